Background: an optimization exercise with open tools, aiming at small area and a short achievable clock period. Do not read the settings as production practice. RTL that was checked went through simulation tests only; none was proved equivalent to the original. Runs are listed by start time; runs that overlapped did not see each other's results, and the first one shown may already differ from the original design. Some runs may be left out. An edit can pass the tests and still lose a function that they never use. For runs 4 to 10, 22, 23 and 36, only the layout was checked, not whether the RTL still works. Power figures rest on the tool's default switching activity, not on a simulated workload.

File: config.mk
export PLATFORM = sky130hd
export DESIGN_NAME = KF6845
export DESIGN_NICKNAME = KF6845
export VERILOG_FILES = /design/flow/design.v
export SDC_FILE = /design/flow/constraint.sdc
export NUM_CORES = 4
export LEC_CHECK = 0
export CAP_MARGIN = 20
export CORE_MARGIN = 2
export CORE_UTILIZATION = 40
export SLEW_MARGIN = 20
File: constraint.sdc
create_clock -name core_clock -period 4.0 [get_ports {clock}]
set_input_delay 0.8000 -clock core_clock [delete_from_list [all_inputs] [get_ports {clock}]]
set_output_delay 0.8000 -clock core_clock [all_outputs]
set_load 0.01 [all_outputs]
File: design.v
module KF6845_Bus_Control_Logic (
    input   logic           clock,
    input   logic           reset,
    input   logic           CS_N,
    input   logic           RS,
    input   logic           ENABLE,
    input   logic           R_OR_W,
    input   logic   [7:0]   D_IN,
    output  logic   [7:0]   internal_data_bus,
    output  logic           write_horizontal_total_register,
    output  logic           write_horizontal_displayed_register,
    output  logic           write_horizontal_sync_position_register,
    output  logic           write_horizontal_sync_width_register,
    output  logic           write_vertical_total_register,
    output  logic           write_vertical_total_adjust_register,
    output  logic           write_vertical_displayed_register,
    output  logic           write_vertical_sync_position_register,
    output  logic           write_interlace_mode_register,
    output  logic           write_maximum_scan_line_register,
    output  logic           write_cursor_start_register,
    output  logic           write_cursor_end_register,
    output  logic           write_start_address_h_register,
    output  logic           write_start_address_l_register,
    output  logic           write_cursor_h_register,
    output  logic           write_cursor_l_register,
    output  logic           write_light_pen_h_register,
    output  logic           write_light_pen_l_register,
    output  logic           read_cursor_h_register,
    output  logic           read_cursor_l_register,
    output  logic           read_light_pen_h_register,
    output  logic           read_light_pen_l_register
);
    logic           latch_chip_select_n;
    logic           latch_r_or_s;
    logic           latch_read_or_write;
    logic   [7:0]   latch_data;
    always_ff @(posedge clock, posedge reset) begin
        if (reset) begin
            latch_chip_select_n <= 1'b1;
            latch_r_or_s        <= 1'b1;
            latch_read_or_write <= 1'b1;
            latch_data          <= 8'hFF;
        end
        else begin
            latch_chip_select_n <= CS_N;
            latch_r_or_s        <= RS;
            latch_read_or_write <= R_OR_W;
            latch_data          <= D_IN;
        end
    end
    logic           prev_enable;
    logic           strobe;
    always_ff @(posedge clock, posedge reset) begin
        if (reset)
            prev_enable         <= 1'b0;
        else
            prev_enable         <= ENABLE;
    end
    assign  strobe  = prev_enable & ~ENABLE;
    wire    write   = strobe      & ~latch_chip_select_n & ~latch_read_or_write;
    wire    read    = prev_enable & ~latch_chip_select_n &  latch_read_or_write;
    logic   [4:0]   address;
    always_ff @(posedge clock, posedge reset) begin
        if (reset)
            address             <= 5'h00;
        else if (write & ~latch_r_or_s)
            address             <= latch_data;
        else
            address             <= address;
    end
    assign  internal_data_bus   =  latch_data;
    wire    write_register  = write & latch_r_or_s;
    assign  write_horizontal_total_register         = (write_register & (address == 5'h00));
    assign  write_horizontal_displayed_register     = (write_register & (address == 5'h01));
    assign  write_horizontal_sync_position_register = (write_register & (address == 5'h02));
    assign  write_horizontal_sync_width_register    = (write_register & (address == 5'h03));
    assign  write_vertical_total_register           = (write_register & (address == 5'h04));
    assign  write_vertical_total_adjust_register    = (write_register & (address == 5'h05));
    assign  write_vertical_displayed_register       = (write_register & (address == 5'h06));
    assign  write_vertical_sync_position_register   = (write_register & (address == 5'h07));
    assign  write_interlace_mode_register           = (write_register & (address == 5'h08));
    assign  write_maximum_scan_line_register        = (write_register & (address == 5'h09));
    assign  write_cursor_start_register             = (write_register & (address == 5'h0A));
    assign  write_cursor_end_register               = (write_register & (address == 5'h0B));
    assign  write_start_address_h_register          = (write_register & (address == 5'h0C));
    assign  write_start_address_l_register          = (write_register & (address == 5'h0D));
    assign  write_cursor_h_register                 = (write_register & (address == 5'h0E));
    assign  write_cursor_l_register                 = (write_register & (address == 5'h0F));
    assign  write_light_pen_h_register              = (write_register & (address == 5'h10));
    assign  write_light_pen_l_register              = (write_register & (address == 5'h11));
    wire    read_register   = read & latch_r_or_s;
    assign  read_cursor_h_register                  = (read_register  & (address == 5'h0E));
    assign  read_cursor_l_register                  = (read_register  & (address == 5'h0F));
    assign  read_light_pen_h_register               = (read_register  & (address == 5'h10));
    assign  read_light_pen_l_register               = (read_register  & (address == 5'h11));
endmodule
module KF6845_Horizontal_Control (
    input   logic           clock,
    input   logic           video_clock_enable,
    input   logic           reset,
    input   logic   [7:0]   internal_data_bus,
    input   logic           write_horizontal_total_register,
    input   logic           write_horizontal_displayed_register,
    input   logic           write_horizontal_sync_position_register,
    input   logic           write_horizontal_sync_width_register,
    output  logic           Horizontal,
    output  logic           Horizontal_Half,
    output  logic           Horizontal_End,
    output  logic           H_Display,
    output  logic           HSYNC
);
    logic   [7:0]   horizontal_total;
    always_ff @(posedge clock, posedge reset) begin
        if (reset)
            horizontal_total                    <= 8'h00;
        else if (write_horizontal_total_register)
            horizontal_total                    <= internal_data_bus;
        else
            horizontal_total                    <= horizontal_total;
    end
    logic   [7:0]   horizontal_displayed;
    always_ff @(posedge clock, posedge reset) begin
        if (reset)
            horizontal_displayed                <= 8'h00;
        else if (write_horizontal_displayed_register)
            horizontal_displayed                <= internal_data_bus;
        else
            horizontal_displayed                <= horizontal_displayed;
    end
    logic   [7:0]   horizontal_sync_position;
    always_ff @(posedge clock, posedge reset) begin
        if (reset)
            horizontal_sync_position            <= 8'h00;
        else if (write_horizontal_sync_position_register)
            horizontal_sync_position            <= internal_data_bus;
        else
            horizontal_sync_position            <= horizontal_sync_position;
    end
    logic   [3:0]   horizontal_sync_width;
    always_ff @(posedge clock, posedge reset) begin
        if (reset)
            horizontal_sync_width               <= 4'h0;
        else if (write_horizontal_sync_width_register)
            horizontal_sync_width               <= internal_data_bus;
        else
            horizontal_sync_width               <= horizontal_sync_width;
    end
    logic   [7:0]   horizontal_counter;
    logic   [7:0]   next_horizontal_counter;
    always_comb begin
        if (Horizontal)
            next_horizontal_counter             = 8'h00;
        else
            next_horizontal_counter             = horizontal_counter + 8'h01;
    end
    always_ff @(posedge clock, posedge reset) begin
        if (reset)
            horizontal_counter                  <= 8'hFF;
        else if (video_clock_enable)
            horizontal_counter                  <= next_horizontal_counter;
        else
            horizontal_counter                  <= horizontal_counter;
    end
    logic   [3:0]   horizontal_sync_width_counter;
    logic   [3:0]   next_horizontal_sync_width_counter;
    logic           wire_reset_horizontal_sync_width;
    logic           reset_horizontal_sync_width;
    always_comb begin
        if (reset_horizontal_sync_width)
            next_horizontal_sync_width_counter  = 4'h0;
        else if (HSYNC)
            next_horizontal_sync_width_counter  = horizontal_sync_width_counter + 4'h1;
        else
            next_horizontal_sync_width_counter  = horizontal_sync_width_counter;
    end
    always_ff @(posedge clock, posedge reset) begin
        if (reset)
            horizontal_sync_width_counter       <= 4'h0;
        else if (video_clock_enable)
            horizontal_sync_width_counter       <= next_horizontal_sync_width_counter;
        else
            horizontal_sync_width_counter       <= horizontal_sync_width_counter;
    end
    assign  wire_reset_horizontal_sync_width = (next_horizontal_sync_width_counter == horizontal_sync_width);
    always_ff @(posedge clock, posedge reset) begin
        if (reset)
            reset_horizontal_sync_width         <= 1'b0;
        else if (video_clock_enable)
            reset_horizontal_sync_width         <= wire_reset_horizontal_sync_width;
        else
            reset_horizontal_sync_width         <= reset_horizontal_sync_width;
    end
    wire    wire_Horizontal         = (next_horizontal_counter == horizontal_total);
    wire    wire_Horizontal_Half    = (next_horizontal_counter == {1'b0, horizontal_total[7:1]});
    wire    wire_Horizontal_End     = (next_horizontal_counter == horizontal_displayed);
    always_ff @(posedge clock, posedge reset) begin
        if (reset)
            Horizontal      <= 1'b0;
        else if (video_clock_enable)
            Horizontal      <= wire_Horizontal;
        else
            Horizontal      <= Horizontal;
    end
    always_ff @(posedge clock, posedge reset) begin
        if (reset)
            Horizontal_Half <= 1'b0;
        else if (video_clock_enable)
            Horizontal_Half <= wire_Horizontal_Half;
        else
            Horizontal_Half <= Horizontal_Half;
    end
    always_ff @(posedge clock, posedge reset) begin
        if (reset)
            Horizontal_End  <= 1'b0;
        else if (video_clock_enable)
            Horizontal_End  <= wire_Horizontal_End;
        else
            Horizontal_End  <= Horizontal_End;
    end
    always_ff @(posedge clock, posedge reset) begin
        if (reset)
            H_Display       <= 1'b0;
        else if ((video_clock_enable) && (wire_Horizontal_End))
            H_Display       <= 1'b0;
        else if ((video_clock_enable) && (wire_Horizontal))
            H_Display       <= 1'b1;
        else
            H_Display       <= H_Display;
    end
    always_ff @(posedge clock, posedge reset) begin
        if (reset)
            HSYNC           <= 1'b0;
        else if ((video_clock_enable) && (wire_reset_horizontal_sync_width))
            HSYNC           <= 1'b0;
        else if ((video_clock_enable) && (next_horizontal_counter == horizontal_sync_position))
            HSYNC           <= 1'b1;
        else
            HSYNC           <= HSYNC;
    end
endmodule
module KF6845_Vertical_Control (
    input   logic           clock,
    input   logic           video_clock_enable,
    input   logic           reset,
    input   logic   [7:0]   internal_data_bus,
    input   logic           write_vertical_total_register,
    input   logic           write_vertical_total_adjust_register,
    input   logic           write_vertical_displayed_register,
    input   logic           write_vertical_sync_position_register,
    input   logic           write_interlace_mode_register,
    input   logic           write_maximum_scan_line_register,
    input   logic           Horizontal,
    input   logic           Horizontal_Half,
    output  logic   [1:0]   interlace,
    output  logic           V_total,
    output  logic           V_Display,
    output  logic           Scanline_End,
    output  logic   [4:0]   RA,
    output  logic           VSYNC
);
    logic   [6:0]   vertical_total;
    always_ff @(posedge clock, posedge reset) begin
        if (reset)
            vertical_total              <= 7'h00;
        else if (write_vertical_total_register)
            vertical_total              <= internal_data_bus[6:0];
        else
            vertical_total              <= vertical_total;
    end
    logic   [4:0]   vertical_total_adjust;
    always_ff @(posedge clock, posedge reset) begin
        if (reset)
            vertical_total_adjust       <= 5'h00;
        else if (write_vertical_total_adjust_register)
            vertical_total_adjust       <= internal_data_bus[4:0];
        else
            vertical_total_adjust       <= vertical_total_adjust;
    end
    logic   [6:0]   vertical_displayed;
    always_ff @(posedge clock, posedge reset) begin
        if (reset)
            vertical_displayed          <= 7'h00;
        else if (write_vertical_displayed_register)
            vertical_displayed          <= internal_data_bus[6:0];
        else
            vertical_displayed          <= vertical_displayed;
    end
    logic   [6:0]   vertical_sync_position;
    always_ff @(posedge clock, posedge reset) begin
        if (reset)
            vertical_sync_position      <= 7'h3F;
        else if (write_vertical_sync_position_register)
            vertical_sync_position      <= internal_data_bus[6:0];
        else
            vertical_sync_position      <= vertical_sync_position;
    end
    logic   [1:0]   interlace_mode;
    always_ff @(posedge clock, posedge reset) begin
        if (reset)
            interlace_mode              <= 2'b00;
        else if (write_interlace_mode_register)
            interlace_mode              <= internal_data_bus[1:0];
        else
            interlace_mode              <= interlace_mode;
    end
    logic   [4:0]   maximum_scan_line;
    always_ff @(posedge clock, posedge reset) begin
        if (reset)
            maximum_scan_line           <= 5'h00;
        else if (write_maximum_scan_line_register)
            maximum_scan_line           <= internal_data_bus[4:0];
        else
            maximum_scan_line           <= maximum_scan_line;
    end
    logic   [4:0]   scan_line_counter;
    always_ff @(posedge clock, posedge reset) begin
        if (reset)
            scan_line_counter           <= 5'h00;
        else if ((video_clock_enable) && (Horizontal))
            if (V_total || Scanline_End)
                scan_line_counter       <= 5'h00;
            else
                scan_line_counter       <= scan_line_counter + 5'h01;
        else
            scan_line_counter           <= scan_line_counter;
    end
    assign  Scanline_End    = video_clock_enable & Horizontal & (scan_line_counter == maximum_scan_line);
    logic   [6:0]   next_character_row_counter;
    logic   [6:0]   character_row_counter;
    always_comb begin
        if (V_total)
            next_character_row_counter  = 8'h00;
        else if (Scanline_End)
            next_character_row_counter  = character_row_counter + 8'h01;
        else
            next_character_row_counter  = character_row_counter;
    end
    always_ff @(posedge clock, posedge reset) begin
        if (reset)
            character_row_counter       <= 8'h00;
        else
            character_row_counter       <= next_character_row_counter;
    end
    logic           odd_or_even;
    always_ff @(posedge clock, posedge reset) begin
        if (reset) begin
            interlace                   <= 2'b00;
            odd_or_even                 <= 1'b1;
        end
        else if (V_total) begin
            interlace                   <= interlace_mode[1:0];
            if (~interlace_mode[0])
                odd_or_even             <= 1'b1;
            else
                odd_or_even             <= ~odd_or_even;
        end
        else begin
            interlace                   <= interlace;
            odd_or_even                 <= odd_or_even;
        end
    end
    logic   Vadjust;
    always_ff @(posedge clock, posedge reset) begin
        if (reset)
            Vadjust                     <= 1'b0;
        else if (V_total)
            Vadjust                     <= 1'b0;
        else if (Scanline_End && (character_row_counter == vertical_total))
            Vadjust                     <= 1'b1;
        else
            Vadjust                     <= Vadjust;
    end
    always_comb begin
        if (odd_or_even)     
            if (~|vertical_total_adjust)     
                V_total = (character_row_counter == vertical_total);
            else                             
                V_total = (Vadjust & scan_line_counter == (vertical_total_adjust-5'h01));
        else                 
            V_total = (Vadjust & (scan_line_counter == vertical_total_adjust));
        V_total = video_clock_enable & Horizontal & V_total;
    end
    wire wire_Vertical_End  = (next_character_row_counter == vertical_displayed);
    always_ff @(posedge clock, posedge reset) begin
        if (reset)
            V_Display                   <= 1'b0;
        else if (wire_Vertical_End)
            V_Display                   <= 1'b0;
        else if (V_total)
            V_Display                   <= 1'b1;
        else
            V_Display                   <= V_Display;
    end
    wire    update_ra_timing = video_clock_enable & Horizontal;
    always_ff @(posedge clock, posedge reset) begin
        if (reset)
            RA                          <= 5'h00;
        else if (V_total || Scanline_End)
            if (~interlace[0] || ~interlace[1] || ~odd_or_even)  
                RA                      <= 5'h00;
            else                                                 
                RA                      <= 5'h01;
        else if (update_ra_timing)
            if (~interlace[0] || ~interlace[1])                  
                RA                      <= RA + 5'h01;
            else                                                 
                RA                      <= RA + 5'h02;
        else
            RA                          <= RA;
    end
    logic   [4:0]   Vsync_counter;
    logic   [4:0]   increment_Vsync_counter;
    logic           Vsync_odd;
    logic           Vsync_even;
    assign  increment_Vsync_counter = Vsync_counter + 5'h1;
    always_ff @(posedge clock, posedge reset) begin
        if (reset) begin
            Vsync_odd                   <= 1'b0;
            Vsync_counter               <= 5'h0;
        end
        else if (update_ra_timing)
            if ((Scanline_End) && (next_character_row_counter == vertical_sync_position)) begin
                Vsync_odd               <= 1'b1;
                Vsync_counter           <= 5'h0;
            end
            else if (increment_Vsync_counter == 5'h10) begin
                Vsync_odd               <= 1'b0;
                Vsync_counter           <= 5'h0;
            end
            else begin
                Vsync_odd               <= Vsync_odd;
                Vsync_counter           <= increment_Vsync_counter;
            end
        else begin
            Vsync_odd                   <= Vsync_odd;
            Vsync_counter               <= Vsync_counter;
        end
    end
    always_ff @(posedge clock, posedge reset) begin
        if (reset)
            Vsync_even                  <= 1'b0;
        else if (video_clock_enable & Horizontal_Half)
            Vsync_even                  <= Vsync_odd;
        else
            Vsync_even                  <= Vsync_even;
    end
    assign  VSYNC   = (odd_or_even) ? Vsync_odd : Vsync_even;
endmodule
module KF6845_Linear_Address_Generator (
    input   logic           clock,
    input   logic           video_clock_enable,
    input   logic           reset,
    input   logic   [7:0]   internal_data_bus,
    input   logic           write_start_address_h_register,
    input   logic           write_start_address_l_register,
    input   logic           Horizontal,
    input   logic           Horizontal_End,
    input   logic           V_total,
    input   logic           Scanline_End,
    output  logic   [13:0]  MA
);
    logic   [13:0]  start_address;
    always_ff @(posedge clock, posedge reset) begin
        if (reset)
            start_address   <= 14'h0;
        else if (write_start_address_h_register)
            start_address   <= {internal_data_bus[5:0], start_address[7:0]};
        else if (write_start_address_l_register)
            start_address   <= {start_address[13:8],    internal_data_bus };
        else
            start_address   <= start_address;
    end
    wire    [13:0]  increment_ma = MA + 14'h1;
    logic   [13:0]  retrace_ma;
    logic   [13:0]  next_line_ma;
    always_ff @(posedge clock, posedge reset) begin
        if (reset)
            retrace_ma      <= 14'h0;
        else if (video_clock_enable)
            if (V_total)
                retrace_ma  <= start_address;
            else if (Scanline_End)
                retrace_ma  <= next_line_ma;
            else
                retrace_ma  <= retrace_ma;
        else
            retrace_ma      <= retrace_ma;
    end
    always_ff @(posedge clock, posedge reset) begin
        if (reset)
            next_line_ma    <= 14'h0;
        else if (video_clock_enable && Horizontal_End)
            next_line_ma    <= increment_ma;
        else
            next_line_ma    <= next_line_ma;
    end
    always_ff @(posedge clock, posedge reset) begin
        if (reset)
            MA              <= 14'h0;
        else if (video_clock_enable)
            if (V_total)
                MA          <= start_address;
            else if (Scanline_End)
                MA          <= next_line_ma;
            else if (Horizontal)
                MA          <= retrace_ma;
            else
                MA          <= increment_ma;
        else
            MA              <= MA;
    end
endmodule
module KF6845_Cursor (
    input   logic           clock,
    input   logic           video_clock_enable,
    input   logic           reset,
    input   logic   [7:0]   internal_data_bus_in,
    output  logic   [7:0]   internal_data_bus_out,
    input   logic           write_cursor_start_register,
    input   logic           write_cursor_end_register,
    input   logic           write_cursor_h_register,
    input   logic           write_cursor_l_register,
    input   logic           read_cursor_h_register,
    input   logic           read_cursor_l_register,
    input   logic           V_total,
    input   logic   [4:0]   RA,
    input   logic   [13:0]  MA,
    output  logic           CURSOR
);
    logic   [1:0]   blink_config;
    logic   [4:0]   cursor_start;
    always_ff @(posedge clock, posedge reset) begin
        if (reset) begin
            blink_config            <= 2'h1;
            cursor_start            <= 5'h0;
        end
        else if (write_cursor_start_register) begin
            blink_config            <= internal_data_bus_in[6:5];
            cursor_start            <= internal_data_bus_in[4:0];
        end
        else begin
            blink_config            <= blink_config;
            cursor_start            <= cursor_start;
        end
    end
    logic   [4:0]   cursor_end;
    always_ff @(posedge clock, posedge reset) begin
        if (reset)
            cursor_end              <= 5'h0;
        else if (write_cursor_end_register)
            cursor_end              <= internal_data_bus_in[4:0];
        else
            cursor_end              <= cursor_end;
    end
    logic   [13:0]  cursor_address;
    always_ff @(posedge clock, posedge reset) begin
        if (reset)
            cursor_address          <= 14'h0;
        else if (write_cursor_h_register)
            cursor_address          <= {internal_data_bus_in[5:0], cursor_address[7:0]};
        else if (write_cursor_l_register)
            cursor_address          <= {cursor_address[13:8], internal_data_bus_in};
        else
            cursor_address          <= cursor_address;
    end
    always_comb begin
        if (read_cursor_h_register)
            internal_data_bus_out   = {2'b00, cursor_address[13:8]};
        else if (read_cursor_l_register)
            internal_data_bus_out   = cursor_address[7:0];
        else
            internal_data_bus_out   = 8'hFF;
    end
    logic   [4:0]   field_rate_counter;
    logic           cursor_on;
    always_ff @(posedge clock, posedge reset) begin
        if (reset)
            field_rate_counter      <= 5'h0;
        else if (V_total)
            field_rate_counter      <= field_rate_counter + 5'h1;
        else
            field_rate_counter      <= field_rate_counter;
    end
    always_ff @(posedge clock, posedge reset) begin
        if (reset)
            cursor_on               <= 1'b0;
        else
            casez (blink_config)
                2'b00:  cursor_on   <= 1'b1;
                2'b01:  cursor_on   <= 1'b0;
                2'b10:  if (V_total)
                            cursor_on   <= (~|field_rate_counter[3:0]) ? ~cursor_on : cursor_on;
                        else
                            cursor_on   <= cursor_on;
                2'b11:  if (V_total)
                            cursor_on   <= (~|field_rate_counter[4:0]) ? ~cursor_on : cursor_on;
                        else
                            cursor_on   <= cursor_on;
            endcase
    end
    wire    cursor_character = (cursor_address == MA);
    wire    cursor_scanline  = (cursor_start <= RA) && (RA <= cursor_end);
    assign  CURSOR  = cursor_character & cursor_scanline & cursor_on;
endmodule
module KF6845_Light_Pen (
    input   logic           clock,
    input   logic           video_clock_enable,
    input   logic           reset,
    output  logic   [7:0]   internal_data_bus_out,
    input   logic           read_light_pen_h_register,
    input   logic           read_light_pen_l_register,
    input   logic   [13:0]  MA,
    input   logic           LPSTB
);
    logic   prev_lpstb;
    always_ff @(posedge clock, posedge reset) begin
        if (reset)
            prev_lpstb              <= 1'b1;
        else if (video_clock_enable)
            prev_lpstb              <= LPSTB;
        else
            prev_lpstb              <= prev_lpstb;
    end
    wire    lpstb_edge  = ~prev_lpstb & LPSTB;
    logic   [13:0]  light_pen;
    always_ff @(posedge clock, posedge reset) begin
        if (reset)
            light_pen               <= 14'h0;
        else if (video_clock_enable & lpstb_edge)
            light_pen               <= MA;
        else
            light_pen               <= light_pen;
    end
    always_comb begin
        if (read_light_pen_h_register)
            internal_data_bus_out   = {2'b00, light_pen[13:8]};
        else if (read_light_pen_l_register)
            internal_data_bus_out   = light_pen[7:0];
        else
            internal_data_bus_out   = 8'hFF;
    end
endmodule
module KF6845 (
    input   logic           clock,
    input   logic           video_clock_enable,
    input   logic           reset,
    input   logic           CS_N,
    input   logic           RS,
    input   logic           ENABLE,
    input   logic           R_OR_W,
    input   logic   [7:0]   D_IN,
    output  logic   [7:0]   D_OUT,
    input   logic           LPSTB,
    output  logic           CURSOR,
    output  logic           HSYNC,
    output  logic           VSYNC,
    output  logic   [4:0]   RA,
    output  logic   [13:0]  MA,
    output  logic           DE
);
    logic   [7:0]   internal_data_bus;
    logic   [7:0]   internal_data_bus_out_cursor;
    logic   [7:0]   internal_data_bus_out_light_pen;
    logic           write_horizontal_total_register;
    logic           write_horizontal_displayed_register;
    logic           write_horizontal_sync_position_register;
    logic           write_horizontal_sync_width_register;
    logic           write_vertical_total_register;
    logic           write_vertical_total_adjust_register;
    logic           write_vertical_displayed_register;
    logic           write_vertical_sync_position_register;
    logic           write_interlace_mode_register;
    logic           write_maximum_scan_line_register;
    logic           write_cursor_start_register;
    logic           write_cursor_end_register;
    logic           write_start_address_h_register;
    logic           write_start_address_l_register;
    logic           write_cursor_h_register;
    logic           write_cursor_l_register;
    logic           write_light_pen_h_register;
    logic           write_light_pen_l_register;
    logic           read_cursor_h_register;
    logic           read_cursor_l_register;
    logic           read_light_pen_h_register;
    logic           read_light_pen_l_register;
    logic           Horizontal;
    logic           Horizontal_Half;
    logic           Horizontal_End;
    logic           H_Display;
    logic           V_Display;
    logic   [1:0]   interlace;
    logic           V_total;
    logic           Scanline_End;
    logic           CURSOR_Buffer;
    logic           HSYNC_Buffer;
    logic           VSYNC_Buffer;
    logic   [4:0]   RA_Buffer;
    logic   [13:0]  MA_Buffer;
    logic           DE_Buffer;
    KF6845_Bus_Control_Logic u_Bus_Control_Logic (
        .clock                                      (clock),
        .reset                                      (reset),
        .CS_N                                       (CS_N),
        .RS                                         (RS),
        .ENABLE                                     (ENABLE),
        .R_OR_W                                     (R_OR_W),
        .D_IN                                       (D_IN),
        .internal_data_bus                          (internal_data_bus),
        .write_horizontal_total_register            (write_horizontal_total_register),
        .write_horizontal_displayed_register        (write_horizontal_displayed_register),
        .write_horizontal_sync_position_register    (write_horizontal_sync_position_register),
        .write_horizontal_sync_width_register       (write_horizontal_sync_width_register),
        .write_vertical_total_register              (write_vertical_total_register),
        .write_vertical_total_adjust_register       (write_vertical_total_adjust_register),
        .write_vertical_displayed_register          (write_vertical_displayed_register),
        .write_vertical_sync_position_register      (write_vertical_sync_position_register),
        .write_interlace_mode_register              (write_interlace_mode_register),
        .write_maximum_scan_line_register           (write_maximum_scan_line_register),
        .write_cursor_start_register                (write_cursor_start_register),
        .write_cursor_end_register                  (write_cursor_end_register),
        .write_start_address_h_register             (write_start_address_h_register),
        .write_start_address_l_register             (write_start_address_l_register),
        .write_cursor_h_register                    (write_cursor_h_register),
        .write_cursor_l_register                    (write_cursor_l_register),
        .write_light_pen_h_register                 (write_light_pen_h_register),
        .write_light_pen_l_register                 (write_light_pen_l_register),
        .read_cursor_h_register                     (read_cursor_h_register),
        .read_cursor_l_register                     (read_cursor_l_register),
        .read_light_pen_h_register                  (read_light_pen_h_register),
        .read_light_pen_l_register                  (read_light_pen_l_register)
    );
    KF6845_Horizontal_Control u_Horizontal_Control (
        .clock                                      (clock),
        .video_clock_enable                         (video_clock_enable),
        .reset                                      (reset),
        .internal_data_bus                          (internal_data_bus),
        .write_horizontal_total_register            (write_horizontal_total_register),
        .write_horizontal_displayed_register        (write_horizontal_displayed_register),
        .write_horizontal_sync_position_register    (write_horizontal_sync_position_register),
        .write_horizontal_sync_width_register       (write_horizontal_sync_width_register),
        .Horizontal                                 (Horizontal),
        .Horizontal_Half                            (Horizontal_Half),
        .Horizontal_End                             (Horizontal_End),
        .H_Display                                  (H_Display),
        .HSYNC                                      (HSYNC_Buffer)
    );
    KF6845_Vertical_Control u_Vertical_Control (
        .clock                                      (clock),
        .video_clock_enable                         (video_clock_enable),
        .reset                                      (reset),
        .internal_data_bus                          (internal_data_bus),
        .write_vertical_total_register              (write_vertical_total_register),
        .write_vertical_total_adjust_register       (write_vertical_total_adjust_register),
        .write_vertical_displayed_register          (write_vertical_displayed_register),
        .write_vertical_sync_position_register      (write_vertical_sync_position_register),
        .write_interlace_mode_register              (write_interlace_mode_register),
        .write_maximum_scan_line_register           (write_maximum_scan_line_register),
        .Horizontal                                 (Horizontal),
        .Horizontal_Half                            (Horizontal_Half),
        .interlace                                  (interlace),
        .V_total                                    (V_total),
        .V_Display                                  (V_Display),
        .Scanline_End                               (Scanline_End),
        .RA                                         (RA_Buffer),
        .VSYNC                                      (VSYNC_Buffer)
    );
    assign  DE_Buffer   = H_Display & V_Display;
    KF6845_Linear_Address_Generator u_Linear_Address_Generator (
        .clock                                      (clock),
        .video_clock_enable                         (video_clock_enable),
        .reset                                      (reset),
        .internal_data_bus                          (internal_data_bus),
        .write_start_address_h_register             (write_start_address_h_register),
        .write_start_address_l_register             (write_start_address_l_register),
        .Horizontal                                 (Horizontal),
        .Horizontal_End                             (Horizontal_End),
        .V_total                                    (V_total),
        .Scanline_End                               (Scanline_End),
        .MA                                         (MA_Buffer)
    );
    KF6845_Cursor u_Cursor (
        .clock                                      (clock),
        .video_clock_enable                         (video_clock_enable),
        .reset                                      (reset),
        .internal_data_bus_in                       (internal_data_bus),
        .internal_data_bus_out                      (internal_data_bus_out_cursor),
        .write_cursor_start_register                (write_cursor_start_register),
        .write_cursor_end_register                  (write_cursor_end_register),
        .write_cursor_h_register                    (write_cursor_h_register),
        .write_cursor_l_register                    (write_cursor_l_register),
        .read_cursor_h_register                     (read_cursor_h_register),
        .read_cursor_l_register                     (read_cursor_l_register),
        .V_total                                    (V_total),
        .RA                                         (RA_Buffer),
        .MA                                         (MA_Buffer),
        .CURSOR                                     (CURSOR_Buffer)
    );
    KF6845_Light_Pen u_Light_Pen (
        .clock                                      (clock),
        .video_clock_enable                         (video_clock_enable),
        .reset                                      (reset),
        .internal_data_bus_out                      (internal_data_bus_out_light_pen),
        .read_light_pen_h_register                  (read_light_pen_h_register),
        .read_light_pen_l_register                  (read_light_pen_l_register),
        .MA                                         (MA),
        .LPSTB                                      (LPSTB)
    );
    always_comb begin
        if (read_cursor_h_register)
            D_OUT   = internal_data_bus_out_cursor;
        else if (read_cursor_l_register)
            D_OUT   = internal_data_bus_out_cursor;
        else if (read_light_pen_h_register)
            D_OUT   = internal_data_bus_out_light_pen;
        else if (read_light_pen_l_register)
            D_OUT   = internal_data_bus_out_light_pen;
        else
            D_OUT   = 8'hFF;
    end
    always_ff @(posedge clock, posedge reset) begin
        if (reset) begin
            CURSOR  <= 1'b0;
            HSYNC   <= 1'b0;
            VSYNC   <= 1'b0;
            RA      <= 5'h0;
            MA      <= 14'h0;
            DE      <= 1'b0;
        end
        else begin
            CURSOR  <= CURSOR_Buffer;
            HSYNC   <= HSYNC_Buffer;
            VSYNC   <= VSYNC_Buffer;
            RA      <= RA_Buffer;
            MA      <= MA_Buffer;
            DE      <= DE_Buffer;
        end
    end
endmodule
File: run.sh
#!/bin/bash
# synth_recipe.tcl (not shown) runs the flow's synth.tcl, then flattens the netlist and writes it again
# the make line also repeats each setting of config.mk as NAME=value (left out here)
make -C /OpenROAD-flow-scripts/flow DESIGN_CONFIG=/design/flow/config.mk WORK_HOME=/design/flow/orfs CLKGATE_MAP_FILE= SYNTH_SCRIPT=/design/flow/synth_recipe.tcl finish
==> flow_summary.toml, run 1 <==
[synthesis]
synthMuxAreaShare_pct = 12.50
yosysSeqAreaShare_pct = 52.63
avgSynthCellArea_um2 = 11.11
synth_edf_count = 0
synth.top_cells.by_area = "dfrtp_1 (46%), mux2_2 (12%), dfstp_2 (6.1%)"
synth_top_family_by_area = "multiplexers"
synth_fa_ha_area_share_pct = 2.189
ys.warnings.count = 7
syn_area_um2 = 12000
synth-seq-cells = 251
syn-num-nets = 1117
syn_inst = 1080
synthSimpleGateAreaFrac_pct = 12.04
synth_common_cells = "dfrtp_1 (223), mux2_2 (132), nand2_1 (127), o21ai_0 (59), xnor2_1 (55)"
yosysMostFrequentCell = "dfrtp_1"
synthXorXnorAreaFrac_pct = 7.955
ys_types = 64
yosysTopAreaCellShare_pct = 46.50
ys.flop_type = "dfrtp_1"
synth_compound_area_share_pct = 9.852
async_flop_share_pct = 100.0
synth_top_area_cell = "dfrtp_1"

[cells_and_area]
area_delta_synth_final_pct = 15.66
diodes = 0
fillers = 2715
drive_gt1_share_pct = 21.08
fin_util_pct = 46.96
layout.nets = 1163

[run]
max-cap-violations = 0

[clock_network]
post_cts_buffers = 0
cts_tree = "built"
h-tree-depth = 1
cts_root_buffer = "clkbuf_16"
clock_latency_ns = 0.55
postCtsHoldBufs = 0
numCtsBuffers = 29
cts_buffer_depth = 3
path_clk_slew_ns = 0.06
clock_sinks = 251
ctsResizeCount = 0

[power]
report.power.total_mw = 8.774
switchingPower_mw = 2.843
p_leak_nw = 6.437
seq_power_share_pct = 42.9
swShare_pct = 32.40
peakVddDrop_mv = 0.3460
intPower_mw = 5.931
pwr-share-clk_pct = 30.6
power_density_nw_per_um2 = 632.1
power_frac_comb_pct = 26.5

[floorplanning]
io_pins = 47
die_y_um = 177.2
dieArea_um2 = 31410
start_util_pct = 40.60
core_area_um2 = 29560
dieWidth_um = 177.2
rows = 63

[sta]
maxSlewHeadroom_pct = 25.73
setup_tns_ns = 0
rsz0062_at_grt = "false"
fin_skew_ns = 0.009586
post-route-period-util_pct = 91.55
max_freq_mhz = 273.1
timing_hold_violations_final = 0
slew_violations = 0
worst_pin_slew_ns = 1.114
setup_viol_count_final = 0
timing.final.crit_period_ns = 3.662

[worst_hold_path]
min_to = "RA[3]$_DFF_PP0_"
worstHoldPathType = "register to register"
hold_depth = 0
worstHoldStart = "u_Vertical_Control.RA[3]$_DFFE_PP0P_"

[drt]
routed_via_density = 5.353
routed-via-count = 8233
first_pass_iters = 5
ant_nets = 0
drc = 0
post_drt_wl_per_cell_um = 18.43
drt_iter0_drc = 536
routed_wl_um = 28340

[setup_path]
r2r-start = "u_Vertical_Control.scan_line_counter[1]$_DFFE_PP0P_"
cp_max_fo = 12
crit_type = "register to output pin"
required_ns = 3.20
r2r_cells = 9
end_kind = "output pin"
crit_path_start_kind = "register"
critPathArrivalTime_ns = 2.86
ff2ff_setup_slack_ns = 1.11
reg2reg_to = "u_Vertical_Control.Vsync_counter[1]$_DFFE_PP0P_"

[grt]
grt_overflow_total = 0
antenna_found_initial = 0
grt_use_met2_pct = 29.30
grt_pass1_wl_um = 45260
first_global_vias = 8086
track_usage_pct = 18.32
met3_usage_pct = 2.899
use_met1_pct = 26.26
grt_max_degree = 173
grt-busiest-layer = "met2"

[run_status]
status = "no timing/DRC/antenna violations"

[placement]
io_buffers = 46
gp_congestion = 0.8060
dp_hpwl_um = 18260
## layout by cell type (no fill, tap or decap), types with 7 or more instances in the layout
cell | netlist | final
nor4_1 | 9 | 9
buf_4 | 0 | 12
xnor2_1 | 55 | 55
xor2_1 | 54 | 54
nor2b_1 | 7 | 7
clkbuf_16 | 0 | 29
o21ai_0 | 59 | 59
dfrtp_1 | 223 | 223
a211o_1 | 7 | 7
o22ai_1 | 7 | 7
nand3_1 | 30 | 30
nor3_1 | 9 | 9
ha_1 | 21 | 21
clkinv_2 | 0 | 8
a21oi_1 | 45 | 45
and3_1 | 14 | 14
inv_1 | 37 | 36
a21o_1 | 9 | 9
a31oi_1 | 10 | 10
nor2_1 | 50 | 50
o21a_1 | 7 | 7
nand2_1 | 127 | 127
mux2_2 | 132 | 132
nand4_1 | 15 | 15
nand2b_1 | 7 | 7
dfstp_2 | 28 | 28
clkdlybuf4s50_1 | 0 | 46
## sequential cells by signal, summed over array words and instances, names as in the netlist, 7 cells and up
register	flops
MA	14
u_Cursor.cursor_address	14
u_Light_Pen.light_pen	14
u_Linear_Address_Generator.MA	14
u_Linear_Address_Generator.next_line_ma	14
u_Linear_Address_Generator.retrace_ma	14
u_Linear_Address_Generator.start_address	14
u_Bus_Control_Logic.latch_data	8
u_Horizontal_Control.horizontal_counter	8
u_Horizontal_Control.horizontal_displayed	8
u_Horizontal_Control.horizontal_sync_position	8
u_Horizontal_Control.horizontal_total	8
u_Vertical_Control.character_row_counter	7
u_Vertical_Control.vertical_displayed	7
u_Vertical_Control.vertical_sync_position	7
u_Vertical_Control.vertical_total	7
## stage by stage
stage / setup WS [ns] / std cells / hold slack, ns / instance area (um2)
after floorplan: -0.07883 / 1080 / 0.3798 / 12010
after global placement: 0.5313 / 1485 / 0.4192 / 12910
after detailed placement: 0.4849 / 1485 / 0.4201 / 12910
after CTS: 0.2792 / 1538 / 0.4363 / 13880
after global routing: 0.03686 / 1538 / 0.4435 / 13880
final: 0.3382 / 1538 / 0.4342 / 13880
## worst max-delay path by stage
stage               slack [ns]                                       start  cells past startpoint                                      end
finish                    0.34  u_Bus_Control_Logic.address[3]$_DFFE_PP0P_                      5                                 D_OUT[5]
global route              0.04  u_Bus_Control_Logic.address[3]$_DFFE_PP0P_                      5                                 D_OUT[4]
CTS                       0.28  u_Bus_Control_Logic.address[3]$_DFFE_PP0P_                      5                                 D_OUT[4]
detailed placement        0.48                                      ENABLE                      7  u_Cursor.cursor_address[11]$_DFFE_PP0P_
global placement          0.53                                      ENABLE                      7  u_Cursor.cursor_address[12]$_DFFE_PP0P_
floorplan                -0.08                                       reset                      1                         CURSOR$_DFF_PP0_
## logic make-up (layout without fill, tap and decap cells)
| group | count (synthesis) | in the layout |
|---|---|---|
| multiplexers | 133 | 133 |
| adder cells (fa/ha/maj) | 21 | 21 |
| flip-flops | 251 | 251 |
| XOR/XNOR | 109 | 109 |
| AO/OA/AOI/OAI | 187 | 187 |
| buffers and inverters | 83 | 151 |
| AND/OR/NAND/NOR | 296 | 296 |
## layer usage
layer | wire (um) | vias to the layer above
met2 | 13070 | 188
met4 | 532 | 0
met1 | 13440 | 4123
met3 | 1304 | 41
met5 | 0 | -
li1 | - | 3881
## layout make-up
type	instances	area (um2)	share of cell area, %
flip-flops and latches	251	6316	45.50
multi-input cells	746	5349	38.53
clock buffers	40	827.0	5.958
repair buffers	61	610.6	4.399
well taps	390	488.0	3.515
clock inverters	13	147.6	1.064
inverters	37	142.6	1.028
## worst max-delay path, stage by stage (launching register included)
cell and delay, ns:
dfrtp_1 0.47, nor4b_1 0.52, nand2_1 0.40, o221ai_1 0.27, o21ai_0 0.13, clkdlybuf4s50_1 0.52
## power groups by stage
stage	logic [mW]	registers [mW]	clock network, mW
4_1_cts	2.35	3.76	2.74
2_1_floorplan	1.75	3.60	0
6_report	2.33	3.76	2.68
3_3_place_gp	2.29	3.78	0
5_1_grt	2.62	3.85	2.85
3_5_place_dp	2.34	3.80	0
==> run 2: changes to the inputs <==
--- a/config.mk
+++ b/config.mk
@@ -7,5 +7,6 @@
 export LEC_CHECK = 0
 export CAP_MARGIN = 20
 export CORE_MARGIN = 2
-export CORE_UTILIZATION = 40
+export CORE_UTILIZATION = 60
+export SETUP_SLACK_MARGIN = 1.5
 export SLEW_MARGIN = 20
==> flow_summary.toml, run 2 <==
[synthesis]
ys.flop_type = "dfrtp_1"
synth_top_area_cell = "dfrtp_1"
synth.top_cells.by_area = "dfrtp_1 (46%), mux2_2 (12%), dfstp_2 (6.1%)"
yosysMostFrequentCell = "dfrtp_1"
syn_inst = 1080
avgSynthCellArea_um2 = 11.11
async_flop_share_pct = 100.0
synth_edf_count = 0
synth_common_cells = "dfrtp_1 (223), mux2_2 (132), nand2_1 (127), o21ai_0 (59), xnor2_1 (55)"
syn_area_um2 = 12000
yosysSeqAreaShare_pct = 52.63
syn-num-nets = 1117
ys_types = 64
yosysTopAreaCellShare_pct = 46.50
synth-seq-cells = 251
ys.warnings.count = 7

[clock_network]
numCtsBuffers = 27
path_clk_slew_ns = 0.07
cts_tree = "built"
clock_sinks = 251
clock_latency_ns = 0.53
cts_buffer_depth = 3
h-tree-depth = 1
cts_root_buffer = "clkbuf_16"

[grt]
grt_max_degree = 94
track_usage_pct = 26.56
first_global_vias = 8459
antenna_found_initial = 0
grt_pass1_wl_um = 45350
grt_overflow_total = 0

[sta]
setup_viol_count_final = 0
timing_hold_violations_final = 0
post-route-period-util_pct = 69.48
fin_skew_ns = 0.01395
rsz0062_at_grt = "true"
fin_ws_ns = 1.221
timing.final.crit_period_ns = 2.779
slew_violations = 0
max_freq_mhz = 359.8
maxSlewHeadroom_pct = 44.18
worst_pin_slew_ns = 0.8353

[power]
power_density_nw_per_um2 = 627.1
peakVddDrop_mv = 0.6954
report.power.total_mw = 9.302
p_leak_nw = 6.794

[setup_path]
critPathArrivalTime_ns = 1.98
cp_max_fo = 6
reg2reg_to = "u_Linear_Address_Generator.MA[4]$_DFFE_PP0P_"
crit_end = "D_OUT[0]"
required_ns = 3.20
end_kind = "output pin"
crit_path_start_kind = "register"
r2r-start = "u_Vertical_Control.vertical_total_adjust[0]$_DFFE_PP0P_"
worstSetupStartpoint = "u_Bus_Control_Logic.latch_r_or_s$_DFF_PP1_"
r2r_cells = 12
ff2ff_setup_slack_ns = 1.43
crit_type = "register to output pin"

[cells_and_area]
final_cell_mix = "dfrtp_1 (216), nand2_1 (115), mux2_2 (110), xnor2_1 (52), xor2_1 (52)"
layout.nets = 1205
area_delta_synth_final_pct = 23.59
finalNonFillerCells = 1453
fillers = 1328
drive_gt1_share_pct = 32.32
final_area_um2 = 14830
fin_util_pct = 75.96
final_common_cell = "dfrtp_1"
diodes = 0

[placement]
dp_hpwl_um = 17620
dpl_cell_area_um2 = 12920
dp_slack_ns = 0.6072
io_buffers = 46
gp_congestion = 0.8524
dp_cells = 1359

[drt]
post_drt_wl_per_cell_um = 19.71
routed-via-count = 8576
routed_via_density = 5.902
first_pass_iters = 5
drc = 0
ant_nets = 0
drt_iter0_drc = 442
routed_wl_um = 28640

[floorplanning]
core_area_um2 = 19530
rows = 51
start_util_pct = 61.46
io_pins = 47
dieArea_um2 = 21150
dieWidth_um = 145.4
die_y_um = 145.4

[worst_hold_path]
worstHoldPathType = "register to register"
worstHoldStart = "u_Vertical_Control.RA[3]$_DFFE_PP0P_"
hold_depth = 0

[run_status]
status = "no timing/DRC/antenna violations"

[run]
max-cap-violations = 0
-- run 2: changes by cell type in the layout (fill, tap and decap cells not counted), sizes merged --
cell,previous run,this run
clkdlybuf4s50,46,36
bufinv,3,8
clkdlybuf4s15,0,2
clkinv,8,4
nand2,127,128
inv,38,36
clkbuf,40,34
clkinvlp,1,5
buf,15,65
-- run 2: cell families after synthesis --
group	after synthesis	share of synthesized area, %
and+or+nand+nor	296	12.04
DFF	251	52.63
AOI/OAI and AO/OA	187	9.852
muxes	133	12.50
xor gates and xnor gates	109	7.954
buffers and inverters	83	2.836
adders and majority gates	21	2.189
-- run 2: how the worst min path moves through the flow --
stage	end	slack, ns
floorplan	RA[3]$_DFF_PP0_	0.38
global placement	RA[3]$_DFF_PP0_	0.42
finish	RA[3]$_DFF_PP0_	0.44
CTS	RA[3]$_DFF_PP0_	0.44
global route	RA[3]$_DFF_PP0_	0.46
detailed placement	RA[3]$_DFF_PP0_	0.43
-- run 2: where the power goes --
part | switching (mW) | internal (mW)
registers | 0.648 | 3.16
clock network | 1.02 | 1.81
logic | 1.34 | 1.33
-- run 2: cell type report --
cell class / count / area, um2 / area share, %
clock inverters: 16 / 290.3 / 1.957
flip-flops and latches: 251 / 6325 / 42.64
multi-input cells: 747 / 6022 / 40.60
repair buffers: 104 / 991.0 / 6.681
clock buffers: 33 / 728.2 / 4.909
well taps: 265 / 331.6 / 2.235
inverters: 37 / 145.1 / 0.9785
-- run 2: what timing repair did --
| action | 4_1_cts | 5_1_grt |
|---|---|---|
| setup endpoints to repair | 157 | 122 |
| pin swaps | 19 | 36 |
| cloned | 1 | 1 |
| resized for setup | 81 | 82 |
| hold buffers | 0 | 0 |
| setup buffers | 20 | 23 |
-- run 2: worst max-delay path, cell delays in order, from the launching register on --
cell,delay [ns]
dfstp_2,0.53
and4b_4,0.32
buf_6,0.14
nand2_8,0.07
o221ai_2,0.13
o21ai_1,0.09
buf_2,0.16
-- run 2: stage by stage --
step	hold WS (ns)	setup TNS (ns)
6_report	0.4370	0
5_1_grt	0.4569	0
4_1_cts	0.4416	0
3_5_place_dp	0.4274	0
3_3_place_gp	0.4175	0
2_1_floorplan	0.3798	-17.58
-- run 2: metal layers --
layer / vias up / GRT usage, % / share of wire, %
met5: - / 0 / 0
met4: 0 / 6.863 / 2.3
met3: 55 / 3.354 / 4.6
met2: 201 / 42.70 / 48
met1: 4365 / 38.73 / 45
li1: 3955 / - / -
==> run 3: changes to the inputs <==
--- a/config.mk
+++ b/config.mk
@@ -7,6 +7,6 @@
 export LEC_CHECK = 0
 export CAP_MARGIN = 20
 export CORE_MARGIN = 2
-export CORE_UTILIZATION = 60
-export SETUP_SLACK_MARGIN = 1.5
+export CORE_UTILIZATION = 70
+export CTS_BUF_LIST = sky130_fd_sc_hd__clkbuf_8
 export SLEW_MARGIN = 20
==> flow_summary.toml, run 3 <==
[sta]
worst_pin_slew_ns = 0.9013
rsz0062_at_grt = "false"
slew_violations = 0
timing_hold_violations_final = 0
hold_ws_ns = 0.4299
maxSlewHeadroom_pct = 39.84
setup_viol_count_final = 0
setup_tns_ns = 0
max_freq_mhz = 275.8
post-route-period-util_pct = 90.66
timing.final.crit_period_ns = 3.626
fin_skew_ns = 0.02199

[synthesis]
ys.flop_type = "dfrtp_1"
ys_types = 64
syn_inst = 1080
syn_area_um2 = 12000
ys.warnings.count = 7
syn-num-nets = 1117
avgSynthCellArea_um2 = 11.11
yosysSeqAreaShare_pct = 52.63
synthSimpleGateAreaFrac_pct = 12.04
synth_edf_count = 0
yosysMostFrequentCell = "dfrtp_1"
synth_fa_ha_area_share_pct = 2.189
synth_top_family_by_area = "multiplexers"
yosysTopAreaCellShare_pct = 46.50
synth_common_cells = "dfrtp_1 (223), mux2_2 (132), nand2_1 (127), o21ai_0 (59), xnor2_1 (55)"
synth_top_area_cell = "dfrtp_1"
synth_compound_area_share_pct = 9.852
synthXorXnorAreaFrac_pct = 7.955
async_flop_share_pct = 100.0
synthMuxAreaShare_pct = 12.50
synth.top_cells.by_area = "dfrtp_1 (46%), mux2_2 (12%), dfstp_2 (6.1%)"
synth-seq-cells = 251

[power]
report.power.total_mw = 8.315
peakVddDrop_mv = 0.5191
p_leak_nw = 6.436
power_density_nw_per_um2 = 614.9

[setup_path]
cp_cell_sequence = "nor4b_2, nand2_1, o221ai_1, o21ai_0, clkdlybuf4s50_1"
end_kind = "output pin"
max_stage_delay_ns = 0.53
worst_path_max_delay_cell = "dfrtp_1"
cp_num_buf_inv = 1
required_ns = 3.20
crit_type = "register to output pin"
critPathArrivalTime_ns = 2.83
cp_max_fo = 12
critPathTopFamily = "simple AND/OR/NAND/NOR gates"
crit_path_start_kind = "register"

[drt]
routed_wl_um = 27540
post_drt_wl_per_cell_um = 19.80
routed-via-count = 8571
ant_nets = 0
first_pass_iters = 5
drt_iter0_drc = 567
routed_via_density = 6.162
drc = 0

[clock_network]
postCtsHoldBufs = 0
cts_root_buffer = "clkbuf_8"
ctsResizeCount = 0
clock_sinks = 251
numCtsBuffers = 41
clock_latency_ns = 0.55
post_cts_buffers = 0
path_clk_slew_ns = 0.06
cts_buffer_depth = 3
cts_tree = "built"
h-tree-depth = 2

[cells_and_area]
final_area_um2 = 13520
final_cell_mix = "dfrtp_1 (223), mux2_2 (132), nand2_1 (127), o21ai_0 (59), xnor2_1 (55)"
fillers = 1060
finalNonFillerCells = 1391
layout.nets = 1176
area_delta_synth_final_pct = 12.68
diodes = 0
drive_gt1_share_pct = 21.95
final_common_cell = "dfrtp_1"

[floorplanning]
start_util_pct = 71.86
dieWidth_um = 134.9
die_y_um = 134.9
rows = 47
io_pins = 47
core_area_um2 = 16700
dieArea_um2 = 18210

[placement]
io_buffers = 46
gp_congestion = 0.8893
dp_cells = 1316
dp_hpwl_um = 17970
dpl_cell_area_um2 = 12700

[grt]
grt_max_degree = 61
grt_pass1_wl_um = 45200
grt-busiest-layer = "met2"
track_usage_pct = 31.89
use_met1_pct = 45.68
grt_overflow_total = 0
first_global_vias = 8611
antenna_found_initial = 0
grt_use_met2_pct = 50.11
met3_usage_pct = 4.992

[worst_hold_path]
worstHoldPathType = "register to register"

[run_status]
status = "no timing/DRC/antenna violations"

[run]
max-cap-violations = 0
[run 3: path summary, 6_finish.rpt]
kind / start / end / slack [ns] / cells past startpoint
worst max register to register: u_Vertical_Control.scan_line_counter[2]$_DFFE_PP0P_ / u_Vertical_Control.Vsync_counter[3]$_DFFE_PP0P_ / 1.14 / 9
max in group asynchronous: reset / u_Light_Pen.light_pen[12]$_DFFE_PP0P_ / 2.44 / 3
worst min-delay path: u_Vertical_Control.RA[3]$_DFFE_PP0P_ / RA[3]$_DFF_PP0_ / 0.43 / 0
worst max-delay path: u_Bus_Control_Logic.address[1]$_DFFE_PP0P_ / D_OUT[0] / 0.37 / 5
worst min register to register: u_Vertical_Control.RA[3]$_DFFE_PP0P_ / RA[3]$_DFF_PP0_ / 0.43 / 0
min in group asynchronous: reset / u_Horizontal_Control.horizontal_displayed[5]$_DFFE_PP0P_ / 0.72 / 2
[run 3: layer usage]
metal	up-vias	wire [um]
li1	3928	-
met3	58	1603
met4	0	725
met2	294	13060
met5	-	0
met1	4291	12160
[run 3: power breakdown]
group          leakage [nW]  switching [mW]  total [mW]  internal (mW)
combinational          2.69            1.20        2.34           1.15
sequential             3.27           0.634        3.79           3.15
clock                 0.480            1.01        2.18           1.17
[run 3: cell type report]
type | instances | area [um2] | area share, %
clock buffers | 52 | 715.7 | 5.292
clock inverters | 23 | 100.1 | 0.7402
inverters | 37 | 142.6 | 1.055
multi-input cells | 746 | 5355 | 39.60
flip-flops and latches | 251 | 6316 | 46.71
well taps | 220 | 275.3 | 2.036
repair buffers | 62 | 618.1 | 4.571
[run 3: stage by stage]
stage               worst slack, ns  utilization [%]
floorplan                  -0.07883                -
global placement             0.5243            76.05
detailed placement           0.4721            76.05
CTS                          0.2351            80.93
global route                 0.1888            80.97
finish                       0.3737            80.97
[run 3: cells by family (layout without fill, tap and decap cells)]
kind of cell	count (synthesis)	count (layout)
compound gates	187	187
simple gates	296	296
buf+inv	83	174
xor+xnor	109	109
fa+ha+maj	21	21
flops	251	251
mux	133	133
==> run 4: changes to the inputs <==
==> design.v (replaced) <==
module KF6845_Bus_Control_Logic (
    input   logic           clock,
    input   logic           reset,
    input   logic           CS_N,
    input   logic           RS,
    input   logic           ENABLE,
    input   logic           R_OR_W,
    input   logic   [7:0]   D_IN,
    output  logic   [7:0]   internal_data_bus,
    output  logic   [15:0]  write_register,
    output  logic           read_cursor_h_register,
    output  logic           read_cursor_l_register,
    output  logic           read_light_pen_h_register,
    output  logic           read_light_pen_l_register,
    output  logic           read_none
);
    logic   [7:0]   latch_data;
    always_ff @(posedge clock) begin
        latch_data  <= D_IN;
    end
    assign  internal_data_bus   = latch_data;
    logic   [4:0]   address;
    logic           wr_addr_arm;
    logic           wr_reg_arm;
    wire    sel_wr  = ENABLE & ~CS_N & ~R_OR_W;
    wire    sel_rd  = ENABLE & ~CS_N &  R_OR_W & RS;
    always_ff @(posedge clock, posedge reset) begin
        if (reset) begin
            wr_addr_arm                 <= 1'b0;
            wr_reg_arm                  <= 1'b0;
            read_cursor_h_register      <= 1'b0;
            read_cursor_l_register      <= 1'b0;
            read_light_pen_h_register   <= 1'b0;
            read_light_pen_l_register   <= 1'b0;
            read_none                   <= 1'b1;
        end
        else begin
            wr_addr_arm                 <= sel_wr & ~RS;
            wr_reg_arm                  <= sel_wr &  RS;
            read_cursor_h_register      <= sel_rd & (address == 5'h0E);
            read_cursor_l_register      <= sel_rd & (address == 5'h0F);
            read_light_pen_h_register   <= sel_rd & (address == 5'h10);
            read_light_pen_l_register   <= sel_rd & (address == 5'h11);
            read_none                   <= ~(sel_rd & (address[4:2] == 3'b011) & address[1])
                                         & ~(sel_rd & (address[4:1] == 4'b1000));
        end
    end
    always_ff @(posedge clock, posedge reset) begin
        if (reset)
            address             <= 5'h00;
        else if (wr_addr_arm & ~ENABLE)
            address             <= latch_data[4:0];
    end
    wire    write_reg   = wr_reg_arm & ~ENABLE;
    genvar i;
    generate
        for (i = 0; i < 16; i = i + 1) begin : g_we
            assign  write_register[i]   = write_reg & (address == i);
        end
    endgenerate
endmodule
module KF6845_Horizontal_Control (
    input   logic           clock,
    input   logic           video_clock_enable,
    input   logic           reset,
    input   logic   [7:0]   internal_data_bus,
    input   logic           write_horizontal_total_register,
    input   logic           write_horizontal_displayed_register,
    input   logic           write_horizontal_sync_position_register,
    input   logic           write_horizontal_sync_width_register,
    output  logic           Horizontal,
    output  logic           Horizontal_Half,
    output  logic           Horizontal_End,
    output  logic           H_Display,
    output  logic           HSYNC
);
    logic   [7:0]   horizontal_total;
    logic   [7:0]   horizontal_displayed;
    logic   [7:0]   horizontal_sync_position;
    logic   [3:0]   horizontal_sync_width;
    always_ff @(posedge clock, posedge reset) begin
        if (reset) begin
            horizontal_total            <= 8'h00;
            horizontal_displayed        <= 8'h00;
            horizontal_sync_position    <= 8'h00;
            horizontal_sync_width       <= 4'h0;
        end
        else begin
            if (write_horizontal_total_register)
                horizontal_total            <= internal_data_bus;
            if (write_horizontal_displayed_register)
                horizontal_displayed        <= internal_data_bus;
            if (write_horizontal_sync_position_register)
                horizontal_sync_position    <= internal_data_bus;
            if (write_horizontal_sync_width_register)
                horizontal_sync_width       <= internal_data_bus[3:0];
        end
    end
    logic   [7:0]   horizontal_counter;
    wire    [7:0]   increment_counter   = horizontal_counter + 8'h01;
    wire    [7:0]   next_horizontal_counter = Horizontal ? 8'h00 : increment_counter;
    always_ff @(posedge clock, posedge reset) begin
        if (reset)
            horizontal_counter  <= 8'hFF;
        else if (video_clock_enable)
            horizontal_counter  <= next_horizontal_counter;
    end
    wire    wire_Horizontal         = (next_horizontal_counter == horizontal_total);
    wire    wire_Horizontal_Half    = (next_horizontal_counter == {1'b0, horizontal_total[7:1]});
    wire    wire_Horizontal_End     = (next_horizontal_counter == horizontal_displayed);
    wire    wire_Sync_Start         = (next_horizontal_counter == horizontal_sync_position);
    logic   [3:0]   horizontal_sync_width_counter;
    logic           reset_horizontal_sync_width;
    wire    [3:0]   next_horizontal_sync_width_counter =
                        reset_horizontal_sync_width ? 4'h0 :
                        HSYNC ? horizontal_sync_width_counter + 4'h1 : horizontal_sync_width_counter;
    wire    wire_reset_horizontal_sync_width = (next_horizontal_sync_width_counter == horizontal_sync_width);
    always_ff @(posedge clock, posedge reset) begin
        if (reset) begin
            horizontal_sync_width_counter   <= 4'h0;
            reset_horizontal_sync_width     <= 1'b0;
            Horizontal                      <= 1'b0;
            Horizontal_Half                 <= 1'b0;
            Horizontal_End                  <= 1'b0;
            H_Display                       <= 1'b0;
            HSYNC                           <= 1'b0;
        end
        else if (video_clock_enable) begin
            horizontal_sync_width_counter   <= next_horizontal_sync_width_counter;
            reset_horizontal_sync_width     <= wire_reset_horizontal_sync_width;
            Horizontal                      <= wire_Horizontal;
            Horizontal_Half                 <= wire_Horizontal_Half;
            Horizontal_End                  <= wire_Horizontal_End;
            if (wire_Horizontal_End)
                H_Display                   <= 1'b0;
            else if (wire_Horizontal)
                H_Display                   <= 1'b1;
            if (wire_reset_horizontal_sync_width)
                HSYNC                       <= 1'b0;
            else if (wire_Sync_Start)
                HSYNC                       <= 1'b1;
        end
    end
endmodule
module KF6845_Vertical_Control (
    input   logic           clock,
    input   logic           video_clock_enable,
    input   logic           reset,
    input   logic   [7:0]   internal_data_bus,
    input   logic           write_vertical_total_register,
    input   logic           write_vertical_total_adjust_register,
    input   logic           write_vertical_displayed_register,
    input   logic           write_vertical_sync_position_register,
    input   logic           write_interlace_mode_register,
    input   logic           write_maximum_scan_line_register,
    input   logic           Horizontal,
    input   logic           Horizontal_Half,
    output  logic           V_total,
    output  logic           V_Display,
    output  logic           Scanline_End,
    output  logic   [4:0]   RA,
    output  logic           VSYNC
);
    logic   [6:0]   vertical_total;
    logic   [4:0]   vertical_total_adjust;
    logic   [6:0]   vertical_displayed;
    logic   [6:0]   vertical_sync_position;
    logic   [1:0]   interlace_mode;
    logic   [4:0]   maximum_scan_line;
    always_ff @(posedge clock, posedge reset) begin
        if (reset) begin
            vertical_total              <= 7'h00;
            vertical_total_adjust       <= 5'h00;
            vertical_displayed          <= 7'h00;
            vertical_sync_position      <= 7'h3F;
            interlace_mode              <= 2'b00;
            maximum_scan_line           <= 5'h00;
        end
        else begin
            if (write_vertical_total_register)
                vertical_total          <= internal_data_bus[6:0];
            if (write_vertical_total_adjust_register)
                vertical_total_adjust   <= internal_data_bus[4:0];
            if (write_vertical_displayed_register)
                vertical_displayed      <= internal_data_bus[6:0];
            if (write_vertical_sync_position_register)
                vertical_sync_position  <= internal_data_bus[6:0];
            if (write_interlace_mode_register)
                interlace_mode          <= internal_data_bus[1:0];
            if (write_maximum_scan_line_register)
                maximum_scan_line       <= internal_data_bus[4:0];
        end
    end
    logic   [4:0]   scan_line_counter;
    logic   [6:0]   character_row_counter;
    logic   [1:0]   interlace;
    logic           odd_or_even;
    logic           Vadjust;
    logic   [3:0]   Vsync_counter;
    logic           Vsync_odd;
    logic           Vsync_even;
    wire    update_ra_timing    = video_clock_enable & Horizontal;
    wire    scan_line_match     = (scan_line_counter == maximum_scan_line);
    wire    row_match           = (character_row_counter == vertical_total);
    logic   v_total_match;
    always_comb begin
        if (odd_or_even)
            if (~|vertical_total_adjust)
                v_total_match   = row_match;
            else
                v_total_match   = Vadjust & (scan_line_counter == (vertical_total_adjust - 5'h01));
        else
            v_total_match       = Vadjust & (scan_line_counter == vertical_total_adjust);
    end
    assign  Scanline_End    = update_ra_timing & scan_line_match;
    assign  V_total         = update_ra_timing & v_total_match;
    wire    [6:0]   row_increment   = character_row_counter + 7'h01;
    wire    vdisp_zero  = (vertical_displayed == 7'h00);
    wire    vdisp_inc   = (row_increment == vertical_displayed);
    wire    vdisp_hold  = (character_row_counter == vertical_displayed);
    wire    vsp_zero    = (vertical_sync_position == 7'h00);
    wire    vsp_inc     = (row_increment == vertical_sync_position);
    wire    vertical_end    = V_total ? vdisp_zero : (Scanline_End ? vdisp_inc : vdisp_hold);
    wire    vsync_start     = Scanline_End & (V_total ? vsp_zero : vsp_inc);
    always_ff @(posedge clock, posedge reset) begin
        if (reset) begin
            scan_line_counter       <= 5'h00;
            character_row_counter   <= 7'h00;
            interlace               <= 2'b00;
            odd_or_even             <= 1'b1;
            Vadjust                 <= 1'b0;
            V_Display               <= 1'b0;
            RA                      <= 5'h00;
            Vsync_counter           <= 4'h0;
            Vsync_odd               <= 1'b0;
            Vsync_even              <= 1'b0;
        end
        else begin
            if (V_total)
                character_row_counter   <= 7'h00;
            else if (Scanline_End)
                character_row_counter   <= row_increment;
            if (V_total) begin
                interlace           <= interlace_mode;
                odd_or_even         <= ~interlace_mode[0] | ~odd_or_even;
            end
            if (V_total)
                Vadjust             <= 1'b0;
            else if (Scanline_End & row_match)
                Vadjust             <= 1'b1;
            if (vertical_end)
                V_Display           <= 1'b0;
            else if (V_total)
                V_Display           <= 1'b1;
            if (update_ra_timing) begin
                if (V_total | scan_line_match) begin
                    scan_line_counter   <= 5'h00;
                    RA                  <= {4'h0, (&interlace) & odd_or_even};
                end
                else begin
                    scan_line_counter   <= scan_line_counter + 5'h01;
                    RA                  <= RA + {3'h0, &interlace, ~&interlace};
                end
                if (vsync_start) begin
                    Vsync_odd           <= 1'b1;
                    Vsync_counter       <= 4'h0;
                end
                else begin
                    if (&Vsync_counter)
                        Vsync_odd       <= 1'b0;
                    Vsync_counter       <= Vsync_counter + 4'h1;
                end
            end
            if (video_clock_enable & Horizontal_Half)
                Vsync_even          <= Vsync_odd;
        end
    end
    assign  VSYNC   = odd_or_even ? Vsync_odd : Vsync_even;
endmodule
module KF6845_Linear_Address_Generator (
    input   logic           clock,
    input   logic           video_clock_enable,
    input   logic           reset,
    input   logic   [7:0]   internal_data_bus,
    input   logic           write_start_address_h_register,
    input   logic           write_start_address_l_register,
    input   logic           Horizontal,
    input   logic           Horizontal_End,
    input   logic           V_total,
    input   logic           Scanline_End,
    output  logic   [13:0]  MA
);
    logic   [13:0]  start_address;
    always_ff @(posedge clock, posedge reset) begin
        if (reset)
            start_address   <= 14'h0;
        else begin
            if (write_start_address_h_register)
                start_address[13:8] <= internal_data_bus[5:0];
            if (write_start_address_l_register)
                start_address[7:0]  <= internal_data_bus;
        end
    end
    wire    [13:0]  increment_ma = MA + 14'h1;
    logic   [13:0]  retrace_ma;
    logic   [13:0]  next_line_ma;
    wire    [13:0]  load_ma = V_total ? start_address : next_line_ma;
    always_ff @(posedge clock, posedge reset) begin
        if (reset) begin
            retrace_ma      <= 14'h0;
            next_line_ma    <= 14'h0;
            MA              <= 14'h0;
        end
        else begin
            if (V_total | Scanline_End)
                retrace_ma  <= load_ma;
            if (video_clock_enable & Horizontal_End)
                next_line_ma    <= increment_ma;
            if (V_total | Scanline_End)
                MA          <= load_ma;
            else if (video_clock_enable)
                MA          <= Horizontal ? retrace_ma : increment_ma;
        end
    end
endmodule
module KF6845_Cursor (
    input   logic           clock,
    input   logic           reset,
    input   logic   [7:0]   internal_data_bus_in,
    input   logic           write_cursor_start_register,
    input   logic           write_cursor_end_register,
    input   logic           write_cursor_h_register,
    input   logic           write_cursor_l_register,
    output  logic   [13:0]  cursor_address,
    input   logic           V_total,
    input   logic   [4:0]   RA,
    input   logic   [13:0]  MA,
    output  logic           CURSOR
);
    logic   [1:0]   blink_config;
    logic   [4:0]   cursor_start;
    logic   [4:0]   cursor_end;
    always_ff @(posedge clock, posedge reset) begin
        if (reset) begin
            blink_config            <= 2'h1;
            cursor_start            <= 5'h0;
            cursor_end              <= 5'h0;
            cursor_address          <= 14'h0;
        end
        else begin
            if (write_cursor_start_register) begin
                blink_config        <= internal_data_bus_in[6:5];
                cursor_start        <= internal_data_bus_in[4:0];
            end
            if (write_cursor_end_register)
                cursor_end          <= internal_data_bus_in[4:0];
            if (write_cursor_h_register)
                cursor_address[13:8] <= internal_data_bus_in[5:0];
            if (write_cursor_l_register)
                cursor_address[7:0] <= internal_data_bus_in;
        end
    end
    logic   [4:0]   field_rate_counter;
    logic           cursor_on;
    always_ff @(posedge clock, posedge reset) begin
        if (reset) begin
            field_rate_counter      <= 5'h0;
            cursor_on               <= 1'b0;
        end
        else begin
            if (V_total)
                field_rate_counter  <= field_rate_counter + 5'h1;
            if (~blink_config[1])
                cursor_on           <= ~blink_config[0];
            else if (V_total & ~|field_rate_counter[3:0] & (~blink_config[0] | ~field_rate_counter[4]))
                cursor_on           <= ~cursor_on;
        end
    end
    wire    cursor_character = (cursor_address == MA);
    wire    cursor_scanline  = (cursor_start <= RA) && (RA <= cursor_end);
    assign  CURSOR  = cursor_character & cursor_scanline & cursor_on;
endmodule
module KF6845_Light_Pen (
    input   logic           clock,
    input   logic           video_clock_enable,
    input   logic           reset,
    output  logic   [13:0]  light_pen,
    input   logic   [13:0]  MA,
    input   logic           LPSTB
);
    logic   prev_lpstb;
    always_ff @(posedge clock, posedge reset) begin
        if (reset) begin
            prev_lpstb      <= 1'b1;
            light_pen       <= 14'h0;
        end
        else if (video_clock_enable) begin
            prev_lpstb      <= LPSTB;
            if (~prev_lpstb & LPSTB)
                light_pen   <= MA;
        end
    end
endmodule
module KF6845 (
    input   logic           clock,
    input   logic           video_clock_enable,
    input   logic           reset,
    input   logic           CS_N,
    input   logic           RS,
    input   logic           ENABLE,
    input   logic           R_OR_W,
    input   logic   [7:0]   D_IN,
    output  logic   [7:0]   D_OUT,
    input   logic           LPSTB,
    output  logic           CURSOR,
    output  logic           HSYNC,
    output  logic           VSYNC,
    output  logic   [4:0]   RA,
    output  logic   [13:0]  MA,
    output  logic           DE
);
    logic   [7:0]   internal_data_bus;
    logic   [15:0]  write_register;
    logic           read_cursor_h_register;
    logic           read_cursor_l_register;
    logic           read_light_pen_h_register;
    logic           read_light_pen_l_register;
    logic           read_none;
    logic           Horizontal;
    logic           Horizontal_Half;
    logic           Horizontal_End;
    logic           H_Display;
    logic           V_Display;
    logic           V_total;
    logic           Scanline_End;
    logic           CURSOR_Buffer;
    logic           HSYNC_Buffer;
    logic           VSYNC_Buffer;
    logic   [4:0]   RA_Buffer;
    logic   [13:0]  MA_Buffer;
    logic   [13:0]  cursor_address;
    logic   [13:0]  light_pen;
    KF6845_Bus_Control_Logic u_Bus_Control_Logic (
        .clock                                      (clock),
        .reset                                      (reset),
        .CS_N                                       (CS_N),
        .RS                                         (RS),
        .ENABLE                                     (ENABLE),
        .R_OR_W                                     (R_OR_W),
        .D_IN                                       (D_IN),
        .internal_data_bus                          (internal_data_bus),
        .write_register                             (write_register),
        .read_cursor_h_register                     (read_cursor_h_register),
        .read_cursor_l_register                     (read_cursor_l_register),
        .read_light_pen_h_register                  (read_light_pen_h_register),
        .read_light_pen_l_register                  (read_light_pen_l_register),
        .read_none                                  (read_none)
    );
    KF6845_Horizontal_Control u_Horizontal_Control (
        .clock                                      (clock),
        .video_clock_enable                         (video_clock_enable),
        .reset                                      (reset),
        .internal_data_bus                          (internal_data_bus),
        .write_horizontal_total_register            (write_register[0]),
        .write_horizontal_displayed_register        (write_register[1]),
        .write_horizontal_sync_position_register    (write_register[2]),
        .write_horizontal_sync_width_register       (write_register[3]),
        .Horizontal                                 (Horizontal),
        .Horizontal_Half                            (Horizontal_Half),
        .Horizontal_End                             (Horizontal_End),
        .H_Display                                  (H_Display),
        .HSYNC                                      (HSYNC_Buffer)
    );
    KF6845_Vertical_Control u_Vertical_Control (
        .clock                                      (clock),
        .video_clock_enable                         (video_clock_enable),
        .reset                                      (reset),
        .internal_data_bus                          (internal_data_bus),
        .write_vertical_total_register              (write_register[4]),
        .write_vertical_total_adjust_register       (write_register[5]),
        .write_vertical_displayed_register          (write_register[6]),
        .write_vertical_sync_position_register      (write_register[7]),
        .write_interlace_mode_register              (write_register[8]),
        .write_maximum_scan_line_register           (write_register[9]),
        .Horizontal                                 (Horizontal),
        .Horizontal_Half                            (Horizontal_Half),
        .V_total                                    (V_total),
        .V_Display                                  (V_Display),
        .Scanline_End                               (Scanline_End),
        .RA                                         (RA_Buffer),
        .VSYNC                                      (VSYNC_Buffer)
    );
    KF6845_Linear_Address_Generator u_Linear_Address_Generator (
        .clock                                      (clock),
        .video_clock_enable                         (video_clock_enable),
        .reset                                      (reset),
        .internal_data_bus                          (internal_data_bus),
        .write_start_address_h_register             (write_register[12]),
        .write_start_address_l_register             (write_register[13]),
        .Horizontal                                 (Horizontal),
        .Horizontal_End                             (Horizontal_End),
        .V_total                                    (V_total),
        .Scanline_End                               (Scanline_End),
        .MA                                         (MA_Buffer)
    );
    KF6845_Cursor u_Cursor (
        .clock                                      (clock),
        .reset                                      (reset),
        .internal_data_bus_in                       (internal_data_bus),
        .write_cursor_start_register                (write_register[10]),
        .write_cursor_end_register                  (write_register[11]),
        .write_cursor_h_register                    (write_register[14]),
        .write_cursor_l_register                    (write_register[15]),
        .cursor_address                             (cursor_address),
        .V_total                                    (V_total),
        .RA                                         (RA_Buffer),
        .MA                                         (MA_Buffer),
        .CURSOR                                     (CURSOR_Buffer)
    );
    KF6845_Light_Pen u_Light_Pen (
        .clock                                      (clock),
        .video_clock_enable                         (video_clock_enable),
        .reset                                      (reset),
        .light_pen                                  (light_pen),
        .MA                                         (MA),
        .LPSTB                                      (LPSTB)
    );
    assign  D_OUT   = {8{read_none}}
                    | ({8{read_cursor_h_register}}    & {2'b00, cursor_address[13:8]})
                    | ({8{read_cursor_l_register}}    & cursor_address[7:0])
                    | ({8{read_light_pen_h_register}} & {2'b00, light_pen[13:8]})
                    | ({8{read_light_pen_l_register}} & light_pen[7:0]);
    always_ff @(posedge clock, posedge reset) begin
        if (reset) begin
            CURSOR  <= 1'b0;
            HSYNC   <= 1'b0;
            VSYNC   <= 1'b0;
            RA      <= 5'h0;
            MA      <= 14'h0;
            DE      <= 1'b0;
        end
        else begin
            CURSOR  <= CURSOR_Buffer;
            HSYNC   <= HSYNC_Buffer;
            VSYNC   <= VSYNC_Buffer;
            RA      <= RA_Buffer;
            MA      <= MA_Buffer;
            DE      <= H_Display & V_Display;
        end
    end
endmodule
--- a/config.mk
+++ b/config.mk
@@ -7,6 +7,6 @@
 export LEC_CHECK = 0
 export CAP_MARGIN = 20
 export CORE_MARGIN = 2
-export CORE_UTILIZATION = 70
-export CTS_BUF_LIST = sky130_fd_sc_hd__clkbuf_8
+export CORE_UTILIZATION = 60
+export SETUP_SLACK_MARGIN = 2.2
 export SLEW_MARGIN = 20
==> flow_summary.toml, run 4 <==
[setup_path]
max_stage_delay_ns = 0.46
r2r_cells = 11
end_kind = "output pin"
crit_type = "register to output pin"
required_ns = 3.20
cp_max_fo = 6
worst_path_max_delay_cell = "dfrtp_2"
crit_path_start_kind = "register"
critPathArrivalTime_ns = 1.66
cp_cell_sequence = "buf_6, a222oi_1, nand2_1, buf_2"

[drt]
met3_wirelength_um = 1847
drc = 0
first_pass_iters = 5
top_layer = "met4"
post_drt_wl_per_cell_um = 21.77
routed-via-count = 8967
routed_wl_um = 32070
m1WireLength_um = 13640
route.met2.wl_um = 15640
ant_nets = 0
drt_iter0_drc = 802
routed_via_density = 6.088

[power]
swShare_pct = 35.54
power_density_nw_per_um2 = 650.6
p_leak_nw = 6.724
pwr-share-clk_pct = 23.1
switchingPower_mw = 3.501
intPower_mw = 6.351
peakVddDrop_mv = 0.4728
seq_power_share_pct = 39.8
power_frac_comb_pct = 37.0

[run]
max-cap-violations = 0

[synthesis]
yosysSeqAreaShare_pct = 52.44
syn-num-nets = 1115
ys_types = 68
synth-seq-cells = 253
ys.flop_type = "dfrtp_1"
syn_area_um2 = 12040
async_flop_share_pct = 96.84
synth_edf_count = 0
syn_inst = 1077
avgSynthCellArea_um2 = 11.18
yosysMostFrequentCell = "dfrtp_1"
synth_common_cells = "dfrtp_1 (227), mux2_2 (134), nand2_1 (105), nor2_1 (66), xnor2_1 (56)"
synth.top_cells.by_area = "dfrtp_1 (47%), mux2_2 (13%), xnor2_1 (4.1%)"
yosysTopAreaCellShare_pct = 47.18
ys.warnings.count = 7
synth_top_area_cell = "dfrtp_1"

[placement]
io_buffers = 46
gp_congestion = 0.8608
dp_slack_ns = 0.7914
dp_hpwl_um = 18170
dpl_cell_area_um2 = 12960

[run_status]
status = "no timing/DRC/antenna violations"

[cells_and_area]
drive_gt1_share_pct = 38.00
diodes = 0
final_common_cell = "dfrtp_1"
layout.nets = 1227
area_delta_synth_final_pct = 25.76
final_area_um2 = 15140
final_cell_mix = "dfrtp_1 (212), mux2_2 (132), nand2_1 (87), xor2_1 (54), xnor2_1 (53)"

[grt]
grt-busiest-layer = "met2"
track_usage_pct = 29.82
grt_max_degree = 107
grt_pass1_wl_um = 50320
first_global_vias = 9037
met3_usage_pct = 4.545
use_met1_pct = 40.85
grt_use_met2_pct = 50.28
antenna_found_initial = 2
grt_overflow_total = 0

[clock_network]
clock_sinks = 253
cts_tree = "built"
cts_buffer_depth = 3
path_clk_slew_ns = 0.06
numCtsBuffers = 26
cts_root_buffer = "clkbuf_16"
clock_latency_ns = 0.54
h-tree-depth = 1
postCtsHoldBufs = 0

[floorplanning]
die_y_um = 145.7
dieWidth_um = 145.7
start_util_pct = 61.46
core_area_um2 = 19590
rows = 51
io_pins = 47
dieArea_um2 = 21220

[sta]
rsz0062_at_grt = "true"
slew_violations = 0
setup_tns_ns = 0
post-route-period-util_pct = 61.54
fin_ws_ns = 1.538
timing_hold_violations_final = 0
hold_ws_ns = 0.4328
max_freq_mhz = 406.2
maxSlewHeadroom_pct = 28.38
worst_pin_slew_ns = 1.073
timing.final.crit_period_ns = 2.462
fin_skew_ns = 0.02217
setup_viol_count_final = 0

[worst_hold_path]
hold_depth = 0
worstHoldPathType = "register to register"
==> run 4: changes by cell type in the layout (fill, tap and decap cells not counted), moves of 20 or more <==
cell / delta
clkbuf_8: -49
o21ai_0: -35
buf_2: +29
inv_1: -24
a21oi_1: -20
buf_4: +38
nand2_1: -40
clkbuf_16: +28
clkdlybuf4s50_1: -33
==> run 4: cells by family after synthesis <==
group | after synthesis | share of synthesized area (%)
and+or+nand+nor | 297 | 11.94
AOI/OAI and AO/OA | 171 | 9.270
buffers and inverters | 83 | 2.795
adders and majority gates | 22 | 2.349
xor gates and xnor gates | 113 | 8.345
muxes | 138 | 12.87
DFF | 253 | 52.44
==> run 4: repair_timing <==
action,4_1_cts,5_1_grt
cloned,10,1
endpoints found under the setup margin,229,166
gates resized for setup,232,84
setup buffers,49,19
pin swaps,43,37
==> run 4: path summary, 6_finish.rpt <==
check / start / to / slack [ns]
worst min-delay path: u_Vertical_Control.RA[4]$_DFFE_PP0P_ / RA[4]$_DFF_PP0_ / 0.43
min in group asynchronous: reset / u_Bus_Control_Logic.wr_addr_arm$_DFF_PP0_ / 0.80
worst max-delay path: u_Bus_Control_Logic.read_cursor_l_register$_DFF_PP0_ / D_OUT[1] / 1.54
worst max register to register: u_Vertical_Control.vertical_total_adjust[0]$_DFFE_PP0P_ / u_Vertical_Control.Vsync_counter[1]$_DFFE_PP0P_ / 1.63
worst min register to register: u_Vertical_Control.RA[4]$_DFFE_PP0P_ / RA[4]$_DFF_PP0_ / 0.43
max in group asynchronous: reset / u_Vertical_Control.character_row_counter[0]$_DFFE_PP0P_ / 2.68
==> run 4: cell type report <==
cell class,instances,area [um2]
multi-input combinational,751,6447
tap,265,331.6
inverter,31,131.4
timing repair buffer,126,1117
fill,1267,4448
clock buffer,46,777.0
sequential,253,6332
clock inverter,1,5.005
==> run 4: power by group through the flow <==
| stage | Sequential (mW) | Clock (mW) | Combinational, mW |
|---|---|---|---|
| floorplan | 3.68 | 0 | 2.00 |
| global placement | 3.90 | 0 | 2.47 |
| detailed placement | 3.91 | 0 | 2.53 |
| CTS | 3.87 | 2.30 | 3.20 |
| global route | 4.00 | 2.41 | 3.93 |
| finish | 3.92 | 2.28 | 3.65 |
==> run 4: per-stage QoR <==
step	power, mW	utilization, %	std cells
after floorplan	5.673	-	1077
after global placement	6.366	66.18	1347
after detailed placement	6.434	66.18	1347
after CTS	9.378	74.33	1453
after global routing	10.35	77.29	1473
final	9.852	77.29	1473
==> run 4: critical path: cells and delay by family (launching register included) <==
family	cells	cell delay, ns
AOI/OAI and AO/OA	1	0.30
buffers and inverters	2	0.29
DFF	1	0.46
and+or+nand+nor	1	0.09
==> run 5: changes to the inputs <==
--- a/config.mk
+++ b/config.mk
@@ -8,5 +8,4 @@
 export CAP_MARGIN = 20
 export CORE_MARGIN = 2
 export CORE_UTILIZATION = 60
-export SETUP_SLACK_MARGIN = 2.2
 export SLEW_MARGIN = 20
==> flow_summary.toml, run 5 <==
[clock_network]
cts_tree = "built"
cts_buffer_depth = 3
clock_latency_ns = 0.54
numCtsBuffers = 27
path_clk_slew_ns = 0.06
cts_root_buffer = "clkbuf_16"
clock_sinks = 253
h-tree-depth = 1
ctsResizeCount = 0
postCtsHoldBufs = 0
post_cts_buffers = 0

[floorplanning]
io_pins = 47
rows = 51
dieWidth_um = 145.7
die_y_um = 145.7
dieArea_um2 = 21220
core_area_um2 = 19590
start_util_pct = 61.46

[synthesis]
syn-num-nets = 1115
syn_inst = 1077
syn_area_um2 = 12040
synth-seq-cells = 253
yosysSeqAreaShare_pct = 52.44
ys_types = 68
ys.warnings.count = 7
yosysMostFrequentCell = "dfrtp_1"
async_flop_share_pct = 96.84
synth_common_cells = "dfrtp_1 (227), mux2_2 (134), nand2_1 (105), nor2_1 (66), xnor2_1 (56)"
ys.flop_type = "dfrtp_1"
avgSynthCellArea_um2 = 11.18
synth_edf_count = 0
yosysTopAreaCellShare_pct = 47.18
synth_top_area_cell = "dfrtp_1"
synth.top_cells.by_area = "dfrtp_1 (47%), mux2_2 (13%), xnor2_1 (4.1%)"

[setup_path]
max_stage_delay_ns = 0.58
cp_max_fo = 9
required_ns = 4.41
critPathArrivalTime_ns = 3.31
cp_cell_sequence = "ha_1, nand3_1, nor2_1, xnor2_1, o211ai_1, a211o_1, a221oi_2, o21ai_1"
crit_path_start_kind = "register"
worst_path_max_delay_cell = "dfrtp_1"
crit_type = "register to register"
end_kind = "register"

[grt]
grt_overflow_total = 0
grt_pass1_wl_um = 45060
antenna_found_initial = 0
grt_max_degree = 131
track_usage_pct = 26.40
first_global_vias = 8304

[power]
p_leak_nw = 6.199
peakVddDrop_mv = 0.4458
report.power.total_mw = 8.824
power_density_nw_per_um2 = 644.7

[worst_hold_path]
worstHoldPathType = "register to register"

[sta]
worst_pin_slew_ns = 1.082
post-route-period-util_pct = 72.62
timing_hold_violations_final = 0
fin_skew_ns = 0.01820
setup_viol_count_final = 0
max_freq_mhz = 344.3
fin_ws_ns = 1.095
setup_tns_ns = 0
maxSlewHeadroom_pct = 27.74
slew_violations = 0
rsz0062_at_grt = "false"
timing.final.crit_period_ns = 2.905

[placement]
dpl_cell_area_um2 = 12770
gp_congestion = 0.8629
io_buffers = 46
dp_slack_ns = 0.7987
dp_hpwl_um = 18210

[cells_and_area]
fin_util_pct = 69.86
layout.nets = 1155
diodes = 0
final_area_um2 = 13690
area_delta_synth_final_pct = 13.66
drive_gt1_share_pct = 19.60
final_cell_mix = "dfrtp_1 (227), mux2_2 (134), nand2_1 (105), nor2_1 (66), xnor2_1 (56)"
final_common_cell = "dfrtp_1"

[drt]
first_pass_iters = 7
routed-via-count = 8272
drt_iter0_drc = 558
drc = 0
post_drt_wl_per_cell_um = 19.45
ant_nets = 0
routed_wl_um = 27290
routed_via_density = 5.896

[run]
max-cap-violations = 0

[run_status]
status = "no timing/DRC/antenna violations"
run 5: cell counts after synthesis:
Identical to the previous run, type by type.
run 5: critical path: cells and delay by family, from the launching register on:
family | cells | cell delay, ns
flops | 1 | 0.58
xor+xnor | 1 | 0.22
simple gates | 2 | 0.54
fa+ha+maj | 1 | 0.43
compound gates | 4 | 0.99
run 5: path summary, 6_finish.rpt:
path | from | end | slack, ns | depth (start not counted)
worst min register to register | u_Vertical_Control.RA[4]$_DFFE_PP0P_ | RA[4]$_DFF_PP0_ | 0.42 | 0
max in group asynchronous | reset | u_Linear_Address_Generator.next_line_ma[6]$_DFFE_PP0P_ | 2.60 | 3
worst max-delay path | u_Vertical_Control.character_row_counter[0]$_DFFE_PP0P_ | u_Vertical_Control.Vsync_counter[1]$_DFFE_PP0P_ | 1.10 | 8
worst max register to register | u_Vertical_Control.character_row_counter[0]$_DFFE_PP0P_ | u_Vertical_Control.Vsync_counter[1]$_DFFE_PP0P_ | 1.10 | 8
worst min-delay path | u_Vertical_Control.RA[4]$_DFFE_PP0P_ | RA[4]$_DFF_PP0_ | 0.42 | 0
min in group asynchronous | reset | RA[2]$_DFF_PP0_ | 0.73 | 3
run 5: power by group:
| part | total [mW] | switching, mW | leakage [nW] | internal [mW] |
|---|---|---|---|---|
| registers | 3.88 | 0.684 | 3.18 | 3.20 |
| clock network | 2.56 | 1.01 | 0.444 | 1.55 |
| logic | 2.38 | 1.20 | 2.57 | 1.18 |
| total | 8.82 | 2.89 | 6.20 | 5.93 |
run 5: area by class of cell:
type	count	area, um2
fillers	1485	5904
well taps	265	331.6
multi-input cells	741	5390
clock inverters	9	128.9
clock buffers	41	788.3
inverters	31	120.1
repair buffers	63	613.1
flip-flops and latches	253	6314
run 5: cells by family (layout without fill, tap and decap cells):
logic type | after synthesis | after routing | synth area share [%]
buffers and inverters | 83 | 144 | 2.795
AO/OA/AOI/OAI | 171 | 171 | 9.270
XOR/XNOR | 113 | 113 | 8.345
multiplexers | 138 | 138 | 12.87
AND/OR/NAND/NOR | 297 | 297 | 11.94
flip-flops | 253 | 253 | 52.44
adder cells (fa/ha/maj) | 22 | 22 | 2.349
run 5: stage by stage:
step	cells	hold WS [ns]
2_1_floorplan	1077	0.3519
3_5_place_dp	1353	0.4133
4_1_cts	1403	0.4293
6_report	1403	0.4244
3_3_place_gp	1353	0.4185
5_1_grt	1403	0.4520
run 5: metal layers:
layer  wire (um)  part of all wire (%)  vias up  global-route usage (%)
met5           0                     0        -                       0
met4         618                   2.3        0                   6.569
met3        1242                   4.6       52                   3.386
met2       12550                    46      212                   41.60
met1       12880                    47     4102                   39.27
li1            -                     -     3906                       -
==> run 6: changes to the inputs <==
--- a/design.v
+++ b/design.v
@@ -8,41 +8,26 @@
     input   logic   [7:0]   D_IN,
     output  logic   [7:0]   internal_data_bus,
     output  logic   [15:0]  write_register,
-    output  logic           read_cursor_h_register,
-    output  logic           read_cursor_l_register,
-    output  logic           read_light_pen_h_register,
-    output  logic           read_light_pen_l_register,
-    output  logic           read_none
+    output  logic           read_next,
+    output  logic   [4:0]   address
 );
     logic   [7:0]   latch_data;
     always_ff @(posedge clock) begin
         latch_data  <= D_IN;
     end
     assign  internal_data_bus   = latch_data;
-    logic   [4:0]   address;
     logic           wr_addr_arm;
     logic           wr_reg_arm;
     wire    sel_wr  = ENABLE & ~CS_N & ~R_OR_W;
-    wire    sel_rd  = ENABLE & ~CS_N &  R_OR_W & RS;
+    assign  read_next   = ENABLE & ~CS_N &  R_OR_W & RS;
     always_ff @(posedge clock, posedge reset) begin
         if (reset) begin
-            wr_addr_arm                 <= 1'b0;
-            wr_reg_arm                  <= 1'b0;
-            read_cursor_h_register      <= 1'b0;
-            read_cursor_l_register      <= 1'b0;
-            read_light_pen_h_register   <= 1'b0;
-            read_light_pen_l_register   <= 1'b0;
-            read_none                   <= 1'b1;
+            wr_addr_arm     <= 1'b0;
+            wr_reg_arm      <= 1'b0;
         end
         else begin
-            wr_addr_arm                 <= sel_wr & ~RS;
-            wr_reg_arm                  <= sel_wr &  RS;
-            read_cursor_h_register      <= sel_rd & (address == 5'h0E);
-            read_cursor_l_register      <= sel_rd & (address == 5'h0F);
-            read_light_pen_h_register   <= sel_rd & (address == 5'h10);
-            read_light_pen_l_register   <= sel_rd & (address == 5'h11);
-            read_none                   <= ~(sel_rd & (address[4:2] == 3'b011) & address[1])
-                                         & ~(sel_rd & (address[4:1] == 4'b1000));
+            wr_addr_arm     <= sel_wr & ~RS;
+            wr_reg_arm      <= sel_wr &  RS;
         end
     end
     always_ff @(posedge clock, posedge reset) begin
@@ -96,14 +81,13 @@
                 horizontal_sync_width       <= internal_data_bus[3:0];
         end
     end
-    logic   [7:0]   horizontal_counter;
-    wire    [7:0]   increment_counter   = horizontal_counter + 8'h01;
-    wire    [7:0]   next_horizontal_counter = Horizontal ? 8'h00 : increment_counter;
+    logic   [7:0]   counter_plus_one;
+    wire    [7:0]   next_horizontal_counter = Horizontal ? 8'h00 : counter_plus_one;
     always_ff @(posedge clock, posedge reset) begin
         if (reset)
-            horizontal_counter  <= 8'hFF;
+            counter_plus_one    <= 8'h00;
         else if (video_clock_enable)
-            horizontal_counter  <= next_horizontal_counter;
+            counter_plus_one    <= next_horizontal_counter + 8'h01;
     end
     wire    wire_Horizontal         = (next_horizontal_counter == horizontal_total);
     wire    wire_Horizontal_Half    = (next_horizontal_counter == {1'b0, horizontal_total[7:1]});
@@ -131,14 +115,8 @@
             Horizontal                      <= wire_Horizontal;
             Horizontal_Half                 <= wire_Horizontal_Half;
             Horizontal_End                  <= wire_Horizontal_End;
-            if (wire_Horizontal_End)
-                H_Display                   <= 1'b0;
-            else if (wire_Horizontal)
-                H_Display                   <= 1'b1;
-            if (wire_reset_horizontal_sync_width)
-                HSYNC                       <= 1'b0;
-            else if (wire_Sync_Start)
-                HSYNC                       <= 1'b1;
+            H_Display                       <= ~wire_Horizontal_End & (wire_Horizontal | H_Display);
+            HSYNC                           <= ~wire_reset_horizontal_sync_width & (wire_Sync_Start | HSYNC);
         end
     end
 endmodule
@@ -155,12 +133,32 @@
     input   logic           write_maximum_scan_line_register,
     input   logic           Horizontal,
     input   logic           Horizontal_Half,
-    output  logic           V_total,
+    output  logic           V_total_at,
+    output  logic           Scanline_End_at,
     output  logic           V_Display,
-    output  logic           Scanline_End,
     output  logic   [4:0]   RA,
     output  logic           VSYNC
 );
+    function automatic logic inc_eq7(input logic [6:0] a, input logic [6:0] b);
+        logic [6:0] carry;
+        integer i;
+        begin
+            carry[0] = 1'b1;
+            for (i = 1; i < 7; i = i + 1)
+                carry[i] = carry[i-1] & a[i-1];
+            inc_eq7 = ((a ^ carry) == b);
+        end
+    endfunction
+    function automatic logic inc_eq5(input logic [4:0] a, input logic [4:0] b);
+        logic [4:0] carry;
+        integer i;
+        begin
+            carry[0] = 1'b1;
+            for (i = 1; i < 5; i = i + 1)
+                carry[i] = carry[i-1] & a[i-1];
+            inc_eq5 = ((a ^ carry) == b);
+        end
+    endfunction
     logic   [6:0]   vertical_total;
     logic   [4:0]   vertical_total_adjust;
     logic   [6:0]   vertical_displayed;
@@ -199,29 +197,24 @@
     logic   [3:0]   Vsync_counter;
     logic           Vsync_odd;
     logic           Vsync_even;
-    wire    update_ra_timing    = video_clock_enable & Horizontal;
-    wire    scan_line_match     = (scan_line_counter == maximum_scan_line);
-    wire    row_match           = (character_row_counter == vertical_total);
-    logic   v_total_match;
-    always_comb begin
-        if (odd_or_even)
-            if (~|vertical_total_adjust)
-                v_total_match   = row_match;
-            else
-                v_total_match   = Vadjust & (scan_line_counter == (vertical_total_adjust - 5'h01));
-        else
-            v_total_match       = Vadjust & (scan_line_counter == vertical_total_adjust);
-    end
-    assign  Scanline_End    = update_ra_timing & scan_line_match;
-    assign  V_total         = update_ra_timing & v_total_match;
-    wire    [6:0]   row_increment   = character_row_counter + 7'h01;
-    wire    vdisp_zero  = (vertical_displayed == 7'h00);
-    wire    vdisp_inc   = (row_increment == vertical_displayed);
+    wire    scan_line_match = (scan_line_counter == maximum_scan_line);
+    wire    row_match       = (character_row_counter == vertical_total);
+    wire    adjust_zero     = ~|vertical_total_adjust;
+    wire    adjust_match    = (scan_line_counter == vertical_total_adjust);
+    wire    adjust_match_m1 = inc_eq5(scan_line_counter, vertical_total_adjust);
+    wire    v_total_match   = odd_or_even ? (adjust_zero ? row_match : (Vadjust & adjust_match_m1))
+                                          : (Vadjust & adjust_match);
+    assign  Scanline_End_at = Horizontal & scan_line_match;
+    assign  V_total_at      = Horizontal & v_total_match;
+    wire    vdisp_zero  = ~|vertical_displayed;
+    wire    vdisp_inc   = inc_eq7(character_row_counter, vertical_displayed);
     wire    vdisp_hold  = (character_row_counter == vertical_displayed);
-    wire    vsp_zero    = (vertical_sync_position == 7'h00);
-    wire    vsp_inc     = (row_increment == vertical_sync_position);
-    wire    vertical_end    = V_total ? vdisp_zero : (Scanline_End ? vdisp_inc : vdisp_hold);
-    wire    vsync_start     = Scanline_End & (V_total ? vsp_zero : vsp_inc);
+    wire    vsp_zero    = ~|vertical_sync_position;
+    wire    vsp_inc     = inc_eq7(character_row_counter, vertical_sync_position);
+    wire    v_display_hold  = ~vdisp_hold & V_Display;
+    wire    v_display_event = V_total_at      ? ~vdisp_zero :
+                              Scanline_End_at ? (~vdisp_inc & V_Display) : v_display_hold;
+    wire    vsync_start     = Scanline_End_at & (V_total_at ? vsp_zero : vsp_inc);
     always_ff @(posedge clock, posedge reset) begin
         if (reset) begin
             scan_line_counter       <= 5'h00;
@@ -236,43 +229,42 @@
             Vsync_even              <= 1'b0;
         end
         else begin
-            if (V_total)
-                character_row_counter   <= 7'h00;
-            else if (Scanline_End)
-                character_row_counter   <= row_increment;
-            if (V_total) begin
-                interlace           <= interlace_mode;
-                odd_or_even         <= ~interlace_mode[0] | ~odd_or_even;
-            end
-            if (V_total)
-                Vadjust             <= 1'b0;
-            else if (Scanline_End & row_match)
-                Vadjust             <= 1'b1;
-            if (vertical_end)
-                V_Display           <= 1'b0;
-            else if (V_total)
-                V_Display           <= 1'b1;
-            if (update_ra_timing) begin
-                if (V_total | scan_line_match) begin
-                    scan_line_counter   <= 5'h00;
-                    RA                  <= {4'h0, (&interlace) & odd_or_even};
-                end
-                else begin
-                    scan_line_counter   <= scan_line_counter + 5'h01;
-                    RA                  <= RA + {3'h0, &interlace, ~&interlace};
+            V_Display               <= video_clock_enable ? v_display_event : v_display_hold;
+            if (video_clock_enable) begin
+                if (V_total_at)
+                    character_row_counter   <= 7'h00;
+                else if (Scanline_End_at)
+                    character_row_counter   <= character_row_counter + 7'h01;
+                if (V_total_at) begin
+                    interlace           <= interlace_mode;
+                    odd_or_even         <= ~interlace_mode[0] | ~odd_or_even;
                 end
-                if (vsync_start) begin
-                    Vsync_odd           <= 1'b1;
-                    Vsync_counter       <= 4'h0;
-                end
-                else begin
-                    if (&Vsync_counter)
-                        Vsync_odd       <= 1'b0;
-                    Vsync_counter       <= Vsync_counter + 4'h1;
+                if (V_total_at)
+                    Vadjust             <= 1'b0;
+                else if (Scanline_End_at & row_match)
+                    Vadjust             <= 1'b1;
+                if (Horizontal) begin
+                    if (v_total_match | scan_line_match) begin
+                        scan_line_counter   <= 5'h00;
+                        RA                  <= {4'h0, (&interlace) & odd_or_even};
+                    end
+                    else begin
+                        scan_line_counter   <= scan_line_counter + 5'h01;
+                        RA                  <= RA + {3'h0, &interlace, ~&interlace};
+                    end
+                    if (vsync_start) begin
+                        Vsync_odd           <= 1'b1;
+                        Vsync_counter       <= 4'h0;
+                    end
+                    else begin
+                        if (&Vsync_counter)
+                            Vsync_odd       <= 1'b0;
+                        Vsync_counter       <= Vsync_counter + 4'h1;
+                    end
                 end
+                if (Horizontal_Half)
+                    Vsync_even          <= Vsync_odd;
             end
-            if (video_clock_enable & Horizontal_Half)
-                Vsync_even          <= Vsync_odd;
         end
     end
     assign  VSYNC   = odd_or_even ? Vsync_odd : Vsync_even;
@@ -286,8 +278,8 @@
     input   logic           write_start_address_l_register,
     input   logic           Horizontal,
     input   logic           Horizontal_End,
-    input   logic           V_total,
-    input   logic           Scanline_End,
+    input   logic           V_total_at,
+    input   logic           Scanline_End_at,
     output  logic   [13:0]  MA
 );
     logic   [13:0]  start_address;
@@ -304,27 +296,26 @@
     wire    [13:0]  increment_ma = MA + 14'h1;
     logic   [13:0]  retrace_ma;
     logic   [13:0]  next_line_ma;
-    wire    [13:0]  load_ma = V_total ? start_address : next_line_ma;
+    wire    [13:0]  line_ma = V_total_at ? start_address :
+                              Scanline_End_at ? next_line_ma : retrace_ma;
     always_ff @(posedge clock, posedge reset) begin
         if (reset) begin
             retrace_ma      <= 14'h0;
             next_line_ma    <= 14'h0;
             MA              <= 14'h0;
         end
-        else begin
-            if (V_total | Scanline_End)
-                retrace_ma  <= load_ma;
-            if (video_clock_enable & Horizontal_End)
+        else if (video_clock_enable) begin
+            if (Horizontal)
+                retrace_ma  <= line_ma;
+            if (Horizontal_End)
                 next_line_ma    <= increment_ma;
-            if (V_total | Scanline_End)
-                MA          <= load_ma;
-            else if (video_clock_enable)
-                MA          <= Horizontal ? retrace_ma : increment_ma;
+            MA              <= Horizontal ? line_ma : increment_ma;
         end
     end
 endmodule
 module KF6845_Cursor (
     input   logic           clock,
+    input   logic           video_clock_enable,
     input   logic           reset,
     input   logic   [7:0]   internal_data_bus_in,
     input   logic           write_cursor_start_register,
@@ -332,7 +323,7 @@
     input   logic           write_cursor_h_register,
     input   logic           write_cursor_l_register,
     output  logic   [13:0]  cursor_address,
-    input   logic           V_total,
+    input   logic           V_total_at,
     input   logic   [4:0]   RA,
     input   logic   [13:0]  MA,
     output  logic           CURSOR
@@ -362,6 +353,7 @@
     end
     logic   [4:0]   field_rate_counter;
     logic           cursor_on;
+    wire    V_total = video_clock_enable & V_total_at;
     always_ff @(posedge clock, posedge reset) begin
         if (reset) begin
             field_rate_counter      <= 5'h0;
@@ -385,20 +377,23 @@
     input   logic           video_clock_enable,
     input   logic           reset,
     output  logic   [13:0]  light_pen,
+    output  logic   [13:0]  next_light_pen,
     input   logic   [13:0]  MA,
     input   logic           LPSTB
 );
     logic   prev_lpstb;
     always_ff @(posedge clock, posedge reset) begin
-        if (reset) begin
+        if (reset)
             prev_lpstb      <= 1'b1;
-            light_pen       <= 14'h0;
-        end
-        else if (video_clock_enable) begin
+        else if (video_clock_enable)
             prev_lpstb      <= LPSTB;
-            if (~prev_lpstb & LPSTB)
-                light_pen   <= MA;
-        end
+    end
+    assign  next_light_pen  = (video_clock_enable & ~prev_lpstb & LPSTB) ? MA : light_pen;
+    always_ff @(posedge clock, posedge reset) begin
+        if (reset)
+            light_pen       <= 14'h0;
+        else
+            light_pen       <= next_light_pen;
     end
 endmodule
 module KF6845 (
@@ -421,18 +416,16 @@
 );
     logic   [7:0]   internal_data_bus;
     logic   [15:0]  write_register;
-    logic           read_cursor_h_register;
-    logic           read_cursor_l_register;
-    logic           read_light_pen_h_register;
-    logic           read_light_pen_l_register;
-    logic           read_none;
+    logic           read_next;
+    logic   [4:0]   address;
+    logic   [13:0]  next_light_pen;
     logic           Horizontal;
     logic           Horizontal_Half;
     logic           Horizontal_End;
     logic           H_Display;
     logic           V_Display;
-    logic           V_total;
-    logic           Scanline_End;
+    logic           V_total_at;
+    logic           Scanline_End_at;
     logic           CURSOR_Buffer;
     logic           HSYNC_Buffer;
     logic           VSYNC_Buffer;
@@ -450,11 +443,8 @@
         .D_IN                                       (D_IN),
         .internal_data_bus                          (internal_data_bus),
         .write_register                             (write_register),
-        .read_cursor_h_register                     (read_cursor_h_register),
-        .read_cursor_l_register                     (read_cursor_l_register),
-        .read_light_pen_h_register                  (read_light_pen_h_register),
-        .read_light_pen_l_register                  (read_light_pen_l_register),
-        .read_none                                  (read_none)
+        .read_next                                  (read_next),
+        .address                                    (address)
     );
     KF6845_Horizontal_Control u_Horizontal_Control (
         .clock                                      (clock),
@@ -484,9 +474,9 @@
         .write_maximum_scan_line_register           (write_register[9]),
         .Horizontal                                 (Horizontal),
         .Horizontal_Half                            (Horizontal_Half),
-        .V_total                                    (V_total),
+        .V_total_at                                 (V_total_at),
         .V_Display                                  (V_Display),
-        .Scanline_End                               (Scanline_End),
+        .Scanline_End_at                            (Scanline_End_at),
         .RA                                         (RA_Buffer),
         .VSYNC                                      (VSYNC_Buffer)
     );
@@ -499,12 +489,13 @@
         .write_start_address_l_register             (write_register[13]),
         .Horizontal                                 (Horizontal),
         .Horizontal_End                             (Horizontal_End),
-        .V_total                                    (V_total),
-        .Scanline_End                               (Scanline_End),
+        .V_total_at                                 (V_total_at),
+        .Scanline_End_at                            (Scanline_End_at),
         .MA                                         (MA_Buffer)
     );
     KF6845_Cursor u_Cursor (
         .clock                                      (clock),
+        .video_clock_enable                         (video_clock_enable),
         .reset                                      (reset),
         .internal_data_bus_in                       (internal_data_bus),
         .write_cursor_start_register                (write_register[10]),
@@ -512,7 +503,7 @@
         .write_cursor_h_register                    (write_register[14]),
         .write_cursor_l_register                    (write_register[15]),
         .cursor_address                             (cursor_address),
-        .V_total                                    (V_total),
+        .V_total_at                                 (V_total_at),
         .RA                                         (RA_Buffer),
         .MA                                         (MA_Buffer),
         .CURSOR                                     (CURSOR_Buffer)
@@ -522,14 +513,26 @@
         .video_clock_enable                         (video_clock_enable),
         .reset                                      (reset),
         .light_pen                                  (light_pen),
+        .next_light_pen                             (next_light_pen),
         .MA                                         (MA),
         .LPSTB                                      (LPSTB)
     );
-    assign  D_OUT   = {8{read_none}}
-                    | ({8{read_cursor_h_register}}    & {2'b00, cursor_address[13:8]})
-                    | ({8{read_cursor_l_register}}    & cursor_address[7:0])
-                    | ({8{read_light_pen_h_register}} & {2'b00, light_pen[13:8]})
-                    | ({8{read_light_pen_l_register}} & light_pen[7:0]);
+    logic   [7:0]   read_data;
+    always_comb begin
+        case (address)
+            5'h0E:   read_data  = {2'b00, cursor_address[13:8]};
+            5'h0F:   read_data  = cursor_address[7:0];
+            5'h10:   read_data  = {2'b00, next_light_pen[13:8]};
+            5'h11:   read_data  = next_light_pen[7:0];
+            default: read_data  = 8'hFF;
+        endcase
+    end
+    always_ff @(posedge clock, posedge reset) begin
+        if (reset)
+            D_OUT   <= 8'hFF;
+        else
+            D_OUT   <= read_next ? read_data : 8'hFF;
+    end
     always_ff @(posedge clock, posedge reset) begin
         if (reset) begin
             CURSOR  <= 1'b0;
--- a/config.mk
+++ b/config.mk
@@ -8,4 +8,5 @@
 export CAP_MARGIN = 20
 export CORE_MARGIN = 2
 export CORE_UTILIZATION = 60
+export SETUP_SLACK_MARGIN = 2.2
 export SLEW_MARGIN = 20
==> flow_summary.toml, run 6 <==
[grt]
use_met1_pct = 43.84
grt_max_degree = 66
grt_pass1_wl_um = 53680
track_usage_pct = 31.63
grt-busiest-layer = "met2"
grt_overflow_total = 0
antenna_found_initial = 0
met3_usage_pct = 4.410
first_global_vias = 9578
grt_use_met2_pct = 51.31

[setup_path]
max_stage_delay_ns = 0.58
required_ns = 4.40
end_kind = "register"
cp_num_buf_inv = 2
critPathTopFamily = "simple AND/OR/NAND/NOR gates"
worst_path_max_delay_cell = "or4_4"
crit_type = "register to register"
cp_max_fo = 5
crit_top_cell = "nor3_4"
critPathArrivalTime_ns = 3.09
cp_cell_sequence = "or4_4, o2111ai_4, nor3_4, nor3_4, clkbuf_16, buf_8, nand3_4, o211ai_1, o311ai_1"
crit_path_start_kind = "register"

[clock_network]
path_clk_slew_ns = 0.06
cts_root_buffer = "clkbuf_16"
cts_tree = "built"
numCtsBuffers = 28
clock_latency_ns = 0.55
clock_sinks = 256
cts_buffer_depth = 3
h-tree-depth = 1

[sta]
post-route-period-util_pct = 67.09
fin_skew_ns = 0.008526
hold_ws_ns = 0.4757
maxSlewHeadroom_pct = 26.13
rsz0062_at_grt = "true"
worst_pin_slew_ns = 1.107
timing_hold_violations_final = 0
setup_viol_count_final = 0
slew_violations = 0
timing.final.crit_period_ns = 2.684
max_freq_mhz = 372.6

[cells_and_area]
layout.nets = 1298
final_common_cell = "dfrtp_1"
final_area_um2 = 16220
final_cell_mix = "dfrtp_1 (204), buf_4 (86), nand2_1 (84), mux2_2 (71)"
drive_gt1_share_pct = 40.64
area_delta_synth_final_pct = 31.65
diodes = 0
fillers = 1181
fin_util_pct = 80.41

[run]
max-cap-violations = 0

[power]
power_density_nw_per_um2 = 558.6
peakVddDrop_mv = 0.3893
p_leak_nw = 7.229
report.power.total_mw = 9.060

[drt]
first_pass_iters = 5
met3_wirelength_um = 2018
routed_via_density = 6.158
route.met2.wl_um = 16290
post_drt_wl_per_cell_um = 21.89
ant_nets = 0
m1WireLength_um = 14270
routed_wl_um = 33870
drc = 0
routed-via-count = 9526
top_layer = "met4"
drt_iter0_drc = 637

[synthesis]
yosysSeqAreaShare_pct = 51.85
syn_inst = 1120
syn_area_um2 = 12320
ys.warnings.count = 7
synth_top_area_cell = "dfrtp_1"
synth_common_cells = "dfrtp_1 (231), mux2_2 (127), nand2_1 (96), nor2_1 (65), xnor2_1 (62)"
yosysTopAreaCellShare_pct = 46.92
yosysMostFrequentCell = "dfrtp_1"
synth.top_cells.by_area = "dfrtp_1 (47%), mux2_2 (12%), xnor2_1 (4.4%)"
async_flop_share_pct = 96.88
ys_types = 68
ys.flop_type = "dfrtp_1"
synth-seq-cells = 256
synth_edf_count = 0
avgSynthCellArea_um2 = 11.00
syn-num-nets = 1163

[floorplanning]
io_pins = 47
dieWidth_um = 147.3
start_util_pct = 61.08
dieArea_um2 = 21690
core_area_um2 = 20170
rows = 52
die_y_um = 147.3

[placement]
dp_hpwl_um = 19930
gp_congestion = 0.8185
io_buffers = 46
dpl_cell_area_um2 = 13690

[worst_hold_path]
worstHoldPathType = "register to register"

[run_status]
status = "no timing/DRC/antenna violations"
run 6: cell types whose count changed after synthesis, moves of 13 or more:
cell      change
xor2_1       -23
nand2b_1     +13
a31oi_1      -22
nand3_1      +28
clkbuf_1     +19
run 6: where the power goes:
| part | total (mW) | internal, mW | switching (mW) |
|---|---|---|---|
| clock | 2.75 | 1.71 | 1.05 |
| combinational | 2.68 | 1.35 | 1.32 |
| sequential | 3.63 | 3.06 | 0.575 |
| total | 9.06 | 6.11 | 2.95 |
run 6: final cells by class:
class                      instances  area (um2)  share of cell area, %
clock buffer                      41       840.8                  5.184
clock inverter                    11       155.1                 0.9566
inverter                          35       142.6                 0.8795
multi-input combinational        766        6726                  41.47
sequential                       256        6421                  39.59
tap                              270       337.8                  2.083
timing repair buffer             168        1594                  9.829
run 6: cells by family after synthesis:
family                     synth area share (%)
and+or+nand+nor                           13.95
DFF                                       51.85
AOI/OAI and AO/OA                         9.212
muxes                                     12.34
buffers and inverters                     3.159
xor gates and xnor gates                  6.683
adders and majority gates                 2.803
run 6: worst min-delay path, cell delays in order (launching register included):
cell	delay, ns
dfrtp_1	0.34
nand2_1	0.05
nand2_1	0.05
run 6: metrics by stage:
step,instances,setup WS (ns),setup TNS (ns)
2_1_floorplan,1120,-0.04584,-10.59
3_3_place_gp,1394,0.9383,0
3_5_place_dp,1394,0.9056,0
4_1_cts,1514,1.360,0
5_1_grt,1547,1.261,0
6_report,1547,1.316,0
run 6: timing repair:
item                       in CTS  in global routing
cloned                          5                  0
setup endpoints to repair     245                171
setup buffers                  63                 33
pin swaps                      35                 39
gates resized for setup       236                 80
hold buffers                    0                  0
run 6: final timing paths:
check | startpoint | to | slack [ns] | cells past startpoint
hold / removal | u_Linear_Address_Generator.retrace_ma[13]$_DFFE_PP0P_ | u_Linear_Address_Generator.retrace_ma[13]$_DFFE_PP0P_ | 0.48 | 2
setup reg to reg | u_Vertical_Control.vertical_total_adjust[0]$_DFFE_PP0P_ | u_Linear_Address_Generator.MA[13]$_DFFE_PP0P_ | 1.32 | 9
setup / recovery | u_Vertical_Control.vertical_total_adjust[0]$_DFFE_PP0P_ | u_Linear_Address_Generator.MA[13]$_DFFE_PP0P_ | 1.32 | 9
min in group asynchronous | reset | u_Horizontal_Control.HSYNC$_DFFE_PP0P_ | 0.78 | 2
max in group asynchronous | reset | u_Cursor.blink_config[0]$_DFFE_PP1P_ | 2.36 | 3
hold reg to reg | u_Linear_Address_Generator.retrace_ma[13]$_DFFE_PP0P_ | u_Linear_Address_Generator.retrace_ma[13]$_DFFE_PP0P_ | 0.48 | 2
==> run 7: changes to the inputs <==
--- a/design.v
+++ b/design.v
@@ -159,6 +159,19 @@
             inc_eq5 = ((a ^ carry) == b);
         end
     endfunction
+    function automatic logic inc_eq4(input logic [3:0] a, input logic [3:0] b);
+        logic [3:0] carry;
+        integer i;
+        begin
+            carry[0] = 1'b1;
+            for (i = 1; i < 4; i = i + 1)
+                carry[i] = carry[i-1] & a[i-1];
+            inc_eq4 = ((a ^ carry) == b);
+        end
+    endfunction
+    function automatic logic inc2_eq5(input logic [4:0] a, input logic [4:0] b);
+        inc2_eq5 = (a[0] == b[0]) & inc_eq4(a[4:1], b[4:1]);
+    endfunction
     logic   [6:0]   vertical_total;
     logic   [4:0]   vertical_total_adjust;
     logic   [6:0]   vertical_displayed;
@@ -197,13 +210,61 @@
     logic   [3:0]   Vsync_counter;
     logic           Vsync_odd;
     logic           Vsync_even;
-    wire    scan_line_match = (scan_line_counter == maximum_scan_line);
-    wire    row_match       = (character_row_counter == vertical_total);
+    logic           scan_line_match;
+    logic           adjust_match;
+    logic           adjust_match_m1;
+    logic           row_match;
     wire    adjust_zero     = ~|vertical_total_adjust;
-    wire    adjust_match    = (scan_line_counter == vertical_total_adjust);
-    wire    adjust_match_m1 = inc_eq5(scan_line_counter, vertical_total_adjust);
     wire    v_total_match   = odd_or_even ? (adjust_zero ? row_match : (Vadjust & adjust_match_m1))
                                           : (Vadjust & adjust_match);
+    wire    [4:0]   bus5    = internal_data_bus[4:0];
+    wire    [6:0]   bus7    = internal_data_bus[6:0];
+    wire    sl_eq_bus       = (scan_line_counter == bus5);
+    wire    sl1_eq_bus      = inc_eq5(scan_line_counter, bus5);
+    wire    sl2_eq_bus      = inc2_eq5(scan_line_counter, bus5);
+    wire    sl1_eq_msl      = inc_eq5(scan_line_counter, maximum_scan_line);
+    wire    sl2_eq_adj      = inc2_eq5(scan_line_counter, vertical_total_adjust);
+    wire    bus5_zero       = (bus5 == 5'd0);
+    wire    bus5_one        = (bus5 == 5'd1);
+    wire    msl_zero        = ~|maximum_scan_line;
+    wire    adj_one         = (vertical_total_adjust == 5'd1);
+    wire    row_eq_bus      = (character_row_counter == bus7);
+    wire    row1_eq_bus     = inc_eq7(character_row_counter, bus7);
+    wire    row1_eq_vt      = inc_eq7(character_row_counter, vertical_total);
+    wire    bus7_zero       = (bus7 == 7'd0);
+    wire    vt_zero         = ~|vertical_total;
+    wire    we_msl          = write_maximum_scan_line_register;
+    wire    we_adj          = write_vertical_total_adjust_register;
+    wire    we_vt           = write_vertical_total_register;
+    always_ff @(posedge clock, posedge reset) begin
+        if (reset) begin
+            scan_line_match     <= 1'b1;
+            adjust_match        <= 1'b1;
+            adjust_match_m1     <= 1'b0;
+            row_match           <= 1'b1;
+        end
+        else if (video_clock_enable & Horizontal & (v_total_match | scan_line_match)) begin
+            scan_line_match     <= we_msl ? bus5_zero : msl_zero;
+            adjust_match        <= we_adj ? bus5_zero : adjust_zero;
+            adjust_match_m1     <= we_adj ? bus5_one  : adj_one;
+            if (v_total_match)
+                row_match       <= we_vt ? bus7_zero : vt_zero;
+            else
+                row_match       <= we_vt ? row1_eq_bus : row1_eq_vt;
+        end
+        else if (video_clock_enable & Horizontal) begin
+            scan_line_match     <= we_msl ? sl1_eq_bus : sl1_eq_msl;
+            adjust_match        <= we_adj ? sl1_eq_bus : adjust_match_m1;
+            adjust_match_m1     <= we_adj ? sl2_eq_bus : sl2_eq_adj;
+            row_match           <= we_vt  ? row_eq_bus : row_match;
+        end
+        else begin
+            scan_line_match     <= we_msl ? sl_eq_bus  : scan_line_match;
+            adjust_match        <= we_adj ? sl_eq_bus  : adjust_match;
+            adjust_match_m1     <= we_adj ? sl1_eq_bus : adjust_match_m1;
+            row_match           <= we_vt  ? row_eq_bus : row_match;
+        end
+    end
     assign  Scanline_End_at = Horizontal & scan_line_match;
     assign  V_total_at      = Horizontal & v_total_match;
     wire    vdisp_zero  = ~|vertical_displayed;
==> flow_summary.toml, run 7 <==
[drt]
top_layer = "met5"
m1WireLength_um = 16420
met3_wirelength_um = 3489
routed_via_density = 6.541
drt_iter0_drc = 1195
drc = 0
post_drt_wl_per_cell_um = 23.96
routed_wl_um = 40900
routed-via-count = 11170
ant_nets = 0
route.met2.wl_um = 18670
first_pass_iters = 5

[power]
swShare_pct = 30.95
peakVddDrop_mv = 0.4952
power_leader = "sequential cells"
pg_clk_mw = 2.60
report.power.total_mw = 7.623
power_density_nw_per_um2 = 440.1
p_comb_mw = 1.60
intPower_mw = 5.263
power_frac_comb_pct = 21.0
switchingPower_mw = 2.360
seq_power_mw = 3.43
seq_power_share_pct = 44.9
p_leak_nw = 7.677
pwr-share-clk_pct = 34.1

[grt]
antenna_found_initial = 1
grt_pass1_wl_um = 59880
grt-busiest-layer = "met2"
use_met1_pct = 44.13
grt_max_degree = 80
grt_use_met2_pct = 49.40
track_usage_pct = 32.14
first_global_vias = 10650
grt_overflow_total = 0
met3_usage_pct = 6.805

[sta]
hold_ws_ns = 0.4156
max_freq_mhz = 400.5
fin_ws_ns = 1.503
setup_viol_count_final = 0
timing.final.crit_period_ns = 2.497
worst_pin_slew_ns = 0.8485
maxSlewHeadroom_pct = 43.36
timing_hold_violations_final = 0
slew_violations = 0
rsz0062_at_grt = "true"
fin_skew_ns = 0.01412
post-route-period-util_pct = 62.43

[setup_path]
required_ns = 4.50
cp_max_fo = 3
r2r_cells = 9
ff2ff_setup_slack_ns = 1.50
crit_type = "register to register"
crit_path_start_kind = "register"
r2r-start = "u_Vertical_Control.character_row_counter[1]$_DFFE_PP0P_"
critPathArrivalTime_ns = 2.99
end_kind = "register"
reg2reg_to = "u_Vertical_Control.row_match$_DFFE_PP1P_"

[synthesis]
synth-seq-cells = 260
ys_types = 78
synth_top_area_cell = "dfrtp_1"
async_flop_share_pct = 96.92
synth.top_cells.by_area = "dfrtp_1 (43%), mux2_2 (9.4%), xnor2_1 (5.0%)"
syn_area_um2 = 13370
synth_edf_count = 0
ys.flop_type = "dfrtp_1"
yosysSeqAreaShare_pct = 48.56
avgSynthCellArea_um2 = 10.58
ys.warnings.count = 7
yosysMostFrequentCell = "dfrtp_1"
synth_common_cells = "dfrtp_1 (232), mux2_2 (111), nand2_1 (97), xnor2_1 (76), nor2_1 (71)"
syn-num-nets = 1308
syn_inst = 1263
yosysTopAreaCellShare_pct = 43.43

[floorplanning]
start_util_pct = 61.25
core_area_um2 = 21820
rows = 54
io_pins = 47
die_y_um = 153.3
dieArea_um2 = 23490
dieWidth_um = 153.3

[cells_and_area]
final_area_um2 = 17320
final_cell_mix = "dfrtp_1 (207), nand2_1 (82), buf_4 (80), xnor2_1 (71), mux2_2 (64)"
diodes = 0
fillers = 1295
final_common_cell = "dfrtp_1"
area_delta_synth_final_pct = 29.59
drive_gt1_share_pct = 36.37
layout.nets = 1451

[clock_network]
numCtsBuffers = 28
cts_buffer_depth = 3
h-tree-depth = 1
clock_latency_ns = 0.56
cts_root_buffer = "clkbuf_16"
postCtsHoldBufs = 0
cts_tree = "built"
path_clk_slew_ns = 0.07
clock_sinks = 260

[worst_hold_path]
hold_depth = 0
min_to = "RA[4]$_DFF_PP0_"
worstHoldStart = "u_Vertical_Control.RA[4]$_DFFE_PP0P_"
worstHoldPathType = "register to register"

[placement]
dpl_cell_area_um2 = 14520
gp_congestion = 0.8608
dp_slack_ns = 0.9057
io_buffers = 46
dp_hpwl_um = 22310

[run_status]
status = "no timing/DRC/antenna violations"

[run]
max-cap-violations = 0
## run 7: cell types whose count changed after synthesis, sizes merged, moves of 7 or more
cell | previous run | this run
o21ai | 35 | 66
mux2i | 9 | 35
a21oi | 38 | 58
nand3 | 55 | 35
mux2 | 127 | 111
xnor2 | 62 | 76
and3 | 7 | 17
buf | 11 | 21
clkbuf | 52 | 62
nand4 | 16 | 25
nor4bb | 2 | 10
nand2b | 19 | 12
## run 7: how the worst max path moves through the flow
| stage | from | endpoint | slack [ns] | cells past startpoint |
|---|---|---|---|---|
| detailed placement | ENABLE | u_Horizontal_Control.horizontal_total[0]$_DFFE_PP0P_ | 0.91 | 6 |
| floorplan | reset | CURSOR$_DFF_PP0_ | -0.1 | 1 |
| global route | u_Vertical_Control.character_row_counter[1]$_DFFE_PP0P_ | u_Vertical_Control.row_match$_DFFE_PP1P_ | 1.45 | 9 |
| finish | u_Vertical_Control.character_row_counter[1]$_DFFE_PP0P_ | u_Vertical_Control.row_match$_DFFE_PP1P_ | 1.50 | 9 |
| global placement | ENABLE | u_Horizontal_Control.horizontal_total[0]$_DFFE_PP0P_ | 0.96 | 6 |
| CTS | u_Vertical_Control.character_row_counter[1]$_DFFE_PP0P_ | u_Vertical_Control.row_match$_DFFE_PP1P_ | 1.52 | 9 |
## run 7: logic make-up after synthesis
kind of cell | share of synthesized area, %
xor gates and xnor gates | 7.469
buffers and inverters | 3.510
and+or+nand+nor | 14.14
adders and majority gates | 2.771
AOI/OAI and AO/OA | 11.55
DFF | 48.56
muxes | 12.00
## run 7: metrics by stage
| step | util [%] | setup TNS [ns] | cells |
|---|---|---|---|
| floorplan | - | -23.05 | 1263 |
| global placement | 66.52 | 0 | 1532 |
| detailed placement | 66.52 | 0 | 1532 |
| CTS | 75.95 | 0 | 1668 |
| global route | 79.38 | 0 | 1707 |
| finish | 79.38 | 0 | 1707 |
## run 7: what timing repair did
action | CTS | global route
gates resized for setup | 265 | 127
endpoints found under the setup margin | 237 | 186
gates cloned | 7 | 2
setup buffers | 78 | 37
pin swaps | 40 | 45
## run 7: layout make-up
type	instances	area, um2	share of cell area (%)
multi-input cells	886	7495	43.26
flip-flops and latches	260	6533	37.71
repair buffers	193	1894	10.94
clock buffers	45	815.8	4.709
well taps	280	350.3	2.022
inverters	37	151.4	0.8740
clock inverters	6	83.83	0.4839
## run 7: worst max-delay path, cell delays in order (launching register included)
cell and delay [ns]:
dfrtp_2 0.44, ha_4 0.18, ha_4 0.16, ha_4 0.16, ha_4 0.16, ha_4 0.23, xor2_1 0.15, or4_4 0.50
a2111oi_4 0.31, a21o_1 0.15
==> run 8: changes to the inputs <==
--- a/config.mk
+++ b/config.mk
@@ -7,6 +7,6 @@
 export LEC_CHECK = 0
 export CAP_MARGIN = 20
 export CORE_MARGIN = 2
-export CORE_UTILIZATION = 60
-export SETUP_SLACK_MARGIN = 2.2
+export CORE_UTILIZATION = 65
+export SETUP_SLACK_MARGIN = 2.5
 export SLEW_MARGIN = 20
==> flow_summary.toml, run 8 <==
[floorplanning]
core_area_um2 = 20230
dieWidth_um = 147.4
die_y_um = 147.4
start_util_pct = 66.06
io_pins = 47
rows = 52
dieArea_um2 = 21730

[drt]
post_drt_wl_per_cell_um = 34.04
first_pass_iters = 10
drc = 0
routed_via_density = 7.758
routed-via-count = 13780
ant_nets = 0
drt_iter0_drc = 2361
routed_wl_um = 60450

[grt]
grt_max_degree = 83
first_global_vias = 12360
track_usage_pct = 42.02
antenna_found_initial = 2
grt_pass1_wl_um = 70120
grt_overflow_total = 0

[sta]
timing.final.crit_period_ns = 2.580
setup_tns_ns = 0
fin_ws_ns = 1.420
hold_ws_ns = 0.4555
rsz0062_at_grt = "true"
timing_hold_violations_final = 0
setup_viol_count_final = 0
max_freq_mhz = 387.7
post-route-period-util_pct = 64.49
fin_skew_ns = 0.04257
slew_violations = 0
worst_pin_slew_ns = 1.065
maxSlewHeadroom_pct = 28.89

[synthesis]
syn_area_um2 = 13370
yosysTopAreaCellShare_pct = 43.43
synth_compound_area_share_pct = 11.55
synthXorXnorAreaFrac_pct = 7.469
yosysSeqAreaShare_pct = 48.56
syn_inst = 1263
async_flop_share_pct = 96.92
synthSimpleGateAreaFrac_pct = 14.14
synth_top_area_cell = "dfrtp_1"
synth_fa_ha_area_share_pct = 2.770
yosysMostFrequentCell = "dfrtp_1"
synthMuxAreaShare_pct = 12.00
ys.warnings.count = 7
synth_top_family_by_area = "simple AND/OR/NAND/NOR gates"
ys_types = 78
synth.top_cells.by_area = "dfrtp_1 (43%), mux2_2 (9.4%), xnor2_1 (5.0%)"
avgSynthCellArea_um2 = 10.58
synth-seq-cells = 260
ys.flop_type = "dfrtp_1"
syn-num-nets = 1308
synth_common_cells = "dfrtp_1 (232), mux2_2 (111), nand2_1 (97), xnor2_1 (76), nor2_1 (71)"
synth_edf_count = 0

[clock_network]
h-tree-depth = 1
cts_buffer_depth = 3
clock_latency_ns = 0.58
clock_sinks = 260
cts_root_buffer = "clkbuf_16"
numCtsBuffers = 27
cts_tree = "built"
path_clk_slew_ns = 0.07

[cells_and_area]
final_cell_mix = "dfrtp_1 (197), buf_4 (128), buf_6 (75), xnor2_1 (68), nand2_1 (64)"
fillers = 574
area_delta_synth_final_pct = 41.48
drive_gt1_share_pct = 47.71
final_area_um2 = 18910
fin_util_pct = 93.47
final_common_cell = "dfrtp_1"
layout.nets = 1529
finalNonFillerCells = 1776

[placement]
gp_congestion = 0.8758
dp_slack_ns = 0.9164
dp_hpwl_um = 21980
dpl_cell_area_um2 = 14700
dp_cells = 1513
io_buffers = 46

[setup_path]
required_ns = 4.49
crit_type = "register to register"
critPathArrivalTime_ns = 3.06
crit_path_start_kind = "register"
end_kind = "register"
cp_max_fo = 3

[run]
max-cap-violations = 0

[power]
seq_power_share_pct = 40.5
report.power.total_mw = 8.547
swShare_pct = 34.79
switchingPower_mw = 2.973
p_leak_nw = 8.258
peakVddDrop_mv = 0.4832
pwr-share-clk_pct = 30.5
intPower_mw = 5.573
power_density_nw_per_um2 = 451.9
power_frac_comb_pct = 29.0

[run_status]
status = "no timing/DRC/antenna violations"

[worst_hold_path]
worstHoldPathType = "register to register"
-- run 8: kinds of logic after synthesis --
kind of cell,Yosys count
compound gates,238
xor+xnor,114
fa+ha+maj,29
buf+inv,120
flops,260
mux,146
simple gates,356
-- run 8: cell type report --
type	instances	area (um2)	area share [%]
Antenna cell	1	2.502	0.01323
Clock buffer	40	804.5	4.254
Clock inverter	10	83.83	0.4432
Inverter	37	165.2	0.8732
Multi-Input combinational cell	888	8314	43.96
Sequential cell	260	6550	34.63
Tap cell	270	337.8	1.786
Timing Repair Buffer	269	2650	14.01
Timing Repair inverter	1	5.005	0.02646
-- run 8: final timing paths --
check                                                                        startpoint                                  endpoint  slack, ns  depth (start not counted)
worst max-delay path            u_Vertical_Control.character_row_counter[1]$_DFFE_PP0P_  u_Vertical_Control.row_match$_DFFE_PP1P_       1.42                          9
worst min-delay path                               u_Vertical_Control.RA[4]$_DFFE_PP0P_                           RA[4]$_DFF_PP0_       0.46                          0
worst max register to register  u_Vertical_Control.character_row_counter[1]$_DFFE_PP0P_  u_Vertical_Control.row_match$_DFFE_PP1P_       1.42                          9
worst min register to register                     u_Vertical_Control.RA[4]$_DFFE_PP0P_                           RA[4]$_DFF_PP0_       0.46                          0
max in group asynchronous                                                         reset    u_Horizontal_Control.HSYNC$_DFFE_PP0P_       2.60                          3
min in group asynchronous                                                         reset        u_Cursor.cursor_end[0]$_DFFE_PP0P_       0.77                          2
-- run 8: what timing repair did --
item | CTS | global route
resized for setup | 383 | 135
buffers inserted | 158 | 43
hold buffers | 0 | 0
setup endpoints to repair | 478 | 229
pin swaps | 87 | 65
cloned | 10 | 1
-- run 8: power groups by stage --
stage	clock, mW	combinational (mW)	sequential (mW)
after floorplan	0	1.23	3.18
after global placement	0	1.32	3.45
after detailed placement	0	1.35	3.47
after CTS	2.53	1.91	3.34
after global routing	2.70	2.53	3.46
final	2.61	2.48	3.46
-- run 8: critical path, cell delays in order (launching register included) --
cell       delay [ns]
dfrtp_2          0.45
ha_4             0.18
ha_4             0.17
ha_4             0.16
ha_4             0.15
ha_4             0.23
xor2_1           0.15
or4_4            0.51
a2111oi_4        0.34
a21o_1           0.17
-- run 8: metal layers --
metal / track usage, % / routed length, um / part of all wire [%] / up-vias
met5: 0 / 36 / 0.060 / -
met4: 24.09 / 6960 / 12 / 6
met3: 9.043 / 9105 / 15 / 726
met2: 66.82 / 25490 / 42 / 1647
met1: 53.89 / 18860 / 31 / 6408
li1: - / - / - / 4991
==> run 9: changes to the inputs <==
--- a/design.v
+++ b/design.v
@@ -140,33 +140,36 @@
     output  logic           VSYNC
 );
     function automatic logic inc_eq7(input logic [6:0] a, input logic [6:0] b);
-        logic [6:0] carry;
+        logic [6:0] diff;
+        logic [6:0] ones_below;
         integer i;
         begin
-            carry[0] = 1'b1;
-            for (i = 1; i < 7; i = i + 1)
-                carry[i] = carry[i-1] & a[i-1];
-            inc_eq7 = ((a ^ carry) == b);
+            diff = a ^ b;
+            for (i = 0; i < 7; i = i + 1)
+                ones_below[i] = ~|(~a & ((7'd1 << i) - 7'd1));
+            inc_eq7 = (diff == ones_below);
         end
     endfunction
     function automatic logic inc_eq5(input logic [4:0] a, input logic [4:0] b);
-        logic [4:0] carry;
+        logic [4:0] diff;
+        logic [4:0] ones_below;
         integer i;
         begin
-            carry[0] = 1'b1;
-            for (i = 1; i < 5; i = i + 1)
-                carry[i] = carry[i-1] & a[i-1];
-            inc_eq5 = ((a ^ carry) == b);
+            diff = a ^ b;
+            for (i = 0; i < 5; i = i + 1)
+                ones_below[i] = ~|(~a & ((5'd1 << i) - 5'd1));
+            inc_eq5 = (diff == ones_below);
         end
     endfunction
     function automatic logic inc_eq4(input logic [3:0] a, input logic [3:0] b);
-        logic [3:0] carry;
+        logic [3:0] diff;
+        logic [3:0] ones_below;
         integer i;
         begin
-            carry[0] = 1'b1;
-            for (i = 1; i < 4; i = i + 1)
-                carry[i] = carry[i-1] & a[i-1];
-            inc_eq4 = ((a ^ carry) == b);
+            diff = a ^ b;
+            for (i = 0; i < 4; i = i + 1)
+                ones_below[i] = ~|(~a & ((4'd1 << i) - 4'd1));
+            inc_eq4 = (diff == ones_below);
         end
     endfunction
     function automatic logic inc2_eq5(input logic [4:0] a, input logic [4:0] b);
--- a/config.mk
+++ b/config.mk
@@ -7,6 +7,6 @@
 export LEC_CHECK = 0
 export CAP_MARGIN = 20
 export CORE_MARGIN = 2
-export CORE_UTILIZATION = 65
-export SETUP_SLACK_MARGIN = 2.5
+export CORE_UTILIZATION = 60
+export SETUP_SLACK_MARGIN = 1.8
 export SLEW_MARGIN = 20
==> flow_summary.toml, run 9 <==
[setup_path]
critical_path_cell_count = 6
cp_num_buf_inv = 0
worstSetupStartpoint = "u_Bus_Control_Logic.address[1]$_DFFE_PP0P_"
cp_max_fo = 6
crit_path_start_kind = "register"
r2r_cells = 6
required_ns = 4.45
max_stage_delay_ns = 0.59
cp_cell_sequence = "or4b_4, or3_4, mux2_2, xor2_1, nand4_1, o31ai_2"
r2r-start = "u_Bus_Control_Logic.address[1]$_DFFE_PP0P_"
end_kind = "register"
critPathArrivalTime_ns = 2.85
reg2reg_to = "u_Vertical_Control.row_match$_DFFE_PP1P_"
crit_end = "u_Vertical_Control.row_match$_DFFE_PP1P_"
ff2ff_setup_slack_ns = 1.60
critPathTopFamily = "simple AND/OR/NAND/NOR gates"
worst_path_max_delay_cell = "or4b_4"
crit_type = "register to register"

[floorplanning]
rows = 54
start_util_pct = 60.67
dieArea_um2 = 23060
dieWidth_um = 151.9
io_pins = 47
core_area_um2 = 21620
die_y_um = 151.9

[sta]
worst_pin_slew_ns = 0.8540
hold_ws_ns = 0.4604
fin_skew_ns = 0.01126
setup_viol_count_final = 0
timing.final.crit_period_ns = 2.398
maxSlewHeadroom_pct = 42.99
setup_tns_ns = 0
post-route-period-util_pct = 59.95
max_freq_mhz = 417.0
timing_hold_violations_final = 0
slew_violations = 0
rsz0062_at_grt = "true"

[clock_network]
ctsResizeCount = 56
clock_latency_ns = 0.54
cts_buffer_depth = 3
cts_root_buffer = "clkbuf_16"
path_clk_slew_ns = 0.06
postCtsHoldBufs = 0
numCtsBuffers = 28
h-tree-depth = 1
post_cts_buffers = 8
clock_sinks = 260
cts_tree = "built"

[synthesis]
ys_types = 67
synth.top_cells.by_area = "dfrtp_1 (44%), mux2_2 (11%), xnor2_1 (4.5%)"
syn_inst = 1279
synth_common_cells = "dfrtp_1 (232), nand2_1 (144), mux2_2 (123), o21ai_0 (99), clkbuf_1 (72)"
syn_area_um2 = 13120
synth_edf_count = 0
avgSynthCellArea_um2 = 10.26
synth_top_area_cell = "dfrtp_1"
ys.flop_type = "dfrtp_1"
ys.warnings.count = 7
syn-num-nets = 1319
async_flop_share_pct = 96.92
yosysSeqAreaShare_pct = 49.48
synth-seq-cells = 260
yosysMostFrequentCell = "dfrtp_1"
yosysTopAreaCellShare_pct = 44.26

[power]
switchingPower_mw = 2.600
peakVddDrop_mv = 0.5366
intPower_mw = 5.810
pwr-share-clk_pct = 34.6
power_density_nw_per_um2 = 549.5
power_frac_comb_pct = 21.3
swShare_pct = 30.91
p_leak_nw = 6.843
seq_power_share_pct = 44.1

[drt]
drc = 0
routed_via_density = 6.063
first_pass_iters = 6
routed-via-count = 9853
routed_wl_um = 31630
ant_nets = 0
post_drt_wl_per_cell_um = 19.47
drt_iter0_drc = 659

[placement]
dp_hpwl_um = 20630
gp_congestion = 0.8452
io_buffers = 46
dp_cells = 1556
dpl_cell_area_um2 = 13920

[cells_and_area]
diodes = 0
final_cell_mix = "dfrtp_1 (225), nand2_1 (143), mux2_2 (122), o21ai_0 (97)"
area_delta_synth_final_pct = 16.66
finalNonFillerCells = 1625
drive_gt1_share_pct = 22.16
layout.nets = 1363
final_area_um2 = 15300
final_common_cell = "dfrtp_1"

[worst_hold_path]
worstHoldStart = "u_Vertical_Control.interlace_mode[1]$_DFFE_PP0P_"
hold_depth = 2
worstHoldPathType = "register to register"

[grt]
grt_overflow_total = 0
track_usage_pct = 27.21
grt_pass1_wl_um = 51030
grt_max_degree = 82
antenna_found_initial = 0
first_global_vias = 9533

[run_status]
status = "no timing/DRC/antenna violations"

[run]
max-cap-violations = 0
run 9: cell count changes after synthesis, sizes merged, moves of 6 or more:
cell	previous run	this run
nand4	25	19
and3	17	11
nand2	98	144
a21oi	58	45
o21ai	66	101
clkbuf	62	72
nand3	35	61
buf	21	6
mux2	111	124
mux2i	35	10
xnor2	76	68
run 9: how the worst min path moves through the flow:
| stage | slack [ns] | end |
|---|---|---|
| 2_1_floorplan | 0.35 | HSYNC$_DFF_PP0_ |
| 3_3_place_gp | 0.45 | RA[4]$_DFF_PP0_ |
| 3_5_place_dp | 0.46 | RA[4]$_DFF_PP0_ |
| 4_1_cts | 0.47 | u_Vertical_Control.interlace[1]$_DFFE_PP0P_ |
| 5_1_grt | 0.48 | RA[4]$_DFF_PP0_ |
| 6_report | 0.46 | u_Vertical_Control.interlace[1]$_DFFE_PP0P_ |
run 9: kinds of logic (layout without fill, tap and decap cells):
| kind of cell | after synthesis | count (layout) | share of synthesized area, % |
|---|---|---|---|
| muxes | 134 | 134 | 11.44 |
| adders and majority gates | 24 | 24 | 2.346 |
| AOI/OAI and AO/OA | 243 | 243 | 11.35 |
| buffers and inverters | 111 | 176 | 3.234 |
| and+or+nand+nor | 405 | 406 | 15.18 |
| DFF | 260 | 260 | 49.48 |
| xor gates and xnor gates | 102 | 102 | 6.973 |
run 9: cell type report:
cell class | count | area, um2
inverters | 33 | 131.4
fillers | 1660 | 6317
multi-input cells | 909 | 6441
repair buffers | 91 | 810.8
clock inverters | 15 | 239.0
clock buffers | 37 | 825.8
well taps | 280 | 350.3
flip-flops and latches | 260 | 6505
run 9: tightest hold or removal path: cells and delay by family, from the launching register on:
kind | cells | cell delay [ns]
AND/OR/NAND/NOR | 2 | 0.10
flip-flops | 1 | 0.34
run 9: stage by stage:
stage | utilization (%) | setup slack [ns] | power, mW
2_1_floorplan | - | -0.09935 | 4.863
3_3_place_gp | 64.37 | 0.5049 | 5.407
3_5_place_dp | 64.37 | 0.4622 | 5.457
4_1_cts | 69.80 | 1.621 | 8.385
5_1_grt | 70.78 | 1.509 | 8.845
6_report | 70.78 | 1.602 | 8.410
run 9: layer usage:
metal | track usage (%) | vias to the layer above | share of wire, %
met5 | 0 | - | 0
met4 | 7.477 | 0 | 1.9
met3 | 4.022 | 50 | 6.4
met2 | 43.14 | 288 | 47
met1 | 39.64 | 4892 | 45
li1 | - | 4623 | -
run 9: power by group through the flow:
stage / sequential, mW / combinational (mW) / clock [mW]
after floorplan: 3.42 / 1.44 / 0
after global placement: 3.74 / 1.67 / 0
after detailed placement: 3.75 / 1.71 / 0
after CTS: 3.68 / 1.75 / 2.95
after global routing: 3.78 / 2.00 / 3.06
final: 3.71 / 1.79 / 2.91
==> run 10: changes to the inputs <==
--- a/config.mk
+++ b/config.mk
@@ -8,5 +8,5 @@
 export CAP_MARGIN = 20
 export CORE_MARGIN = 2
 export CORE_UTILIZATION = 60
-export SETUP_SLACK_MARGIN = 1.8
+export SETUP_SLACK_MARGIN = 2.2
 export SLEW_MARGIN = 20
==> flow_summary.toml, run 10 <==
[cells_and_area]
area_delta_synth_final_pct = 33.57
multiInputGateArea_um2 = 7523
final_common_cell = "dfrtp_1"
finalNonFillerCells = 1747
regArea_um2 = 6543
fillers = 1284
diodes = 0
drive_gt1_share_pct = 40.76
final_cell_mix = "dfrtp_1 (197), nand2_1 (125), buf_4 (91), mux2_2 (85), xnor2_1 (60)"
layout.nets = 1485

[grt]
antenna_found_initial = 0
use_met1_pct = 44.91
grt-busiest-layer = "met2"
grt_max_degree = 111
track_usage_pct = 32.13
grt_overflow_total = 0
first_global_vias = 10630
grt_use_met2_pct = 51.31
grt_pass1_wl_um = 59240
met3_usage_pct = 5.533

[sta]
worst_pin_slew_ns = 0.8721
timing.final.crit_period_ns = 2.323
post-route-period-util_pct = 58.07
timing_hold_violations_final = 0
maxSlewHeadroom_pct = 41.78
fin_ws_ns = 1.677
setup_viol_count_final = 0
fin_skew_ns = 0.01548
max_freq_mhz = 430.5
rsz0062_at_grt = "true"
slew_violations = 0

[floorplanning]
start_util_pct = 60.67
dieArea_um2 = 23060
dieWidth_um = 151.9
die_y_um = 151.9
core_area_um2 = 21620
io_pins = 47
rows = 54

[power]
peakVddDrop_mv = 0.4468
p_leak_nw = 7.818
power_density_nw_per_um2 = 503.6
report.power.total_mw = 8.823

[clock_network]
clock_sinks = 260
cts_buffer_depth = 3
cts_root_buffer = "clkbuf_16"
cts_tree = "built"
clock_latency_ns = 0.55
h-tree-depth = 1
numCtsBuffers = 28
path_clk_slew_ns = 0.06
postCtsHoldBufs = 0

[placement]
gp_congestion = 0.8777
dp_slack_ns = 0.5550
dp_hpwl_um = 21650
dp_cells = 1549
io_buffers = 46

[synthesis]
ys.warnings.count = 7
synth.top_cells.by_area = "dfrtp_1 (44%), mux2_2 (11%), xnor2_1 (4.5%)"
synth_common_cells = "dfrtp_1 (232), nand2_1 (144), mux2_2 (123), o21ai_0 (99), clkbuf_1 (72)"
yosysMostFrequentCell = "dfrtp_1"
synth-seq-cells = 260
syn_inst = 1279
synth_edf_count = 0
syn-num-nets = 1319
ys.flop_type = "dfrtp_1"
syn_area_um2 = 13120
ys_types = 67
synth_top_area_cell = "dfrtp_1"
yosysTopAreaCellShare_pct = 44.26
yosysSeqAreaShare_pct = 49.48
async_flop_share_pct = 96.92
avgSynthCellArea_um2 = 10.26

[setup_path]
r2r-start = "u_Bus_Control_Logic.address[1]$_DFFE_PP0P_"
required_ns = 4.46
r2r_cells = 6
critPathArrivalTime_ns = 2.78
crit_type = "primary input to register"
reg2reg_to = "u_Vertical_Control.row_match$_DFFE_PP1P_"
crit_path_start_kind = "primary input"
ff2ff_setup_slack_ns = 1.69
cp_max_fo = 8
end_kind = "register"

[drt]
drt_iter0_drc = 1016
post_drt_wl_per_cell_um = 22.88
routed_via_density = 6.358
routed_wl_um = 39970
routed-via-count = 11110
first_pass_iters = 8
drc = 0
ant_nets = 0

[worst_hold_path]
hold_depth = 0
min_to = "RA[1]$_DFF_PP0_"
worstHoldPathType = "register to register"
worstHoldStart = "u_Vertical_Control.RA[1]$_DFFE_PP0P_"

[run_status]
status = "no timing/DRC/antenna violations"

[run]
max-cap-violations = 0
run 10: cell families after synthesis:
logic type	count (synthesis)	synth area share (%)
flops	260	49.48
simple gates	405	15.18
buf+inv	111	3.234
xor+xnor	102	6.973
mux	134	11.44
fa+ha+maj	24	2.346
compound gates	243	11.35
run 10: area by class of cell:
cell class | instances | share of cell area, %
clock buffers | 41 | 4.684
clock inverters | 11 | 0.4927
inverters | 33 | 0.7855
multi-input cells | 914 | 42.94
flip-flops and latches | 260 | 37.34
well taps | 280 | 1.999
repair buffers | 208 | 11.76
run 10: report_power, final:
group	internal [mW]	switching, mW
Clock	1.48	1.08
Combinational	1.24	1.31
Sequential	3.11	0.598
Total	5.83	2.99
run 10: how the worst max path moves through the flow:
| stage | start | endpoint | slack (ns) |
|---|---|---|---|
| finish | ENABLE | u_Vertical_Control.row_match$_DFFE_PP1P_ | 1.68 |
| global route | u_Bus_Control_Logic.address[4]$_DFFE_PP0P_ | u_Vertical_Control.adjust_match_m1$_DFF_PP0_ | 1.64 |
| CTS | u_Bus_Control_Logic.address[1]$_DFFE_PP0P_ | u_Vertical_Control.row_match$_DFFE_PP1P_ | 1.69 |
| detailed placement | ENABLE | u_Vertical_Control.row_match$_DFFE_PP1P_ | 0.56 |
| global placement | ENABLE | u_Vertical_Control.row_match$_DFFE_PP1P_ | 0.56 |
| floorplan | reset | CURSOR$_DFF_PP0_ | -0.1 |
run 10: per-stage QoR:
stage	TNS, ns	area, um2	hold WS (ns)	util, %
floorplan	-23.05	13600	0.3519	-
global placement	0	14210	0.4533	65.74
detailed placement	0	14210	0.4582	65.74
CTS	0	16730	0.4263	77.39
global route	0	17520	0.4466	81.04
finish	0	17520	0.4292	81.04
run 10: repair_timing:
| action | CTS | global route |
|---|---|---|
| endpoints found under the setup margin | 245 | 207 |
| resized for setup | 352 | 114 |
| pin swaps | 60 | 51 |
| buffers inserted | 95 | 42 |
| cloned | 7 | 2 |
run 10: routing by layer:
layer / part of all wire, % / routed length, um
met1: 41 / 16450
met2: 47 / 18810
met3: 7.1 / 2843
met4: 4.7 / 1863
met5: 0 / 0
run 10: critical path, stage by stage:
cell	delay (ns)
clkdlybuf4s15_2	0.21
or4b_4	0.53
or3_4	0.42
mux2_2	0.32
xor2_1	0.14
nand3_1	0.12
o31ai_2	0.24
==> run 11: changes to the inputs <==
--- a/design.v
+++ b/design.v
@@ -18,16 +18,25 @@
     assign  internal_data_bus   = latch_data;
     logic           wr_addr_arm;
     logic           wr_reg_arm;
+    logic           wr_vt_arm;
+    logic           wr_adj_arm;
+    logic           wr_msl_arm;
     wire    sel_wr  = ENABLE & ~CS_N & ~R_OR_W;
     assign  read_next   = ENABLE & ~CS_N &  R_OR_W & RS;
     always_ff @(posedge clock, posedge reset) begin
         if (reset) begin
             wr_addr_arm     <= 1'b0;
             wr_reg_arm      <= 1'b0;
+            wr_vt_arm       <= 1'b0;
+            wr_adj_arm      <= 1'b0;
+            wr_msl_arm      <= 1'b0;
         end
         else begin
             wr_addr_arm     <= sel_wr & ~RS;
             wr_reg_arm      <= sel_wr &  RS;
+            wr_vt_arm       <= sel_wr &  RS & (address == 5'h04);
+            wr_adj_arm      <= sel_wr &  RS & (address == 5'h05);
+            wr_msl_arm      <= sel_wr &  RS & (address == 5'h09);
         end
     end
     always_ff @(posedge clock, posedge reset) begin
@@ -40,7 +49,14 @@
     genvar i;
     generate
         for (i = 0; i < 16; i = i + 1) begin : g_we
-            assign  write_register[i]   = write_reg & (address == i);
+            if (i == 4)
+                assign  write_register[i]   = wr_vt_arm & ~ENABLE;
+            else if (i == 5)
+                assign  write_register[i]   = wr_adj_arm & ~ENABLE;
+            else if (i == 9)
+                assign  write_register[i]   = wr_msl_arm & ~ENABLE;
+            else
+                assign  write_register[i]   = write_reg & (address == i);
         end
     endgenerate
 endmodule
@@ -175,30 +191,31 @@
     function automatic logic inc2_eq5(input logic [4:0] a, input logic [4:0] b);
         inc2_eq5 = (a[0] == b[0]) & inc_eq4(a[4:1], b[4:1]);
     endfunction
-    logic   [6:0]   vertical_total;
+    logic   [6:0]   vertical_total_m1;             
+    wire    [6:0]   bus7_m1 = internal_data_bus[6:0] - 7'h01;
     logic   [4:0]   vertical_total_adjust;
     logic   [6:0]   vertical_displayed;
-    logic   [6:0]   vertical_sync_position;
+    logic   [6:0]   vertical_sync_position_m1;     
     logic   [1:0]   interlace_mode;
     logic   [4:0]   maximum_scan_line;
     always_ff @(posedge clock, posedge reset) begin
         if (reset) begin
-            vertical_total              <= 7'h00;
+            vertical_total_m1           <= 7'h7F;
             vertical_total_adjust       <= 5'h00;
             vertical_displayed          <= 7'h00;
-            vertical_sync_position      <= 7'h3F;
+            vertical_sync_position_m1   <= 7'h3E;
             interlace_mode              <= 2'b00;
             maximum_scan_line           <= 5'h00;
         end
         else begin
             if (write_vertical_total_register)
-                vertical_total          <= internal_data_bus[6:0];
+                vertical_total_m1       <= bus7_m1;
             if (write_vertical_total_adjust_register)
                 vertical_total_adjust   <= internal_data_bus[4:0];
             if (write_vertical_displayed_register)
                 vertical_displayed      <= internal_data_bus[6:0];
             if (write_vertical_sync_position_register)
-                vertical_sync_position  <= internal_data_bus[6:0];
+                vertical_sync_position_m1   <= internal_data_bus[6:0] - 7'h01;
             if (write_interlace_mode_register)
                 interlace_mode          <= internal_data_bus[1:0];
             if (write_maximum_scan_line_register)
@@ -232,10 +249,10 @@
     wire    msl_zero        = ~|maximum_scan_line;
     wire    adj_one         = (vertical_total_adjust == 5'd1);
     wire    row_eq_bus      = (character_row_counter == bus7);
-    wire    row1_eq_bus     = inc_eq7(character_row_counter, bus7);
-    wire    row1_eq_vt      = inc_eq7(character_row_counter, vertical_total);
+    wire    row1_eq_bus     = (character_row_counter == bus7_m1);
+    wire    row1_eq_vt      = (character_row_counter == vertical_total_m1);
     wire    bus7_zero       = (bus7 == 7'd0);
-    wire    vt_zero         = ~|vertical_total;
+    wire    vt_zero         = &vertical_total_m1;
     wire    we_msl          = write_maximum_scan_line_register;
     wire    we_adj          = write_vertical_total_adjust_register;
     wire    we_vt           = write_vertical_total_register;
@@ -273,8 +290,8 @@
     wire    vdisp_zero  = ~|vertical_displayed;
     wire    vdisp_inc   = inc_eq7(character_row_counter, vertical_displayed);
     wire    vdisp_hold  = (character_row_counter == vertical_displayed);
-    wire    vsp_zero    = ~|vertical_sync_position;
-    wire    vsp_inc     = inc_eq7(character_row_counter, vertical_sync_position);
+    wire    vsp_zero    = &vertical_sync_position_m1;
+    wire    vsp_inc     = (character_row_counter == vertical_sync_position_m1);
     wire    v_display_hold  = ~vdisp_hold & V_Display;
     wire    v_display_event = V_total_at      ? ~vdisp_zero :
                               Scanline_End_at ? (~vdisp_inc & V_Display) : v_display_hold;
--- a/config.mk
+++ b/config.mk
@@ -8,5 +8,5 @@
 export CAP_MARGIN = 20
 export CORE_MARGIN = 2
 export CORE_UTILIZATION = 60
-export SETUP_SLACK_MARGIN = 2.2
+export SETUP_SLACK_MARGIN = 1.7
 export SLEW_MARGIN = 20
==> flow_summary.toml, run 11 <==
[clock_network]
ctsResizeCount = 19
clock_latency_ns = 0.55
path_clk_slew_ns = 0.06
postCtsHoldBufs = 0
cts_buffer_depth = 3
cts_tree = "built"
h-tree-depth = 1
numCtsBuffers = 29
cts_root_buffer = "clkbuf_16"
post_cts_buffers = 5
clock_sinks = 263

[drt]
first_pass_iters = 5
drt_iter0_drc = 747
post_drt_wl_per_cell_um = 20.57
drc = 0
routed-via-count = 10240
ant_nets = 0
routed_via_density = 6.152
routed_wl_um = 34240

[grt]
grt_max_degree = 58
grt_pass1_wl_um = 54970
grt_overflow_total = 0
track_usage_pct = 29.49
antenna_found_initial = 0
first_global_vias = 9796

[power]
swShare_pct = 32.08
report.power.total_mw = 8.288
p_leak_nw = 6.623
seq_power_share_pct = 45.9
switchingPower_mw = 2.659
pwr-share-clk_pct = 31.8
intPower_mw = 5.630
power_frac_comb_pct = 22.3
peakVddDrop_mv = 0.5160
power_density_nw_per_um2 = 544.3

[sta]
post-route-period-util_pct = 58.57
setup_viol_count_final = 0
timing.final.crit_period_ns = 2.343
worst_pin_slew_ns = 0.9495
rsz0062_at_grt = "true"
setup_tns_ns = 0
timing_hold_violations_final = 0
max_freq_mhz = 426.9
fin_ws_ns = 1.657
maxSlewHeadroom_pct = 36.57
slew_violations = 0
fin_skew_ns = 0.01638

[setup_path]
crit_path_start_kind = "register"
critPathArrivalTime_ns = 2.82
worstSetupStartpoint = "u_Bus_Control_Logic.latch_data[0]$_DFF_P_"
cp_max_fo = 6
r2r-start = "u_Bus_Control_Logic.latch_data[0]$_DFF_P_"
ff2ff_setup_slack_ns = 1.66
reg2reg_to = "u_Vertical_Control.row_match$_DFFE_PP1P_"
crit_end = "u_Vertical_Control.row_match$_DFFE_PP1P_"
crit_type = "register to register"
end_kind = "register"
required_ns = 4.47
r2r_cells = 8

[cells_and_area]
layout.nets = 1404
drive_gt1_share_pct = 16.97
fillers = 1708
final_cell_mix = "dfrtp_1 (227), nand2_1 (146), o21ai_0 (119), mux2_2 (79), nor2_1 (78)"
diodes = 0
multiInputGateArea_um2 = 6377
fin_util_pct = 69.77
final_common_cell = "dfrtp_1"
regArea_um2 = 6579
finalNonFillerCells = 1665
area_delta_synth_final_pct = 13.94

[synthesis]
synth_edf_count = 0
synth.top_cells.by_area = "dfrtp_1 (43%), mux2_2 (6.7%), dfstp_2 (5.1%)"
yosysMostFrequentCell = "dfrtp_1"
ys.flop_type = "dfrtp_1"
ys_types = 84
synth-seq-cells = 263
avgSynthCellArea_um2 = 10.06
syn-num-nets = 1371
async_flop_share_pct = 96.96
synth_top_area_cell = "dfrtp_1"
yosysSeqAreaShare_pct = 49.19
syn_area_um2 = 13360
synth_common_cells = "dfrtp_1 (229), nand2_1 (147), o21ai_0 (119), mux2_2 (79), nor2_1 (78)"
syn_inst = 1329
ys.warnings.count = 7
yosysTopAreaCellShare_pct = 42.88

[floorplanning]
die_y_um = 153.2
start_util_pct = 61.24
dieWidth_um = 153.2
rows = 54
io_pins = 47
core_area_um2 = 21820
dieArea_um2 = 23480

[placement]
dp_slack_ns = 0.8601
io_buffers = 46
gp_congestion = 0.8635
dp_hpwl_um = 22480
dp_cells = 1597

[run]
max-cap-violations = 0

[worst_hold_path]
worstHoldPathType = "register to register"

[run_status]
status = "no timing/DRC/antenna violations"
-- run 11: cell types whose count changed after synthesis, moves of 7 or more --
cell	previous run	this run
mux2_2	123	79
buf_2	0	29
clkbuf_1	72	44
o21ai_0	99	119
nor2_1	69	78
o21a_1	9	18
xnor2_1	67	75
o31ai_1	2	9
-- run 11: worst min path at each step --
stage / start / end / cells after the start
after floorplan: u_Linear_Address_Generator.MA[2]$_DFFE_PP0P_ / MA[2]$_DFF_PP0_ / 0
after global placement: u_Vertical_Control.RA[4]$_DFFE_PP0P_ / RA[4]$_DFF_PP0_ / 0
after detailed placement: u_Vertical_Control.RA[4]$_DFFE_PP0P_ / RA[4]$_DFF_PP0_ / 0
after CTS: u_Vertical_Control.RA[4]$_DFFE_PP0P_ / RA[4]$_DFF_PP0_ / 0
after global routing: u_Vertical_Control.RA[4]$_DFFE_PP0P_ / RA[4]$_DFF_PP0_ / 0
final: u_Vertical_Control.RA[4]$_DFFE_PP0P_ / RA[4]$_DFF_PP0_ / 0
-- run 11: power by group through the flow --
stage	clock (mW)	combinational (mW)	sequential, mW
finish	2.63	1.85	3.81
floorplan	0	1.51	3.51
global placement	0	1.78	3.82
CTS	2.68	1.83	3.79
global route	2.76	2.08	3.89
detailed placement	0	1.82	3.83
-- run 11: through the flow --
step / hold WS [ns] / instance area [um2]
3_5_place_dp: 0.4356 / 14070
2_1_floorplan: 0.3487 / 13370
5_1_grt: 0.4602 / 15230
3_3_place_gp: 0.4299 / 14070
4_1_cts: 0.4445 / 15080
6_report: 0.4439 / 15230
-- run 11: final cells by class --
| type | count | area share (%) |
|---|---|---|
| clock buffers | 41 | 5.325 |
| clock inverters | 13 | 0.8546 |
| inverters | 36 | 0.9860 |
| multi-input cells | 944 | 41.88 |
| flip-flops and latches | 263 | 43.20 |
| well taps | 280 | 2.301 |
| repair buffers | 88 | 5.448 |
-- run 11: cells by family after synthesis --
logic type	count (synthesis)	synth area share [%]
simple gates	442	16.79
compound gates	273	12.83
flops	263	49.19
buf+inv	123	3.820
xor+xnor	106	6.947
mux	96	7.939
fa+ha+maj	26	2.490
-- run 11: worst max-delay path, stage by stage, from the launching register on --
cell	delay, ns
dfxtp_1	0.40
clkinvlp_4	0.24
ha_1	0.30
xnor2_1	0.42
and3_1	0.24
o32ai_1	0.10
nor4b_2	0.27
nand4_1	0.13
a31oi_1	0.18
-- run 11: routing by layer --
metal | global-route usage (%) | part of all wire (%)
met5 | 0 | 0
met1 | 42.59 | 45
met3 | 4.565 | 6.3
met2 | 46.49 | 46
met4 | 8.862 | 2.8
==> run 12: changes to the inputs <==
--- a/config.mk
+++ b/config.mk
@@ -8,5 +8,6 @@
 export CAP_MARGIN = 20
 export CORE_MARGIN = 2
 export CORE_UTILIZATION = 60
-export SETUP_SLACK_MARGIN = 1.7
+export SETUP_SLACK_MARGIN = 2.2
 export SLEW_MARGIN = 20
+export TNS_END_PERCENT = 5
==> flow_summary.toml, run 12 <==
[placement]
dp_hpwl_um = 22480
dpl_cell_area_um2 = 14070
io_buffers = 46
gp_congestion = 0.8635

[cells_and_area]
fillers = 1674
fin_util_pct = 71.37
diodes = 0
layout.nets = 1428
final_cell_mix = "dfrtp_1 (211), nand2_1 (145), o21ai_0 (117), mux2_2 (78), nor2_1 (76)"
final_area_um2 = 15570
final_common_cell = "dfrtp_1"
area_delta_synth_final_pct = 16.54
drive_gt1_share_pct = 21.08
multiInputGateArea_um2 = 6514
regArea_um2 = 6601

[floorplanning]
start_util_pct = 61.24
rows = 54
io_pins = 47
dieWidth_um = 153.2
core_area_um2 = 21820
die_y_um = 153.2
dieArea_um2 = 23480

[setup_path]
reg2reg_to = "u_Linear_Address_Generator.retrace_ma[1]$_DFFE_PP0P_"
max_stage_delay_ns = 0.55
crit_path_start_kind = "register"
worst_path_max_delay_cell = "dfstp_2"
crit_end = "u_Linear_Address_Generator.retrace_ma[1]$_DFFE_PP0P_"
critPathArrivalTime_ns = 2.59
cp_num_buf_inv = 1
r2r-start = "u_Vertical_Control.odd_or_even$_DFFE_PP1P_"
end_kind = "register"
ff2ff_setup_slack_ns = 1.86
r2r_cells = 6
worstSetupStartpoint = "u_Vertical_Control.odd_or_even$_DFFE_PP1P_"
crit_type = "register to register"
cp_cell_sequence = "and3b_1, a41o_4, o21ai_4, buf_12, mux2_4, mux2_4"
critical_path_cell_count = 6
crit_top_cell = "mux2_4"
critPathTopFamily = "compound AO/OA/AOI/OAI gates"
cp_max_fo = 6
required_ns = 4.44

[grt]
grt_pass1_wl_um = 55780
track_usage_pct = 29.92
grt_overflow_total = 0
first_global_vias = 9975
grt_max_degree = 58
antenna_found_initial = 0

[drt]
routed_wl_um = 35130
top_layer = "met4"
first_pass_iters = 5
drt_iter0_drc = 723
route.met2.wl_um = 16170
routed-via-count = 10440
routed_via_density = 6.182
drc = 0
ant_nets = 0
post_drt_wl_per_cell_um = 20.80
m1WireLength_um = 15630
met3_wirelength_um = 2311

[sta]
timing_hold_violations_final = 0
worst_pin_slew_ns = 0.9319
post-route-period-util_pct = 53.61
slew_violations = 0
maxSlewHeadroom_pct = 37.75
max_freq_mhz = 466.3
timing.final.crit_period_ns = 2.144
fin_skew_ns = 0.01796
rsz0062_at_grt = "true"
setup_viol_count_final = 0

[synthesis]
avgSynthCellArea_um2 = 10.06
async_flop_share_pct = 96.96
yosysMostFrequentCell = "dfrtp_1"
syn_area_um2 = 13360
yosysTopAreaCellShare_pct = 42.88
ys_types = 84
synth_common_cells = "dfrtp_1 (229), nand2_1 (147), o21ai_0 (119), mux2_2 (79), nor2_1 (78)"
synth.top_cells.by_area = "dfrtp_1 (43%), mux2_2 (6.7%), dfstp_2 (5.1%)"
ys.warnings.count = 7
synth-seq-cells = 263
ys.flop_type = "dfrtp_1"
syn-num-nets = 1371
yosysSeqAreaShare_pct = 49.19
syn_inst = 1329
synth_edf_count = 0
synth_top_area_cell = "dfrtp_1"

[run]
max-cap-violations = 0

[clock_network]
cts_buffer_depth = 3
clock_sinks = 263
cts_tree = "built"
cts_root_buffer = "clkbuf_16"
clock_latency_ns = 0.56
h-tree-depth = 1
numCtsBuffers = 29
postCtsHoldBufs = 0
path_clk_slew_ns = 0.06

[power]
p_leak_nw = 6.830
peakVddDrop_mv = 0.5147
power_density_nw_per_um2 = 537.4

[worst_hold_path]
worstHoldPathType = "register to register"

[run_status]
status = "no timing/DRC/antenna violations"
[run 12: cell counts after synthesis]
No cell type changed its count.
[run 12: worst min-delay path by stage]
stage / start / endpoint / slack, ns / cells past startpoint
after floorplan: u_Linear_Address_Generator.MA[2]$_DFFE_PP0P_ / MA[2]$_DFF_PP0_ / 0.35 / 0
after global placement: u_Vertical_Control.RA[4]$_DFFE_PP0P_ / RA[4]$_DFF_PP0_ / 0.43 / 0
after detailed placement: u_Vertical_Control.RA[4]$_DFFE_PP0P_ / RA[4]$_DFF_PP0_ / 0.44 / 0
after CTS: u_Vertical_Control.RA[4]$_DFFE_PP0P_ / RA[4]$_DFF_PP0_ / 0.44 / 0
after global routing: u_Vertical_Control.RA[4]$_DFFE_PP0P_ / RA[4]$_DFF_PP0_ / 0.46 / 0
final: u_Vertical_Control.RA[4]$_DFFE_PP0P_ / RA[4]$_DFF_PP0_ / 0.44 / 0
[run 12: power breakdown]
part | switching, mW | leakage (nW) | internal [mW]
sequential | 0.649 | 3.27 | 3.16
clock | 1.10 | 0.464 | 1.54
combinational | 0.963 | 3.09 | 0.954
[run 12: cell families after synthesis]
group | count (synthesis) | synth area share (%)
DFF | 263 | 49.19
xor gates and xnor gates | 106 | 6.947
buffers and inverters | 123 | 3.820
and+or+nand+nor | 442 | 16.79
muxes | 96 | 7.939
adders and majority gates | 26 | 2.490
AOI/OAI and AO/OA | 273 | 12.83
[run 12: stage by stage]
stage               TNS [ns]  cells  hold WS [ns]  power [mW]  worst slack (ns)
floorplan             -31.24   1329        0.3487       5.014           -0.1364
global placement           0   1597        0.4299       5.605            0.8926
detailed placement         0   1597        0.4356       5.652            0.8601
CTS                        0   1666        0.4445       8.277             1.890
global route               0   1689        0.4602       8.803             1.763
finish                     0   1689        0.4441       8.369             1.856
[run 12: routing by layer]
metal	vias up	track usage [%]
met4	0	9.303
met3	70	4.225
met1	5201	43.23
met5	-	0
met2	364	47.30
li1	4807	-
[run 12: repair_timing]
action	4_1_cts	5_1_grt
setup endpoints to repair	242	191
pin swaps	7	19
setup buffers	13	23
gates cloned	2	0
gates resized for setup	84	42
[run 12: layout make-up]
| type | count | area share (%) |
|---|---|---|
| clock inverters | 13 | 0.8355 |
| multi-input cells | 945 | 41.82 |
| repair buffers | 111 | 6.563 |
| well taps | 280 | 2.249 |
| flip-flops and latches | 263 | 42.38 |
| inverters | 36 | 0.9399 |
| clock buffers | 41 | 5.206 |
==> run 13: changes to the inputs <==
--- a/config.mk
+++ b/config.mk
@@ -8,6 +8,5 @@
 export CAP_MARGIN = 20
 export CORE_MARGIN = 2
 export CORE_UTILIZATION = 60
-export SETUP_SLACK_MARGIN = 2.2
+export SETUP_SLACK_MARGIN = 2.0
 export SLEW_MARGIN = 20
-export TNS_END_PERCENT = 5
==> flow_summary.toml, run 13 <==
[synthesis]
synth_top_area_cell = "dfrtp_1"
synth_edf_count = 0
yosysTopAreaCellShare_pct = 42.88
avgSynthCellArea_um2 = 10.06
synth.top_cells.by_area = "dfrtp_1 (43%), mux2_2 (6.7%), dfstp_2 (5.1%)"
ys.warnings.count = 7
syn_area_um2 = 13360
yosysMostFrequentCell = "dfrtp_1"
yosysSeqAreaShare_pct = 49.19
syn-num-nets = 1371
synth-seq-cells = 263
async_flop_share_pct = 96.96
synth_common_cells = "dfrtp_1 (229), nand2_1 (147), o21ai_0 (119), mux2_2 (79), nor2_1 (78)"
syn_inst = 1329
ys.flop_type = "dfrtp_1"
ys_types = 84

[sta]
setup_tns_ns = 0
fin_ws_ns = 1.907
setup_viol_count_final = 0
worst_pin_slew_ns = 0.9479
slew_violations = 0
rsz0062_at_grt = "true"
timing_hold_violations_final = 0
timing.final.crit_period_ns = 2.093
fin_skew_ns = 0.01952
post-route-period-util_pct = 52.33
max_freq_mhz = 477.8
maxSlewHeadroom_pct = 36.81

[cells_and_area]
layout.nets = 1438
area_delta_synth_final_pct = 18.56
fillers = 1578
final_common_cell = "dfrtp_1"
final_cell_mix = "dfrtp_1 (211), nand2_1 (145), o21ai_0 (114), mux2_2 (78), nor2_1 (74)"
finalNonFillerCells = 1699
drive_gt1_share_pct = 23.06
final_area_um2 = 15840

[setup_path]
end_kind = "register"
worstSetupStartpoint = "u_Bus_Control_Logic.latch_data[2]$_DFF_P_"
r2r_cells = 6
required_ns = 4.47
critical_path_cell_count = 6
crit_path_start_kind = "register"
r2r-start = "u_Bus_Control_Logic.latch_data[2]$_DFF_P_"
cp_max_fo = 16
critPathTopFamily = "simple AND/OR/NAND/NOR gates"
ff2ff_setup_slack_ns = 1.91
cp_num_buf_inv = 0
crit_end = "u_Vertical_Control.row_match$_DFFE_PP1P_"
cp_cell_sequence = "or4b_4, mux2i_2, o211ai_1, xnor2_1, nand4_1, a31oi_1"
critPathArrivalTime_ns = 2.56
max_stage_delay_ns = 0.66
reg2reg_to = "u_Vertical_Control.row_match$_DFFE_PP1P_"
worst_path_max_delay_cell = "or4b_4"
crit_type = "register to register"

[drt]
post_drt_wl_per_cell_um = 20.45
routed_wl_um = 34740
drt_iter0_drc = 701
ant_nets = 0
drc = 0
routed_via_density = 6.094
routed-via-count = 10350
first_pass_iters = 5

[power]
seq_power_share_pct = 44.2
peakVddDrop_mv = 0.4503
power_density_nw_per_um2 = 545.8
pwr-share-clk_pct = 33.3
pg_clk_mw = 2.88
p_leak_nw = 6.890
report.power.total_mw = 8.647
power_leader = "sequential cells"
seq_power_mw = 3.83
power_frac_comb_pct = 22.4
p_comb_mw = 1.94
intPower_mw = 5.953
switchingPower_mw = 2.694
swShare_pct = 31.16

[placement]
dp_slack_ns = 0.8075
gp_congestion = 0.8558
dpl_cell_area_um2 = 14060
dp_cells = 1591
dp_hpwl_um = 21430
io_buffers = 46

[clock_network]
path_clk_slew_ns = 0.06
cts_tree = "built"
h-tree-depth = 1
clock_sinks = 263
cts_buffer_depth = 3
cts_root_buffer = "clkbuf_16"
clock_latency_ns = 0.54
numCtsBuffers = 28

[run_status]
status = "no timing/DRC/antenna violations"

[floorplanning]
dieArea_um2 = 23480
start_util_pct = 61.24
dieWidth_um = 153.2
die_y_um = 153.2
io_pins = 47
rows = 54
core_area_um2 = 21820

[run]
max-cap-violations = 0

[grt]
track_usage_pct = 29.50
first_global_vias = 9986
grt_overflow_total = 0
grt_max_degree = 177
antenna_found_initial = 1
grt_pass1_wl_um = 55070

[worst_hold_path]
worstHoldPathType = "register to register"
run 13: cell count changes in the layout (fill, tap and decap cells not counted), sizes merged:
| cell | delta |
|---|---|
| buf | +19 |
| bufinv | +3 |
| clkbuf | +2 |
| clkdlybuf4s15 | +8 |
| clkinv | -6 |
| clkinvlp | +2 |
| diode | +1 |
| dlygate4sd2 | -18 |
| inv | -2 |
| o21ai | +1 |
run 13: logic make-up (layout without fill, tap and decap cells):
group	after synthesis	count (layout)	share of synthesized area (%)
xor+xnor	106	106	6.947
fa+ha+maj	26	26	2.490
flops	263	263	49.19
simple gates	442	443	16.79
mux	96	96	7.939
other cells	0	1	0
buf+inv	123	209	3.820
compound gates	273	275	12.83
run 13: cell type report:
cell class | instances | area [um2] | share of cell area (%)
flip-flops and latches | 263 | 6605 | 41.69
multi-input cells | 946 | 6578 | 41.51
repair buffers | 121 | 1102 | 6.957
clock buffers | 42 | 864.6 | 5.457
well taps | 280 | 350.3 | 2.211
clock inverters | 10 | 182.7 | 1.153
inverters | 36 | 158.9 | 1.003
diodes | 1 | 2.502 | 0.01579
run 13: worst min-delay path by stage:
| stage | startpoint | endpoint | slack [ns] | cells past startpoint |
|---|---|---|---|---|
| after floorplan | u_Linear_Address_Generator.MA[2]$_DFFE_PP0P_ | MA[2]$_DFF_PP0_ | 0.35 | 0 |
| after global placement | u_Vertical_Control.RA[4]$_DFFE_PP0P_ | RA[4]$_DFF_PP0_ | 0.43 | 0 |
| after detailed placement | u_Vertical_Control.RA[4]$_DFFE_PP0P_ | RA[4]$_DFF_PP0_ | 0.44 | 0 |
| after CTS | u_Vertical_Control.RA[4]$_DFFE_PP0P_ | RA[4]$_DFF_PP0_ | 0.46 | 0 |
| after global routing | u_Vertical_Control.RA[4]$_DFFE_PP0P_ | RA[4]$_DFF_PP0_ | 0.47 | 0 |
| final | u_Vertical_Control.RA[4]$_DFFE_PP0P_ | RA[4]$_DFF_PP0_ | 0.46 | 0 |
run 13: stage by stage:
stage / utilization (%) / hold slack [ns]
after floorplan: - / 0.3487
after global placement: 64.44 / 0.4314
after detailed placement: 64.44 / 0.4424
after CTS: 71.02 / 0.4586
after global routing: 72.59 / 0.4722
final: 72.60 / 0.4650
run 13: repair_timing:
item / CTS / global route
gates cloned: 1 / 2
setup endpoints to repair: 229 / 89
buffers inserted: 27 / 25
gates resized for setup: 122 / 47
pin swaps: 10 / 18
hold buffers: 0 / 0
run 13: per-layer routing:
metal / wire (um) / track usage, %
met1: 15350 / 42.36
met5: 0 / 0
met3: 2246 / 4.281
met4: 1085 / 9.656
met2: 16060 / 46.49
==> run 14: changes to the inputs <==
--- a/config.mk
+++ b/config.mk
@@ -5,6 +5,7 @@
 export SDC_FILE = /design/flow/constraint.sdc
 export NUM_CORES = 4
 export LEC_CHECK = 0
+export ABC_AREA = 1
 export CAP_MARGIN = 20
 export CORE_MARGIN = 2
 export CORE_UTILIZATION = 60
==> flow_summary.toml, run 14 <==
[run_status]
status = "no timing/DRC/antenna violations"

[drt]
post_drt_wl_per_cell_um = 18.14
routed-via-count = 10930
drc = 0
routed_wl_um = 34740
first_pass_iters = 5
routed_via_density = 5.707
ant_nets = 0
drt_iter0_drc = 802

[floorplanning]
dieArea_um2 = 22960
core_area_um2 = 21220
io_pins = 47
rows = 53
dieWidth_um = 151.5
die_y_um = 151.5
start_util_pct = 61.53

[sta]
rsz0062_at_grt = "true"
worst_pin_slew_ns = 0.7250
fin_skew_ns = 0.01201
post-route-period-util_pct = 49.58
timing_hold_violations_final = 0
slew_violations = 0
timing.final.crit_period_ns = 1.983
max_freq_mhz = 504.2
maxSlewHeadroom_pct = 51.40
setup_viol_count_final = 0

[placement]
io_buffers = 46
dp_hpwl_um = 22350
dpl_cell_area_um2 = 13700
dp_cells = 1832
gp_congestion = 0.9048

[cells_and_area]
final_cell_mix = "nand2_1 (461), dfrtp_1 (222), o21ai_0 (153), inv_1 (140), nand3_1 (83)"
drive_gt1_share_pct = 13.17
fillers = 1715
multiInputGateArea_um2 = 5751
final_area_um2 = 15010
area_delta_synth_final_pct = 14.93
final_common_cell = "nand2_1"
finalNonFillerCells = 1915
regArea_um2 = 6589
layout.nets = 1662
diodes = 0

[grt]
track_usage_pct = 30.49
grt_max_degree = 90
grt_pass1_wl_um = 54410
antenna_found_initial = 0
first_global_vias = 10200
grt_overflow_total = 0

[setup_path]
required_ns = 4.47
critPathArrivalTime_ns = 2.45
worst_path_max_delay_cell = "dfxtp_2"
crit_top_cell = "nand2_1"
crit_path_start_kind = "register"
cp_max_fo = 10
end_kind = "register"
crit_type = "register to register"
ff2ff_setup_slack_ns = 2.02
max_stage_delay_ns = 0.40
cp_cell_sequence = "clkinvlp_4, buf_4, ha_1, inv_1, nand3_1, nand2_1, nand2_1, nand2_1, nand2_1, nor2_1, nand2_1, nor2_1, nand3_1, a21oi_1"
r2r_cells = 14

[synthesis]
synth_edf_count = 0
avgSynthCellArea_um2 = 8.397
synth_common_cells = "nand2_1 (464), dfrtp_1 (229), o21ai_0 (153), inv_1 (145), nand3_1 (87)"
syn_area_um2 = 13060
yosysSeqAreaShare_pct = 50.34
synth.top_cells.by_area = "dfrtp_1 (44%), nand2_1 (13%), o21ai_0 (5.9%)"
async_flop_share_pct = 96.96
syn-num-nets = 1597
synth_top_area_cell = "dfrtp_1"
ys.flop_type = "dfrtp_1"
yosysMostFrequentCell = "nand2_1"
ys_types = 55
yosysTopAreaCellShare_pct = 43.89
synth-seq-cells = 263
syn_inst = 1555
ys.warnings.count = 7

[clock_network]
numCtsBuffers = 28
path_clk_slew_ns = 0.06
postCtsHoldBufs = 0
cts_buffer_depth = 3
cts_root_buffer = "clkbuf_16"
h-tree-depth = 1
clock_latency_ns = 0.54
clock_sinks = 263
cts_tree = "built"

[worst_hold_path]
hold_depth = 0
worstHoldPathType = "register to register"

[power]
p_leak_nw = 7.082
peakVddDrop_mv = 0.4336
power_density_nw_per_um2 = 580.3
report.power.total_mw = 8.709

[run]
max-cap-violations = 0
run 14: cell families after synthesis:
kind of cell | Yosys count | share of synthesized area [%]
multiplexers | 1 | 0.07666
adder cells (fa/ha/maj) | 26 | 2.549
AO/OA/AOI/OAI | 245 | 10.44
flip-flops | 263 | 50.34
XOR/XNOR | 72 | 4.829
AND/OR/NAND/NOR | 738 | 25.12
buffers and inverters | 210 | 6.650
run 14: layout make-up:
type | instances | share of cell area [%]
Timing Repair Buffer | 83 | 5.153
Timing Repair inverter | 2 | 0.06670
Clock inverter | 10 | 0.5169
Multi-Input combinational cell | 1085 | 38.32
Inverter | 157 | 4.235
Sequential cell | 263 | 43.91
Clock buffer | 40 | 5.511
Tap cell | 275 | 2.293
run 14: timing repair:
| action | 4_1_cts | 5_1_grt |
|---|---|---|
| pin swaps | 2 | 3 |
| resized for setup | 91 | 55 |
| endpoints found under the setup margin | 197 | 107 |
| cloned | 2 | 3 |
| hold endpoints to repair | 0 | 0 |
| setup buffers | 15 | 13 |
run 14: worst paths after layout:
path	end	start
worst min-delay path	RA[2]$_DFF_PP0_	u_Vertical_Control.RA[2]$_DFFE_PP0P_
worst max register to register	u_Vertical_Control.row_match$_DFFE_PP1P_	u_Bus_Control_Logic.latch_data[1]$_DFF_P_
min in group asynchronous	u_Vertical_Control.maximum_scan_line[0]$_DFFE_PP0P_	reset
worst max-delay path	u_Vertical_Control.row_match$_DFFE_PP1P_	u_Bus_Control_Logic.latch_data[1]$_DFF_P_
max in group asynchronous	u_Light_Pen.prev_lpstb$_DFFE_PP1P_	reset
worst min register to register	RA[2]$_DFF_PP0_	u_Vertical_Control.RA[2]$_DFFE_PP0P_
run 14: routing by layer:
metal | track usage, % | part of all wire (%)
met2 | 47.13 | 45
met5 | 0 | 0
met3 | 5.240 | 6.8
met4 | 11.06 | 3.7
met1 | 43.71 | 44
run 14: critical path: cells and delay by family (launching register included):
family                     cells  cell delay [ns]
AOI/OAI and AO/OA              1             0.15
adders and majority gates      1             0.30
buffers and inverters          3             0.35
DFF                            1             0.40
and+or+nand+nor                9             0.72
run 14: metrics by stage:
stage,setup TNS (ns),util [%],setup slack (ns),hold slack [ns]
final,0,70.72,2.017,0.4370
after global routing,0,70.72,1.906,0.4538
after floorplan,-31.24,-,-0.1364,0.3519
after detailed placement,0,64.55,0.8954,0.4300
after CTS,0,69.55,1.864,0.4432
after global placement,0,64.55,0.9569,0.4295
run 14: power breakdown:
part           switching, mW  internal (mW)  total, mW
clock                   1.06           1.49       2.55
combinational           1.43          0.949       2.38
sequential             0.539           3.24       3.78
==> run 15: changes to the inputs <==
--- a/config.mk
+++ b/config.mk
@@ -5,9 +5,9 @@
 export SDC_FILE = /design/flow/constraint.sdc
 export NUM_CORES = 4
 export LEC_CHECK = 0
-export ABC_AREA = 1
 export CAP_MARGIN = 20
 export CORE_MARGIN = 2
 export CORE_UTILIZATION = 60
+export CTS_BUF_LIST = sky130_fd_sc_hd__clkbuf_8
 export SETUP_SLACK_MARGIN = 2.0
 export SLEW_MARGIN = 20
==> flow_summary.toml, run 15 <==
[clock_network]
numCtsBuffers = 44
cts_tree = "built"
h-tree-depth = 2
postCtsHoldBufs = 0
ctsResizeCount = 129
clock_sinks = 263
post_cts_buffers = 27
cts_buffer_depth = 3
clock_latency_ns = 0.55
path_clk_slew_ns = 0.06
cts_root_buffer = "clkbuf_8"

[synthesis]
synth_top_family_by_area = "simple AND/OR/NAND/NOR gates"
ys.warnings.count = 7
synth-seq-cells = 263
synthMuxAreaShare_pct = 7.939
yosysMostFrequentCell = "dfrtp_1"
synthXorXnorAreaFrac_pct = 6.947
avgSynthCellArea_um2 = 10.06
synthSimpleGateAreaFrac_pct = 16.79
ys_types = 84
synth_top_area_cell = "dfrtp_1"
syn_area_um2 = 13360
synth_edf_count = 0
async_flop_share_pct = 96.96
yosysSeqAreaShare_pct = 49.19
synth_fa_ha_area_share_pct = 2.490
syn_inst = 1329
syn-num-nets = 1371
synth_compound_area_share_pct = 12.83
ys.flop_type = "dfrtp_1"
synth_common_cells = "dfrtp_1 (229), nand2_1 (147), o21ai_0 (119), mux2_2 (79), nor2_1 (78)"
yosysTopAreaCellShare_pct = 42.88
synth.top_cells.by_area = "dfrtp_1 (43%), mux2_2 (6.7%), dfstp_2 (5.1%)"

[sta]
rsz0062_at_grt = "true"
setup_tns_ns = 0
timing_hold_violations_final = 0
timing.final.crit_period_ns = 2.050
maxSlewHeadroom_pct = 27.86
hold_ws_ns = 0.4627
post-route-period-util_pct = 51.26
slew_violations = 0
max_freq_mhz = 487.7
setup_viol_count_final = 0
fin_skew_ns = 0.01538
worst_pin_slew_ns = 1.082

[drt]
ant_nets = 0
first_pass_iters = 5
routed_wl_um = 34580
drc = 0
post_drt_wl_per_cell_um = 20.02
routed-via-count = 10400
routed_via_density = 6.020
drt_iter0_drc = 758

[floorplanning]
rows = 54
dieArea_um2 = 23480
die_y_um = 153.2
dieWidth_um = 153.2
io_pins = 47
start_util_pct = 61.24
core_area_um2 = 21820

[cells_and_area]
area_delta_synth_final_pct = 17.70
final_common_cell = "dfrtp_1"
final_cell_mix = "dfrtp_1 (210), nand2_1 (144), o21ai_0 (112), mux2_2 (78), nor2_1 (74)"
fillers = 1636
drive_gt1_share_pct = 24.43
finalNonFillerCells = 1727
layout.nets = 1455

[power]
p_leak_nw = 6.947
seq_power_share_pct = 47.2
intPower_mw = 5.384
peakVddDrop_mv = 0.4044
power_frac_comb_pct = 24.5
swShare_pct = 33.38
pwr-share-clk_pct = 28.3
report.power.total_mw = 8.081
power_density_nw_per_um2 = 513.8
switchingPower_mw = 2.698

[grt]
first_global_vias = 10060
use_met1_pct = 41.97
grt_pass1_wl_um = 55190
grt-busiest-layer = "met2"
antenna_found_initial = 2
grt_overflow_total = 0
track_usage_pct = 29.53
grt_max_degree = 177
met3_usage_pct = 5.387
grt_use_met2_pct = 45.90

[setup_path]
r2r_cells = 9
crit_type = "register to register"
crit_path_start_kind = "register"
worstSetupStartpoint = "u_Bus_Control_Logic.latch_data[0]$_DFF_P_"
end_kind = "register"
crit_end = "u_Vertical_Control.row_match$_DFFE_PP1P_"
ff2ff_setup_slack_ns = 1.95
critPathArrivalTime_ns = 2.53
r2r-start = "u_Bus_Control_Logic.latch_data[0]$_DFF_P_"
cp_max_fo = 4
reg2reg_to = "u_Vertical_Control.row_match$_DFFE_PP1P_"
required_ns = 4.48

[placement]
dp_hpwl_um = 21430
gp_congestion = 0.8558
dp_cells = 1591
io_buffers = 46

[run]
max-cap-violations = 0

[worst_hold_path]
worstHoldPathType = "register to register"
hold_depth = 0

[run_status]
status = "no timing/DRC/antenna violations"
==> run 15: how the worst min path moves through the flow <==
stage,end,start
2_1_floorplan,MA[2]$_DFF_PP0_,u_Linear_Address_Generator.MA[2]$_DFFE_PP0P_
3_3_place_gp,RA[4]$_DFF_PP0_,u_Vertical_Control.RA[4]$_DFFE_PP0P_
3_5_place_dp,RA[4]$_DFF_PP0_,u_Vertical_Control.RA[4]$_DFFE_PP0P_
4_1_cts,RA[4]$_DFF_PP0_,u_Vertical_Control.RA[4]$_DFFE_PP0P_
5_1_grt,RA[4]$_DFF_PP0_,u_Vertical_Control.RA[4]$_DFFE_PP0P_
6_report,RA[4]$_DFF_PP0_,u_Vertical_Control.RA[4]$_DFFE_PP0P_
==> run 15: critical path, stage by stage (launching register included) <==
cell	delay (ns)
dfxtp_2	0.33
buf_12	0.14
inv_12	0.07
ha_4	0.15
or4b_4	0.51
mux2i_1	0.19
o211ai_1	0.18
xnor2_1	0.17
nand4_1	0.09
a31oi_1	0.15
==> run 15: final cells by class <==
cell class | instances | area [um2] | area share (%)
flip-flops and latches | 263 | 6606 | 42.00
multi-input cells | 944 | 6578 | 41.82
repair buffers | 124 | 1187 | 7.549
clock buffers | 54 | 743.2 | 4.725
well taps | 280 | 350.3 | 2.227
inverters | 36 | 158.9 | 1.010
clock inverters | 24 | 101.3 | 0.6443
diodes | 2 | 5.005 | 0.03182
==> run 15: metrics by stage <==
| step | instance area, um2 | setup WS (ns) | utilization [%] |
|---|---|---|---|
| global placement | 14060 | 0.8716 | 64.44 |
| global route | 15730 | 1.838 | 72.06 |
| finish | 15730 | 1.950 | 72.08 |
| CTS | 15320 | 1.962 | 70.20 |
| floorplan | 13450 | -0.1364 | - |
| detailed placement | 14060 | 0.8075 | 64.44 |
==> run 15: kinds of logic (layout without fill, tap and decap cells) <==
family                   count (synthesis)  in the layout
flip-flops                             263            263
other                                    0              2
multiplexers                            96             96
XOR/XNOR                               106            106
AND/OR/NAND/NOR                        442            442
buffers and inverters                  123            238
adder cells (fa/ha/maj)                 26             26
AO/OA/AOI/OAI                          273            274
==> run 15: layer usage <==
| layer | wire length, um | up-vias |
|---|---|---|
| met4 | 890 | 0 |
| met2 | 16020 | 351 |
| met3 | 2288 | 71 |
| met1 | 15380 | 5113 |
| li1 | - | 4861 |
| met5 | 0 | - |
==> run 15: power groups by stage <==
stage          sequential, mW  combinational, mW  clock [mW]
3_3_place_gp             3.84               1.77           0
6_report                 3.81               1.98        2.29
5_1_grt                  3.88               2.22        2.45
4_1_cts                  3.80               1.84        2.32
2_1_floorplan            3.51               1.51           0
3_5_place_dp             3.85               1.80           0
==> run 16: changes to the inputs <==
--- a/config.mk
+++ b/config.mk
@@ -5,6 +5,7 @@
 export SDC_FILE = /design/flow/constraint.sdc
 export NUM_CORES = 4
 export LEC_CHECK = 0
+export ABC_AREA = 1
 export CAP_MARGIN = 20
 export CORE_MARGIN = 2
 export CORE_UTILIZATION = 60
==> flow_summary.toml, run 16 <==
[cells_and_area]
multiInputGateArea_um2 = 5808
regArea_um2 = 6586
fillers = 1705
fin_util_pct = 70.41
finalNonFillerCells = 1930
layout.nets = 1666
final_area_um2 = 14940
final_cell_mix = "nand2_1 (460), dfrtp_1 (223), o21ai_0 (152), inv_1 (148), nand3_1 (81)"
final_common_cell = "nand2_1"
drive_gt1_share_pct = 14.14
diodes = 0
area_delta_synth_final_pct = 14.42

[floorplanning]
start_util_pct = 61.53
io_pins = 47
rows = 53
core_area_um2 = 21220
dieArea_um2 = 22960
die_y_um = 151.5
dieWidth_um = 151.5

[clock_network]
path_clk_slew_ns = 0.06
postCtsHoldBufs = 0
clock_sinks = 263
h-tree-depth = 2
numCtsBuffers = 44
cts_buffer_depth = 3
cts_root_buffer = "clkbuf_8"
cts_tree = "built"
clock_latency_ns = 0.55

[sta]
maxSlewHeadroom_pct = 48.63
worst_pin_slew_ns = 0.7663
setup_viol_count_final = 0
slew_violations = 0
timing.final.crit_period_ns = 2.027
fin_skew_ns = 0.01986
hold_ws_ns = 0.4559
max_freq_mhz = 493.3
rsz0062_at_grt = "true"
timing_hold_violations_final = 0
fin_ws_ns = 1.973
post-route-period-util_pct = 50.68
setup_tns_ns = 0

[power]
pwr-share-clk_pct = 28.3
power_frac_comb_pct = 27.3
p_leak_nw = 7.081
power_density_nw_per_um2 = 570.8
intPower_mw = 5.473
swShare_pct = 35.83
seq_power_share_pct = 44.4
peakVddDrop_mv = 0.3075
report.power.total_mw = 8.528
switchingPower_mw = 3.056

[placement]
dp_cells = 1832
gp_congestion = 0.9048
dp_hpwl_um = 22350
io_buffers = 46
dp_slack_ns = 0.8954
dpl_cell_area_um2 = 13700

[grt]
grt_pass1_wl_um = 54150
grt_max_degree = 90
grt_overflow_total = 0
track_usage_pct = 30.53
antenna_found_initial = 0
first_global_vias = 10270

[synthesis]
synth_edf_count = 0
syn_inst = 1555
syn-num-nets = 1597
syn_area_um2 = 13060
synth_common_cells = "nand2_1 (464), dfrtp_1 (229), o21ai_0 (153), inv_1 (145), nand3_1 (87)"
ys.flop_type = "dfrtp_1"
ys_types = 55
yosysMostFrequentCell = "nand2_1"
synth_top_area_cell = "dfrtp_1"
ys.warnings.count = 7
yosysTopAreaCellShare_pct = 43.89
synth-seq-cells = 263
synth.top_cells.by_area = "dfrtp_1 (44%), nand2_1 (13%), o21ai_0 (5.9%)"
avgSynthCellArea_um2 = 8.397
yosysSeqAreaShare_pct = 50.34
async_flop_share_pct = 96.96

[setup_path]
cp_max_fo = 10
end_kind = "register"
crit_path_start_kind = "primary input"
required_ns = 4.47
r2r_cells = 14
critPathArrivalTime_ns = 2.50
crit_type = "primary input to register"

[drt]
post_drt_wl_per_cell_um = 17.93
first_pass_iters = 6
drc = 0
ant_nets = 0
routed_wl_um = 34610
routed_via_density = 5.679
drt_iter0_drc = 843
routed-via-count = 10960

[worst_hold_path]
hold_depth = 0
worstHoldPathType = "register to register"

[run_status]
status = "no timing/DRC/antenna violations"

[run]
max-cap-violations = 0
-- run 16: cells by family after synthesis --
kind of cell	Yosys count	synth area share, %
xor gates and xnor gates	72	4.829
DFF	263	50.34
adders and majority gates	26	2.549
buffers and inverters	210	6.650
muxes	1	0.07666
and+or+nand+nor	738	25.12
AOI/OAI and AO/OA	245	10.44
-- run 16: path summary, 6_finish.rpt --
kind,startpoint,endpoint,slack [ns]
worst max-delay path,ENABLE,u_Vertical_Control.row_match$_DFFE_PP1P_,1.97
worst min-delay path,u_Vertical_Control.RA[2]$_DFFE_PP0P_,RA[2]$_DFF_PP0_,0.46
worst max register to register,u_Bus_Control_Logic.latch_data[1]$_DFF_P_,u_Vertical_Control.row_match$_DFFE_PP1P_,2.00
worst min register to register,u_Vertical_Control.RA[2]$_DFFE_PP0P_,RA[2]$_DFF_PP0_,0.46
max in group asynchronous,reset,u_Light_Pen.prev_lpstb$_DFFE_PP1P_,2.66
min in group asynchronous,reset,u_Vertical_Control.maximum_scan_line[0]$_DFFE_PP0P_,0.56
-- run 16: metal layers --
metal  global-route usage (%)  wire, um
met5                        0         0
met4                    12.36      1168
met3                    5.329      2384
met2                    46.63     15580
met1                    43.67     15480
-- run 16: cell type report --
type / instances / area share [%]
multi-input combinational: 1085 / 38.87
tap: 275 / 2.303
clock inverter: 21 / 0.8040
inverter: 157 / 4.212
sequential: 263 / 44.08
timing repair inverter: 2 / 0.08374
clock buffer: 56 / 5.159
timing repair buffer: 71 / 4.480
-- run 16: critical path, stage by stage --
cell	delay [ns]
clkdlybuf4s50_1	0.57
inv_4	0.13
nand2_4	0.14
nand2_2	0.08
or3_1	0.38
a21oi_1	0.20
nor2_1	0.06
a21oi_1	0.14
-- run 16: timing repair --
action,in CTS,in global routing
pin swaps,2,2
gates resized for setup,101,51
gates cloned,2,3
buffers inserted,10,6
endpoints found under the setup margin,190,92
-- run 16: power by group through the flow --
stage,Clock (mW),Sequential [mW],Combinational (mW)
finish,2.41,3.79,2.33
global route,2.56,3.85,2.66
CTS,2.45,3.78,2.24
detailed placement,0,3.82,2.25
global placement,0,3.81,2.18
floorplan,0,3.64,1.65
==> run 17: changes to the inputs <==
--- a/design.v
+++ b/design.v
@@ -227,6 +227,7 @@
     logic   [1:0]   interlace;
     logic           odd_or_even;
     logic           Vadjust;
+    logic           ra_base;
     logic   [3:0]   Vsync_counter;
     logic           Vsync_odd;
     logic           Vsync_even;
@@ -234,7 +235,13 @@
     logic           adjust_match;
     logic           adjust_match_m1;
     logic           row_match;
-    wire    adjust_zero     = ~|vertical_total_adjust;
+    logic           adjust_zero;     
+    always_ff @(posedge clock, posedge reset) begin
+        if (reset)
+            adjust_zero     <= 1'b1;
+        else if (write_vertical_total_adjust_register)
+            adjust_zero     <= ~|internal_data_bus[4:0];
+    end
     wire    v_total_match   = odd_or_even ? (adjust_zero ? row_match : (Vadjust & adjust_match_m1))
                                           : (Vadjust & adjust_match);
     wire    [4:0]   bus5    = internal_data_bus[4:0];
@@ -304,7 +311,7 @@
             odd_or_even             <= 1'b1;
             Vadjust                 <= 1'b0;
             V_Display               <= 1'b0;
-            RA                      <= 5'h00;
+            ra_base                 <= 1'b0;
             Vsync_counter           <= 4'h0;
             Vsync_odd               <= 1'b0;
             Vsync_even              <= 1'b0;
@@ -327,11 +334,10 @@
                 if (Horizontal) begin
                     if (v_total_match | scan_line_match) begin
                         scan_line_counter   <= 5'h00;
-                        RA                  <= {4'h0, (&interlace) & odd_or_even};
+                        ra_base             <= (&interlace) & odd_or_even;
                     end
                     else begin
                         scan_line_counter   <= scan_line_counter + 5'h01;
-                        RA                  <= RA + {3'h0, &interlace, ~&interlace};
                     end
                     if (vsync_start) begin
                         Vsync_odd           <= 1'b1;
@@ -349,6 +355,8 @@
         end
     end
     assign  VSYNC   = odd_or_even ? Vsync_odd : Vsync_even;
+    assign  RA      = (&interlace) ? {scan_line_counter[3:0], ra_base}
+                                   : scan_line_counter + {4'h0, ra_base};
 endmodule
 module KF6845_Linear_Address_Generator (
     input   logic           clock,
--- a/config.mk
+++ b/config.mk
@@ -10,5 +10,6 @@
 export CORE_MARGIN = 2
 export CORE_UTILIZATION = 60
 export CTS_BUF_LIST = sky130_fd_sc_hd__clkbuf_8
-export SETUP_SLACK_MARGIN = 2.0
+export SETUP_SLACK_MARGIN = 2.3
 export SLEW_MARGIN = 20
+export TNS_END_PERCENT = 20
==> flow_summary.toml, run 17 <==
[clock_network]
cts_buffer_depth = 3
numCtsBuffers = 44
postCtsHoldBufs = 0
cts_root_buffer = "clkbuf_8"
clock_sinks = 260
clock_latency_ns = 0.56
path_clk_slew_ns = 0.06
h-tree-depth = 2
cts_tree = "built"

[synthesis]
syn_area_um2 = 12670
ys.warnings.count = 7
synth.top_cells.by_area = "dfrtp_1 (44%), nand2_1 (13%), o21ai_0 (6.1%)"
synth_compound_area_share_pct = 11.51
syn_inst = 1523
yosysSeqAreaShare_pct = 51.29
synthXorXnorAreaFrac_pct = 5.460
async_flop_share_pct = 96.92
synth_common_cells = "nand2_1 (452), dfrtp_1 (225), o21ai_0 (155), inv_1 (150), nand3_1 (87)"
avgSynthCellArea_um2 = 8.321
synth_edf_count = 0
synth-seq-cells = 260
synth_top_family_by_area = "simple AND/OR/NAND/NOR gates"
yosysMostFrequentCell = "nand2_1"
synth_fa_ha_area_share_pct = 1.777
synth_top_area_cell = "dfrtp_1"
synthMuxAreaShare_pct = 0
ys.flop_type = "dfrtp_1"
syn-num-nets = 1557
ys_types = 50
yosysTopAreaCellShare_pct = 44.43
synthSimpleGateAreaFrac_pct = 23.20

[grt]
grt_pass1_wl_um = 55320
first_global_vias = 10240
track_usage_pct = 31.96
grt_max_degree = 172
antenna_found_initial = 0
grt_overflow_total = 0

[power]
power_density_nw_per_um2 = 542.5
swShare_pct = 35.97
intPower_mw = 5.280
peakVddDrop_mv = 0.3487
p_leak_nw = 7.404
report.power.total_mw = 8.247
pwr-share-clk_pct = 26.4
switchingPower_mw = 2.967
seq_power_share_pct = 42.6
power_frac_comb_pct = 31.0

[drt]
drt_iter0_drc = 864
routed_wl_um = 34880
routed-via-count = 10880
m1WireLength_um = 15280
route.met2.wl_um = 15910
first_pass_iters = 6
ant_nets = 0
drc = 0
routed_via_density = 5.578
post_drt_wl_per_cell_um = 17.89
top_layer = "met4"
met3_wirelength_um = 2592

[setup_path]
r2r-start = "u_Vertical_Control.character_row_counter[1]$_DFFE_PP0P_"
cp_num_buf_inv = 1
cp_max_fo = 1
cp_cell_sequence = "buf_6"
r2r_cells = 13
reg2reg_to = "u_Vertical_Control.V_Display$_DFF_PP0_"
crit_path_start_kind = "register"
worst_path_max_delay_cell = "dfstp_2"
max_stage_delay_ns = 0.53
crit_type = "register to output pin"
required_ns = 3.20
end_kind = "output pin"
critPathTopFamily = "flip-flops"
critPathArrivalTime_ns = 1.18
ff2ff_setup_slack_ns = 2.12

[sta]
max_freq_mhz = 504.0
rsz0062_at_grt = "true"
maxSlewHeadroom_pct = 58.07
timing.final.crit_period_ns = 1.984
post-route-period-util_pct = 49.61
timing_hold_violations_final = 0
slew_violations = 0
setup_viol_count_final = 0
fin_skew_ns = 0.02991
fin_ws_ns = 2.016
worst_pin_slew_ns = 0.6282

[placement]
io_buffers = 46
gp_congestion = 0.9228
dp_slack_ns = 1.047
dp_hpwl_um = 21830
dp_cells = 1800

[cells_and_area]
final_common_cell = "nand2_1"
finalNonFillerCells = 1950
fillers = 1665
area_delta_synth_final_pct = 19.95
final_cell_mix = "nand2_1 (433), dfrtp_1 (211), inv_1 (161), o21ai_0 (151), nand3_1 (82)"
layout.nets = 1676
diodes = 0
fin_util_pct = 72.77
drive_gt1_share_pct = 19.16

[floorplanning]
dieWidth_um = 149.3
start_util_pct = 60.66
io_pins = 47
rows = 53
die_y_um = 149.3
core_area_um2 = 20890
dieArea_um2 = 22300

[worst_hold_path]
worstHoldStart = "u_Linear_Address_Generator.MA[13]$_DFFE_PP0P_"
min_to = "MA[13]$_DFF_PP0_"
hold_depth = 0
worstHoldPathType = "register to register"

[run_status]
status = "no timing/DRC/antenna violations"

[run]
max-cap-violations = 0
==> run 17: worst max path at each step <==
stage / cells past startpoint / to / startpoint / slack (ns)
floorplan: 1 / CURSOR$_DFF_PP0_ / reset / -0.09
global placement: 10 / D_OUT[7]$_DFF_PP1_ / video_clock_enable / 1.12
detailed placement: 10 / D_OUT[7]$_DFF_PP1_ / video_clock_enable / 1.05
CTS: 1 / D_OUT[6] / D_OUT[6]$_DFF_PP1_ / 2.00
global route: 1 / D_OUT[7] / D_OUT[7]$_DFF_PP1_ / 1.99
finish: 1 / D_OUT[6] / D_OUT[6]$_DFF_PP1_ / 2.02
==> run 17: final cells by class <==
class,instances,area (um2),share of cell area (%)
clock buffer,49,674.4,4.437
clock inverter,30,123.9,0.8149
inverter,158,660.6,4.346
multi-input combinational,1051,5746,37.80
sequential,260,6528,42.94
tap,275,344.1,2.264
timing repair buffer,125,1110,7.301
timing repair inverter,2,15.01,0.09877
==> run 17: per-stage QoR <==
stage               hold WS [ns]  TNS (ns)  area [um2]
floorplan                 0.3529    -21.07       12680
global placement          0.3887         0       13320
detailed placement        0.3922         0       13320
CTS                       0.4068         0       14780
global route              0.4267         0       15200
finish                    0.4069         0       15200
==> run 17: power by group through the flow <==
stage	clock, mW	sequential (mW)	combinational, mW
final	2.18	3.51	2.56
after global routing	2.34	3.56	2.86
after CTS	2.21	3.49	2.31
after detailed placement	0	3.57	2.06
after global placement	0	3.57	2.02
after floorplan	0	3.42	1.57
==> run 17: cells by family (layout without fill, tap and decap cells) <==
group,count (synthesis),in the layout
compound gates,256,256
xor+xnor,79,79
fa+ha+maj,18,18
buf+inv,212,364
flops,260,260
simple gates,698,698
==> run 17: timing repair <==
action,CTS,global route
gates cloned,3,1
resized for setup,229,68
buffers inserted,42,25
pin swaps,14,17
endpoints found under the setup margin,373,354
==> run 17: metal layers <==
| layer | vias to the layer above | global-route usage (%) |
|---|---|---|
| li1 | 5210 | - |
| met1 | 5152 | 45.94 |
| met2 | 434 | 49.12 |
| met3 | 81 | 6.239 |
| met4 | 0 | 10.62 |
| met5 | - | 0 |
==> run 18: changes to the inputs <==
--- a/config.mk
+++ b/config.mk
@@ -12,4 +12,3 @@
 export CTS_BUF_LIST = sky130_fd_sc_hd__clkbuf_8
 export SETUP_SLACK_MARGIN = 2.3
 export SLEW_MARGIN = 20
-export TNS_END_PERCENT = 20
==> flow_summary.toml, run 18 <==
[run_status]
status = "no timing/DRC/antenna violations"

[synthesis]
yosysSeqAreaShare_pct = 51.29
ys.warnings.count = 7
synthXorXnorAreaFrac_pct = 5.460
synth_common_cells = "nand2_1 (452), dfrtp_1 (225), o21ai_0 (155), inv_1 (150), nand3_1 (87)"
synth_top_family_by_area = "simple AND/OR/NAND/NOR gates"
ys_types = 50
avgSynthCellArea_um2 = 8.321
syn_area_um2 = 12670
ys.flop_type = "dfrtp_1"
synth_compound_area_share_pct = 11.51
syn-num-nets = 1557
synth_top_area_cell = "dfrtp_1"
yosysTopAreaCellShare_pct = 44.43
yosysMostFrequentCell = "nand2_1"
synthMuxAreaShare_pct = 0
async_flop_share_pct = 96.92
synth_edf_count = 0
syn_inst = 1523
synthSimpleGateAreaFrac_pct = 23.20
synth-seq-cells = 260
synth.top_cells.by_area = "dfrtp_1 (44%), nand2_1 (13%), o21ai_0 (6.1%)"
synth_fa_ha_area_share_pct = 1.777

[clock_network]
cts_buffer_depth = 3
numCtsBuffers = 44
path_clk_slew_ns = 0.06
h-tree-depth = 2
clock_latency_ns = 0.55
postCtsHoldBufs = 0
cts_tree = "built"
cts_root_buffer = "clkbuf_8"
clock_sinks = 260

[sta]
setup_viol_count_final = 0
max_freq_mhz = 510.9
fin_ws_ns = 2.043
rsz0062_at_grt = "true"
hold_ws_ns = 0.4270
worst_pin_slew_ns = 0.6443
maxSlewHeadroom_pct = 57.00
post-route-period-util_pct = 48.93
timing.final.crit_period_ns = 1.957
slew_violations = 0
timing_hold_violations_final = 0
fin_skew_ns = 0.02391

[floorplanning]
start_util_pct = 60.66
die_y_um = 149.3
rows = 53
core_area_um2 = 20890
dieWidth_um = 149.3
dieArea_um2 = 22300
io_pins = 47

[cells_and_area]
final_cell_mix = "nand2_1 (411), dfrtp_1 (207), inv_1 (140), o21ai_0 (135), buf_4 (77)"
multiInputGateArea_um2 = 6057
layout.nets = 1706
regArea_um2 = 6541
drive_gt1_share_pct = 24.49
final_common_cell = "nand2_1"
fillers = 1540
diodes = 0
area_delta_synth_final_pct = 26.53

[power]
power_density_nw_per_um2 = 554.8
p_leak_nw = 7.792
peakVddDrop_mv = 0.3826

[drt]
drc = 0
post_drt_wl_per_cell_um = 18.17
met3_wirelength_um = 2766
ant_nets = 0
top_layer = "met4"
route.met2.wl_um = 16620
routed_via_density = 5.698
routed-via-count = 11270
first_pass_iters = 5
m1WireLength_um = 15210
drt_iter0_drc = 970
routed_wl_um = 35950

[setup_path]
cp_num_buf_inv = 1
end_kind = "output pin"
cp_cell_sequence = "buf_6"
max_stage_delay_ns = 0.53
crit_path_start_kind = "register"
critPathTopFamily = "flip-flops"
cp_max_fo = 1
required_ns = 3.20
critPathArrivalTime_ns = 1.16
crit_type = "register to output pin"
worst_path_max_delay_cell = "dfstp_2"

[grt]
track_usage_pct = 31.37
first_global_vias = 10510
met3_usage_pct = 5.443
antenna_found_initial = 1
grt_pass1_wl_um = 54620
use_met1_pct = 43.45
grt_use_met2_pct = 50.05
grt-busiest-layer = "met2"
grt_overflow_total = 0
grt_max_degree = 82

[placement]
gp_congestion = 0.8924
dp_hpwl_um = 21930
dp_slack_ns = 1.176
io_buffers = 46

[worst_hold_path]
worstHoldPathType = "register to register"

[run]
max-cap-violations = 0
==> run 18: cells by family (layout without fill, tap and decap cells) <==
family,Yosys count,in the layout
xor+xnor,79,79
fa+ha+maj,18,18
buf+inv,212,391
compound gates,256,256
simple gates,698,699
flops,260,260
==> run 18: worst register-to-register path: cells and delay by family, from the launching register on <==
family | cells | cell delay [ns]
simple gates | 2 | 0.14
buf+inv | 4 | 0.62
compound gates | 3 | 0.46
flops | 1 | 0.50
==> run 18: where the power goes <==
part | internal [mW] | switching [mW] | leakage [nW] | total, mW
clock network | 1.48 | 1.08 | 0.536 | 2.55
logic | 1.19 | 1.60 | 3.97 | 2.79
registers | 3.12 | 0.429 | 3.29 | 3.55
total | 5.79 | 3.11 | 7.79 | 8.90
==> run 18: path summary, 6_finish.rpt <==
path	start	end	slack (ns)	depth (start not counted)
setup / recovery	D_OUT[4]$_DFF_PP1_	D_OUT[4]	2.04	1
hold / removal	u_Linear_Address_Generator.MA[13]$_DFFE_PP0P_	MA[13]$_DFF_PP0_	0.43	0
setup reg to reg	u_Horizontal_Control.Horizontal$_DFFE_PP0P_	u_Linear_Address_Generator.MA[7]$_DFFE_PP0P_	2.14	9
hold reg to reg	u_Linear_Address_Generator.MA[13]$_DFFE_PP0P_	MA[13]$_DFF_PP0_	0.43	0
max in group asynchronous	reset	u_Vertical_Control.vertical_total_m1[1]$_DFFE_PP1P_	2.47	3
min in group asynchronous	reset	u_Light_Pen.light_pen[1]$_DFF_PP0_	0.67	2
==> run 18: what timing repair did <==
action | in CTS | in global routing
pin swaps | 19 | 53
endpoints found under the setup margin | 232 | 175
gates cloned | 3 | 3
buffers inserted | 45 | 51
gates resized for setup | 245 | 143
==> run 18: through the flow <==
step / instances / setup TNS (ns) / area, um2 / total power [mW] / util, %
6_report: 1978 / 0 / 16030 / 8.896 / 76.76
5_1_grt: 1978 / 0 / 16030 / 9.404 / 76.76
4_1_cts: 1924 / 0 / 15100 / 8.466 / 72.28
3_5_place_dp: 1799 / 0 / 13400 / 5.648 / 64.14
3_3_place_gp: 1799 / 0 / 13400 / 5.597 / 64.14
2_1_floorplan: 1523 / -21.07 / 12800 / 5.001 / -
==> run 18: cell type report <==
| cell class | count | area share, % |
|---|---|---|
| clock buffer | 61 | 5.236 |
| clock inverter | 16 | 0.7335 |
| inverter | 158 | 4.222 |
| multi-input combinational | 1052 | 37.78 |
| sequential | 260 | 40.80 |
| tap | 275 | 2.146 |
| timing repair buffer | 154 | 8.989 |
| timing repair inverter | 2 | 0.1014 |
==> run 19: changes to the inputs <==
--- a/config.mk
+++ b/config.mk
@@ -10,5 +10,5 @@
 export CORE_MARGIN = 2
 export CORE_UTILIZATION = 60
 export CTS_BUF_LIST = sky130_fd_sc_hd__clkbuf_8
-export SETUP_SLACK_MARGIN = 2.3
+export SETUP_SLACK_MARGIN = 2.0
 export SLEW_MARGIN = 20
==> flow_summary.toml, run 19 <==
[grt]
grt_max_degree = 172
grt_overflow_total = 0
first_global_vias = 9989
grt_pass1_wl_um = 53450
antenna_found_initial = 0
track_usage_pct = 30.84

[sta]
timing_hold_violations_final = 0
rsz0062_at_grt = "true"
maxSlewHeadroom_pct = 41.85
max_freq_mhz = 506.4
fin_ws_ns = 2.025
setup_tns_ns = 0
post-route-period-util_pct = 49.37
hold_ws_ns = 0.4057
setup_viol_count_final = 0
fin_skew_ns = 0.02682
worst_pin_slew_ns = 0.8722
slew_violations = 0
timing.final.crit_period_ns = 1.975

[drt]
routed_wl_um = 33100
first_pass_iters = 5
m1WireLength_um = 14760
routed-via-count = 10660
post_drt_wl_per_cell_um = 17.29
drc = 0
met3_wirelength_um = 2356
drt_iter0_drc = 941
routed_via_density = 5.571
route.met2.wl_um = 15120
top_layer = "met4"
ant_nets = 0

[floorplanning]
dieWidth_um = 149.3
rows = 53
dieArea_um2 = 22300
die_y_um = 149.3
start_util_pct = 60.66
io_pins = 47
core_area_um2 = 20890

[clock_network]
h-tree-depth = 2
clock_latency_ns = 0.55
numCtsBuffers = 44
cts_buffer_depth = 3
path_clk_slew_ns = 0.06
cts_root_buffer = "clkbuf_8"
postCtsHoldBufs = 0
cts_tree = "built"
clock_sinks = 260

[synthesis]
synthMuxAreaShare_pct = 0
async_flop_share_pct = 96.92
ys.flop_type = "dfrtp_1"
synth_top_area_cell = "dfrtp_1"
ys.warnings.count = 7
synth_common_cells = "nand2_1 (452), dfrtp_1 (225), o21ai_0 (155), inv_1 (150), nand3_1 (87)"
ys_types = 50
yosysSeqAreaShare_pct = 51.29
avgSynthCellArea_um2 = 8.321
syn-num-nets = 1557
syn_inst = 1523
synth_edf_count = 0
synth-seq-cells = 260
synth.top_cells.by_area = "dfrtp_1 (44%), nand2_1 (13%), o21ai_0 (6.1%)"
synthXorXnorAreaFrac_pct = 5.460
synth_top_family_by_area = "simple AND/OR/NAND/NOR gates"
syn_area_um2 = 12670
synth_fa_ha_area_share_pct = 1.777
yosysTopAreaCellShare_pct = 44.43
yosysMostFrequentCell = "nand2_1"
synth_compound_area_share_pct = 11.51
synthSimpleGateAreaFrac_pct = 23.20

[run_status]
status = "no timing/DRC/antenna violations"

[setup_path]
crit_type = "register to output pin"
end_kind = "output pin"
worst_path_max_delay_cell = "dfstp_2"
cp_num_buf_inv = 1
critPathArrivalTime_ns = 1.17
max_stage_delay_ns = 0.53
cp_cell_sequence = "buf_6"
required_ns = 3.20
critPathTopFamily = "flip-flops"
crit_path_start_kind = "register"
cp_max_fo = 1

[cells_and_area]
layout.nets = 1640
final_cell_mix = "nand2_1 (439), dfrtp_1 (218), inv_1 (167), o21ai_0 (153), nand3_1 (84)"
final_common_cell = "nand2_1"
drive_gt1_share_pct = 14.03
diodes = 0
area_delta_synth_final_pct = 15.50

[power]
power_density_nw_per_um2 = 542.8
report.power.total_mw = 7.945
peakVddDrop_mv = 0.3482
p_leak_nw = 7.128

[placement]
dp_slack_ns = 1.047
dp_hpwl_um = 21830
io_buffers = 46
gp_congestion = 0.9228

[run]
max-cap-violations = 0

[worst_hold_path]
worstHoldPathType = "register to register"
-- run 19: cell counts after synthesis --
Identical to the previous run, type by type.
-- run 19: final timing paths --
kind	slack (ns)	start	endpoint	cells after the start
setup / recovery	2.03	D_OUT[6]$_DFF_PP1_	D_OUT[6]	1
min in group asynchronous	0.56	reset	u_Linear_Address_Generator.MA[7]$_DFFE_PP0P_	2
hold / removal	0.41	u_Linear_Address_Generator.MA[13]$_DFFE_PP0P_	MA[13]$_DFF_PP0_	0
setup reg to reg	2.09	u_Bus_Control_Logic.latch_data[6]$_DFF_P_	u_Vertical_Control.row_match$_DFFE_PP1P_	8
max in group asynchronous	2.25	reset	u_Vertical_Control.character_row_counter[1]$_DFFE_PP0P_	3
hold reg to reg	0.41	u_Linear_Address_Generator.MA[13]$_DFFE_PP0P_	MA[13]$_DFF_PP0_	0
-- run 19: power by group --
| group | switching, mW | leakage (nW) | internal, mW |
|---|---|---|---|
| registers | 0.395 | 3.30 | 3.11 |
| clock network | 1.05 | 0.503 | 1.12 |
| logic | 1.36 | 3.33 | 0.904 |
| total | 2.81 | 7.13 | 5.14 |
-- run 19: per-layer routing --
| metal | vias up | track usage (%) |
|---|---|---|
| met4 | 0 | 9.524 |
| met5 | - | 0 |
| met2 | 384 | 47.37 |
| li1 | 5129 | - |
| met1 | 5081 | 44.81 |
| met3 | 69 | 5.810 |
-- run 19: layout make-up --
| type | instances | area [um2] |
|---|---|---|
| sequential | 260 | 6516 |
| fill | 1758 | 6252 |
| multi-input combinational | 1051 | 5498 |
| timing repair buffer | 89 | 837.1 |
| clock buffer | 49 | 674.4 |
| inverter | 158 | 628.1 |
| tap | 275 | 344.1 |
| clock inverter | 30 | 123.9 |
| timing repair inverter | 2 | 15.01 |
-- run 19: repair_timing --
item	in CTS	in global routing
setup buffers	13	20
resized for setup	102	74
pin swaps	2	9
endpoints found under the setup margin	138	154
cloned	1	1
-- run 19: metrics by stage --
stage,std cells,cell area (um2),util [%]
finish,1914,14640,70.07
global route,1914,14640,70.07
CTS,1893,14280,68.38
detailed placement,1800,13320,63.76
global placement,1800,13320,63.76
floorplan,1523,12680,-
-- run 19: kinds of logic after synthesis --
kind of cell	after synthesis
AO/OA/AOI/OAI	256
XOR/XNOR	79
adder cells (fa/ha/maj)	18
flip-flops	260
AND/OR/NAND/NOR	698
buffers and inverters	212
-- run 19: worst reg2reg max path, delay by kind of cell, from the launching register on --
| kind | cells | cell delay (ns) |
|---|---|---|
| simple gates | 6 | 0.74 |
| flops | 1 | 0.37 |
| compound gates | 1 | 0.15 |
| buf+inv | 1 | 0.59 |
==> run 20: changes to the inputs <==
--- a/design.v
+++ b/design.v
@@ -224,7 +224,7 @@
     end
     logic   [4:0]   scan_line_counter;
     logic   [6:0]   character_row_counter;
-    logic   [1:0]   interlace;
+    logic           interlace_video;     
     logic           odd_or_even;
     logic           Vadjust;
     logic           ra_base;
@@ -307,7 +307,7 @@
         if (reset) begin
             scan_line_counter       <= 5'h00;
             character_row_counter   <= 7'h00;
-            interlace               <= 2'b00;
+            interlace_video         <= 1'b0;
             odd_or_even             <= 1'b1;
             Vadjust                 <= 1'b0;
             V_Display               <= 1'b0;
@@ -324,7 +324,7 @@
                 else if (Scanline_End_at)
                     character_row_counter   <= character_row_counter + 7'h01;
                 if (V_total_at) begin
-                    interlace           <= interlace_mode;
+                    interlace_video     <= &interlace_mode;
                     odd_or_even         <= ~interlace_mode[0] | ~odd_or_even;
                 end
                 if (V_total_at)
@@ -334,7 +334,7 @@
                 if (Horizontal) begin
                     if (v_total_match | scan_line_match) begin
                         scan_line_counter   <= 5'h00;
-                        ra_base             <= (&interlace) & odd_or_even;
+                        ra_base             <= interlace_video & odd_or_even;
                     end
                     else begin
                         scan_line_counter   <= scan_line_counter + 5'h01;
@@ -355,7 +355,7 @@
         end
     end
     assign  VSYNC   = odd_or_even ? Vsync_odd : Vsync_even;
-    assign  RA      = (&interlace) ? {scan_line_counter[3:0], ra_base}
+    assign  RA      = interlace_video ? {scan_line_counter[3:0], ra_base}
                                    : scan_line_counter + {4'h0, ra_base};
 endmodule
 module KF6845_Linear_Address_Generator (
--- a/config.mk
+++ b/config.mk
@@ -10,5 +10,7 @@
 export CORE_MARGIN = 2
 export CORE_UTILIZATION = 60
 export CTS_BUF_LIST = sky130_fd_sc_hd__clkbuf_8
+export CTS_CLUSTER_DIAMETER = 60
+export CTS_CLUSTER_SIZE = 16
 export SETUP_SLACK_MARGIN = 2.0
 export SLEW_MARGIN = 20
==> flow_summary.toml, run 20 <==
[setup_path]
critPathTopFamily = "simple AND/OR/NAND/NOR gates"
cp_cell_sequence = "clkdlybuf4s50_1, inv_2, nand2_1, nor2_4, nand3_1, nand2_1, o21ai_1"
crit_top_cell = "nand2_1"
crit_type = "primary input to register"
crit_path_start_kind = "primary input"
worst_path_max_delay_cell = "nand3_1"
required_ns = 4.41
ff2ff_setup_slack_ns = 2.03
max_stage_delay_ns = 0.45
cp_max_fo = 16
end_kind = "register"
critPathArrivalTime_ns = 2.43
cp_num_buf_inv = 2

[clock_network]
cts_tree = "built"
cts_root_buffer = "clkbuf_8"
clock_sinks = 259
clock_latency_ns = 0.57
cts_buffer_depth = 3
numCtsBuffers = 24
path_clk_slew_ns = 0.10
h-tree-depth = 1

[cells_and_area]
layout.nets = 1605
drive_gt1_share_pct = 13.80
diodes = 0
final_common_cell = "nand2_1"
final_area_um2 = 14210
final_cell_mix = "nand2_1 (419), dfrtp_1 (218), inv_1 (141), o21ai_0 (103), nor2_1 (83)"
area_delta_synth_final_pct = 11.36

[run_status]
status = "no timing/DRC/antenna violations"

[synthesis]
synth_common_cells = "nand2_1 (428), dfrtp_1 (224), inv_1 (142), o21ai_0 (105), nor2_1 (84)"
syn_area_um2 = 12760
synth_top_family_by_area = "simple AND/OR/NAND/NOR gates"
synth-seq-cells = 259
synthMuxAreaShare_pct = 0
ys_types = 52
synth_compound_area_share_pct = 11.98
avgSynthCellArea_um2 = 8.399
yosysSeqAreaShare_pct = 50.75
synthXorXnorAreaFrac_pct = 5.070
yosysTopAreaCellShare_pct = 43.93
synth.top_cells.by_area = "dfrtp_1 (44%), nand2_1 (13%), dfstp_2 (5.6%)"
syn_inst = 1519
synth_top_area_cell = "dfrtp_1"
syn-num-nets = 1554
ys.flop_type = "dfrtp_1"
ys.warnings.count = 7
async_flop_share_pct = 96.91
synthSimpleGateAreaFrac_pct = 23.73
synth_fa_ha_area_share_pct = 1.863
yosysMostFrequentCell = "nand2_1"
synth_edf_count = 0

[floorplanning]
core_area_um2 = 20960
dieWidth_um = 149.8
rows = 53
io_pins = 47
die_y_um = 149.8
dieArea_um2 = 22450
start_util_pct = 60.88

[power]
p_leak_nw = 6.752
power_frac_comb_pct = 32.6
seq_power_share_pct = 46.7
swShare_pct = 39.09
pwr-share-clk_pct = 20.7
intPower_mw = 5.059
power_density_nw_per_um2 = 584.6
report.power.total_mw = 8.305
peakVddDrop_mv = 0.4933
switchingPower_mw = 3.247

[grt]
grt-busiest-layer = "met2"
antenna_found_initial = 0
grt_use_met2_pct = 47.88
met3_usage_pct = 3.720
track_usage_pct = 29.22
use_met1_pct = 41.10
first_global_vias = 9952
grt_max_degree = 173
grt_overflow_total = 0
grt_pass1_wl_um = 51780

[drt]
routed-via-count = 10370
met3_wirelength_um = 2019
routed_via_density = 5.568
m1WireLength_um = 14120
post_drt_wl_per_cell_um = 17.27
ant_nets = 0
first_pass_iters = 5
drc = 0
routed_wl_um = 32150
top_layer = "met4"
route.met2.wl_um = 15140
drt_iter0_drc = 746

[sta]
worst_pin_slew_ns = 0.9988
timing_hold_violations_final = 0
maxSlewHeadroom_pct = 33.41
post-route-period-util_pct = 50.47
setup_viol_count_final = 0
max_freq_mhz = 495.3
slew_violations = 0
fin_skew_ns = 0.03162
timing.final.crit_period_ns = 2.019
rsz0062_at_grt = "true"
hold_ws_ns = 0.4784

[placement]
dpl_cell_area_um2 = 13430
dp_hpwl_um = 21710
io_buffers = 46
gp_congestion = 0.9045

[run]
max-cap-violations = 0

[worst_hold_path]
worstHoldPathType = "register to register"
[run 20: cell count changes after synthesis, sizes merged, moves of 6 or more]
cell	change
a21oi	-8
nand2	-20
nand3	-6
nand4	+13
nor2	+8
nor3	-7
o211ai	+8
o22ai	+7
or2	+6
[run 20: power by group through the flow]
| stage | sequential (mW) | clock, mW | combinational, mW |
|---|---|---|---|
| 2_1_floorplan | 3.66 | 0 | 1.99 |
| 3_3_place_gp | 3.92 | 0 | 2.51 |
| 3_5_place_dp | 3.92 | 0 | 2.57 |
| 4_1_cts | 3.87 | 1.76 | 2.60 |
| 5_1_grt | 3.95 | 1.86 | 3.06 |
| 6_report | 3.88 | 1.72 | 2.71 |
[run 20: repair_timing]
action                                  in CTS  in global routing
gates resized for setup                    129                 51
endpoints found under the setup margin     136                127
pin swaps                                    3                 11
hold buffers                                 0                  0
cloned                                       0                  1
buffers inserted                             8                 12
[run 20: worst min-delay path, delay by kind of cell, from the launching register on]
family / cells / cell delay, ns
AND/OR/NAND/NOR: 2 / 0.10
flip-flops: 1 / 0.38
[run 20: final timing paths]
check                                                                          end  depth (start not counted)                                   start
setup / recovery           u_Linear_Address_Generator.start_address[5]$_DFFE_PP0P_                          7                                  ENABLE
hold / removal                                  u_Light_Pen.prev_lpstb$_DFFE_PP1P_                          2      u_Light_Pen.prev_lpstb$_DFFE_PP1P_
setup reg to reg                                                  CURSOR$_DFF_PP0_                         13  u_Vertical_Control.ra_base$_DFFE_PP0P_
hold reg to reg                                 u_Light_Pen.prev_lpstb$_DFFE_PP1P_                          2      u_Light_Pen.prev_lpstb$_DFFE_PP1P_
max in group asynchronous             u_Linear_Address_Generator.MA[0]$_DFFE_PP0P_                          3                                   reset
min in group asynchronous                       u_Cursor.cursor_end[1]$_DFFE_PP0P_                          3                                   reset
[run 20: area by class of cell]
cell class,instances,area [um2]
Clock buffer,25,344.1
Clock inverter,18,165.2
Fill cell,1795,6748
Inverter,162,641.9
Multi-Input combinational cell,1047,5600
Sequential cell,259,6487
Tap cell,275,344.1
Timing Repair Buffer,76,624.3
[run 20: metrics by stage]
step	setup TNS [ns]	setup WS (ns)	cells	utilization, %
3_3_place_gp	0	1.033	1798	64.11
4_1_cts	0	1.847	1849	66.96
3_5_place_dp	0	1.036	1798	64.11
2_1_floorplan	-17.84	-0.07964	1519	-
5_1_grt	0	1.793	1862	67.80
6_report	0	1.981	1862	67.80
[run 20: kinds of logic after synthesis]
logic type               after synthesis
adder cells (fa/ha/maj)               19
AO/OA/AOI/OAI                        263
flip-flops                           259
XOR/XNOR                              73
buffers and inverters                214
AND/OR/NAND/NOR                      691
==> run 21: changes to the inputs <==
--- a/config.mk
+++ b/config.mk
@@ -10,7 +10,5 @@
 export CORE_MARGIN = 2
 export CORE_UTILIZATION = 60
 export CTS_BUF_LIST = sky130_fd_sc_hd__clkbuf_8
-export CTS_CLUSTER_DIAMETER = 60
-export CTS_CLUSTER_SIZE = 16
 export SETUP_SLACK_MARGIN = 2.0
 export SLEW_MARGIN = 20
==> flow_summary.toml, run 21 <==
[run_status]
status = "no timing/DRC/antenna violations"

[synthesis]
synth-seq-cells = 259
syn_area_um2 = 12760
synth_common_cells = "nand2_1 (428), dfrtp_1 (224), inv_1 (142), o21ai_0 (105), nor2_1 (84)"
ys.flop_type = "dfrtp_1"
synth_edf_count = 0
avgSynthCellArea_um2 = 8.399
ys_types = 52
synth_top_area_cell = "dfrtp_1"
syn-num-nets = 1554
async_flop_share_pct = 96.91
syn_inst = 1519
yosysMostFrequentCell = "nand2_1"
yosysTopAreaCellShare_pct = 43.93
synth.top_cells.by_area = "dfrtp_1 (44%), nand2_1 (13%), dfstp_2 (5.6%)"
yosysSeqAreaShare_pct = 50.75
ys.warnings.count = 7

[grt]
grt_max_degree = 173
track_usage_pct = 29.70
grt_overflow_total = 0
antenna_found_initial = 0
first_global_vias = 10100
grt_pass1_wl_um = 52520

[setup_path]
end_kind = "register"
critPathArrivalTime_ns = 2.38
crit_type = "primary input to register"
crit_path_start_kind = "primary input"
cp_max_fo = 16
required_ns = 4.39

[placement]
io_buffers = 46
dp_hpwl_um = 21710
dp_cells = 1798
dp_slack_ns = 1.036
dpl_cell_area_um2 = 13430
gp_congestion = 0.9045

[clock_network]
cts_buffer_depth = 3
path_clk_slew_ns = 0.06
clock_latency_ns = 0.54
h-tree-depth = 2
cts_tree = "built"
numCtsBuffers = 44
clock_sinks = 259
postCtsHoldBufs = 0
cts_root_buffer = "clkbuf_8"

[sta]
timing_hold_violations_final = 0
max_freq_mhz = 503.8
fin_ws_ns = 2.015
setup_viol_count_final = 0
worst_pin_slew_ns = 0.9951
post-route-period-util_pct = 49.62
fin_skew_ns = 0.02292
maxSlewHeadroom_pct = 33.66
rsz0062_at_grt = "true"
slew_violations = 0
timing.final.crit_period_ns = 1.985

[floorplanning]
die_y_um = 149.8
start_util_pct = 60.88
rows = 53
dieWidth_um = 149.8
core_area_um2 = 20960
io_pins = 47
dieArea_um2 = 22450

[cells_and_area]
layout.nets = 1620
drive_gt1_share_pct = 13.75
multiInputGateArea_um2 = 5650
diodes = 0
finalNonFillerCells = 1890
fillers = 1756
final_cell_mix = "nand2_1 (418), dfrtp_1 (218), inv_1 (153), o21ai_0 (103), nor2_1 (81)"
regArea_um2 = 6487
final_common_cell = "nand2_1"
area_delta_synth_final_pct = 14.56
fin_util_pct = 69.75
final_area_um2 = 14620

[drt]
drc = 0
ant_nets = 0
routed-via-count = 10570
routed_wl_um = 32690
first_pass_iters = 5
post_drt_wl_per_cell_um = 17.29
drt_iter0_drc = 856
routed_via_density = 5.595

[power]
p_leak_nw = 6.944
power_density_nw_per_um2 = 611.8
peakVddDrop_mv = 0.4891

[worst_hold_path]
worstHoldPathType = "register to register"

[run]
max-cap-violations = 0
==> run 21: cell counts after synthesis <==
Identical to the previous run, type by type.
==> run 21: kinds of logic after synthesis <==
family / synth area share (%)
compound gates: 11.98
xor+xnor: 5.070
fa+ha+maj: 1.863
flops: 50.75
simple gates: 23.73
buf+inv: 6.600
==> run 21: power by group <==
group          switching, mW  internal, mW
logic                   1.65          1.08
registers              0.639          3.25
clock network           1.04          1.28
total                   3.33          5.61
==> run 21: final timing paths <==
path / start / to / slack, ns / depth (start not counted)
worst max-delay path: ENABLE / u_Horizontal_Control.horizontal_displayed[6]$_DFFE_PP0P_ / 2.02 / 7
worst max register to register: u_Vertical_Control.scan_line_counter[0]$_DFFE_PP0P_ / CURSOR$_DFF_PP0_ / 2.04 / 12
max in group asynchronous: reset / u_Horizontal_Control.Horizontal$_DFFE_PP0P_ / 2.32 / 3
worst min register to register: u_Light_Pen.light_pen[7]$_DFF_PP0_ / u_Light_Pen.light_pen[7]$_DFF_PP0_ / 0.47 / 2
min in group asynchronous: reset / u_Cursor.cursor_end[1]$_DFFE_PP0P_ / 0.85 / 3
worst min-delay path: u_Light_Pen.light_pen[7]$_DFF_PP0_ / u_Light_Pen.light_pen[7]$_DFF_PP0_ / 0.47 / 2
==> run 21: worst max-delay path: stages <==
cell and delay (ns):
clkdlybuf4s50_1 0.44, inv_4 0.14, nand2_1 0.16, nor2_4 0.28, nand3_2 0.33, nand2_1 0.13
o21ai_0 0.10
==> run 21: timing repair <==
action,4_1_cts,5_1_grt
setup endpoints to repair,143,109
setup buffers,4,10
cloned,0,2
resized for setup,96,53
pin swaps,4,12
==> run 21: routing by layer <==
metal | GRT usage [%] | routed length [um] | up-vias
li1 | - | - | 5117
met1 | 41.04 | 14360 | 5089
met5 | 0 | 0 | -
met2 | 48.74 | 15730 | 306
met4 | 9.481 | 749 | 0
met3 | 4.329 | 1841 | 62
==> run 21: metrics by stage <==
| stage | TNS [ns] | total power [mW] | hold slack (ns) |
|---|---|---|---|
| after global placement | 0 | 6.423 | 0.4530 |
| final | 0 | 8.942 | 0.4722 |
| after CTS | 0 | 8.848 | 0.4690 |
| after global routing | 0 | 9.523 | 0.4879 |
| after floorplan | -17.84 | 5.658 | 0.3487 |
| after detailed placement | 0 | 6.496 | 0.4568 |
==> run 21: cell type report <==
class,instances,share of cell area (%)
Sequential cell,259,44.38
Multi-Input combinational cell,1047,38.66
Clock buffer,54,5.085
Inverter,162,4.408
Timing Repair Buffer,70,4.272
Tap cell,275,2.354
Clock inverter,22,0.7875
Timing Repair inverter,1,0.05136
==> run 22: changes to the inputs <==
--- a/design.v
+++ b/design.v
@@ -18,25 +18,16 @@
     assign  internal_data_bus   = latch_data;
     logic           wr_addr_arm;
     logic           wr_reg_arm;
-    logic           wr_vt_arm;
-    logic           wr_adj_arm;
-    logic           wr_msl_arm;
     wire    sel_wr  = ENABLE & ~CS_N & ~R_OR_W;
     assign  read_next   = ENABLE & ~CS_N &  R_OR_W & RS;
     always_ff @(posedge clock, posedge reset) begin
         if (reset) begin
             wr_addr_arm     <= 1'b0;
             wr_reg_arm      <= 1'b0;
-            wr_vt_arm       <= 1'b0;
-            wr_adj_arm      <= 1'b0;
-            wr_msl_arm      <= 1'b0;
         end
         else begin
             wr_addr_arm     <= sel_wr & ~RS;
             wr_reg_arm      <= sel_wr &  RS;
-            wr_vt_arm       <= sel_wr &  RS & (address == 5'h04);
-            wr_adj_arm      <= sel_wr &  RS & (address == 5'h05);
-            wr_msl_arm      <= sel_wr &  RS & (address == 5'h09);
         end
     end
     always_ff @(posedge clock, posedge reset) begin
@@ -49,14 +40,7 @@
     genvar i;
     generate
         for (i = 0; i < 16; i = i + 1) begin : g_we
-            if (i == 4)
-                assign  write_register[i]   = wr_vt_arm & ~ENABLE;
-            else if (i == 5)
-                assign  write_register[i]   = wr_adj_arm & ~ENABLE;
-            else if (i == 9)
-                assign  write_register[i]   = wr_msl_arm & ~ENABLE;
-            else
-                assign  write_register[i]   = write_reg & (address == i);
+            assign  write_register[i]   = write_reg & (address == i);
         end
     endgenerate
 endmodule
@@ -191,8 +175,7 @@
     function automatic logic inc2_eq5(input logic [4:0] a, input logic [4:0] b);
         inc2_eq5 = (a[0] == b[0]) & inc_eq4(a[4:1], b[4:1]);
     endfunction
-    logic   [6:0]   vertical_total_m1;             
-    wire    [6:0]   bus7_m1 = internal_data_bus[6:0] - 7'h01;
+    logic   [6:0]   vertical_total;
     logic   [4:0]   vertical_total_adjust;
     logic   [6:0]   vertical_displayed;
     logic   [6:0]   vertical_sync_position_m1;     
@@ -200,7 +183,7 @@
     logic   [4:0]   maximum_scan_line;
     always_ff @(posedge clock, posedge reset) begin
         if (reset) begin
-            vertical_total_m1           <= 7'h7F;
+            vertical_total              <= 7'h00;
             vertical_total_adjust       <= 5'h00;
             vertical_displayed          <= 7'h00;
             vertical_sync_position_m1   <= 7'h3E;
@@ -209,7 +192,7 @@
         end
         else begin
             if (write_vertical_total_register)
-                vertical_total_m1       <= bus7_m1;
+                vertical_total          <= internal_data_bus[6:0];
             if (write_vertical_total_adjust_register)
                 vertical_total_adjust   <= internal_data_bus[4:0];
             if (write_vertical_displayed_register)
@@ -227,71 +210,16 @@
     logic           interlace_video;     
     logic           odd_or_even;
     logic           Vadjust;
-    logic           ra_base;
     logic   [3:0]   Vsync_counter;
     logic           Vsync_odd;
     logic           Vsync_even;
-    logic           scan_line_match;
-    logic           adjust_match;
-    logic           adjust_match_m1;
-    logic           row_match;
-    logic           adjust_zero;     
-    always_ff @(posedge clock, posedge reset) begin
-        if (reset)
-            adjust_zero     <= 1'b1;
-        else if (write_vertical_total_adjust_register)
-            adjust_zero     <= ~|internal_data_bus[4:0];
-    end
+    wire    scan_line_match = (scan_line_counter == maximum_scan_line);
+    wire    row_match       = (character_row_counter == vertical_total);
+    wire    adjust_zero     = ~|vertical_total_adjust;
+    wire    adjust_match    = (scan_line_counter == vertical_total_adjust);
+    wire    adjust_match_m1 = inc_eq5(scan_line_counter, vertical_total_adjust);
     wire    v_total_match   = odd_or_even ? (adjust_zero ? row_match : (Vadjust & adjust_match_m1))
                                           : (Vadjust & adjust_match);
-    wire    [4:0]   bus5    = internal_data_bus[4:0];
-    wire    [6:0]   bus7    = internal_data_bus[6:0];
-    wire    sl_eq_bus       = (scan_line_counter == bus5);
-    wire    sl1_eq_bus      = inc_eq5(scan_line_counter, bus5);
-    wire    sl2_eq_bus      = inc2_eq5(scan_line_counter, bus5);
-    wire    sl1_eq_msl      = inc_eq5(scan_line_counter, maximum_scan_line);
-    wire    sl2_eq_adj      = inc2_eq5(scan_line_counter, vertical_total_adjust);
-    wire    bus5_zero       = (bus5 == 5'd0);
-    wire    bus5_one        = (bus5 == 5'd1);
-    wire    msl_zero        = ~|maximum_scan_line;
-    wire    adj_one         = (vertical_total_adjust == 5'd1);
-    wire    row_eq_bus      = (character_row_counter == bus7);
-    wire    row1_eq_bus     = (character_row_counter == bus7_m1);
-    wire    row1_eq_vt      = (character_row_counter == vertical_total_m1);
-    wire    bus7_zero       = (bus7 == 7'd0);
-    wire    vt_zero         = &vertical_total_m1;
-    wire    we_msl          = write_maximum_scan_line_register;
-    wire    we_adj          = write_vertical_total_adjust_register;
-    wire    we_vt           = write_vertical_total_register;
-    always_ff @(posedge clock, posedge reset) begin
-        if (reset) begin
-            scan_line_match     <= 1'b1;
-            adjust_match        <= 1'b1;
-            adjust_match_m1     <= 1'b0;
-            row_match           <= 1'b1;
-        end
-        else if (video_clock_enable & Horizontal & (v_total_match | scan_line_match)) begin
-            scan_line_match     <= we_msl ? bus5_zero : msl_zero;
-            adjust_match        <= we_adj ? bus5_zero : adjust_zero;
-            adjust_match_m1     <= we_adj ? bus5_one  : adj_one;
-            if (v_total_match)
-                row_match       <= we_vt ? bus7_zero : vt_zero;
-            else
-                row_match       <= we_vt ? row1_eq_bus : row1_eq_vt;
-        end
-        else if (video_clock_enable & Horizontal) begin
-            scan_line_match     <= we_msl ? sl1_eq_bus : sl1_eq_msl;
-            adjust_match        <= we_adj ? sl1_eq_bus : adjust_match_m1;
-            adjust_match_m1     <= we_adj ? sl2_eq_bus : sl2_eq_adj;
-            row_match           <= we_vt  ? row_eq_bus : row_match;
-        end
-        else begin
-            scan_line_match     <= we_msl ? sl_eq_bus  : scan_line_match;
-            adjust_match        <= we_adj ? sl_eq_bus  : adjust_match;
-            adjust_match_m1     <= we_adj ? sl1_eq_bus : adjust_match_m1;
-            row_match           <= we_vt  ? row_eq_bus : row_match;
-        end
-    end
     assign  Scanline_End_at = Horizontal & scan_line_match;
     assign  V_total_at      = Horizontal & v_total_match;
     wire    vdisp_zero  = ~|vertical_displayed;
@@ -311,7 +239,7 @@
             odd_or_even             <= 1'b1;
             Vadjust                 <= 1'b0;
             V_Display               <= 1'b0;
-            ra_base                 <= 1'b0;
+            RA                      <= 5'h00;
             Vsync_counter           <= 4'h0;
             Vsync_odd               <= 1'b0;
             Vsync_even              <= 1'b0;
@@ -334,10 +262,11 @@
                 if (Horizontal) begin
                     if (v_total_match | scan_line_match) begin
                         scan_line_counter   <= 5'h00;
-                        ra_base             <= interlace_video & odd_or_even;
+                        RA                  <= {4'h0, interlace_video & odd_or_even};
                     end
                     else begin
                         scan_line_counter   <= scan_line_counter + 5'h01;
+                        RA                  <= RA + {3'h0, interlace_video, ~interlace_video};
                     end
                     if (vsync_start) begin
                         Vsync_odd           <= 1'b1;
@@ -355,8 +284,6 @@
         end
     end
     assign  VSYNC   = odd_or_even ? Vsync_odd : Vsync_even;
-    assign  RA      = interlace_video ? {scan_line_counter[3:0], ra_base}
-                                   : scan_line_counter + {4'h0, ra_base};
 endmodule
 module KF6845_Linear_Address_Generator (
     input   logic           clock,
==> flow_summary.toml, run 22 <==
[floorplanning]
core_area_um2 = 19650
dieWidth_um = 146.1
dieArea_um2 = 21330
rows = 51
io_pins = 47
die_y_um = 146.1
start_util_pct = 61.61

[cells_and_area]
layout.nets = 1521
finalNonFillerCells = 1782
final_common_cell = "nand2_1"
drive_gt1_share_pct = 21.70
area_delta_synth_final_pct = 21.16
final_cell_mix = "nand2_1 (344), dfrtp_1 (217), inv_1 (151), o21ai_0 (147), clkbuf_8 (56)"
final_area_um2 = 14670

[placement]
dp_cells = 1662
io_buffers = 46
dp_slack_ns = 0.7461
dpl_cell_area_um2 = 12760
dp_hpwl_um = 19000
gp_congestion = 0.9222

[power]
p_leak_nw = 6.965
switchingPower_mw = 3.510
power_frac_comb_pct = 35.0
power_density_nw_per_um2 = 636.2
intPower_mw = 5.824
report.power.total_mw = 9.334
peakVddDrop_mv = 0.4131
seq_power_share_pct = 40.2
swShare_pct = 37.61
pwr-share-clk_pct = 24.8

[run_status]
status = "no timing/DRC/antenna violations"

[setup_path]
crit_type = "register to register"
cp_max_fo = 7
ff2ff_setup_slack_ns = 1.92
crit_path_start_kind = "register"
r2r-start = "u_Vertical_Control.scan_line_counter[0]$_DFFE_PP0P_"
r2r_cells = 13
critPathArrivalTime_ns = 2.56
end_kind = "register"
required_ns = 4.48
reg2reg_to = "u_Cursor.field_rate_counter[4]$_DFFE_PP0P_"

[sta]
timing_hold_violations_final = 0
worst_pin_slew_ns = 0.8667
slew_violations = 0
maxSlewHeadroom_pct = 42.16
max_freq_mhz = 480.5
rsz0062_at_grt = "true"
fin_skew_ns = 0.01694
setup_tns_ns = 0
post-route-period-util_pct = 52.03
fin_ws_ns = 1.919
timing.final.crit_period_ns = 2.081
setup_viol_count_final = 0

[synthesis]
yosysTopAreaCellShare_pct = 47.74
synth_top_area_cell = "dfrtp_1"
syn_inst = 1392
synth_common_cells = "nand2_1 (392), dfrtp_1 (231), o21ai_0 (161), inv_1 (144), nand3_1 (85)"
async_flop_share_pct = 96.86
ys_types = 49
synth.top_cells.by_area = "dfrtp_1 (48%), nand2_1 (12%), o21ai_0 (6.7%)"
avgSynthCellArea_um2 = 8.699
syn_area_um2 = 12110
synth-seq-cells = 255
yosysSeqAreaShare_pct = 52.53
ys.flop_type = "dfrtp_1"
syn-num-nets = 1432
synth_edf_count = 0
yosysMostFrequentCell = "nand2_1"
ys.warnings.count = 7

[clock_network]
h-tree-depth = 2
numCtsBuffers = 44
cts_root_buffer = "clkbuf_8"
clock_sinks = 255
path_clk_slew_ns = 0.06
clock_latency_ns = 0.56
cts_buffer_depth = 3
cts_tree = "built"

[drt]
ant_nets = 0
routed_wl_um = 30640
drt_iter0_drc = 644
routed_via_density = 5.533
first_pass_iters = 5
routed-via-count = 9860
post_drt_wl_per_cell_um = 17.19
drc = 0

[run]
max-cap-violations = 0

[worst_hold_path]
min_to = "RA[2]$_DFF_PP0_"
worstHoldPathType = "register to register"
hold_depth = 0
worstHoldStart = "u_Vertical_Control.RA[2]$_DFFE_PP0P_"

[grt]
track_usage_pct = 29.02
grt_max_degree = 97
grt_pass1_wl_um = 49600
grt_overflow_total = 0
antenna_found_initial = 0
first_global_vias = 9618
## run 22: cells by family after synthesis
family          share of synthesized area, %
compound gates                         9.950
xor+xnor                               5.931
fa+ha+maj                              2.542
buf+inv                                6.726
flops                                  52.53
mux                                    1.385
simple gates                           20.93
## run 22: critical path: stages (launching register included)
cell and delay (ns):
dfrtp_2 0.45, ha_4 0.20, ha_4 0.17, nand3_2 0.06, nand2_2 0.05, nor2_2 0.10, nand3_2 0.11, nand3_4 0.14
buf_12 0.13, nand2_8 0.07, nor2_4 0.25, buf_6 0.18, nand2_2 0.05, nand2_1 0.06
## run 22: final cells by class
class                   count  area (um2)
well taps                 265       331.6
repair buffers             86       867.1
multi-input cells         942        5595
diodes                      1       2.502
fillers                  1511        4982
inverters                 151       608.1
repair inverters            1       8.758
flip-flops and latches    255        6379
clock buffers              56       770.7
clock inverters            25       108.9
## run 22: power by group through the flow
stage / logic (mW) / registers, mW / clock network [mW]
4_1_cts: 2.72 / 3.72 / 2.36
2_1_floorplan: 1.79 / 3.60 / 0
5_1_grt: 3.62 / 3.83 / 2.48
3_3_place_gp: 2.37 / 3.73 / 0
6_report: 3.27 / 3.75 / 2.32
3_5_place_dp: 2.43 / 3.75 / 0
## run 22: worst max path at each step
stage	from	endpoint	depth (start not counted)
2_1_floorplan	reset	CURSOR$_DFF_PP0_	1
3_3_place_gp	video_clock_enable	D_OUT[6]$_DFF_PP1_	5
3_5_place_dp	video_clock_enable	D_OUT[6]$_DFF_PP1_	5
4_1_cts	u_Horizontal_Control.Horizontal$_DFFE_PP0P_	u_Horizontal_Control.counter_plus_one[6]$_DFFE_PP0P_	9
5_1_grt	u_Vertical_Control.scan_line_counter[1]$_DFFE_PP0P_	u_Cursor.field_rate_counter[0]$_DFFE_PP0P_	12
6_report	u_Vertical_Control.scan_line_counter[0]$_DFFE_PP0P_	u_Cursor.field_rate_counter[4]$_DFFE_PP0P_	13
## run 22: repair_timing
item	in CTS	in global routing
buffers inserted	20	13
pin swaps	12	35
gates cloned	4	1
gates resized for setup	134	178
endpoints found under the setup margin	177	161
hold buffers	0	0
## run 22: routing by layer
metal | GRT usage (%) | part of all wire, %
met3 | 5.438 | 5.9
met4 | 10.49 | 2.7
met1 | 40.49 | 44
met2 | 45.99 | 47
met5 | 0 | 0
## run 22: through the flow
stage / utilization [%] / hold WS [ns]
after floorplan: - / 0.3519
after global placement: 64.93 / 0.4163
after detailed placement: 64.93 / 0.4208
after CTS: 71.30 / 0.4329
after global routing: 74.64 / 0.4557
final: 74.65 / 0.4412
==> run 23: changes to the inputs <==
==> flow/run.sh (new file) <==
#!/bin/bash
set -euo pipefail
export BUFFER_PORTS_ARGS="-buffer_cell sky130_fd_sc_hd__buf_4"
export CTS_ARGS="-sink_clustering_enable -repair_clock_nets -sink_clustering_size 16 -sink_clustering_max_diameter 60 -buf_list sky130_fd_sc_hd__clkbuf_8 -dont_use_dummy_load"
bash standard.sh finish > flow_make.log 2>&1
==> standard.sh (new file) <==
#!/bin/bash
# synth_recipe.tcl (not shown) runs the flow's synth.tcl, then flattens the netlist and writes it again
# the make line also repeats each setting of config.mk as NAME=value (left out here)
make -C /OpenROAD-flow-scripts/flow DESIGN_CONFIG=/design/flow/config.mk WORK_HOME=/design/flow/orfs CLKGATE_MAP_FILE= SYNTH_SCRIPT=/design/flow/synth_recipe.tcl "${@:-finish}"
--- a/config.mk
+++ b/config.mk
@@ -9,6 +9,5 @@
 export CAP_MARGIN = 20
 export CORE_MARGIN = 2
 export CORE_UTILIZATION = 60
-export CTS_BUF_LIST = sky130_fd_sc_hd__clkbuf_8
 export SETUP_SLACK_MARGIN = 2.0
 export SLEW_MARGIN = 20
removed: run.sh
==> flow_summary.toml, run 23 <==
[run_status]
status = "no timing/DRC/antenna violations"

[power]
seq_power_mw = 3.72
power_frac_comb_pct = 35.2
p_leak_nw = 6.459
peakVddDrop_mv = 0.3531
power_leader = "sequential cells"
p_comb_mw = 2.74
swShare_pct = 38.17
report.power.total_mw = 7.788
pwr-share-clk_pct = 17.0
intPower_mw = 4.815
power_density_nw_per_um2 = 576.9
pg_clk_mw = 1.33
seq_power_share_pct = 47.7
switchingPower_mw = 2.973

[cells_and_area]
final_common_cell = "nand2_1"
drive_gt1_share_pct = 15.69
diodes = 0
final_cell_mix = "nand2_1 (372), dfrtp_1 (220), o21ai_0 (153), inv_1 (136), nand3_1 (63)"
area_delta_synth_final_pct = 11.48
layout.nets = 1482
final_area_um2 = 13500

[clock_network]
numCtsBuffers = 23
postCtsHoldBufs = 0
cts_buffer_depth = 3
h-tree-depth = 1
path_clk_slew_ns = 0.09
clock_latency_ns = 0.56
cts_tree = "built"
cts_root_buffer = "clkbuf_8"
clock_sinks = 255

[sta]
post-route-period-util_pct = 51.60
max_freq_mhz = 484.5
maxSlewHeadroom_pct = 35.97
slew_violations = 0
timing.final.crit_period_ns = 2.064
setup_viol_count_final = 0
setup_tns_ns = 0
fin_skew_ns = 0.04396
rsz0062_at_grt = "true"
timing_hold_violations_final = 0
worst_pin_slew_ns = 0.9594

[drt]
routed_wl_um = 28800
drt_iter0_drc = 627
routed-via-count = 9462
drc = 0
post_drt_wl_per_cell_um = 16.89
first_pass_iters = 5
ant_nets = 0
routed_via_density = 5.550

[setup_path]
end_kind = "register"
ff2ff_setup_slack_ns = 1.94
crit_end = "u_Linear_Address_Generator.retrace_ma[3]$_DFFE_PP0P_"
r2r-start = "u_Vertical_Control.scan_line_counter[0]$_DFFE_PP0P_"
reg2reg_to = "u_Linear_Address_Generator.retrace_ma[3]$_DFFE_PP0P_"
r2r_cells = 12
cp_max_fo = 6
crit_type = "register to register"
worstSetupStartpoint = "u_Vertical_Control.scan_line_counter[0]$_DFFE_PP0P_"
crit_path_start_kind = "register"
critPathArrivalTime_ns = 2.51
cp_cell_sequence = "ha_4, ha_4, nand3_2, nand2_1, nor2_1, nand3_1, nand3_4, nand3_4, buf_12, nand2_2, nand3_2, o21ai_0"
worst_path_max_delay_cell = "dfrtp_2"
max_stage_delay_ns = 0.43
required_ns = 4.45

[floorplanning]
dieWidth_um = 146.1
start_util_pct = 61.61
io_pins = 47
rows = 51
core_area_um2 = 19650
dieArea_um2 = 21330
die_y_um = 146.1

[grt]
first_global_vias = 8891
track_usage_pct = 26.91
grt_max_degree = 161
antenna_found_initial = 1
grt_overflow_total = 0
grt_pass1_wl_um = 46110

[synthesis]
yosysTopAreaCellShare_pct = 47.74
synth.top_cells.by_area = "dfrtp_1 (48%), nand2_1 (12%), o21ai_0 (6.7%)"
avgSynthCellArea_um2 = 8.699
syn-num-nets = 1432
async_flop_share_pct = 96.86
synth_top_area_cell = "dfrtp_1"
syn_inst = 1392
yosysSeqAreaShare_pct = 52.53
ys.warnings.count = 7
ys.flop_type = "dfrtp_1"
yosysMostFrequentCell = "nand2_1"
synth_common_cells = "nand2_1 (392), dfrtp_1 (231), o21ai_0 (161), inv_1 (144), nand3_1 (85)"
syn_area_um2 = 12110
synth_edf_count = 0
synth-seq-cells = 255
ys_types = 49

[run]
max-cap-violations = 0

[worst_hold_path]
worstHoldPathType = "primary input to register"

[placement]
dp_hpwl_um = 19040
io_buffers = 46
gp_congestion = 0.8799
dpl_cell_area_um2 = 12620
==> run 23: cell families after synthesis <==
| family | after synthesis | synth area share (%) |
|---|---|---|
| XOR/XNOR | 82 | 5.931 |
| flip-flops | 255 | 52.53 |
| buffers and inverters | 199 | 6.726 |
| adder cells (fa/ha/maj) | 24 | 2.542 |
| AND/OR/NAND/NOR | 596 | 20.93 |
| AO/OA/AOI/OAI | 221 | 9.950 |
| multiplexers | 15 | 1.385 |
==> run 23: routing by layer <==
| layer | global-route usage, % | vias up | wire length, um |
|---|---|---|---|
| li1 | - | 4588 | - |
| met1 | 38.05 | 4556 | 13020 |
| met2 | 44.06 | 260 | 13580 |
| met3 | 3.438 | 58 | 1398 |
| met4 | 8.204 | 0 | 795 |
| met5 | 0 | - | 0 |
==> run 23: worst min-delay path by stage <==
stage / startpoint / endpoint / depth (start not counted) / slack [ns]
2_1_floorplan: u_Linear_Address_Generator.MA[10]$_DFFE_PP0P_ / MA[10]$_DFF_PP0_ / 0 / 0.35
6_report: D_IN[5] / u_Bus_Control_Logic.latch_data[5]$_DFF_P_ / 1 / 0.34
3_3_place_gp: u_Vertical_Control.RA[2]$_DFFE_PP0P_ / RA[2]$_DFF_PP0_ / 0 / 0.43
5_1_grt: D_IN[6] / u_Bus_Control_Logic.latch_data[6]$_DFF_P_ / 1 / 0.31
3_5_place_dp: u_Vertical_Control.RA[2]$_DFFE_PP0P_ / RA[2]$_DFF_PP0_ / 0 / 0.43
4_1_cts: D_IN[6] / u_Bus_Control_Logic.latch_data[6]$_DFF_P_ / 1 / 0.31
==> run 23: metrics by stage <==
step	cells	hold slack (ns)	setup slack [ns]	util, %
2_1_floorplan	1392	0.3519	-0.03267	-
3_3_place_gp	1662	0.4261	1.300	64.22
3_5_place_dp	1662	0.4275	1.251	64.22
4_1_cts	1692	0.3113	1.976	66.50
5_1_grt	1705	0.3092	1.816	68.68
6_report	1705	0.3391	1.936	68.68
==> run 23: worst max-delay path, delay by kind of cell, from the launching register on <==
kind | cells | cell delay (ns)
buffers and inverters | 1 | 0.22
adder cells (fa/ha/maj) | 2 | 0.36
flip-flops | 1 | 0.43
AO/OA/AOI/OAI | 1 | 0.11
AND/OR/NAND/NOR | 8 | 0.85
==> run 23: area by class of cell <==
class / count / area [um2]
flip-flops and latches: 255 / 6375
multi-input cells: 939 / 5230
repair inverters: 1 / 6.256
fillers: 1686 / 6155
inverters: 151 / 590.6
well taps: 265 / 331.6
clock buffers: 23 / 316.6
repair buffers: 71 / 649.4
==> run 23: repair_timing <==
item                       CTS  global route
resized for setup           22            92
setup buffers                6            10
gates cloned                 1             2
setup endpoints to repair   70           131
pin swaps                    1            12
==> run 24: changes to the inputs <==
==> design.v: back to that of run 20 <==
==> flow_summary.toml, run 24 <==
[power]
swShare_pct = 38.96
peakVddDrop_mv = 0.3392
report.power.total_mw = 8.017
intPower_mw = 4.894
power_density_nw_per_um2 = 573.8
switchingPower_mw = 3.124
seq_power_share_pct = 48.3
power_frac_comb_pct = 34.8
p_leak_nw = 6.632
pwr-share-clk_pct = 16.9

[sta]
fin_ws_ns = 2.023
hold_ws_ns = 0.3413
timing.final.crit_period_ns = 1.977
setup_viol_count_final = 0
maxSlewHeadroom_pct = 35.46
worst_pin_slew_ns = 0.9681
fin_skew_ns = 0.03799
slew_violations = 0
max_freq_mhz = 505.7
rsz0062_at_grt = "true"
post-route-period-util_pct = 49.43
timing_hold_violations_final = 0
setup_tns_ns = 0

[placement]
dp_slack_ns = 1.195
io_buffers = 46
gp_congestion = 0.8941
dp_cells = 1797
dp_hpwl_um = 21330
dpl_cell_area_um2 = 13310

[synthesis]
syn_area_um2 = 12760
ys_types = 52
yosysSeqAreaShare_pct = 50.75
ys.warnings.count = 7
synth.top_cells.by_area = "dfrtp_1 (44%), nand2_1 (13%), dfstp_2 (5.6%)"
synth_top_area_cell = "dfrtp_1"
synth_common_cells = "nand2_1 (428), dfrtp_1 (224), inv_1 (142), o21ai_0 (105), nor2_1 (84)"
syn-num-nets = 1554
ys.flop_type = "dfrtp_1"
synth-seq-cells = 259
yosysMostFrequentCell = "nand2_1"
synth_edf_count = 0
yosysTopAreaCellShare_pct = 43.93
syn_inst = 1519
avgSynthCellArea_um2 = 8.399
async_flop_share_pct = 96.91

[floorplanning]
core_area_um2 = 20960
start_util_pct = 60.88
rows = 53
die_y_um = 149.8
dieArea_um2 = 22450
dieWidth_um = 149.8
io_pins = 47

[drt]
ant_nets = 0
routed_wl_um = 31890
post_drt_wl_per_cell_um = 17.38
drt_iter0_drc = 663
routed-via-count = 10360
first_pass_iters = 5
routed_via_density = 5.645
drc = 0

[setup_path]
required_ns = 3.20
cp_max_fo = 1
max_stage_delay_ns = 0.54
crit_type = "register to output pin"
critPathTopFamily = "flip-flops"
critPathArrivalTime_ns = 1.18
cp_num_buf_inv = 1
cp_cell_sequence = "buf_6"
crit_path_start_kind = "register"
end_kind = "output pin"
worst_path_max_delay_cell = "dfstp_2"

[cells_and_area]
layout.nets = 1597
fin_util_pct = 66.68
final_cell_mix = "nand2_1 (424), dfrtp_1 (217), inv_1 (138), o21ai_0 (101), nor2_1 (81)"
final_area_um2 = 13970
fillers = 1810
area_delta_synth_final_pct = 9.522
diodes = 0
finalNonFillerCells = 1835
drive_gt1_share_pct = 13.59
final_common_cell = "nand2_1"

[clock_network]
postCtsHoldBufs = 0
h-tree-depth = 1
cts_tree = "built"
cts_buffer_depth = 3
clock_sinks = 259
clock_latency_ns = 0.56
numCtsBuffers = 23
cts_root_buffer = "clkbuf_8"
path_clk_slew_ns = 0.10

[run]
max-cap-violations = 0

[grt]
track_usage_pct = 29.38
grt_overflow_total = 0
grt_max_degree = 173
first_global_vias = 9867
antenna_found_initial = 1
grt_pass1_wl_um = 51830

[worst_hold_path]
worstHoldPathType = "primary input to register"

[run_status]
status = "no timing/DRC/antenna violations"
[run 24: cell count changes after synthesis, moves of 13 or more]
cell,before,now
nor2_1,55,84
o211ai_1,2,37
o21ai_1,13,59
o22ai_1,6,22
mux2_2,14,0
nand2_1,392,428
inv_2,5,18
o21ai_0,161,105
[run 24: final timing paths]
| check | start | end | slack (ns) | depth (start not counted) |
|---|---|---|---|---|
| worst max-delay path | D_OUT[2]$_DFF_PP1_ | D_OUT[2] | 2.02 | 1 |
| min in group asynchronous | reset | u_Light_Pen.light_pen[0]$_DFF_PP0_ | 0.49 | 3 |
| worst min register to register | u_Linear_Address_Generator.MA[4]$_DFFE_PP0P_ | MA[4]$_DFF_PP0_ | 0.47 | 0 |
| worst min-delay path | D_IN[7] | u_Bus_Control_Logic.latch_data[7]$_DFF_P_ | 0.34 | 1 |
| max in group asynchronous | reset | u_Horizontal_Control.Horizontal$_DFFE_PP0P_ | 2.61 | 3 |
| worst max register to register | u_Vertical_Control.ra_base$_DFFE_PP0P_ | CURSOR$_DFF_PP0_ | 2.04 | 15 |
[run 24: logic make-up after synthesis]
family | after synthesis | synth area share [%]
DFF | 259 | 50.75
adders and majority gates | 19 | 1.863
AOI/OAI and AO/OA | 263 | 11.98
and+or+nand+nor | 691 | 23.73
buffers and inverters | 214 | 6.600
xor gates and xnor gates | 73 | 5.070
[run 24: layout make-up]
type                            count  area [um2]  area share, %
Clock buffer                       23       316.6          2.265
Inverter                          162       628.1          4.495
Multi-Input combinational cell   1047        5617          40.20
Sequential cell                   259        6489          46.44
Tap cell                          275       344.1          2.462
Timing Repair Buffer               69       579.3          4.146
[run 24: power by group through the flow]
stage / clock [mW] / sequential [mW] / combinational, mW
after global placement: 0 / 3.90 / 2.50
after detailed placement: 0 / 3.91 / 2.55
after floorplan: 0 / 3.66 / 1.99
after CTS: 1.38 / 3.87 / 2.68
after global routing: 1.48 / 3.95 / 3.17
final: 1.35 / 3.87 / 2.79
[run 24: routing by layer]
layer / track usage [%] / share of wire (%) / wire length [um] / up-vias
li1: - / - / - / 5037
met1: 41.28 / 45 / 14320 / 5001
met2: 48.52 / 48 / 15270 / 274
met3: 3.689 / 5.2 / 1653 / 46
met4: 7.972 / 2.0 / 638 / 0
met5: 0 / 0 / 0 / -
[run 24: repair_timing]
item | 4_1_cts | 5_1_grt
setup endpoints to repair | 64 | 59
gates resized for setup | 27 | 37
buffers inserted | 8 | 6
cloned | 1 | 0
pin swaps | 7 | 12
==> run 25: changes to the inputs <==
--- a/config.mk
+++ b/config.mk
@@ -8,6 +8,6 @@
 export ABC_AREA = 1
 export CAP_MARGIN = 20
 export CORE_MARGIN = 2
-export CORE_UTILIZATION = 60
+export CORE_UTILIZATION = 70
 export SETUP_SLACK_MARGIN = 2.0
 export SLEW_MARGIN = 20
==> flow_summary.toml, run 25 <==
[run_status]
status = "no timing/DRC/antenna violations"

[synthesis]
syn_inst = 1519
ys.flop_type = "dfrtp_1"
async_flop_share_pct = 96.91
synth_top_area_cell = "dfrtp_1"
avgSynthCellArea_um2 = 8.399
ys_types = 52
synth_common_cells = "nand2_1 (428), dfrtp_1 (224), inv_1 (142), o21ai_0 (105), nor2_1 (84)"
synth-seq-cells = 259
syn_area_um2 = 12760
synth_edf_count = 0
yosysMostFrequentCell = "nand2_1"
ys.warnings.count = 7
yosysSeqAreaShare_pct = 50.75
synth.top_cells.by_area = "dfrtp_1 (44%), nand2_1 (13%), dfstp_2 (5.6%)"
yosysTopAreaCellShare_pct = 43.93
syn-num-nets = 1554

[setup_path]
ff2ff_setup_slack_ns = 2.00
worst_path_max_delay_cell = "dfrtp_2"
crit_top_cell = "nand2_2"
crit_path_start_kind = "register"
cp_cell_sequence = "ha_4, ha_4, nand2_2, nand2_2, o22ai_2, inv_2, ha_4, or2_4, nand2_2, nand2_2, nand2_1, nand2_1, nor2_1"
reg2reg_to = "CURSOR$_DFF_PP0_"
end_kind = "register"
critPathArrivalTime_ns = 2.47
cp_max_fo = 3
critPathTopFamily = "simple AND/OR/NAND/NOR gates"
cp_num_buf_inv = 1
r2r_cells = 13
max_stage_delay_ns = 0.44
crit_type = "register to register"
required_ns = 4.46
r2r-start = "u_Vertical_Control.scan_line_counter[0]$_DFFE_PP0P_"

[sta]
max_freq_mhz = 499.0
setup_tns_ns = 0
fin_skew_ns = 0.03411
post-route-period-util_pct = 50.10
timing_hold_violations_final = 0
timing.final.crit_period_ns = 2.004
worst_pin_slew_ns = 0.9170
fin_ws_ns = 1.996
setup_viol_count_final = 0
slew_violations = 0
rsz0062_at_grt = "true"
maxSlewHeadroom_pct = 38.87

[drt]
drc = 0
met3_wirelength_um = 2013
m1WireLength_um = 13610
route.met2.wl_um = 15020
top_layer = "met4"
drt_iter0_drc = 899
routed_via_density = 5.890
post_drt_wl_per_cell_um = 17.68
ant_nets = 0
first_pass_iters = 5
routed_wl_um = 31630
routed-via-count = 10540

[grt]
antenna_found_initial = 0
grt_overflow_total = 0
grt-busiest-layer = "met2"
grt_use_met2_pct = 54.16
track_usage_pct = 32.92
grt_max_degree = 163
first_global_vias = 10310
grt_pass1_wl_um = 51680
met3_usage_pct = 4.523
use_met1_pct = 45.80

[run]
max-cap-violations = 0

[cells_and_area]
drive_gt1_share_pct = 13.27
layout.nets = 1597
diodes = 0
regArea_um2 = 6489
area_delta_synth_final_pct = 8.336
final_common_cell = "nand2_1"
multiInputGateArea_um2 = 5577
final_cell_mix = "nand2_1 (423), dfrtp_1 (218), inv_1 (138), o21ai_0 (102), nor2_1 (81)"
fillers = 1297

[floorplanning]
rows = 49
dieArea_um2 = 19320
core_area_um2 = 17900
dieWidth_um = 139.0
die_y_um = 139.0
io_pins = 47
start_util_pct = 71.27

[worst_hold_path]
worstHoldPathType = "primary input to async pin"

[clock_network]
clock_sinks = 259
numCtsBuffers = 20
cts_tree = "built"
path_clk_slew_ns = 0.10
clock_latency_ns = 0.56
cts_buffer_depth = 3
cts_root_buffer = "clkbuf_8"
h-tree-depth = 1

[power]
power_density_nw_per_um2 = 572.4
peakVddDrop_mv = 0.4504
p_leak_nw = 6.616
report.power.total_mw = 7.911

[placement]
gp_congestion = 0.9869
dp_hpwl_um = 21160
dp_slack_ns = 1.287
io_buffers = 46
## run 25: changes by cell type in the layout (fill, tap and decap cells not counted), moves of 2 or more
cell      delta
buf_4       +12
buf_6       -10
clkbuf_8     -3
dfxtp_2      -2
ha_1         +2
ha_4         -2
## run 25: kinds of logic after synthesis
family	count (synthesis)	synth area share, %
and+or+nand+nor	691	23.73
buffers and inverters	214	6.600
adders and majority gates	19	1.863
xor gates and xnor gates	73	5.070
DFF	259	50.75
AOI/OAI and AO/OA	263	11.98
## run 25: worst register-to-register path, stage by stage, from the launching register on
cell,delay [ns]
dfrtp_2,0.44
ha_4,0.18
ha_4,0.16
nand2_2,0.07
nand2_2,0.07
o22ai_2,0.16
inv_2,0.07
ha_4,0.24
or2_4,0.22
nand2_2,0.08
nand2_2,0.04
nand2_1,0.05
nand2_1,0.05
nor2_1,0.09
## run 25: worst max-delay path by stage
stage / from / endpoint / slack (ns) / cells past startpoint
final: u_Vertical_Control.scan_line_counter[0]$_DFFE_PP0P_ / CURSOR$_DFF_PP0_ / 2.00 / 13
after global routing: u_Vertical_Control.scan_line_counter[0]$_DFFE_PP0P_ / CURSOR$_DFF_PP0_ / 1.87 / 15
after CTS: u_Vertical_Control.row_match$_DFFE_PP1P_ / u_Cursor.field_rate_counter[4]$_DFFE_PP0P_ / 1.90 / 11
after detailed placement: video_clock_enable / u_Vertical_Control.Vsync_counter[2]$_DFFE_PP0P_ / 1.29 / 8
after global placement: video_clock_enable / u_Vertical_Control.Vsync_counter[2]$_DFFE_PP0P_ / 1.33 / 8
after floorplan: reset / CURSOR$_DFF_PP0_ / -0.08 / 1
## run 25: final cells by class
cell class / instances / area share, %
tap: 229 / 2.073
inverter: 162 / 4.580
timing repair buffer: 71 / 4.028
timing repair inverter: 1 / 0.03621
clock buffer: 20 / 1.991
sequential: 259 / 46.94
multi-input combinational: 1047 / 40.35
## run 25: repair_timing
action,in CTS,in global routing
endpoints found under the setup margin,55,53
pin swaps,3,9
gates cloned,0,2
setup buffers,4,11
gates resized for setup,16,36
hold buffers,0,0
## run 25: through the flow
step	hold WS [ns]	area (um2)	std cells	utilization (%)
after CTS	0.1687	13630	1776	76.13
after floorplan	0.3487	12780	1519	-
after global routing	0.1883	13820	1789	77.21
after global placement	0.4509	13260	1752	74.08
final	0.1843	13820	1789	77.21
after detailed placement	0.4557	13260	1752	74.08
## run 25: power breakdown
| group | total, mW | internal, mW | switching [mW] |
|---|---|---|---|
| clock | 1.26 | 0.451 | 0.807 |
| sequential | 3.87 | 3.25 | 0.624 |
| combinational | 2.78 | 1.11 | 1.68 |
| total | 7.91 | 4.80 | 3.11 |
==> run 26: changes to the inputs <==
--- a/design.v
+++ b/design.v
@@ -227,7 +227,6 @@
     logic           interlace_video;     
     logic           odd_or_even;
     logic           Vadjust;
-    logic           ra_base;
     logic   [3:0]   Vsync_counter;
     logic           Vsync_odd;
     logic           Vsync_even;
@@ -311,7 +310,7 @@
             odd_or_even             <= 1'b1;
             Vadjust                 <= 1'b0;
             V_Display               <= 1'b0;
-            ra_base                 <= 1'b0;
+            RA                      <= 5'h00;
             Vsync_counter           <= 4'h0;
             Vsync_odd               <= 1'b0;
             Vsync_even              <= 1'b0;
@@ -334,10 +333,11 @@
                 if (Horizontal) begin
                     if (v_total_match | scan_line_match) begin
                         scan_line_counter   <= 5'h00;
-                        ra_base             <= interlace_video & odd_or_even;
+                        RA                  <= {4'h0, interlace_video & odd_or_even};
                     end
                     else begin
                         scan_line_counter   <= scan_line_counter + 5'h01;
+                        RA                  <= RA + {3'h0, interlace_video, ~interlace_video};
                     end
                     if (vsync_start) begin
                         Vsync_odd           <= 1'b1;
@@ -355,8 +355,6 @@
         end
     end
     assign  VSYNC   = odd_or_even ? Vsync_odd : Vsync_even;
-    assign  RA      = interlace_video ? {scan_line_counter[3:0], ra_base}
-                                   : scan_line_counter + {4'h0, ra_base};
 endmodule
 module KF6845_Linear_Address_Generator (
     input   logic           clock,
@@ -616,12 +614,14 @@
             default: read_data  = 8'hFF;
         endcase
     end
+    logic   [7:0]   D_OUT_n;
     always_ff @(posedge clock, posedge reset) begin
         if (reset)
-            D_OUT   <= 8'hFF;
+            D_OUT_n <= 8'h00;
         else
-            D_OUT   <= read_next ? read_data : 8'hFF;
+            D_OUT_n <= read_next ? ~read_data : 8'h00;
     end
+    assign  D_OUT   = ~D_OUT_n;
     always_ff @(posedge clock, posedge reset) begin
         if (reset) begin
             CURSOR  <= 1'b0;
--- a/config.mk
+++ b/config.mk
@@ -8,6 +8,6 @@
 export ABC_AREA = 1
 export CAP_MARGIN = 20
 export CORE_MARGIN = 2
-export CORE_UTILIZATION = 70
+export CORE_UTILIZATION = 60
 export SETUP_SLACK_MARGIN = 2.0
 export SLEW_MARGIN = 20
==> flow_summary.toml, run 26 <==
[run]
max-cap-violations = 0

[synthesis]
syn_inst = 1485
avgSynthCellArea_um2 = 8.639
yosysSeqAreaShare_pct = 51.18
synth_common_cells = "nand2_1 (390), dfrtp_1 (236), inv_1 (162), o21ai_0 (155), nand3_1 (73)"
ys.warnings.count = 7
synth-seq-cells = 263
synth_top_area_cell = "dfrtp_1"
syn-num-nets = 1527
yosysTopAreaCellShare_pct = 46.04
synth_edf_count = 0
ys.flop_type = "dfrtp_1"
synth.top_cells.by_area = "dfrtp_1 (46%), nand2_1 (11%), o21ai_0 (6.0%)"
syn_area_um2 = 12830
async_flop_share_pct = 96.96
ys_types = 52
yosysMostFrequentCell = "nand2_1"

[setup_path]
end_kind = "register"
critPathTopFamily = "buffers and inverters"
crit_type = "primary input to register"
max_stage_delay_ns = 0.58
crit_path_start_kind = "primary input"
cp_max_fo = 24
r2r_cells = 7
reg2reg_to = "u_Linear_Address_Generator.MA[10]$_DFFE_PP0P_"
r2r-start = "u_Horizontal_Control.Horizontal$_DFFE_PP0P_"
worst_path_max_delay_cell = "nand2_1"
critPathArrivalTime_ns = 2.48
ff2ff_setup_slack_ns = 2.02
cp_cell_sequence = "buf_4, nand2_1, clkinv_1, a31oi_1"
cp_num_buf_inv = 2
required_ns = 4.48

[power]
peakVddDrop_mv = 0.3442
p_leak_nw = 6.754
power_density_nw_per_um2 = 567.0
report.power.total_mw = 8.053

[grt]
track_usage_pct = 29.83
antenna_found_initial = 0
first_global_vias = 9750
grt_max_degree = 86
grt_overflow_total = 0
grt_pass1_wl_um = 52560

[floorplanning]
rows = 53
dieWidth_um = 150.2
io_pins = 47
die_y_um = 150.2
start_util_pct = 61.03
core_area_um2 = 21020
dieArea_um2 = 22570

[sta]
rsz0062_at_grt = "true"
worst_pin_slew_ns = 0.8852
maxSlewHeadroom_pct = 40.86
slew_violations = 0
timing_hold_violations_final = 0
max_freq_mhz = 499.3
fin_skew_ns = 0.05092
post-route-period-util_pct = 50.07
setup_viol_count_final = 0
fin_ws_ns = 1.997
hold_ws_ns = 0.3342
timing.final.crit_period_ns = 2.003

[drt]
routed_wl_um = 32700
post_drt_wl_per_cell_um = 17.90
first_pass_iters = 5
ant_nets = 0
met3_wirelength_um = 1620
route.met2.wl_um = 15230
m1WireLength_um = 14930
drc = 0
top_layer = "met4"
routed-via-count = 10370
drt_iter0_drc = 736
routed_via_density = 5.675

[clock_network]
h-tree-depth = 1
numCtsBuffers = 23
clock_sinks = 263
cts_tree = "built"
cts_root_buffer = "clkbuf_8"
cts_buffer_depth = 3
postCtsHoldBufs = 0
path_clk_slew_ns = 0.10
clock_latency_ns = 0.57

[placement]
dp_hpwl_um = 22090
gp_congestion = 0.9064
io_buffers = 46
dp_slack_ns = 1.095

[cells_and_area]
regArea_um2 = 6583
diodes = 0
drive_gt1_share_pct = 14.18
fillers = 1786
fin_util_pct = 67.56
layout.nets = 1596
final_common_cell = "nand2_1"
multiInputGateArea_um2 = 5507
area_delta_synth_final_pct = 10.71
final_cell_mix = "nand2_1 (385), dfrtp_1 (228), o21ai_0 (154), inv_1 (152), buf_4 (84)"

[run_status]
status = "no timing/DRC/antenna violations"

[worst_hold_path]
min_to = "u_Bus_Control_Logic.latch_data[1]$_DFF_P_"
worstHoldStart = "D_IN[1]"
worstHoldPathType = "primary input to register"
hold_depth = 1
run 26: worst register-to-register path, delay by kind of cell (launching register included):
family / cells / cell delay (ns)
buffers and inverters: 1 / 0.50
AO/OA/AOI/OAI: 4 / 0.59
flip-flops: 1 / 0.46
AND/OR/NAND/NOR: 2 / 0.35
run 26: cell type report:
type | count | area share [%]
Timing Repair Buffer | 93 | 5.427
Multi-Input combinational cell | 1003 | 38.77
Sequential cell | 263 | 46.35
Inverter | 169 | 4.748
Timing Repair inverter | 1 | 0.05286
Clock buffer | 23 | 2.229
Tap cell | 275 | 2.423
run 26: what timing repair did:
item,CTS,global route
buffers inserted,19,17
pin swaps,1,13
gates resized for setup,19,42
endpoints found under the setup margin,58,79
cloned,1,0
hold endpoints to repair,0,0
run 26: power breakdown:
group          internal [mW]  switching [mW]  leakage [nW]
logic                   1.16            1.58          3.22
clock network          0.514           0.853         0.165
registers               3.30           0.640          3.37
total                   4.98            3.08          6.75
run 26: worst max-delay path by stage:
stage	startpoint	end	slack, ns	cells past startpoint
after floorplan	reset	CURSOR$_DFF_PP0_	-0.14	1
after global placement	video_clock_enable	u_Vertical_Control.Vsync_counter[0]$_DFFE_PP0P_	1.17	7
after detailed placement	video_clock_enable	u_Vertical_Control.Vsync_counter[0]$_DFFE_PP0P_	1.09	7
after CTS	u_Bus_Control_Logic.address[0]$_DFFE_PP0P_	u_Horizontal_Control.horizontal_displayed[0]$_DFFE_PP0P_	1.98	4
after global routing	u_Horizontal_Control.Horizontal$_DFFE_PP0P_	u_Linear_Address_Generator.MA[10]$_DFFE_PP0P_	1.89	7
final	video_clock_enable	u_Linear_Address_Generator.next_line_ma[12]$_DFFE_PP0P_	2.00	4
run 26: kinds of logic (layout without fill, tap and decap cells):
group | count (synthesis) | in the layout | synth area share, %
mux | 6 | 6 | 0.6437
flops | 263 | 263 | 51.18
fa+ha+maj | 26 | 26 | 2.594
buf+inv | 219 | 286 | 6.749
xor+xnor | 81 | 81 | 5.530
compound gates | 266 | 266 | 12.31
simple gates | 624 | 624 | 21.00
run 26: metal layers:
layer | track usage, % | vias up
met5 | 0 | -
met4 | 9.387 | 0
met3 | 3.152 | 54
met2 | 47.49 | 291
met1 | 43.38 | 5020
li1 | - | 5003
run 26: stage by stage:
stage / std cells / TNS [ns] / cell area, um2
after floorplan: 1485 / -33.54 / 12830
after global placement: 1767 / 0 / 13410
after detailed placement: 1767 / 0 / 13410
after CTS: 1810 / 0 / 13930
after global routing: 1827 / 0 / 14200
final: 1827 / 0 / 14200
==> run 27: changes to the inputs <==
--- a/design.v
+++ b/design.v
@@ -227,6 +227,7 @@
     logic           interlace_video;     
     logic           odd_or_even;
     logic           Vadjust;
+    logic           ra_base;
     logic   [3:0]   Vsync_counter;
     logic           Vsync_odd;
     logic           Vsync_even;
@@ -310,7 +311,7 @@
             odd_or_even             <= 1'b1;
             Vadjust                 <= 1'b0;
             V_Display               <= 1'b0;
-            RA                      <= 5'h00;
+            ra_base                 <= 1'b0;
             Vsync_counter           <= 4'h0;
             Vsync_odd               <= 1'b0;
             Vsync_even              <= 1'b0;
@@ -333,11 +334,10 @@
                 if (Horizontal) begin
                     if (v_total_match | scan_line_match) begin
                         scan_line_counter   <= 5'h00;
-                        RA                  <= {4'h0, interlace_video & odd_or_even};
+                        ra_base             <= interlace_video & odd_or_even;
                     end
                     else begin
                         scan_line_counter   <= scan_line_counter + 5'h01;
-                        RA                  <= RA + {3'h0, interlace_video, ~interlace_video};
                     end
                     if (vsync_start) begin
                         Vsync_odd           <= 1'b1;
@@ -355,6 +355,8 @@
         end
     end
     assign  VSYNC   = odd_or_even ? Vsync_odd : Vsync_even;
+    assign  RA      = interlace_video ? {scan_line_counter[3:0], ra_base}
+                                   : scan_line_counter + {4'h0, ra_base};
 endmodule
 module KF6845_Linear_Address_Generator (
     input   logic           clock,
@@ -614,14 +616,12 @@
             default: read_data  = 8'hFF;
         endcase
     end
-    logic   [7:0]   D_OUT_n;
     always_ff @(posedge clock, posedge reset) begin
         if (reset)
-            D_OUT_n <= 8'h00;
+            D_OUT   <= 8'hFF;
         else
-            D_OUT_n <= read_next ? ~read_data : 8'h00;
+            D_OUT   <= read_next ? read_data : 8'hFF;
     end
-    assign  D_OUT   = ~D_OUT_n;
     always_ff @(posedge clock, posedge reset) begin
         if (reset) begin
             CURSOR  <= 1'b0;
--- a/config.mk
+++ b/config.mk
@@ -9,5 +9,5 @@
 export CAP_MARGIN = 20
 export CORE_MARGIN = 2
 export CORE_UTILIZATION = 60
-export SETUP_SLACK_MARGIN = 2.0
+export SETUP_SLACK_MARGIN = 2.1
 export SLEW_MARGIN = 20
==> flow_summary.toml, run 27 <==
[floorplanning]
dieWidth_um = 149.8
core_area_um2 = 20960
die_y_um = 149.8
rows = 53
start_util_pct = 60.88
io_pins = 47
dieArea_um2 = 22450

[synthesis]
ys.flop_type = "dfrtp_1"
syn_area_um2 = 12760
ys_types = 52
synth_top_area_cell = "dfrtp_1"
synth.top_cells.by_area = "dfrtp_1 (44%), nand2_1 (13%), dfstp_2 (5.6%)"
yosysMostFrequentCell = "nand2_1"
synth_common_cells = "nand2_1 (428), dfrtp_1 (224), inv_1 (142), o21ai_0 (105), nor2_1 (84)"
yosysTopAreaCellShare_pct = 43.93
yosysSeqAreaShare_pct = 50.75
syn-num-nets = 1554
async_flop_share_pct = 96.91
synth-seq-cells = 259
syn_inst = 1519
synth_edf_count = 0
ys.warnings.count = 7
avgSynthCellArea_um2 = 8.399

[sta]
fin_skew_ns = 0.05827
max_freq_mhz = 500.9
timing_hold_violations_final = 0
worst_pin_slew_ns = 0.9517
post-route-period-util_pct = 49.91
timing.final.crit_period_ns = 1.996
maxSlewHeadroom_pct = 36.42
setup_tns_ns = 0
hold_ws_ns = 0.3382
rsz0062_at_grt = "true"
setup_viol_count_final = 0
slew_violations = 0
fin_ws_ns = 2.004

[setup_path]
end_kind = "register"
worst_path_max_delay_cell = "dfrtp_1"
max_stage_delay_ns = 0.44
r2r-start = "u_Vertical_Control.ra_base$_DFFE_PP0P_"
cp_cell_sequence = "ha_4, ha_4, nand2_4, nand2_4, o22ai_4, inv_2, ha_4, or2_4, nand2_2, nand2_1, nand2_1, nand2_1, nor2_1"
crit_type = "register to register"
cp_max_fo = 3
critPathArrivalTime_ns = 2.48
crit_path_start_kind = "register"
required_ns = 4.49
worstSetupStartpoint = "u_Vertical_Control.ra_base$_DFFE_PP0P_"
ff2ff_setup_slack_ns = 2.00
reg2reg_to = "CURSOR$_DFF_PP0_"
crit_end = "CURSOR$_DFF_PP0_"
r2r_cells = 13

[placement]
dp_slack_ns = 1.530
dp_cells = 1800
dpl_cell_area_um2 = 13360
gp_congestion = 0.9164
io_buffers = 46
dp_hpwl_um = 22020

[drt]
post_drt_wl_per_cell_um = 17.75
first_pass_iters = 5
routed_wl_um = 33330
routed-via-count = 10640
drt_iter0_drc = 756
routed_via_density = 5.663
drc = 0
ant_nets = 0

[worst_hold_path]
worstHoldPathType = "primary input to register"

[cells_and_area]
layout.nets = 1640
drive_gt1_share_pct = 16.91
regArea_um2 = 6494
multiInputGateArea_um2 = 5705
final_common_cell = "nand2_1"
final_area_um2 = 14530
fillers = 1739
finalNonFillerCells = 1878
final_cell_mix = "nand2_1 (420), dfrtp_1 (215), inv_1 (135), o21ai_0 (101), nor2_1 (79)"
diodes = 0
area_delta_synth_final_pct = 13.87

[grt]
track_usage_pct = 30.41
grt_pass1_wl_um = 53810
antenna_found_initial = 0
grt_max_degree = 69
grt_overflow_total = 0
first_global_vias = 10230

[power]
seq_power_share_pct = 46.7
pwr-share-clk_pct = 16.7
power_density_nw_per_um2 = 571.7
intPower_mw = 5.066
switchingPower_mw = 3.240
peakVddDrop_mv = 0.3704
swShare_pct = 39.01
p_leak_nw = 6.890
power_frac_comb_pct = 36.6

[clock_network]
clock_sinks = 259
clock_latency_ns = 0.57
cts_root_buffer = "clkbuf_8"
h-tree-depth = 1
cts_buffer_depth = 3
path_clk_slew_ns = 0.10
postCtsHoldBufs = 0
numCtsBuffers = 24
cts_tree = "built"

[run]
max-cap-violations = 0

[run_status]
status = "no timing/DRC/antenna violations"
==> run 27: cell families (layout without fill, tap and decap cells) <==
group | Yosys count | in the layout | share of synthesized area, %
simple gates | 691 | 692 | 23.73
buf+inv | 214 | 297 | 6.600
xor+xnor | 73 | 73 | 5.070
compound gates | 263 | 263 | 11.98
fa+ha+maj | 19 | 19 | 1.863
flops | 259 | 259 | 50.75
==> run 27: stage by stage <==
step	utilization (%)	power, mW
after floorplan	-	5.663
after global placement	63.76	6.391
after detailed placement	63.76	6.469
after global routing	69.33	8.898
after CTS	67.06	8.045
final	69.33	8.306
==> run 27: worst min path at each step <==
stage	cells past startpoint	slack, ns	startpoint	endpoint
2_1_floorplan	0	0.35	u_Linear_Address_Generator.MA[10]$_DFFE_PP0P_	MA[10]$_DFF_PP0_
3_3_place_gp	2	0.45	u_Light_Pen.light_pen[3]$_DFF_PP0_	u_Light_Pen.light_pen[3]$_DFF_PP0_
3_5_place_dp	2	0.46	u_Light_Pen.light_pen[2]$_DFF_PP0_	u_Light_Pen.light_pen[2]$_DFF_PP0_
4_1_cts	1	0.30	D_IN[0]	u_Bus_Control_Logic.latch_data[0]$_DFF_P_
5_1_grt	1	0.31	D_IN[6]	u_Bus_Control_Logic.latch_data[6]$_DFF_P_
6_report	1	0.34	D_IN[0]	u_Bus_Control_Logic.latch_data[0]$_DFF_P_
==> run 27: area by class of cell <==
type,instances,area share (%)
clock buffers,24,2.274
flip-flops and latches,259,44.70
repair buffers,108,6.692
well taps,275,2.368
inverters,162,4.530
multi-input cells,1047,39.27
repair inverters,3,0.1636
==> run 27: power groups by stage <==
| stage | sequential (mW) | combinational (mW) | clock (mW) |
|---|---|---|---|
| after floorplan | 3.66 | 2.00 | 0 |
| after global placement | 3.89 | 2.50 | 0 |
| after detailed placement | 3.91 | 2.56 | 0 |
| after CTS | 3.86 | 2.76 | 1.42 |
| after global routing | 3.96 | 3.43 | 1.51 |
| final | 3.88 | 3.04 | 1.39 |
==> run 27: critical path: cells and delay by family (launching register included) <==
kind                       cells  cell delay (ns)
AOI/OAI and AO/OA              1             0.12
adders and majority gates      3             0.60
buffers and inverters          1             0.07
DFF                            1             0.44
and+or+nand+nor                8             0.69
==> run 27: repair_timing <==
item / 4_1_cts / 5_1_grt
pin swaps: 8 / 13
cloned: 2 / 2
gates resized for setup: 51 / 60
endpoints found under the setup margin: 83 / 93
buffers inserted: 20 / 30
==> run 27: metal layers <==
layer	vias to the layer above	GRT usage (%)	wire (um)
li1	5143	-	-
met1	5098	41.86	14360
met2	330	50.84	16050
met3	65	3.323	1934
met4	0	9.717	985
met5	-	0	0
==> run 28: changes to the inputs <==
--- a/design.v
+++ b/design.v
@@ -227,7 +227,6 @@
     logic           interlace_video;     
     logic           odd_or_even;
     logic           Vadjust;
-    logic           ra_base;
     logic   [3:0]   Vsync_counter;
     logic           Vsync_odd;
     logic           Vsync_even;
@@ -311,7 +310,7 @@
             odd_or_even             <= 1'b1;
             Vadjust                 <= 1'b0;
             V_Display               <= 1'b0;
-            ra_base                 <= 1'b0;
+            RA                      <= 5'h00;
             Vsync_counter           <= 4'h0;
             Vsync_odd               <= 1'b0;
             Vsync_even              <= 1'b0;
@@ -334,10 +333,11 @@
                 if (Horizontal) begin
                     if (v_total_match | scan_line_match) begin
                         scan_line_counter   <= 5'h00;
-                        ra_base             <= interlace_video & odd_or_even;
+                        RA                  <= {4'h0, interlace_video & odd_or_even};
                     end
                     else begin
                         scan_line_counter   <= scan_line_counter + 5'h01;
+                        RA                  <= RA + {3'h0, interlace_video, ~interlace_video};
                     end
                     if (vsync_start) begin
                         Vsync_odd           <= 1'b1;
@@ -355,8 +355,6 @@
         end
     end
     assign  VSYNC   = odd_or_even ? Vsync_odd : Vsync_even;
-    assign  RA      = interlace_video ? {scan_line_counter[3:0], ra_base}
-                                   : scan_line_counter + {4'h0, ra_base};
 endmodule
 module KF6845_Linear_Address_Generator (
     input   logic           clock,
@@ -616,12 +614,14 @@
             default: read_data  = 8'hFF;
         endcase
     end
+    logic   [7:0]   D_OUT_n;
     always_ff @(posedge clock, posedge reset) begin
         if (reset)
-            D_OUT   <= 8'hFF;
+            D_OUT_n <= 8'h00;
         else
-            D_OUT   <= read_next ? read_data : 8'hFF;
+            D_OUT_n <= read_next ? ~read_data : 8'h00;
     end
+    assign  D_OUT   = ~D_OUT_n;
     always_ff @(posedge clock, posedge reset) begin
         if (reset) begin
             CURSOR  <= 1'b0;
==> flow_summary.toml, run 28 <==
[synthesis]
ys.flop_type = "dfrtp_1"
synthMuxAreaShare_pct = 0.6437
synthXorXnorAreaFrac_pct = 5.530
avgSynthCellArea_um2 = 8.639
synth.top_cells.by_area = "dfrtp_1 (46%), nand2_1 (11%), o21ai_0 (6.0%)"
synth_compound_area_share_pct = 12.31
syn-num-nets = 1527
synth-seq-cells = 263
synth_fa_ha_area_share_pct = 2.594
synth_edf_count = 0
synthSimpleGateAreaFrac_pct = 21.00
synth_top_family_by_area = "simple AND/OR/NAND/NOR gates"
synth_common_cells = "nand2_1 (390), dfrtp_1 (236), inv_1 (162), o21ai_0 (155), nand3_1 (73)"
yosysSeqAreaShare_pct = 51.18
yosysMostFrequentCell = "nand2_1"
ys_types = 52
yosysTopAreaCellShare_pct = 46.04
async_flop_share_pct = 96.96
synth_top_area_cell = "dfrtp_1"
syn_area_um2 = 12830
syn_inst = 1485
ys.warnings.count = 7

[grt]
use_met1_pct = 43.63
grt_use_met2_pct = 47.92
grt-busiest-layer = "met2"
grt_overflow_total = 0
antenna_found_initial = 0
grt_pass1_wl_um = 52990
first_global_vias = 9847
met3_usage_pct = 3.000
grt_max_degree = 86
track_usage_pct = 30.08

[drt]
routed_via_density = 5.673
drt_iter0_drc = 649
drc = 0
routed_wl_um = 33220
ant_nets = 0
routed-via-count = 10450
post_drt_wl_per_cell_um = 18.03
first_pass_iters = 5

[sta]
worst_pin_slew_ns = 0.8826
setup_viol_count_final = 0
max_freq_mhz = 518.2
slew_violations = 0
timing_hold_violations_final = 0
post-route-period-util_pct = 48.24
hold_ws_ns = 0.3341
maxSlewHeadroom_pct = 41.04
rsz0062_at_grt = "true"
fin_skew_ns = 0.05007
fin_ws_ns = 2.070
timing.final.crit_period_ns = 1.930

[floorplanning]
rows = 53
dieWidth_um = 150.2
dieArea_um2 = 22570
die_y_um = 150.2
start_util_pct = 61.03
core_area_um2 = 21020
io_pins = 47

[clock_network]
cts_root_buffer = "clkbuf_8"
clock_sinks = 263
cts_tree = "built"
numCtsBuffers = 23
h-tree-depth = 1
cts_buffer_depth = 3
path_clk_slew_ns = 0.10
clock_latency_ns = 0.56

[cells_and_area]
fillers = 1745
multiInputGateArea_um2 = 5598
drive_gt1_share_pct = 16.66
layout.nets = 1611
diodes = 0
final_cell_mix = "nand2_1 (380), dfrtp_1 (225), inv_1 (148), o21ai_0 (147), buf_4 (70)"
final_common_cell = "nand2_1"
area_delta_synth_final_pct = 13.30
final_area_um2 = 14540
regArea_um2 = 6589

[setup_path]
critPathArrivalTime_ns = 2.33
end_kind = "register"
max_stage_delay_ns = 0.57
worst_path_max_delay_cell = "dfstp_2"
required_ns = 4.40
cp_max_fo = 6
crit_top_cell = "o211ai_1"
ff2ff_setup_slack_ns = 2.07
cp_cell_sequence = "nand2_2, nand3_2, nand2_4, nor2_4, clkinvlp_4, buf_6, o211ai_1, o211ai_1"
crit_type = "register to register"
crit_path_start_kind = "register"

[run_status]
status = "no timing/DRC/antenna violations"

[placement]
io_buffers = 46
dpl_cell_area_um2 = 13410
dp_slack_ns = 1.095
gp_congestion = 0.9064
dp_hpwl_um = 22090

[power]
p_leak_nw = 6.883
power_density_nw_per_um2 = 567.0
peakVddDrop_mv = 0.3123

[worst_hold_path]
worstHoldPathType = "primary input to register"

[run]
max-cap-violations = 0
-- run 28: cell types whose count changed in the layout (fill, tap and decap cells not counted), sizes merged, moves of 9 or more --
cell	previous run	this run
nand2	437	398
nor3	18	29
o22ai	22	13
nor2	98	76
xnor2	26	36
dfrtp	224	236
-- run 28: layer usage --
metal / wire length, um / part of all wire [%]
met4: 1291 / 3.9
met3: 1648 / 5.0
met2: 15170 / 46
met5: 0 / 0
met1: 15110 / 45
-- run 28: through the flow --
| stage | setup TNS [ns] | power [mW] | cells | utilization (%) |
|---|---|---|---|---|
| 6_report | 0 | 8.242 | 1842 | 69.14 |
| 5_1_grt | 0 | 8.818 | 1842 | 69.14 |
| 4_1_cts | 0 | 8.064 | 1823 | 67.29 |
| 3_5_place_dp | 0 | 6.506 | 1767 | 63.79 |
| 3_3_place_gp | 0 | 6.443 | 1767 | 63.79 |
| 2_1_floorplan | -33.54 | 5.721 | 1485 | - |
-- run 28: area by class of cell --
cell class / count / area share [%]
Clock buffer: 23 / 2.178
Inverter: 169 / 4.674
Timing Repair Buffer: 107 / 6.835
Sequential cell: 263 / 45.33
Tap cell: 275 / 2.367
Multi-Input combinational cell: 1003 / 38.51
Timing Repair inverter: 2 / 0.1033
-- run 28: repair_timing --
| action | CTS | global route |
|---|---|---|
| resized for setup | 54 | 76 |
| setup buffers | 32 | 18 |
| setup endpoints to repair | 113 | 110 |
| hold buffers | 0 | 0 |
| pin swaps | 2 | 20 |
| gates cloned | 1 | 1 |
-- run 28: worst max-delay path: cells and delay by family (launching register included) --
family / cells / cell delay, ns
flip-flops: 1 / 0.57
buffers and inverters: 2 / 0.43
AND/OR/NAND/NOR: 4 / 0.38
AO/OA/AOI/OAI: 2 / 0.38
-- run 28: where the power goes --
group	internal [mW]	switching (mW)	total, mW
logic	1.29	1.66	2.94
clock network	0.514	0.845	1.36
registers	3.31	0.633	3.94
-- run 28: worst paths after layout --
check | start | end | depth (start not counted)
max reg2reg | u_Vertical_Control.row_match$_DFFE_PP1P_ | u_Linear_Address_Generator.MA[5]$_DFFE_PP0P_ | 8
max in group asynchronous | reset | u_Horizontal_Control.horizontal_displayed[0]$_DFFE_PP0P_ | 3
min in group asynchronous | reset | u_Light_Pen.light_pen[3]$_DFF_PP0_ | 2
max | u_Vertical_Control.row_match$_DFFE_PP1P_ | u_Linear_Address_Generator.MA[5]$_DFFE_PP0P_ | 8
min | D_IN[1] | u_Bus_Control_Logic.latch_data[1]$_DFF_P_ | 1
min reg2reg | u_Linear_Address_Generator.MA[13]$_DFFE_PP0P_ | MA[13]$_DFF_PP0_ | 0
==> run 29: changes to the inputs <==
==> flow/run.sh (replaced) <==
#!/bin/bash
set -euo pipefail
export BUFFER_PORTS_ARGS="-buffer_cell sky130_fd_sc_hd__buf_4"
export CTS_ARGS="-sink_clustering_enable -repair_clock_nets -sink_clustering_size 16 -sink_clustering_max_diameter 60 -buf_list sky130_fd_sc_hd__clkbuf_16 -dont_use_dummy_load"
bash standard.sh finish > flow_make.log 2>&1
==> flow_summary.toml, run 29 <==
[run_status]
status = "no timing/DRC/antenna violations"

[grt]
track_usage_pct = 30.12
grt-busiest-layer = "met2"
grt_use_met2_pct = 48.40
met3_usage_pct = 3.091
grt_overflow_total = 0
antenna_found_initial = 0
first_global_vias = 9810
use_met1_pct = 44.02
grt_pass1_wl_um = 53200
grt_max_degree = 86

[cells_and_area]
fillers = 1732
final_common_cell = "nand2_1"
layout.nets = 1603
diodes = 0
fin_util_pct = 69.44
drive_gt1_share_pct = 15.39
final_cell_mix = "nand2_1 (381), dfrtp_1 (228), o21ai_0 (155), inv_1 (149), buf_4 (82)"
area_delta_synth_final_pct = 13.79

[clock_network]
clock_latency_ns = 0.52
cts_buffer_depth = 3
h-tree-depth = 1
cts_tree = "built"
clock_sinks = 263
path_clk_slew_ns = 0.07
numCtsBuffers = 23
cts_root_buffer = "clkbuf_16"
postCtsHoldBufs = 0

[synthesis]
avgSynthCellArea_um2 = 8.639
ys.warnings.count = 7
synth-seq-cells = 263
synth_edf_count = 0
ys.flop_type = "dfrtp_1"
synth.top_cells.by_area = "dfrtp_1 (46%), nand2_1 (11%), o21ai_0 (6.0%)"
yosysTopAreaCellShare_pct = 46.04
syn_area_um2 = 12830
synth_top_area_cell = "dfrtp_1"
async_flop_share_pct = 96.96
yosysSeqAreaShare_pct = 51.18
syn_inst = 1485
synth_common_cells = "nand2_1 (390), dfrtp_1 (236), inv_1 (162), o21ai_0 (155), nand3_1 (73)"
ys_types = 52
yosysMostFrequentCell = "nand2_1"
syn-num-nets = 1527

[worst_hold_path]
min_to = "u_Bus_Control_Logic.latch_data[1]$_DFF_P_"
worstHoldPathType = "primary input to register"
worstHoldStart = "D_IN[1]"
hold_depth = 1

[floorplanning]
io_pins = 47
die_y_um = 150.2
dieArea_um2 = 22570
core_area_um2 = 21020
start_util_pct = 61.03
rows = 53
dieWidth_um = 150.2

[sta]
rsz0062_at_grt = "true"
max_freq_mhz = 529.0
timing_hold_violations_final = 0
setup_viol_count_final = 0
fin_skew_ns = 0.03814
fin_ws_ns = 2.110
post-route-period-util_pct = 47.26
hold_ws_ns = 0.3831
timing.final.crit_period_ns = 1.890
maxSlewHeadroom_pct = 40.95
slew_violations = 0
worst_pin_slew_ns = 0.8838

[setup_path]
end_kind = "register"
crit_path_start_kind = "register"
crit_type = "register to register"
ff2ff_setup_slack_ns = 2.11
r2r_cells = 6
reg2reg_to = "D_OUT_n[4]$_DFF_PP0_"
r2r-start = "u_Bus_Control_Logic.address[3]$_DFFE_PP0P_"
critPathArrivalTime_ns = 2.30
required_ns = 4.41
cp_max_fo = 8

[drt]
post_drt_wl_per_cell_um = 18.14
first_pass_iters = 6
routed-via-count = 10400
drc = 0
routed_via_density = 5.670
drt_iter0_drc = 781
routed_wl_um = 33270
ant_nets = 0

[run]
max-cap-violations = 0

[placement]
dp_hpwl_um = 22090
io_buffers = 46
dp_slack_ns = 1.095
gp_congestion = 0.9064

[power]
report.power.total_mw = 8.657
p_leak_nw = 6.917
peakVddDrop_mv = 0.3804
power_density_nw_per_um2 = 593.1
run 29: worst max-delay path by stage:
stage,end,depth (start not counted),from
2_1_floorplan,CURSOR$_DFF_PP0_,1,reset
3_3_place_gp,u_Vertical_Control.Vsync_counter[0]$_DFFE_PP0P_,7,video_clock_enable
4_1_cts,u_Linear_Address_Generator.MA[10]$_DFFE_PP0P_,7,u_Horizontal_Control.Horizontal$_DFFE_PP0P_
3_5_place_dp,u_Vertical_Control.Vsync_counter[0]$_DFFE_PP0P_,7,video_clock_enable
6_report,D_OUT_n[4]$_DFF_PP0_,6,u_Bus_Control_Logic.address[3]$_DFFE_PP0P_
5_1_grt,u_Horizontal_Control.counter_plus_one[6]$_DFFE_PP0P_,9,u_Horizontal_Control.Horizontal$_DFFE_PP0P_
run 29: cell type report:
cell class                      count  area (um2)  share of cell area [%]
Inverter                          169       679.4                   4.654
Tap cell                          275       344.1                   2.357
Timing Repair inverter              2       15.01                  0.1029
Sequential cell                   263        6584                   45.10
Multi-Input combinational cell   1003        5545                   37.99
Timing Repair Buffer               99       854.6                   5.854
Clock buffer                       23       575.6                   3.943
run 29: layer usage:
metal	wire [um]	part of all wire, %	vias to the layer above
li1	-	-	5036
met3	1771	5.3	59
met5	0	0	-
met4	1081	3.2	0
met2	15390	46	340
met1	15020	45	4964
run 29: metrics by stage:
| stage | cells | TNS (ns) | cell area [um2] |
|---|---|---|---|
| after floorplan | 1485 | -33.54 | 12830 |
| after global placement | 1767 | 0 | 13410 |
| after detailed placement | 1767 | 0 | 13410 |
| after CTS | 1816 | 0 | 14270 |
| after global routing | 1834 | 0 | 14600 |
| final | 1834 | 0 | 14600 |
run 29: power by group:
group	switching, mW	internal, mW	leakage [nW]	total, mW
logic	1.63	1.18	3.26	2.81
clock network	0.910	1.01	0.283	1.92
registers	0.617	3.31	3.37	3.92
run 29: repair_timing:
| action | 4_1_cts | 5_1_grt |
|---|---|---|
| gates cloned | 1 | 1 |
| resized for setup | 31 | 53 |
| pin swaps | 2 | 8 |
| endpoints found under the setup margin | 107 | 89 |
| buffers inserted | 25 | 17 |
run 29: cell families (layout without fill, tap and decap cells):
kind of cell	after synthesis	count (layout)	synth area share (%)
flip-flops	263	263	51.18
AO/OA/AOI/OAI	266	266	12.31
adder cells (fa/ha/maj)	26	26	2.594
AND/OR/NAND/NOR	624	624	21.00
XOR/XNOR	81	81	5.530
buffers and inverters	219	293	6.749
multiplexers	6	6	0.6437
run 29: critical path, cell delays in order, from the launching register on:
cell and delay (ns):
dfrtp_1 0.52, nand2_2 0.11, nor2_4 0.21, inv_1 0.08, nor2_1 0.49, a32o_1 0.27
nor3_1 0.07
==> run 30: changes to the inputs <==
==> flow/run.sh (replaced) <==
#!/bin/bash
set -euo pipefail
export BUFFER_PORTS_ARGS="-buffer_cell sky130_fd_sc_hd__buf_4"
export CTS_ARGS="-repair_clock_nets -buf_list sky130_fd_sc_hd__clkbuf_8 -dont_use_dummy_load"
bash standard.sh finish > flow_make.log 2>&1
==> flow_summary.toml, run 30 <==
[floorplanning]
core_area_um2 = 21020
dieArea_um2 = 22570
start_util_pct = 61.03
rows = 53
die_y_um = 150.2
dieWidth_um = 150.2
io_pins = 47

[synthesis]
synth-seq-cells = 263
yosysSeqAreaShare_pct = 51.18
ys.warnings.count = 7
synth_compound_area_share_pct = 12.31
ys.flop_type = "dfrtp_1"
synthSimpleGateAreaFrac_pct = 21.00
synth_edf_count = 0
async_flop_share_pct = 96.96
synthXorXnorAreaFrac_pct = 5.530
synth_fa_ha_area_share_pct = 2.594
yosysMostFrequentCell = "nand2_1"
yosysTopAreaCellShare_pct = 46.04
synthMuxAreaShare_pct = 0.6437
ys_types = 52
synth_top_area_cell = "dfrtp_1"
syn-num-nets = 1527
syn_area_um2 = 12830
synth_top_family_by_area = "simple AND/OR/NAND/NOR gates"
synth_common_cells = "nand2_1 (390), dfrtp_1 (236), inv_1 (162), o21ai_0 (155), nand3_1 (73)"
syn_inst = 1485
synth.top_cells.by_area = "dfrtp_1 (46%), nand2_1 (11%), o21ai_0 (6.0%)"
avgSynthCellArea_um2 = 8.639

[setup_path]
end_kind = "output pin"
critPathArrivalTime_ns = 1.14
cp_max_fo = 1
crit_path_start_kind = "register"
crit_type = "register to output pin"
required_ns = 3.20

[cells_and_area]
final_area_um2 = 14820
final_common_cell = "nand2_1"
final_cell_mix = "nand2_1 (383), dfrtp_1 (226), o21ai_0 (153), inv_1 (149)"
area_delta_synth_final_pct = 15.49
layout.nets = 1636
diodes = 0
fin_util_pct = 70.48
drive_gt1_share_pct = 16.90

[power]
p_leak_nw = 7.042
power_density_nw_per_um2 = 599.1
peakVddDrop_mv = 0.3699

[sta]
setup_viol_count_final = 0
fin_ws_ns = 2.062
setup_tns_ns = 0
max_freq_mhz = 516.1
worst_pin_slew_ns = 0.9025
hold_ws_ns = 0.3353
slew_violations = 0
fin_skew_ns = 0.04230
timing_hold_violations_final = 0
maxSlewHeadroom_pct = 39.71
timing.final.crit_period_ns = 1.938
post-route-period-util_pct = 48.44
rsz0062_at_grt = "true"

[grt]
antenna_found_initial = 0
grt_pass1_wl_um = 54340
grt_overflow_total = 0
first_global_vias = 10210
track_usage_pct = 31.28
grt_max_degree = 86

[drt]
drc = 0
routed_wl_um = 33550
post_drt_wl_per_cell_um = 17.97
ant_nets = 0
first_pass_iters = 5
drt_iter0_drc = 758
routed-via-count = 10610
routed_via_density = 5.681

[run_status]
status = "no timing/DRC/antenna violations"

[worst_hold_path]
worstHoldPathType = "primary input to register"

[placement]
dp_hpwl_um = 22090
io_buffers = 46
dp_slack_ns = 1.095
dpl_cell_area_um2 = 13410
gp_congestion = 0.9064

[clock_network]
numCtsBuffers = 49
cts_root_buffer = "clkbuf_8"
h-tree-depth = 5
clock_sinks = 263
path_clk_slew_ns = 0.09
postCtsHoldBufs = 0
cts_buffer_depth = 3
cts_tree = "built"
clock_latency_ns = 0.59

[run]
max-cap-violations = 0
[run 30: logic make-up after synthesis]
logic type               Yosys count
adder cells (fa/ha/maj)           26
AO/OA/AOI/OAI                    266
XOR/XNOR                          81
flip-flops                       263
AND/OR/NAND/NOR                  624
multiplexers                       6
buffers and inverters            219
[run 30: repair_timing]
item / CTS / global route
pin swaps: 3 / 13
resized for setup: 62 / 42
buffers inserted: 34 / 15
setup endpoints to repair: 110 / 107
cloned: 2 / 0
[run 30: layout make-up]
| type | instances | area (um2) |
|---|---|---|
| clock buffers | 49 | 674.4 |
| fillers | 1690 | 6206 |
| inverters | 169 | 676.9 |
| multi-input cells | 1003 | 5513 |
| flip-flops and latches | 263 | 6586 |
| well taps | 275 | 344.1 |
| repair buffers | 106 | 1006 |
| repair inverters | 2 | 15.01 |
[run 30: worst max-delay path, cell delays in order, from the launching register on]
cell	delay, ns
dfrtp_1	0.38
inv_1	0.07
buf_6	0.10
[run 30: path summary, 6_finish.rpt]
path / start / to / slack (ns) / cells after the start
setup / recovery: D_OUT_n[4]$_DFF_PP0_ / D_OUT[4] / 2.06 / 2
hold / removal: D_IN[7] / u_Bus_Control_Logic.latch_data[7]$_DFF_P_ / 0.34 / 1
setup reg to reg: u_Bus_Control_Logic.latch_data[1]$_DFF_P_ / u_Vertical_Control.row_match$_DFFE_PP1P_ / 2.15 / 13
hold reg to reg: u_Linear_Address_Generator.MA[13]$_DFFE_PP0P_ / MA[13]$_DFF_PP0_ / 0.43 / 0
max in group asynchronous: reset / u_Vertical_Control.row_match$_DFFE_PP1P_ / 2.63 / 3
min in group asynchronous: reset / u_Light_Pen.light_pen[3]$_DFF_PP0_ / 0.38 / 2
[run 30: layer usage]
layer	wire [um]	track usage, %
met2	15830	49.66
met5	0	0
met3	1897	5.455
met4	931	10.85
met1	14890	43.76
[run 30: stage by stage]
step                      std cells  power [mW]
after floorplan                1485       5.721
after global placement         1767       6.443
after detailed placement       1767       6.506
after CTS                      1852       8.758
after global routing           1867       9.494
final                          1867       8.877
[run 30: where the power goes]
part	switching [mW]	leakage (nW)	internal [mW]	total, mW
sequential	0.632	3.37	3.31	3.94
clock	0.972	0.352	1.08	2.05
combinational	1.63	3.32	1.25	2.88
==> run 31: changes to the inputs <==
--- a/design.v
+++ b/design.v
@@ -227,6 +227,7 @@
     logic           interlace_video;     
     logic           odd_or_even;
     logic           Vadjust;
+    logic           ra_base;
     logic   [3:0]   Vsync_counter;
     logic           Vsync_odd;
     logic           Vsync_even;
@@ -310,7 +311,7 @@
             odd_or_even             <= 1'b1;
             Vadjust                 <= 1'b0;
             V_Display               <= 1'b0;
-            RA                      <= 5'h00;
+            ra_base                 <= 1'b0;
             Vsync_counter           <= 4'h0;
             Vsync_odd               <= 1'b0;
             Vsync_even              <= 1'b0;
@@ -333,11 +334,10 @@
                 if (Horizontal) begin
                     if (v_total_match | scan_line_match) begin
                         scan_line_counter   <= 5'h00;
-                        RA                  <= {4'h0, interlace_video & odd_or_even};
+                        ra_base             <= interlace_video & odd_or_even;
                     end
                     else begin
                         scan_line_counter   <= scan_line_counter + 5'h01;
-                        RA                  <= RA + {3'h0, interlace_video, ~interlace_video};
                     end
                     if (vsync_start) begin
                         Vsync_odd           <= 1'b1;
@@ -355,6 +355,8 @@
         end
     end
     assign  VSYNC   = odd_or_even ? Vsync_odd : Vsync_even;
+    assign  RA      = interlace_video ? {scan_line_counter[3:0], ra_base}
+                                   : scan_line_counter + {4'h0, ra_base};
 endmodule
 module KF6845_Linear_Address_Generator (
     input   logic           clock,
@@ -614,14 +616,12 @@
             default: read_data  = 8'hFF;
         endcase
     end
-    logic   [7:0]   D_OUT_n;
     always_ff @(posedge clock, posedge reset) begin
         if (reset)
-            D_OUT_n <= 8'h00;
+            D_OUT   <= 8'hFF;
         else
-            D_OUT_n <= read_next ? ~read_data : 8'h00;
+            D_OUT   <= read_next ? read_data : 8'hFF;
     end
-    assign  D_OUT   = ~D_OUT_n;
     always_ff @(posedge clock, posedge reset) begin
         if (reset) begin
             CURSOR  <= 1'b0;
==> flow/run.sh (replaced) <==
#!/bin/bash
set -euo pipefail
export BUFFER_PORTS_ARGS="-buffer_cell sky130_fd_sc_hd__buf_4"
export CTS_ARGS="-sink_clustering_enable -repair_clock_nets -sink_clustering_size 16 -sink_clustering_max_diameter 60 -buf_list sky130_fd_sc_hd__clkbuf_8 -dont_use_dummy_load"
bash standard.sh finish > flow_make.log 2>&1
--- a/config.mk
+++ b/config.mk
@@ -9,5 +9,6 @@
 export CAP_MARGIN = 20
 export CORE_MARGIN = 2
 export CORE_UTILIZATION = 60
-export SETUP_SLACK_MARGIN = 2.1
+export PLACE_DENSITY = 0.75
+export SETUP_SLACK_MARGIN = 2.05
 export SLEW_MARGIN = 20
==> flow_summary.toml, run 31 <==
[synthesis]
synth-seq-cells = 259
synth_edf_count = 0
ys_types = 52
syn_inst = 1519
yosysSeqAreaShare_pct = 50.75
async_flop_share_pct = 96.91
avgSynthCellArea_um2 = 8.399
ys.warnings.count = 7
syn-num-nets = 1554
yosysMostFrequentCell = "nand2_1"
syn_area_um2 = 12760
synth_top_area_cell = "dfrtp_1"
yosysTopAreaCellShare_pct = 43.93
synth.top_cells.by_area = "dfrtp_1 (44%), nand2_1 (13%), dfstp_2 (5.6%)"
synth_common_cells = "nand2_1 (428), dfrtp_1 (224), inv_1 (142), o21ai_0 (105), nor2_1 (84)"
ys.flop_type = "dfrtp_1"

[sta]
worst_pin_slew_ns = 0.9498
setup_viol_count_final = 0
max_freq_mhz = 495.9
fin_skew_ns = 0.07568
timing.final.crit_period_ns = 2.016
setup_tns_ns = 0
slew_violations = 0
maxSlewHeadroom_pct = 36.55
post-route-period-util_pct = 50.41
timing_hold_violations_final = 0
rsz0062_at_grt = "true"

[setup_path]
max_stage_delay_ns = 0.54
worstSetupStartpoint = "D_OUT[1]$_DFF_PP1_"
critical_path_cell_count = 1
crit_end = "D_OUT[1]"
crit_type = "register to output pin"
worst_path_max_delay_cell = "dfstp_2"
ff2ff_setup_slack_ns = 2.02
critPathArrivalTime_ns = 1.22
required_ns = 3.20
cp_num_buf_inv = 1
cp_max_fo = 1
critPathTopFamily = "flip-flops"
crit_path_start_kind = "register"
reg2reg_to = "CURSOR$_DFF_PP0_"
end_kind = "output pin"
cp_cell_sequence = "buf_6"
r2r-start = "u_Vertical_Control.scan_line_counter[0]$_DFFE_PP0P_"
r2r_cells = 13

[placement]
io_buffers = 46
dp_cells = 1798
dpl_cell_area_um2 = 13350
dp_hpwl_um = 21400
gp_congestion = 0.9533

[drt]
drc = 0
routed-via-count = 10560
first_pass_iters = 5
post_drt_wl_per_cell_um = 17.33
routed_via_density = 5.724
routed_wl_um = 31970
ant_nets = 0
drt_iter0_drc = 801

[floorplanning]
die_y_um = 149.8
core_area_um2 = 20960
start_util_pct = 60.88
io_pins = 47
dieArea_um2 = 22450
rows = 53
dieWidth_um = 149.8

[power]
peakVddDrop_mv = 0.3477
power_density_nw_per_um2 = 571.9
p_leak_nw = 6.706

[grt]
grt_overflow_total = 0
grt_pass1_wl_um = 51000
track_usage_pct = 28.63
first_global_vias = 9920
antenna_found_initial = 0
grt_max_degree = 80

[cells_and_area]
final_common_cell = "nand2_1"
multiInputGateArea_um2 = 5655
final_area_um2 = 14190
drive_gt1_share_pct = 14.65
area_delta_synth_final_pct = 11.19
layout.nets = 1607
finalNonFillerCells = 1845
fillers = 1765
final_cell_mix = "nand2_1 (424), dfrtp_1 (217), inv_1 (136), o21ai_0 (100), nor2_1 (79)"
diodes = 0
regArea_um2 = 6496

[clock_network]
clock_sinks = 259
clock_latency_ns = 0.58
cts_buffer_depth = 3
h-tree-depth = 1
cts_tree = "built"
numCtsBuffers = 22
cts_root_buffer = "clkbuf_8"
path_clk_slew_ns = 0.11
postCtsHoldBufs = 0

[worst_hold_path]
worstHoldPathType = "primary input to register"

[run]
max-cap-violations = 0

[run_status]
status = "no timing/DRC/antenna violations"
run 31: where the power goes:
| group | switching (mW) | leakage [nW] | internal [mW] |
|---|---|---|---|
| clock | 0.842 | 0.158 | 0.493 |
| combinational | 1.71 | 3.24 | 1.20 |
| sequential | 0.624 | 3.30 | 3.24 |
| total | 3.18 | 6.71 | 4.94 |
run 31: kinds of logic (layout without fill, tap and decap cells):
family / after synthesis / in the layout / share of synthesized area [%]
compound gates: 263 / 263 / 11.98
fa+ha+maj: 19 / 19 / 1.863
buf+inv: 214 / 264 / 6.600
xor+xnor: 73 / 73 / 5.070
flops: 259 / 259 / 50.75
simple gates: 691 / 692 / 23.73
run 31: metrics by stage:
step           hold slack [ns]  utilization, %  total power [mW]  worst slack (ns)
2_1_floorplan           0.3487               -             5.663          -0.07964
3_3_place_gp            0.4427           63.69             6.372             1.638
3_5_place_dp            0.4432           63.69             6.447             1.625
4_1_cts                 0.3348           65.94             7.844             1.972
5_1_grt                 0.3360           67.70             8.663             1.953
6_report                0.3505           67.70             8.113             1.984
run 31: per-layer routing:
layer | up-vias | part of all wire, % | global-route usage (%)
met1 | 5076 | 44 | 39.41
met5 | - | 0 | 0
met3 | 65 | 6.3 | 3.750
met2 | 346 | 47 | 47.72
met4 | 0 | 2.7 | 8.585
li1 | 5074 | - | -
run 31: layout make-up:
class                           instances  share of cell area, %
Multi-Input combinational cell       1047                  39.87
Tap cell                              275                  2.425
Timing Repair inverter                  1                0.05292
Clock buffer                           22                  2.134
Inverter                              162                  4.516
Sequential cell                       259                  45.79
Timing Repair Buffer                   79                  5.213
run 31: repair_timing:
action / 4_1_cts / 5_1_grt
endpoints found under the setup margin: 61 / 67
pin swaps: 3 / 22
setup buffers: 5 / 18
gates cloned: 0 / 2
resized for setup: 35 / 56
run 31: worst min-delay path by stage:
stage	start	end	depth (start not counted)	slack [ns]
after global placement	u_Linear_Address_Generator.MA[4]$_DFFE_PP0P_	MA[4]$_DFF_PP0_	0	0.44
after detailed placement	u_Linear_Address_Generator.MA[4]$_DFFE_PP0P_	MA[4]$_DFF_PP0_	0	0.44
after global routing	D_IN[6]	u_Bus_Control_Logic.latch_data[6]$_DFF_P_	1	0.34
final	D_IN[0]	u_Bus_Control_Logic.latch_data[0]$_DFF_P_	1	0.35
after CTS	D_IN[0]	u_Bus_Control_Logic.latch_data[0]$_DFF_P_	1	0.33
after floorplan	u_Linear_Address_Generator.MA[10]$_DFFE_PP0P_	MA[10]$_DFF_PP0_	0	0.35
==> run 32: changes to the inputs <==
--- a/design.v
+++ b/design.v
@@ -18,25 +18,16 @@
     assign  internal_data_bus   = latch_data;
     logic           wr_addr_arm;
     logic           wr_reg_arm;
-    logic           wr_vt_arm;
-    logic           wr_adj_arm;
-    logic           wr_msl_arm;
     wire    sel_wr  = ENABLE & ~CS_N & ~R_OR_W;
     assign  read_next   = ENABLE & ~CS_N &  R_OR_W & RS;
     always_ff @(posedge clock, posedge reset) begin
         if (reset) begin
             wr_addr_arm     <= 1'b0;
             wr_reg_arm      <= 1'b0;
-            wr_vt_arm       <= 1'b0;
-            wr_adj_arm      <= 1'b0;
-            wr_msl_arm      <= 1'b0;
         end
         else begin
             wr_addr_arm     <= sel_wr & ~RS;
             wr_reg_arm      <= sel_wr &  RS;
-            wr_vt_arm       <= sel_wr &  RS & (address == 5'h04);
-            wr_adj_arm      <= sel_wr &  RS & (address == 5'h05);
-            wr_msl_arm      <= sel_wr &  RS & (address == 5'h09);
         end
     end
     always_ff @(posedge clock, posedge reset) begin
@@ -49,14 +40,7 @@
     genvar i;
     generate
         for (i = 0; i < 16; i = i + 1) begin : g_we
-            if (i == 4)
-                assign  write_register[i]   = wr_vt_arm & ~ENABLE;
-            else if (i == 5)
-                assign  write_register[i]   = wr_adj_arm & ~ENABLE;
-            else if (i == 9)
-                assign  write_register[i]   = wr_msl_arm & ~ENABLE;
-            else
-                assign  write_register[i]   = write_reg & (address == i);
+            assign  write_register[i]   = write_reg & (address == i);
         end
     endgenerate
 endmodule
@@ -227,7 +211,6 @@
     logic           interlace_video;     
     logic           odd_or_even;
     logic           Vadjust;
-    logic           ra_base;
     logic   [3:0]   Vsync_counter;
     logic           Vsync_odd;
     logic           Vsync_even;
@@ -311,7 +294,7 @@
             odd_or_even             <= 1'b1;
             Vadjust                 <= 1'b0;
             V_Display               <= 1'b0;
-            ra_base                 <= 1'b0;
+            RA                      <= 5'h00;
             Vsync_counter           <= 4'h0;
             Vsync_odd               <= 1'b0;
             Vsync_even              <= 1'b0;
@@ -334,10 +317,11 @@
                 if (Horizontal) begin
                     if (v_total_match | scan_line_match) begin
                         scan_line_counter   <= 5'h00;
-                        ra_base             <= interlace_video & odd_or_even;
+                        RA                  <= {4'h0, interlace_video & odd_or_even};
                     end
                     else begin
                         scan_line_counter   <= scan_line_counter + 5'h01;
+                        RA                  <= RA + {3'h0, interlace_video, ~interlace_video};
                     end
                     if (vsync_start) begin
                         Vsync_odd           <= 1'b1;
@@ -355,8 +339,6 @@
         end
     end
     assign  VSYNC   = odd_or_even ? Vsync_odd : Vsync_even;
-    assign  RA      = interlace_video ? {scan_line_counter[3:0], ra_base}
-                                   : scan_line_counter + {4'h0, ra_base};
 endmodule
 module KF6845_Linear_Address_Generator (
     input   logic           clock,
@@ -616,12 +598,14 @@
             default: read_data  = 8'hFF;
         endcase
     end
+    logic   [7:0]   D_OUT_n;
     always_ff @(posedge clock, posedge reset) begin
         if (reset)
-            D_OUT   <= 8'hFF;
+            D_OUT_n <= 8'h00;
         else
-            D_OUT   <= read_next ? read_data : 8'hFF;
+            D_OUT_n <= read_next ? ~read_data : 8'h00;
     end
+    assign  D_OUT   = ~D_OUT_n;
     always_ff @(posedge clock, posedge reset) begin
         if (reset) begin
             CURSOR  <= 1'b0;
--- a/config.mk
+++ b/config.mk
@@ -9,6 +9,5 @@
 export CAP_MARGIN = 20
 export CORE_MARGIN = 2
 export CORE_UTILIZATION = 60
-export PLACE_DENSITY = 0.75
-export SETUP_SLACK_MARGIN = 2.05
+export SETUP_SLACK_MARGIN = 2.0
 export SLEW_MARGIN = 20
==> flow_summary.toml, run 32 <==
[sta]
worst_pin_slew_ns = 0.9017
rsz0062_at_grt = "true"
maxSlewHeadroom_pct = 39.76
post-route-period-util_pct = 48.53
slew_violations = 0
timing.final.crit_period_ns = 1.941
setup_viol_count_final = 0
fin_ws_ns = 2.059
max_freq_mhz = 515.2
setup_tns_ns = 0
timing_hold_violations_final = 0
fin_skew_ns = 0.03486

[synthesis]
ys.warnings.count = 7
synth-seq-cells = 260
synthXorXnorAreaFrac_pct = 5.576
synth_common_cells = "nand2_1 (380), dfrtp_1 (233), o21ai_0 (141), inv_1 (137), nand3_1 (76)"
synth_edf_count = 0
synthMuxAreaShare_pct = 1.062
synth_compound_area_share_pct = 12.23
syn_area_um2 = 12720
ys.flop_type = "dfrtp_1"
ys_types = 58
yosysMostFrequentCell = "nand2_1"
yosysSeqAreaShare_pct = 51.01
synth_top_area_cell = "dfrtp_1"
synthSimpleGateAreaFrac_pct = 21.28
synth.top_cells.by_area = "dfrtp_1 (46%), nand2_1 (11%), o21ai_0 (5.5%)"
synth_fa_ha_area_share_pct = 2.616
syn-num-nets = 1497
avgSynthCellArea_um2 = 8.744
synth_top_family_by_area = "simple AND/OR/NAND/NOR gates"
yosysTopAreaCellShare_pct = 45.83
async_flop_share_pct = 96.92
syn_inst = 1455

[setup_path]
end_kind = "output pin"
crit_path_start_kind = "register"
cp_max_fo = 1
critPathArrivalTime_ns = 1.14
ff2ff_setup_slack_ns = 2.08
critPathTopFamily = "flip-flops"
cp_cell_sequence = "buf_4"
cp_num_buf_inv = 1
required_ns = 3.20
crit_type = "register to output pin"
max_stage_delay_ns = 0.43
worst_path_max_delay_cell = "dfrtp_1"

[drt]
drc = 0
first_pass_iters = 5
routed-via-count = 10100
post_drt_wl_per_cell_um = 17.83
met3_wirelength_um = 1868
route.met2.wl_um = 14790
routed_wl_um = 31820
top_layer = "met4"
drt_iter0_drc = 782
routed_via_density = 5.660
m1WireLength_um = 14460
ant_nets = 0

[clock_network]
cts_root_buffer = "clkbuf_8"
clock_latency_ns = 0.56
postCtsHoldBufs = 0
path_clk_slew_ns = 0.11
numCtsBuffers = 23
h-tree-depth = 1
cts_buffer_depth = 3
clock_sinks = 260
cts_tree = "built"

[cells_and_area]
drive_gt1_share_pct = 14.24
final_common_cell = "nand2_1"
layout.nets = 1554
final_cell_mix = "nand2_1 (377), dfrtp_1 (226), o21ai_0 (140), inv_1 (130), nand3_1 (72)"
area_delta_synth_final_pct = 10.08
diodes = 0

[grt]
grt_overflow_total = 0
antenna_found_initial = 0
grt_pass1_wl_um = 51060
track_usage_pct = 29.08
grt_max_degree = 60
first_global_vias = 9543

[placement]
dp_hpwl_um = 21790
gp_congestion = 0.9147
io_buffers = 46
dp_slack_ns = 1.493

[floorplanning]
dieArea_um2 = 22380
start_util_pct = 60.90
core_area_um2 = 20890
dieWidth_um = 149.6
die_y_um = 149.6
io_pins = 47
rows = 53

[power]
peakVddDrop_mv = 0.4143
p_leak_nw = 6.678
power_density_nw_per_um2 = 556.8

[run]
max-cap-violations = 0

[worst_hold_path]
worstHoldPathType = "primary input to register"

[run_status]
status = "no timing/DRC/antenna violations"
## run 32: cell count changes in the layout (fill, tap and decap cells not counted), moves of 9 or more
cell,before,now
o22ai_1,20,7
o21ai_0,100,140
nor3_1,14,23
nand2_1,424,377
nand4_1,31,17
o21ai_1,62,32
dfrtp_1,217,226
buf_6,19,0
buf_4,54,69
nor2_1,79,57
ha_1,12,22
mux2_2,0,12
## run 32: metrics by stage
step,hold slack [ns],cell area [um2],power [mW],util [%],cells
2_1_floorplan,0.3741,12730,5.585,-,1455
3_3_place_gp,0.4375,13340,6.327,63.84,1740
3_5_place_dp,0.4304,13340,6.394,63.84,1740
4_1_cts,0.3101,13720,7.739,65.70,1766
5_1_grt,0.3085,14000,8.368,67.04,1785
6_report,0.3354,14000,7.798,67.04,1785
## run 32: repair_timing
item,4_1_cts,5_1_grt
cloned,0,3
resized for setup,15,33
setup endpoints to repair,40,45
buffers inserted,3,16
pin swaps,1,8
## run 32: cell type report
class	count	area (um2)
clock buffers	23	316.6
fillers	1742	6884
inverters	154	618.1
multi-input cells	995	5533
flip-flops and latches	260	6502
well taps	275	344.1
repair buffers	77	683.2
repair inverters	1	7.507
## run 32: power breakdown
group,leakage [nW],internal (mW),switching [mW],total [mW]
registers,3.33,3.26,0.617,3.88
logic,3.19,1.07,1.51,2.58
clock network,0.165,0.514,0.827,1.34
## run 32: cells by family after synthesis
family | Yosys count
simple gates | 606
compound gates | 269
flops | 260
buf+inv | 201
xor+xnor | 81
fa+ha+maj | 26
mux | 12
## run 32: final timing paths
path                                                                   start                                                  end  depth (start not counted)
worst min register to register  u_Linear_Address_Generator.MA[6]$_DFFE_PP0P_                                      MA[6]$_DFF_PP0_                          0
worst max register to register      u_Vertical_Control.row_match$_DFFE_PP1P_         u_Linear_Address_Generator.MA[7]$_DFFE_PP0P_                          9
worst min-delay path                                                 D_IN[3]            u_Bus_Control_Logic.latch_data[3]$_DFF_P_                          1
worst max-delay path                                         VSYNC$_DFF_PP0_                                                VSYNC                          1
min in group asynchronous                                              reset                                      HSYNC$_DFF_PP0_                          2
max in group asynchronous                                              reset  u_Vertical_Control.vertical_total_m1[4]$_DFFE_PP1P_                          3
## run 32: routing by layer
layer	track usage, %	vias up
met4	6.524	0
met5	0	-
li1	-	4890
met2	47.04	294
met1	42.25	4877
met3	3.811	42
==> run 33: changes to the inputs <==
--- a/design.v
+++ b/design.v
@@ -18,16 +18,25 @@
     assign  internal_data_bus   = latch_data;
     logic           wr_addr_arm;
     logic           wr_reg_arm;
+    logic           wr_vt_arm;
+    logic           wr_adj_arm;
+    logic           wr_msl_arm;
     wire    sel_wr  = ENABLE & ~CS_N & ~R_OR_W;
     assign  read_next   = ENABLE & ~CS_N &  R_OR_W & RS;
     always_ff @(posedge clock, posedge reset) begin
         if (reset) begin
             wr_addr_arm     <= 1'b0;
             wr_reg_arm      <= 1'b0;
+            wr_vt_arm       <= 1'b0;
+            wr_adj_arm      <= 1'b0;
+            wr_msl_arm      <= 1'b0;
         end
         else begin
             wr_addr_arm     <= sel_wr & ~RS;
             wr_reg_arm      <= sel_wr &  RS;
+            wr_vt_arm       <= sel_wr &  RS & (address == 5'h04);
+            wr_adj_arm      <= sel_wr &  RS & (address == 5'h05);
+            wr_msl_arm      <= sel_wr &  RS & (address == 5'h09);
         end
     end
     always_ff @(posedge clock, posedge reset) begin
@@ -40,7 +49,14 @@
     genvar i;
     generate
         for (i = 0; i < 16; i = i + 1) begin : g_we
-            assign  write_register[i]   = write_reg & (address == i);
+            if (i == 4)
+                assign  write_register[i]   = wr_vt_arm & ~ENABLE;
+            else if (i == 5)
+                assign  write_register[i]   = wr_adj_arm & ~ENABLE;
+            else if (i == 9)
+                assign  write_register[i]   = wr_msl_arm & ~ENABLE;
+            else
+                assign  write_register[i]   = write_reg & (address == i);
         end
     endgenerate
 endmodule
--- a/config.mk
+++ b/config.mk
@@ -9,5 +9,6 @@
 export CAP_MARGIN = 20
 export CORE_MARGIN = 2
 export CORE_UTILIZATION = 60
-export SETUP_SLACK_MARGIN = 2.0
+export PLACE_DENSITY = 0.75
+export SETUP_SLACK_MARGIN = 2.05
 export SLEW_MARGIN = 20
==> flow_summary.toml, run 33 <==
[setup_path]
end_kind = "output pin"
reg2reg_to = "u_Vertical_Control.row_match$_DFFE_PP1P_"
crit_type = "register to output pin"
cp_cell_sequence = "buf_4"
max_stage_delay_ns = 0.42
ff2ff_setup_slack_ns = 2.09
crit_path_start_kind = "register"
critical_path_cell_count = 1
required_ns = 3.20
worst_path_max_delay_cell = "dfrtp_1"
r2r-start = "u_Bus_Control_Logic.latch_data[1]$_DFF_P_"
critPathTopFamily = "flip-flops"
cp_num_buf_inv = 1
critPathArrivalTime_ns = 1.11
cp_max_fo = 2
r2r_cells = 12

[synthesis]
syn_inst = 1485
ys.warnings.count = 7
yosysMostFrequentCell = "nand2_1"
synth_top_area_cell = "dfrtp_1"
syn-num-nets = 1527
yosysSeqAreaShare_pct = 51.18
ys.flop_type = "dfrtp_1"
synth.top_cells.by_area = "dfrtp_1 (46%), nand2_1 (11%), o21ai_0 (6.0%)"
synth_edf_count = 0
synth_common_cells = "nand2_1 (390), dfrtp_1 (236), inv_1 (162), o21ai_0 (155), nand3_1 (73)"
synth-seq-cells = 263
avgSynthCellArea_um2 = 8.639
syn_area_um2 = 12830
async_flop_share_pct = 96.96
yosysTopAreaCellShare_pct = 46.04
ys_types = 52

[grt]
antenna_found_initial = 0
track_usage_pct = 29.08
grt_max_degree = 177
first_global_vias = 9978
grt_overflow_total = 0
grt_pass1_wl_um = 51810

[clock_network]
path_clk_slew_ns = 0.10
cts_root_buffer = "clkbuf_8"
cts_buffer_depth = 3
postCtsHoldBufs = 0
numCtsBuffers = 22
clock_latency_ns = 0.56
clock_sinks = 263
cts_tree = "built"
h-tree-depth = 1

[run]
max-cap-violations = 0

[drt]
ant_nets = 0
routed_via_density = 5.713
first_pass_iters = 5
routed_wl_um = 31850
drc = 0
routed-via-count = 10390
drt_iter0_drc = 861
post_drt_wl_per_cell_um = 17.52

[sta]
worst_pin_slew_ns = 1.004
post-route-period-util_pct = 47.72
rsz0062_at_grt = "true"
maxSlewHeadroom_pct = 33.09
fin_skew_ns = 0.04597
setup_viol_count_final = 0
timing_hold_violations_final = 0
hold_ws_ns = 0.3473
slew_violations = 0
max_freq_mhz = 523.9
timing.final.crit_period_ns = 1.909

[power]
power_density_nw_per_um2 = 565.9
p_leak_nw = 6.710
peakVddDrop_mv = 0.3238
report.power.total_mw = 7.965

[cells_and_area]
fillers = 1675
fin_util_pct = 66.96
final_common_cell = "nand2_1"
area_delta_synth_final_pct = 9.724
drive_gt1_share_pct = 13.09
final_cell_mix = "nand2_1 (388), dfrtp_1 (229), o21ai_0 (155), inv_1 (154), buf_4 (77)"
layout.nets = 1587
diodes = 0

[floorplanning]
dieWidth_um = 150.2
start_util_pct = 61.03
dieArea_um2 = 22570
rows = 53
die_y_um = 150.2
core_area_um2 = 21020
io_pins = 47

[worst_hold_path]
hold_depth = 1
worstHoldStart = "D_IN[7]"
worstHoldPathType = "primary input to register"
min_to = "u_Bus_Control_Logic.latch_data[7]$_DFF_P_"

[run_status]
status = "no timing/DRC/antenna violations"

[placement]
dp_hpwl_um = 21020
io_buffers = 46
gp_congestion = 0.8870
run 33: how the worst max path moves through the flow:
stage	end	from
floorplan	CURSOR$_DFF_PP0_	reset
global placement	u_Cursor.cursor_on$_DFFE_PP0P_	video_clock_enable
detailed placement	u_Cursor.cursor_on$_DFFE_PP0P_	video_clock_enable
CTS	u_Linear_Address_Generator.retrace_ma[1]$_DFFE_PP0P_	u_Horizontal_Control.Horizontal$_DFFE_PP0P_
global route	u_Vertical_Control.row_match$_DFFE_PP1P_	u_Bus_Control_Logic.latch_data[5]$_DFF_P_
finish	MA[12]	MA[12]$_DFF_PP0_
run 33: logic make-up (layout without fill, tap and decap cells):
logic type	after synthesis	in the layout	synth area share (%)
adder cells (fa/ha/maj)	26	26	2.594
multiplexers	6	6	0.6437
buffers and inverters	219	277	6.749
flip-flops	263	263	51.18
XOR/XNOR	81	81	5.530
AND/OR/NAND/NOR	624	624	21.00
AO/OA/AOI/OAI	266	266	12.31
run 33: stage by stage:
step	worst slack (ns)	cells	setup TNS, ns	area [um2]
after global routing	1.902	1818	0	14080
after floorplan	-0.1421	1485	-33.54	12830
after detailed placement	1.427	1765	0	13380
after global placement	1.471	1765	0	13380
after CTS	1.993	1807	0	13890
final	2.091	1818	0	14080
run 33: report_power, final:
group	total (mW)	leakage, nW	switching (mW)	internal, mW
registers	3.91	3.37	0.605	3.30
logic	2.73	3.18	1.58	1.15
clock network	1.33	0.158	0.839	0.494
total	7.96	6.71	3.02	4.94
run 33: what timing repair did:
item,4_1_cts,5_1_grt
resized for setup,18,31
cloned,2,0
buffers inserted,18,11
pin swaps,2,2
setup endpoints to repair,51,64
hold endpoints to repair,0,0
run 33: area by class of cell:
cell class              instances  area (um2)  area share [%]
repair inverters                2       15.01          0.1067
inverters                     169       668.1           4.747
flip-flops and latches        263        6584           46.77
repair buffers                 84       699.4           4.969
well taps                     275       344.1           2.444
clock buffers                  22       302.8           2.151
multi-input cells            1003        5463           38.81
run 33: metal layers:
metal | vias up | wire length, um | GRT usage, %
met2 | 371 | 14970 | 47.03
li1 | 4978 | - | -
met5 | - | 0 | 0
met4 | 0 | 1048 | 10.52
met1 | 4968 | 13870 | 40.80
met3 | 70 | 1969 | 3.455
==> run 34: changes to the inputs <==
--- a/design.v
+++ b/design.v
@@ -18,25 +18,16 @@
     assign  internal_data_bus   = latch_data;
     logic           wr_addr_arm;
     logic           wr_reg_arm;
-    logic           wr_vt_arm;
-    logic           wr_adj_arm;
-    logic           wr_msl_arm;
     wire    sel_wr  = ENABLE & ~CS_N & ~R_OR_W;
     assign  read_next   = ENABLE & ~CS_N &  R_OR_W & RS;
     always_ff @(posedge clock, posedge reset) begin
         if (reset) begin
             wr_addr_arm     <= 1'b0;
             wr_reg_arm      <= 1'b0;
-            wr_vt_arm       <= 1'b0;
-            wr_adj_arm      <= 1'b0;
-            wr_msl_arm      <= 1'b0;
         end
         else begin
             wr_addr_arm     <= sel_wr & ~RS;
             wr_reg_arm      <= sel_wr &  RS;
-            wr_vt_arm       <= sel_wr &  RS & (address == 5'h04);
-            wr_adj_arm      <= sel_wr &  RS & (address == 5'h05);
-            wr_msl_arm      <= sel_wr &  RS & (address == 5'h09);
         end
     end
     always_ff @(posedge clock, posedge reset) begin
@@ -49,14 +40,7 @@
     genvar i;
     generate
         for (i = 0; i < 16; i = i + 1) begin : g_we
-            if (i == 4)
-                assign  write_register[i]   = wr_vt_arm & ~ENABLE;
-            else if (i == 5)
-                assign  write_register[i]   = wr_adj_arm & ~ENABLE;
-            else if (i == 9)
-                assign  write_register[i]   = wr_msl_arm & ~ENABLE;
-            else
-                assign  write_register[i]   = write_reg & (address == i);
+            assign  write_register[i]   = write_reg & (address == i);
         end
     endgenerate
 endmodule
==> flow_summary.toml, run 34 <==
[run_status]
status = "no timing/DRC/antenna violations"

[grt]
grt_pass1_wl_um = 49710
antenna_found_initial = 0
grt_overflow_total = 0
first_global_vias = 9681
track_usage_pct = 28.07
grt_max_degree = 132

[sta]
timing.final.crit_period_ns = 1.931
timing_hold_violations_final = 0
setup_viol_count_final = 0
rsz0062_at_grt = "true"
maxSlewHeadroom_pct = 40.70
worst_pin_slew_ns = 0.8821
max_freq_mhz = 517.9
fin_skew_ns = 0.03080
post-route-period-util_pct = 48.27
slew_violations = 0

[drt]
routed-via-count = 10180
met3_wirelength_um = 2282
first_pass_iters = 5
m1WireLength_um = 12950
routed_via_density = 5.736
drc = 0
post_drt_wl_per_cell_um = 17.47
routed_wl_um = 31020
top_layer = "met4"
ant_nets = 0
route.met2.wl_um = 14930
drt_iter0_drc = 986

[power]
power_leader = "sequential cells"
switchingPower_mw = 2.922
p_comb_mw = 2.60
pwr-share-clk_pct = 16.4
seq_power_mw = 3.87
intPower_mw = 4.814
seq_power_share_pct = 50.0
power_frac_comb_pct = 33.6
peakVddDrop_mv = 0.3259
pg_clk_mw = 1.27
p_leak_nw = 6.585
power_density_nw_per_um2 = 558.4
swShare_pct = 37.77

[cells_and_area]
final_common_cell = "nand2_1"
inv_count = 155
diodes = 0
dominant_cells = "sequential cells"
regArea_um2 = 6510
fillers = 1769
clock_area_share_pct = 2.086
drive_gt1_share_pct = 13.67
fin_util_pct = 66.33
layout.nets = 1544
multi_input_gates = 994
final_cell_mix = "nand2_1 (375), dfrtp_1 (224), o21ai_0 (140), inv_1 (131), nand3_1 (74)"
seq_cell_count = 260
multi_input_area_share_pct = 39.73
signal_buffers = 70
final_area_um2 = 13850
area_delta_synth_final_pct = 8.900
nClkBuffers = 21
sh_seq_area_pct = 46.99
area_share_nonclk_buffers_pct = 4.181
multiInputGateArea_um2 = 5504

[floorplanning]
io_pins = 47
core_area_um2 = 20890
die_y_um = 149.6
dieArea_um2 = 22380
rows = 53
start_util_pct = 60.90
dieWidth_um = 149.6
nWellTaps = 275

[synthesis]
ys_types = 58
synth-seq-cells = 260
synth.top_cells.by_area = "dfrtp_1 (46%), nand2_1 (11%), o21ai_0 (5.5%)"
syn_area_um2 = 12720
ys.warnings.count = 7
synth_common_cells = "nand2_1 (380), dfrtp_1 (233), o21ai_0 (141), inv_1 (137), nand3_1 (76)"
yosysMostFrequentCell = "nand2_1"
ys.flop_type = "dfrtp_1"
synth_top_area_cell = "dfrtp_1"
yosysSeqAreaShare_pct = 51.01
synth_edf_count = 0
syn_inst = 1455
syn-num-nets = 1497
avgSynthCellArea_um2 = 8.744
yosysTopAreaCellShare_pct = 45.83
async_flop_share_pct = 96.92

[setup_path]
r2r-start = "u_Horizontal_Control.Horizontal$_DFFE_PP0P_"
required_ns = 4.42
crit_path_start_kind = "register"
cp_max_fo = 15
r2r_cells = 6
end_kind = "register"
crit_type = "register to register"
ff2ff_setup_slack_ns = 2.07
reg2reg_to = "u_Linear_Address_Generator.retrace_ma[9]$_DFFE_PP0P_"
critPathArrivalTime_ns = 2.35

[placement]
io_buffers = 46
dpl_cell_area_um2 = 13280
gp_congestion = 0.8954
dp_hpwl_um = 21490

[run]
max-cap-violations = 0

[clock_network]
clock_latency_ns = 0.54
cts_root_buffer = "clkbuf_8"
cts_buffer_depth = 3
numCtsBuffers = 21
cts_tree = "built"
postCtsHoldBufs = 0
h-tree-depth = 1
path_clk_slew_ns = 0.10
clock_sinks = 260

[worst_hold_path]
worstHoldPathType = "primary input to async pin"
## run 34: cell types whose count changed after synthesis, moves of 6 or more
cell | previous run | this run
nand4_1 | 28 | 17
o21ai_0 | 155 | 141
nand2_1 | 390 | 380
inv_2 | 6 | 15
inv_1 | 162 | 137
o21ai_1 | 7 | 31
nor2_1 | 71 | 58
mux2_2 | 2 | 12
buf_2 | 17 | 11
## run 34: cell families after synthesis
group / synth area share (%)
compound gates: 12.23
xor+xnor: 5.576
fa+ha+maj: 2.616
buf+inv: 6.215
flops: 51.01
mux: 1.062
simple gates: 21.28
## run 34: worst max path at each step
stage	start	to	slack, ns	cells after the start
2_1_floorplan	reset	CURSOR$_DFF_PP0_	-0.10	1
3_3_place_gp	u_Vertical_Control.adjust_zero$_DFFE_PP1P_	u_Linear_Address_Generator.MA[7]$_DFFE_PP0P_	1.45	8
3_5_place_dp	u_Vertical_Control.adjust_zero$_DFFE_PP1P_	u_Linear_Address_Generator.MA[7]$_DFFE_PP0P_	1.44	8
4_1_cts	u_Vertical_Control.row_match$_DFFE_PP1P_	u_Linear_Address_Generator.MA[8]$_DFFE_PP0P_	2.01	8
5_1_grt	u_Horizontal_Control.Horizontal$_DFFE_PP0P_	u_Horizontal_Control.counter_plus_one[6]$_DFFE_PP0P_	1.93	9
6_report	u_Horizontal_Control.Horizontal$_DFFE_PP0P_	u_Linear_Address_Generator.retrace_ma[9]$_DFFE_PP0P_	2.07	6
## run 34: metrics by stage
| stage | setup WS [ns] | power (mW) | hold WS (ns) | TNS, ns | cells |
|---|---|---|---|---|---|
| floorplan | -0.1002 | 5.585 | 0.3741 | -23.34 | 1455 |
| global placement | 1.450 | 6.277 | 0.4245 | 0 | 1736 |
| detailed placement | 1.440 | 6.379 | 0.4314 | 0 | 1736 |
| CTS | 2.009 | 7.658 | 0.2773 | 0 | 1760 |
| global route | 1.931 | 8.286 | 0.2961 | 0 | 1775 |
| finish | 2.069 | 7.736 | 0.2860 | 0 | 1775 |
## run 34: what timing repair did
item                                    in CTS  in global routing
pin swaps                                    0                  1
cloned                                       0                  1
buffers inserted                             3                 14
gates resized for setup                     17                 30
endpoints found under the setup margin      45                 55
## run 34: metal layers
layer / GRT usage, % / up-vias
met1: 38.43 / 4865
met4: 8.143 / 0
li1: - / 4852
met3: 3.933 / 65
met2: 47.00 / 399
met5: 0 / -
## run 34: critical path: stages (launching register included)
cell	delay, ns
dfrtp_2	0.54
nand2_1	0.33
clkinvlp_4	0.42
nand2_1	0.15
o211ai_1	0.11
o211ai_1	0.13
o21ai_0	0.12
==> run 35: changes to the inputs <==
--- a/config.mk
+++ b/config.mk
@@ -10,5 +10,5 @@
 export CORE_MARGIN = 2
 export CORE_UTILIZATION = 60
 export PLACE_DENSITY = 0.75
-export SETUP_SLACK_MARGIN = 2.05
+export SETUP_SLACK_MARGIN = 2.15
 export SLEW_MARGIN = 20
==> flow_summary.toml, run 35 <==
[run_status]
status = "no timing/DRC/antenna violations"

[sta]
fin_ws_ns = 2.110
max_freq_mhz = 529.2
rsz0062_at_grt = "true"
setup_tns_ns = 0
timing_hold_violations_final = 0
slew_violations = 0
worst_pin_slew_ns = 1.124
fin_skew_ns = 0.06224
hold_ws_ns = 0.3341
maxSlewHeadroom_pct = 25.09
post-route-period-util_pct = 47.24
timing.final.crit_period_ns = 1.890
setup_viol_count_final = 0

[synthesis]
synth_edf_count = 0
syn-num-nets = 1497
yosysMostFrequentCell = "nand2_1"
yosysTopAreaCellShare_pct = 45.83
ys_types = 58
avgSynthCellArea_um2 = 8.744
synth-seq-cells = 260
syn_area_um2 = 12720
async_flop_share_pct = 96.92
syn_inst = 1455
synth.top_cells.by_area = "dfrtp_1 (46%), nand2_1 (11%), o21ai_0 (5.5%)"
ys.flop_type = "dfrtp_1"
yosysSeqAreaShare_pct = 51.01
synth_common_cells = "nand2_1 (380), dfrtp_1 (233), o21ai_0 (141), inv_1 (137), nand3_1 (76)"
ys.warnings.count = 7
synth_top_area_cell = "dfrtp_1"

[setup_path]
cp_max_fo = 12
crit_type = "register to register"
end_kind = "register"
crit_end = "u_Vertical_Control.row_match$_DFFE_PP1P_"
crit_path_start_kind = "register"
r2r_cells = 10
ff2ff_setup_slack_ns = 2.11
r2r-start = "u_Bus_Control_Logic.latch_data[5]$_DFF_P_"
worstSetupStartpoint = "u_Bus_Control_Logic.latch_data[5]$_DFF_P_"
required_ns = 4.50
reg2reg_to = "u_Vertical_Control.row_match$_DFFE_PP1P_"
critPathArrivalTime_ns = 2.39

[clock_network]
clock_sinks = 260
clock_latency_ns = 0.56
cts_tree = "built"
path_clk_slew_ns = 0.10
numCtsBuffers = 23
cts_buffer_depth = 3
h-tree-depth = 1
cts_root_buffer = "clkbuf_8"

[drt]
routed_via_density = 5.795
routed_wl_um = 32630
drt_iter0_drc = 932
drc = 0
ant_nets = 0
first_pass_iters = 6
post_drt_wl_per_cell_um = 17.99
routed-via-count = 10510

[power]
p_leak_nw = 6.917
report.power.total_mw = 8.148
power_density_nw_per_um2 = 558.8
peakVddDrop_mv = 0.3965

[floorplanning]
die_y_um = 149.6
io_pins = 47
start_util_pct = 60.90
dieArea_um2 = 22380
dieWidth_um = 149.6
rows = 53
core_area_um2 = 20890

[cells_and_area]
area_delta_synth_final_pct = 14.60
fin_util_pct = 69.80
drive_gt1_share_pct = 18.52
diodes = 0
fillers = 1655
final_area_um2 = 14580
finalNonFillerCells = 1814
layout.nets = 1583
final_common_cell = "nand2_1"
final_cell_mix = "nand2_1 (368), dfrtp_1 (218), o21ai_0 (131), inv_1 (121), nand3_1 (70)"

[worst_hold_path]
worstHoldPathType = "primary input to register"

[grt]
antenna_found_initial = 0
first_global_vias = 10120
grt_max_degree = 170
track_usage_pct = 29.49
grt_overflow_total = 0
grt_pass1_wl_um = 52330

[placement]
dp_hpwl_um = 21730
io_buffers = 46
dp_cells = 1734
dpl_cell_area_um2 = 13310
dp_slack_ns = 1.379
gp_congestion = 0.9261

[run]
max-cap-violations = 0
==> run 35: cell count changes in the layout (fill, tap and decap cells not counted), sizes merged <==
cell      delta
buf         +35
clkbuf       +3
bufinv       +1
clkinvlp     -1
inv          +1
==> run 35: report_power, final <==
part / total [mW] / internal [mW] / switching, mW
combinational: 2.96 / 1.31 / 1.66
sequential: 3.85 / 3.26 / 0.582
clock: 1.34 / 0.514 / 0.823
total: 8.15 / 5.08 / 3.06
==> run 35: critical path, cell delays in order, from the launching register on <==
cell,delay (ns)
dfxtp_1,0.43
clkinvlp_4,0.38
nand3_1,0.29
o21ai_1,0.11
nand2_1,0.10
nand2_1,0.08
nand2_1,0.06
nand2_1,0.05
nor2_1,0.13
nand2_1,0.10
a21oi_2,0.12
==> run 35: timing repair <==
item                       4_1_cts  5_1_grt
resized for setup               75       67
hold buffers                     0        0
setup endpoints to repair       89      131
setup buffers                   21       31
cloned                           3        2
pin swaps                        7       25
==> run 35: worst min-delay path by stage <==
stage / start / endpoint / slack (ns) / cells after the start
2_1_floorplan: u_Linear_Address_Generator.MA[13]$_DFFE_PP0P_ / MA[13]$_DFF_PP0_ / 0.37 / 0
3_3_place_gp: u_Vertical_Control.RA[2]$_DFFE_PP0P_ / RA[2]$_DFF_PP0_ / 0.43 / 0
3_5_place_dp: u_Linear_Address_Generator.MA[6]$_DFFE_PP0P_ / MA[6]$_DFF_PP0_ / 0.44 / 0
4_1_cts: D_IN[0] / u_Bus_Control_Logic.latch_data[0]$_DFF_P_ / 0.32 / 1
5_1_grt: D_IN[6] / u_Bus_Control_Logic.latch_data[6]$_DFF_P_ / 0.31 / 1
6_report: D_IN[0] / u_Bus_Control_Logic.latch_data[0]$_DFF_P_ / 0.33 / 1
==> run 35: layout make-up <==
class                      instances  area, um2  area share [%]
sequential                       260       6516           44.69
inverter                         154      655.6           4.497
timing repair inverter             2      16.27          0.1116
multi-input combinational        994       5703           39.11
clock buffer                      23      316.6           2.171
timing repair buffer             106       1028           7.054
tap                              275      344.1           2.360
==> run 35: cell families (layout without fill, tap and decap cells) <==
kind of cell / count (synthesis) / in the layout / share of synthesized area (%)
adder cells (fa/ha/maj): 26 / 26 / 2.616
AND/OR/NAND/NOR: 606 / 606 / 21.28
flip-flops: 260 / 260 / 51.01
multiplexers: 12 / 12 / 1.062
XOR/XNOR: 81 / 81 / 5.576
AO/OA/AOI/OAI: 269 / 269 / 12.23
buffers and inverters: 201 / 285 / 6.215
==> run 35: routing by layer <==
layer  track usage (%)  wire [um]  part of all wire [%]
met1             40.07      13640                    42
met2             48.56      15900                    49
met3             4.299       2096                   6.4
met4             10.76       1000                   3.1
met5                 0          0                     0
==> run 36: changes to the inputs <==
--- a/design.v
+++ b/design.v
@@ -175,8 +175,7 @@
     function automatic logic inc2_eq5(input logic [4:0] a, input logic [4:0] b);
         inc2_eq5 = (a[0] == b[0]) & inc_eq4(a[4:1], b[4:1]);
     endfunction
-    logic   [6:0]   vertical_total_m1;             
-    wire    [6:0]   bus7_m1 = internal_data_bus[6:0] - 7'h01;
+    logic   [6:0]   vertical_total;
     logic   [4:0]   vertical_total_adjust;
     logic   [6:0]   vertical_displayed;
     logic   [6:0]   vertical_sync_position_m1;     
@@ -184,7 +183,7 @@
     logic   [4:0]   maximum_scan_line;
     always_ff @(posedge clock, posedge reset) begin
         if (reset) begin
-            vertical_total_m1           <= 7'h7F;
+            vertical_total              <= 7'h00;
             vertical_total_adjust       <= 5'h00;
             vertical_displayed          <= 7'h00;
             vertical_sync_position_m1   <= 7'h3E;
@@ -193,7 +192,7 @@
         end
         else begin
             if (write_vertical_total_register)
-                vertical_total_m1       <= bus7_m1;
+                vertical_total          <= internal_data_bus[6:0];
             if (write_vertical_total_adjust_register)
                 vertical_total_adjust   <= internal_data_bus[4:0];
             if (write_vertical_displayed_register)
@@ -214,67 +213,13 @@
     logic   [3:0]   Vsync_counter;
     logic           Vsync_odd;
     logic           Vsync_even;
-    logic           scan_line_match;
-    logic           adjust_match;
-    logic           adjust_match_m1;
-    logic           row_match;
-    logic           adjust_zero;     
-    always_ff @(posedge clock, posedge reset) begin
-        if (reset)
-            adjust_zero     <= 1'b1;
-        else if (write_vertical_total_adjust_register)
-            adjust_zero     <= ~|internal_data_bus[4:0];
-    end
+    wire    scan_line_match = (scan_line_counter == maximum_scan_line);
+    wire    row_match       = (character_row_counter == vertical_total);
+    wire    adjust_zero     = ~|vertical_total_adjust;
+    wire    adjust_match    = (scan_line_counter == vertical_total_adjust);
+    wire    adjust_match_m1 = inc_eq5(scan_line_counter, vertical_total_adjust);
     wire    v_total_match   = odd_or_even ? (adjust_zero ? row_match : (Vadjust & adjust_match_m1))
                                           : (Vadjust & adjust_match);
-    wire    [4:0]   bus5    = internal_data_bus[4:0];
-    wire    [6:0]   bus7    = internal_data_bus[6:0];
-    wire    sl_eq_bus       = (scan_line_counter == bus5);
-    wire    sl1_eq_bus      = inc_eq5(scan_line_counter, bus5);
-    wire    sl2_eq_bus      = inc2_eq5(scan_line_counter, bus5);
-    wire    sl1_eq_msl      = inc_eq5(scan_line_counter, maximum_scan_line);
-    wire    sl2_eq_adj      = inc2_eq5(scan_line_counter, vertical_total_adjust);
-    wire    bus5_zero       = (bus5 == 5'd0);
-    wire    bus5_one        = (bus5 == 5'd1);
-    wire    msl_zero        = ~|maximum_scan_line;
-    wire    adj_one         = (vertical_total_adjust == 5'd1);
-    wire    row_eq_bus      = (character_row_counter == bus7);
-    wire    row1_eq_bus     = (character_row_counter == bus7_m1);
-    wire    row1_eq_vt      = (character_row_counter == vertical_total_m1);
-    wire    bus7_zero       = (bus7 == 7'd0);
-    wire    vt_zero         = &vertical_total_m1;
-    wire    we_msl          = write_maximum_scan_line_register;
-    wire    we_adj          = write_vertical_total_adjust_register;
-    wire    we_vt           = write_vertical_total_register;
-    always_ff @(posedge clock, posedge reset) begin
-        if (reset) begin
-            scan_line_match     <= 1'b1;
-            adjust_match        <= 1'b1;
-            adjust_match_m1     <= 1'b0;
-            row_match           <= 1'b1;
-        end
-        else if (video_clock_enable & Horizontal & (v_total_match | scan_line_match)) begin
-            scan_line_match     <= we_msl ? bus5_zero : msl_zero;
-            adjust_match        <= we_adj ? bus5_zero : adjust_zero;
-            adjust_match_m1     <= we_adj ? bus5_one  : adj_one;
-            if (v_total_match)
-                row_match       <= we_vt ? bus7_zero : vt_zero;
-            else
-                row_match       <= we_vt ? row1_eq_bus : row1_eq_vt;
-        end
-        else if (video_clock_enable & Horizontal) begin
-            scan_line_match     <= we_msl ? sl1_eq_bus : sl1_eq_msl;
-            adjust_match        <= we_adj ? sl1_eq_bus : adjust_match_m1;
-            adjust_match_m1     <= we_adj ? sl2_eq_bus : sl2_eq_adj;
-            row_match           <= we_vt  ? row_eq_bus : row_match;
-        end
-        else begin
-            scan_line_match     <= we_msl ? sl_eq_bus  : scan_line_match;
-            adjust_match        <= we_adj ? sl_eq_bus  : adjust_match;
-            adjust_match_m1     <= we_adj ? sl1_eq_bus : adjust_match_m1;
-            row_match           <= we_vt  ? row_eq_bus : row_match;
-        end
-    end
     assign  Scanline_End_at = Horizontal & scan_line_match;
     assign  V_total_at      = Horizontal & v_total_match;
     wire    vdisp_zero  = ~|vertical_displayed;
--- a/config.mk
+++ b/config.mk
@@ -10,5 +10,5 @@
 export CORE_MARGIN = 2
 export CORE_UTILIZATION = 60
 export PLACE_DENSITY = 0.75
-export SETUP_SLACK_MARGIN = 2.15
+export SETUP_SLACK_MARGIN = 2.05
 export SLEW_MARGIN = 20
==> flow_summary.toml, run 36 <==
[synthesis]
synth_common_cells = "nand2_1 (347), dfrtp_1 (239), o21ai_0 (152), inv_1 (147), nand3_1 (80)"
ys.warnings.count = 7
yosysMostFrequentCell = "nand2_1"
avgSynthCellArea_um2 = 8.877
synth.top_cells.by_area = "dfrtp_1 (49%), nand2_1 (11%), o21ai_0 (6.3%)"
async_flop_share_pct = 96.86
syn_area_um2 = 12160
ys.flop_type = "dfrtp_1"
synth_top_area_cell = "dfrtp_1"
syn_inst = 1370
synth_edf_count = 0
synth-seq-cells = 255
syn-num-nets = 1411
yosysSeqAreaShare_pct = 52.22
yosysTopAreaCellShare_pct = 49.18
ys_types = 50

[run_status]
status = "no timing/DRC/antenna violations"

[clock_network]
cts_root_buffer = "clkbuf_8"
numCtsBuffers = 21
clock_latency_ns = 0.55
cts_tree = "built"
cts_buffer_depth = 3
postCtsHoldBufs = 0
clock_sinks = 255
h-tree-depth = 1
path_clk_slew_ns = 0.11

[cells_and_area]
finalNonFillerCells = 1714
fillers = 1599
diodes = 0
drive_gt1_share_pct = 18.42
final_cell_mix = "nand2_1 (333), dfrtp_1 (225), o21ai_0 (144), inv_1 (140), buf_4 (73)"
layout.nets = 1487
area_delta_synth_final_pct = 13.48
final_common_cell = "nand2_1"

[floorplanning]
dieArea_um2 = 21420
die_y_um = 146.4
dieWidth_um = 146.4
io_pins = 47
core_area_um2 = 20040
rows = 52
start_util_pct = 60.69

[placement]
gp_congestion = 0.8726
dp_cells = 1649
io_buffers = 46
dp_hpwl_um = 18960

[sta]
worst_pin_slew_ns = 0.8932
maxSlewHeadroom_pct = 40.39
fin_skew_ns = 0.02935
slew_violations = 0
setup_viol_count_final = 0
post-route-period-util_pct = 53.01
timing_hold_violations_final = 0
rsz0062_at_grt = "true"
max_freq_mhz = 471.7
timing.final.crit_period_ns = 2.120

[setup_path]
crit_end = "u_Linear_Address_Generator.MA[2]$_DFFE_PP0P_"
critical_path_cell_count = 14
cp_cell_sequence = "ha_4, ha_4, nand2_2, nand2_2, nor2_2, nand3_2, nand3_4, buf_4, nand3_4, buf_4, nand2_1, nand2_1, nand2_2, nand2_1"
critPathTopFamily = "simple AND/OR/NAND/NOR gates"
cp_num_buf_inv = 2
ff2ff_setup_slack_ns = 1.88
required_ns = 4.42
end_kind = "register"
crit_type = "register to register"
r2r_cells = 14
critPathArrivalTime_ns = 2.55
max_stage_delay_ns = 0.47
r2r-start = "u_Vertical_Control.scan_line_counter[1]$_DFFE_PP0P_"
worstSetupStartpoint = "u_Vertical_Control.scan_line_counter[1]$_DFFE_PP0P_"
reg2reg_to = "u_Linear_Address_Generator.MA[2]$_DFFE_PP0P_"
crit_path_start_kind = "register"
worst_path_max_delay_cell = "dfrtp_2"
cp_max_fo = 8

[power]
peakVddDrop_mv = 0.2521
p_leak_nw = 6.582
power_density_nw_per_um2 = 482.2
report.power.total_mw = 6.655

[drt]
first_pass_iters = 5
drc = 0
ant_nets = 0
routed_via_density = 5.593
routed_wl_um = 29860
routed-via-count = 9587
post_drt_wl_per_cell_um = 17.42
drt_iter0_drc = 721

[grt]
track_usage_pct = 27.17
grt_overflow_total = 0
antenna_found_initial = 0
first_global_vias = 9060
grt_pass1_wl_um = 46690
grt_max_degree = 133

[worst_hold_path]
worstHoldPathType = "primary input to async pin"

[run]
max-cap-violations = 0
[run 36: cell types whose count changed in the layout (fill, tap and decap cells not counted), sizes merged, moves of 6 or more]
| cell | change |
|---|---|
| a21oi | -7 |
| buf | -14 |
| dfrtp | +6 |
| dfstp | -11 |
| inv | +6 |
| nand2 | -35 |
| nand3 | +14 |
| nor2 | -6 |
| o211ai | -35 |
| o21ai | -20 |
| o22ai | +6 |
| or2 | +10 |
[run 36: report_power, final]
group          total (mW)  switching [mW]  internal [mW]
registers            3.41           0.409           3.00
clock network        1.28           0.809          0.472
logic                1.97            1.14          0.831
total                6.65            2.36           4.30
[run 36: metrics by stage]
step | instance area, um2 | util [%] | TNS [ns] | hold WS (ns) | worst slack [ns]
2_1_floorplan | 12170 | - | -9.370 | 0.3519 | -0.03921
3_3_place_gp | 12700 | 63.37 | 0 | 0.4152 | 1.394
3_5_place_dp | 12700 | 63.37 | 0 | 0.4008 | 1.344
4_1_cts | 13310 | 66.43 | 0 | 0.2453 | 1.947
5_1_grt | 13800 | 68.87 | 0 | 0.2615 | 1.806
6_report | 13800 | 68.87 | 0 | 0.2425 | 1.880
[run 36: kinds of logic after synthesis]
group,after synthesis,share of synthesized area [%]
AOI/OAI and AO/OA,213,9.732
xor gates and xnor gates,89,6.471
adders and majority gates,25,2.634
buffers and inverters,201,6.677
DFF,255,52.22
muxes,15,1.379
and+or+nand+nor,572,20.88
[run 36: routing by layer]
layer / part of all wire [%] / track usage (%) / wire length [um]
met5: 0 / 0 / 0
met3: 6.2 / 3.375 / 1861
met1: 43 / 38.84 / 12960
met4: 2.9 / 7.427 / 867
met2: 47 / 44.50 / 14170
[run 36: worst register-to-register path, stage by stage, from the launching register on]
cell and delay [ns]:
dfrtp_2 0.47, ha_4 0.19, ha_4 0.16, nand2_2 0.05, nand2_2 0.05, nor2_2 0.11, nand3_2 0.09, nand3_4 0.17
buf_4 0.16, nand3_4 0.12, buf_4 0.17, nand2_1 0.06, nand2_1 0.06, nand2_2 0.08, nand2_1 0.05
[run 36: what timing repair did]
item / in CTS / in global routing
pin swaps: 6 / 40
resized for setup: 35 / 95
setup buffers: 22 / 15
hold endpoints to repair: 0 / 0
gates cloned: 4 / 3
endpoints found under the setup margin: 109 / 128
[run 36: final cells by class]
cell class | count | area (um2) | area share, %
repair inverters | 1 | 11.26 | 0.08160
flip-flops and latches | 255 | 6369 | 46.15
well taps | 270 | 337.8 | 2.448
inverters | 155 | 605.6 | 4.388
repair buffers | 92 | 798.3 | 5.784
clock buffers | 21 | 289.0 | 2.094
multi-input cells | 920 | 5390 | 39.06
==> run 37: changes to the inputs <==
==> design.v: back to that of run 32 <==
==> flow/run.sh (replaced) <==
#!/bin/bash
set -euo pipefail
export BUFFER_PORTS_ARGS="-buffer_cell sky130_fd_sc_hd__buf_2"
export CTS_ARGS="-sink_clustering_enable -repair_clock_nets -sink_clustering_size 16 -sink_clustering_max_diameter 60 -buf_list sky130_fd_sc_hd__clkbuf_8 -dont_use_dummy_load"
bash standard.sh finish > flow_make.log 2>&1
--- a/config.mk
+++ b/config.mk
@@ -9,6 +9,5 @@
 export CAP_MARGIN = 20
 export CORE_MARGIN = 2
 export CORE_UTILIZATION = 60
-export PLACE_DENSITY = 0.75
-export SETUP_SLACK_MARGIN = 2.05
+export SETUP_SLACK_MARGIN = 2.0
 export SLEW_MARGIN = 20
==> flow_summary.toml, run 37 <==
[setup_path]
critPathArrivalTime_ns = 1.14
r2r_cells = 11
crit_type = "register to output pin"
crit_path_start_kind = "register"
r2r-start = "u_Bus_Control_Logic.address[0]$_DFFE_PP0P_"
end_kind = "output pin"
worst_path_max_delay_cell = "dfrtp_1"
required_ns = 3.20
critPathTopFamily = "flip-flops"
ff2ff_setup_slack_ns = 2.09
max_stage_delay_ns = 0.41
reg2reg_to = "u_Vertical_Control.row_match$_DFFE_PP1P_"
worstSetupStartpoint = "MA[1]$_DFF_PP0_"
cp_max_fo = 2
cp_num_buf_inv = 1
cp_cell_sequence = "buf_2"

[synthesis]
ys.warnings.count = 7
syn_area_um2 = 12720
synth.top_cells.by_area = "dfrtp_1 (46%), nand2_1 (11%), o21ai_0 (5.5%)"
syn_inst = 1455
yosysMostFrequentCell = "nand2_1"
synth-seq-cells = 260
synth_top_area_cell = "dfrtp_1"
ys_types = 58
synth_common_cells = "nand2_1 (380), dfrtp_1 (233), o21ai_0 (141), inv_1 (137), nand3_1 (76)"
syn-num-nets = 1497
synth_edf_count = 0
async_flop_share_pct = 96.92
avgSynthCellArea_um2 = 8.744
ys.flop_type = "dfrtp_1"
yosysSeqAreaShare_pct = 51.01
yosysTopAreaCellShare_pct = 45.83

[run]
max-cap-violations = 0

[sta]
timing_hold_violations_final = 0
rsz0062_at_grt = "true"
setup_viol_count_final = 0
worst_pin_slew_ns = 0.7111
timing.final.crit_period_ns = 1.937
slew_violations = 0
fin_skew_ns = 0.08371
max_freq_mhz = 516.3
maxSlewHeadroom_pct = 52.20
post-route-period-util_pct = 48.42
setup_tns_ns = 0
hold_ws_ns = 0.2445

[drt]
routed-via-count = 10070
drc = 0
routed_via_density = 5.627
routed_wl_um = 32080
first_pass_iters = 6
ant_nets = 0
post_drt_wl_per_cell_um = 17.93
drt_iter0_drc = 712

[clock_network]
cts_buffer_depth = 3
cts_tree = "built"
h-tree-depth = 1
path_clk_slew_ns = 0.10
clock_sinks = 260
cts_root_buffer = "clkbuf_8"
numCtsBuffers = 24
clock_latency_ns = 0.60

[grt]
first_global_vias = 9630
grt_max_degree = 107
grt_overflow_total = 0
track_usage_pct = 29.49
antenna_found_initial = 0
grt_pass1_wl_um = 51610

[cells_and_area]
area_delta_synth_final_pct = 9.009
layout.nets = 1558
drive_gt1_share_pct = 14.27
finalNonFillerCells = 1789
diodes = 0
fin_util_pct = 66.39
final_cell_mix = "nand2_1 (377), dfrtp_1 (225), o21ai_0 (140), inv_1 (130), nand3_1 (75)"
final_common_cell = "nand2_1"

[floorplanning]
rows = 53
dieArea_um2 = 22380
core_area_um2 = 20890
die_y_um = 149.6
io_pins = 47
start_util_pct = 60.90
dieWidth_um = 149.6

[power]
power_density_nw_per_um2 = 564.0
peakVddDrop_mv = 0.3116
report.power.total_mw = 7.822
p_leak_nw = 6.622

[placement]
gp_congestion = 0.9318
io_buffers = 46
dp_cells = 1739
dp_hpwl_um = 21610

[worst_hold_path]
worstHoldPathType = "primary input to async pin"

[run_status]
status = "no timing/DRC/antenna violations"
-- run 37: per-stage QoR --
stage / worst slack [ns] / cell area [um2]
4_1_cts: 2.002 / 13660
3_3_place_gp: 1.379 / 13200
6_report: 2.063 / 13870
5_1_grt: 1.905 / 13870
3_5_place_dp: 1.351 / 13200
2_1_floorplan: -0.1002 / 12730
-- run 37: logic make-up after synthesis --
family	synth area share, %
DFF	51.01
buffers and inverters	6.215
muxes	1.062
AOI/OAI and AO/OA	12.23
and+or+nand+nor	21.28
xor gates and xnor gates	5.576
adders and majority gates	2.616
-- run 37: how the worst max path moves through the flow --
stage	cells after the start	endpoint	slack, ns
global route	9	u_Vertical_Control.character_row_counter[5]$_DFFE_PP0P_	1.91
detailed placement	8	u_Vertical_Control.character_row_counter[5]$_DFFE_PP0P_	1.35
finish	1	MA[1]	2.06
global placement	8	u_Vertical_Control.character_row_counter[5]$_DFFE_PP0P_	1.38
floorplan	1	CURSOR$_DFF_PP0_	-0.10
CTS	11	u_Vertical_Control.row_match$_DFFE_PP1P_	2.00
-- run 37: area by class of cell --
| type | instances | area (um2) |
|---|---|---|
| clock buffers | 24 | 330.3 |
| fillers | 1828 | 7020 |
| inverters | 154 | 615.6 |
| multi-input cells | 995 | 5520 |
| flip-flops and latches | 260 | 6509 |
| well taps | 275 | 344.1 |
| repair buffers | 80 | 541.8 |
| repair inverters | 1 | 7.507 |
-- run 37: timing repair --
action,in CTS,in global routing
buffers inserted,7,17
hold buffers,0,0
endpoints found under the hold margin,0,0
gates cloned,1,1
endpoints found under the setup margin,44,38
gates resized for setup,18,26
pin swaps,2,10
-- run 37: layer usage --
layer | routed length, um | track usage, % | up-vias
met5 | 0 | 0 | -
met4 | 903 | 7.714 | 0
met3 | 1524 | 2.957 | 63
met2 | 14970 | 48.10 | 286
met1 | 14690 | 42.62 | 4821
li1 | - | - | 4896
-- run 37: worst register-to-register path: cells and delay by family (launching register included) --
family	cells	cell delay (ns)
AO/OA/AOI/OAI	1	0.12
buffers and inverters	1	0.06
flip-flops	1	0.48
AND/OR/NAND/NOR	9	1.14
-- run 37: power by group --
part,internal (mW),total (mW),switching [mW]
Combinational,1.04,2.59,1.55
Sequential,3.26,3.84,0.578
Clock,0.535,1.39,0.856
Total,4.84,7.82,2.98
==> run 38: changes to the inputs <==
--- a/config.mk
+++ b/config.mk
@@ -9,5 +9,6 @@
 export CAP_MARGIN = 20
 export CORE_MARGIN = 2
 export CORE_UTILIZATION = 60
-export SETUP_SLACK_MARGIN = 2.0
+export PLACE_DENSITY = 0.75
+export SETUP_SLACK_MARGIN = 2.05
 export SLEW_MARGIN = 20
==> flow_summary.toml, run 38 <==
[run_status]
status = "no timing/DRC/antenna violations"

[sta]
post-route-period-util_pct = 48.44
hold_ws_ns = 0.3655
fin_skew_ns = 0.04926
timing_hold_violations_final = 0
maxSlewHeadroom_pct = 37.91
slew_violations = 0
setup_viol_count_final = 0
timing.final.crit_period_ns = 1.938
fin_ws_ns = 2.062
rsz0062_at_grt = "true"
max_freq_mhz = 516.1
worst_pin_slew_ns = 0.9236

[run]
max-cap-violations = 0

[grt]
track_usage_pct = 28.39
grt_pass1_wl_um = 49940
grt_overflow_total = 0
grt_max_degree = 71
first_global_vias = 9656
antenna_found_initial = 0

[placement]
gp_congestion = 0.8861
dp_cells = 1738
dp_slack_ns = 1.328
dp_hpwl_um = 21360
io_buffers = 46

[cells_and_area]
fillers = 1738
multiInputGateArea_um2 = 5529
final_common_cell = "nand2_1"
regArea_um2 = 6509
finalNonFillerCells = 1781
area_delta_synth_final_pct = 8.488
diodes = 0
layout.nets = 1550
final_cell_mix = "nand2_1 (376), dfrtp_1 (225), o21ai_0 (140), inv_1 (130), nand3_1 (74)"
drive_gt1_share_pct = 14.21

[synthesis]
avgSynthCellArea_um2 = 8.744
async_flop_share_pct = 96.92
ys.warnings.count = 7
synth-seq-cells = 260
ys.flop_type = "dfrtp_1"
synth_top_area_cell = "dfrtp_1"
ys_types = 58
synth.top_cells.by_area = "dfrtp_1 (46%), nand2_1 (11%), o21ai_0 (5.5%)"
syn-num-nets = 1497
yosysTopAreaCellShare_pct = 45.83
synth_common_cells = "nand2_1 (380), dfrtp_1 (233), o21ai_0 (141), inv_1 (137), nand3_1 (76)"
yosysMostFrequentCell = "nand2_1"
synth_edf_count = 0
syn_area_um2 = 12720
syn_inst = 1455
yosysSeqAreaShare_pct = 51.01

[setup_path]
critPathTopFamily = "simple AND/OR/NAND/NOR gates"
crit_type = "register to register"
cp_cell_sequence = "inv_1, o211ai_1, nand2_2, inv_2, nand2_1, nor2_1, nand3_1, xnor2_1"
crit_path_start_kind = "register"
required_ns = 4.42
critPathArrivalTime_ns = 2.36
max_stage_delay_ns = 0.53
worst_path_max_delay_cell = "dfstp_2"
cp_max_fo = 8
end_kind = "register"
cp_num_buf_inv = 2

[drt]
drc = 0
first_pass_iters = 5
post_drt_wl_per_cell_um = 17.34
routed-via-count = 10150
routed_wl_um = 30880
ant_nets = 0
routed_via_density = 5.697
drt_iter0_drc = 848

[power]
peakVddDrop_mv = 0.2590
power_density_nw_per_um2 = 556.7
p_leak_nw = 6.603

[clock_network]
cts_root_buffer = "clkbuf_8"
numCtsBuffers = 21
clock_latency_ns = 0.55
cts_tree = "built"
postCtsHoldBufs = 0
path_clk_slew_ns = 0.10
cts_buffer_depth = 3
h-tree-depth = 1
clock_sinks = 260

[floorplanning]
rows = 53
start_util_pct = 60.90
dieArea_um2 = 22380
core_area_um2 = 20890
dieWidth_um = 149.6
io_pins = 47
die_y_um = 149.6

[worst_hold_path]
worstHoldPathType = "primary input to register"
==> run 38: cell types whose count changed in the layout (fill, tap and decap cells not counted), moves of 2 or more <==
cell      before  now
ha_1          24   22
clkbuf_8      24   21
ha_2           1    3
inv_6          2    0
buf_4         30   28
inv_8          0    2
nand2_2        6    8
==> run 38: metrics by stage <==
step	cell area, um2	TNS (ns)	power (mW)	util [%]
2_1_floorplan	12730	-23.34	5.585	-
3_3_place_gp	13190	0	6.230	63.16
3_5_place_dp	13190	0	6.307	63.16
4_1_cts	13580	0	7.603	65.03
5_1_grt	13800	0	8.217	66.07
6_report	13800	0	7.683	66.07
==> run 38: repair_timing <==
| item | in CTS | in global routing |
|---|---|---|
| resized for setup | 18 | 37 |
| pin swaps | 0 | 5 |
| setup endpoints to repair | 47 | 68 |
| gates cloned | 1 | 0 |
| setup buffers | 5 | 16 |
==> run 38: final cells by class <==
type / instances / area share (%)
tap: 275 / 2.493
timing repair buffer: 76 / 3.635
multi-input combinational: 994 / 40.06
clock buffer: 21 / 2.094
inverter: 154 / 4.505
timing repair inverter: 1 / 0.05439
sequential: 260 / 47.16
==> run 38: path summary, 6_finish.rpt <==
check                                                             start  depth (start not counted)  slack (ns)                                                 endpoint
hold reg to reg            u_Linear_Address_Generator.MA[6]$_DFFE_PP0P_                          0        0.45                                          MA[6]$_DFF_PP0_
setup / recovery             u_Vertical_Control.adjust_zero$_DFFE_PP1P_                          8        2.06               u_Cursor.field_rate_counter[4]$_DFFE_PP0P_
hold / removal                                                  D_IN[7]                          1        0.37                u_Bus_Control_Logic.latch_data[7]$_DFF_P_
min in group asynchronous                                         reset                          2        0.42     u_Horizontal_Control.horizontal_total[6]$_DFFE_PP0P_
max in group asynchronous                                         reset                          3        2.69  u_Vertical_Control.vertical_total_adjust[2]$_DFFE_PP0P_
setup reg to reg             u_Vertical_Control.adjust_zero$_DFFE_PP1P_                          8        2.06               u_Cursor.field_rate_counter[4]$_DFFE_PP0P_
==> run 38: kinds of logic after synthesis <==
kind of cell | after synthesis | share of synthesized area, %
compound gates | 269 | 12.23
xor+xnor | 81 | 5.576
buf+inv | 201 | 6.215
flops | 260 | 51.01
mux | 12 | 1.062
fa+ha+maj | 26 | 2.616
simple gates | 606 | 21.28
==> run 38: report_power, final <==
part	internal [mW]	switching, mW
Sequential	3.26	0.579
Clock	0.472	0.805
Combinational	1.04	1.53
Total	4.77	2.91
==> run 38: metal layers <==
layer  part of all wire, %  vias to the layer above  track usage [%]
met5                     0                        -                0
met1                    44                     4886            38.83
met4                   3.5                        0            10.62
met2                    47                      311            46.08
met3                   5.4                       74            4.421
li1                      -                     4875                -
==> run 39: changes to the inputs <==
==> flow/run.sh (replaced) <==
#!/bin/bash
set -euo pipefail
export BUFFER_PORTS_ARGS="-buffer_cell sky130_fd_sc_hd__buf_2"
export CTS_ARGS="-sink_clustering_enable -repair_clock_nets -sink_clustering_size 12 -sink_clustering_max_diameter 50 -buf_list {sky130_fd_sc_hd__clkbuf_4 sky130_fd_sc_hd__clkbuf_8} -dont_use_dummy_load"
bash standard.sh finish > flow_make.log 2>&1
--- a/config.mk
+++ b/config.mk
@@ -9,6 +9,5 @@
 export CAP_MARGIN = 20
 export CORE_MARGIN = 2
 export CORE_UTILIZATION = 60
-export PLACE_DENSITY = 0.75
-export SETUP_SLACK_MARGIN = 2.05
+export SETUP_SLACK_MARGIN = 2.0
 export SLEW_MARGIN = 20
==> flow_summary.toml, run 39 <==
[synthesis]
synth_common_cells = "nand2_1 (380), dfrtp_1 (233), o21ai_0 (141), inv_1 (137), nand3_1 (76)"
synthMuxAreaShare_pct = 1.062
async_flop_share_pct = 96.92
synth_fa_ha_area_share_pct = 2.616
synth_edf_count = 0
syn-num-nets = 1497
ys.flop_type = "dfrtp_1"
ys.warnings.count = 7
yosysMostFrequentCell = "nand2_1"
synthSimpleGateAreaFrac_pct = 21.28
synth-seq-cells = 260
avgSynthCellArea_um2 = 8.744
synth_compound_area_share_pct = 12.23
synth_top_family_by_area = "simple AND/OR/NAND/NOR gates"
syn_inst = 1455
yosysSeqAreaShare_pct = 51.01
ys_types = 58
synth_top_area_cell = "dfrtp_1"
yosysTopAreaCellShare_pct = 45.83
syn_area_um2 = 12720
synth.top_cells.by_area = "dfrtp_1 (46%), nand2_1 (11%), o21ai_0 (5.5%)"
synthXorXnorAreaFrac_pct = 5.576

[grt]
track_usage_pct = 29.73
grt_overflow_total = 0
antenna_found_initial = 1
grt_pass1_wl_um = 51760
first_global_vias = 9766
grt_max_degree = 107

[run]
max-cap-violations = 0

[cells_and_area]
area_delta_synth_final_pct = 10.92
diodes = 0
finalNonFillerCells = 1807
final_common_cell = "nand2_1"
drive_gt1_share_pct = 15.54
final_cell_mix = "nand2_1 (376), dfrtp_1 (226), o21ai_0 (140), inv_1 (130), nand3_1 (73)"
final_area_um2 = 14110
fillers = 1804
fin_util_pct = 67.55
layout.nets = 1576

[floorplanning]
io_pins = 47
rows = 53
core_area_um2 = 20890
start_util_pct = 60.90
dieArea_um2 = 22380
die_y_um = 149.6
dieWidth_um = 149.6

[clock_network]
numCtsBuffers = 35
cts_root_buffer = "clkbuf_8"
postCtsHoldBufs = 0
h-tree-depth = 2
clock_latency_ns = 0.55
cts_buffer_depth = 3
cts_tree = "built"
path_clk_slew_ns = 0.09
clock_sinks = 260

[setup_path]
critPathArrivalTime_ns = 2.37
reg2reg_to = "u_Linear_Address_Generator.retrace_ma[11]$_DFFE_PP0P_"
r2r_cells = 9
ff2ff_setup_slack_ns = 2.04
r2r-start = "u_Vertical_Control.adjust_zero$_DFFE_PP1P_"
worstSetupStartpoint = "u_Vertical_Control.adjust_zero$_DFFE_PP1P_"
crit_type = "register to register"
end_kind = "register"
required_ns = 4.41
crit_end = "u_Linear_Address_Generator.retrace_ma[11]$_DFFE_PP0P_"
cp_max_fo = 6
crit_path_start_kind = "register"

[drt]
post_drt_wl_per_cell_um = 18.13
routed_wl_um = 32760
drc = 0
ant_nets = 0
routed-via-count = 10190
first_pass_iters = 5
routed_via_density = 5.636
drt_iter0_drc = 711

[placement]
io_buffers = 46
gp_congestion = 0.9318
dpl_cell_area_um2 = 13200
dp_hpwl_um = 21610
dp_cells = 1739

[sta]
hold_ws_ns = 0.3004
max_freq_mhz = 510.1
timing.final.crit_period_ns = 1.961
rsz0062_at_grt = "false"
setup_tns_ns = 0
fin_skew_ns = 0.05171
worst_pin_slew_ns = 0.7223
timing_hold_violations_final = 0
slew_violations = 0
maxSlewHeadroom_pct = 51.44
post-route-period-util_pct = 49.01
setup_viol_count_final = 0

[run_status]
status = "no timing/DRC/antenna violations"

[power]
p_leak_nw = 6.752
peakVddDrop_mv = 0.3390
power_density_nw_per_um2 = 578.1

[worst_hold_path]
worstHoldPathType = "primary input to async pin"
==> run 39: through the flow <==
step,power (mW),worst slack (ns)
final,8.158,2.039
after global routing,8.736,1.968
after CTS,8.056,1.864
after detailed placement,6.330,1.351
after global placement,6.268,1.379
after floorplan,5.585,-0.1002
==> run 39: where the power goes <==
| group | leakage (nW) | total (mW) | switching, mW | internal [mW] |
|---|---|---|---|---|
| Combinational | 3.17 | 2.60 | 1.55 | 1.05 |
| Sequential | 3.33 | 3.86 | 0.593 | 3.26 |
| Clock | 0.252 | 1.70 | 0.924 | 0.778 |
| Total | 6.75 | 8.16 | 3.07 | 5.09 |
==> run 39: timing repair <==
| action | CTS | global route |
|---|---|---|
| endpoints found under the setup margin | 46 | 53 |
| gates cloned | 0 | 3 |
| pin swaps | 0 | 11 |
| resized for setup | 14 | 39 |
| buffers inserted | 4 | 26 |
==> run 39: metal layers <==
metal / part of all wire [%] / routed length (um) / GRT usage [%] / vias up
li1: - / - / - / 4918
met1: 45 / 14870 / 42.44 / 4876
met2: 46 / 15030 / 47.52 / 311
met4: 2.9 / 965 / 9.571 / 2
met3: 5.8 / 1885 / 3.902 / 78
met5: 0.040 / 13 / 0 / -
==> run 39: worst min-delay path by stage <==
stage / from / end / slack [ns] / depth (start not counted)
finish: reset / MA[3]$_DFF_PP0_ / 0.30 / 2
global route: reset / MA[3]$_DFF_PP0_ / 0.33 / 2
CTS: reset / MA[3]$_DFF_PP0_ / 0.30 / 2
detailed placement: u_Linear_Address_Generator.MA[7]$_DFFE_PP0P_ / MA[7]$_DFF_PP0_ / 0.44 / 0
global placement: u_Linear_Address_Generator.MA[7]$_DFFE_PP0P_ / MA[7]$_DFF_PP0_ / 0.43 / 0
floorplan: u_Linear_Address_Generator.MA[13]$_DFFE_PP0P_ / MA[13]$_DFF_PP0_ / 0.37 / 0
==> run 39: layout make-up <==
cell class | count | area, um2 | area share (%)
clock buffers | 35 | 481.7 | 3.414
inverters | 154 | 625.6 | 4.433
multi-input cells | 996 | 5549 | 39.32
flip-flops and latches | 260 | 6507 | 46.12
well taps | 275 | 344.1 | 2.438
repair buffers | 86 | 595.6 | 4.221
repair inverters | 1 | 7.507 | 0.05320
==> run 39: critical path: stages, from the launching register on <==
cell and delay (ns):
dfstp_2 0.52, inv_1 0.05, o211ai_1 0.20, nand2_2 0.13, clkinvlp_4 0.18, buf_4 0.17, nand2_4 0.08, buf_4 0.15
o211ai_1 0.23, o21ai_0 0.13
==> run 40: changes to the inputs <==
==> flow/run.sh (replaced) <==
#!/bin/bash
set -euo pipefail
export BUFFER_PORTS_ARGS="-buffer_cell sky130_fd_sc_hd__buf_2"
export CTS_ARGS="-sink_clustering_enable -repair_clock_nets -sink_clustering_size 16 -sink_clustering_max_diameter 60 -buf_list sky130_fd_sc_hd__clkbuf_8 -dont_use_dummy_load"
bash standard.sh finish > flow_make.log 2>&1
--- a/config.mk
+++ b/config.mk
@@ -9,5 +9,6 @@
 export CAP_MARGIN = 20
 export CORE_MARGIN = 2
 export CORE_UTILIZATION = 60
-export SETUP_SLACK_MARGIN = 2.0
+export SETUP_SLACK_MARGIN = 2.05
 export SLEW_MARGIN = 20
+export TNS_END_PERCENT = 0
==> flow_summary.toml, run 40 <==
[drt]
routed-via-count = 10000
routed_via_density = 5.633
ant_nets = 0
routed_wl_um = 31910
drc = 0
drt_iter0_drc = 688
post_drt_wl_per_cell_um = 17.97
first_pass_iters = 7

[setup_path]
r2r-start = "u_Vertical_Control.odd_or_even$_DFFE_PP1P_"
reg2reg_to = "u_Linear_Address_Generator.MA[12]$_DFFE_PP0P_"
r2r_cells = 8
cp_cell_sequence = "o211ai_1, nand2_2, clkinvlp_4, nand2_8, buf_4, o211ai_1, o211ai_1, o211ai_1"
end_kind = "register"
worst_path_max_delay_cell = "dfstp_2"
crit_path_start_kind = "register"
crit_top_cell = "o211ai_1"
ff2ff_setup_slack_ns = 2.06
critPathArrivalTime_ns = 2.39
max_stage_delay_ns = 0.62
crit_type = "register to register"
required_ns = 4.45
cp_max_fo = 12

[placement]
io_buffers = 46
dp_slack_ns = 1.351
dp_cells = 1739
gp_congestion = 0.9318
dp_hpwl_um = 21610

[sta]
setup_viol_count_final = 0
fin_ws_ns = 2.060
fin_skew_ns = 0.08083
worst_pin_slew_ns = 0.7166
post-route-period-util_pct = 48.49
timing.final.crit_period_ns = 1.940
timing_hold_violations_final = 0
rsz0062_at_grt = "true"
max_freq_mhz = 515.6
slew_violations = 0
maxSlewHeadroom_pct = 51.83

[synthesis]
avgSynthCellArea_um2 = 8.744
yosysTopAreaCellShare_pct = 45.83
yosysSeqAreaShare_pct = 51.01
synth.top_cells.by_area = "dfrtp_1 (46%), nand2_1 (11%), o21ai_0 (5.5%)"
ys.warnings.count = 7
syn-num-nets = 1497
syn_area_um2 = 12720
yosysMostFrequentCell = "nand2_1"
ys.flop_type = "dfrtp_1"
ys_types = 58
synth_edf_count = 0
synth_top_area_cell = "dfrtp_1"
synth-seq-cells = 260
syn_inst = 1455
async_flop_share_pct = 96.92
synth_common_cells = "nand2_1 (380), dfrtp_1 (233), o21ai_0 (141), inv_1 (137), nand3_1 (76)"

[floorplanning]
die_y_um = 149.6
rows = 53
start_util_pct = 60.90
dieArea_um2 = 22380
core_area_um2 = 20890
dieWidth_um = 149.6
io_pins = 47

[cells_and_area]
final_cell_mix = "nand2_1 (377), dfrtp_1 (227), o21ai_0 (140), inv_1 (131), nand3_1 (74)"
final_common_cell = "nand2_1"
drive_gt1_share_pct = 13.32
finalNonFillerCells = 1776
fin_util_pct = 65.80
area_delta_synth_final_pct = 8.035
diodes = 0
layout.nets = 1545

[power]
peakVddDrop_mv = 0.3108
power_density_nw_per_um2 = 566.4
p_leak_nw = 6.579

[run]
max-cap-violations = 0

[run_status]
status = "no timing/DRC/antenna violations"

[clock_network]
cts_buffer_depth = 3
clock_sinks = 260
clock_latency_ns = 0.59
path_clk_slew_ns = 0.10
h-tree-depth = 1
cts_root_buffer = "clkbuf_8"
cts_tree = "built"
postCtsHoldBufs = 0
numCtsBuffers = 24

[grt]
antenna_found_initial = 0
track_usage_pct = 29.43
grt_max_degree = 107
grt_overflow_total = 0
first_global_vias = 9584
grt_pass1_wl_um = 51500

[worst_hold_path]
worstHoldPathType = "primary input to async pin"
run 40: metal layers:
layer,vias to the layer above,GRT usage (%),part of all wire (%),routed length [um]
met4,0,7.667,2.5,784
met2,272,47.89,46,14790
li1,4864,-,-,-
met1,4815,42.63,46,14670
met5,-,0,0,0
met3,53,2.957,5.2,1661
run 40: critical path, delay by kind of cell (launching register included):
| family | cells | cell delay (ns) |
|---|---|---|
| compound gates | 4 | 0.55 |
| buf+inv | 2 | 0.36 |
| flops | 1 | 0.62 |
| simple gates | 2 | 0.31 |
run 40: power by group:
part	switching, mW	internal [mW]	total, mW
clock network	0.852	0.535	1.39
logic	1.53	1.02	2.55
registers	0.591	3.26	3.85
total	2.97	4.81	7.78
run 40: area by class of cell:
type / instances / area, um2
fillers: 1832 / 7144
multi-input cells: 995 / 5514
repair inverters: 1 / 7.507
clock buffers: 24 / 330.3
repair buffers: 67 / 427.9
well taps: 275 / 344.1
flip-flops and latches: 260 / 6506
inverters: 154 / 614.3
run 40: per-stage QoR:
step	TNS, ns	hold slack (ns)	power (mW)	cell area, um2
final	0	0.2452	7.785	13740
after global routing	0	0.2879	8.355	13740
after CTS	0	0.2449	7.739	13620
after detailed placement	0	0.4356	6.330	13200
after global placement	0	0.4345	6.268	13200
after floorplan	-23.34	0.3741	5.585	12730
run 40: worst max path at each step:
stage,start,endpoint,cells past startpoint
final,u_Vertical_Control.odd_or_even$_DFFE_PP1P_,u_Linear_Address_Generator.MA[12]$_DFFE_PP0P_,8
after global routing,u_Vertical_Control.adjust_zero$_DFFE_PP1P_,u_Linear_Address_Generator.MA[12]$_DFFE_PP0P_,10
after CTS,u_Horizontal_Control.Horizontal$_DFFE_PP0P_,u_Horizontal_Control.counter_plus_one[6]$_DFFE_PP0P_,10
after detailed placement,video_clock_enable,u_Vertical_Control.character_row_counter[5]$_DFFE_PP0P_,8
after global placement,video_clock_enable,u_Vertical_Control.character_row_counter[5]$_DFFE_PP0P_,8
after floorplan,reset,CURSOR$_DFF_PP0_,1
run 40: cells by family (layout without fill, tap and decap cells):
kind of cell,count (synthesis),after routing,share of synthesized area [%]
AOI/OAI and AO/OA,269,269,12.23
xor gates and xnor gates,81,81,5.576
adders and majority gates,26,26,2.616
DFF,260,260,51.01
muxes,12,12,1.062
and+or+nand+nor,606,607,21.28
buffers and inverters,201,246,6.215
run 40: timing repair:
action,in CTS,in global routing
buffers inserted,4,7
endpoints found under the setup margin,48,94
pin swaps,0,9
resized for setup,13,28
cloned,1,1
==> run 41: changes to the inputs <==
--- a/config.mk
+++ b/config.mk
@@ -8,7 +8,6 @@
 export ABC_AREA = 1
 export CAP_MARGIN = 20
 export CORE_MARGIN = 2
-export CORE_UTILIZATION = 60
-export SETUP_SLACK_MARGIN = 2.05
+export CORE_UTILIZATION = 50
+export SETUP_SLACK_MARGIN = 2.0
 export SLEW_MARGIN = 20
-export TNS_END_PERCENT = 0
==> flow_summary.toml, run 41 <==
[synthesis]
synth_compound_area_share_pct = 12.23
ys_types = 58
yosysMostFrequentCell = "nand2_1"
avgSynthCellArea_um2 = 8.744
syn_inst = 1455
synthSimpleGateAreaFrac_pct = 21.28
synth_edf_count = 0
ys.warnings.count = 7
synthXorXnorAreaFrac_pct = 5.576
syn-num-nets = 1497
synth.top_cells.by_area = "dfrtp_1 (46%), nand2_1 (11%), o21ai_0 (5.5%)"
yosysTopAreaCellShare_pct = 45.83
async_flop_share_pct = 96.92
ys.flop_type = "dfrtp_1"
synth-seq-cells = 260
synth_fa_ha_area_share_pct = 2.616
syn_area_um2 = 12720
synth_top_area_cell = "dfrtp_1"
synthMuxAreaShare_pct = 1.062
synth_top_family_by_area = "simple AND/OR/NAND/NOR gates"
yosysSeqAreaShare_pct = 51.01
synth_common_cells = "nand2_1 (380), dfrtp_1 (233), o21ai_0 (141), inv_1 (137), nand3_1 (76)"

[drt]
routed-via-count = 9841
drt_iter0_drc = 785
post_drt_wl_per_cell_um = 17.36
ant_nets = 0
first_pass_iters = 5
drc = 0
routed_wl_um = 31870
routed_via_density = 5.360

[sta]
post-route-period-util_pct = 48.76
fin_ws_ns = 2.050
setup_viol_count_final = 0
timing_hold_violations_final = 0
fin_skew_ns = 0.06413
timing.final.crit_period_ns = 1.950
rsz0062_at_grt = "true"
maxSlewHeadroom_pct = 44.97
max_freq_mhz = 512.7
worst_pin_slew_ns = 0.8246
slew_violations = 0

[grt]
first_global_vias = 9478
grt_max_degree = 71
grt_overflow_total = 0
track_usage_pct = 24.62
antenna_found_initial = 1
grt_pass1_wl_um = 51800

[worst_hold_path]
worstHoldPathType = "primary input to async pin"

[cells_and_area]
area_delta_synth_final_pct = 9.215
drive_gt1_share_pct = 14.41
final_cell_mix = "nand2_1 (376), dfrtp_1 (222), o21ai_0 (140), inv_1 (130), nand3_1 (73)"
diodes = 0
final_common_cell = "nand2_1"
layout.nets = 1550

[floorplanning]
die_y_um = 163.5
dieArea_um2 = 26740
start_util_pct = 50.67
rows = 58
dieWidth_um = 163.5
core_area_um2 = 25110
io_pins = 47

[clock_network]
postCtsHoldBufs = 0
h-tree-depth = 1
clock_sinks = 260
cts_root_buffer = "clkbuf_8"
cts_tree = "built"
numCtsBuffers = 25
clock_latency_ns = 0.58
cts_buffer_depth = 3
path_clk_slew_ns = 0.11

[power]
peakVddDrop_mv = 0.2819
p_leak_nw = 6.594
report.power.total_mw = 7.816
power_density_nw_per_um2 = 562.5

[placement]
gp_congestion = 0.9111
dp_hpwl_um = 22520
io_buffers = 46
dp_slack_ns = 1.334

[setup_path]
crit_path_start_kind = "register"
crit_type = "register to register"
required_ns = 4.44
r2r-start = "u_Vertical_Control.odd_or_even$_DFFE_PP1P_"
cp_max_fo = 33
end_kind = "register"
critPathArrivalTime_ns = 2.39
worstSetupStartpoint = "u_Vertical_Control.odd_or_even$_DFFE_PP1P_"

[run]
max-cap-violations = 0

[run_status]
status = "no timing/DRC/antenna violations"
[run 41: layout make-up]
type,count,area (um2)
Fill cell,2377,11210
Sequential cell,260,6513
Multi-Input combinational cell,994,5527
Inverter,154,625.6
Timing Repair Buffer,73,473.0
Tap cell,330,412.9
Clock buffer,25,344.1
[run 41: final timing paths]
kind	end	slack, ns	cells after the start
setup / recovery	u_Linear_Address_Generator.MA[12]$_DFFE_PP0P_	2.05	7
setup reg to reg	u_Linear_Address_Generator.MA[12]$_DFFE_PP0P_	2.05	7
hold reg to reg	RA[2]$_DFF_PP0_	0.42	0
max in group asynchronous	u_Vertical_Control.character_row_counter[1]$_DFFE_PP0P_	2.64	3
min in group core_clock	u_Bus_Control_Logic.latch_data[7]$_DFF_P_	0.34	1
hold / removal	u_Horizontal_Control.horizontal_sync_width[0]$_DFFE_PP0P_	0.21	2
[run 41: per-layer routing]
metal	up-vias	GRT usage, %	wire length, um
met5	-	0	0
met4	0	7.496	945
met2	237	39.84	14680
met3	50	2.844	1449
met1	4689	34.97	14800
li1	4865	-	-
[run 41: kinds of logic after synthesis]
logic type | after synthesis
AOI/OAI and AO/OA | 269
xor gates and xnor gates | 81
adders and majority gates | 26
buffers and inverters | 201
and+or+nand+nor | 606
muxes | 12
DFF | 260
[run 41: report_power, final]
group	internal [mW]	switching [mW]	leakage (nW)	total [mW]
Sequential	3.26	0.590	3.32	3.85
Combinational	1.04	1.52	3.09	2.55
Clock	0.556	0.854	0.180	1.41
Total	4.86	2.96	6.59	7.82
[run 41: repair_timing]
action                                 4_1_cts  5_1_grt
gates resized for setup                     15       41
setup endpoints to repair                   46       56
pin swaps                                    2        5
setup buffers                                7       12
endpoints found under the hold margin        0        0
[run 41: worst max-delay path: stages, from the launching register on]
cell and delay [ns]:
dfstp_2 0.62, o211ai_1 0.12, nand2_2 0.15, clkinvlp_4 0.20
nand2_8 0.23, o211ai_1 0.13, o211ai_1 0.19, o211ai_1 0.17
[run 41: stage by stage]
| stage | instance area [um2] | util [%] | TNS [ns] | hold slack (ns) | cells |
|---|---|---|---|---|---|
| after floorplan | 12730 | - | -23.34 | 0.3741 | 1455 |
| after global placement | 13240 | 52.74 | 0 | 0.4036 | 1792 |
| after detailed placement | 13240 | 52.74 | 0 | 0.4016 | 1792 |
| after CTS | 13690 | 54.51 | 0 | 0.1889 | 1824 |
| after global routing | 13890 | 55.34 | 0 | 0.2125 | 1836 |
| final | 13890 | 55.34 | 0 | 0.2052 | 1836 |
==> run 42: changes to the inputs <==
--- a/design.v
+++ b/design.v
@@ -87,7 +87,7 @@
         if (reset)
             counter_plus_one    <= 8'h00;
         else if (video_clock_enable)
-            counter_plus_one    <= next_horizontal_counter + 8'h01;
+            counter_plus_one    <= Horizontal ? 8'h01 : counter_plus_one + 8'h01;
     end
     wire    wire_Horizontal         = (next_horizontal_counter == horizontal_total);
     wire    wire_Horizontal_Half    = (next_horizontal_counter == {1'b0, horizontal_total[7:1]});
--- a/config.mk
+++ b/config.mk
@@ -8,6 +8,6 @@
 export ABC_AREA = 1
 export CAP_MARGIN = 20
 export CORE_MARGIN = 2
-export CORE_UTILIZATION = 50
+export CORE_UTILIZATION = 60
 export SETUP_SLACK_MARGIN = 2.0
 export SLEW_MARGIN = 20
==> flow_summary.toml, run 42 <==
[setup_path]
crit_type = "register to register"
worst_path_max_delay_cell = "dfrtp_2"
r2r-start = "u_Linear_Address_Generator.MA[0]$_DFFE_PP0P_"
critPathTopFamily = "simple AND/OR/NAND/NOR gates"
cp_num_buf_inv = 1
ff2ff_setup_slack_ns = 2.04
required_ns = 4.43
cp_cell_sequence = "buf_4, nand3_1, nor3_2, nand3_1, nor2_2, nand2_1, xor2_1, nand2_1, o211ai_1"
cp_max_fo = 6
critPathArrivalTime_ns = 2.39
max_stage_delay_ns = 0.46
end_kind = "register"
reg2reg_to = "u_Linear_Address_Generator.MA[11]$_DFFE_PP0P_"
r2r_cells = 9
crit_path_start_kind = "register"

[grt]
track_usage_pct = 29.21
grt_max_degree = 131
antenna_found_initial = 1
grt_pass1_wl_um = 50740
first_global_vias = 9452
grt_overflow_total = 0

[power]
peakVddDrop_mv = 0.3792
power_density_nw_per_um2 = 516.3
p_leak_nw = 6.510

[floorplanning]
io_pins = 47
rows = 52
start_util_pct = 61.61
die_y_um = 148.6
dieArea_um2 = 22080
dieWidth_um = 148.6
core_area_um2 = 20360

[synthesis]
synth-seq-cells = 260
yosysMostFrequentCell = "nand2_1"
synthMuxAreaShare_pct = 0.7180
ys.warnings.count = 7
synth_fa_ha_area_share_pct = 2.653
syn_inst = 1450
synth.top_cells.by_area = "dfrtp_1 (46%), nand2_1 (11%), o21ai_0 (7.3%)"
ys_types = 53
syn-num-nets = 1492
avgSynthCellArea_um2 = 8.653
synthXorXnorAreaFrac_pct = 6.003
synth_top_family_by_area = "simple AND/OR/NAND/NOR gates"
synth_edf_count = 0
synth_top_area_cell = "dfrtp_1"
ys.flop_type = "dfrtp_1"
synth_common_cells = "nand2_1 (364), dfrtp_1 (233), o21ai_0 (183), inv_1 (149), nand3_1 (74)"
synth_compound_area_share_pct = 13.07
synthSimpleGateAreaFrac_pct = 19.52
async_flop_share_pct = 96.92
syn_area_um2 = 12550
yosysTopAreaCellShare_pct = 46.47
yosysSeqAreaShare_pct = 51.73

[clock_network]
cts_buffer_depth = 3
clock_latency_ns = 0.57
h-tree-depth = 1
clock_sinks = 260
numCtsBuffers = 23
cts_tree = "built"
path_clk_slew_ns = 0.10
cts_root_buffer = "clkbuf_8"

[sta]
timing_hold_violations_final = 0
post-route-period-util_pct = 49.00
hold_ws_ns = 0.3267
max_freq_mhz = 510.2
rsz0062_at_grt = "true"
fin_skew_ns = 0.04116
timing.final.crit_period_ns = 1.960
maxSlewHeadroom_pct = 49.67
worst_pin_slew_ns = 0.7509
setup_viol_count_final = 0
slew_violations = 0

[drt]
drc = 0
drt_iter0_drc = 687
routed-via-count = 10090
routed_wl_um = 31670
post_drt_wl_per_cell_um = 17.90
routed_via_density = 5.703
first_pass_iters = 5
ant_nets = 0

[cells_and_area]
diodes = 0
drive_gt1_share_pct = 12.68
finalNonFillerCells = 1769
final_common_cell = "nand2_1"
final_cell_mix = "nand2_1 (358), dfrtp_1 (227), o21ai_0 (179), inv_1 (139), nand3_1 (71)"
area_delta_synth_final_pct = 8.915
layout.nets = 1543

[placement]
dp_cells = 1726
io_buffers = 46
dp_hpwl_um = 21130
gp_congestion = 0.8661

[run]
max-cap-violations = 0

[run_status]
status = "no timing/DRC/antenna violations"

[worst_hold_path]
hold_depth = 1
worstHoldPathType = "primary input to register"
worstHoldStart = "D_IN[3]"
min_to = "u_Bus_Control_Logic.latch_data[3]$_DFF_P_"
## run 42: kinds of logic (layout without fill, tap and decap cells)
family          Yosys count  count (layout)
compound gates          288             288
xor+xnor                 86              86
fa+ha+maj                26              26
buf+inv                 205             254
flops                   260             260
mux                       8               8
simple gates            577             577
## run 42: cell type report
class                           instances  area (um2)
Clock buffer                           23       316.6
Timing Repair Buffer                   74       481.7
Sequential cell                       260        6505
Fill cell                            1740        6699
Timing Repair inverter                  2       12.51
Multi-Input combinational cell        985        5388
Tap cell                              270       337.8
Inverter                              155       624.3
## run 42: where the power goes
part,internal (mW),switching (mW)
registers,3.19,0.488
clock network,0.515,0.857
logic,0.820,1.19
## run 42: worst max-delay path by stage
stage                                                      start                                                      end  slack (ns)  cells after the start
finish              u_Linear_Address_Generator.MA[0]$_DFFE_PP0P_            u_Linear_Address_Generator.MA[11]$_DFFE_PP0P_        2.04                      9
global route          u_Bus_Control_Logic.address[0]$_DFFE_PP0P_           u_Vertical_Control.scan_line_match$_DFFE_PP1P_        1.92                     12
CTS                    u_Bus_Control_Logic.latch_data[5]$_DFF_P_                 u_Vertical_Control.row_match$_DFFE_PP1P_        1.97                      9
detailed placement                            video_clock_enable  u_Vertical_Control.character_row_counter[5]$_DFFE_PP0P_        1.14                     10
global placement                              video_clock_enable  u_Vertical_Control.character_row_counter[5]$_DFFE_PP0P_        1.23                     10
floorplan                                                  reset                                         CURSOR$_DFF_PP0_       -0.10                      1
## run 42: timing repair
item | 4_1_cts | 5_1_grt
hold endpoints to repair | 0 | 0
hold buffers | 0 | 0
setup buffers | 10 | 8
endpoints found under the setup margin | 75 | 58
cloned | 1 | 1
resized for setup | 26 | 32
pin swaps | 1 | 5
## run 42: layer usage
layer | vias up | global-route usage, % | part of all wire, %
li1 | 4851 | - | -
met1 | 4850 | 42.44 | 45
met2 | 323 | 46.60 | 46
met3 | 62 | 3.865 | 6.1
met4 | 2 | 8.143 | 2.6
met5 | - | 0 | 0.041
## run 42: per-stage QoR
| stage | setup WS, ns | util, % | cell area (um2) | setup TNS, ns | power, mW |
|---|---|---|---|---|---|
| 4_1_cts | 1.972 | 66.29 | 13500 | 0 | 7.022 |
| 3_3_place_gp | 1.234 | 63.89 | 13010 | 0 | 5.605 |
| 2_1_floorplan | -0.1002 | - | 12550 | -23.34 | 5.068 |
| 6_report | 2.040 | 67.10 | 13670 | 0 | 7.056 |
| 3_5_place_dp | 1.138 | 63.89 | 13010 | 0 | 5.648 |
| 5_1_grt | 1.919 | 67.10 | 13670 | 0 | 7.515 |
==> run 43: changes to the inputs <==
--- a/config.mk
+++ b/config.mk
@@ -9,5 +9,6 @@
 export CAP_MARGIN = 20
 export CORE_MARGIN = 2
 export CORE_UTILIZATION = 60
-export SETUP_SLACK_MARGIN = 2.0
+export PLACE_DENSITY = 0.75
+export SETUP_SLACK_MARGIN = 2.05
 export SLEW_MARGIN = 20
==> flow_summary.toml, run 43 <==
[setup_path]
worst_path_max_delay_cell = "dfrtp_1"
end_kind = "output pin"
cp_cell_sequence = "buf_2"
crit_type = "register to output pin"
critPathArrivalTime_ns = 1.10
required_ns = 3.20
cp_num_buf_inv = 1
critPathTopFamily = "flip-flops"
crit_path_start_kind = "register"
cp_max_fo = 2
max_stage_delay_ns = 0.41

[sta]
fin_ws_ns = 2.096
fin_skew_ns = 0.05158
hold_ws_ns = 0.3501
max_freq_mhz = 525.2
slew_violations = 0
timing.final.crit_period_ns = 1.904
setup_tns_ns = 0
rsz0062_at_grt = "true"
maxSlewHeadroom_pct = 41.66
timing_hold_violations_final = 0
post-route-period-util_pct = 47.60
setup_viol_count_final = 0
worst_pin_slew_ns = 0.8751

[placement]
dp_cells = 1726
gp_congestion = 0.9170
dpl_cell_area_um2 = 13030
io_buffers = 46
dp_hpwl_um = 20760
dp_slack_ns = 1.297

[clock_network]
cts_tree = "built"
clock_latency_ns = 0.56
cts_root_buffer = "clkbuf_8"
cts_buffer_depth = 3
clock_sinks = 260
numCtsBuffers = 21
path_clk_slew_ns = 0.10
h-tree-depth = 1
postCtsHoldBufs = 0

[run_status]
status = "no timing/DRC/antenna violations"

[power]
swShare_pct = 35.89
intPower_mw = 4.554
pwr-share-clk_pct = 18.1
power_frac_comb_pct = 30.0
report.power.total_mw = 7.104
switchingPower_mw = 2.550
power_density_nw_per_um2 = 512.7
seq_power_share_pct = 51.9
peakVddDrop_mv = 0.4389
p_leak_nw = 6.586

[cells_and_area]
area_delta_synth_final_pct = 10.43
multiInputGateArea_um2 = 5460
final_cell_mix = "nand2_1 (353), dfrtp_1 (224), o21ai_0 (178), inv_1 (140), nand3_1 (69)"
final_common_cell = "nand2_1"
finalNonFillerCells = 1782
final_area_um2 = 13860
layout.nets = 1556
diodes = 0
fillers = 1637
fin_util_pct = 68.04
regArea_um2 = 6506
drive_gt1_share_pct = 14.09

[synthesis]
yosysTopAreaCellShare_pct = 46.47
synth_top_area_cell = "dfrtp_1"
synth.top_cells.by_area = "dfrtp_1 (46%), nand2_1 (11%), o21ai_0 (7.3%)"
ys_types = 53
ys.warnings.count = 7
yosysMostFrequentCell = "nand2_1"
syn_area_um2 = 12550
ys.flop_type = "dfrtp_1"
synth_edf_count = 0
yosysSeqAreaShare_pct = 51.73
avgSynthCellArea_um2 = 8.653
async_flop_share_pct = 96.92
syn_inst = 1450
syn-num-nets = 1492
synth-seq-cells = 260
synth_common_cells = "nand2_1 (364), dfrtp_1 (233), o21ai_0 (183), inv_1 (149), nand3_1 (74)"

[drt]
drc = 0
first_pass_iters = 8
routed-via-count = 10150
drt_iter0_drc = 896
routed_via_density = 5.695
ant_nets = 0
post_drt_wl_per_cell_um = 17.45
routed_wl_um = 31100

[floorplanning]
start_util_pct = 61.61
dieWidth_um = 148.6
die_y_um = 148.6
core_area_um2 = 20360
rows = 52
io_pins = 47
dieArea_um2 = 22080

[grt]
grt_pass1_wl_um = 49610
antenna_found_initial = 1
grt_max_degree = 156
first_global_vias = 9420
track_usage_pct = 28.30
grt_overflow_total = 0

[worst_hold_path]
worstHoldPathType = "primary input to register"

[run]
max-cap-violations = 0
-- run 43: worst paths after layout --
kind | startpoint | cells after the start | slack, ns | end
max | MA[2]$_DFF_PP0_ | 1 | 2.10 | MA[2]
min | D_IN[3] | 1 | 0.35 | u_Bus_Control_Logic.latch_data[3]$_DFF_P_
max reg2reg | u_Bus_Control_Logic.address[3]$_DFFE_PP0P_ | 8 | 2.10 | D_OUT_n[3]$_DFF_PP0_
min reg2reg | u_Vertical_Control.RA[2]$_DFFE_PP0P_ | 0 | 0.43 | RA[2]$_DFF_PP0_
max in group asynchronous | reset | 3 | 2.79 | u_Vertical_Control.character_row_counter[1]$_DFFE_PP0P_
min in group asynchronous | reset | 3 | 0.43 | async pin
-- run 43: repair_timing --
action	in CTS	in global routing
setup buffers	9	23
setup endpoints to repair	65	85
pin swaps	1	10
resized for setup	23	55
gates cloned	2	1
-- run 43: power by group through the flow --
stage,Combinational [mW],Sequential (mW),Clock (mW)
3_5_place_dp,1.94,3.71,0
5_1_grt,2.41,3.76,1.40
6_report,2.13,3.69,1.28
3_3_place_gp,1.88,3.70,0
2_1_floorplan,1.47,3.60,0
4_1_cts,1.97,3.67,1.31
-- run 43: area by class of cell --
type | instances | area share [%]
Multi-Input combinational cell | 985 | 39.41
Sequential cell | 260 | 46.96
Tap cell | 270 | 2.438
Clock buffer | 21 | 2.086
Timing Repair inverter | 3 | 0.1264
Timing Repair Buffer | 88 | 4.353
Inverter | 155 | 4.632
-- run 43: kinds of logic (layout without fill, tap and decap cells) --
family | Yosys count | in the layout | synth area share, %
AOI/OAI and AO/OA | 288 | 288 | 13.07
xor gates and xnor gates | 86 | 86 | 6.003
adders and majority gates | 26 | 26 | 2.653
buffers and inverters | 205 | 267 | 6.312
DFF | 260 | 260 | 51.73
muxes | 8 | 8 | 0.7180
and+or+nand+nor | 577 | 577 | 19.52
-- run 43: routing by layer --
| layer | wire length, um | GRT usage, % | vias up |
|---|---|---|---|
| li1 | - | - | 4873 |
| met1 | 13760 | 40.21 | 4865 |
| met2 | 14500 | 46.16 | 348 |
| met3 | 2073 | 4.417 | 61 |
| met4 | 744 | 7.048 | 2 |
| met5 | 17 | 0 | - |
==> run 44: changes to the inputs <==
--- a/config.mk
+++ b/config.mk
@@ -10,5 +10,5 @@
 export CORE_MARGIN = 2
 export CORE_UTILIZATION = 60
 export PLACE_DENSITY = 0.75
-export SETUP_SLACK_MARGIN = 2.05
+export SETUP_SLACK_MARGIN = 2.1
 export SLEW_MARGIN = 20
==> flow_summary.toml, run 44 <==
[clock_network]
h-tree-depth = 1
cts_buffer_depth = 3
clock_latency_ns = 0.56
clock_sinks = 260
numCtsBuffers = 22
postCtsHoldBufs = 0
cts_root_buffer = "clkbuf_8"
path_clk_slew_ns = 0.09
cts_tree = "built"

[synthesis]
synthSimpleGateAreaFrac_pct = 19.52
synth_common_cells = "nand2_1 (364), dfrtp_1 (233), o21ai_0 (183), inv_1 (149), nand3_1 (74)"
syn_inst = 1450
avgSynthCellArea_um2 = 8.653
synthMuxAreaShare_pct = 0.7180
syn-num-nets = 1492
ys.warnings.count = 7
async_flop_share_pct = 96.92
ys_types = 53
yosysMostFrequentCell = "nand2_1"
synth.top_cells.by_area = "dfrtp_1 (46%), nand2_1 (11%), o21ai_0 (7.3%)"
synth_compound_area_share_pct = 13.07
yosysTopAreaCellShare_pct = 46.47
synth_fa_ha_area_share_pct = 2.653
yosysSeqAreaShare_pct = 51.73
syn_area_um2 = 12550
synth_top_family_by_area = "simple AND/OR/NAND/NOR gates"
synthXorXnorAreaFrac_pct = 6.003
synth_top_area_cell = "dfrtp_1"
synth_edf_count = 0
ys.flop_type = "dfrtp_1"
synth-seq-cells = 260

[placement]
io_buffers = 46
gp_congestion = 0.9128
dp_hpwl_um = 21740
dp_cells = 1729
dp_slack_ns = 1.137

[setup_path]
crit_top_cell = "inv_1"
cp_max_fo = 8
ff2ff_setup_slack_ns = 2.05
worst_path_max_delay_cell = "dfrtp_1"
crit_type = "register to register"
max_stage_delay_ns = 0.46
crit_path_start_kind = "register"
cp_cell_sequence = "nor2_1, inv_1, nor3_4, inv_1, nor2_4, a22o_1, nor4_1"
reg2reg_to = "D_OUT_n[1]$_DFF_PP0_"
critPathArrivalTime_ns = 2.37
r2r_cells = 7
required_ns = 4.41
r2r-start = "u_Bus_Control_Logic.address[3]$_DFFE_PP0P_"
end_kind = "register"

[grt]
met3_usage_pct = 4.663
track_usage_pct = 29.30
grt_overflow_total = 0
use_met1_pct = 40.92
grt_pass1_wl_um = 51340
grt_use_met2_pct = 46.67
grt-busiest-layer = "met2"
first_global_vias = 9936
grt_max_degree = 88
antenna_found_initial = 0

[run_status]
status = "no timing/DRC/antenna violations"

[power]
power_frac_comb_pct = 29.7
report.power.total_mw = 7.154
power_density_nw_per_um2 = 502.5
seq_power_share_pct = 51.7
p_leak_nw = 6.766
switchingPower_mw = 2.598
peakVddDrop_mv = 0.3740
intPower_mw = 4.557
swShare_pct = 36.31
pwr-share-clk_pct = 18.6

[floorplanning]
dieArea_um2 = 22080
start_util_pct = 61.61
io_pins = 47
die_y_um = 148.6
rows = 52
core_area_um2 = 20360
dieWidth_um = 148.6

[cells_and_area]
final_common_cell = "nand2_1"
finalNonFillerCells = 1803
area_delta_synth_final_pct = 13.48
drive_gt1_share_pct = 15.99
final_cell_mix = "nand2_1 (358), dfrtp_1 (223), o21ai_0 (165), inv_1 (135), nand3_1 (65)"
layout.nets = 1576

[run]
max-cap-violations = 0

[sta]
timing_hold_violations_final = 0
rsz0062_at_grt = "true"
worst_pin_slew_ns = 0.9569
setup_tns_ns = 0
slew_violations = 0
hold_ws_ns = 0.3400
setup_viol_count_final = 0
maxSlewHeadroom_pct = 36.07
max_freq_mhz = 511.8
fin_skew_ns = 0.02856
timing.final.crit_period_ns = 1.954
fin_ws_ns = 2.046
post-route-period-util_pct = 48.85

[drt]
first_pass_iters = 6
routed-via-count = 10370
ant_nets = 0
post_drt_wl_per_cell_um = 18.20
routed_via_density = 5.753
drt_iter0_drc = 901
routed_wl_um = 32810
drc = 0

[worst_hold_path]
worstHoldStart = "D_IN[6]"
worstHoldPathType = "primary input to register"
min_to = "u_Bus_Control_Logic.latch_data[6]$_DFF_P_"
hold_depth = 1
==> run 44: through the flow <==
step                      util [%]  cell area [um2]
final                        69.92            14240
after global routing         69.91            14240
after CTS                    66.93            13630
after detailed placement     64.33            13100
after global placement       64.33            13100
after floorplan                  -            12610
==> run 44: final cells by class <==
class	instances	area, um2
fill	1552	6126
antenna	1	2.502
clock buffer	22	302.8
timing repair inverter	3	32.53
timing repair buffer	106	858.3
tap	270	337.8
inverter	155	654.4
multi-input combinational	986	5545
sequential	260	6505
==> run 44: worst max-delay path by stage <==
stage	startpoint	to	slack, ns	cells past startpoint
5_1_grt	u_Bus_Control_Logic.address[0]$_DFFE_PP0P_	u_Vertical_Control.scan_line_match$_DFFE_PP1P_	1.94	12
3_5_place_dp	video_clock_enable	u_Horizontal_Control.counter_plus_one[5]$_DFFE_PP0P_	1.14	6
4_1_cts	u_Bus_Control_Logic.address[1]$_DFFE_PP0P_	u_Vertical_Control.row_match$_DFFE_PP1P_	2.03	11
3_3_place_gp	video_clock_enable	u_Horizontal_Control.counter_plus_one[5]$_DFFE_PP0P_	1.32	6
2_1_floorplan	reset	CURSOR$_DFF_PP0_	-0.10	1
6_report	u_Bus_Control_Logic.address[3]$_DFFE_PP0P_	D_OUT_n[1]$_DFF_PP0_	2.05	7
==> run 44: worst max-delay path, delay by kind of cell, from the launching register on <==
| family | cells | cell delay, ns |
|---|---|---|
| DFF | 1 | 0.46 |
| AOI/OAI and AO/OA | 1 | 0.21 |
| buffers and inverters | 2 | 0.30 |
| and+or+nand+nor | 4 | 0.86 |
==> run 44: kinds of logic after synthesis <==
kind of cell,after synthesis
compound gates,288
xor+xnor,86
fa+ha+maj,26
buf+inv,205
flops,260
mux,8
simple gates,577
==> run 44: routing by layer <==
metal / vias to the layer above / share of wire, % / wire length [um]
li1: 4911 / - / -
met1: 4932 / 42 / 13940
met2: 422 / 46 / 15070
met3: 108 / 7.7 / 2524
met4: 0 / 3.9 / 1273
met5: - / 0 / 0
==> run 44: what timing repair did <==
item / in CTS / in global routing
setup endpoints to repair: 99 / 119
cloned: 0 / 4
gates resized for setup: 46 / 79
pin swaps: 2 / 14
setup buffers: 10 / 37
==> run 44: power groups by stage <==
stage | clock network, mW | logic (mW) | registers [mW]
floorplan | 0 | 1.48 | 3.60
global placement | 0 | 1.90 | 3.70
detailed placement | 0 | 1.96 | 3.72
CTS | 1.34 | 2.03 | 3.67
global route | 1.44 | 2.41 | 3.77
finish | 1.33 | 2.13 | 3.70
==> run 45: changes to the inputs <==
--- a/config.mk
+++ b/config.mk
@@ -8,7 +8,7 @@
 export ABC_AREA = 1
 export CAP_MARGIN = 20
 export CORE_MARGIN = 2
-export CORE_UTILIZATION = 60
+export CORE_UTILIZATION = 65
 export PLACE_DENSITY = 0.75
-export SETUP_SLACK_MARGIN = 2.1
+export SETUP_SLACK_MARGIN = 2.05
 export SLEW_MARGIN = 20
==> flow_summary.toml, run 45 <==
[run_status]
status = "no timing/DRC/antenna violations"

[clock_network]
path_clk_slew_ns = 0.10
numCtsBuffers = 21
clock_latency_ns = 0.55
cts_buffer_depth = 3
cts_root_buffer = "clkbuf_8"
h-tree-depth = 1
clock_sinks = 260
cts_tree = "built"

[synthesis]
syn_area_um2 = 12550
ys.flop_type = "dfrtp_1"
yosysSeqAreaShare_pct = 51.73
ys_types = 53
yosysTopAreaCellShare_pct = 46.47
synth_common_cells = "nand2_1 (364), dfrtp_1 (233), o21ai_0 (183), inv_1 (149), nand3_1 (74)"
syn_inst = 1450
ys.warnings.count = 7
async_flop_share_pct = 96.92
syn-num-nets = 1492
synth_top_area_cell = "dfrtp_1"
yosysMostFrequentCell = "nand2_1"
avgSynthCellArea_um2 = 8.653
synth_edf_count = 0
synth-seq-cells = 260
synth.top_cells.by_area = "dfrtp_1 (46%), nand2_1 (11%), o21ai_0 (7.3%)"

[setup_path]
max_stage_delay_ns = 0.41
ff2ff_setup_slack_ns = 2.09
crit_path_start_kind = "primary input"
critPathTopFamily = "simple AND/OR/NAND/NOR gates"
cp_cell_sequence = "buf_2, inv_16, nand2_8, nor2_4, and2_4, nand3_1, mux2_2"
crit_type = "primary input to register"
critPathArrivalTime_ns = 2.37
cp_max_fo = 13
worst_path_max_delay_cell = "mux2_2"
required_ns = 4.43
end_kind = "register"
cp_num_buf_inv = 2

[run]
max-cap-violations = 0

[floorplanning]
die_y_um = 142.9
io_pins = 47
rows = 50
dieWidth_um = 142.9
start_util_pct = 66.63
core_area_um2 = 18830
dieArea_um2 = 20430

[cells_and_area]
final_cell_mix = "nand2_1 (352), dfrtp_1 (226), o21ai_0 (177), inv_1 (139), nand3_1 (68)"
layout.nets = 1551
fin_util_pct = 73.48
area_delta_synth_final_pct = 10.27
drive_gt1_share_pct = 13.60
final_common_cell = "nand2_1"

[power]
power_density_nw_per_um2 = 511.4
p_leak_nw = 6.584
peakVddDrop_mv = 0.4517

[sta]
timing_hold_violations_final = 0
maxSlewHeadroom_pct = 52.91
hold_ws_ns = 0.3485
post-route-period-util_pct = 48.36
timing.final.crit_period_ns = 1.935
setup_tns_ns = 0
setup_viol_count_final = 0
slew_violations = 0
max_freq_mhz = 516.9
worst_pin_slew_ns = 0.7064
rsz0062_at_grt = "true"
fin_skew_ns = 0.02941

[placement]
dp_hpwl_um = 21460
io_buffers = 46
gp_congestion = 0.9168

[drt]
post_drt_wl_per_cell_um = 18.04
routed-via-count = 10250
routed_wl_um = 31890
ant_nets = 0
drt_iter0_drc = 860
first_pass_iters = 5
routed_via_density = 5.796
drc = 0

[grt]
track_usage_pct = 31.74
grt_overflow_total = 0
first_global_vias = 9715
grt_pass1_wl_um = 50760
antenna_found_initial = 1
grt_max_degree = 130

[worst_hold_path]
worstHoldPathType = "primary input to register"
run 45: cell counts after synthesis:
Identical to the previous run, type by type.
run 45: worst register-to-register path, cell delays in order, from the launching register on:
cell and delay, ns:
dfrtp_2 0.42, ha_1 0.24, nand3_1 0.15, inv_1 0.06
ha_1 0.21, xor2_1 0.16, nor3_1 0.16, nand3_1 0.12
nand2_1 0.07, nand2_1 0.05, a21o_1 0.16
run 45: layout make-up:
type / count / area [um2]
diodes: 1 / 2.502
clock buffers: 21 / 289.0
fillers: 1433 / 4995
inverters: 155 / 648.1
multi-input cells: 985 / 5455
flip-flops and latches: 260 / 6505
well taps: 260 / 325.3
repair buffers: 82 / 573.1
repair inverters: 4 / 37.54
run 45: metal layers:
layer,track usage (%),share of wire (%),vias to the layer above
li1,-,-,4869
met1,45.97,43,4925
met2,49.91,46,369
met3,4.527,6.9,82
met4,10.21,3.5,2
met5,0,0.025,-
run 45: cell families (layout without fill, tap and decap cells):
group	count (synthesis)	in the layout	synth area share [%]
adders and majority gates	26	26	2.653
and+or+nand+nor	577	577	19.52
xor gates and xnor gates	86	86	6.003
buffers and inverters	205	262	6.312
AOI/OAI and AO/OA	288	288	13.07
muxes	8	8	0.7180
DFF	260	260	51.73
other	0	1	0
run 45: timing repair:
item,CTS,global route
pin swaps,1,11
gates resized for setup,31,50
endpoints found under the setup margin,83,86
hold buffers,0,0
endpoints found under the hold margin,0,0
setup buffers,12,13
gates cloned,1,3
run 45: through the flow:
step,setup WS (ns),cell area [um2],instances,power [mW]
floorplan,-0.1002,12580,1450,5.071
global placement,1.225,13040,1717,5.598
finish,2.065,13840,1768,7.075
detailed placement,1.159,13040,1717,5.673
CTS,1.985,13520,1751,6.972
global route,1.946,13830,1767,7.540
run 45: final timing paths:
path,start,to,cells past startpoint
min in group asynchronous,reset,D_OUT_n[1]$_DFF_PP0_,3
max in group asynchronous,reset,u_Cursor.cursor_start[4]$_DFFE_PP0P_,3
setup / recovery,ENABLE,u_Vertical_Control.vertical_sync_position_m1[6]$_DFFE_PP0P_,7
hold reg to reg,u_Vertical_Control.RA[2]$_DFFE_PP0P_,RA[2]$_DFF_PP0_,0
hold / removal,D_IN[4],u_Bus_Control_Logic.latch_data[4]$_DFF_P_,1
setup reg to reg,u_Vertical_Control.character_row_counter[0]$_DFFE_PP0P_,u_Vertical_Control.V_Display$_DFF_PP0_,10
run 45: power breakdown:
part,leakage [nW],switching [mW],total [mW],internal (mW)
registers,3.29,0.493,3.68,3.19
clock network,0.151,0.819,1.29,0.472
logic,3.14,1.24,2.10,0.864
==> run 46: changes to the inputs <==
--- a/config.mk
+++ b/config.mk
@@ -6,9 +6,9 @@
 export NUM_CORES = 4
 export LEC_CHECK = 0
 export ABC_AREA = 1
-export CAP_MARGIN = 20
+export CAP_MARGIN = 5
 export CORE_MARGIN = 2
-export CORE_UTILIZATION = 65
+export CORE_UTILIZATION = 60
 export PLACE_DENSITY = 0.75
 export SETUP_SLACK_MARGIN = 2.05
-export SLEW_MARGIN = 20
+export SLEW_MARGIN = 5
==> flow_summary.toml, run 46 <==
[run_status]
status = "no timing/DRC/antenna violations"

[floorplanning]
die_y_um = 148.6
start_util_pct = 61.61
core_area_um2 = 20360
dieWidth_um = 148.6
dieArea_um2 = 22080
rows = 52
io_pins = 47

[setup_path]
r2r_cells = 8
crit_path_start_kind = "register"
ff2ff_setup_slack_ns = 2.10
critPathArrivalTime_ns = 1.10
r2r-start = "u_Bus_Control_Logic.address[3]$_DFFE_PP0P_"
worst_path_max_delay_cell = "dfrtp_1"
critical_path_cell_count = 1
end_kind = "output pin"
crit_type = "register to output pin"
cp_max_fo = 2
cp_cell_sequence = "buf_2"
max_stage_delay_ns = 0.41
required_ns = 3.20
critPathTopFamily = "flip-flops"
cp_num_buf_inv = 1
reg2reg_to = "D_OUT_n[3]$_DFF_PP0_"

[synthesis]
avgSynthCellArea_um2 = 8.653
synthXorXnorAreaFrac_pct = 6.003
synth.top_cells.by_area = "dfrtp_1 (46%), nand2_1 (11%), o21ai_0 (7.3%)"
synthMuxAreaShare_pct = 0.7180
async_flop_share_pct = 96.92
synth_edf_count = 0
synth-seq-cells = 260
synth_common_cells = "nand2_1 (364), dfrtp_1 (233), o21ai_0 (183), inv_1 (149), nand3_1 (74)"
ys_types = 53
ys.flop_type = "dfrtp_1"
syn_area_um2 = 12550
yosysSeqAreaShare_pct = 51.73
syn_inst = 1450
synthSimpleGateAreaFrac_pct = 19.52
synth_top_area_cell = "dfrtp_1"
syn-num-nets = 1492
synth_compound_area_share_pct = 13.07
yosysMostFrequentCell = "nand2_1"
yosysTopAreaCellShare_pct = 46.47
synth_fa_ha_area_share_pct = 2.653
ys.warnings.count = 7
synth_top_family_by_area = "simple AND/OR/NAND/NOR gates"

[grt]
grt_pass1_wl_um = 49610
first_global_vias = 9420
track_usage_pct = 28.30
antenna_found_initial = 1
grt_max_degree = 156
grt_overflow_total = 0

[clock_network]
cts_root_buffer = "clkbuf_8"
clock_latency_ns = 0.56
cts_buffer_depth = 3
postCtsHoldBufs = 0
cts_tree = "built"
numCtsBuffers = 21
path_clk_slew_ns = 0.10
clock_sinks = 260
h-tree-depth = 1

[sta]
timing.final.crit_period_ns = 1.904
hold_ws_ns = 0.3501
setup_tns_ns = 0
max_freq_mhz = 525.2
fin_ws_ns = 2.096
timing_hold_violations_final = 0
worst_pin_slew_ns = 0.8751
rsz0062_at_grt = "true"
fin_skew_ns = 0.05158
post-route-period-util_pct = 47.60
slew_violations = 0
setup_viol_count_final = 0
maxSlewHeadroom_pct = 41.66

[drt]
ant_nets = 0
drc = 0
drt_iter0_drc = 896
first_pass_iters = 8
routed-via-count = 10150
post_drt_wl_per_cell_um = 17.45
routed_via_density = 5.695
routed_wl_um = 31100

[power]
peakVddDrop_mv = 0.4389
power_frac_comb_pct = 30.0
power_density_nw_per_um2 = 512.7
pwr-share-clk_pct = 18.1
report.power.total_mw = 7.104
switchingPower_mw = 2.550
swShare_pct = 35.89
intPower_mw = 4.554
seq_power_share_pct = 51.9
p_leak_nw = 6.586

[placement]
dpl_cell_area_um2 = 13030
dp_hpwl_um = 20760
gp_congestion = 0.9170
io_buffers = 46
dp_slack_ns = 1.297

[cells_and_area]
final_cell_mix = "nand2_1 (353), dfrtp_1 (224), o21ai_0 (178), inv_1 (140), nand3_1 (69)"
drive_gt1_share_pct = 14.09
diodes = 0
area_delta_synth_final_pct = 10.43
layout.nets = 1556
final_common_cell = "nand2_1"
final_area_um2 = 13860

[worst_hold_path]
worstHoldPathType = "primary input to register"
worstHoldStart = "D_IN[3]"
hold_depth = 1
min_to = "u_Bus_Control_Logic.latch_data[3]$_DFF_P_"

[run]
max-cap-violations = 0
## run 46: cell counts after synthesis
No cell type changed its count.
## run 46: what timing repair did
action	4_1_cts	5_1_grt
pin swaps	1	10
setup buffers	9	23
gates cloned	2	1
setup endpoints to repair	65	85
hold endpoints to repair	0	0
gates resized for setup	23	55
## run 46: final cells by class
type | instances | area (um2)
timing repair buffer | 88 | 603.1
fill | 1637 | 6509
tap | 270 | 337.8
inverter | 155 | 641.9
clock buffer | 21 | 289.0
multi-input combinational | 985 | 5460
sequential | 260 | 6506
timing repair inverter | 3 | 17.52
## run 46: stage by stage
stage / cells / utilization (%)
after detailed placement: 1726 / 63.98
after CTS: 1758 / 66.10
after global routing: 1782 / 68.04
final: 1782 / 68.04
after floorplan: 1450 / -
after global placement: 1726 / 63.98
## run 46: cell families after synthesis
group	after synthesis
and+or+nand+nor	577
AOI/OAI and AO/OA	288
DFF	260
buffers and inverters	205
xor gates and xnor gates	86
adders and majority gates	26
muxes	8
## run 46: per-layer routing
metal	up-vias	global-route usage (%)	wire [um]
met1	4865	40.21	13760
li1	4873	-	-
met2	348	46.16	14500
met4	2	7.048	744
met3	61	4.417	2073
met5	-	0	17
## run 46: how the worst max path moves through the flow
stage | from | to | slack (ns)
2_1_floorplan | reset | CURSOR$_DFF_PP0_ | -0.10
4_1_cts | u_Bus_Control_Logic.address[3]$_DFFE_PP0P_ | D_OUT_n[2]$_DFF_PP0_ | 1.95
6_report | MA[2]$_DFF_PP0_ | MA[2] | 2.10
5_1_grt | u_Vertical_Control.row_match$_DFFE_PP1P_ | u_Linear_Address_Generator.retrace_ma[11]$_DFFE_PP0P_ | 1.99
3_3_place_gp | video_clock_enable | D_OUT_n[5]$_DFF_PP0_ | 1.41
3_5_place_dp | video_clock_enable | D_OUT_n[2]$_DFF_PP0_ | 1.30
## run 46: power groups by stage
stage	combinational [mW]	sequential [mW]	clock, mW
final	2.13	3.69	1.28
after global routing	2.41	3.76	1.40
after CTS	1.97	3.67	1.31
after detailed placement	1.94	3.71	0
after global placement	1.88	3.70	0
after floorplan	1.47	3.60	0
==> run 47: changes to the inputs <==
--- a/config.mk
+++ b/config.mk
@@ -6,9 +6,9 @@
 export NUM_CORES = 4
 export LEC_CHECK = 0
 export ABC_AREA = 1
-export CAP_MARGIN = 5
+export CAP_MARGIN = 10
 export CORE_MARGIN = 2
 export CORE_UTILIZATION = 60
 export PLACE_DENSITY = 0.75
 export SETUP_SLACK_MARGIN = 2.05
-export SLEW_MARGIN = 5
+export SLEW_MARGIN = 10
==> flow_summary.toml, run 47 <==
[cells_and_area]
fin_util_pct = 68.04
regArea_um2 = 6506
drive_gt1_share_pct = 14.09
finalNonFillerCells = 1782
layout.nets = 1556
area_delta_synth_final_pct = 10.43
final_cell_mix = "nand2_1 (353), dfrtp_1 (224), o21ai_0 (178), inv_1 (140), nand3_1 (69)"
final_common_cell = "nand2_1"
multiInputGateArea_um2 = 5460
diodes = 0
fillers = 1637

[clock_network]
cts_tree = "built"
path_clk_slew_ns = 0.10
cts_root_buffer = "clkbuf_8"
cts_buffer_depth = 3
clock_sinks = 260
clock_latency_ns = 0.56
postCtsHoldBufs = 0
numCtsBuffers = 21
h-tree-depth = 1

[floorplanning]
core_area_um2 = 20360
die_y_um = 148.6
start_util_pct = 61.61
dieArea_um2 = 22080
io_pins = 47
rows = 52
dieWidth_um = 148.6

[setup_path]
crit_type = "register to output pin"
cp_num_buf_inv = 1
reg2reg_to = "D_OUT_n[3]$_DFF_PP0_"
r2r-start = "u_Bus_Control_Logic.address[3]$_DFFE_PP0P_"
required_ns = 3.20
end_kind = "output pin"
cp_max_fo = 2
cp_cell_sequence = "buf_2"
crit_path_start_kind = "register"
r2r_cells = 8
critPathArrivalTime_ns = 1.10
critPathTopFamily = "flip-flops"
worst_path_max_delay_cell = "dfrtp_1"
ff2ff_setup_slack_ns = 2.10
max_stage_delay_ns = 0.41

[power]
p_leak_nw = 6.586
peakVddDrop_mv = 0.4389
report.power.total_mw = 7.104
power_density_nw_per_um2 = 512.7

[drt]
ant_nets = 0
top_layer = "met5"
m1WireLength_um = 13760
met3_wirelength_um = 2073
routed-via-count = 10150
drt_iter0_drc = 896
post_drt_wl_per_cell_um = 17.45
first_pass_iters = 8
drc = 0
route.met2.wl_um = 14500
routed_via_density = 5.695
routed_wl_um = 31100

[run]
max-cap-violations = 0

[synthesis]
synth_top_area_cell = "dfrtp_1"
syn-num-nets = 1492
synth_common_cells = "nand2_1 (364), dfrtp_1 (233), o21ai_0 (183), inv_1 (149), nand3_1 (74)"
yosysMostFrequentCell = "nand2_1"
synth-seq-cells = 260
syn_area_um2 = 12550
ys.warnings.count = 7
ys.flop_type = "dfrtp_1"
yosysSeqAreaShare_pct = 51.73
async_flop_share_pct = 96.92
synth_edf_count = 0
syn_inst = 1450
avgSynthCellArea_um2 = 8.653
ys_types = 53
synth.top_cells.by_area = "dfrtp_1 (46%), nand2_1 (11%), o21ai_0 (7.3%)"
yosysTopAreaCellShare_pct = 46.47

[sta]
max_freq_mhz = 525.2
timing.final.crit_period_ns = 1.904
slew_violations = 0
timing_hold_violations_final = 0
post-route-period-util_pct = 47.60
worst_pin_slew_ns = 0.8751
fin_skew_ns = 0.05158
setup_viol_count_final = 0
maxSlewHeadroom_pct = 41.66
rsz0062_at_grt = "true"

[grt]
grt_max_degree = 156
first_global_vias = 9420
track_usage_pct = 28.30
grt_overflow_total = 0
grt_pass1_wl_um = 49610
antenna_found_initial = 1

[worst_hold_path]
worstHoldPathType = "primary input to register"
min_to = "u_Bus_Control_Logic.latch_data[3]$_DFF_P_"
hold_depth = 1
worstHoldStart = "D_IN[3]"

[placement]
dp_hpwl_um = 20760
gp_congestion = 0.9170
io_buffers = 46
dp_cells = 1726

[run_status]
status = "no timing/DRC/antenna violations"
-- run 47: cell counts after synthesis --
Identical to the previous run, type by type.
-- run 47: layout make-up --
type | count | share of cell area, %
Clock buffer | 21 | 2.086
Inverter | 155 | 4.632
Multi-Input combinational cell | 985 | 39.41
Sequential cell | 260 | 46.96
Tap cell | 270 | 2.438
Timing Repair Buffer | 88 | 4.353
Timing Repair inverter | 3 | 0.1264
-- run 47: timing repair --
action                                 in CTS  in global routing
setup endpoints to repair                  65                 85
pin swaps                                   1                 10
buffers inserted                            9                 23
cloned                                      2                  1
endpoints found under the hold margin       0                  0
resized for setup                          23                 55
-- run 47: worst max-delay path by stage --
stage,from,end,slack (ns),cells after the start
2_1_floorplan,reset,CURSOR$_DFF_PP0_,-0.10,1
3_3_place_gp,video_clock_enable,D_OUT_n[5]$_DFF_PP0_,1.41,5
3_5_place_dp,video_clock_enable,D_OUT_n[2]$_DFF_PP0_,1.30,6
4_1_cts,u_Bus_Control_Logic.address[3]$_DFFE_PP0P_,D_OUT_n[2]$_DFF_PP0_,1.95,8
5_1_grt,u_Vertical_Control.row_match$_DFFE_PP1P_,u_Linear_Address_Generator.retrace_ma[11]$_DFFE_PP0P_,1.99,7
6_report,MA[2]$_DFF_PP0_,MA[2],2.10,1
-- run 47: layer usage --
layer	GRT usage, %	vias to the layer above
met5	0	-
met4	7.048	2
met3	4.417	61
met2	46.16	348
met1	40.21	4865
li1	-	4873
-- run 47: report_power, final --
| group | switching, mW | internal, mW | leakage (nW) |
|---|---|---|---|
| clock network | 0.812 | 0.472 | 0.151 |
| logic | 1.24 | 0.888 | 3.15 |
| registers | 0.496 | 3.19 | 3.29 |
| total | 2.55 | 4.55 | 6.59 |
-- run 47: stage by stage --
| stage | TNS [ns] | setup WS [ns] | area (um2) | hold WS [ns] |
|---|---|---|---|---|
| final | 0 | 2.096 | 13860 | 0.3501 |
| after global routing | 0 | 1.990 | 13860 | 0.3423 |
| after CTS | 0 | 1.945 | 13460 | 0.3319 |
| after detailed placement | 0 | 1.297 | 13030 | 0.4112 |
| after global placement | 0 | 1.412 | 13030 | 0.4028 |
| after floorplan | -23.34 | -0.1002 | 12580 | 0.3798 |
-- run 47: cell families (layout without fill, tap and decap cells) --
family                     count (synthesis)  after routing  share of synthesized area, %
AOI/OAI and AO/OA                        288            288                         13.07
xor gates and xnor gates                  86             86                         6.003
adders and majority gates                 26             26                         2.653
buffers and inverters                    205            267                         6.312
DFF                                      260            260                         51.73
muxes                                      8              8                        0.7180
and+or+nand+nor                          577            577                         19.52

==> what the ideal ports hide <==
No port has a modelled driver above. Below, the same layouts with a new extraction and two added sets of constraints.
Step 1, drivers: a clkbuf_16 drives clock and a buf_2 each remaining input, both assumed.
Step 2 also shifts input and output timing later by t, the mid clock arrival at the registers, as if the neighbouring blocks saw the same clock.
Three values: ideal, step 1, step 2; two values: the first two.
| run | shift t [ns] | slack for setup (ns) | latest minus earliest clock arrival (ns) |
|---|---|---|---|
| run 1 | 0.589 | 0.338 / 0.290 / 0.470 | 0.012 / 0.011 |
| run 2 | 0.571 | 1.221 / 1.174 / 1.001 | 0.014 / 0.014 |
| run 3 | 0.575 | 0.374 / 0.335 / 0.458 | 0.025 / 0.025 |
| run 4 | 0.575 | 1.538 / 1.493 / 1.022 | 0.024 / 0.023 |
| run 5 | 0.580 | 1.095 / 1.095 / 0.767 | 0.018 / 0.018 |
| run 6 | 0.589 | 1.316 / 1.316 / 1.316 | 0.008 / 0.009 |
| run 7 | 0.603 | 1.503 / 1.503 / 1.340 | 0.014 / 0.014 |
| run 8 | 0.609 | 1.420 / 1.420 / 1.043 | 0.043 / 0.043 |
| run 9 | 0.581 | 1.602 / 1.602 / 1.060 | 0.013 / 0.013 |
| run 10 | 0.590 | 1.677 / 1.687 / 1.112 | 0.016 / 0.016 |
| run 11 | 0.595 | 1.657 / 1.657 / 1.246 | 0.017 / 0.018 |
| run 12 | 0.597 | 1.856 / 1.856 / 1.387 | 0.019 / 0.019 |
| run 13 | 0.587 | 1.907 / 1.907 / 1.507 | 0.021 / 0.021 |
| run 14 | 0.588 | 2.017 / 1.979 / 1.520 | 0.013 / 0.012 |
| run 15 | 0.591 | 1.950 / 1.950 / 1.556 | 0.017 / 0.017 |
| run 16 | 0.589 | 1.973 / 1.985 / 1.406 | 0.021 / 0.022 |
| run 17 | 0.590 | 2.016 / 1.970 / 1.629 | 0.032 / 0.032 |
| run 18 | 0.583 | 2.043 / 1.996 / 1.803 | 0.024 / 0.024 |
| run 19 | 0.585 | 2.025 / 1.980 / 1.565 | 0.029 / 0.028 |
| run 20 | 0.594 | 1.981 / 1.970 / 1.407 | 0.032 / 0.032 |
| run 21 | 0.575 | 2.015 / 1.986 / 1.461 | 0.025 / 0.025 |
| run 22 | 0.590 | 1.919 / 1.919 / 1.403 | 0.018 / 0.018 |
| run 23 | 0.582 | 1.936 / 1.936 / 1.659 | 0.044 / 0.044 |
| run 24 | 0.585 | 2.023 / 1.977 / 1.517 | 0.039 / 0.039 |
| run 25 | 0.577 | 1.996 / 1.995 / 1.602 | 0.036 / 0.036 |
| run 26 | 0.585 | 1.997 / 2.019 / 1.435 | 0.053 / 0.053 |
| run 27 | 0.586 | 2.004 / 1.966 / 1.650 | 0.059 / 0.059 |
| run 28 | 0.582 | 2.070 / 2.045 / 1.613 | 0.051 / 0.051 |
| run 29 | 0.553 | 2.110 / 2.078 / 1.622 | 0.043 / 0.043 |
| run 30 | 0.617 | 2.062 / 2.015 / 1.620 | 0.053 / 0.053 |
| run 31 | 0.590 | 1.984 / 1.937 / 1.624 | 0.079 / 0.079 |
| run 32 | 0.584 | 2.059 / 2.015 / 1.576 | 0.036 / 0.036 |
| run 33 | 0.574 | 2.091 / 2.051 / 1.602 | 0.049 / 0.049 |
| run 34 | 0.569 | 2.069 / 2.050 / 1.552 | 0.031 / 0.031 |
| run 35 | 0.567 | 2.110 / 2.073 / 1.712 | 0.062 / 0.063 |
| run 36 | 0.577 | 1.880 / 1.880 / 1.588 | 0.029 / 0.029 |
| run 37 | 0.599 | 2.063 / 2.019 / 1.559 | 0.086 / 0.086 |
| run 38 | 0.574 | 2.062 / 2.059 / 1.560 | 0.050 / 0.050 |
| run 39 | 0.559 | 2.039 / 2.039 / 1.560 | 0.062 / 0.063 |
| run 40 | 0.598 | 2.060 / 2.017 / 1.521 | 0.084 / 0.084 |
| run 41 | 0.592 | 2.050 / 2.043 / 1.562 | 0.064 / 0.065 |
| run 42 | 0.592 | 2.040 / 2.040 / 1.504 | 0.046 / 0.046 |
| run 43 | 0.570 | 2.096 / 2.056 / 1.598 | 0.052 / 0.052 |
| run 44 | 0.595 | 2.046 / 2.036 / 1.556 | 0.028 / 0.029 |
| run 45 | 0.574 | 2.065 / 2.066 / 1.514 | 0.033 / 0.033 |
| run 46 | 0.570 | 2.096 / 2.056 / 1.598 | 0.052 / 0.052 |
| run 47 | 0.570 | 2.096 / 2.056 / 1.598 | 0.052 / 0.052 |
After both steps setup and hold are still met in every run listed. For run 20, which loses most, drivers alone change the setup slack by -0.011 ns; drivers and shift together by -0.574 ns.
